Source: an optimization exercise on an open RTL-to-GDS flow (aim: small area). Production flows keep margins and buffers that such runs may drop.
At most, simulation tests tie the RTL to the original design; equivalence was not proved.
The runs stand in the order in which they began. Some may have run side by side, so a run need not build on the results above it, and the first need not be the original design.
Some runs may be left out. An edit can pass the tests and still lose a function that they never use.
No functional check of the RTL was part of runs 2, 3, 11, 13, 14, 20 and 21.
Power figures rest on the tool's default switching activity, not on a simulated workload.

$ cat design.v
module ALU(
    input [31:0] A, B,
    input [2:0] ALUControl,
    output Carry, OverFlow, Zero, Negative,
    output [31:0] Result
);
    wire [31:0] B_inv;
    wire [32:0] Sum_result;
    wire is_sub;
    assign is_sub = (ALUControl == 3'b001);
    assign B_inv = is_sub ? ~B : B;
    assign Sum_result = A + B_inv + is_sub;
    reg [31:0] Result_reg;
    reg Cout_reg, OverFlow_reg;
    always @(*) begin
        Result_reg = 32'h0;
        Cout_reg = 1'b0;
        OverFlow_reg = 1'b0;
        case (ALUControl)
            3'b000: begin  
                Result_reg = Sum_result[31:0];
                Cout_reg = Sum_result[32];
                OverFlow_reg = (A[31] == B[31]) && (Result_reg[31] != A[31]);
            end
            3'b001: begin  
                Result_reg = Sum_result[31:0];
                Cout_reg = Sum_result[32];
                OverFlow_reg = (A[31] != B[31]) && (Result_reg[31] != A[31]);
            end
            3'b010: Result_reg = A & B;    
            3'b011: Result_reg = A | B;    
            3'b100: Result_reg = A ^ B;    
            3'b101: Result_reg = ($signed(A) < $signed(B)) ? 32'b1 : 32'b0;  
            3'b110: Result_reg = A << B[4:0];  
            3'b111: Result_reg = A >> B[4:0];  
            default: Result_reg = 32'h0;
        endcase
    end
    assign Result   = Result_reg;
    assign Zero     = (Result_reg == 32'b0);
    assign Negative = Result_reg[31];
    assign Carry    = Cout_reg;
    assign OverFlow = OverFlow_reg;
endmodule
`timescale 1ns / 1ps
module ALU_ft (
    input              clk,
    input              rst,
    input      [31:0]  A,
    input      [31:0]  B,
    input      [2:0]   ALUControl,
    output reg [31:0]  Result,
    output reg         Zero,
    output reg         Carry,
    output reg         OverFlow,
    output reg         Negative,
    output reg         fault_detected_out
);
    wire [31:0] alu_res;
    wire alu_z, alu_c, alu_v, alu_n;
    ALU u_alu (
        .A(A),
        .B(B),
        .ALUControl(ALUControl),
        .Result(alu_res),
        .Zero(alu_z),
        .Carry(alu_c),
        .OverFlow(alu_v),
        .Negative(alu_n)
    );
    reg [31:0] res_t1;
    reg [31:0] res_t2;
    localparam STAGE1 = 2'b00;
    localparam STAGE2 = 2'b01;
    localparam STAGE3 = 2'b10;
    reg [1:0] state;
    always @(posedge clk or negedge rst) begin
        if (!rst) begin
            state              <= STAGE1;
            fault_detected_out <= 1'b0;
            res_t1             <= 32'b0;
            res_t2             <= 32'b0;
            Result             <= 32'b0;
            Zero               <= 1'b0;
            Carry              <= 1'b0;
            OverFlow           <= 1'b0;
            Negative           <= 1'b0;
        end
        else begin
            case (state)
                STAGE1: begin
                    res_t1 <= alu_res;           
                    fault_detected_out <= 1'b0;
                    state <= STAGE2;
                end
                STAGE2: begin
                    res_t2 <= alu_res;           
                    if (res_t2 == res_t1) begin
                        Result   <= alu_res;
                        Zero     <= alu_z;
                        Carry    <= alu_c;
                        OverFlow <= alu_v;
                        Negative <= alu_n;
                        state    <= STAGE1;
                    end
                    else begin
                        fault_detected_out <= 1'b1;
                        state <= STAGE3;
                    end
                end
                STAGE3: begin
                    Result   <= alu_res;
                    Zero     <= alu_z;
                    Carry    <= alu_c;
                    OverFlow <= alu_v;
                    Negative <= alu_n;
                    state <= STAGE1;
                end
            endcase
        end
    end
endmodule
$ cat run.sh
#!/bin/bash
# synth_recipe.tcl (not shown) runs the flow's synth.tcl, then flattens the netlist and writes it again
# the make line also repeats each setting of config.mk as NAME=value (left out here)
make -C /OpenROAD-flow-scripts/flow DESIGN_CONFIG=/design/flow/config.mk WORK_HOME=/design/flow/orfs CLKGATE_MAP_FILE= SYNTH_SCRIPT=/design/flow/synth_recipe.tcl finish
$ cat config.mk
export PLATFORM = sky130hd
export DESIGN_NAME = ALU_ft
export DESIGN_NICKNAME = ALU_ft
export VERILOG_FILES = /design/flow/design.v
export SDC_FILE = /design/flow/constraint.sdc
export NUM_CORES = 4
export LEC_CHECK = 0
export CAP_MARGIN = 30
export CORE_MARGIN = 2
export CORE_UTILIZATION = 40
export SLEW_MARGIN = 30
$ cat constraint.sdc
create_clock -name core_clock -period 6.0 [get_ports {clk}]
set_input_delay 1.2000 -clock core_clock [delete_from_list [all_inputs] [get_ports {clk}]]
set_output_delay 1.2000 -clock core_clock [all_outputs]
set_load 0.01 [all_outputs]
==> qor.yml, run 1 <==
run_status:
  status: "complete, no violations"
logic_synthesis:
  synth_edf_count: 0
  syn_inst: 1547
  synth-async-reset-ratio_pct: 100
  synth.area.top_cells: "dfrtp_1 (20%), ha_1 (13%), mux4_2 (8.8%)"
  ys_seq_area_share_pct: 19.6
  yosysUniqueCellTypes: 86
  synth.avg_cell_area_um2: 8.43
  synth_compound_area_share_pct: 22.1
  syn-num-nets: 1748
  synthXorXnorAreaFrac_pct: 5.44
  synth-main-ff-cell: "dfrtp_1"
  synth_top_family_by_area: "compound AO/OA/AOI/OAI gates"
  synthMuxAreaShare_pct: 18.4
  synth_top_area_share_pct: 19.6
  synth-seq-cells: 102
  yosysTopAreaCell: "dfrtp_1"
  netlist_area_um2: 13000
  ys_warn_count: 2
  synth-simple-area-share_pct: 14.8
  synth_adder_area_share_pct: 12.7
routing:
  routedWlPerCell_um: 26.2
  num_vias: 13262
  drc: 0
  drt-total-wl_um: 55400
  drtPass1Iterations: 5
  viasPerCell: 6.28
  ant_nets: 0
  drt_iter0_markers: 1443
die:
  rows: 66
  die_area_um2: 34100
  die_x_um: 185
  start_util_pct: 40.4
  die_h_um: 185
  ios: 106
  coreArea_um2: 32300
clocking:
  clkTransAtPathRegs_ns: 0.07
  clk-insertion-delay-late_ns: 0.35
  clkSinkCount: 102
  post_cts_resized: 0
  cts.path.max_buffers: 2
  cts_root_buffer: "clkbuf_16"
  cts_made_buffers: 9
  htree_levels: 3
  cts_tree: "built"
  holdBufCountCts: 0
  postCtsSetupRepairBufs: 0
min_path:
  min_path_type: "register to register"
sta:
  worstMarginPinSlew_ns: 0.990
  slew_headroom_pct: 33.8
  fin_skew_ns: 0.0121
  rsz0062_at_grt: "false"
  setup_viol: 0
  fin_hold_ws_ns: 0.478
  finalMaxSlewViolations: 0
  report.final.hold_viol_count: 0
  period_share_pct: 95.3
  period_minus_slack_ns: 5.72
  max_freq_mhz: 175
worst_setup_path:
  critPathLaunchType: "input port"
  required_ns: 6.25
  crit_type: "input port to register"
  cp_max_fo: 7
  crit_arrival_ns: 5.97
  critPathCaptureType: "register"
grt:
  overflow: 0
  grt_pass1_vias: 13054
  grt_pass1_wl_um: 83800
  grt_max_degree: 79
  antenna_found_initial: 1
  grt_use_total_pct: 32.9
placed_design:
  place.gp.congestion: 1.03
  dp_hpwl_um: 44000
  dp_cells: 2097
  port_buffers: 105
final_layout:
  final_cells: 2113
  fillers: 3189
  num_antenna_cells: 0
  final_layout_size_suffix_gt1_share_pct: 16.2
  syn_to_final_growth_pct: 18.5
  nets: 1867
run:
  max-cap-violations: 0
power_and_ir_drop:
  vdd_drop_max_uv: 156
  powerDensity_nw_per_um2: 191
  p_leak_uw: 0.00671
## layer usage
layer	GRT usage, %	routed length [um]	vias up
li1	-	-	5934
met2	53.9	25600	642
met5	0	0	-
met1	43.3	22900	6530
met4	14.7	2890	0
met3	4.39	4030	156
## layout make-up
| class | instances | area, um2 | area share [%] |
|---|---|---|---|
| clock buffers | 10 | 229 | 1.48 |
| clock inverters | 6 | 100 | 0.648 |
| inverters | 96 | 360 | 2.33 |
| multi-input cells | 1228 | 9630 | 62.3 |
| flip-flops and latches | 102 | 2550 | 16.5 |
| well taps | 442 | 553 | 3.58 |
| repair buffers | 229 | 2030 | 13.1 |
## cell usage after synthesis, types with 6 or more instances
library cell,number
nor2_1,131
a22oi_1,33
nor2b_1,11
buf_1,19
a21o_1,9
mux4_2,51
mux2_2,49
o211ai_1,15
ha_1,131
o221ai_1,13
inv_1,92
nand4_1,18
a22o_1,6
a21oi_1,119
nand3_1,26
and2_1,6
buf_2,24
a32oi_1,6
a221oi_1,7
a31oi_1,15
mux2i_1,59
nand2_1,134
nor4_1,22
o31ai_1,7
dfrtp_1,102
or3_1,6
xor2_1,42
o21ai_0,81
nand2b_1,11
clkbuf_1,70
a211oi_1,24
xnor2_1,39
and3_1,8
o22ai_1,20
o21a_1,18
nor3_1,19
## cell families after synthesis
logic type | Yosys count
AND/OR/NAND/NOR | 415
buffers and inverters | 217
XOR/XNOR | 81
AO/OA/AOI/OAI | 436
adder cells (fa/ha/maj) | 132
flip-flops | 102
multiplexers | 164
## critical path: stages
cell             delay (ns)
clkdlybuf4s50_1        0.46
or2_2                  0.35
nor2_4                 0.28
xnor2_1                0.11
ha_1                   0.36
nand4_1                0.14
a211oi_1               0.33
nor2_1                 0.15
buf_4                  0.16
o21ba_2                0.21
xor2_1                 0.35
o2111a_1               0.34
nand3_1                0.13
or4b_1                 0.58
nor4_2                 0.34
nand4_1                0.16
o41ai_2                0.29
## where the power goes
part | switching [uW] | internal, uW | leakage, uW
clock network | 273 | 374 | 0.000161
logic | 836 | 610 | 0.00528
registers | 67.5 | 795 | 0.00126
total | 1180 | 1780 | 0.00671
## worst paths after layout
check	end	slack (ns)	startpoint	depth (start not counted)
min reg2reg	Result[23]	0.48	Result[23]	2
max	Zero	0.28	ALUControl[1]	17
max in group asynchronous	res_t1[18]	4.27	rst	2
min in group asynchronous	Zero	0.79	rst	1
min	Result[23]	0.48	Result[23]	2
max reg2reg	Zero	2.64	res_t1[22]	11
## metrics by stage
stage	power (uW)	instance area, um2	TNS [ns]	setup WS (ns)	utilization (%)
finish	2960	15500	0	0.281	47.9
global route	3110	15500	0	0.0497	47.9
CTS	2940	15400	0	0.176	47.8
detailed placement	2290	15100	-0.166	-0.166	46.8
global placement	2280	15100	-0.122	-0.122	46.8
floorplan	1680	13000	0	0.0497	-
## placed cells by master (no fill, tap or decap), drive strengths merged, types with 8 or more instances in the layout
cell | synthesis | layout
mux4 | 54 | 54
nand3 | 27 | 27
a21o | 9 | 9
o22ai | 20 | 20
a221oi | 8 | 8
inv | 93 | 96
ha | 131 | 131
o21ai | 84 | 84
buf | 51 | 129
dfrtp | 102 | 102
a21oi | 120 | 120
a211oi | 25 | 25
nor4 | 22 | 22
clkdlybuf4s50 | 0 | 100
mux2i | 59 | 59
nand2b | 11 | 11
o221ai | 13 | 13
xnor2 | 39 | 39
and3 | 8 | 8
nor2 | 132 | 132
a22oi | 33 | 33
o21a | 19 | 19
clkbuf | 70 | 10
o211ai | 15 | 15
mux2 | 51 | 51
nor3 | 19 | 19
nand4 | 18 | 18
nand2 | 134 | 134
a31oi | 15 | 15
xor2 | 42 | 42
nor2b | 11 | 11
==> run 2: changes to the inputs <==
==> design.v (replaced) <==
module ALU(
    input  [31:0] A, B,
    input  [2:0]  ALUControl,
    output        Carry, OverFlow, Zero, Negative,
    output [31:0] Result
);
    wire op_arith = (ALUControl[2:1] == 2'b00);
    wire is_sub   = (ALUControl == 3'b001) | (ALUControl == 3'b101);
    wire [31:0] bx = B ^ {32{is_sub}};
    wire [31:0] p  = A ^ bx;
    wire [31:0] g  = A & bx;
    wire [32:0] c;
    wire [7:0]  bg, bp;
    assign c[0] = is_sub;
    genvar i;
    generate
        for (i = 0; i < 8; i = i + 1) begin : blk
            assign bp[i] = &p[4*i+3:4*i];
            assign bg[i] = g[4*i+3] | (p[4*i+3] & g[4*i+2])
                         | (p[4*i+3] & p[4*i+2] & g[4*i+1])
                         | (p[4*i+3] & p[4*i+2] & p[4*i+1] & g[4*i]);
            assign c[4*i+1] = g[4*i]   | (p[4*i]   & c[4*i]);
            assign c[4*i+2] = g[4*i+1] | (p[4*i+1] & c[4*i+1]);
            assign c[4*i+3] = g[4*i+2] | (p[4*i+2] & c[4*i+2]);
            assign c[4*i+4] = bg[i]    | (bp[i]    & c[4*i]);
        end
    endgenerate
    wire [31:0] sum = p ^ c[31:0];
    wire slt = (A[31] ^ B[31]) ? A[31] : sum[31];
    wire [31:0] a_rev;
    generate
        for (i = 0; i < 32; i = i + 1) begin : rev_in
            assign a_rev[i] = A[31-i];
        end
    endgenerate
    wire [31:0] sh_in = ALUControl[0] ? A : a_rev;
    wire [31:0] sh = sh_in >> B[4:0];
    wire [31:0] sh_rev;
    generate
        for (i = 0; i < 32; i = i + 1) begin : rev_out
            assign sh_rev[i] = sh[31-i];
        end
    endgenerate
    reg [31:0] r;
    always @(*) begin
        case (ALUControl)
            3'b000, 3'b001: r = sum;
            3'b010: r = g;
            3'b011: r = p | g;
            3'b100: r = p;
            3'b101: r = {31'b0, slt};
            3'b110: r = sh_rev;
            default: r = sh;
        endcase
    end
    assign Result   = r;
    assign Zero     = (r == 32'b0);
    assign Negative = r[31];
    assign Carry    = op_arith & c[32];
    assign OverFlow = op_arith & (c[32] ^ c[31]);
endmodule
`timescale 1ns / 1ps
module ALU_ft (
    input              clk,
    input              rst,
    input      [31:0]  A,
    input      [31:0]  B,
    input      [2:0]   ALUControl,
    output reg [31:0]  Result,
    output reg         Zero,
    output reg         Carry,
    output reg         OverFlow,
    output             Negative,
    output reg         fault_detected_out
);
    wire [31:0] alu_res;
    wire alu_z, alu_c, alu_v, alu_n;
    ALU u_alu (
        .A(A),
        .B(B),
        .ALUControl(ALUControl),
        .Result(alu_res),
        .Zero(alu_z),
        .Carry(alu_c),
        .OverFlow(alu_v),
        .Negative(alu_n)
    );
    reg        q;
    reg        t2_valid;
    reg        mism;
    reg [31:0] t2;
    wire f    = fault_detected_out;
    wire s3   = q & f;
    wire load = q & (f | ~mism);
    always @(posedge clk or negedge rst) begin
        if (!rst) begin
            q                  <= 1'b0;
            fault_detected_out <= 1'b0;
            t2_valid           <= 1'b0;
            Result             <= 32'b0;
            Zero               <= 1'b0;
            Carry              <= 1'b0;
            OverFlow           <= 1'b0;
        end
        else begin
            q                  <= ~q | (~f & mism);
            fault_detected_out <= q & (f | mism);
            t2_valid           <= 1'b1;
            if (load) begin
                Result   <= alu_res;
                Zero     <= alu_z;
                Carry    <= alu_c;
                OverFlow <= alu_v;
            end
        end
    end
    always @(posedge clk) begin
        mism <= t2_valid ? (t2 != alu_res) : ~alu_z;
        if (!s3)
            t2 <= alu_res;
    end
    assign Negative = Result[31];
endmodule
--- a/config.mk
+++ b/config.mk
@@ -6,4 +6,5 @@
 export NUM_CORES = 4
 export LEC_CHECK = 0
+export ABC_AREA = 1
 export CAP_MARGIN = 30
 export CORE_MARGIN = 2
==> run 2 against run 1 <==
Net effect:
- area after synthesis decreased by 29%
- global-route usage decreased by 2.9 points
- register-to-register slack improved by 1.7 ns
- power increased by 2.7%
- still clean
==> qor.yml, run 2 <==
run_status:
  status: "complete, no violations"
placed_design:
  place.gp.congestion: 1.00  # -2.5%
  dp_hpwl_um: 28800  # -35%
  dp_cells: 1869  # -11%
  port_buffers: 105  # unchanged
  placed_cell_area_um2: 11200  # -26%
power_and_ir_drop:
  powerDensity_nw_per_um2: 261  # +36%
  vdd_drop_max_uv: 236  # +51%
  p_sw_uw: 1280  # +8.7%
  power.share.clock_pct: 17.1  # -4.8 points
  seqPwrFrac_pct: 29.0  # -0.2 points
  combinationalPowerShare_pct: 53.9  # +5.0 points
  switching_share_pct: 42.1  # +2.3 points
  p_int_uw: 1760  # -1.2%
  p_leak_uw: 0.00590  # -12%
logic_synthesis:
  synth_top_area_share_pct: 16.5  # -3.1 points
  synth.area.top_cells: "nand3_1 (16%), nand2_1 (16%), edfxtp_1 (10%)"
  synth_adder_area_share_pct: 13.7  # +0.97 points
  synth_edf_count: 32  # +32
  synthMuxAreaShare_pct: 0  # -18 points
  syn-num-nets: 1576  # -9.8%
  synth-seq-cells: 71  # -30%
  synth_compound_area_share_pct: 9.26  # -13 points
  synth_top_family_by_area: "simple AND/OR/NAND/NOR gates"
  syn_inst: 1420  # -8.2%
  synth_most_common_cell: "nand2_1"
  synthXorXnorAreaFrac_pct: 3.61  # -1.8 points
  synthTopCellsByCount: "nand2_1 (381), nand3_1 (303), inv_1 (174)"
  synth-main-ff-cell: "dfrtp_1"
  synth-simple-area-share_pct: 40.7  # +26 points
  netlist_area_um2: 9210  # -29%
  yosysUniqueCellTypes: 50  # -42%
  ys_warn_count: 2  # unchanged
  ys_seq_area_share_pct: 21.0  # +1.4 points
  yosysTopAreaCell: "nand3_1"
  synth-async-reset-ratio_pct: 53.5  # -46 points
  synth.avg_cell_area_um2: 6.49  # -23%
worst_setup_path:
  crit_arrival_ns: 5.84  # -0.13 ns
  crit_top_cell: "nand2_1"
  cpPeakStageDelay_ns: 0.55  # -0.03 ns
  crit_type: "input port to register"
  slowest_stage: "clkdlybuf4s50_1"
  critPathCaptureType: "register"
  critPathLaunchType: "input port"
  cp_num_buf_inv: 2  # unchanged
  required_ns: 6.24  # about the same
  crit_family: "simple AND/OR/NAND/NOR gates"
  r2r-start: "mism"
  rrSetupSlack_ns: 4.38  # +1.74 ns
  cp_max_fo: 4  # -3
  cp-startpoint: "A[7]"
sta:
  fin_setup_tns_ns: 0  # unchanged
  setup_viol: 0  # unchanged
  max_freq_mhz: 178  # +2.0%
  worstMarginPinSlew_ns: 0.733  # -0.257 ns
  period_minus_slack_ns: 5.60  # -0.114 ns
  slew_headroom_pct: 51.0  # +17 points
  period_share_pct: 93.4  # -1.9 points
  finalMaxSlewViolations: 0  # unchanged
  rsz0062_at_grt: "false"
  fin_skew_ns: 0.00852  # -0.00353 ns
  report.final.hold_viol_count: 0  # unchanged
grt:
  grtUsageMet2_pct: 45.4  # -8.4 points
  grt_use_total_pct: 30.0  # -2.9 points
  overflow: 0  # unchanged
  grt_max_degree: 69  # -13%
  busiest_layer: "met2"
  grt_pass1_wl_um: 55400  # -34%
  met3_usage_pct: 6.67  # +2.3 points
  grt_pass1_vias: 9727  # -25%
  antenna_found_initial: 0  # -1
  met1_usage_pct: 41.2  # -2.1 points
die:
  start_util_pct: 40.7  # +0.29 points
  die_area_um2: 24300  # -29%
  rows: 55  # -17%
  ios: 106  # unchanged
  die_x_um: 156  # -16%
  coreArea_um2: 22600  # -30%
  die_h_um: 156  # -16%
routing:
  drc: 0  # unchanged
  drt-total-wl_um: 36000  # -35%
  routedWlPerCell_um: 19.1  # -27%
  viasPerCell: 5.48  # -13%
  num_vias: 10332  # -22%
  drtPass1Iterations: 6  # +1
  ant_nets: 0  # unchanged
  drt_iter0_markers: 1059  # -27%
min_path:
  min_from: "Result[12]"
  min_path_type: "register to register"
final_layout:
  final_cells: 1887  # -11%
  mostFrequentLayoutCells: "nand2_1 (380), nand3_1 (303), inv_1 (171)"
  final_util_pct: 51.5  # +3.6 points
  nets: 1753  # -6.1%
  fillers: 2265  # -29%
  syn_to_final_growth_pct: 26.5
  final_layout_size_suffix_gt1_share_pct: 13.0  # -3.2 points
  final_common_cell: "nand2_1"
  top_regs: "Result x32, t2 x32"
  fin_area_um2: 11700  # -25%
  num_antenna_cells: 0  # unchanged
clocking:
  htree_levels: 3  # unchanged
  cts_tree: "built"
  clk-insertion-delay-late_ns: 0.34  # about the same
  clkSinkCount: 71  # -30%
  cts_root_buffer: "clkbuf_16"
  cts.path.max_buffers: 2  # unchanged
  cts_made_buffers: 9  # unchanged
  clkTransAtPathRegs_ns: 0.06  # about the same
run:
  max-cap-violations: 0  # unchanged
-- run 2: cell count changes in the layout (fill, tap and decap cells not counted), moves of 59 or more --
cell	delta
nand3_1	+277
mux2i_1	-59
nand2_1	+247
dfrtp_1	-64
inv_1	+79
ha_1	-65
a21oi_1	-106
-- run 2: cell families (layout without fill, tap and decap cells) --
kind of cell | Yosys count | count (layout)
simple gates | 830 | 831
xor+xnor | 38 | 38
compound gates | 137 | 137
fa+ha+maj | 87 | 87
buf+inv | 256 | 437
flops | 71 | 71
other cells | 1 | 1
-- run 2: routing by layer --
layer | up-vias | wire length [um] | part of all wire [%]
met3 | 71 | 3530 | 9.8
met1 | 4776 | 15600 | 43
met4 | 0 | 1600 | 4.4
met2 | 446 | 15300 | 43
met5 | - | 0 | 0
li1 | 5039 | - | -
-- run 2: path summary, 6_finish.rpt --
check,end,cells after the start
max in group asynchronous,Result[23],1
hold reg to reg,Result[12],2
setup / recovery,mism,32
setup reg to reg,Carry,5
hold / removal,Result[12],2
min in group asynchronous,Result[8],1
-- run 2: power groups by stage --
| stage | registers (uW) | clock network, uW | logic (uW) |
|---|---|---|---|
| final | 879 | 520 | 1640 |
| after global routing | 906 | 551 | 1820 |
| after CTS | 880 | 530 | 1630 |
| after detailed placement | 884 | 0 | 1620 |
| after global placement | 881 | 0 | 1600 |
| after floorplan | 906 | 0 | 851 |
-- run 2: layout make-up --
| class | instances | area [um2] | area share [%] |
|---|---|---|---|
| repair buffers | 238 | 2080 | 17.8 |
| multi-input cells | 1094 | 6300 | 54.1 |
| flip-flops and latches | 71 | 1930 | 16.6 |
| well taps | 285 | 357 | 3.06 |
| clock buffers | 10 | 239 | 2.05 |
| clock inverters | 6 | 52.6 | 0.451 |
| inverters | 183 | 691 | 5.93 |
-- run 2: tightest hold or removal path: cells and delay by family (launching register included) --
kind	cells	cell delay (ns)
AOI/OAI and AO/OA	1	0.06
DFF	1	0.34
and+or+nand+nor	1	0.05
-- run 2: stage by stage --
step                      hold WS [ns]  worst slack (ns)  power, uW
after global routing             0.507            0.0356       3280
final                            0.480             0.396       3040
after CTS                        0.486            0.0439       3040
after floorplan                  0.417            0.0840       1760
after detailed placement         0.472            -0.458       2500
after global placement           0.467            -0.245       2480
-- run 2: timing repair --
item	CTS	global route
setup endpoints to repair	2	7
buffers inserted	0	1
hold endpoints to repair	0	0
pin swaps	2	2
hold buffers	0	0
resized for setup	11	16
gates cloned	0	1
==> run 3: changes to the inputs <==
--- a/config.mk
+++ b/config.mk
@@ -10,3 +10,4 @@
 export CORE_MARGIN = 2
 export CORE_UTILIZATION = 40
+export GPL_TIMING_DRIVEN = 0
 export SLEW_MARGIN = 30
==> run 3 against run 2 <==
Net effect:
- global-route usage grew 3.5 points
- cell area is 1.8% lower
- critical path depth decreased by 4
- cell count down 2.4%
- wire length grew 12%
- die area did not move
- core utilization is 0.92 points lower
- sequential share of layout area rose by 0.30 points
- clock skew rose by 0.00098 ns
- setup slack worse by 0.24 ns
- largest cell class unchanged
- critical path type unchanged
==> qor.yml, run 3 <==
run_status:
  status: "complete, no violations"
placed_design:
  place.gp.congestion: 1.00  # +0.20%
  port_buffers: 100  # -4.8%
  dp_cells: 1808  # -3.3%
  placed_cell_area_um2: 10600  # -5.2%
  dp_hpwl_um: 32800  # +14%
clocking:
  cts_root_buffer: "clkbuf_16"
  clkTransAtPathRegs_ns: 0.06  # about the same
  cts.path.max_buffers: 2  # unchanged
  cts_tree: "built"
  clkSinkCount: 71  # unchanged
  clk-insertion-delay-late_ns: 0.34  # about the same
  holdBufCountCts: 0  # unchanged
  cts_made_buffers: 9  # unchanged
  htree_levels: 3  # unchanged
power_and_ir_drop:
  p_total_uw: 3080  # +1.3%
  p_leak_uw: 0.00567  # -3.8%
  vdd_drop_max_uv: 281  # +19%
  powerDensity_nw_per_um2: 269  # +3.1%
worst_setup_path:
  critPathLaunchType: "input port"
  slowest_stage: "a221oi_1"
  r2r-start: "fault_detected_out"
  cpPeakStageDelay_ns: 0.63  # +0.08 ns
  crit_type: "input port to register"
  crit_top_cell: "nand2_1"
  cp-startpoint: "ALUControl[1]"
  required_ns: 6.23  # about the same
  critPathCaptureType: "register"
  rrSetupSlack_ns: 4.32  # -0.06 ns
  crit_arrival_ns: 6.07  # +0.23 ns
  cp_max_fo: 6  # +2
routing:
  drt-total-wl_um: 40300  # +12%
  drtPass1Iterations: 8  # +2
  ant_nets: 0  # unchanged
  routedWlPerCell_um: 21.9  # +15%
  viasPerCell: 5.65  # +3.2%
  drc: 0  # unchanged
  drt_iter0_markers: 1086  # +2.5%
  num_vias: 10398  # +0.64%
logic_synthesis:
  synth.area.top_cells: "nand3_1 (16%), nand2_1 (16%), edfxtp_1 (10%)"
  synth_edf_count: 32  # unchanged
  synth-async-reset-ratio_pct: 53.5  # unchanged
  ys_warn_count: 2  # unchanged
  yosysUniqueCellTypes: 50  # unchanged
  synth_top_area_share_pct: 16.5  # unchanged
  syn-num-nets: 1576  # unchanged
  syn_inst: 1420  # unchanged
  ys_seq_area_share_pct: 21.0  # unchanged
  netlist_area_um2: 9210  # unchanged
  synth_most_common_cell: "nand2_1"
  synth-seq-cells: 71  # unchanged
  synth.avg_cell_area_um2: 6.49  # unchanged
  synth-main-ff-cell: "dfrtp_1"
  yosysTopAreaCell: "nand3_1"
  synthTopCellsByCount: "nand2_1 (381), nand3_1 (303), inv_1 (174)"
final_layout:
  top_regs: "Result x32, t2 x32"
  num_antenna_cells: 0  # unchanged
  final_util_pct: 50.5  # -0.92 points
  final_common_cell: "nand2_1"
  final_layout_size_suffix_gt1_share_pct: 11.1  # -1.9 points
  multi_input_area_um2: 6480  # +2.8%
  fin_area_um2: 11400  # -1.8%
  syn_to_final_growth_pct: 24.2
  regArea_um2: 1930  # unchanged
  final_cells: 1841  # -2.4%
  fillers: 2349  # +3.7%
  nets: 1707  # -2.6%
  mostFrequentLayoutCells: "nand2_1 (366), nand3_1 (302), inv_1 (172)"
die:
  die_x_um: 156  # unchanged
  die_h_um: 156  # unchanged
  die_area_um2: 24300  # unchanged
  ios: 106  # unchanged
  start_util_pct: 40.7  # unchanged
  coreArea_um2: 22600  # unchanged
  rows: 55  # unchanged
grt:
  antenna_found_initial: 0  # unchanged
  grt_use_total_pct: 33.5  # +3.5 points
  grt_pass1_vias: 9984  # +2.6%
  grt_max_degree: 27  # -61%
  grt_pass1_wl_um: 60200  # +8.6%
  overflow: 0  # unchanged
sta:
  period_minus_slack_ns: 5.84  # +0.238 ns
  fin_setup_tns_ns: 0  # unchanged
  finalMaxSlewViolations: 0  # unchanged
  slew_headroom_pct: 39.5  # -11 points
  report.final.hold_viol_count: 0  # unchanged
  setup_viol: 0  # unchanged
  max_freq_mhz: 171  # -4.1%
  rsz0062_at_grt: "true"
  worstMarginPinSlew_ns: 0.905  # +0.172 ns
  period_share_pct: 97.4  # +4.0 points
  fin_skew_ns: 0.00949  # +0.000976 ns
min_path:
  min_from: "mism"
  min_path_type: "register to register"
run:
  max-cap-violations: 0  # unchanged
run 3: cell types whose count changed in the layout (fill, tap and decap cells not counted), moves of 4 or more:
| cell | delta |
|---|---|
| buf_4 | -106 |
| ha_4 | +4 |
| a2111oi_0 | -5 |
| clkdlybuf4s50_1 | -7 |
| clkbuf_1 | +17 |
| buf_6 | +9 |
| nand2_1 | -14 |
| xor2_4 | +4 |
| ha_1 | -4 |
| buf_1 | +4 |
| buf_2 | +32 |
| nand2_2 | +11 |
run 3: path summary, 6_finish.rpt:
| check | cells past startpoint | to |
|---|---|---|
| worst max-delay path | 28 | mism |
| min in group asynchronous | 1 | Result[11] |
| max in group asynchronous | 2 | Result[24] |
| worst max register to register | 3 | Result[13] |
| worst min register to register | 2 | fault_detected_out |
| worst min-delay path | 2 | fault_detected_out |
run 3: metrics by stage:
stage | setup WS, ns | hold WS [ns]
6_report | 0.157 | 0.446
5_1_grt | -0.156 | 0.458
4_1_cts | 0.00553 | 0.454
3_5_place_dp | -2.01 | 0.444
3_3_place_gp | -2.09 | 0.436
2_1_floorplan | 0.0840 | 0.417
run 3: per-layer routing:
layer | GRT usage [%] | up-vias | part of all wire [%]
met4 | 10.7 | 0 | 3.5
met2 | 52.1 | 474 | 43
li1 | - | 4949 | -
met3 | 5.89 | 68 | 8.6
met1 | 47.2 | 4907 | 45
met5 | 0 | - | 0
run 3: report_power, final:
part           switching (uW)  internal (uW)
Clock                     225            325
Sequential                108            760
Combinational            1000            652
run 3: worst max-delay path, delay by kind of cell:
| kind | cells | cell delay, ns |
|---|---|---|
| AND/OR/NAND/NOR | 14 | 1.61 |
| adder cells (fa/ha/maj) | 4 | 1.52 |
| AO/OA/AOI/OAI | 3 | 0.85 |
| buffers and inverters | 6 | 0.64 |
| XOR/XNOR | 1 | 0.20 |
run 3: cell families (layout without fill, tap and decap cells):
| logic type | after synthesis | in the layout | share of synthesized area [%] |
|---|---|---|---|
| AND/OR/NAND/NOR | 830 | 830 | 40.7 |
| buffers and inverters | 256 | 392 | 11.7 |
| flip-flops | 71 | 71 | 21.0 |
| AO/OA/AOI/OAI | 137 | 137 | 9.26 |
| XOR/XNOR | 38 | 38 | 3.61 |
| adder cells (fa/ha/maj) | 87 | 87 | 13.7 |
| other | 1 | 1 | 0.0407 |
run 3: what timing repair did:
item,CTS,global route
gates resized for setup,42,57
endpoints found under the setup margin,43,4
pin swaps,12,27
setup buffers,9,11
run 3: layout make-up:
type	count	area share, %
multi-input cells	1093	56.6
clock buffers	10	2.00
well taps	285	3.12
clock inverters	6	0.601
repair buffers	123	10.9
inverters	183	6.13
plain buffers	70	3.70
flip-flops and latches	71	16.9
==> run 4: changes to the inputs <==
==> design.v (replaced) <==
module c_xor2(input a, input b, output y);
    assign y = a ^ b;
endmodule
module c_xnor2(input a, input b, output y);
    assign y = ~(a ^ b);
endmodule
module c_nand2(input a, input b, output y);
    assign y = ~(a & b);
endmodule
module c_nor2(input a, input b, output y);
    assign y = ~(a | b);
endmodule
module c_nand3(input a, input b, input c, output y);
    assign y = ~(a & b & c);
endmodule
module c_nand4(input a, input b, input c, input d, output y);
    assign y = ~(a & b & c & d);
endmodule
module c_and2(input a, input b, output y);
    assign y = a & b;
endmodule
module c_or4(input a, input b, input c, input d, output y);
    assign y = a | b | c | d;
endmodule
module c_inv(input a, output y);
    assign y = ~a;
endmodule
module c_a21o(input a1, input a2, input b1, output y);
    assign y = (a1 & a2) | b1;
endmodule
module c_o21ai(input a1, input a2, input b1, output y);
    assign y = ~((a1 | a2) & b1);
endmodule
module c_o22ai(input a1, input a2, input b1, input b2, output y);
    assign y = ~((a1 | a2) & (b1 | b2));
endmodule
module c_o22a(input a1, input a2, input b1, input b2, output y);
    assign y = (a1 | a2) & (b1 | b2);
endmodule
module c_a222oi(input a1, input a2, input b1, input b2, input c1, input c2, output y);
    assign y = ~((a1 & a2) | (b1 & b2) | (c1 & c2));
endmodule
module c_mux2i(input a0, input a1, input s, output y);
    assign y = ~(s ? a1 : a0);
endmodule
module c_ha(input a, input b, output s, output c);
    assign s = a ^ b;
    assign c = a & b;
endmodule
module ALU(
    input  [31:0] A, B,
    input  [2:0]  ALUControl,
    output [31:0] res,
    output        z, nz,
    output        cout, c31
);
    wire [2:0] op = ALUControl;
    wire sub  = op[0] & ~op[1];
    wire cen  = ~op[1] & ~(op[2] & ~op[0]);
    wire selx = (~op[2] & ~op[1]) | (~op[2] & op[1] & op[0]) | (op[2] & ~op[1] & ~op[0]);
    wire selg = ~op[2] & op[1];
    wire selr = op[2] & op[1] & op[0];
    wire sell = op[2] & op[1] & ~op[0];
    wire selt = op[2] & ~op[1] & op[0];
    wire dir  = op[0];
    wire dirn = ~op[0];
    wire [4:0] s  = B[4:0];
    wire [4:0] sn = ~B[4:0];
    wire [31:0] bx, p, g, xs, ncg;
    wire [32:0] c;
    c_xor2 u1 (.a(B[0]), .b(sub), .y(bx[0]));
    c_ha h0 (.a(A[0]), .b(bx[0]), .s(p[0]), .c(g[0]));
    c_xor2 u2 (.a(B[1]), .b(sub), .y(bx[1]));
    c_ha h1 (.a(A[1]), .b(bx[1]), .s(p[1]), .c(g[1]));
    c_xor2 u3 (.a(B[2]), .b(sub), .y(bx[2]));
    c_ha h2 (.a(A[2]), .b(bx[2]), .s(p[2]), .c(g[2]));
    c_xor2 u4 (.a(B[3]), .b(sub), .y(bx[3]));
    c_ha h3 (.a(A[3]), .b(bx[3]), .s(p[3]), .c(g[3]));
    c_xor2 u5 (.a(B[4]), .b(sub), .y(bx[4]));
    c_ha h4 (.a(A[4]), .b(bx[4]), .s(p[4]), .c(g[4]));
    c_xor2 u6 (.a(B[5]), .b(sub), .y(bx[5]));
    c_ha h5 (.a(A[5]), .b(bx[5]), .s(p[5]), .c(g[5]));
    c_xor2 u7 (.a(B[6]), .b(sub), .y(bx[6]));
    c_ha h6 (.a(A[6]), .b(bx[6]), .s(p[6]), .c(g[6]));
    c_xor2 u8 (.a(B[7]), .b(sub), .y(bx[7]));
    c_ha h7 (.a(A[7]), .b(bx[7]), .s(p[7]), .c(g[7]));
    c_xor2 u9 (.a(B[8]), .b(sub), .y(bx[8]));
    c_ha h8 (.a(A[8]), .b(bx[8]), .s(p[8]), .c(g[8]));
    c_xor2 u10 (.a(B[9]), .b(sub), .y(bx[9]));
    c_ha h9 (.a(A[9]), .b(bx[9]), .s(p[9]), .c(g[9]));
    c_xor2 u11 (.a(B[10]), .b(sub), .y(bx[10]));
    c_ha h10 (.a(A[10]), .b(bx[10]), .s(p[10]), .c(g[10]));
    c_xor2 u12 (.a(B[11]), .b(sub), .y(bx[11]));
    c_ha h11 (.a(A[11]), .b(bx[11]), .s(p[11]), .c(g[11]));
    c_xor2 u13 (.a(B[12]), .b(sub), .y(bx[12]));
    c_ha h12 (.a(A[12]), .b(bx[12]), .s(p[12]), .c(g[12]));
    c_xor2 u14 (.a(B[13]), .b(sub), .y(bx[13]));
    c_ha h13 (.a(A[13]), .b(bx[13]), .s(p[13]), .c(g[13]));
    c_xor2 u15 (.a(B[14]), .b(sub), .y(bx[14]));
    c_ha h14 (.a(A[14]), .b(bx[14]), .s(p[14]), .c(g[14]));
    c_xor2 u16 (.a(B[15]), .b(sub), .y(bx[15]));
    c_ha h15 (.a(A[15]), .b(bx[15]), .s(p[15]), .c(g[15]));
    c_xor2 u17 (.a(B[16]), .b(sub), .y(bx[16]));
    c_ha h16 (.a(A[16]), .b(bx[16]), .s(p[16]), .c(g[16]));
    c_xor2 u18 (.a(B[17]), .b(sub), .y(bx[17]));
    c_ha h17 (.a(A[17]), .b(bx[17]), .s(p[17]), .c(g[17]));
    c_xor2 u19 (.a(B[18]), .b(sub), .y(bx[18]));
    c_ha h18 (.a(A[18]), .b(bx[18]), .s(p[18]), .c(g[18]));
    c_xor2 u20 (.a(B[19]), .b(sub), .y(bx[19]));
    c_ha h19 (.a(A[19]), .b(bx[19]), .s(p[19]), .c(g[19]));
    c_xor2 u21 (.a(B[20]), .b(sub), .y(bx[20]));
    c_ha h20 (.a(A[20]), .b(bx[20]), .s(p[20]), .c(g[20]));
    c_xor2 u22 (.a(B[21]), .b(sub), .y(bx[21]));
    c_ha h21 (.a(A[21]), .b(bx[21]), .s(p[21]), .c(g[21]));
    c_xor2 u23 (.a(B[22]), .b(sub), .y(bx[22]));
    c_ha h22 (.a(A[22]), .b(bx[22]), .s(p[22]), .c(g[22]));
    c_xor2 u24 (.a(B[23]), .b(sub), .y(bx[23]));
    c_ha h23 (.a(A[23]), .b(bx[23]), .s(p[23]), .c(g[23]));
    c_xor2 u25 (.a(B[24]), .b(sub), .y(bx[24]));
    c_ha h24 (.a(A[24]), .b(bx[24]), .s(p[24]), .c(g[24]));
    c_xor2 u26 (.a(B[25]), .b(sub), .y(bx[25]));
    c_ha h25 (.a(A[25]), .b(bx[25]), .s(p[25]), .c(g[25]));
    c_xor2 u27 (.a(B[26]), .b(sub), .y(bx[26]));
    c_ha h26 (.a(A[26]), .b(bx[26]), .s(p[26]), .c(g[26]));
    c_xor2 u28 (.a(B[27]), .b(sub), .y(bx[27]));
    c_ha h27 (.a(A[27]), .b(bx[27]), .s(p[27]), .c(g[27]));
    c_xor2 u29 (.a(B[28]), .b(sub), .y(bx[28]));
    c_ha h28 (.a(A[28]), .b(bx[28]), .s(p[28]), .c(g[28]));
    c_xor2 u30 (.a(B[29]), .b(sub), .y(bx[29]));
    c_ha h29 (.a(A[29]), .b(bx[29]), .s(p[29]), .c(g[29]));
    c_xor2 u31 (.a(B[30]), .b(sub), .y(bx[30]));
    c_ha h30 (.a(A[30]), .b(bx[30]), .s(p[30]), .c(g[30]));
    c_xor2 u32 (.a(B[31]), .b(sub), .y(bx[31]));
    c_ha h31 (.a(A[31]), .b(bx[31]), .s(p[31]), .c(g[31]));
    assign c[0] = sub;
    wire g0c;
    c_a21o u33 (.a1(p[0]), .a2(sub), .b1(g[0]), .y(g0c));
    wire G1;
    c_a21o u34 (.a1(p[1]), .a2(g0c), .b1(g[1]), .y(G1));
    wire G2;
    c_a21o u35 (.a1(p[3]), .a2(g[2]), .b1(g[3]), .y(G2));
    wire P2;
    c_and2 u36 (.a(p[3]), .b(p[2]), .y(P2));
    wire G3;
    c_a21o u37 (.a1(p[5]), .a2(g[4]), .b1(g[5]), .y(G3));
    wire P3;
    c_and2 u38 (.a(p[5]), .b(p[4]), .y(P3));
    wire G4;
    c_a21o u39 (.a1(p[7]), .a2(g[6]), .b1(g[7]), .y(G4));
    wire P4;
    c_and2 u40 (.a(p[7]), .b(p[6]), .y(P4));
    wire G5;
    c_a21o u41 (.a1(p[9]), .a2(g[8]), .b1(g[9]), .y(G5));
    wire P5;
    c_and2 u42 (.a(p[9]), .b(p[8]), .y(P5));
    wire G6;
    c_a21o u43 (.a1(p[11]), .a2(g[10]), .b1(g[11]), .y(G6));
    wire P6;
    c_and2 u44 (.a(p[11]), .b(p[10]), .y(P6));
    wire G7;
    c_a21o u45 (.a1(p[13]), .a2(g[12]), .b1(g[13]), .y(G7));
    wire P7;
    c_and2 u46 (.a(p[13]), .b(p[12]), .y(P7));
    wire G8;
    c_a21o u47 (.a1(p[15]), .a2(g[14]), .b1(g[15]), .y(G8));
    wire P8;
    c_and2 u48 (.a(p[15]), .b(p[14]), .y(P8));
    wire G9;
    c_a21o u49 (.a1(p[17]), .a2(g[16]), .b1(g[17]), .y(G9));
    wire P9;
    c_and2 u50 (.a(p[17]), .b(p[16]), .y(P9));
    wire G10;
    c_a21o u51 (.a1(p[19]), .a2(g[18]), .b1(g[19]), .y(G10));
    wire P10;
    c_and2 u52 (.a(p[19]), .b(p[18]), .y(P10));
    wire G11;
    c_a21o u53 (.a1(p[21]), .a2(g[20]), .b1(g[21]), .y(G11));
    wire P11;
    c_and2 u54 (.a(p[21]), .b(p[20]), .y(P11));
    wire G12;
    c_a21o u55 (.a1(p[23]), .a2(g[22]), .b1(g[23]), .y(G12));
    wire P12;
    c_and2 u56 (.a(p[23]), .b(p[22]), .y(P12));
    wire G13;
    c_a21o u57 (.a1(p[25]), .a2(g[24]), .b1(g[25]), .y(G13));
    wire P13;
    c_and2 u58 (.a(p[25]), .b(p[24]), .y(P13));
    wire G14;
    c_a21o u59 (.a1(p[27]), .a2(g[26]), .b1(g[27]), .y(G14));
    wire P14;
    c_and2 u60 (.a(p[27]), .b(p[26]), .y(P14));
    wire G15;
    c_a21o u61 (.a1(p[29]), .a2(g[28]), .b1(g[29]), .y(G15));
    wire P15;
    c_and2 u62 (.a(p[29]), .b(p[28]), .y(P15));
    wire G16;
    c_a21o u63 (.a1(p[31]), .a2(g[30]), .b1(g[31]), .y(G16));
    wire P16;
    c_and2 u64 (.a(p[31]), .b(p[30]), .y(P16));
    wire G17;
    c_a21o u65 (.a1(P2), .a2(G1), .b1(G2), .y(G17));
    wire G18;
    c_a21o u66 (.a1(P4), .a2(G3), .b1(G4), .y(G18));
    wire P18;
    c_and2 u67 (.a(P4), .b(P3), .y(P18));
    wire G19;
    c_a21o u68 (.a1(P6), .a2(G5), .b1(G6), .y(G19));
    wire P19;
    c_and2 u69 (.a(P6), .b(P5), .y(P19));
    wire G20;
    c_a21o u70 (.a1(P8), .a2(G7), .b1(G8), .y(G20));
    wire P20;
    c_and2 u71 (.a(P8), .b(P7), .y(P20));
    wire G21;
    c_a21o u72 (.a1(P10), .a2(G9), .b1(G10), .y(G21));
    wire P21;
    c_and2 u73 (.a(P10), .b(P9), .y(P21));
    wire G22;
    c_a21o u74 (.a1(P12), .a2(G11), .b1(G12), .y(G22));
    wire P22;
    c_and2 u75 (.a(P12), .b(P11), .y(P22));
    wire G23;
    c_a21o u76 (.a1(P14), .a2(G13), .b1(G14), .y(G23));
    wire P23;
    c_and2 u77 (.a(P14), .b(P13), .y(P23));
    wire G24;
    c_a21o u78 (.a1(P16), .a2(G15), .b1(G16), .y(G24));
    wire P24;
    c_and2 u79 (.a(P16), .b(P15), .y(P24));
    wire G25;
    c_a21o u80 (.a1(P18), .a2(G17), .b1(G18), .y(G25));
    wire G26;
    c_a21o u81 (.a1(P20), .a2(G19), .b1(G20), .y(G26));
    wire P26;
    c_and2 u82 (.a(P20), .b(P19), .y(P26));
    wire G27;
    c_a21o u83 (.a1(P22), .a2(G21), .b1(G22), .y(G27));
    wire P27;
    c_and2 u84 (.a(P22), .b(P21), .y(P27));
    wire G28;
    c_a21o u85 (.a1(P24), .a2(G23), .b1(G24), .y(G28));
    wire P28;
    c_and2 u86 (.a(P24), .b(P23), .y(P28));
    wire G29;
    c_a21o u87 (.a1(P26), .a2(G25), .b1(G26), .y(G29));
    wire G30;
    c_a21o u88 (.a1(P28), .a2(G27), .b1(G28), .y(G30));
    wire P30;
    c_and2 u89 (.a(P28), .b(P27), .y(P30));
    wire G31;
    c_a21o u90 (.a1(P30), .a2(G29), .b1(G30), .y(G31));
    wire G32;
    c_a21o u91 (.a1(P27), .a2(G29), .b1(G27), .y(G32));
    wire G33;
    c_a21o u92 (.a1(P19), .a2(G25), .b1(G19), .y(G33));
    wire G34;
    c_a21o u93 (.a1(P21), .a2(G29), .b1(G21), .y(G34));
    wire G35;
    c_a21o u94 (.a1(P23), .a2(G32), .b1(G23), .y(G35));
    wire G36;
    c_a21o u95 (.a1(P3), .a2(G17), .b1(G3), .y(G36));
    wire G37;
    c_a21o u96 (.a1(P5), .a2(G25), .b1(G5), .y(G37));
    wire G38;
    c_a21o u97 (.a1(P7), .a2(G33), .b1(G7), .y(G38));
    wire G39;
    c_a21o u98 (.a1(P9), .a2(G29), .b1(G9), .y(G39));
    wire G40;
    c_a21o u99 (.a1(P11), .a2(G34), .b1(G11), .y(G40));
    wire G41;
    c_a21o u100 (.a1(P13), .a2(G32), .b1(G13), .y(G41));
    wire G42;
    c_a21o u101 (.a1(P15), .a2(G35), .b1(G15), .y(G42));
    wire G43;
    c_a21o u102 (.a1(p[2]), .a2(G1), .b1(g[2]), .y(G43));
    wire G44;
    c_a21o u103 (.a1(p[4]), .a2(G17), .b1(g[4]), .y(G44));
    wire G45;
    c_a21o u104 (.a1(p[6]), .a2(G36), .b1(g[6]), .y(G45));
    wire G46;
    c_a21o u105 (.a1(p[8]), .a2(G25), .b1(g[8]), .y(G46));
    wire G47;
    c_a21o u106 (.a1(p[10]), .a2(G37), .b1(g[10]), .y(G47));
    wire G48;
    c_a21o u107 (.a1(p[12]), .a2(G33), .b1(g[12]), .y(G48));
    wire G49;
    c_a21o u108 (.a1(p[14]), .a2(G38), .b1(g[14]), .y(G49));
    wire G50;
    c_a21o u109 (.a1(p[16]), .a2(G29), .b1(g[16]), .y(G50));
    wire G51;
    c_a21o u110 (.a1(p[18]), .a2(G39), .b1(g[18]), .y(G51));
    wire G52;
    c_a21o u111 (.a1(p[20]), .a2(G34), .b1(g[20]), .y(G52));
    wire G53;
    c_a21o u112 (.a1(p[22]), .a2(G40), .b1(g[22]), .y(G53));
    wire G54;
    c_a21o u113 (.a1(p[24]), .a2(G32), .b1(g[24]), .y(G54));
    wire G55;
    c_a21o u114 (.a1(p[26]), .a2(G41), .b1(g[26]), .y(G55));
    wire G56;
    c_a21o u115 (.a1(p[28]), .a2(G35), .b1(g[28]), .y(G56));
    wire G57;
    c_a21o u116 (.a1(p[30]), .a2(G42), .b1(g[30]), .y(G57));
    assign c[1] = g0c;
    assign c[2] = G1;
    assign c[3] = G43;
    assign c[4] = G17;
    assign c[5] = G44;
    assign c[6] = G36;
    assign c[7] = G45;
    assign c[8] = G25;
    assign c[9] = G46;
    assign c[10] = G37;
    assign c[11] = G47;
    assign c[12] = G33;
    assign c[13] = G48;
    assign c[14] = G38;
    assign c[15] = G49;
    assign c[16] = G29;
    assign c[17] = G50;
    assign c[18] = G39;
    assign c[19] = G51;
    assign c[20] = G34;
    assign c[21] = G52;
    assign c[22] = G40;
    assign c[23] = G53;
    assign c[24] = G32;
    assign c[25] = G54;
    assign c[26] = G41;
    assign c[27] = G55;
    assign c[28] = G35;
    assign c[29] = G56;
    assign c[30] = G42;
    assign c[31] = G57;
    assign c[32] = G31;
    assign cout = c[32];
    assign c31 = c[31];
    c_nand2 u117 (.a(c[0]), .b(cen), .y(ncg[0]));
    c_xnor2 u118 (.a(p[0]), .b(ncg[0]), .y(xs[0]));
    c_nand2 u119 (.a(c[1]), .b(cen), .y(ncg[1]));
    c_xnor2 u120 (.a(p[1]), .b(ncg[1]), .y(xs[1]));
    c_nand2 u121 (.a(c[2]), .b(cen), .y(ncg[2]));
    c_xnor2 u122 (.a(p[2]), .b(ncg[2]), .y(xs[2]));
    c_nand2 u123 (.a(c[3]), .b(cen), .y(ncg[3]));
    c_xnor2 u124 (.a(p[3]), .b(ncg[3]), .y(xs[3]));
    c_nand2 u125 (.a(c[4]), .b(cen), .y(ncg[4]));
    c_xnor2 u126 (.a(p[4]), .b(ncg[4]), .y(xs[4]));
    c_nand2 u127 (.a(c[5]), .b(cen), .y(ncg[5]));
    c_xnor2 u128 (.a(p[5]), .b(ncg[5]), .y(xs[5]));
    c_nand2 u129 (.a(c[6]), .b(cen), .y(ncg[6]));
    c_xnor2 u130 (.a(p[6]), .b(ncg[6]), .y(xs[6]));
    c_nand2 u131 (.a(c[7]), .b(cen), .y(ncg[7]));
    c_xnor2 u132 (.a(p[7]), .b(ncg[7]), .y(xs[7]));
    c_nand2 u133 (.a(c[8]), .b(cen), .y(ncg[8]));
    c_xnor2 u134 (.a(p[8]), .b(ncg[8]), .y(xs[8]));
    c_nand2 u135 (.a(c[9]), .b(cen), .y(ncg[9]));
    c_xnor2 u136 (.a(p[9]), .b(ncg[9]), .y(xs[9]));
    c_nand2 u137 (.a(c[10]), .b(cen), .y(ncg[10]));
    c_xnor2 u138 (.a(p[10]), .b(ncg[10]), .y(xs[10]));
    c_nand2 u139 (.a(c[11]), .b(cen), .y(ncg[11]));
    c_xnor2 u140 (.a(p[11]), .b(ncg[11]), .y(xs[11]));
    c_nand2 u141 (.a(c[12]), .b(cen), .y(ncg[12]));
    c_xnor2 u142 (.a(p[12]), .b(ncg[12]), .y(xs[12]));
    c_nand2 u143 (.a(c[13]), .b(cen), .y(ncg[13]));
    c_xnor2 u144 (.a(p[13]), .b(ncg[13]), .y(xs[13]));
    c_nand2 u145 (.a(c[14]), .b(cen), .y(ncg[14]));
    c_xnor2 u146 (.a(p[14]), .b(ncg[14]), .y(xs[14]));
    c_nand2 u147 (.a(c[15]), .b(cen), .y(ncg[15]));
    c_xnor2 u148 (.a(p[15]), .b(ncg[15]), .y(xs[15]));
    c_nand2 u149 (.a(c[16]), .b(cen), .y(ncg[16]));
    c_xnor2 u150 (.a(p[16]), .b(ncg[16]), .y(xs[16]));
    c_nand2 u151 (.a(c[17]), .b(cen), .y(ncg[17]));
    c_xnor2 u152 (.a(p[17]), .b(ncg[17]), .y(xs[17]));
    c_nand2 u153 (.a(c[18]), .b(cen), .y(ncg[18]));
    c_xnor2 u154 (.a(p[18]), .b(ncg[18]), .y(xs[18]));
    c_nand2 u155 (.a(c[19]), .b(cen), .y(ncg[19]));
    c_xnor2 u156 (.a(p[19]), .b(ncg[19]), .y(xs[19]));
    c_nand2 u157 (.a(c[20]), .b(cen), .y(ncg[20]));
    c_xnor2 u158 (.a(p[20]), .b(ncg[20]), .y(xs[20]));
    c_nand2 u159 (.a(c[21]), .b(cen), .y(ncg[21]));
    c_xnor2 u160 (.a(p[21]), .b(ncg[21]), .y(xs[21]));
    c_nand2 u161 (.a(c[22]), .b(cen), .y(ncg[22]));
    c_xnor2 u162 (.a(p[22]), .b(ncg[22]), .y(xs[22]));
    c_nand2 u163 (.a(c[23]), .b(cen), .y(ncg[23]));
    c_xnor2 u164 (.a(p[23]), .b(ncg[23]), .y(xs[23]));
    c_nand2 u165 (.a(c[24]), .b(cen), .y(ncg[24]));
    c_xnor2 u166 (.a(p[24]), .b(ncg[24]), .y(xs[24]));
    c_nand2 u167 (.a(c[25]), .b(cen), .y(ncg[25]));
    c_xnor2 u168 (.a(p[25]), .b(ncg[25]), .y(xs[25]));
    c_nand2 u169 (.a(c[26]), .b(cen), .y(ncg[26]));
    c_xnor2 u170 (.a(p[26]), .b(ncg[26]), .y(xs[26]));
    c_nand2 u171 (.a(c[27]), .b(cen), .y(ncg[27]));
    c_xnor2 u172 (.a(p[27]), .b(ncg[27]), .y(xs[27]));
    c_nand2 u173 (.a(c[28]), .b(cen), .y(ncg[28]));
    c_xnor2 u174 (.a(p[28]), .b(ncg[28]), .y(xs[28]));
    c_nand2 u175 (.a(c[29]), .b(cen), .y(ncg[29]));
    c_xnor2 u176 (.a(p[29]), .b(ncg[29]), .y(xs[29]));
    c_nand2 u177 (.a(c[30]), .b(cen), .y(ncg[30]));
    c_xnor2 u178 (.a(p[30]), .b(ncg[30]), .y(xs[30]));
    c_nand2 u179 (.a(c[31]), .b(cen), .y(ncg[31]));
    c_xnor2 u180 (.a(p[31]), .b(ncg[31]), .y(xs[31]));
    wire slt;
    assign slt = p[31] ? xs[31] : A[31];
    wire [31:0] l0;
    c_o22ai u181 (.a1(A[0]), .a2(dirn), .b1(A[31]), .b2(dir), .y(l0[0]));
    c_o22ai u182 (.a1(A[1]), .a2(dirn), .b1(A[30]), .b2(dir), .y(l0[1]));
    c_o22ai u183 (.a1(A[2]), .a2(dirn), .b1(A[29]), .b2(dir), .y(l0[2]));
    c_o22ai u184 (.a1(A[3]), .a2(dirn), .b1(A[28]), .b2(dir), .y(l0[3]));
    c_o22ai u185 (.a1(A[4]), .a2(dirn), .b1(A[27]), .b2(dir), .y(l0[4]));
    c_o22ai u186 (.a1(A[5]), .a2(dirn), .b1(A[26]), .b2(dir), .y(l0[5]));
    c_o22ai u187 (.a1(A[6]), .a2(dirn), .b1(A[25]), .b2(dir), .y(l0[6]));
    c_o22ai u188 (.a1(A[7]), .a2(dirn), .b1(A[24]), .b2(dir), .y(l0[7]));
    c_o22ai u189 (.a1(A[8]), .a2(dirn), .b1(A[23]), .b2(dir), .y(l0[8]));
    c_o22ai u190 (.a1(A[9]), .a2(dirn), .b1(A[22]), .b2(dir), .y(l0[9]));
    c_o22ai u191 (.a1(A[10]), .a2(dirn), .b1(A[21]), .b2(dir), .y(l0[10]));
    c_o22ai u192 (.a1(A[11]), .a2(dirn), .b1(A[20]), .b2(dir), .y(l0[11]));
    c_o22ai u193 (.a1(A[12]), .a2(dirn), .b1(A[19]), .b2(dir), .y(l0[12]));
    c_o22ai u194 (.a1(A[13]), .a2(dirn), .b1(A[18]), .b2(dir), .y(l0[13]));
    c_o22ai u195 (.a1(A[14]), .a2(dirn), .b1(A[17]), .b2(dir), .y(l0[14]));
    c_o22ai u196 (.a1(A[15]), .a2(dirn), .b1(A[16]), .b2(dir), .y(l0[15]));
    c_o22ai u197 (.a1(A[16]), .a2(dirn), .b1(A[15]), .b2(dir), .y(l0[16]));
    c_o22ai u198 (.a1(A[17]), .a2(dirn), .b1(A[14]), .b2(dir), .y(l0[17]));
    c_o22ai u199 (.a1(A[18]), .a2(dirn), .b1(A[13]), .b2(dir), .y(l0[18]));
    c_o22ai u200 (.a1(A[19]), .a2(dirn), .b1(A[12]), .b2(dir), .y(l0[19]));
    c_o22ai u201 (.a1(A[20]), .a2(dirn), .b1(A[11]), .b2(dir), .y(l0[20]));
    c_o22ai u202 (.a1(A[21]), .a2(dirn), .b1(A[10]), .b2(dir), .y(l0[21]));
    c_o22ai u203 (.a1(A[22]), .a2(dirn), .b1(A[9]), .b2(dir), .y(l0[22]));
    c_o22ai u204 (.a1(A[23]), .a2(dirn), .b1(A[8]), .b2(dir), .y(l0[23]));
    c_o22ai u205 (.a1(A[24]), .a2(dirn), .b1(A[7]), .b2(dir), .y(l0[24]));
    c_o22ai u206 (.a1(A[25]), .a2(dirn), .b1(A[6]), .b2(dir), .y(l0[25]));
    c_o22ai u207 (.a1(A[26]), .a2(dirn), .b1(A[5]), .b2(dir), .y(l0[26]));
    c_o22ai u208 (.a1(A[27]), .a2(dirn), .b1(A[4]), .b2(dir), .y(l0[27]));
    c_o22ai u209 (.a1(A[28]), .a2(dirn), .b1(A[3]), .b2(dir), .y(l0[28]));
    c_o22ai u210 (.a1(A[29]), .a2(dirn), .b1(A[2]), .b2(dir), .y(l0[29]));
    c_o22ai u211 (.a1(A[30]), .a2(dirn), .b1(A[1]), .b2(dir), .y(l0[30]));
    c_o22ai u212 (.a1(A[31]), .a2(dirn), .b1(A[0]), .b2(dir), .y(l0[31]));
    wire [31:0] l1;
    c_o22ai u213 (.a1(l0[1]), .a2(sn[0]), .b1(l0[0]), .b2(s[0]), .y(l1[0]));
    c_o22ai u214 (.a1(l0[2]), .a2(sn[0]), .b1(l0[1]), .b2(s[0]), .y(l1[1]));
    c_o22ai u215 (.a1(l0[3]), .a2(sn[0]), .b1(l0[2]), .b2(s[0]), .y(l1[2]));
    c_o22ai u216 (.a1(l0[4]), .a2(sn[0]), .b1(l0[3]), .b2(s[0]), .y(l1[3]));
    c_o22ai u217 (.a1(l0[5]), .a2(sn[0]), .b1(l0[4]), .b2(s[0]), .y(l1[4]));
    c_o22ai u218 (.a1(l0[6]), .a2(sn[0]), .b1(l0[5]), .b2(s[0]), .y(l1[5]));
    c_o22ai u219 (.a1(l0[7]), .a2(sn[0]), .b1(l0[6]), .b2(s[0]), .y(l1[6]));
    c_o22ai u220 (.a1(l0[8]), .a2(sn[0]), .b1(l0[7]), .b2(s[0]), .y(l1[7]));
    c_o22ai u221 (.a1(l0[9]), .a2(sn[0]), .b1(l0[8]), .b2(s[0]), .y(l1[8]));
    c_o22ai u222 (.a1(l0[10]), .a2(sn[0]), .b1(l0[9]), .b2(s[0]), .y(l1[9]));
    c_o22ai u223 (.a1(l0[11]), .a2(sn[0]), .b1(l0[10]), .b2(s[0]), .y(l1[10]));
    c_o22ai u224 (.a1(l0[12]), .a2(sn[0]), .b1(l0[11]), .b2(s[0]), .y(l1[11]));
    c_o22ai u225 (.a1(l0[13]), .a2(sn[0]), .b1(l0[12]), .b2(s[0]), .y(l1[12]));
    c_o22ai u226 (.a1(l0[14]), .a2(sn[0]), .b1(l0[13]), .b2(s[0]), .y(l1[13]));
    c_o22ai u227 (.a1(l0[15]), .a2(sn[0]), .b1(l0[14]), .b2(s[0]), .y(l1[14]));
    c_o22ai u228 (.a1(l0[16]), .a2(sn[0]), .b1(l0[15]), .b2(s[0]), .y(l1[15]));
    c_o22ai u229 (.a1(l0[17]), .a2(sn[0]), .b1(l0[16]), .b2(s[0]), .y(l1[16]));
    c_o22ai u230 (.a1(l0[18]), .a2(sn[0]), .b1(l0[17]), .b2(s[0]), .y(l1[17]));
    c_o22ai u231 (.a1(l0[19]), .a2(sn[0]), .b1(l0[18]), .b2(s[0]), .y(l1[18]));
    c_o22ai u232 (.a1(l0[20]), .a2(sn[0]), .b1(l0[19]), .b2(s[0]), .y(l1[19]));
    c_o22ai u233 (.a1(l0[21]), .a2(sn[0]), .b1(l0[20]), .b2(s[0]), .y(l1[20]));
    c_o22ai u234 (.a1(l0[22]), .a2(sn[0]), .b1(l0[21]), .b2(s[0]), .y(l1[21]));
    c_o22ai u235 (.a1(l0[23]), .a2(sn[0]), .b1(l0[22]), .b2(s[0]), .y(l1[22]));
    c_o22ai u236 (.a1(l0[24]), .a2(sn[0]), .b1(l0[23]), .b2(s[0]), .y(l1[23]));
    c_o22ai u237 (.a1(l0[25]), .a2(sn[0]), .b1(l0[24]), .b2(s[0]), .y(l1[24]));
    c_o22ai u238 (.a1(l0[26]), .a2(sn[0]), .b1(l0[25]), .b2(s[0]), .y(l1[25]));
    c_o22ai u239 (.a1(l0[27]), .a2(sn[0]), .b1(l0[26]), .b2(s[0]), .y(l1[26]));
    c_o22ai u240 (.a1(l0[28]), .a2(sn[0]), .b1(l0[27]), .b2(s[0]), .y(l1[27]));
    c_o22ai u241 (.a1(l0[29]), .a2(sn[0]), .b1(l0[28]), .b2(s[0]), .y(l1[28]));
    c_o22ai u242 (.a1(l0[30]), .a2(sn[0]), .b1(l0[29]), .b2(s[0]), .y(l1[29]));
    c_o22ai u243 (.a1(l0[31]), .a2(sn[0]), .b1(l0[30]), .b2(s[0]), .y(l1[30]));
    c_nor2 u244 (.a(s[0]), .b(l0[31]), .y(l1[31]));
    wire [31:0] l2;
    c_o22ai u245 (.a1(l1[2]), .a2(sn[1]), .b1(l1[0]), .b2(s[1]), .y(l2[0]));
    c_o22ai u246 (.a1(l1[3]), .a2(sn[1]), .b1(l1[1]), .b2(s[1]), .y(l2[1]));
    c_o22ai u247 (.a1(l1[4]), .a2(sn[1]), .b1(l1[2]), .b2(s[1]), .y(l2[2]));
    c_o22ai u248 (.a1(l1[5]), .a2(sn[1]), .b1(l1[3]), .b2(s[1]), .y(l2[3]));
    c_o22ai u249 (.a1(l1[6]), .a2(sn[1]), .b1(l1[4]), .b2(s[1]), .y(l2[4]));
    c_o22ai u250 (.a1(l1[7]), .a2(sn[1]), .b1(l1[5]), .b2(s[1]), .y(l2[5]));
    c_o22ai u251 (.a1(l1[8]), .a2(sn[1]), .b1(l1[6]), .b2(s[1]), .y(l2[6]));
    c_o22ai u252 (.a1(l1[9]), .a2(sn[1]), .b1(l1[7]), .b2(s[1]), .y(l2[7]));
    c_o22ai u253 (.a1(l1[10]), .a2(sn[1]), .b1(l1[8]), .b2(s[1]), .y(l2[8]));
    c_o22ai u254 (.a1(l1[11]), .a2(sn[1]), .b1(l1[9]), .b2(s[1]), .y(l2[9]));
    c_o22ai u255 (.a1(l1[12]), .a2(sn[1]), .b1(l1[10]), .b2(s[1]), .y(l2[10]));
    c_o22ai u256 (.a1(l1[13]), .a2(sn[1]), .b1(l1[11]), .b2(s[1]), .y(l2[11]));
    c_o22ai u257 (.a1(l1[14]), .a2(sn[1]), .b1(l1[12]), .b2(s[1]), .y(l2[12]));
    c_o22ai u258 (.a1(l1[15]), .a2(sn[1]), .b1(l1[13]), .b2(s[1]), .y(l2[13]));
    c_o22ai u259 (.a1(l1[16]), .a2(sn[1]), .b1(l1[14]), .b2(s[1]), .y(l2[14]));
    c_o22ai u260 (.a1(l1[17]), .a2(sn[1]), .b1(l1[15]), .b2(s[1]), .y(l2[15]));
    c_o22ai u261 (.a1(l1[18]), .a2(sn[1]), .b1(l1[16]), .b2(s[1]), .y(l2[16]));
    c_o22ai u262 (.a1(l1[19]), .a2(sn[1]), .b1(l1[17]), .b2(s[1]), .y(l2[17]));
    c_o22ai u263 (.a1(l1[20]), .a2(sn[1]), .b1(l1[18]), .b2(s[1]), .y(l2[18]));
    c_o22ai u264 (.a1(l1[21]), .a2(sn[1]), .b1(l1[19]), .b2(s[1]), .y(l2[19]));
    c_o22ai u265 (.a1(l1[22]), .a2(sn[1]), .b1(l1[20]), .b2(s[1]), .y(l2[20]));
    c_o22ai u266 (.a1(l1[23]), .a2(sn[1]), .b1(l1[21]), .b2(s[1]), .y(l2[21]));
    c_o22ai u267 (.a1(l1[24]), .a2(sn[1]), .b1(l1[22]), .b2(s[1]), .y(l2[22]));
    c_o22ai u268 (.a1(l1[25]), .a2(sn[1]), .b1(l1[23]), .b2(s[1]), .y(l2[23]));
    c_o22ai u269 (.a1(l1[26]), .a2(sn[1]), .b1(l1[24]), .b2(s[1]), .y(l2[24]));
    c_o22ai u270 (.a1(l1[27]), .a2(sn[1]), .b1(l1[25]), .b2(s[1]), .y(l2[25]));
    c_o22ai u271 (.a1(l1[28]), .a2(sn[1]), .b1(l1[26]), .b2(s[1]), .y(l2[26]));
    c_o22ai u272 (.a1(l1[29]), .a2(sn[1]), .b1(l1[27]), .b2(s[1]), .y(l2[27]));
    c_o22ai u273 (.a1(l1[30]), .a2(sn[1]), .b1(l1[28]), .b2(s[1]), .y(l2[28]));
    c_o22ai u274 (.a1(l1[31]), .a2(sn[1]), .b1(l1[29]), .b2(s[1]), .y(l2[29]));
    c_nand2 u275 (.a(sn[1]), .b(l1[30]), .y(l2[30]));
    c_nand2 u276 (.a(sn[1]), .b(l1[31]), .y(l2[31]));
    wire [31:0] l3;
    c_o22ai u277 (.a1(l2[4]), .a2(sn[2]), .b1(l2[0]), .b2(s[2]), .y(l3[0]));
    c_o22ai u278 (.a1(l2[5]), .a2(sn[2]), .b1(l2[1]), .b2(s[2]), .y(l3[1]));
    c_o22ai u279 (.a1(l2[6]), .a2(sn[2]), .b1(l2[2]), .b2(s[2]), .y(l3[2]));
    c_o22ai u280 (.a1(l2[7]), .a2(sn[2]), .b1(l2[3]), .b2(s[2]), .y(l3[3]));
    c_o22ai u281 (.a1(l2[8]), .a2(sn[2]), .b1(l2[4]), .b2(s[2]), .y(l3[4]));
    c_o22ai u282 (.a1(l2[9]), .a2(sn[2]), .b1(l2[5]), .b2(s[2]), .y(l3[5]));
    c_o22ai u283 (.a1(l2[10]), .a2(sn[2]), .b1(l2[6]), .b2(s[2]), .y(l3[6]));
    c_o22ai u284 (.a1(l2[11]), .a2(sn[2]), .b1(l2[7]), .b2(s[2]), .y(l3[7]));
    c_o22ai u285 (.a1(l2[12]), .a2(sn[2]), .b1(l2[8]), .b2(s[2]), .y(l3[8]));
    c_o22ai u286 (.a1(l2[13]), .a2(sn[2]), .b1(l2[9]), .b2(s[2]), .y(l3[9]));
    c_o22ai u287 (.a1(l2[14]), .a2(sn[2]), .b1(l2[10]), .b2(s[2]), .y(l3[10]));
    c_o22ai u288 (.a1(l2[15]), .a2(sn[2]), .b1(l2[11]), .b2(s[2]), .y(l3[11]));
    c_o22ai u289 (.a1(l2[16]), .a2(sn[2]), .b1(l2[12]), .b2(s[2]), .y(l3[12]));
    c_o22ai u290 (.a1(l2[17]), .a2(sn[2]), .b1(l2[13]), .b2(s[2]), .y(l3[13]));
    c_o22ai u291 (.a1(l2[18]), .a2(sn[2]), .b1(l2[14]), .b2(s[2]), .y(l3[14]));
    c_o22ai u292 (.a1(l2[19]), .a2(sn[2]), .b1(l2[15]), .b2(s[2]), .y(l3[15]));
    c_o22ai u293 (.a1(l2[20]), .a2(sn[2]), .b1(l2[16]), .b2(s[2]), .y(l3[16]));
    c_o22ai u294 (.a1(l2[21]), .a2(sn[2]), .b1(l2[17]), .b2(s[2]), .y(l3[17]));
    c_o22ai u295 (.a1(l2[22]), .a2(sn[2]), .b1(l2[18]), .b2(s[2]), .y(l3[18]));
    c_o22ai u296 (.a1(l2[23]), .a2(sn[2]), .b1(l2[19]), .b2(s[2]), .y(l3[19]));
    c_o22ai u297 (.a1(l2[24]), .a2(sn[2]), .b1(l2[20]), .b2(s[2]), .y(l3[20]));
    c_o22ai u298 (.a1(l2[25]), .a2(sn[2]), .b1(l2[21]), .b2(s[2]), .y(l3[21]));
    c_o22ai u299 (.a1(l2[26]), .a2(sn[2]), .b1(l2[22]), .b2(s[2]), .y(l3[22]));
    c_o22ai u300 (.a1(l2[27]), .a2(sn[2]), .b1(l2[23]), .b2(s[2]), .y(l3[23]));
    c_o22ai u301 (.a1(l2[28]), .a2(sn[2]), .b1(l2[24]), .b2(s[2]), .y(l3[24]));
    c_o22ai u302 (.a1(l2[29]), .a2(sn[2]), .b1(l2[25]), .b2(s[2]), .y(l3[25]));
    c_o22ai u303 (.a1(l2[30]), .a2(sn[2]), .b1(l2[26]), .b2(s[2]), .y(l3[26]));
    c_o22ai u304 (.a1(l2[31]), .a2(sn[2]), .b1(l2[27]), .b2(s[2]), .y(l3[27]));
    c_nor2 u305 (.a(s[2]), .b(l2[28]), .y(l3[28]));
    c_nor2 u306 (.a(s[2]), .b(l2[29]), .y(l3[29]));
    c_nor2 u307 (.a(s[2]), .b(l2[30]), .y(l3[30]));
    c_nor2 u308 (.a(s[2]), .b(l2[31]), .y(l3[31]));
    wire [31:0] l4;
    c_o22ai u309 (.a1(l3[8]), .a2(sn[3]), .b1(l3[0]), .b2(s[3]), .y(l4[0]));
    c_o22ai u310 (.a1(l3[9]), .a2(sn[3]), .b1(l3[1]), .b2(s[3]), .y(l4[1]));
    c_o22ai u311 (.a1(l3[10]), .a2(sn[3]), .b1(l3[2]), .b2(s[3]), .y(l4[2]));
    c_o22ai u312 (.a1(l3[11]), .a2(sn[3]), .b1(l3[3]), .b2(s[3]), .y(l4[3]));
    c_o22ai u313 (.a1(l3[12]), .a2(sn[3]), .b1(l3[4]), .b2(s[3]), .y(l4[4]));
    c_o22ai u314 (.a1(l3[13]), .a2(sn[3]), .b1(l3[5]), .b2(s[3]), .y(l4[5]));
    c_o22ai u315 (.a1(l3[14]), .a2(sn[3]), .b1(l3[6]), .b2(s[3]), .y(l4[6]));
    c_o22ai u316 (.a1(l3[15]), .a2(sn[3]), .b1(l3[7]), .b2(s[3]), .y(l4[7]));
    c_o22ai u317 (.a1(l3[16]), .a2(sn[3]), .b1(l3[8]), .b2(s[3]), .y(l4[8]));
    c_o22ai u318 (.a1(l3[17]), .a2(sn[3]), .b1(l3[9]), .b2(s[3]), .y(l4[9]));
    c_o22ai u319 (.a1(l3[18]), .a2(sn[3]), .b1(l3[10]), .b2(s[3]), .y(l4[10]));
    c_o22ai u320 (.a1(l3[19]), .a2(sn[3]), .b1(l3[11]), .b2(s[3]), .y(l4[11]));
    c_o22ai u321 (.a1(l3[20]), .a2(sn[3]), .b1(l3[12]), .b2(s[3]), .y(l4[12]));
    c_o22ai u322 (.a1(l3[21]), .a2(sn[3]), .b1(l3[13]), .b2(s[3]), .y(l4[13]));
    c_o22ai u323 (.a1(l3[22]), .a2(sn[3]), .b1(l3[14]), .b2(s[3]), .y(l4[14]));
    c_o22ai u324 (.a1(l3[23]), .a2(sn[3]), .b1(l3[15]), .b2(s[3]), .y(l4[15]));
    c_o22ai u325 (.a1(l3[24]), .a2(sn[3]), .b1(l3[16]), .b2(s[3]), .y(l4[16]));
    c_o22ai u326 (.a1(l3[25]), .a2(sn[3]), .b1(l3[17]), .b2(s[3]), .y(l4[17]));
    c_o22ai u327 (.a1(l3[26]), .a2(sn[3]), .b1(l3[18]), .b2(s[3]), .y(l4[18]));
    c_o22ai u328 (.a1(l3[27]), .a2(sn[3]), .b1(l3[19]), .b2(s[3]), .y(l4[19]));
    c_o22ai u329 (.a1(l3[28]), .a2(sn[3]), .b1(l3[20]), .b2(s[3]), .y(l4[20]));
    c_o22ai u330 (.a1(l3[29]), .a2(sn[3]), .b1(l3[21]), .b2(s[3]), .y(l4[21]));
    c_o22ai u331 (.a1(l3[30]), .a2(sn[3]), .b1(l3[22]), .b2(s[3]), .y(l4[22]));
    c_o22ai u332 (.a1(l3[31]), .a2(sn[3]), .b1(l3[23]), .b2(s[3]), .y(l4[23]));
    c_nand2 u333 (.a(sn[3]), .b(l3[24]), .y(l4[24]));
    c_nand2 u334 (.a(sn[3]), .b(l3[25]), .y(l4[25]));
    c_nand2 u335 (.a(sn[3]), .b(l3[26]), .y(l4[26]));
    c_nand2 u336 (.a(sn[3]), .b(l3[27]), .y(l4[27]));
    c_nand2 u337 (.a(sn[3]), .b(l3[28]), .y(l4[28]));
    c_nand2 u338 (.a(sn[3]), .b(l3[29]), .y(l4[29]));
    c_nand2 u339 (.a(sn[3]), .b(l3[30]), .y(l4[30]));
    c_nand2 u340 (.a(sn[3]), .b(l3[31]), .y(l4[31]));
    wire [31:0] l5;
    c_o22ai u341 (.a1(l4[16]), .a2(sn[4]), .b1(l4[0]), .b2(s[4]), .y(l5[0]));
    c_o22ai u342 (.a1(l4[17]), .a2(sn[4]), .b1(l4[1]), .b2(s[4]), .y(l5[1]));
    c_o22ai u343 (.a1(l4[18]), .a2(sn[4]), .b1(l4[2]), .b2(s[4]), .y(l5[2]));
    c_o22ai u344 (.a1(l4[19]), .a2(sn[4]), .b1(l4[3]), .b2(s[4]), .y(l5[3]));
    c_o22ai u345 (.a1(l4[20]), .a2(sn[4]), .b1(l4[4]), .b2(s[4]), .y(l5[4]));
    c_o22ai u346 (.a1(l4[21]), .a2(sn[4]), .b1(l4[5]), .b2(s[4]), .y(l5[5]));
    c_o22ai u347 (.a1(l4[22]), .a2(sn[4]), .b1(l4[6]), .b2(s[4]), .y(l5[6]));
    c_o22ai u348 (.a1(l4[23]), .a2(sn[4]), .b1(l4[7]), .b2(s[4]), .y(l5[7]));
    c_o22ai u349 (.a1(l4[24]), .a2(sn[4]), .b1(l4[8]), .b2(s[4]), .y(l5[8]));
    c_o22ai u350 (.a1(l4[25]), .a2(sn[4]), .b1(l4[9]), .b2(s[4]), .y(l5[9]));
    c_o22ai u351 (.a1(l4[26]), .a2(sn[4]), .b1(l4[10]), .b2(s[4]), .y(l5[10]));
    c_o22ai u352 (.a1(l4[27]), .a2(sn[4]), .b1(l4[11]), .b2(s[4]), .y(l5[11]));
    c_o22ai u353 (.a1(l4[28]), .a2(sn[4]), .b1(l4[12]), .b2(s[4]), .y(l5[12]));
    c_o22ai u354 (.a1(l4[29]), .a2(sn[4]), .b1(l4[13]), .b2(s[4]), .y(l5[13]));
    c_o22ai u355 (.a1(l4[30]), .a2(sn[4]), .b1(l4[14]), .b2(s[4]), .y(l5[14]));
    c_o22ai u356 (.a1(l4[31]), .a2(sn[4]), .b1(l4[15]), .b2(s[4]), .y(l5[15]));
    c_nor2 u357 (.a(s[4]), .b(l4[16]), .y(l5[16]));
    c_nor2 u358 (.a(s[4]), .b(l4[17]), .y(l5[17]));
    c_nor2 u359 (.a(s[4]), .b(l4[18]), .y(l5[18]));
    c_nor2 u360 (.a(s[4]), .b(l4[19]), .y(l5[19]));
    c_nor2 u361 (.a(s[4]), .b(l4[20]), .y(l5[20]));
    c_nor2 u362 (.a(s[4]), .b(l4[21]), .y(l5[21]));
    c_nor2 u363 (.a(s[4]), .b(l4[22]), .y(l5[22]));
    c_nor2 u364 (.a(s[4]), .b(l4[23]), .y(l5[23]));
    c_nor2 u365 (.a(s[4]), .b(l4[24]), .y(l5[24]));
    c_nor2 u366 (.a(s[4]), .b(l4[25]), .y(l5[25]));
    c_nor2 u367 (.a(s[4]), .b(l4[26]), .y(l5[26]));
    c_nor2 u368 (.a(s[4]), .b(l4[27]), .y(l5[27]));
    c_nor2 u369 (.a(s[4]), .b(l4[28]), .y(l5[28]));
    c_nor2 u370 (.a(s[4]), .b(l4[29]), .y(l5[29]));
    c_nor2 u371 (.a(s[4]), .b(l4[30]), .y(l5[30]));
    c_nor2 u372 (.a(s[4]), .b(l4[31]), .y(l5[31]));
    wire [31:0] sh = l5;
    wire [31:0] ra, rb;
    c_a222oi u373 (.a1(xs[0]), .a2(selx), .b1(g[0]), .b2(selg), .c1(sh[0]), .c2(selr), .y(ra[0]));
    c_nand2 u374 (.a(sh[31]), .b(sell), .y(rb[0]));
    wire rt;
    c_nand2 u375 (.a(slt), .b(selt), .y(rt));
    c_nand3 u376 (.a(ra[0]), .b(rb[0]), .c(rt), .y(res[0]));
    c_a222oi u377 (.a1(xs[1]), .a2(selx), .b1(g[1]), .b2(selg), .c1(sh[1]), .c2(selr), .y(ra[1]));
    c_nand2 u378 (.a(sh[30]), .b(sell), .y(rb[1]));
    c_nand2 u379 (.a(ra[1]), .b(rb[1]), .y(res[1]));
    c_a222oi u380 (.a1(xs[2]), .a2(selx), .b1(g[2]), .b2(selg), .c1(sh[2]), .c2(selr), .y(ra[2]));
    c_nand2 u381 (.a(sh[29]), .b(sell), .y(rb[2]));
    c_nand2 u382 (.a(ra[2]), .b(rb[2]), .y(res[2]));
    c_a222oi u383 (.a1(xs[3]), .a2(selx), .b1(g[3]), .b2(selg), .c1(sh[3]), .c2(selr), .y(ra[3]));
    c_nand2 u384 (.a(sh[28]), .b(sell), .y(rb[3]));
    c_nand2 u385 (.a(ra[3]), .b(rb[3]), .y(res[3]));
    c_a222oi u386 (.a1(xs[4]), .a2(selx), .b1(g[4]), .b2(selg), .c1(sh[4]), .c2(selr), .y(ra[4]));
    c_nand2 u387 (.a(sh[27]), .b(sell), .y(rb[4]));
    c_nand2 u388 (.a(ra[4]), .b(rb[4]), .y(res[4]));
    c_a222oi u389 (.a1(xs[5]), .a2(selx), .b1(g[5]), .b2(selg), .c1(sh[5]), .c2(selr), .y(ra[5]));
    c_nand2 u390 (.a(sh[26]), .b(sell), .y(rb[5]));
    c_nand2 u391 (.a(ra[5]), .b(rb[5]), .y(res[5]));
    c_a222oi u392 (.a1(xs[6]), .a2(selx), .b1(g[6]), .b2(selg), .c1(sh[6]), .c2(selr), .y(ra[6]));
    c_nand2 u393 (.a(sh[25]), .b(sell), .y(rb[6]));
    c_nand2 u394 (.a(ra[6]), .b(rb[6]), .y(res[6]));
    c_a222oi u395 (.a1(xs[7]), .a2(selx), .b1(g[7]), .b2(selg), .c1(sh[7]), .c2(selr), .y(ra[7]));
    c_nand2 u396 (.a(sh[24]), .b(sell), .y(rb[7]));
    c_nand2 u397 (.a(ra[7]), .b(rb[7]), .y(res[7]));
    c_a222oi u398 (.a1(xs[8]), .a2(selx), .b1(g[8]), .b2(selg), .c1(sh[8]), .c2(selr), .y(ra[8]));
    c_nand2 u399 (.a(sh[23]), .b(sell), .y(rb[8]));
    c_nand2 u400 (.a(ra[8]), .b(rb[8]), .y(res[8]));
    c_a222oi u401 (.a1(xs[9]), .a2(selx), .b1(g[9]), .b2(selg), .c1(sh[9]), .c2(selr), .y(ra[9]));
    c_nand2 u402 (.a(sh[22]), .b(sell), .y(rb[9]));
    c_nand2 u403 (.a(ra[9]), .b(rb[9]), .y(res[9]));
    c_a222oi u404 (.a1(xs[10]), .a2(selx), .b1(g[10]), .b2(selg), .c1(sh[10]), .c2(selr), .y(ra[10]));
    c_nand2 u405 (.a(sh[21]), .b(sell), .y(rb[10]));
    c_nand2 u406 (.a(ra[10]), .b(rb[10]), .y(res[10]));
    c_a222oi u407 (.a1(xs[11]), .a2(selx), .b1(g[11]), .b2(selg), .c1(sh[11]), .c2(selr), .y(ra[11]));
    c_nand2 u408 (.a(sh[20]), .b(sell), .y(rb[11]));
    c_nand2 u409 (.a(ra[11]), .b(rb[11]), .y(res[11]));
    c_a222oi u410 (.a1(xs[12]), .a2(selx), .b1(g[12]), .b2(selg), .c1(sh[12]), .c2(selr), .y(ra[12]));
    c_nand2 u411 (.a(sh[19]), .b(sell), .y(rb[12]));
    c_nand2 u412 (.a(ra[12]), .b(rb[12]), .y(res[12]));
    c_a222oi u413 (.a1(xs[13]), .a2(selx), .b1(g[13]), .b2(selg), .c1(sh[13]), .c2(selr), .y(ra[13]));
    c_nand2 u414 (.a(sh[18]), .b(sell), .y(rb[13]));
    c_nand2 u415 (.a(ra[13]), .b(rb[13]), .y(res[13]));
    c_a222oi u416 (.a1(xs[14]), .a2(selx), .b1(g[14]), .b2(selg), .c1(sh[14]), .c2(selr), .y(ra[14]));
    c_nand2 u417 (.a(sh[17]), .b(sell), .y(rb[14]));
    c_nand2 u418 (.a(ra[14]), .b(rb[14]), .y(res[14]));
    c_a222oi u419 (.a1(xs[15]), .a2(selx), .b1(g[15]), .b2(selg), .c1(sh[15]), .c2(selr), .y(ra[15]));
    c_nand2 u420 (.a(sh[16]), .b(sell), .y(rb[15]));
    c_nand2 u421 (.a(ra[15]), .b(rb[15]), .y(res[15]));
    c_a222oi u422 (.a1(xs[16]), .a2(selx), .b1(g[16]), .b2(selg), .c1(sh[16]), .c2(selr), .y(ra[16]));
    c_nand2 u423 (.a(sh[15]), .b(sell), .y(rb[16]));
    c_nand2 u424 (.a(ra[16]), .b(rb[16]), .y(res[16]));
    c_a222oi u425 (.a1(xs[17]), .a2(selx), .b1(g[17]), .b2(selg), .c1(sh[17]), .c2(selr), .y(ra[17]));
    c_nand2 u426 (.a(sh[14]), .b(sell), .y(rb[17]));
    c_nand2 u427 (.a(ra[17]), .b(rb[17]), .y(res[17]));
    c_a222oi u428 (.a1(xs[18]), .a2(selx), .b1(g[18]), .b2(selg), .c1(sh[18]), .c2(selr), .y(ra[18]));
    c_nand2 u429 (.a(sh[13]), .b(sell), .y(rb[18]));
    c_nand2 u430 (.a(ra[18]), .b(rb[18]), .y(res[18]));
    c_a222oi u431 (.a1(xs[19]), .a2(selx), .b1(g[19]), .b2(selg), .c1(sh[19]), .c2(selr), .y(ra[19]));
    c_nand2 u432 (.a(sh[12]), .b(sell), .y(rb[19]));
    c_nand2 u433 (.a(ra[19]), .b(rb[19]), .y(res[19]));
    c_a222oi u434 (.a1(xs[20]), .a2(selx), .b1(g[20]), .b2(selg), .c1(sh[20]), .c2(selr), .y(ra[20]));
    c_nand2 u435 (.a(sh[11]), .b(sell), .y(rb[20]));
    c_nand2 u436 (.a(ra[20]), .b(rb[20]), .y(res[20]));
    c_a222oi u437 (.a1(xs[21]), .a2(selx), .b1(g[21]), .b2(selg), .c1(sh[21]), .c2(selr), .y(ra[21]));
    c_nand2 u438 (.a(sh[10]), .b(sell), .y(rb[21]));
    c_nand2 u439 (.a(ra[21]), .b(rb[21]), .y(res[21]));
    c_a222oi u440 (.a1(xs[22]), .a2(selx), .b1(g[22]), .b2(selg), .c1(sh[22]), .c2(selr), .y(ra[22]));
    c_nand2 u441 (.a(sh[9]), .b(sell), .y(rb[22]));
    c_nand2 u442 (.a(ra[22]), .b(rb[22]), .y(res[22]));
    c_a222oi u443 (.a1(xs[23]), .a2(selx), .b1(g[23]), .b2(selg), .c1(sh[23]), .c2(selr), .y(ra[23]));
    c_nand2 u444 (.a(sh[8]), .b(sell), .y(rb[23]));
    c_nand2 u445 (.a(ra[23]), .b(rb[23]), .y(res[23]));
    c_a222oi u446 (.a1(xs[24]), .a2(selx), .b1(g[24]), .b2(selg), .c1(sh[24]), .c2(selr), .y(ra[24]));
    c_nand2 u447 (.a(sh[7]), .b(sell), .y(rb[24]));
    c_nand2 u448 (.a(ra[24]), .b(rb[24]), .y(res[24]));
    c_a222oi u449 (.a1(xs[25]), .a2(selx), .b1(g[25]), .b2(selg), .c1(sh[25]), .c2(selr), .y(ra[25]));
    c_nand2 u450 (.a(sh[6]), .b(sell), .y(rb[25]));
    c_nand2 u451 (.a(ra[25]), .b(rb[25]), .y(res[25]));
    c_a222oi u452 (.a1(xs[26]), .a2(selx), .b1(g[26]), .b2(selg), .c1(sh[26]), .c2(selr), .y(ra[26]));
    c_nand2 u453 (.a(sh[5]), .b(sell), .y(rb[26]));
    c_nand2 u454 (.a(ra[26]), .b(rb[26]), .y(res[26]));
    c_a222oi u455 (.a1(xs[27]), .a2(selx), .b1(g[27]), .b2(selg), .c1(sh[27]), .c2(selr), .y(ra[27]));
    c_nand2 u456 (.a(sh[4]), .b(sell), .y(rb[27]));
    c_nand2 u457 (.a(ra[27]), .b(rb[27]), .y(res[27]));
    c_a222oi u458 (.a1(xs[28]), .a2(selx), .b1(g[28]), .b2(selg), .c1(sh[28]), .c2(selr), .y(ra[28]));
    c_nand2 u459 (.a(sh[3]), .b(sell), .y(rb[28]));
    c_nand2 u460 (.a(ra[28]), .b(rb[28]), .y(res[28]));
    c_a222oi u461 (.a1(xs[29]), .a2(selx), .b1(g[29]), .b2(selg), .c1(sh[29]), .c2(selr), .y(ra[29]));
    c_nand2 u462 (.a(sh[2]), .b(sell), .y(rb[29]));
    c_nand2 u463 (.a(ra[29]), .b(rb[29]), .y(res[29]));
    c_a222oi u464 (.a1(xs[30]), .a2(selx), .b1(g[30]), .b2(selg), .c1(sh[30]), .c2(selr), .y(ra[30]));
    c_nand2 u465 (.a(sh[1]), .b(sell), .y(rb[30]));
    c_nand2 u466 (.a(ra[30]), .b(rb[30]), .y(res[30]));
    c_a222oi u467 (.a1(xs[31]), .a2(selx), .b1(g[31]), .b2(selg), .c1(sh[31]), .c2(selr), .y(ra[31]));
    c_nand2 u468 (.a(sh[0]), .b(sell), .y(rb[31]));
    c_nand2 u469 (.a(ra[31]), .b(rb[31]), .y(res[31]));
    wire [7:0] o4;
    wire [3:0] z8;
    wire [1:0] z16;
    c_or4 u470 (.a(res[0]), .b(res[1]), .c(res[2]), .d(res[3]), .y(o4[0]));
    c_or4 u471 (.a(res[4]), .b(res[5]), .c(res[6]), .d(res[7]), .y(o4[1]));
    c_or4 u472 (.a(res[8]), .b(res[9]), .c(res[10]), .d(res[11]), .y(o4[2]));
    c_or4 u473 (.a(res[12]), .b(res[13]), .c(res[14]), .d(res[15]), .y(o4[3]));
    c_or4 u474 (.a(res[16]), .b(res[17]), .c(res[18]), .d(res[19]), .y(o4[4]));
    c_or4 u475 (.a(res[20]), .b(res[21]), .c(res[22]), .d(res[23]), .y(o4[5]));
    c_or4 u476 (.a(res[24]), .b(res[25]), .c(res[26]), .d(res[27]), .y(o4[6]));
    c_or4 u477 (.a(res[28]), .b(res[29]), .c(res[30]), .d(res[31]), .y(o4[7]));
    c_nor2 u478 (.a(o4[0]), .b(o4[1]), .y(z8[0]));
    c_nor2 u479 (.a(o4[2]), .b(o4[3]), .y(z8[1]));
    c_nor2 u480 (.a(o4[4]), .b(o4[5]), .y(z8[2]));
    c_nor2 u481 (.a(o4[6]), .b(o4[7]), .y(z8[3]));
    wire n16a, n16b;
    c_nand2 u482 (.a(z8[0]), .b(z8[1]), .y(n16a));
    c_nand2 u483 (.a(z8[2]), .b(z8[3]), .y(n16b));
    c_nor2 u484 (.a(n16a), .b(n16b), .y(z));
    c_inv u485 (.a(z), .y(nz));
endmodule
`timescale 1ns / 1ps
module ALU_ft (
    input              clk,
    input              rst,
    input      [31:0]  A,
    input      [31:0]  B,
    input      [2:0]   ALUControl,
    output reg [31:0]  Result,
    output reg         Zero,
    output reg         Carry,
    output reg         OverFlow,
    output             Negative,
    output reg         fault_detected_out
);
    wire [31:0] res;
    wire z, nz, cout, c31;
    ALU u_alu (
        .A(A),
        .B(B),
        .ALUControl(ALUControl),
        .res(res),
        .z(z),
        .nz(nz),
        .cout(cout),
        .c31(c31)
    );
    reg        q;
    reg        t2_valid;
    reg        mism;
    reg [31:0] t2;
    wire f     = fault_detected_out;
    wire s3    = q & f;
    wire load  = q & (f | ~mism);
    wire nload = ~load;
    wire arith = ~ALUControl[2] & ~ALUControl[1];
    wire [31:0] r_d;
    genvar i;
    generate
        for (i = 0; i < 32; i = i + 1) begin : hold
            c_o22a u_h (.a1(res[i]), .a2(nload), .b1(Result[i]), .b2(load), .y(r_d[i]));
        end
    endgenerate
    wire [31:0] eq;
    wire [7:0]  e4n;
    wire [3:0]  e8;
    wire        ne;
    generate
        for (i = 0; i < 32; i = i + 1) begin : cmp
            c_xnor2 u_x (.a(res[i]), .b(t2[i]), .y(eq[i]));
        end
        for (i = 0; i < 8; i = i + 1) begin : cmp4
            c_nand4 u_n (.a(eq[4*i]), .b(eq[4*i+1]), .c(eq[4*i+2]), .d(eq[4*i+3]), .y(e4n[i]));
        end
        for (i = 0; i < 4; i = i + 1) begin : cmp8
            c_nor2 u_r (.a(e4n[2*i]), .b(e4n[2*i+1]), .y(e8[i]));
        end
    endgenerate
    c_nand4 u_ne (.a(e8[0]), .b(e8[1]), .c(e8[2]), .d(e8[3]), .y(ne));
    always @(posedge clk or negedge rst) begin
        if (!rst) begin
            q                  <= 1'b0;
            fault_detected_out <= 1'b0;
            t2_valid           <= 1'b0;
            Result             <= 32'b0;
            Zero               <= 1'b0;
            Carry              <= 1'b0;
            OverFlow           <= 1'b0;
        end
        else begin
            q                  <= ~q | (~f & mism);
            fault_detected_out <= q & (f | mism);
            t2_valid           <= 1'b1;
            Result             <= r_d;
            if (load) begin
                Zero     <= z;
                Carry    <= arith & cout;
                OverFlow <= arith & (cout ^ c31);
            end
        end
    end
    always @(posedge clk) begin
        mism <= t2_valid ? ne : nz;
        if (!s3)
            t2 <= res;
    end
    assign Negative = Result[31];
endmodule
--- a/config.mk
+++ b/config.mk
@@ -6,8 +6,7 @@
 export NUM_CORES = 4
 export LEC_CHECK = 0
-export ABC_AREA = 1
 export CAP_MARGIN = 30
 export CORE_MARGIN = 2
 export CORE_UTILIZATION = 40
-export GPL_TIMING_DRIVEN = 0
 export SLEW_MARGIN = 30
+export SYNTH_HIERARCHICAL = 1
==> run 4 against run 3 <==
Net effect:
- critical path depth is 4 lower
- hold slack better by 0.037 ns
- sequential power is 5.8% lower
- largest cell class unchanged
- highest routed layer unchanged
==> qor.yml, run 4 <==
min_path:
  min_path_type: "register to register"
clocking:
  cts_tree: "built"
  cts_made_buffers: 9  # unchanged
  clk-insertion-delay-late_ns: 0.32  # -0.02 ns
  postCtsSetupRepairBufs: 0  # -9
  clkSinkCount: 71  # unchanged
  htree_levels: 3  # unchanged
  cts_root_buffer: "clkbuf_16"
  clkTransAtPathRegs_ns: 0.06  # about the same
  cts.path.max_buffers: 2  # unchanged
final_layout:
  final_util_pct: 53.5  # +2.9 points
  regArea_um2: 1930  # unchanged
  final_layout_size_suffix_gt1_share_pct: 8.60  # -2.5 points
  final_common_cell: "o22ai_1"
  mostFrequentLayoutCells: "o22ai_1 (161), nand2_1 (110), clkdlybuf4s50_1 (104)"
  fillers: 1438  # -39%
  top_regs: "Result x32, t2 x32"
  nets: 956  # -44%
  syn_to_final_growth_pct: 30.8
  num_antenna_cells: 0  # unchanged
  multi_input_area_um2: 4260  # -34%
sta:
  worstMarginPinSlew_ns: 0.924  # +0.0195 ns
  fin_setup_tns_ns: 0  # unchanged
  finalMaxSlewViolations: 0  # unchanged
  fin_ws_ns: 0.317  # +0.160 ns
  max_freq_mhz: 176  # +2.8%
  slew_headroom_pct: 38.3  # -1.2 points
  period_minus_slack_ns: 5.68  # -0.160 ns
  fin_skew_ns: 0.00494  # -0.00455 ns
  fin_hold_ws_ns: 0.483  # +0.0368 ns
  setup_viol: 0  # unchanged
  period_share_pct: 94.7  # -2.7 points
  rsz0062_at_grt: "false"
  report.final.hold_viol_count: 0  # unchanged
grt:
  grt_max_degree: 39  # +44%
  grt_pass1_vias: 6557  # -34%
  grt_pass1_wl_um: 35400  # -41%
  antenna_found_initial: 0  # unchanged
  grt_use_total_pct: 27.5  # -5.9 points
  overflow: 0  # unchanged
logic_synthesis:
  syn_inst: 694  # -51%
  yosysUniqueCellTypes: 30  # -40%
  synth_edf_count: 32  # unchanged
  netlist_area_um2: 6210  # -33%
  synth.area.top_cells: "o22ai_1 (16%), edfxtp_1 (15%), dfrtp_1 (15%)"
  synth.avg_cell_area_um2: 8.95  # +38%
  synthTopCellsByCount: "o22ai_1 (161), nand2_1 (110), xnor2_1 (65)"
  synth-main-ff-cell: "dfrtp_1"
  synth_most_common_cell: "o22ai_1"
  synth_top_area_share_pct: 16.2  # -0.25 points
  syn-num-nets: 795  # -50%
  synth-async-reset-ratio_pct: 53.5  # unchanged
  synth-seq-cells: 71  # unchanged
  ys_warn_count: 7  # +5
  yosysTopAreaCell: "o22ai_1"
  ys_seq_area_share_pct: 31.1  # +10 points
routing:
  viasPerCell: 6.38  # +13%
  ant_nets: 0  # unchanged
  drtPass1Iterations: 9  # +1
  routedWlPerCell_um: 21.9  # about the same
  drt-total-wl_um: 22900  # -43%
  drt_iter0_markers: 885  # -19%
  num_vias: 6687  # -36%
  drc: 0  # unchanged
power_and_ir_drop:
  powerDensity_nw_per_um2: 318  # +18%
  vdd_drop_max_uv: 254  # -9.6%
  p_leak_uw: 0.00344  # -39%
worst_setup_path:
  crit_type: "input port to register"
  cp_max_fo: 15  # +9
  critPathLaunchType: "input port"
  required_ns: 6.22  # about the same
  crit_arrival_ns: 5.90  # -0.17 ns
  critPathCaptureType: "register"
run:
  max-cap-violations: 0  # unchanged
die:
  die_area_um2: 16500  # -32%
  rows: 45  # -18%
  coreArea_um2: 15200  # -33%
  die_x_um: 129  # -17%
  ios: 106  # unchanged
  start_util_pct: 40.9  # +0.18 points
  die_h_um: 129  # -17%
placed_design:
  port_buffers: 105  # +5.0%
  detailedPlace.worstSlack_ns: -0.0214  # +1.99 ns
  dp_hpwl_um: 17600  # -46%
  place.gp.congestion: 0.955  # -4.7%
run_status:
  status: "complete, no violations"
[run 4: cell types whose count changed in the layout (fill, tap and decap cells not counted), moves of 58 or more]
cell     change
xnor2_1     +61
o22ai_1    +151
nand2_1    -256
inv_1      -165
o21ai_0     -64
a21o_1      +58
nand3_1    -301
[run 4: what timing repair did]
action | in CTS | in global routing
resized for setup | 0 | 1
endpoints found under the setup margin | 0 | 1
hold buffers | 0 | 0
[run 4: worst max-delay path, stage by stage]
cell	delay, ns
clkdlybuf4s50_1	0.49
inv_2	0.07
nor2_4	0.14
buf_4	0.28
xor2_1	0.21
ha_1	0.30
and2_1	0.19
and2_1	0.16
a21o_1	0.20
a21o_1	0.18
a21o_1	0.20
a21o_1	0.18
a21o_1	0.17
a21o_1	0.17
nand2_1	0.08
xnor2_1	0.10
a222oi_1	0.37
nand2_1	0.11
or4_1	0.47
nor2_1	0.12
nand2_1	0.07
nor2_1	0.14
inv_1	0.05
mux2_2	0.25
[run 4: modules after synthesis, one instance, submodules excluded, a selection]
| module | cell area (um2) | flip-flops and latches | times used |
|---|---|---|---|
| ALU_ft | 2040 | 71 | 1 |
| c_and2 | 6.26 | 0 | 26 |
| c_xnor2 | 8.76 | 0 | 64 |
| c_inv | 3.75 | 0 | 1 |
| c_o22ai | 6.26 | 0 | 161 |
| ALU | 80.1 | 0 | 1 |
| c_nand4 | 6.26 | 0 | 9 |
| c_o22a | 8.76 | 0 | 32 |
| c_or4 | 7.51 | 0 | 8 |
| c_xor2 | 8.76 | 0 | 32 |
| c_ha | 12.5 | 0 | 32 |
| c_a21o | 7.51 | 0 | 58 |
| c_nor2 | 3.75 | 0 | 30 |
[run 4: final cells by class]
cell class | count | area share [%]
clock buffer | 12 | 2.91
clock inverter | 4 | 0.277
inverter | 9 | 0.416
multi-input combinational | 613 | 52.4
sequential | 71 | 23.8
tap | 188 | 2.89
timing repair buffer | 151 | 17.3
[run 4: power breakdown]
group	switching [uW]	internal [uW]	leakage (uW)	total, uW
combinational	629	677	0.00248	1310
clock	186	277	0.000126	464
sequential	98.9	719	0.000829	818
[run 4: kinds of logic (layout without fill, tap and decap cells)]
group	Yosys count	in the layout	synth area share, %
buffers and inverters	10	176	0.664
multiplexers	5	5	0.966
flip-flops	71	71	31.1
XOR/XNOR	97	97	13.7
AO/OA/AOI/OAI	287	287	33.5
adder cells (fa/ha/maj)	32	32	6.44
AND/OR/NAND/NOR	191	191	13.7
other	1	1	0.0603
[run 4: final timing paths]
check / slack (ns) / depth (start not counted) / start / endpoint
setup / recovery: 0.32 / 24 / ALUControl[0] / mism
hold / removal: 0.48 / 1 / Result[29] / Result[29]
setup reg to reg: 4.20 / 3 / fault_detected_out / Result[6]
hold reg to reg: 0.48 / 1 / Result[29] / Result[29]
max in group asynchronous: 4.81 / 1 / rst / Result[7]
min in group asynchronous: 0.84 / 1 / rst / Result[26]
[run 4: routing by layer]
layer  GRT usage [%]  vias to the layer above  wire length (um)
met4            8.31                        0               631
met2            43.7                      341             10200
met3            3.70                       47              1850
li1                -                     3114                 -
met5               0                        -                 0
met1            39.2                     3185             10200
[run 4: per-stage QoR]
step / instance area [um2] / instances / total power [uW]
final: 8130 / 1048 / 2590
after detailed placement: 7850 / 1031 / 2120
after global routing: 8130 / 1048 / 2740
after floorplan: 6220 / 694 / 1540
after global placement: 7840 / 1031 / 2090
after CTS: 8110 / 1047 / 2590
==> run 5: changes to the inputs <==
==> flow/run.sh (new file) <==
#!/bin/bash
# Own flow: the standard layout (standard.sh, unchanged synthesis), with
# the port buffers that buffer_ports inserts made sky130_fd_sc_hd__buf_1
# instead of the default it picks. Every tool's full output stays in
# orfs/logs/ under this folder; make's output goes to layout.log here.
set -euo pipefail
export BUFFER_PORTS_ARGS="-buffer_cell sky130_fd_sc_hd__buf_1"
bash standard.sh finish > layout.log 2>&1
test -f out/final.def
==> standard.sh (new file) <==
#!/bin/bash
# synth_recipe.tcl (not shown) runs the flow's synth.tcl, then flattens the netlist and writes it again
# the make line also repeats each setting of config.mk as NAME=value (left out here)
make -C /OpenROAD-flow-scripts/flow DESIGN_CONFIG=/design/flow/config.mk WORK_HOME=/design/flow/orfs CLKGATE_MAP_FILE= SYNTH_SCRIPT=/design/flow/synth_recipe.tcl "${@:-finish}"
removed: run.sh
==> run 5 against run 4 <==
Net effect:
- largest power group unchanged
- setup slack better by 0.15 ns
- sequential power about the same
- hold slack about the same
- still clean
- first-iteration DRC count down 18%
- sequential share of layout area up 2.6 points
- critical endpoint unchanged
- core utilization down 5.2 points
- synthesized cell count unchanged
- critical path type unchanged
- count of clock-buffer cells in the layout down 3
- maximum frequency up 2.7%
==> qor.yml, run 5 <==
logic_synthesis:
  netlist_area_um2: 6210  # unchanged
  yosysUniqueCellTypes: 30  # unchanged
  synth_edf_count: 32  # unchanged
  syn_inst: 694  # unchanged
  synth_top_family_by_area: "compound AO/OA/AOI/OAI gates"
  synth.avg_cell_area_um2: 8.95  # unchanged
  synth_adder_area_share_pct: 6.44  # unchanged
  synthXorXnorAreaFrac_pct: 13.7  # unchanged
  yosysTopAreaCell: "o22ai_1"
  ys_seq_area_share_pct: 31.1  # unchanged
  synthTopCellsByCount: "o22ai_1 (161), nand2_1 (110), xnor2_1 (65)"
  syn-num-nets: 795  # unchanged
  ys_warn_count: 7  # unchanged
  synth-main-ff-cell: "dfrtp_1"
  synth_top_area_share_pct: 16.2  # unchanged
  synth-seq-cells: 71  # unchanged
  synth_compound_area_share_pct: 33.5  # unchanged
  synth-simple-area-share_pct: 13.7  # unchanged
  synth-async-reset-ratio_pct: 53.5  # unchanged
  synth.area.top_cells: "o22ai_1 (16%), edfxtp_1 (15%), dfrtp_1 (15%)"
  synthMuxAreaShare_pct: 0.966  # unchanged
  synth_most_common_cell: "o22ai_1"
final_layout:
  final_cells: 1019  # -2.8%
  fin_area_um2: 7340  # -9.7%
  num_antenna_cells: 0  # unchanged
  final_common_cell: "o22ai_1"
  syn_to_final_growth_pct: 18.0
  nets: 927  # -3.0%
  final_layout_size_suffix_gt1_share_pct: 5.78  # -2.8 points
  top_regs: "Result x32, t2 x32"
  mostFrequentLayoutCells: "o22ai_1 (161), nand2_1 (110), buf_1 (104)"
grt:
  antenna_found_initial: 0  # unchanged
  grt_pass1_wl_um: 33900  # -4.3%
  grt_pass1_vias: 6268  # -4.4%
  overflow: 0  # unchanged
  grt_use_total_pct: 26.1  # -1.4 points
  grt_max_degree: 39  # unchanged
clocking:
  cts.path.max_buffers: 2  # unchanged
  postCtsSetupRepairBufs: 0  # unchanged
  cts_made_buffers: 9  # unchanged
  clkSinkCount: 71  # unchanged
  cts_tree: "built"
  holdBufCountCts: 0  # unchanged
  clkTransAtPathRegs_ns: 0.06  # about the same
  cts_root_buffer: "clkbuf_16"
  htree_levels: 3  # unchanged
  post_cts_resized: 0  # unchanged
  clk-insertion-delay-late_ns: 0.32  # about the same
worst_setup_path:
  critPathLaunchType: "input port"
  critPathCaptureType: "register"
  crit_top_cell: "a21o_1"
  r2r-end: "Result[30]"
  slowest_stage: "or4_1"
  r2r-start: "fault_detected_out"
  worstRegToRegCells: 4  # +1
  rrSetupSlack_ns: 4.30  # +0.10 ns
  crit_type: "input port to register"
  cp-endpoint: "mism"
  cp_max_fo: 8  # -7
  cpPeakStageDelay_ns: 0.54  # +0.05 ns
  required_ns: 6.21  # about the same
  cp-startpoint: "ALUControl[0]"
  crit_arrival_ns: 5.74  # -0.16 ns
routing:
  routedWlPerCell_um: 21.6  # -1.2%
  num_vias: 6596  # -1.4%
  drtPass1Iterations: 8  # -1
  drt-total-wl_um: 22000  # -4.0%
  ant_nets: 0  # unchanged
  drt_iter0_markers: 722  # -18%
  viasPerCell: 6.47  # +1.4%
  drc: 0  # unchanged
die:
  rows: 45  # unchanged
  start_util_pct: 40.9  # unchanged
  die_h_um: 129  # unchanged
  coreArea_um2: 15200  # unchanged
  ios: 106  # unchanged
  die_area_um2: 16500  # unchanged
  die_x_um: 129  # unchanged
sta:
  setup_viol: 0  # unchanged
  finalMaxSlewViolations: 0  # unchanged
  max_freq_mhz: 181  # +2.7%
  worstMarginPinSlew_ns: 0.941  # +0.0165 ns
  fin_skew_ns: 0.00533  # +0.000388 ns
  fin_setup_tns_ns: 0  # unchanged
  rsz0062_at_grt: "false"
  period_minus_slack_ns: 5.53  # -0.150 ns
  period_share_pct: 92.2  # -2.5 points
  slew_headroom_pct: 37.2  # -1.1 points
  report.final.hold_viol_count: 0  # unchanged
min_path:
  min_from: "Result[25]"
  min_path_type: "register to register"
  hold_depth: 1  # unchanged
power_and_ir_drop:
  switching_share_pct: 37.1  # +1.8 points
  p_int_uw: 1550  # -7.4%
  powerDensity_nw_per_um2: 336  # +5.5%
  p_leak_uw: 0.00305  # -11%
  p_total_uw: 2470  # -4.7%
  seqPwrFrac_pct: 33.0  # +1.4 points
  power.share.clock_pct: 23.0  # +5.1 points
  vdd_drop_max_uv: 235  # -7.4%
  p_sw_uw: 915  # about the same
  combinationalPowerShare_pct: 44.0  # -6.5 points
run_status:
  status: "complete, no violations"
placed_design:
  port_buffers: 105  # unchanged
  dp_cells: 1002  # -2.8%
  dp_hpwl_um: 16700  # -5.1%
  place.gp.congestion: 0.935  # -2.2%
  placed_cell_area_um2: 6980  # -11%
run:
  max-cap-violations: 0  # unchanged
run 5: cell types whose count changed in the layout (fill, tap and decap cells not counted), moves of 2 or more:
cell	before	now
clkbuf_1	3	0
clkinv_2	3	1
clkinv_4	0	2
bufinv_16	0	2
buf_1	0	104
clkdlybuf4s50_1	104	0
buf_4	45	17
run 5: worst min-delay path by stage:
stage / end / slack (ns)
final: Result[25] / 0.48
after global routing: mism / 0.50
after CTS: Result[1] / 0.49
after detailed placement: Result[1] / 0.48
after global placement: Result[25] / 0.47
after floorplan: fault_detected_out / 0.45
run 5: layout make-up:
| cell class | instances | area, um2 |
|---|---|---|
| clock buffer | 9 | 225 |
| clock inverter | 7 | 97.6 |
| fill | 1550 | 7870 |
| inverter | 9 | 33.8 |
| multi-input combinational | 613 | 4270 |
| sequential | 71 | 1930 |
| tap | 188 | 235 |
| timing repair buffer | 122 | 546 |
run 5: routing by layer:
layer | wire [um] | part of all wire [%] | global-route usage, %
met4 | 455 | 2.1 | 6.07
met1 | 9910 | 45 | 36.9
met5 | 0 | 0 | 0
met3 | 1820 | 8.3 | 4.32
met2 | 9820 | 45 | 42.1
run 5: critical path: cells and delay by family:
kind	cells	cell delay, ns
xor+xnor	2	0.28
simple gates	8	1.32
mux	2	0.51
buf+inv	4	0.47
compound gates	8	1.67
fa+ha+maj	1	0.28
run 5: Yosys stat by module (local to each module, per instance), a selection:
| module | copies in the design | area [um2] |
|---|---|---|
| ALU_ft | 1 | 2040 |
| c_o22a | 32 | 8.76 |
| c_inv | 1 | 3.75 |
| c_xor2 | 32 | 8.76 |
| c_ha | 32 | 12.5 |
| c_or4 | 8 | 7.51 |
| c_a21o | 58 | 7.51 |
| c_nand3 | 1 | 5.00 |
| c_a222oi | 32 | 10.0 |
| c_nand4 | 9 | 6.26 |
run 5: kinds of logic (layout without fill, tap and decap cells):
family                   Yosys count  count (layout)
AO/OA/AOI/OAI                    287             287
AND/OR/NAND/NOR                  191             191
XOR/XNOR                          97              97
flip-flops                        71              71
adder cells (fa/ha/maj)           32              32
buffers and inverters             10             147
multiplexers                       5               5
other                              1               1
run 5: power by group through the flow:
stage                     sequential (uW)  combinational, uW  clock, uW
after CTS                             817               1070        572
after global routing                  834               1190        595
final                                 815               1080        566
after floorplan                       863                679          0
after global placement                816               1050          0
after detailed placement              825               1060          0
run 5: through the flow:
stage | setup slack [ns] | hold slack [ns] | utilization, %
2_1_floorplan | 0.0185 | 0.448 | -
3_3_place_gp | 0.374 | 0.468 | 45.9
3_5_place_dp | 0.260 | 0.475 | 45.9
4_1_cts | 0.559 | 0.488 | 48.1
5_1_grt | 0.204 | 0.501 | 48.3
6_report | 0.468 | 0.483 | 48.3
==> run 6: changes to the inputs <==
--- a/config.mk
+++ b/config.mk
@@ -9,4 +9,6 @@
 export CORE_MARGIN = 2
 export CORE_UTILIZATION = 40
+export CTS_BUF_LIST = sky130_fd_sc_hd__clkbuf_4 sky130_fd_sc_hd__clkbuf_8
+export GPL_TIMING_DRIVEN = 0
 export SLEW_MARGIN = 30
 export SYNTH_HIERARCHICAL = 1
==> run 6 against run 5 <==
Net effect:
- critical path depth unchanged
- sequential power hardly changed
- clock skew increased by 0.0010 ns
- core utilization increased by 0.32 points
- via count is 1.4% lower
- area after synthesis is the same
- sequential share of layout area decreased by 0.17 points
- cell count shrank 0.39%
- non-clock buffer count decreased by 5
- synthesized cell count unchanged
- count of clock-buffer cells in the layout up 2
- largest power group unchanged
- combinational power is essentially flat
==> qor.yml, run 6 <==
placed_design:
  place.gp.congestion: 0.873  # -6.6%
  port_buffers: 105  # unchanged
  dp_hpwl_um: 16400  # -1.8%
  detailedPlace.worstSlack_ns: -1.72  # -1.98 ns
  placed_cell_area_um2: 7000  # +0.29%
clocking:
  clk-insertion-delay-late_ns: 0.35  # +0.03 ns
  cts_made_buffers: 9  # unchanged
  cts_tree: "built"
  cts.path.max_buffers: 2  # unchanged
  clkSinkCount: 71  # unchanged
  clkTransAtPathRegs_ns: 0.07  # about the same
  holdBufCountCts: 0  # unchanged
  htree_levels: 3  # unchanged
  cts_root_buffer: "clkbuf_8"
logic_synthesis:
  synth-seq-cells: 71  # unchanged
  synth-main-ff-cell: "dfrtp_1"
  synth-async-reset-ratio_pct: 53.5  # unchanged
  yosysUniqueCellTypes: 30  # unchanged
  synth_edf_count: 32  # unchanged
  ys_warn_count: 7  # unchanged
  synth_most_common_cell: "o22ai_1"
  synth.avg_cell_area_um2: 8.95  # unchanged
  yosysTopAreaCell: "o22ai_1"
  synthTopCellsByCount: "o22ai_1 (161), nand2_1 (110), xnor2_1 (65)"
  synth.area.top_cells: "o22ai_1 (16%), edfxtp_1 (15%), dfrtp_1 (15%)"
  syn-num-nets: 795  # unchanged
  ys_seq_area_share_pct: 31.1  # unchanged
  netlist_area_um2: 6210  # unchanged
  syn_inst: 694  # unchanged
  synth_top_area_share_pct: 16.2  # unchanged
run_status:
  status: "complete, no violations"
final_layout:
  fillers: 1507  # -2.8%
  final_common_cell: "o22ai_1"
  mostFrequentLayoutCells: "o22ai_1 (161), nand2_1 (109), buf_1 (97)"
  num_antenna_cells: 0  # unchanged
  top_regs: "Result x32, t2 x32"
  syn_to_final_growth_pct: 18.8
  nets: 923  # -0.43%
  fin_area_um2: 7380  # +0.67%
  final_layout_size_suffix_gt1_share_pct: 6.77  # +1.0 points
grt:
  grt_pass1_wl_um: 33300  # -1.7%
  overflow: 0  # unchanged
  antenna_found_initial: 0  # unchanged
  grt_use_total_pct: 25.8  # -0.32 points
  grt_pass1_vias: 6221  # -0.75%
  grt_max_degree: 38  # -2.6%
die:
  die_area_um2: 16500  # unchanged
  start_util_pct: 40.9  # unchanged
  die_h_um: 129  # unchanged
  die_x_um: 129  # unchanged
  ios: 106  # unchanged
  coreArea_um2: 15200  # unchanged
  rows: 45  # unchanged
sta:
  report.final.hold_viol_count: 0  # unchanged
  period_minus_slack_ns: 5.85  # +0.314 ns
  period_share_pct: 97.4  # +5.2 points
  fin_skew_ns: 0.00635  # +0.00102 ns
  fin_ws_ns: 0.153  # -0.314 ns
  slew_headroom_pct: 36.6  # -0.61 points
  setup_viol: 0  # unchanged
  rsz0062_at_grt: "false"
  finalMaxSlewViolations: 0  # unchanged
  worstMarginPinSlew_ns: 0.950  # +0.00912 ns
  max_freq_mhz: 171  # -5.4%
worst_setup_path:
  critPathCaptureType: "register"
  crit_arrival_ns: 6.09  # +0.35 ns
  cp_max_fo: 18  # +10
  critPathLaunchType: "input port"
  required_ns: 6.24  # +0.03 ns
  crit_type: "input port to register"
routing:
  ant_nets: 0  # unchanged
  drt_iter0_markers: 701  # -2.9%
  top_layer: "met4"
  wl_met3_um: 1670  # -8.1%
  drt-total-wl_um: 21800  # -1.1%
  drc: 0  # unchanged
  drtPass1Iterations: 10  # +2
  routedWlPerCell_um: 21.4  # -0.74%
  wl_met2_um: 10100  # +2.7%
  num_vias: 6502  # -1.4%
  viasPerCell: 6.41  # -1.0%
  drt-met1-wl_um: 9420  # -4.9%
run:
  max-cap-violations: 0  # unchanged
min_path:
  min_path_type: "register to register"
power_and_ir_drop:
  powerDensity_nw_per_um2: 312  # -7.2%
  vdd_drop_max_uv: 228  # -2.8%
  p_total_uw: 2300  # -6.6%
  p_leak_uw: 0.00305  # +0.11%
-- run 6: worst max-delay path, stage by stage --
cell and delay [ns]:
buf_16 0.16, clkinv_16 0.10, nor2_4 0.14, buf_16 0.19
xor2_2 0.17, ha_1 0.28, a21o_1 0.20, a21o_1 0.19
a21o_1 0.22, a21o_4 0.25, a21o_4 0.25, a21o_4 0.24
a21o_1 0.19, a21o_1 0.18, a21o_1 0.19, nand2_1 0.08
xnor2_1 0.10, a222oi_1 0.39, nand2_1 0.16, or4_1 0.48
nor2_1 0.17, nand2_1 0.09, nor2_2 0.14, inv_1 0.05
mux2_2 0.25
-- run 6: final cells by class --
class	instances	area, um2	share of cell area [%]
multi-input cells	613	4320	58.5
clock buffers	11	151	2.05
repair buffers	116	609	8.25
clock inverters	5	56.3	0.762
repair inverters	1	11.3	0.152
flip-flops and latches	71	1930	26.2
inverters	9	60.1	0.813
plain buffers	1	7.51	0.102
well taps	188	235	3.19
-- run 6: cells by family (layout without fill, tap and decap cells) --
| kind of cell | Yosys count | after routing | synth area share, % |
|---|---|---|---|
| DFF | 71 | 71 | 31.1 |
| other | 1 | 1 | 0.0603 |
| and+or+nand+nor | 191 | 191 | 13.7 |
| xor gates and xnor gates | 97 | 97 | 13.7 |
| adders and majority gates | 32 | 32 | 6.44 |
| muxes | 5 | 5 | 0.966 |
| buffers and inverters | 10 | 143 | 0.664 |
| AOI/OAI and AO/OA | 287 | 287 | 33.5 |
-- run 6: per-module statistics from Yosys, one instance, submodules excluded, a selection --
| module | cell area, um2 | cells inside | flip-flops and latches | times used |
|---|---|---|---|---|
| c_nand3 | 5.00 | 1 | 0 | 1 |
| c_nand4 | 6.26 | 1 | 0 | 9 |
| c_nor2 | 3.75 | 1 | 0 | 30 |
| c_xor2 | 8.76 | 1 | 0 | 32 |
| c_o22ai | 6.26 | 1 | 0 | 161 |
| c_or4 | 7.51 | 1 | 0 | 8 |
| c_inv | 3.75 | 1 | 0 | 1 |
| ALU | 80.1 | 15 | 0 | 1 |
| c_nand2 | 3.75 | 1 | 0 | 108 |
| c_a222oi | 10.0 | 1 | 0 | 32 |
| c_o22a | 8.76 | 1 | 0 | 32 |
| c_xnor2 | 8.76 | 1 | 0 | 64 |
| c_and2 | 6.26 | 1 | 0 | 26 |
-- run 6: worst paths after layout --
path | from | to | slack [ns] | cells past startpoint
worst max-delay path | ALUControl[0] | mism | 0.15 | 25
max in group asynchronous | rst | Result[0] | 4.84 | 2
worst min-delay path | mism | fault_detected_out | 0.48 | 1
worst min register to register | mism | fault_detected_out | 0.48 | 1
worst max register to register | fault_detected_out | Result[0] | 4.04 | 5
min in group asynchronous | rst | Result[24] | 0.73 | 1
-- run 6: per-stage QoR --
stage               utilization, %  hold WS [ns]  std cells  setup TNS (ns)
global placement              45.1         0.461        987          -74.30
floorplan                        -         0.448        694               0
detailed placement            46.1         0.472        993          -13.12
finish                        48.6         0.484       1015               0
CTS                           47.7         0.489       1011               0
global route                  48.6         0.504       1015               0
-- run 6: power by group --
part | internal, uW | switching (uW)
registers | 718 | 93.9
clock network | 213 | 174
logic | 486 | 618
total | 1420 | 887
-- run 6: timing repair --
action                                 CTS  global route
setup endpoints to repair               13             2
gates resized for setup                  9            12
endpoints found under the hold margin    0             0
gates cloned                             0             2
setup buffers                            2             1
pin swaps                                2             2
-- run 6: routing by layer --
metal  vias to the layer above  GRT usage (%)
met3                        42           3.87
met5                         -              0
met4                         0           8.06
li1                       3040              -
met2                       315           42.5
met1                      3105           35.1
==> run 7: changes to the inputs <==
==> design.v (replaced) <==
module c_xor2(input a, input b, output y);
    assign y = a ^ b;
endmodule
module c_xnor2(input a, input b, output y);
    assign y = ~(a ^ b);
endmodule
module c_nand2(input a, input b, output y);
    assign y = ~(a & b);
endmodule
module c_nor2(input a, input b, output y);
    assign y = ~(a | b);
endmodule
module c_nand3(input a, input b, input c, output y);
    assign y = ~(a & b & c);
endmodule
module c_nand4(input a, input b, input c, input d, output y);
    assign y = ~(a & b & c & d);
endmodule
module c_and2(input a, input b, output y);
    assign y = a & b;
endmodule
module c_or4(input a, input b, input c, input d, output y);
    assign y = a | b | c | d;
endmodule
module c_inv(input a, output y);
    assign y = ~a;
endmodule
module c_a21o(input a1, input a2, input b1, output y);
    assign y = (a1 & a2) | b1;
endmodule
module c_a21oi(input a1, input a2, input b1, output y);
    assign y = ~((a1 & a2) | b1);
endmodule
module c_o21ai(input a1, input a2, input b1, output y);
    assign y = ~((a1 | a2) & b1);
endmodule
module c_o22ai(input a1, input a2, input b1, input b2, output y);
    assign y = ~((a1 | a2) & (b1 | b2));
endmodule
module c_o22a(input a1, input a2, input b1, input b2, output y);
    assign y = (a1 | a2) & (b1 | b2);
endmodule
module c_a222oi(input a1, input a2, input b1, input b2, input c1, input c2, output y);
    assign y = ~((a1 & a2) | (b1 & b2) | (c1 & c2));
endmodule
module c_mux2i(input a0, input a1, input s, output y);
    assign y = ~(s ? a1 : a0);
endmodule
module c_ha(input a, input b, output s, output c);
    assign s = a ^ b;
    assign c = a & b;
endmodule
module ALU(
    input  [31:0] A, B,
    input  [2:0]  ALUControl,
    output [31:0] res,
    output        z, nz,
    output        cout, c31
);
    wire [2:0] op = ALUControl;
    wire sub  = op[0] & ~op[1];
    wire cen  = ~op[1] & ~(op[2] & ~op[0]);
    wire selx = (~op[2] & ~op[1]) | (~op[2] & op[1] & op[0]) | (op[2] & ~op[1] & ~op[0]);
    wire selg = ~op[2] & op[1];
    wire selr = op[2] & op[1] & op[0];
    wire sell = op[2] & op[1] & ~op[0];
    wire selt = op[2] & ~op[1] & op[0];
    wire dir  = op[0];
    wire dirn = ~op[0];
    wire [4:0] s  = B[4:0];
    wire [4:0] sn = ~B[4:0];
    wire [31:0] bx, p, g, xs, ncg;
    c_xor2 u1 (.a(B[0]), .b(sub), .y(bx[0]));
    c_ha h0 (.a(A[0]), .b(bx[0]), .s(p[0]), .c(g[0]));
    c_xor2 u2 (.a(B[1]), .b(sub), .y(bx[1]));
    c_ha h1 (.a(A[1]), .b(bx[1]), .s(p[1]), .c(g[1]));
    c_xor2 u3 (.a(B[2]), .b(sub), .y(bx[2]));
    c_ha h2 (.a(A[2]), .b(bx[2]), .s(p[2]), .c(g[2]));
    c_xor2 u4 (.a(B[3]), .b(sub), .y(bx[3]));
    c_ha h3 (.a(A[3]), .b(bx[3]), .s(p[3]), .c(g[3]));
    c_xor2 u5 (.a(B[4]), .b(sub), .y(bx[4]));
    c_ha h4 (.a(A[4]), .b(bx[4]), .s(p[4]), .c(g[4]));
    c_xor2 u6 (.a(B[5]), .b(sub), .y(bx[5]));
    c_ha h5 (.a(A[5]), .b(bx[5]), .s(p[5]), .c(g[5]));
    c_xor2 u7 (.a(B[6]), .b(sub), .y(bx[6]));
    c_ha h6 (.a(A[6]), .b(bx[6]), .s(p[6]), .c(g[6]));
    c_xor2 u8 (.a(B[7]), .b(sub), .y(bx[7]));
    c_ha h7 (.a(A[7]), .b(bx[7]), .s(p[7]), .c(g[7]));
    c_xor2 u9 (.a(B[8]), .b(sub), .y(bx[8]));
    c_ha h8 (.a(A[8]), .b(bx[8]), .s(p[8]), .c(g[8]));
    c_xor2 u10 (.a(B[9]), .b(sub), .y(bx[9]));
    c_ha h9 (.a(A[9]), .b(bx[9]), .s(p[9]), .c(g[9]));
    c_xor2 u11 (.a(B[10]), .b(sub), .y(bx[10]));
    c_ha h10 (.a(A[10]), .b(bx[10]), .s(p[10]), .c(g[10]));
    c_xor2 u12 (.a(B[11]), .b(sub), .y(bx[11]));
    c_ha h11 (.a(A[11]), .b(bx[11]), .s(p[11]), .c(g[11]));
    c_xor2 u13 (.a(B[12]), .b(sub), .y(bx[12]));
    c_ha h12 (.a(A[12]), .b(bx[12]), .s(p[12]), .c(g[12]));
    c_xor2 u14 (.a(B[13]), .b(sub), .y(bx[13]));
    c_ha h13 (.a(A[13]), .b(bx[13]), .s(p[13]), .c(g[13]));
    c_xor2 u15 (.a(B[14]), .b(sub), .y(bx[14]));
    c_ha h14 (.a(A[14]), .b(bx[14]), .s(p[14]), .c(g[14]));
    c_xor2 u16 (.a(B[15]), .b(sub), .y(bx[15]));
    c_ha h15 (.a(A[15]), .b(bx[15]), .s(p[15]), .c(g[15]));
    c_xor2 u17 (.a(B[16]), .b(sub), .y(bx[16]));
    c_ha h16 (.a(A[16]), .b(bx[16]), .s(p[16]), .c(g[16]));
    c_xor2 u18 (.a(B[17]), .b(sub), .y(bx[17]));
    c_ha h17 (.a(A[17]), .b(bx[17]), .s(p[17]), .c(g[17]));
    c_xor2 u19 (.a(B[18]), .b(sub), .y(bx[18]));
    c_ha h18 (.a(A[18]), .b(bx[18]), .s(p[18]), .c(g[18]));
    c_xor2 u20 (.a(B[19]), .b(sub), .y(bx[19]));
    c_ha h19 (.a(A[19]), .b(bx[19]), .s(p[19]), .c(g[19]));
    c_xor2 u21 (.a(B[20]), .b(sub), .y(bx[20]));
    c_ha h20 (.a(A[20]), .b(bx[20]), .s(p[20]), .c(g[20]));
    c_xor2 u22 (.a(B[21]), .b(sub), .y(bx[21]));
    c_ha h21 (.a(A[21]), .b(bx[21]), .s(p[21]), .c(g[21]));
    c_xor2 u23 (.a(B[22]), .b(sub), .y(bx[22]));
    c_ha h22 (.a(A[22]), .b(bx[22]), .s(p[22]), .c(g[22]));
    c_xor2 u24 (.a(B[23]), .b(sub), .y(bx[23]));
    c_ha h23 (.a(A[23]), .b(bx[23]), .s(p[23]), .c(g[23]));
    c_xor2 u25 (.a(B[24]), .b(sub), .y(bx[24]));
    c_ha h24 (.a(A[24]), .b(bx[24]), .s(p[24]), .c(g[24]));
    c_xor2 u26 (.a(B[25]), .b(sub), .y(bx[25]));
    c_ha h25 (.a(A[25]), .b(bx[25]), .s(p[25]), .c(g[25]));
    c_xor2 u27 (.a(B[26]), .b(sub), .y(bx[26]));
    c_ha h26 (.a(A[26]), .b(bx[26]), .s(p[26]), .c(g[26]));
    c_xor2 u28 (.a(B[27]), .b(sub), .y(bx[27]));
    c_ha h27 (.a(A[27]), .b(bx[27]), .s(p[27]), .c(g[27]));
    c_xor2 u29 (.a(B[28]), .b(sub), .y(bx[28]));
    c_ha h28 (.a(A[28]), .b(bx[28]), .s(p[28]), .c(g[28]));
    c_xor2 u30 (.a(B[29]), .b(sub), .y(bx[29]));
    c_ha h29 (.a(A[29]), .b(bx[29]), .s(p[29]), .c(g[29]));
    c_xor2 u31 (.a(B[30]), .b(sub), .y(bx[30]));
    c_ha h30 (.a(A[30]), .b(bx[30]), .s(p[30]), .c(g[30]));
    c_xor2 u32 (.a(B[31]), .b(sub), .y(bx[31]));
    c_ha h31 (.a(A[31]), .b(bx[31]), .s(p[31]), .c(g[31]));
    wire n1;
    c_a21oi u33 (.a1(p[0]), .a2(sub), .b1(g[0]), .y(n1));
    wire n2;
    c_inv u34 (.a(n1), .y(n2));
    wire n3;
    c_a21oi u35 (.a1(p[1]), .a2(n2), .b1(g[1]), .y(n3));
    wire n4;
    c_a21oi u36 (.a1(p[3]), .a2(g[2]), .b1(g[3]), .y(n4));
    wire n5;
    c_nand2 u37 (.a(p[3]), .b(p[2]), .y(n5));
    wire n6;
    c_a21oi u38 (.a1(p[5]), .a2(g[4]), .b1(g[5]), .y(n6));
    wire n7;
    c_nand2 u39 (.a(p[5]), .b(p[4]), .y(n7));
    wire n8;
    c_a21oi u40 (.a1(p[7]), .a2(g[6]), .b1(g[7]), .y(n8));
    wire n9;
    c_nand2 u41 (.a(p[7]), .b(p[6]), .y(n9));
    wire n10;
    c_a21oi u42 (.a1(p[9]), .a2(g[8]), .b1(g[9]), .y(n10));
    wire n11;
    c_nand2 u43 (.a(p[9]), .b(p[8]), .y(n11));
    wire n12;
    c_a21oi u44 (.a1(p[11]), .a2(g[10]), .b1(g[11]), .y(n12));
    wire n13;
    c_nand2 u45 (.a(p[11]), .b(p[10]), .y(n13));
    wire n14;
    c_a21oi u46 (.a1(p[13]), .a2(g[12]), .b1(g[13]), .y(n14));
    wire n15;
    c_nand2 u47 (.a(p[13]), .b(p[12]), .y(n15));
    wire n16;
    c_a21oi u48 (.a1(p[15]), .a2(g[14]), .b1(g[15]), .y(n16));
    wire n17;
    c_nand2 u49 (.a(p[15]), .b(p[14]), .y(n17));
    wire n18;
    c_a21oi u50 (.a1(p[17]), .a2(g[16]), .b1(g[17]), .y(n18));
    wire n19;
    c_nand2 u51 (.a(p[17]), .b(p[16]), .y(n19));
    wire n20;
    c_a21oi u52 (.a1(p[19]), .a2(g[18]), .b1(g[19]), .y(n20));
    wire n21;
    c_nand2 u53 (.a(p[19]), .b(p[18]), .y(n21));
    wire n22;
    c_a21oi u54 (.a1(p[21]), .a2(g[20]), .b1(g[21]), .y(n22));
    wire n23;
    c_nand2 u55 (.a(p[21]), .b(p[20]), .y(n23));
    wire n24;
    c_a21oi u56 (.a1(p[23]), .a2(g[22]), .b1(g[23]), .y(n24));
    wire n25;
    c_nand2 u57 (.a(p[23]), .b(p[22]), .y(n25));
    wire n26;
    c_a21oi u58 (.a1(p[25]), .a2(g[24]), .b1(g[25]), .y(n26));
    wire n27;
    c_nand2 u59 (.a(p[25]), .b(p[24]), .y(n27));
    wire n28;
    c_a21oi u60 (.a1(p[27]), .a2(g[26]), .b1(g[27]), .y(n28));
    wire n29;
    c_nand2 u61 (.a(p[27]), .b(p[26]), .y(n29));
    wire n30;
    c_a21oi u62 (.a1(p[29]), .a2(g[28]), .b1(g[29]), .y(n30));
    wire n31;
    c_nand2 u63 (.a(p[29]), .b(p[28]), .y(n31));
    wire n32;
    c_a21oi u64 (.a1(p[31]), .a2(g[30]), .b1(g[31]), .y(n32));
    wire n33;
    c_nand2 u65 (.a(p[31]), .b(p[30]), .y(n33));
    wire n34;
    c_o21ai u66 (.a1(n5), .a2(n3), .b1(n4), .y(n34));
    wire n35;
    c_o21ai u67 (.a1(n9), .a2(n6), .b1(n8), .y(n35));
    wire n36;
    c_nor2 u68 (.a(n9), .b(n7), .y(n36));
    wire n37;
    c_o21ai u69 (.a1(n13), .a2(n10), .b1(n12), .y(n37));
    wire n38;
    c_nor2 u70 (.a(n13), .b(n11), .y(n38));
    wire n39;
    c_o21ai u71 (.a1(n17), .a2(n14), .b1(n16), .y(n39));
    wire n40;
    c_nor2 u72 (.a(n17), .b(n15), .y(n40));
    wire n41;
    c_o21ai u73 (.a1(n21), .a2(n18), .b1(n20), .y(n41));
    wire n42;
    c_nor2 u74 (.a(n21), .b(n19), .y(n42));
    wire n43;
    c_o21ai u75 (.a1(n25), .a2(n22), .b1(n24), .y(n43));
    wire n44;
    c_nor2 u76 (.a(n25), .b(n23), .y(n44));
    wire n45;
    c_o21ai u77 (.a1(n29), .a2(n26), .b1(n28), .y(n45));
    wire n46;
    c_nor2 u78 (.a(n29), .b(n27), .y(n46));
    wire n47;
    c_o21ai u79 (.a1(n33), .a2(n30), .b1(n32), .y(n47));
    wire n48;
    c_nor2 u80 (.a(n33), .b(n31), .y(n48));
    wire n49;
    c_a21oi u81 (.a1(n36), .a2(n34), .b1(n35), .y(n49));
    wire n50;
    c_a21oi u82 (.a1(n40), .a2(n37), .b1(n39), .y(n50));
    wire n51;
    c_nand2 u83 (.a(n40), .b(n38), .y(n51));
    wire n52;
    c_a21oi u84 (.a1(n44), .a2(n41), .b1(n43), .y(n52));
    wire n53;
    c_nand2 u85 (.a(n44), .b(n42), .y(n53));
    wire n54;
    c_a21oi u86 (.a1(n48), .a2(n45), .b1(n47), .y(n54));
    wire n55;
    c_nand2 u87 (.a(n48), .b(n46), .y(n55));
    wire n56;
    c_o21ai u88 (.a1(n51), .a2(n49), .b1(n50), .y(n56));
    wire n57;
    c_o21ai u89 (.a1(n55), .a2(n52), .b1(n54), .y(n57));
    wire n58;
    c_nor2 u90 (.a(n55), .b(n53), .y(n58));
    wire n59;
    c_a21oi u91 (.a1(n58), .a2(n56), .b1(n57), .y(n59));
    wire n60;
    c_inv u92 (.a(n56), .y(n60));
    wire n61;
    c_o21ai u93 (.a1(n53), .a2(n60), .b1(n52), .y(n61));
    wire n62;
    c_inv u94 (.a(n49), .y(n62));
    wire n63;
    c_a21oi u95 (.a1(n38), .a2(n62), .b1(n37), .y(n63));
    wire n64;
    c_a21oi u96 (.a1(n42), .a2(n56), .b1(n41), .y(n64));
    wire n65;
    c_a21oi u97 (.a1(n46), .a2(n61), .b1(n45), .y(n65));
    wire n66;
    c_inv u98 (.a(n34), .y(n66));
    wire n67;
    c_o21ai u99 (.a1(n7), .a2(n66), .b1(n6), .y(n67));
    wire n68;
    c_o21ai u100 (.a1(n11), .a2(n49), .b1(n10), .y(n68));
    wire n69;
    c_o21ai u101 (.a1(n15), .a2(n63), .b1(n14), .y(n69));
    wire n70;
    c_o21ai u102 (.a1(n19), .a2(n60), .b1(n18), .y(n70));
    wire n71;
    c_o21ai u103 (.a1(n23), .a2(n64), .b1(n22), .y(n71));
    wire n72;
    c_inv u104 (.a(n61), .y(n72));
    wire n73;
    c_o21ai u105 (.a1(n27), .a2(n72), .b1(n26), .y(n73));
    wire n74;
    c_o21ai u106 (.a1(n31), .a2(n65), .b1(n30), .y(n74));
    wire n75;
    c_inv u107 (.a(n3), .y(n75));
    wire n76;
    c_a21oi u108 (.a1(p[2]), .a2(n75), .b1(g[2]), .y(n76));
    wire n77;
    c_a21oi u109 (.a1(p[4]), .a2(n34), .b1(g[4]), .y(n77));
    wire n78;
    c_a21oi u110 (.a1(p[6]), .a2(n67), .b1(g[6]), .y(n78));
    wire n79;
    c_a21oi u111 (.a1(p[8]), .a2(n62), .b1(g[8]), .y(n79));
    wire n80;
    c_a21oi u112 (.a1(p[10]), .a2(n68), .b1(g[10]), .y(n80));
    wire n81;
    c_inv u113 (.a(n63), .y(n81));
    wire n82;
    c_a21oi u114 (.a1(p[12]), .a2(n81), .b1(g[12]), .y(n82));
    wire n83;
    c_a21oi u115 (.a1(p[14]), .a2(n69), .b1(g[14]), .y(n83));
    wire n84;
    c_a21oi u116 (.a1(p[16]), .a2(n56), .b1(g[16]), .y(n84));
    wire n85;
    c_a21oi u117 (.a1(p[18]), .a2(n70), .b1(g[18]), .y(n85));
    wire n86;
    c_inv u118 (.a(n64), .y(n86));
    wire n87;
    c_a21oi u119 (.a1(p[20]), .a2(n86), .b1(g[20]), .y(n87));
    wire n88;
    c_a21oi u120 (.a1(p[22]), .a2(n71), .b1(g[22]), .y(n88));
    wire n89;
    c_a21oi u121 (.a1(p[24]), .a2(n61), .b1(g[24]), .y(n89));
    wire n90;
    c_a21oi u122 (.a1(p[26]), .a2(n73), .b1(g[26]), .y(n90));
    wire n91;
    c_inv u123 (.a(n65), .y(n91));
    wire n92;
    c_a21oi u124 (.a1(p[28]), .a2(n91), .b1(g[28]), .y(n92));
    wire n93;
    c_a21oi u125 (.a1(p[30]), .a2(n74), .b1(g[30]), .y(n93));
    wire n94;
    c_inv u126 (.a(n59), .y(n94));
    assign cout = n94;
    wire n95;
    c_inv u127 (.a(n93), .y(n95));
    assign c31 = n95;
    wire ncen = ~cen;
    c_nand2 u128 (.a(sub), .b(cen), .y(ncg[0]));
    c_xnor2 u129 (.a(p[0]), .b(ncg[0]), .y(xs[0]));
    c_nor2 u130 (.a(n1), .b(ncen), .y(ncg[1]));
    c_xor2 u131 (.a(p[1]), .b(ncg[1]), .y(xs[1]));
    c_nor2 u132 (.a(n3), .b(ncen), .y(ncg[2]));
    c_xor2 u133 (.a(p[2]), .b(ncg[2]), .y(xs[2]));
    c_nor2 u134 (.a(n76), .b(ncen), .y(ncg[3]));
    c_xor2 u135 (.a(p[3]), .b(ncg[3]), .y(xs[3]));
    c_nand2 u136 (.a(n34), .b(cen), .y(ncg[4]));
    c_xnor2 u137 (.a(p[4]), .b(ncg[4]), .y(xs[4]));
    c_nor2 u138 (.a(n77), .b(ncen), .y(ncg[5]));
    c_xor2 u139 (.a(p[5]), .b(ncg[5]), .y(xs[5]));
    c_nand2 u140 (.a(n67), .b(cen), .y(ncg[6]));
    c_xnor2 u141 (.a(p[6]), .b(ncg[6]), .y(xs[6]));
    c_nor2 u142 (.a(n78), .b(ncen), .y(ncg[7]));
    c_xor2 u143 (.a(p[7]), .b(ncg[7]), .y(xs[7]));
    c_nor2 u144 (.a(n49), .b(ncen), .y(ncg[8]));
    c_xor2 u145 (.a(p[8]), .b(ncg[8]), .y(xs[8]));
    c_nor2 u146 (.a(n79), .b(ncen), .y(ncg[9]));
    c_xor2 u147 (.a(p[9]), .b(ncg[9]), .y(xs[9]));
    c_nand2 u148 (.a(n68), .b(cen), .y(ncg[10]));
    c_xnor2 u149 (.a(p[10]), .b(ncg[10]), .y(xs[10]));
    c_nor2 u150 (.a(n80), .b(ncen), .y(ncg[11]));
    c_xor2 u151 (.a(p[11]), .b(ncg[11]), .y(xs[11]));
    c_nor2 u152 (.a(n63), .b(ncen), .y(ncg[12]));
    c_xor2 u153 (.a(p[12]), .b(ncg[12]), .y(xs[12]));
    c_nor2 u154 (.a(n82), .b(ncen), .y(ncg[13]));
    c_xor2 u155 (.a(p[13]), .b(ncg[13]), .y(xs[13]));
    c_nand2 u156 (.a(n69), .b(cen), .y(ncg[14]));
    c_xnor2 u157 (.a(p[14]), .b(ncg[14]), .y(xs[14]));
    c_nor2 u158 (.a(n83), .b(ncen), .y(ncg[15]));
    c_xor2 u159 (.a(p[15]), .b(ncg[15]), .y(xs[15]));
    c_nand2 u160 (.a(n56), .b(cen), .y(ncg[16]));
    c_xnor2 u161 (.a(p[16]), .b(ncg[16]), .y(xs[16]));
    c_nor2 u162 (.a(n84), .b(ncen), .y(ncg[17]));
    c_xor2 u163 (.a(p[17]), .b(ncg[17]), .y(xs[17]));
    c_nand2 u164 (.a(n70), .b(cen), .y(ncg[18]));
    c_xnor2 u165 (.a(p[18]), .b(ncg[18]), .y(xs[18]));
    c_nor2 u166 (.a(n85), .b(ncen), .y(ncg[19]));
    c_xor2 u167 (.a(p[19]), .b(ncg[19]), .y(xs[19]));
    c_nor2 u168 (.a(n64), .b(ncen), .y(ncg[20]));
    c_xor2 u169 (.a(p[20]), .b(ncg[20]), .y(xs[20]));
    c_nor2 u170 (.a(n87), .b(ncen), .y(ncg[21]));
    c_xor2 u171 (.a(p[21]), .b(ncg[21]), .y(xs[21]));
    c_nand2 u172 (.a(n71), .b(cen), .y(ncg[22]));
    c_xnor2 u173 (.a(p[22]), .b(ncg[22]), .y(xs[22]));
    c_nor2 u174 (.a(n88), .b(ncen), .y(ncg[23]));
    c_xor2 u175 (.a(p[23]), .b(ncg[23]), .y(xs[23]));
    c_nand2 u176 (.a(n61), .b(cen), .y(ncg[24]));
    c_xnor2 u177 (.a(p[24]), .b(ncg[24]), .y(xs[24]));
    c_nor2 u178 (.a(n89), .b(ncen), .y(ncg[25]));
    c_xor2 u179 (.a(p[25]), .b(ncg[25]), .y(xs[25]));
    c_nand2 u180 (.a(n73), .b(cen), .y(ncg[26]));
    c_xnor2 u181 (.a(p[26]), .b(ncg[26]), .y(xs[26]));
    c_nor2 u182 (.a(n90), .b(ncen), .y(ncg[27]));
    c_xor2 u183 (.a(p[27]), .b(ncg[27]), .y(xs[27]));
    c_nor2 u184 (.a(n65), .b(ncen), .y(ncg[28]));
    c_xor2 u185 (.a(p[28]), .b(ncg[28]), .y(xs[28]));
    c_nor2 u186 (.a(n92), .b(ncen), .y(ncg[29]));
    c_xor2 u187 (.a(p[29]), .b(ncg[29]), .y(xs[29]));
    c_nand2 u188 (.a(n74), .b(cen), .y(ncg[30]));
    c_xnor2 u189 (.a(p[30]), .b(ncg[30]), .y(xs[30]));
    c_nor2 u190 (.a(n93), .b(ncen), .y(ncg[31]));
    c_xor2 u191 (.a(p[31]), .b(ncg[31]), .y(xs[31]));
    wire slt;
    assign slt = p[31] ? xs[31] : A[31];
    wire [31:0] l0;
    c_o22ai u192 (.a1(A[0]), .a2(dirn), .b1(A[31]), .b2(dir), .y(l0[0]));
    c_o22ai u193 (.a1(A[1]), .a2(dirn), .b1(A[30]), .b2(dir), .y(l0[1]));
    c_o22ai u194 (.a1(A[2]), .a2(dirn), .b1(A[29]), .b2(dir), .y(l0[2]));
    c_o22ai u195 (.a1(A[3]), .a2(dirn), .b1(A[28]), .b2(dir), .y(l0[3]));
    c_o22ai u196 (.a1(A[4]), .a2(dirn), .b1(A[27]), .b2(dir), .y(l0[4]));
    c_o22ai u197 (.a1(A[5]), .a2(dirn), .b1(A[26]), .b2(dir), .y(l0[5]));
    c_o22ai u198 (.a1(A[6]), .a2(dirn), .b1(A[25]), .b2(dir), .y(l0[6]));
    c_o22ai u199 (.a1(A[7]), .a2(dirn), .b1(A[24]), .b2(dir), .y(l0[7]));
    c_o22ai u200 (.a1(A[8]), .a2(dirn), .b1(A[23]), .b2(dir), .y(l0[8]));
    c_o22ai u201 (.a1(A[9]), .a2(dirn), .b1(A[22]), .b2(dir), .y(l0[9]));
    c_o22ai u202 (.a1(A[10]), .a2(dirn), .b1(A[21]), .b2(dir), .y(l0[10]));
    c_o22ai u203 (.a1(A[11]), .a2(dirn), .b1(A[20]), .b2(dir), .y(l0[11]));
    c_o22ai u204 (.a1(A[12]), .a2(dirn), .b1(A[19]), .b2(dir), .y(l0[12]));
    c_o22ai u205 (.a1(A[13]), .a2(dirn), .b1(A[18]), .b2(dir), .y(l0[13]));
    c_o22ai u206 (.a1(A[14]), .a2(dirn), .b1(A[17]), .b2(dir), .y(l0[14]));
    c_o22ai u207 (.a1(A[15]), .a2(dirn), .b1(A[16]), .b2(dir), .y(l0[15]));
    c_o22ai u208 (.a1(A[16]), .a2(dirn), .b1(A[15]), .b2(dir), .y(l0[16]));
    c_o22ai u209 (.a1(A[17]), .a2(dirn), .b1(A[14]), .b2(dir), .y(l0[17]));
    c_o22ai u210 (.a1(A[18]), .a2(dirn), .b1(A[13]), .b2(dir), .y(l0[18]));
    c_o22ai u211 (.a1(A[19]), .a2(dirn), .b1(A[12]), .b2(dir), .y(l0[19]));
    c_o22ai u212 (.a1(A[20]), .a2(dirn), .b1(A[11]), .b2(dir), .y(l0[20]));
    c_o22ai u213 (.a1(A[21]), .a2(dirn), .b1(A[10]), .b2(dir), .y(l0[21]));
    c_o22ai u214 (.a1(A[22]), .a2(dirn), .b1(A[9]), .b2(dir), .y(l0[22]));
    c_o22ai u215 (.a1(A[23]), .a2(dirn), .b1(A[8]), .b2(dir), .y(l0[23]));
    c_o22ai u216 (.a1(A[24]), .a2(dirn), .b1(A[7]), .b2(dir), .y(l0[24]));
    c_o22ai u217 (.a1(A[25]), .a2(dirn), .b1(A[6]), .b2(dir), .y(l0[25]));
    c_o22ai u218 (.a1(A[26]), .a2(dirn), .b1(A[5]), .b2(dir), .y(l0[26]));
    c_o22ai u219 (.a1(A[27]), .a2(dirn), .b1(A[4]), .b2(dir), .y(l0[27]));
    c_o22ai u220 (.a1(A[28]), .a2(dirn), .b1(A[3]), .b2(dir), .y(l0[28]));
    c_o22ai u221 (.a1(A[29]), .a2(dirn), .b1(A[2]), .b2(dir), .y(l0[29]));
    c_o22ai u222 (.a1(A[30]), .a2(dirn), .b1(A[1]), .b2(dir), .y(l0[30]));
    c_o22ai u223 (.a1(A[31]), .a2(dirn), .b1(A[0]), .b2(dir), .y(l0[31]));
    wire [31:0] l1;
    c_o22ai u224 (.a1(l0[1]), .a2(sn[0]), .b1(l0[0]), .b2(s[0]), .y(l1[0]));
    c_o22ai u225 (.a1(l0[2]), .a2(sn[0]), .b1(l0[1]), .b2(s[0]), .y(l1[1]));
    c_o22ai u226 (.a1(l0[3]), .a2(sn[0]), .b1(l0[2]), .b2(s[0]), .y(l1[2]));
    c_o22ai u227 (.a1(l0[4]), .a2(sn[0]), .b1(l0[3]), .b2(s[0]), .y(l1[3]));
    c_o22ai u228 (.a1(l0[5]), .a2(sn[0]), .b1(l0[4]), .b2(s[0]), .y(l1[4]));
    c_o22ai u229 (.a1(l0[6]), .a2(sn[0]), .b1(l0[5]), .b2(s[0]), .y(l1[5]));
    c_o22ai u230 (.a1(l0[7]), .a2(sn[0]), .b1(l0[6]), .b2(s[0]), .y(l1[6]));
    c_o22ai u231 (.a1(l0[8]), .a2(sn[0]), .b1(l0[7]), .b2(s[0]), .y(l1[7]));
    c_o22ai u232 (.a1(l0[9]), .a2(sn[0]), .b1(l0[8]), .b2(s[0]), .y(l1[8]));
    c_o22ai u233 (.a1(l0[10]), .a2(sn[0]), .b1(l0[9]), .b2(s[0]), .y(l1[9]));
    c_o22ai u234 (.a1(l0[11]), .a2(sn[0]), .b1(l0[10]), .b2(s[0]), .y(l1[10]));
    c_o22ai u235 (.a1(l0[12]), .a2(sn[0]), .b1(l0[11]), .b2(s[0]), .y(l1[11]));
    c_o22ai u236 (.a1(l0[13]), .a2(sn[0]), .b1(l0[12]), .b2(s[0]), .y(l1[12]));
    c_o22ai u237 (.a1(l0[14]), .a2(sn[0]), .b1(l0[13]), .b2(s[0]), .y(l1[13]));
    c_o22ai u238 (.a1(l0[15]), .a2(sn[0]), .b1(l0[14]), .b2(s[0]), .y(l1[14]));
    c_o22ai u239 (.a1(l0[16]), .a2(sn[0]), .b1(l0[15]), .b2(s[0]), .y(l1[15]));
    c_o22ai u240 (.a1(l0[17]), .a2(sn[0]), .b1(l0[16]), .b2(s[0]), .y(l1[16]));
    c_o22ai u241 (.a1(l0[18]), .a2(sn[0]), .b1(l0[17]), .b2(s[0]), .y(l1[17]));
    c_o22ai u242 (.a1(l0[19]), .a2(sn[0]), .b1(l0[18]), .b2(s[0]), .y(l1[18]));
    c_o22ai u243 (.a1(l0[20]), .a2(sn[0]), .b1(l0[19]), .b2(s[0]), .y(l1[19]));
    c_o22ai u244 (.a1(l0[21]), .a2(sn[0]), .b1(l0[20]), .b2(s[0]), .y(l1[20]));
    c_o22ai u245 (.a1(l0[22]), .a2(sn[0]), .b1(l0[21]), .b2(s[0]), .y(l1[21]));
    c_o22ai u246 (.a1(l0[23]), .a2(sn[0]), .b1(l0[22]), .b2(s[0]), .y(l1[22]));
    c_o22ai u247 (.a1(l0[24]), .a2(sn[0]), .b1(l0[23]), .b2(s[0]), .y(l1[23]));
    c_o22ai u248 (.a1(l0[25]), .a2(sn[0]), .b1(l0[24]), .b2(s[0]), .y(l1[24]));
    c_o22ai u249 (.a1(l0[26]), .a2(sn[0]), .b1(l0[25]), .b2(s[0]), .y(l1[25]));
    c_o22ai u250 (.a1(l0[27]), .a2(sn[0]), .b1(l0[26]), .b2(s[0]), .y(l1[26]));
    c_o22ai u251 (.a1(l0[28]), .a2(sn[0]), .b1(l0[27]), .b2(s[0]), .y(l1[27]));
    c_o22ai u252 (.a1(l0[29]), .a2(sn[0]), .b1(l0[28]), .b2(s[0]), .y(l1[28]));
    c_o22ai u253 (.a1(l0[30]), .a2(sn[0]), .b1(l0[29]), .b2(s[0]), .y(l1[29]));
    c_o22ai u254 (.a1(l0[31]), .a2(sn[0]), .b1(l0[30]), .b2(s[0]), .y(l1[30]));
    c_nor2 u255 (.a(s[0]), .b(l0[31]), .y(l1[31]));
    wire [31:0] l2;
    c_o22ai u256 (.a1(l1[2]), .a2(sn[1]), .b1(l1[0]), .b2(s[1]), .y(l2[0]));
    c_o22ai u257 (.a1(l1[3]), .a2(sn[1]), .b1(l1[1]), .b2(s[1]), .y(l2[1]));
    c_o22ai u258 (.a1(l1[4]), .a2(sn[1]), .b1(l1[2]), .b2(s[1]), .y(l2[2]));
    c_o22ai u259 (.a1(l1[5]), .a2(sn[1]), .b1(l1[3]), .b2(s[1]), .y(l2[3]));
    c_o22ai u260 (.a1(l1[6]), .a2(sn[1]), .b1(l1[4]), .b2(s[1]), .y(l2[4]));
    c_o22ai u261 (.a1(l1[7]), .a2(sn[1]), .b1(l1[5]), .b2(s[1]), .y(l2[5]));
    c_o22ai u262 (.a1(l1[8]), .a2(sn[1]), .b1(l1[6]), .b2(s[1]), .y(l2[6]));
    c_o22ai u263 (.a1(l1[9]), .a2(sn[1]), .b1(l1[7]), .b2(s[1]), .y(l2[7]));
    c_o22ai u264 (.a1(l1[10]), .a2(sn[1]), .b1(l1[8]), .b2(s[1]), .y(l2[8]));
    c_o22ai u265 (.a1(l1[11]), .a2(sn[1]), .b1(l1[9]), .b2(s[1]), .y(l2[9]));
    c_o22ai u266 (.a1(l1[12]), .a2(sn[1]), .b1(l1[10]), .b2(s[1]), .y(l2[10]));
    c_o22ai u267 (.a1(l1[13]), .a2(sn[1]), .b1(l1[11]), .b2(s[1]), .y(l2[11]));
    c_o22ai u268 (.a1(l1[14]), .a2(sn[1]), .b1(l1[12]), .b2(s[1]), .y(l2[12]));
    c_o22ai u269 (.a1(l1[15]), .a2(sn[1]), .b1(l1[13]), .b2(s[1]), .y(l2[13]));
    c_o22ai u270 (.a1(l1[16]), .a2(sn[1]), .b1(l1[14]), .b2(s[1]), .y(l2[14]));
    c_o22ai u271 (.a1(l1[17]), .a2(sn[1]), .b1(l1[15]), .b2(s[1]), .y(l2[15]));
    c_o22ai u272 (.a1(l1[18]), .a2(sn[1]), .b1(l1[16]), .b2(s[1]), .y(l2[16]));
    c_o22ai u273 (.a1(l1[19]), .a2(sn[1]), .b1(l1[17]), .b2(s[1]), .y(l2[17]));
    c_o22ai u274 (.a1(l1[20]), .a2(sn[1]), .b1(l1[18]), .b2(s[1]), .y(l2[18]));
    c_o22ai u275 (.a1(l1[21]), .a2(sn[1]), .b1(l1[19]), .b2(s[1]), .y(l2[19]));
    c_o22ai u276 (.a1(l1[22]), .a2(sn[1]), .b1(l1[20]), .b2(s[1]), .y(l2[20]));
    c_o22ai u277 (.a1(l1[23]), .a2(sn[1]), .b1(l1[21]), .b2(s[1]), .y(l2[21]));
    c_o22ai u278 (.a1(l1[24]), .a2(sn[1]), .b1(l1[22]), .b2(s[1]), .y(l2[22]));
    c_o22ai u279 (.a1(l1[25]), .a2(sn[1]), .b1(l1[23]), .b2(s[1]), .y(l2[23]));
    c_o22ai u280 (.a1(l1[26]), .a2(sn[1]), .b1(l1[24]), .b2(s[1]), .y(l2[24]));
    c_o22ai u281 (.a1(l1[27]), .a2(sn[1]), .b1(l1[25]), .b2(s[1]), .y(l2[25]));
    c_o22ai u282 (.a1(l1[28]), .a2(sn[1]), .b1(l1[26]), .b2(s[1]), .y(l2[26]));
    c_o22ai u283 (.a1(l1[29]), .a2(sn[1]), .b1(l1[27]), .b2(s[1]), .y(l2[27]));
    c_o22ai u284 (.a1(l1[30]), .a2(sn[1]), .b1(l1[28]), .b2(s[1]), .y(l2[28]));
    c_o22ai u285 (.a1(l1[31]), .a2(sn[1]), .b1(l1[29]), .b2(s[1]), .y(l2[29]));
    c_nand2 u286 (.a(sn[1]), .b(l1[30]), .y(l2[30]));
    c_nand2 u287 (.a(sn[1]), .b(l1[31]), .y(l2[31]));
    wire [31:0] l3;
    c_o22ai u288 (.a1(l2[4]), .a2(sn[2]), .b1(l2[0]), .b2(s[2]), .y(l3[0]));
    c_o22ai u289 (.a1(l2[5]), .a2(sn[2]), .b1(l2[1]), .b2(s[2]), .y(l3[1]));
    c_o22ai u290 (.a1(l2[6]), .a2(sn[2]), .b1(l2[2]), .b2(s[2]), .y(l3[2]));
    c_o22ai u291 (.a1(l2[7]), .a2(sn[2]), .b1(l2[3]), .b2(s[2]), .y(l3[3]));
    c_o22ai u292 (.a1(l2[8]), .a2(sn[2]), .b1(l2[4]), .b2(s[2]), .y(l3[4]));
    c_o22ai u293 (.a1(l2[9]), .a2(sn[2]), .b1(l2[5]), .b2(s[2]), .y(l3[5]));
    c_o22ai u294 (.a1(l2[10]), .a2(sn[2]), .b1(l2[6]), .b2(s[2]), .y(l3[6]));
    c_o22ai u295 (.a1(l2[11]), .a2(sn[2]), .b1(l2[7]), .b2(s[2]), .y(l3[7]));
    c_o22ai u296 (.a1(l2[12]), .a2(sn[2]), .b1(l2[8]), .b2(s[2]), .y(l3[8]));
    c_o22ai u297 (.a1(l2[13]), .a2(sn[2]), .b1(l2[9]), .b2(s[2]), .y(l3[9]));
    c_o22ai u298 (.a1(l2[14]), .a2(sn[2]), .b1(l2[10]), .b2(s[2]), .y(l3[10]));
    c_o22ai u299 (.a1(l2[15]), .a2(sn[2]), .b1(l2[11]), .b2(s[2]), .y(l3[11]));
    c_o22ai u300 (.a1(l2[16]), .a2(sn[2]), .b1(l2[12]), .b2(s[2]), .y(l3[12]));
    c_o22ai u301 (.a1(l2[17]), .a2(sn[2]), .b1(l2[13]), .b2(s[2]), .y(l3[13]));
    c_o22ai u302 (.a1(l2[18]), .a2(sn[2]), .b1(l2[14]), .b2(s[2]), .y(l3[14]));
    c_o22ai u303 (.a1(l2[19]), .a2(sn[2]), .b1(l2[15]), .b2(s[2]), .y(l3[15]));
    c_o22ai u304 (.a1(l2[20]), .a2(sn[2]), .b1(l2[16]), .b2(s[2]), .y(l3[16]));
    c_o22ai u305 (.a1(l2[21]), .a2(sn[2]), .b1(l2[17]), .b2(s[2]), .y(l3[17]));
    c_o22ai u306 (.a1(l2[22]), .a2(sn[2]), .b1(l2[18]), .b2(s[2]), .y(l3[18]));
    c_o22ai u307 (.a1(l2[23]), .a2(sn[2]), .b1(l2[19]), .b2(s[2]), .y(l3[19]));
    c_o22ai u308 (.a1(l2[24]), .a2(sn[2]), .b1(l2[20]), .b2(s[2]), .y(l3[20]));
    c_o22ai u309 (.a1(l2[25]), .a2(sn[2]), .b1(l2[21]), .b2(s[2]), .y(l3[21]));
    c_o22ai u310 (.a1(l2[26]), .a2(sn[2]), .b1(l2[22]), .b2(s[2]), .y(l3[22]));
    c_o22ai u311 (.a1(l2[27]), .a2(sn[2]), .b1(l2[23]), .b2(s[2]), .y(l3[23]));
    c_o22ai u312 (.a1(l2[28]), .a2(sn[2]), .b1(l2[24]), .b2(s[2]), .y(l3[24]));
    c_o22ai u313 (.a1(l2[29]), .a2(sn[2]), .b1(l2[25]), .b2(s[2]), .y(l3[25]));
    c_o22ai u314 (.a1(l2[30]), .a2(sn[2]), .b1(l2[26]), .b2(s[2]), .y(l3[26]));
    c_o22ai u315 (.a1(l2[31]), .a2(sn[2]), .b1(l2[27]), .b2(s[2]), .y(l3[27]));
    c_nor2 u316 (.a(s[2]), .b(l2[28]), .y(l3[28]));
    c_nor2 u317 (.a(s[2]), .b(l2[29]), .y(l3[29]));
    c_nor2 u318 (.a(s[2]), .b(l2[30]), .y(l3[30]));
    c_nor2 u319 (.a(s[2]), .b(l2[31]), .y(l3[31]));
    wire [31:0] l4;
    c_o22ai u320 (.a1(l3[8]), .a2(sn[3]), .b1(l3[0]), .b2(s[3]), .y(l4[0]));
    c_o22ai u321 (.a1(l3[9]), .a2(sn[3]), .b1(l3[1]), .b2(s[3]), .y(l4[1]));
    c_o22ai u322 (.a1(l3[10]), .a2(sn[3]), .b1(l3[2]), .b2(s[3]), .y(l4[2]));
    c_o22ai u323 (.a1(l3[11]), .a2(sn[3]), .b1(l3[3]), .b2(s[3]), .y(l4[3]));
    c_o22ai u324 (.a1(l3[12]), .a2(sn[3]), .b1(l3[4]), .b2(s[3]), .y(l4[4]));
    c_o22ai u325 (.a1(l3[13]), .a2(sn[3]), .b1(l3[5]), .b2(s[3]), .y(l4[5]));
    c_o22ai u326 (.a1(l3[14]), .a2(sn[3]), .b1(l3[6]), .b2(s[3]), .y(l4[6]));
    c_o22ai u327 (.a1(l3[15]), .a2(sn[3]), .b1(l3[7]), .b2(s[3]), .y(l4[7]));
    c_o22ai u328 (.a1(l3[16]), .a2(sn[3]), .b1(l3[8]), .b2(s[3]), .y(l4[8]));
    c_o22ai u329 (.a1(l3[17]), .a2(sn[3]), .b1(l3[9]), .b2(s[3]), .y(l4[9]));
    c_o22ai u330 (.a1(l3[18]), .a2(sn[3]), .b1(l3[10]), .b2(s[3]), .y(l4[10]));
    c_o22ai u331 (.a1(l3[19]), .a2(sn[3]), .b1(l3[11]), .b2(s[3]), .y(l4[11]));
    c_o22ai u332 (.a1(l3[20]), .a2(sn[3]), .b1(l3[12]), .b2(s[3]), .y(l4[12]));
    c_o22ai u333 (.a1(l3[21]), .a2(sn[3]), .b1(l3[13]), .b2(s[3]), .y(l4[13]));
    c_o22ai u334 (.a1(l3[22]), .a2(sn[3]), .b1(l3[14]), .b2(s[3]), .y(l4[14]));
    c_o22ai u335 (.a1(l3[23]), .a2(sn[3]), .b1(l3[15]), .b2(s[3]), .y(l4[15]));
    c_o22ai u336 (.a1(l3[24]), .a2(sn[3]), .b1(l3[16]), .b2(s[3]), .y(l4[16]));
    c_o22ai u337 (.a1(l3[25]), .a2(sn[3]), .b1(l3[17]), .b2(s[3]), .y(l4[17]));
    c_o22ai u338 (.a1(l3[26]), .a2(sn[3]), .b1(l3[18]), .b2(s[3]), .y(l4[18]));
    c_o22ai u339 (.a1(l3[27]), .a2(sn[3]), .b1(l3[19]), .b2(s[3]), .y(l4[19]));
    c_o22ai u340 (.a1(l3[28]), .a2(sn[3]), .b1(l3[20]), .b2(s[3]), .y(l4[20]));
    c_o22ai u341 (.a1(l3[29]), .a2(sn[3]), .b1(l3[21]), .b2(s[3]), .y(l4[21]));
    c_o22ai u342 (.a1(l3[30]), .a2(sn[3]), .b1(l3[22]), .b2(s[3]), .y(l4[22]));
    c_o22ai u343 (.a1(l3[31]), .a2(sn[3]), .b1(l3[23]), .b2(s[3]), .y(l4[23]));
    c_nand2 u344 (.a(sn[3]), .b(l3[24]), .y(l4[24]));
    c_nand2 u345 (.a(sn[3]), .b(l3[25]), .y(l4[25]));
    c_nand2 u346 (.a(sn[3]), .b(l3[26]), .y(l4[26]));
    c_nand2 u347 (.a(sn[3]), .b(l3[27]), .y(l4[27]));
    c_nand2 u348 (.a(sn[3]), .b(l3[28]), .y(l4[28]));
    c_nand2 u349 (.a(sn[3]), .b(l3[29]), .y(l4[29]));
    c_nand2 u350 (.a(sn[3]), .b(l3[30]), .y(l4[30]));
    c_nand2 u351 (.a(sn[3]), .b(l3[31]), .y(l4[31]));
    wire [31:0] l5;
    c_o22ai u352 (.a1(l4[16]), .a2(sn[4]), .b1(l4[0]), .b2(s[4]), .y(l5[0]));
    c_o22ai u353 (.a1(l4[17]), .a2(sn[4]), .b1(l4[1]), .b2(s[4]), .y(l5[1]));
    c_o22ai u354 (.a1(l4[18]), .a2(sn[4]), .b1(l4[2]), .b2(s[4]), .y(l5[2]));
    c_o22ai u355 (.a1(l4[19]), .a2(sn[4]), .b1(l4[3]), .b2(s[4]), .y(l5[3]));
    c_o22ai u356 (.a1(l4[20]), .a2(sn[4]), .b1(l4[4]), .b2(s[4]), .y(l5[4]));
    c_o22ai u357 (.a1(l4[21]), .a2(sn[4]), .b1(l4[5]), .b2(s[4]), .y(l5[5]));
    c_o22ai u358 (.a1(l4[22]), .a2(sn[4]), .b1(l4[6]), .b2(s[4]), .y(l5[6]));
    c_o22ai u359 (.a1(l4[23]), .a2(sn[4]), .b1(l4[7]), .b2(s[4]), .y(l5[7]));
    c_o22ai u360 (.a1(l4[24]), .a2(sn[4]), .b1(l4[8]), .b2(s[4]), .y(l5[8]));
    c_o22ai u361 (.a1(l4[25]), .a2(sn[4]), .b1(l4[9]), .b2(s[4]), .y(l5[9]));
    c_o22ai u362 (.a1(l4[26]), .a2(sn[4]), .b1(l4[10]), .b2(s[4]), .y(l5[10]));
    c_o22ai u363 (.a1(l4[27]), .a2(sn[4]), .b1(l4[11]), .b2(s[4]), .y(l5[11]));
    c_o22ai u364 (.a1(l4[28]), .a2(sn[4]), .b1(l4[12]), .b2(s[4]), .y(l5[12]));
    c_o22ai u365 (.a1(l4[29]), .a2(sn[4]), .b1(l4[13]), .b2(s[4]), .y(l5[13]));
    c_o22ai u366 (.a1(l4[30]), .a2(sn[4]), .b1(l4[14]), .b2(s[4]), .y(l5[14]));
    c_o22ai u367 (.a1(l4[31]), .a2(sn[4]), .b1(l4[15]), .b2(s[4]), .y(l5[15]));
    c_nor2 u368 (.a(s[4]), .b(l4[16]), .y(l5[16]));
    c_nor2 u369 (.a(s[4]), .b(l4[17]), .y(l5[17]));
    c_nor2 u370 (.a(s[4]), .b(l4[18]), .y(l5[18]));
    c_nor2 u371 (.a(s[4]), .b(l4[19]), .y(l5[19]));
    c_nor2 u372 (.a(s[4]), .b(l4[20]), .y(l5[20]));
    c_nor2 u373 (.a(s[4]), .b(l4[21]), .y(l5[21]));
    c_nor2 u374 (.a(s[4]), .b(l4[22]), .y(l5[22]));
    c_nor2 u375 (.a(s[4]), .b(l4[23]), .y(l5[23]));
    c_nor2 u376 (.a(s[4]), .b(l4[24]), .y(l5[24]));
    c_nor2 u377 (.a(s[4]), .b(l4[25]), .y(l5[25]));
    c_nor2 u378 (.a(s[4]), .b(l4[26]), .y(l5[26]));
    c_nor2 u379 (.a(s[4]), .b(l4[27]), .y(l5[27]));
    c_nor2 u380 (.a(s[4]), .b(l4[28]), .y(l5[28]));
    c_nor2 u381 (.a(s[4]), .b(l4[29]), .y(l5[29]));
    c_nor2 u382 (.a(s[4]), .b(l4[30]), .y(l5[30]));
    c_nor2 u383 (.a(s[4]), .b(l4[31]), .y(l5[31]));
    wire [31:0] sh = l5;
    wire [31:0] ra, rb;
    c_a222oi u384 (.a1(xs[0]), .a2(selx), .b1(g[0]), .b2(selg), .c1(sh[0]), .c2(selr), .y(ra[0]));
    c_nand2 u385 (.a(sh[31]), .b(sell), .y(rb[0]));
    wire rt;
    c_nand2 u386 (.a(slt), .b(selt), .y(rt));
    c_nand3 u387 (.a(ra[0]), .b(rb[0]), .c(rt), .y(res[0]));
    c_a222oi u388 (.a1(xs[1]), .a2(selx), .b1(g[1]), .b2(selg), .c1(sh[1]), .c2(selr), .y(ra[1]));
    c_nand2 u389 (.a(sh[30]), .b(sell), .y(rb[1]));
    c_nand2 u390 (.a(ra[1]), .b(rb[1]), .y(res[1]));
    c_a222oi u391 (.a1(xs[2]), .a2(selx), .b1(g[2]), .b2(selg), .c1(sh[2]), .c2(selr), .y(ra[2]));
    c_nand2 u392 (.a(sh[29]), .b(sell), .y(rb[2]));
    c_nand2 u393 (.a(ra[2]), .b(rb[2]), .y(res[2]));
    c_a222oi u394 (.a1(xs[3]), .a2(selx), .b1(g[3]), .b2(selg), .c1(sh[3]), .c2(selr), .y(ra[3]));
    c_nand2 u395 (.a(sh[28]), .b(sell), .y(rb[3]));
    c_nand2 u396 (.a(ra[3]), .b(rb[3]), .y(res[3]));
    c_a222oi u397 (.a1(xs[4]), .a2(selx), .b1(g[4]), .b2(selg), .c1(sh[4]), .c2(selr), .y(ra[4]));
    c_nand2 u398 (.a(sh[27]), .b(sell), .y(rb[4]));
    c_nand2 u399 (.a(ra[4]), .b(rb[4]), .y(res[4]));
    c_a222oi u400 (.a1(xs[5]), .a2(selx), .b1(g[5]), .b2(selg), .c1(sh[5]), .c2(selr), .y(ra[5]));
    c_nand2 u401 (.a(sh[26]), .b(sell), .y(rb[5]));
    c_nand2 u402 (.a(ra[5]), .b(rb[5]), .y(res[5]));
    c_a222oi u403 (.a1(xs[6]), .a2(selx), .b1(g[6]), .b2(selg), .c1(sh[6]), .c2(selr), .y(ra[6]));
    c_nand2 u404 (.a(sh[25]), .b(sell), .y(rb[6]));
    c_nand2 u405 (.a(ra[6]), .b(rb[6]), .y(res[6]));
    c_a222oi u406 (.a1(xs[7]), .a2(selx), .b1(g[7]), .b2(selg), .c1(sh[7]), .c2(selr), .y(ra[7]));
    c_nand2 u407 (.a(sh[24]), .b(sell), .y(rb[7]));
    c_nand2 u408 (.a(ra[7]), .b(rb[7]), .y(res[7]));
    c_a222oi u409 (.a1(xs[8]), .a2(selx), .b1(g[8]), .b2(selg), .c1(sh[8]), .c2(selr), .y(ra[8]));
    c_nand2 u410 (.a(sh[23]), .b(sell), .y(rb[8]));
    c_nand2 u411 (.a(ra[8]), .b(rb[8]), .y(res[8]));
    c_a222oi u412 (.a1(xs[9]), .a2(selx), .b1(g[9]), .b2(selg), .c1(sh[9]), .c2(selr), .y(ra[9]));
    c_nand2 u413 (.a(sh[22]), .b(sell), .y(rb[9]));
    c_nand2 u414 (.a(ra[9]), .b(rb[9]), .y(res[9]));
    c_a222oi u415 (.a1(xs[10]), .a2(selx), .b1(g[10]), .b2(selg), .c1(sh[10]), .c2(selr), .y(ra[10]));
    c_nand2 u416 (.a(sh[21]), .b(sell), .y(rb[10]));
    c_nand2 u417 (.a(ra[10]), .b(rb[10]), .y(res[10]));
    c_a222oi u418 (.a1(xs[11]), .a2(selx), .b1(g[11]), .b2(selg), .c1(sh[11]), .c2(selr), .y(ra[11]));
    c_nand2 u419 (.a(sh[20]), .b(sell), .y(rb[11]));
    c_nand2 u420 (.a(ra[11]), .b(rb[11]), .y(res[11]));
    c_a222oi u421 (.a1(xs[12]), .a2(selx), .b1(g[12]), .b2(selg), .c1(sh[12]), .c2(selr), .y(ra[12]));
    c_nand2 u422 (.a(sh[19]), .b(sell), .y(rb[12]));
    c_nand2 u423 (.a(ra[12]), .b(rb[12]), .y(res[12]));
    c_a222oi u424 (.a1(xs[13]), .a2(selx), .b1(g[13]), .b2(selg), .c1(sh[13]), .c2(selr), .y(ra[13]));
    c_nand2 u425 (.a(sh[18]), .b(sell), .y(rb[13]));
    c_nand2 u426 (.a(ra[13]), .b(rb[13]), .y(res[13]));
    c_a222oi u427 (.a1(xs[14]), .a2(selx), .b1(g[14]), .b2(selg), .c1(sh[14]), .c2(selr), .y(ra[14]));
    c_nand2 u428 (.a(sh[17]), .b(sell), .y(rb[14]));
    c_nand2 u429 (.a(ra[14]), .b(rb[14]), .y(res[14]));
    c_a222oi u430 (.a1(xs[15]), .a2(selx), .b1(g[15]), .b2(selg), .c1(sh[15]), .c2(selr), .y(ra[15]));
    c_nand2 u431 (.a(sh[16]), .b(sell), .y(rb[15]));
    c_nand2 u432 (.a(ra[15]), .b(rb[15]), .y(res[15]));
    c_a222oi u433 (.a1(xs[16]), .a2(selx), .b1(g[16]), .b2(selg), .c1(sh[16]), .c2(selr), .y(ra[16]));
    c_nand2 u434 (.a(sh[15]), .b(sell), .y(rb[16]));
    c_nand2 u435 (.a(ra[16]), .b(rb[16]), .y(res[16]));
    c_a222oi u436 (.a1(xs[17]), .a2(selx), .b1(g[17]), .b2(selg), .c1(sh[17]), .c2(selr), .y(ra[17]));
    c_nand2 u437 (.a(sh[14]), .b(sell), .y(rb[17]));
    c_nand2 u438 (.a(ra[17]), .b(rb[17]), .y(res[17]));
    c_a222oi u439 (.a1(xs[18]), .a2(selx), .b1(g[18]), .b2(selg), .c1(sh[18]), .c2(selr), .y(ra[18]));
    c_nand2 u440 (.a(sh[13]), .b(sell), .y(rb[18]));
    c_nand2 u441 (.a(ra[18]), .b(rb[18]), .y(res[18]));
    c_a222oi u442 (.a1(xs[19]), .a2(selx), .b1(g[19]), .b2(selg), .c1(sh[19]), .c2(selr), .y(ra[19]));
    c_nand2 u443 (.a(sh[12]), .b(sell), .y(rb[19]));
    c_nand2 u444 (.a(ra[19]), .b(rb[19]), .y(res[19]));
    c_a222oi u445 (.a1(xs[20]), .a2(selx), .b1(g[20]), .b2(selg), .c1(sh[20]), .c2(selr), .y(ra[20]));
    c_nand2 u446 (.a(sh[11]), .b(sell), .y(rb[20]));
    c_nand2 u447 (.a(ra[20]), .b(rb[20]), .y(res[20]));
    c_a222oi u448 (.a1(xs[21]), .a2(selx), .b1(g[21]), .b2(selg), .c1(sh[21]), .c2(selr), .y(ra[21]));
    c_nand2 u449 (.a(sh[10]), .b(sell), .y(rb[21]));
    c_nand2 u450 (.a(ra[21]), .b(rb[21]), .y(res[21]));
    c_a222oi u451 (.a1(xs[22]), .a2(selx), .b1(g[22]), .b2(selg), .c1(sh[22]), .c2(selr), .y(ra[22]));
    c_nand2 u452 (.a(sh[9]), .b(sell), .y(rb[22]));
    c_nand2 u453 (.a(ra[22]), .b(rb[22]), .y(res[22]));
    c_a222oi u454 (.a1(xs[23]), .a2(selx), .b1(g[23]), .b2(selg), .c1(sh[23]), .c2(selr), .y(ra[23]));
    c_nand2 u455 (.a(sh[8]), .b(sell), .y(rb[23]));
    c_nand2 u456 (.a(ra[23]), .b(rb[23]), .y(res[23]));
    c_a222oi u457 (.a1(xs[24]), .a2(selx), .b1(g[24]), .b2(selg), .c1(sh[24]), .c2(selr), .y(ra[24]));
    c_nand2 u458 (.a(sh[7]), .b(sell), .y(rb[24]));
    c_nand2 u459 (.a(ra[24]), .b(rb[24]), .y(res[24]));
    c_a222oi u460 (.a1(xs[25]), .a2(selx), .b1(g[25]), .b2(selg), .c1(sh[25]), .c2(selr), .y(ra[25]));
    c_nand2 u461 (.a(sh[6]), .b(sell), .y(rb[25]));
    c_nand2 u462 (.a(ra[25]), .b(rb[25]), .y(res[25]));
    c_a222oi u463 (.a1(xs[26]), .a2(selx), .b1(g[26]), .b2(selg), .c1(sh[26]), .c2(selr), .y(ra[26]));
    c_nand2 u464 (.a(sh[5]), .b(sell), .y(rb[26]));
    c_nand2 u465 (.a(ra[26]), .b(rb[26]), .y(res[26]));
    c_a222oi u466 (.a1(xs[27]), .a2(selx), .b1(g[27]), .b2(selg), .c1(sh[27]), .c2(selr), .y(ra[27]));
    c_nand2 u467 (.a(sh[4]), .b(sell), .y(rb[27]));
    c_nand2 u468 (.a(ra[27]), .b(rb[27]), .y(res[27]));
    c_a222oi u469 (.a1(xs[28]), .a2(selx), .b1(g[28]), .b2(selg), .c1(sh[28]), .c2(selr), .y(ra[28]));
    c_nand2 u470 (.a(sh[3]), .b(sell), .y(rb[28]));
    c_nand2 u471 (.a(ra[28]), .b(rb[28]), .y(res[28]));
    c_a222oi u472 (.a1(xs[29]), .a2(selx), .b1(g[29]), .b2(selg), .c1(sh[29]), .c2(selr), .y(ra[29]));
    c_nand2 u473 (.a(sh[2]), .b(sell), .y(rb[29]));
    c_nand2 u474 (.a(ra[29]), .b(rb[29]), .y(res[29]));
    c_a222oi u475 (.a1(xs[30]), .a2(selx), .b1(g[30]), .b2(selg), .c1(sh[30]), .c2(selr), .y(ra[30]));
    c_nand2 u476 (.a(sh[1]), .b(sell), .y(rb[30]));
    c_nand2 u477 (.a(ra[30]), .b(rb[30]), .y(res[30]));
    c_a222oi u478 (.a1(xs[31]), .a2(selx), .b1(g[31]), .b2(selg), .c1(sh[31]), .c2(selr), .y(ra[31]));
    c_nand2 u479 (.a(sh[0]), .b(sell), .y(rb[31]));
    c_nand2 u480 (.a(ra[31]), .b(rb[31]), .y(res[31]));
    wire [7:0] o4;
    wire [3:0] z8;
    wire [1:0] z16;
    c_or4 u481 (.a(res[0]), .b(res[1]), .c(res[2]), .d(res[3]), .y(o4[0]));
    c_or4 u482 (.a(res[4]), .b(res[5]), .c(res[6]), .d(res[7]), .y(o4[1]));
    c_or4 u483 (.a(res[8]), .b(res[9]), .c(res[10]), .d(res[11]), .y(o4[2]));
    c_or4 u484 (.a(res[12]), .b(res[13]), .c(res[14]), .d(res[15]), .y(o4[3]));
    c_or4 u485 (.a(res[16]), .b(res[17]), .c(res[18]), .d(res[19]), .y(o4[4]));
    c_or4 u486 (.a(res[20]), .b(res[21]), .c(res[22]), .d(res[23]), .y(o4[5]));
    c_or4 u487 (.a(res[24]), .b(res[25]), .c(res[26]), .d(res[27]), .y(o4[6]));
    c_or4 u488 (.a(res[28]), .b(res[29]), .c(res[30]), .d(res[31]), .y(o4[7]));
    c_nor2 u489 (.a(o4[0]), .b(o4[1]), .y(z8[0]));
    c_nor2 u490 (.a(o4[2]), .b(o4[3]), .y(z8[1]));
    c_nor2 u491 (.a(o4[4]), .b(o4[5]), .y(z8[2]));
    c_nor2 u492 (.a(o4[6]), .b(o4[7]), .y(z8[3]));
    wire n16a, n16b;
    c_nand2 u493 (.a(z8[0]), .b(z8[1]), .y(n16a));
    c_nand2 u494 (.a(z8[2]), .b(z8[3]), .y(n16b));
    c_nor2 u495 (.a(n16a), .b(n16b), .y(z));
    c_inv u496 (.a(z), .y(nz));
endmodule
`timescale 1ns / 1ps
module ALU_ft (
    input              clk,
    input              rst,
    input      [31:0]  A,
    input      [31:0]  B,
    input      [2:0]   ALUControl,
    output reg [31:0]  Result,
    output reg         Zero,
    output reg         Carry,
    output reg         OverFlow,
    output             Negative,
    output reg         fault_detected_out
);
    wire [31:0] res;
    wire z, nz, cout, c31;
    ALU u_alu (
        .A(A),
        .B(B),
        .ALUControl(ALUControl),
        .res(res),
        .z(z),
        .nz(nz),
        .cout(cout),
        .c31(c31)
    );
    reg        q;
    reg        t2_valid;
    reg        mism;
    reg [31:0] t2;
    wire f     = fault_detected_out;
    wire s3    = q & f;
    wire load  = q & (f | ~mism);
    wire nload = ~load;
    wire arith = ~ALUControl[2] & ~ALUControl[1];
    wire [31:0] r_d;
    genvar i;
    generate
        for (i = 0; i < 32; i = i + 1) begin : hold
            c_o22a u_h (.a1(res[i]), .a2(nload), .b1(Result[i]), .b2(load), .y(r_d[i]));
        end
    endgenerate
    wire [31:0] t2_d;
    wire ns3 = ~s3;
    generate
        for (i = 0; i < 32; i = i + 1) begin : t2hold
            c_o22a u_t (.a1(res[i]), .a2(s3), .b1(t2[i]), .b2(ns3), .y(t2_d[i]));
        end
    endgenerate
    wire zero_d, carry_d, ovf_d, mism_d;
    wire nt2v = ~t2_valid;
    c_o22a u_zd (.a1(z), .a2(nload), .b1(Zero), .b2(load), .y(zero_d));
    c_o22a u_cd (.a1(arith & cout), .a2(nload), .b1(Carry), .b2(load), .y(carry_d));
    c_o22a u_vd (.a1(arith & (cout ^ c31)), .a2(nload), .b1(OverFlow), .b2(load), .y(ovf_d));
    c_o22a u_md (.a1(ne), .a2(nt2v), .b1(nz), .b2(t2_valid), .y(mism_d));
    wire [31:0] eq;
    wire [7:0]  e4n;
    wire [3:0]  e8;
    wire        ne;
    generate
        for (i = 0; i < 32; i = i + 1) begin : cmp
            c_xnor2 u_x (.a(res[i]), .b(t2[i]), .y(eq[i]));
        end
        for (i = 0; i < 8; i = i + 1) begin : cmp4
            c_nand4 u_n (.a(eq[4*i]), .b(eq[4*i+1]), .c(eq[4*i+2]), .d(eq[4*i+3]), .y(e4n[i]));
        end
        for (i = 0; i < 4; i = i + 1) begin : cmp8
            c_nor2 u_r (.a(e4n[2*i]), .b(e4n[2*i+1]), .y(e8[i]));
        end
    endgenerate
    c_nand4 u_ne (.a(e8[0]), .b(e8[1]), .c(e8[2]), .d(e8[3]), .y(ne));
    always @(posedge clk or negedge rst) begin
        if (!rst) begin
            q                  <= 1'b0;
            fault_detected_out <= 1'b0;
            t2_valid           <= 1'b0;
            Result             <= 32'b0;
            Zero               <= 1'b0;
            Carry              <= 1'b0;
            OverFlow           <= 1'b0;
        end
        else begin
            q                  <= ~q | (~f & mism);
            fault_detected_out <= q & (f | mism);
            t2_valid           <= 1'b1;
            Result             <= r_d;
            Zero               <= zero_d;
            Carry              <= carry_d;
            OverFlow           <= ovf_d;
        end
    end
    always @(posedge clk) begin
        mism <= mism_d;
        t2   <= t2_d;
    end
    assign Negative = Result[31];
endmodule
--- a/config.mk
+++ b/config.mk
@@ -10,5 +10,4 @@
 export CORE_UTILIZATION = 40
 export CTS_BUF_LIST = sky130_fd_sc_hd__clkbuf_4 sky130_fd_sc_hd__clkbuf_8
-export GPL_TIMING_DRIVEN = 0
 export SLEW_MARGIN = 30
 export SYNTH_HIERARCHICAL = 1
==> run 7 against run 6 <==
Net effect:
- count of clock-buffer cells in the layout increased by 1
- global-route usage down 0.14 points
- area after synthesis decreased by 0.91%
- register-to-register slack improved by 0.49 ns
- first-iteration DRC count up 0.57%
- wire length fell by 1.7%
- core utilization shrank 0.82 points
- critical path depth increased by 1
- non-clock buffer count rose by 14
- sequential cell count unchanged
- cell area fell by 2.1%
- critical endpoint unchanged
- largest cell class unchanged
- highest routed layer unchanged
==> qor.yml, run 7 <==
clocking:
  htree_levels: 3  # unchanged
  cts_tree: "built"
  postCtsSetupRepairBufs: 0  # -2
  clk-insertion-delay-late_ns: 0.35  # about the same
  holdBufCountCts: 0  # unchanged
  post_cts_resized: 0  # -9
  cts_root_buffer: "clkbuf_8"
  cts.path.max_buffers: 2  # unchanged
  clkSinkCount: 71  # unchanged
  clkTransAtPathRegs_ns: 0.07  # about the same
  cts_made_buffers: 9  # unchanged
power_and_ir_drop:
  p_leak_uw: 0.00277  # -9.1%
  vdd_drop_max_uv: 265  # +16%
  powerDensity_nw_per_um2: 346  # +11%
die:
  start_util_pct: 40.7  # -0.22 points
  die_h_um: 128  # -0.44%
  die_area_um2: 16400  # -0.88%
  ios: 106  # unchanged
  rows: 45  # unchanged
  coreArea_um2: 15100  # -0.37%
  die_x_um: 128  # -0.44%
logic_synthesis:
  synth-async-reset-ratio_pct: 53.5  # unchanged
  synth.area.top_cells: "o22ai_1 (16%), dfrtp_1 (15%), dfxtp_1 (11%)"
  synthTopCellsByCount: "o22ai_1 (161), nand2_1 (106), o22a_1 (68)"
  synth_top_area_share_pct: 16.4  # +0.15 points
  synth_most_common_cell: "o22ai_1"
  syn_inst: 740  # +6.6%
  ys_warn_count: 7  # unchanged
  yosysUniqueCellTypes: 30  # unchanged
  yosysTopAreaCell: "o22ai_1"
  synth.avg_cell_area_um2: 8.32  # -7.1%
  synth-seq-cells: 71  # unchanged
  ys_seq_area_share_pct: 26.2  # -4.9 points
  synth_edf_count: 0  # -100%
  synth-main-ff-cell: "dfrtp_1"
  netlist_area_um2: 6160  # -0.91%
  syn-num-nets: 841  # +5.8%
final_layout:
  final_layout_size_suffix_gt1_share_pct: 10.4  # +3.6 points
  final_util_pct: 47.8  # -0.82 points
  top_regs: "Result x32, t2 x32"
  final_common_cell: "o22ai_1"
  syn_to_final_growth_pct: 17.5
  mostFrequentLayoutCells: "o22ai_1 (161), nand2_1 (106), buf_1 (104)"
  nets: 982  # +6.4%
  num_antenna_cells: 0  # unchanged
routing:
  ant_nets: 0  # unchanged
  viasPerCell: 6.36  # -0.77%
  routedWlPerCell_um: 19.9  # -7.1%
  drt-total-wl_um: 21400  # -1.7%
  num_vias: 6827  # +5.0%
  drt_iter0_markers: 705  # +0.57%
  drtPass1Iterations: 8  # -2
  drc: 0  # unchanged
worst_setup_path:
  required_ns: 6.24  # about the same
  crit_type: "input port to register"
  cp_max_fo: 16  # -2
  crit_family: "simple AND/OR/NAND/NOR gates"
  cpPeakStageDelay_ns: 0.55  # +0.07 ns
  cp_num_buf_inv: 5  # +1
  critPathLaunchType: "input port"
  slowest_stage: "or4_1"
  critPathCaptureType: "register"
  crit_arrival_ns: 5.60  # -0.49 ns
min_path:
  min_path_type: "register to register"
sta:
  worstMarginPinSlew_ns: 0.906  # -0.0436 ns
  report.final.hold_viol_count: 0  # unchanged
  rsz0062_at_grt: "false"
  period_share_pct: 89.4  # -8.1 points
  slew_headroom_pct: 39.3  # +2.7 points
  period_minus_slack_ns: 5.36  # -0.484 ns
  fin_setup_tns_ns: 0  # unchanged
  fin_skew_ns: 0.00862  # +0.00227 ns
  setup_viol: 0  # unchanged
  finalMaxSlewViolations: 0  # unchanged
  max_freq_mhz: 186  # +9.0%
grt:
  grt_max_degree: 37  # -2.6%
  grt_use_total_pct: 25.7  # -0.14 points
  grt_pass1_wl_um: 33600  # +0.75%
  grt_pass1_vias: 6183  # -0.61%
  overflow: 0  # unchanged
  antenna_found_initial: 0  # unchanged
run:
  max-cap-violations: 0  # unchanged
placed_design:
  place.gp.congestion: 0.911  # +4.4%
  dp_hpwl_um: 16600  # +0.97%
  port_buffers: 105  # unchanged
run_status:
  status: "complete, no violations"
## run 7: cell count changes in the layout (fill, tap and decap cells not counted), moves of 12 or more
cell / previous run / this run
a21o_1: 55 / 0
a21oi_2: 0 / 40
o22a_1: 32 / 68
dfxtp_1: 1 / 33
edfxtp_1: 32 / 0
nor2_1: 30 / 60
and2_1: 26 / 1
xor2_1: 31 / 53
xnor2_1: 65 / 44
buf_4: 4 / 22
o21ai_1: 0 / 18
inv_1: 8 / 20
## run 7: worst register-to-register path: cells and delay by family, from the launching register on
| family | cells | cell delay, ns |
|---|---|---|
| AO/OA/AOI/OAI | 1 | 0.16 |
| AND/OR/NAND/NOR | 1 | 0.19 |
| flip-flops | 1 | 0.43 |
| buffers and inverters | 2 | 0.64 |
## run 7: Yosys stat by module (local to each module, per instance), excerpt
| module | copies in the design | flip-flops and latches | area, um2 |
|---|---|---|---|
| ALU | 1 | 0 | 85.1 |
| c_a222oi | 32 | 0 | 10.0 |
| c_ha | 32 | 0 | 12.5 |
| c_inv | 12 | 0 | 3.75 |
| c_nand2 | 105 | 0 | 3.75 |
| c_nand3 | 1 | 0 | 5.00 |
| c_nand4 | 9 | 0 | 6.26 |
| c_nor2 | 59 | 0 | 3.75 |
| c_or4 | 8 | 0 | 7.51 |
| c_xnor2 | 43 | 0 | 8.76 |
| c_xor2 | 53 | 0 | 8.76 |
## run 7: cells by family after synthesis
family / count (synthesis) / synth area share (%)
buffers and inverters: 22 / 1.40
adder cells (fa/ha/maj): 32 / 6.50
AO/OA/AOI/OAI: 325 / 39.0
XOR/XNOR: 97 / 13.8
AND/OR/NAND/NOR: 191 / 12.8
multiplexers: 1 / 0.183
other: 1 / 0.0609
flip-flops: 71 / 26.2
## run 7: power breakdown
part           switching (uW)  internal (uW)
clock network             169            168
registers                 139            710
logic                     721            598
## run 7: cell type report
cell class | instances | area, um2
Multi-Input combinational cell | 647 | 4490
Timing Repair Buffer | 131 | 646
Inverter | 21 | 78.8
Sequential cell | 71 | 1610
Tap cell | 188 | 235
Clock inverter | 4 | 22.5
Fill cell | 1549 | 7910
Clock buffer | 12 | 153
## run 7: worst paths after layout
check,from,endpoint,slack [ns],depth (start not counted)
worst max-delay path,ALUControl[0],mism,0.64,26
worst min-delay path,t2[11],t2[11],0.48,1
worst max register to register,q,t2[27],4.53,4
worst min register to register,t2[11],t2[11],0.48,1
max in group asynchronous,rst,fault_detected_out,4.74,3
min in group asynchronous,rst,Result[9],0.73,1
## run 7: layer usage
metal	vias up	wire (um)	track usage [%]
met5	-	0	0
met4	0	620	8.86
met3	48	1490	2.80
met2	323	9250	38.8
met1	3214	10000	38.0
li1	3242	-	-
## run 7: per-stage QoR
stage / hold WS [ns] / worst slack [ns] / area, um2 / instances / power [uW]
floorplan: 0.448 / 0.00567 / 6170 / 740 / 1770
global placement: 0.466 / 0.399 / 6970 / 1054 / 2140
detailed placement: 0.472 / 0.306 / 7040 / 1057 / 2160
CTS: 0.488 / 0.648 / 7220 / 1073 / 2510
global route: 0.497 / 0.260 / 7230 / 1074 / 2690
finish: 0.485 / 0.637 / 7230 / 1074 / 2510
==> run 8: changes to the inputs <==
==> config.mk (replaced) <==
export PLATFORM = sky130hd
export DESIGN_NAME = ALU_ft
export DESIGN_NICKNAME = ALU_ft
export VERILOG_FILES = /design/flow/design.v
export SDC_FILE = /design/flow/constraint.sdc
export NUM_CORES = 4
export LEC_CHECK = 0
export CAP_MARGIN = 10
export CORE_MARGIN = 2
export CORE_UTILIZATION = 40
export CTS_BUF_LIST = sky130_fd_sc_hd__clkbuf_4
export CTS_CLUSTER_SIZE = 30
export SLEW_MARGIN = 10
export SYNTH_HIERARCHICAL = 1
==> run 8 against run 7 <==
Net effect:
- synthesized cell count stayed put
- die area is the same
- clock skew increased by 0.0023 ns
- highest routed layer unchanged
- critical path depth decreased by 1
- first-iteration DRC count fell by 7.4%
- wire length is 0.19% lower
- largest cell class unchanged
- setup slack better by 0.067 ns
- register-to-register slack got worse by 0.22 ns
- non-clock buffer count shrank 4
- sequential share of layout area rose by 0.42 points
- count of clock-buffer cells in the layout decreased by 2
==> qor.yml, run 8 <==
sta:
  finalMaxSlewViolations: 0  # unchanged
  fin_skew_ns: 0.0109  # +0.00233 ns
  report.final.hold_viol_count: 0  # unchanged
  setup_viol: 0  # unchanged
  rsz0062_at_grt: "false"
  slew_headroom_pct: 23.9  # -15 points
  worstMarginPinSlew_ns: 1.14  # +0.235 ns
  period_minus_slack_ns: 5.30  # -0.0671 ns
  max_freq_mhz: 189  # +1.3%
  period_share_pct: 88.3  # -1.1 points
  fin_setup_tns_ns: 0  # unchanged
grt:
  antenna_found_initial: 1  # +1
  overflow: 0  # unchanged
  grt_pass1_wl_um: 33300  # -1.0%
  grt_pass1_vias: 6169  # -0.23%
  grt_use_total_pct: 25.5  # -0.15 points
  grt_max_degree: 39  # +5.4%
power_and_ir_drop:
  combinationalPowerShare_pct: 53.4  # +0.8 points
  switching_share_pct: 41.7  # +0.64 points
  power.share.clock_pct: 11.7  # -1.8 points
  seqPwrFrac_pct: 34.9  # +1.0 points
  vdd_drop_max_uv: 260  # -1.8%
  p_sw_uw: 1010  # -1.4%
  p_int_uw: 1420  # -4.0%
  p_leak_uw: 0.00271  # -2.2%
  powerDensity_nw_per_um2: 343  # -1.1%
final_layout:
  fillers: 1590  # +2.6%
  multi_input_area_um2: 4490  # about the same
  final_layout_size_suffix_gt1_share_pct: 9.52  # -0.86 points
  nets: 978  # -0.41%
  top_regs: "Result x32, t2 x32"
  mostFrequentLayoutCells: "o22ai_1 (161), nand2_1 (106), buf_1 (104)"
  regArea_um2: 1610  # unchanged
  syn_to_final_growth_pct: 15.3
  final_common_cell: "o22ai_1"
  final_cells: 1071  # -0.28%
  final_util_pct: 46.9  # -0.88 points
placed_design:
  place.gp.congestion: 0.911  # unchanged
  dp_hpwl_um: 16400  # -1.2%
  port_buffers: 105  # unchanged
  dp_cells: 1054  # -0.28%
worst_setup_path:
  slowest_stage: "or4_1"
  worstRegToRegCells: 3  # -1
  critPathCaptureType: "register"
  cpPeakStageDelay_ns: 0.55  # about the same
  cp_max_fo: 16  # unchanged
  required_ns: 6.30  # +0.06 ns
  critPathLaunchType: "input port"
  crit_type: "input port to register"
  crit_arrival_ns: 5.60  # about the same
clocking:
  holdBufCountCts: 0  # unchanged
  clk-insertion-delay-late_ns: 0.40  # +0.05 ns
  clkSinkCount: 71  # unchanged
  cts_tree: "built"
  cts.path.max_buffers: 2  # unchanged
  clkTransAtPathRegs_ns: 0.10  # +0.03 ns
  post_cts_resized: 0  # unchanged
  htree_levels: 3  # unchanged
  postCtsSetupRepairBufs: 0  # unchanged
  cts_root_buffer: "clkbuf_4"
  cts_made_buffers: 9  # unchanged
logic_synthesis:
  synth-main-ff-cell: "dfrtp_1"
  synthTopCellsByCount: "o22ai_1 (161), nand2_1 (106), o22a_1 (68)"
  netlist_area_um2: 6160  # unchanged
  synth_most_common_cell: "o22ai_1"
  yosysTopAreaCell: "o22ai_1"
  synth.avg_cell_area_um2: 8.32  # unchanged
  ys_warn_count: 7  # unchanged
  synth-async-reset-ratio_pct: 53.5  # unchanged
  synth_edf_count: 0  # unchanged
  ys_seq_area_share_pct: 26.2  # unchanged
  yosysUniqueCellTypes: 30  # unchanged
  synth-seq-cells: 71  # unchanged
  syn-num-nets: 841  # unchanged
  syn_inst: 740  # unchanged
  synth.area.top_cells: "o22ai_1 (16%), dfrtp_1 (15%), dfxtp_1 (11%)"
  synth_top_area_share_pct: 16.4  # unchanged
die:
  rows: 45  # unchanged
  die_area_um2: 16400  # unchanged
  die_x_um: 128  # unchanged
  start_util_pct: 40.7  # unchanged
  ios: 106  # unchanged
  coreArea_um2: 15100  # unchanged
  die_h_um: 128  # unchanged
routing:
  ant_nets: 0  # unchanged
  drt-total-wl_um: 21300  # -0.19%
  viasPerCell: 6.30  # -0.85%
  drtPass1Iterations: 9  # +1
  drt_iter0_markers: 653  # -7.4%
  routedWlPerCell_um: 19.9  # about the same
  drc: 0  # unchanged
  num_vias: 6750  # -1.1%
min_path:
  min_path_type: "register to register"
  hold_depth: 1  # unchanged
run:
  max-cap-violations: 0  # unchanged
run_status:
  status: "complete, no violations"
==> run 8: cell counts after synthesis <==
Identical to the previous run, type by type.
==> run 8: final timing paths <==
check	endpoint	start	slack, ns
max	mism	ALUControl[1]	0.70
min	t2[21]	t2[21]	0.49
max reg2reg	t2[19]	q	4.31
min reg2reg	t2[21]	t2[21]	0.49
max in group asynchronous	Result[27]	rst	4.47
min in group asynchronous	Result[22]	rst	0.92
==> run 8: final cells by class <==
cell class | count | share of cell area (%)
sequential | 71 | 22.7
inverter | 21 | 1.11
clock buffer | 10 | 1.06
tap | 188 | 3.31
timing repair buffer | 127 | 7.89
antenna | 1 | 0.0352
multi-input combinational | 647 | 63.2
clock inverter | 6 | 0.722
==> run 8: layer usage <==
| metal | global-route usage [%] | wire (um) |
|---|---|---|
| met2 | 39.1 | 9350 |
| met3 | 3.09 | 1600 |
| met5 | 0 | 0 |
| met1 | 36.9 | 9850 |
| met4 | 9.24 | 547 |
==> run 8: modules after synthesis, one instance, submodules excluded <==
module / flip-flops and latches / cells inside / cell area [um2] / copies in the design
ALU: 0 / 16 / 85.1 / 1
ALU_ft: 71 / 83 / 1690 / 1
c_a21oi: 0 / 1 / 8.76 / 40
c_a222oi: 0 / 1 / 10.0 / 32
c_ha: 0 / 1 / 12.5 / 32
c_inv: 0 / 1 / 3.75 / 12
c_nand2: 0 / 1 / 3.75 / 105
c_nand3: 0 / 1 / 5.00 / 1
c_nand4: 0 / 1 / 6.26 / 9
c_nor2: 0 / 1 / 3.75 / 59
c_o21ai: 0 / 1 / 5.00 / 18
c_o22a: 0 / 1 / 8.76 / 68
c_o22ai: 0 / 1 / 6.26 / 161
c_or4: 0 / 1 / 7.51 / 8
c_xnor2: 0 / 1 / 8.76 / 43
c_xor2: 0 / 1 / 8.76 / 53
==> run 8: per-stage QoR <==
step | hold slack, ns | area (um2) | total power, uW | setup WS [ns]
after detailed placement | 0.472 | 6970 | 2150 | 0.305
after global placement | 0.466 | 6970 | 2140 | 0.399
after CTS | 0.496 | 7100 | 2440 | 0.741
final | 0.493 | 7100 | 2430 | 0.704
after floorplan | 0.448 | 6170 | 1770 | 0.00567
after global routing | 0.507 | 7100 | 2620 | 0.300
==> run 8: cell families after synthesis <==
kind of cell	share of synthesized area [%]
adders and majority gates	6.50
other	0.0609
muxes	0.183
DFF	26.2
xor gates and xnor gates	13.8
AOI/OAI and AO/OA	39.0
buffers and inverters	1.40
and+or+nand+nor	12.8
==> run 8: power by group through the flow <==
stage               clock (uW)  sequential [uW]  combinational, uW
CTS                        294              849               1300
floorplan                    0              893                873
global route               313              878               1430
detailed placement           0              860               1290
global placement             0              855               1290
finish                     285              848               1300
==> run 8: worst max-delay path: cells and delay by family <==
family	cells	cell delay, ns
compound gates	6	1.16
simple gates	11	1.80
xor+xnor	2	0.21
mux	1	0.27
buf+inv	4	0.58
fa+ha+maj	1	0.35
==> run 9: changes to the inputs <==
==> flow/run.sh (replaced) <==
#!/bin/bash
# Own flow: the standard layout (standard.sh, unchanged synthesis) with
#  - port buffers made sky130_fd_sc_hd__buf_1 (BUFFER_PORTS_ARGS);
#  - clock tree synthesis without dummy loads, with clkbuf_4 buffers
#    (CTS_ARGS; the rest as cts.tcl sets them).
# Every tool's full output stays in orfs/logs/ under this folder; make's
# output goes to layout.log here.
set -euo pipefail
export BUFFER_PORTS_ARGS="-buffer_cell sky130_fd_sc_hd__buf_1"
export CTS_ARGS="-sink_clustering_enable -repair_clock_nets -buf_list sky130_fd_sc_hd__clkbuf_4 -sink_clustering_size 30 -dont_use_dummy_load"
bash standard.sh finish > layout.log 2>&1
test -f out/final.def
--- a/config.mk
+++ b/config.mk
@@ -9,6 +9,4 @@
 export CORE_MARGIN = 2
 export CORE_UTILIZATION = 40
-export CTS_BUF_LIST = sky130_fd_sc_hd__clkbuf_4
-export CTS_CLUSTER_SIZE = 30
 export SLEW_MARGIN = 10
 export SYNTH_HIERARCHICAL = 1
==> run 9 against run 8 <==
Net effect:
- count of clock-buffer cells in the layout shrank 1
- critical endpoint unchanged
- die area unchanged
- register-to-register slack improved by 0.02 ns
- hold slack worse by 0.0053 ns
- global-route usage hardly changed
- largest power group unchanged
- setup slack lost 0.028 ns
- still clean on timing, DRC and antenna
- core utilization shrank 0.39 points
- power down 3.1%
- maximum frequency down 0.52%
- via count is essentially flat
==> qor.yml, run 9 <==
sta:
  period_share_pct: 88.7  # +0.46 points
  worstMarginPinSlew_ns: 1.14  # -0.000113 ns
  fin_setup_tns_ns: 0  # unchanged
  fin_hold_ws_ns: 0.488  # -0.00527 ns
  max_freq_mhz: 188  # -0.52%
  fin_skew_ns: 0.0238  # +0.0128 ns
  report.final.hold_viol_count: 0  # unchanged
  rsz0062_at_grt: "false"
  fin_ws_ns: 0.677  # -0.0276 ns
  setup_viol: 0  # unchanged
  period_minus_slack_ns: 5.32  # +0.0276 ns
  finalMaxSlewViolations: 0  # unchanged
  slew_headroom_pct: 23.9  # about the same
die:
  die_x_um: 128  # unchanged
  start_util_pct: 40.7  # unchanged
  coreArea_um2: 15100  # unchanged
  ios: 106  # unchanged
  die_h_um: 128  # unchanged
  rows: 45  # unchanged
  die_area_um2: 16400  # unchanged
logic_synthesis:
  synth-simple-area-share_pct: 12.8  # unchanged
  syn_inst: 740  # unchanged
  synth_compound_area_share_pct: 39.0  # unchanged
  synth-async-reset-ratio_pct: 53.5  # unchanged
  synth_adder_area_share_pct: 6.50  # unchanged
  synth_edf_count: 0  # unchanged
  ys_warn_count: 7  # unchanged
  ys_seq_area_share_pct: 26.2  # unchanged
  synth_top_area_share_pct: 16.4  # unchanged
  synth_most_common_cell: "o22ai_1"
  synth_top_family_by_area: "compound AO/OA/AOI/OAI gates"
  netlist_area_um2: 6160  # unchanged
  synth-main-ff-cell: "dfrtp_1"
  synthTopCellsByCount: "o22ai_1 (161), nand2_1 (106), o22a_1 (68)"
  synthXorXnorAreaFrac_pct: 13.8  # unchanged
  synth.avg_cell_area_um2: 8.32  # unchanged
  syn-num-nets: 841  # unchanged
  yosysUniqueCellTypes: 30  # unchanged
  synth.area.top_cells: "o22ai_1 (16%), dfrtp_1 (15%), dfxtp_1 (11%)"
  synth-seq-cells: 71  # unchanged
  synthMuxAreaShare_pct: 0.183  # unchanged
  yosysTopAreaCell: "o22ai_1"
clocking:
  htree_levels: 3  # unchanged
  postCtsSetupRepairBufs: 0  # unchanged
  clkTransAtPathRegs_ns: 0.09  # about the same
  post_cts_resized: 0  # unchanged
  holdBufCountCts: 0  # unchanged
  clk-insertion-delay-late_ns: 0.40  # about the same
  cts_made_buffers: 9  # unchanged
  cts_tree: "built"
  clkSinkCount: 71  # unchanged
  cts_root_buffer: "clkbuf_4"
  cts.path.max_buffers: 2  # unchanged
final_layout:
  final_common_cell: "o22ai_1"
  syn_to_final_growth_pct: 14.3
  mostFrequentLayoutCells: "o22ai_1 (161), nand2_1 (106), buf_1 (104)"
  fillers: 1599  # +0.57%
  regArea_um2: 1610  # unchanged
  nets: 978  # unchanged
  top_regs: "Result x32, t2 x32"
  final_layout_size_suffix_gt1_share_pct: 9.14  # -0.38 points
  multi_input_area_um2: 4490  # unchanged
routing:
  drc: 0  # unchanged
  ant_nets: 0  # unchanged
  routedWlPerCell_um: 19.9  # about the same
  drt_iter0_markers: 638  # -2.3%
  num_vias: 6745  # -0.074%
  drtPass1Iterations: 7  # -2
  viasPerCell: 6.34  # +0.58%
  drt-total-wl_um: 21200  # -0.59%
min_path:
  min_path_type: "register to register"
run_status:
  status: "complete, no violations"
placed_design:
  dp_hpwl_um: 16400  # unchanged
  port_buffers: 105  # unchanged
  place.gp.congestion: 0.911  # unchanged
  detailedPlace.worstSlack_ns: 0.305  # unchanged
worst_setup_path:
  cp_max_fo: 16  # unchanged
  critPathCaptureType: "register"
  cp_num_buf_inv: 4  # unchanged
  crit_arrival_ns: 5.61  # about the same
  critPathLaunchType: "input port"
  required_ns: 6.29  # about the same
  slowest_stage: "or4_1"
  crit_family: "simple AND/OR/NAND/NOR gates"
  crit_type: "input port to register"
  cpPeakStageDelay_ns: 0.55  # about the same
grt:
  grt_max_degree: 39  # unchanged
  grtUsageMet2_pct: 39.1  # about the same
  grt_pass1_wl_um: 33200  # -0.19%
  grt_pass1_vias: 6156  # -0.21%
  antenna_found_initial: 1  # unchanged
  met3_usage_pct: 3.09  # unchanged
  busiest_layer: "met2"
  overflow: 0  # unchanged
  grt_use_total_pct: 25.5  # -0.035 points
  met1_usage_pct: 36.8  # -0.078 points
run:
  max-cap-violations: 0  # unchanged
power_and_ir_drop:
  vdd_drop_max_uv: 253  # -2.9%
  p_leak_uw: 0.00268  # -1.2%
  powerDensity_nw_per_um2: 335  # -2.3%
-- run 9: cell types whose count changed in the layout (fill, tap and decap cells not counted) --
cell,delta
clkinv_1,-3
clkinv_2,-2
bufinv_16,-1
clkbuf_4,-1
-- run 9: cell type report --
| type | count | share of cell area [%] |
|---|---|---|
| diodes | 1 | 0.0355 |
| repair buffers | 127 | 7.96 |
| inverters | 21 | 1.12 |
| well taps | 188 | 3.34 |
| clock buffers | 9 | 0.959 |
| flip-flops and latches | 71 | 22.9 |
| multi-input cells | 647 | 63.7 |
-- run 9: stage by stage --
step                      cells  total power, uW  area, um2  util, %
after global placement     1054             2140       6970     46.0
after CTS                  1063             2370       7040     46.5
after global routing       1064             2540       7040     46.5
after detailed placement   1054             2150       6970     46.0
after floorplan             740             1770       6170        -
final                      1064             2360       7040     46.5
-- run 9: final timing paths --
check                      slack (ns)          start  cells after the start         end
setup / recovery                 0.68  ALUControl[1]                     25        mism
hold / removal                   0.49          t2[2]                      1       t2[2]
setup reg to reg                 4.33              q                      3      t2[19]
hold reg to reg                  0.49          t2[2]                      1       t2[2]
max in group asynchronous        4.44            rst                      1  Result[25]
min in group asynchronous        0.93            rst                      1  Result[22]
-- run 9: per-module statistics from Yosys (local to each module, per instance), a selection --
module    flops+latches  cells  cell area, um2  copies in the design
c_or4                 0      1            7.51                     8
ALU_ft               71     83            1690                     1
ALU                   0     16            85.1                     1
c_nand4               0      1            6.26                     9
c_a21oi               0      1            8.76                    40
c_nor2                0      1            3.75                    59
c_ha                  0      1            12.5                    32
c_xor2                0      1            8.76                    53
c_a222oi              0      1            10.0                    32
c_inv                 0      1            3.75                    12
c_o22ai               0      1            6.26                   161
c_xnor2               0      1            8.76                    43
c_nand3               0      1            5.00                     1
c_o22a                0      1            8.76                    68
c_o21ai               0      1            5.00                    18
-- run 9: where the power goes --
part / internal (uW) / total (uW) / switching [uW]
combinational: 583 / 1300 / 715
sequential: 708 / 849 / 140
clock: 69.8 / 211 / 141
total: 1360 / 2360 / 996
-- run 9: routing by layer --
metal	routed length, um	share of wire (%)
met3	1570	7.4
met4	578	2.7
met1	9890	47
met2	9180	43
met5	0	0
-- run 9: logic make-up (layout without fill, tap and decap cells) --
group | count (synthesis) | in the layout
mux | 1 | 1
simple gates | 191 | 191
fa+ha+maj | 32 | 32
xor+xnor | 97 | 97
flops | 71 | 71
buf+inv | 22 | 157
other cells | 1 | 2
compound gates | 325 | 325
-- run 9: worst register-to-register path, cell delays in order, from the launching register on --
cell     delay, ns
dfrtp_1       0.44
and2_1        0.19
inv_1         0.71
o22a_1        0.28
==> run 10: changes to the inputs <==
==> flow/run.sh (replaced) <==
#!/bin/bash
# Own flow: the standard layout (standard.sh, unchanged synthesis) with
#  - the synthesized netlist's combinational cells set to drive strength 1
#    (flow/downsize.py) before floorplanning; the flow's repair steps size
#    them up again where needed;
#  - port buffers made sky130_fd_sc_hd__buf_1 (BUFFER_PORTS_ARGS);
#  - clock tree synthesis without dummy loads, with clkbuf_4 buffers
#    (CTS_ARGS; the rest as cts.tcl sets them).
# Every tool's full output stays in orfs/logs/ under this folder; make's
# output goes to synth.log and layout.log here, downsize.py's to downsize.log.
set -euo pipefail
export BUFFER_PORTS_ARGS="-buffer_cell sky130_fd_sc_hd__buf_1"
export CTS_ARGS="-sink_clustering_enable -repair_clock_nets -buf_list sky130_fd_sc_hd__clkbuf_4 -sink_clustering_size 30 -dont_use_dummy_load"
res=orfs/results/$FLOW_PLATFORM/ALU_ft/base
bash standard.sh synth > synth.log 2>&1
python3 flow/downsize.py $res/1_2_yosys.v $FLOW_HOME/platforms/$FLOW_PLATFORM/lib/sky130_fd_sc_hd__tt_025C_1v80.lib > downsize.log 2>&1
touch $res/1_2_yosys.v $res/1_2_yosys.sdc
rm -f $res/1_synth.odb $res/1_synth.sdc
bash standard.sh finish > layout.log 2>&1
test -f out/final.def
==> flow/downsize.py (new file) <==
#!/usr/bin/env python3
"""Sets every combinational cell of a synthesized netlist to its drive
strength 1 variant (same function and pins), when the platform has one.
Flip-flops, latches, tie cells and other special cells are left alone.
The layout flow's repair steps upsize cells again where timing, slew or
capacitance need it.  Usage: downsize.py NETLIST LIBERTY"""
import re, sys

net, lib = sys.argv[1], sys.argv[2]
cells = set(re.findall(r'^\s*cell\s*\(\s*"?(sky130_fd_sc_hd__\w+?)"?\s*\)', open(lib).read(), re.M))
skip = re.compile(r'sky130_fd_sc_hd__(df|edf|sdf|sedf|dl|conb|tap|fill|decap|diode|probe|lpflow|clk)')
pat = re.compile(r'^(\s*)(sky130_fd_sc_hd__[a-z0-9]+?)_(\d+)(\s)', re.M)
count = {}
def repl(m):
    base, size = m.group(2), m.group(3)
    if skip.match(base + '_') or size == '1' or base + '_1' not in cells:
        return m.group(0)
    key = f'{base}_{size}'
    count[key] = count.get(key, 0) + 1
    return f'{m.group(1)}{base}_1{m.group(4)}'
text = pat.sub(repl, open(net).read())
open(net, 'w').write(text)
for k, v in sorted(count.items()):
    print(f'downsized {v} x {k}')
==> run 10 against run 9 <==
Net effect:
- critical path type unchanged
- sequential share of layout area rose by 0.54 points
- core utilization rose by 0.67 points
- critical path depth did not move
- clock power fell by 2%
- hold slack improved by 0.0012 ns
- cell area fell by 2.3%
- setup slack got worse by 0.027 ns
- largest power group unchanged
- sequential power barely moved
- first-iteration DRC count rose by 14%
- synthesized cell count did not move
- highest routed layer unchanged
- clock skew fell by 0.0091 ns
==> qor.yml, run 10 <==
grt:
  grt_max_degree: 39  # unchanged
  busiest_layer: "met2"
  overflow: 0  # unchanged
  grtUsageMet2_pct: 43.3  # +4.2 points
  antenna_found_initial: 0  # -1
  met1_usage_pct: 36.6  # -0.26 points
  met3_usage_pct: 3.37  # +0.29 points
  grt_pass1_wl_um: 34500  # +3.9%
  grt_pass1_vias: 6463  # +5.0%
  grt_use_total_pct: 26.8  # +1.3 points
worst_setup_path:
  rrSetupSlack_ns: 4.10  # -0.23 ns
  cp-startpoint: "ALUControl[1]"
  r2r-end: "t2[29]"
  r2r-start: "q"
  critPathLaunchType: "input port"
  cp_max_fo: 10  # -6
  worstRegToRegCells: 4  # +1
  crit_arrival_ns: 5.65  # +0.04 ns
  critPathCaptureType: "register"
  cp-endpoint: "mism"
  crit_type: "input port to register"
  required_ns: 6.29  # about the same
power_and_ir_drop:
  p_leak_uw: 0.00265  # -1.4%
  seqPwrFrac_pct: 36.3  # +0.3 points
  switching_share_pct: 42.2  # about the same
  p_sw_uw: 985  # -1.1%
  p_int_uw: 1350  # -1.0%
  combinationalPowerShare_pct: 54.9  # -0.2 points
  powerDensity_nw_per_um2: 339  # +1.3%
  power.share.clock_pct: 8.9  # about the same
  vdd_drop_max_uv: 293  # +16%
sta:
  rsz0062_at_grt: "false"
  worstMarginPinSlew_ns: 1.24  # +0.0968 ns
  period_minus_slack_ns: 5.35  # +0.0268 ns
  max_freq_mhz: 187  # -0.50%
  fin_skew_ns: 0.0147  # -0.00911 ns
  finalMaxSlewViolations: 0  # unchanged
  fin_setup_tns_ns: 0  # unchanged
  fin_hold_ws_ns: 0.489  # +0.00125 ns
  period_share_pct: 89.2  # +0.45 points
  slew_headroom_pct: 17.5  # -6.5 points
  report.final.hold_viol_count: 0  # unchanged
  setup_viol: 0  # unchanged
clocking:
  cts_tree: "built"
  clk-insertion-delay-late_ns: 0.41  # about the same
  htree_levels: 3  # unchanged
  cts_made_buffers: 9  # unchanged
  clkSinkCount: 71  # unchanged
  post_cts_resized: 0  # unchanged
  postCtsSetupRepairBufs: 0  # unchanged
  cts.path.max_buffers: 2  # unchanged
  cts_root_buffer: "clkbuf_4"
  clkTransAtPathRegs_ns: 0.09  # about the same
  holdBufCountCts: 0  # unchanged
routing:
  num_vias: 6887  # +2.1%
  viasPerCell: 6.53  # +3.1%
  ant_nets: 0  # unchanged
  drtPass1Iterations: 9  # +2
  routedWlPerCell_um: 21.3  # +6.7%
  drt-total-wl_um: 22400  # +5.7%
  drc: 0  # unchanged
  drt_iter0_markers: 730  # +14%
logic_synthesis:
  synth.avg_cell_area_um2: 8.11  # -2.6%
  ys_warn_count: 7  # unchanged
  syn-num-nets: 841  # unchanged
  netlist_area_um2: 6000  # -2.6%
  syn_inst: 740  # unchanged
placed_design:
  dp_hpwl_um: 17300  # +5.5%
  place.gp.congestion: 0.932  # +2.3%
  port_buffers: 105  # unchanged
final_layout:
  mostFrequentLayoutCells: "o22ai_1 (161), nand2_1 (106), buf_1 (104)"
  final_common_cell: "o22ai_1"
  syn_to_final_growth_pct: 14.7
  final_layout_size_suffix_gt1_share_pct: 4.60  # -4.5 points
  nets: 973  # -0.51%
  num_antenna_cells: 0  # -1
  top_regs: "Result x32, t2 x32"
min_path:
  min_path_type: "register to register"
run:
  max-cap-violations: 0  # unchanged
die:
  die_area_um2: 16000  # -2.5%
  rows: 44  # -2.2%
  coreArea_um2: 14600  # -3.7%
  die_x_um: 126  # -1.3%
  die_h_um: 126  # -1.3%
  start_util_pct: 41.1  # +0.45 points
  ios: 106  # unchanged
run_status:
  status: "complete, no violations"
-- run 10: power groups by stage --
stage / clock [uW] / combinational [uW] / sequential, uW
2_1_floorplan: 0 / 844 / 893
3_3_place_gp: 0 / 1250 / 847
3_5_place_dp: 0 / 1260 / 858
4_1_cts: 218 / 1270 / 847
5_1_grt: 234 / 1400 / 877
6_report: 206 / 1280 / 846
-- run 10: routing by layer --
layer	vias to the layer above	part of all wire [%]	wire [um]
li1	3212	-	-
met1	3305	45	10100
met2	330	45	10200
met3	40	6.5	1470
met4	0	2.9	660
met5	-	0	0
-- run 10: cell type report --
| type | instances | area, um2 |
|---|---|---|
| tap | 184 | 230 |
| clock buffer | 9 | 67.6 |
| inverter | 21 | 82.6 |
| fill | 1494 | 7710 |
| sequential | 71 | 1610 |
| timing repair buffer | 122 | 536 |
| multi-input combinational | 647 | 4350 |
-- run 10: worst max-delay path, stage by stage --
cell      delay [ns]
buf_1           0.36
nor2_4          0.10
xor2_1          0.16
ha_1            0.34
a21oi_2         0.15
inv_1           0.07
a21oi_2         0.21
o21ai_2         0.12
a21oi_2         0.28
o21ai_2         0.14
inv_1           0.11
o21ai_2         0.11
a21oi_2         0.20
o21ai_1         0.10
a21oi_1         0.20
nor2_1          0.07
xor2_1          0.19
a222oi_1        0.34
nand2_1         0.17
or4_1           0.52
nor2_1          0.12
nand2_1         0.05
nor2_1          0.14
inv_1           0.05
o22a_1          0.14
-- run 10: worst min path at each step --
stage,cells after the start,slack [ns],to,from
after global placement,1,0.47,t2[31],t2[31]
after global routing,1,0.51,t2[16],t2[16]
after detailed placement,1,0.47,t2[22],t2[22]
after CTS,1,0.49,t2[31],t2[31]
final,1,0.49,t2[20],t2[20]
after floorplan,1,0.45,fault_detected_out,mism
-- run 10: per-stage QoR --
step	total power [uW]	setup slack (ns)	area, um2	std cells	util, %
6_report	2330	0.650	6880	1054	47.2
5_1_grt	2510	0.306	6880	1054	47.2
4_1_cts	2340	0.702	6880	1054	47.2
3_5_place_dp	2120	0.275	6810	1045	46.7
3_3_place_gp	2100	0.393	6810	1045	46.7
2_1_floorplan	1740	0.0418	6040	740	-
==> run 11: changes to the inputs <==
--- a/design.v
+++ b/design.v
@@ -23,4 +23,7 @@
     assign y = a | b | c | d;
 endmodule
+module c_nor4(input a, input b, input c, input d, output y);
+    assign y = ~(a | b | c | d);
+endmodule
 module c_inv(input a, output y);
     assign y = ~a;
@@ -692,24 +695,18 @@
     c_nand2 u479 (.a(sh[0]), .b(sell), .y(rb[31]));
     c_nand2 u480 (.a(ra[31]), .b(rb[31]), .y(res[31]));
-    wire [7:0] o4;
-    wire [3:0] z8;
-    wire [1:0] z16;
-    c_or4 u481 (.a(res[0]), .b(res[1]), .c(res[2]), .d(res[3]), .y(o4[0]));
-    c_or4 u482 (.a(res[4]), .b(res[5]), .c(res[6]), .d(res[7]), .y(o4[1]));
-    c_or4 u483 (.a(res[8]), .b(res[9]), .c(res[10]), .d(res[11]), .y(o4[2]));
-    c_or4 u484 (.a(res[12]), .b(res[13]), .c(res[14]), .d(res[15]), .y(o4[3]));
-    c_or4 u485 (.a(res[16]), .b(res[17]), .c(res[18]), .d(res[19]), .y(o4[4]));
-    c_or4 u486 (.a(res[20]), .b(res[21]), .c(res[22]), .d(res[23]), .y(o4[5]));
-    c_or4 u487 (.a(res[24]), .b(res[25]), .c(res[26]), .d(res[27]), .y(o4[6]));
-    c_or4 u488 (.a(res[28]), .b(res[29]), .c(res[30]), .d(res[31]), .y(o4[7]));
-    c_nor2 u489 (.a(o4[0]), .b(o4[1]), .y(z8[0]));
-    c_nor2 u490 (.a(o4[2]), .b(o4[3]), .y(z8[1]));
-    c_nor2 u491 (.a(o4[4]), .b(o4[5]), .y(z8[2]));
-    c_nor2 u492 (.a(o4[6]), .b(o4[7]), .y(z8[3]));
-    wire n16a, n16b;
-    c_nand2 u493 (.a(z8[0]), .b(z8[1]), .y(n16a));
-    c_nand2 u494 (.a(z8[2]), .b(z8[3]), .y(n16b));
-    c_nor2 u495 (.a(n16a), .b(n16b), .y(z));
-    c_inv u496 (.a(z), .y(nz));
+    wire [7:0] z4;
+    wire [1:0] zn16;
+    c_nor4 u481 (.a(res[0]), .b(res[1]), .c(res[2]), .d(res[3]), .y(z4[0]));
+    c_nor4 u482 (.a(res[4]), .b(res[5]), .c(res[6]), .d(res[7]), .y(z4[1]));
+    c_nor4 u483 (.a(res[8]), .b(res[9]), .c(res[10]), .d(res[11]), .y(z4[2]));
+    c_nor4 u484 (.a(res[12]), .b(res[13]), .c(res[14]), .d(res[15]), .y(z4[3]));
+    c_nor4 u485 (.a(res[16]), .b(res[17]), .c(res[18]), .d(res[19]), .y(z4[4]));
+    c_nor4 u486 (.a(res[20]), .b(res[21]), .c(res[22]), .d(res[23]), .y(z4[5]));
+    c_nor4 u487 (.a(res[24]), .b(res[25]), .c(res[26]), .d(res[27]), .y(z4[6]));
+    c_nor4 u488 (.a(res[28]), .b(res[29]), .c(res[30]), .d(res[31]), .y(z4[7]));
+    c_nand4 u489 (.a(z4[0]), .b(z4[1]), .c(z4[2]), .d(z4[3]), .y(zn16[0]));
+    c_nand4 u490 (.a(z4[4]), .b(z4[5]), .c(z4[6]), .d(z4[7]), .y(zn16[1]));
+    c_nor2 u491 (.a(zn16[0]), .b(zn16[1]), .y(z));
+    c_inv u492 (.a(z), .y(nz));
 endmodule
 `timescale 1ns / 1ps
==> flow/downsize.py (replaced) <==
#!/usr/bin/env python3
"""Sets every combinational cell of a synthesized netlist to its smallest
drive strength variant (same function and pins).
Flip-flops, latches, tie cells and other special cells are left alone.
The layout flow's repair steps upsize cells again where timing, slew or
capacitance need it.  Usage: downsize.py NETLIST LIBERTY"""
import re, sys

net, lib = sys.argv[1], sys.argv[2]
area = {}
text = open(lib).read()
heads = [(m.start(), m.group(1)) for m in re.finditer(r'^\s*cell\s*\(\s*"?(sky130_fd_sc_hd__\w+?)"?\s*\)', text, re.M)]
for k, (pos, name) in enumerate(heads):
    end = heads[k + 1][0] if k + 1 < len(heads) else len(text)
    m = re.search(r'\barea\s*:\s*([0-9.]+)', text[pos:end])
    if m:
        area[name] = float(m.group(1))
variants = {}
for name in area:
    m = re.match(r'(sky130_fd_sc_hd__[a-z0-9]+?)_(\d+)$', name)
    if m:
        variants.setdefault(m.group(1), []).append(m.group(2))
skip = re.compile(r'sky130_fd_sc_hd__(df|edf|sdf|sedf|dl|conb|tap|fill|decap|diode|probe|lpflow|clk)')
pat = re.compile(r'^(\s*)(sky130_fd_sc_hd__[a-z0-9]+?)_(\d+)(\s)', re.M)
count = {}
def repl(m):
    base, size = m.group(2), m.group(3)
    cur = f'{base}_{size}'
    if skip.match(base + '_') or cur not in area:
        return m.group(0)
    # smallest variant; on a tie keep the current one, else prefer _1
    best = min(variants[base], key=lambda v: (area[f'{base}_{v}'], v != size, v != '1'))
    if best == size:
        return m.group(0)
    count[cur] = count.get(cur, 0) + 1
    return f'{m.group(1)}{base}_{best}{m.group(4)}'
text = pat.sub(repl, open(net).read())
open(net, 'w').write(text)
for k, v in sorted(count.items()):
    print(f'downsized {v} x {k}')
==> run 11 against run 10 <==
Net effect:
- still clean
- cell area fell by 0.24%
- count of clock-buffer cells in the layout did not move
- non-clock buffer count is 5 higher
- sequential share of layout area is 0.056 points higher
- die area fell by 0.32%
- power grew 0.55%
- sequential cell count did not move
- via count grew 0.51%
- first-iteration DRC count increased by 13%
- critical path depth is the same
- critical endpoint unchanged
- largest cell class unchanged
- highest routed layer unchanged
==> qor.yml, run 11 <==
clocking:
  cts_tree: "built"
  cts_root_buffer: "clkbuf_4"
  htree_levels: 3  # unchanged
  cts_made_buffers: 9  # unchanged
  clkTransAtPathRegs_ns: 0.08  # about the same
  post_cts_resized: 0  # unchanged
  holdBufCountCts: 0  # unchanged
  clk-insertion-delay-late_ns: 0.42  # about the same
  clkSinkCount: 71  # unchanged
  cts.path.max_buffers: 2  # unchanged
  postCtsSetupRepairBufs: 0  # unchanged
worst_setup_path:
  cp-endpoint: "mism"
  crit_family: "compound AO/OA/AOI/OAI gates"
  r2r-end: "t2[1]"
  critPathCaptureType: "register"
  crit_top_cell: "a21oi_1"
  r2r-start: "fault_detected_out"
  crit_type: "input port to register"
  slowest_stage: "nor4_1"
  rrSetupSlack_ns: 3.30  # -0.80 ns
  required_ns: 6.29  # about the same
  path_depth: 25  # unchanged
  cp-startpoint: "ALUControl[0]"
  critPathLaunchType: "input port"
  cp_num_buf_inv: 5  # +1
  worstRegToRegCells: 3  # -1
  cpPeakStageDelay_ns: 0.36  # -0.16 ns
  crit_arrival_ns: 5.70  # +0.05 ns
  cp_max_fo: 5  # -5
placed_design:
  dp_hpwl_um: 17600  # +2.0%
  place.gp.congestion: 0.985  # +5.7%
  port_buffers: 105  # unchanged
die:
  die_h_um: 126  # -0.16%
  die_x_um: 126  # -0.16%
  ios: 106  # unchanged
  coreArea_um2: 14600  # unchanged
  rows: 44  # unchanged
  die_area_um2: 15900  # -0.32%
  start_util_pct: 41.0  # -0.14 points
power_and_ir_drop:
  vdd_drop_max_uv: 341  # +16%
  switching_share_pct: 42.5  # +0.30 points
  p_int_uw: 1350  # about the same
  p_sw_uw: 998  # +1.3%
  powerDensity_nw_per_um2: 342  # +0.79%
  combinationalPowerShare_pct: 54.9  # about the same
  power.share.clock_pct: 8.7  # -0.2 points
  seqPwrFrac_pct: 36.3  # about the same
  p_leak_uw: 0.00266  # +0.38%
logic_synthesis:
  synth.avg_cell_area_um2: 8.12  # +0.21%
  syn_inst: 736  # -0.54%
  ys_warn_count: 7  # unchanged
  syn-num-nets: 837  # -0.48%
  netlist_area_um2: 5980  # -0.33%
sta:
  fin_hold_ws_ns: 0.487  # -0.00279 ns
  slew_headroom_pct: 21.2  # +3.7 points
  finalMaxSlewViolations: 0  # unchanged
  fin_skew_ns: 0.0297  # +0.0150 ns
  setup_viol: 0  # unchanged
  period_minus_slack_ns: 5.41  # +0.0633 ns
  period_share_pct: 90.2  # +1.1 points
  rsz0062_at_grt: "false"
  worstMarginPinSlew_ns: 1.18  # -0.0556 ns
  max_freq_mhz: 185  # -1.2%
  fin_setup_tns_ns: 0  # unchanged
  report.final.hold_viol_count: 0  # unchanged
grt:
  grtUsageMet2_pct: 43.5  # +0.17 points
  grt_pass1_wl_um: 35400  # +2.8%
  overflow: 0  # unchanged
  grt_max_degree: 39  # unchanged
  busiest_layer: "met2"
  antenna_found_initial: 0  # unchanged
  met3_usage_pct: 2.63  # -0.74 points
  grt_pass1_vias: 6491  # +0.43%
  met1_usage_pct: 40.3  # +3.7 points
  grt_use_total_pct: 27.7  # +0.96 points
routing:
  routedWlPerCell_um: 21.6  # +1.7%
  drc: 0  # unchanged
  num_vias: 6922  # +0.51%
  drt-total-wl_um: 22800  # +1.8%
  drtPass1Iterations: 9  # unchanged
  viasPerCell: 6.56  # +0.41%
  drt_iter0_markers: 826  # +13%
  ant_nets: 0  # unchanged
run:
  max-cap-violations: 0  # unchanged
final_layout:
  nets: 974  # +0.10%
  num_antenna_cells: 0  # unchanged
  top_regs: "Result x32, t2 x32"
  mostFrequentLayoutCells: "o22ai_1 (161), nand2_1 (104), buf_1 (104)"
  syn_to_final_growth_pct: 14.8  # about the same
  final_layout_size_suffix_gt1_share_pct: 4.48  # -0.12 points
  final_common_cell: "o22ai_1"
min_path:
  min_path_type: "register to register"
run_status:
  status: "complete, no violations"
[run 11: worst min-delay path by stage]
stage,from,end,cells past startpoint
global route,t2[6],t2[6],1
CTS,t2[2],t2[2],1
detailed placement,t2[2],t2[2],1
finish,t2[2],t2[2],1
global placement,t2[18],t2[18],1
floorplan,mism,fault_detected_out,1
[run 11: layer usage]
metal	part of all wire (%)	wire length [um]	up-vias
met5	0	0	-
met4	2.6	599	0
met3	7.4	1690	45
met2	45	10300	378
met1	45	10200	3286
li1	-	-	3213
[run 11: cell type report]
class / instances / area (um2)
fill: 1461 / 7720
multi-input combinational: 643 / 4300
sequential: 71 / 1610
timing repair buffer: 127 / 573
tap: 184 / 230
inverter: 21 / 78.8
clock buffer: 9 / 67.6
[run 11: power groups by stage]
stage / registers, uW / logic [uW] / clock network, uW
2_1_floorplan: 893 / 840 / 0
3_3_place_gp: 849 / 1270 / 0
3_5_place_dp: 864 / 1280 / 0
4_1_cts: 854 / 1280 / 217
5_1_grt: 882 / 1410 / 231
6_report: 852 / 1290 / 205
[run 11: metrics by stage]
step           power (uW)  instances  instance area, um2  util (%)  setup WS (ns)
5_1_grt              2520       1055                6860      47.0          0.188
6_report             2350       1055                6860      47.0          0.587
4_1_cts              2350       1055                6860      47.0          0.695
3_5_place_dp         2140       1046                6800      46.6          0.267
2_1_floorplan        1730        736                5990         -          0.313
3_3_place_gp         2120       1046                6800      46.6          0.404
==> run 12: changes to the inputs <==
--- a/design.v
+++ b/design.v
@@ -23,7 +23,4 @@
     assign y = a | b | c | d;
 endmodule
-module c_nor4(input a, input b, input c, input d, output y);
-    assign y = ~(a | b | c | d);
-endmodule
 module c_inv(input a, output y);
     assign y = ~a;
@@ -695,18 +692,24 @@
     c_nand2 u479 (.a(sh[0]), .b(sell), .y(rb[31]));
     c_nand2 u480 (.a(ra[31]), .b(rb[31]), .y(res[31]));
-    wire [7:0] z4;
-    wire [1:0] zn16;
-    c_nor4 u481 (.a(res[0]), .b(res[1]), .c(res[2]), .d(res[3]), .y(z4[0]));
-    c_nor4 u482 (.a(res[4]), .b(res[5]), .c(res[6]), .d(res[7]), .y(z4[1]));
-    c_nor4 u483 (.a(res[8]), .b(res[9]), .c(res[10]), .d(res[11]), .y(z4[2]));
-    c_nor4 u484 (.a(res[12]), .b(res[13]), .c(res[14]), .d(res[15]), .y(z4[3]));
-    c_nor4 u485 (.a(res[16]), .b(res[17]), .c(res[18]), .d(res[19]), .y(z4[4]));
-    c_nor4 u486 (.a(res[20]), .b(res[21]), .c(res[22]), .d(res[23]), .y(z4[5]));
-    c_nor4 u487 (.a(res[24]), .b(res[25]), .c(res[26]), .d(res[27]), .y(z4[6]));
-    c_nor4 u488 (.a(res[28]), .b(res[29]), .c(res[30]), .d(res[31]), .y(z4[7]));
-    c_nand4 u489 (.a(z4[0]), .b(z4[1]), .c(z4[2]), .d(z4[3]), .y(zn16[0]));
-    c_nand4 u490 (.a(z4[4]), .b(z4[5]), .c(z4[6]), .d(z4[7]), .y(zn16[1]));
-    c_nor2 u491 (.a(zn16[0]), .b(zn16[1]), .y(z));
-    c_inv u492 (.a(z), .y(nz));
+    wire [7:0] o4;
+    wire [3:0] z8;
+    wire [1:0] z16;
+    c_or4 u481 (.a(res[0]), .b(res[1]), .c(res[2]), .d(res[3]), .y(o4[0]));
+    c_or4 u482 (.a(res[4]), .b(res[5]), .c(res[6]), .d(res[7]), .y(o4[1]));
+    c_or4 u483 (.a(res[8]), .b(res[9]), .c(res[10]), .d(res[11]), .y(o4[2]));
+    c_or4 u484 (.a(res[12]), .b(res[13]), .c(res[14]), .d(res[15]), .y(o4[3]));
+    c_or4 u485 (.a(res[16]), .b(res[17]), .c(res[18]), .d(res[19]), .y(o4[4]));
+    c_or4 u486 (.a(res[20]), .b(res[21]), .c(res[22]), .d(res[23]), .y(o4[5]));
+    c_or4 u487 (.a(res[24]), .b(res[25]), .c(res[26]), .d(res[27]), .y(o4[6]));
+    c_or4 u488 (.a(res[28]), .b(res[29]), .c(res[30]), .d(res[31]), .y(o4[7]));
+    c_nor2 u489 (.a(o4[0]), .b(o4[1]), .y(z8[0]));
+    c_nor2 u490 (.a(o4[2]), .b(o4[3]), .y(z8[1]));
+    c_nor2 u491 (.a(o4[4]), .b(o4[5]), .y(z8[2]));
+    c_nor2 u492 (.a(o4[6]), .b(o4[7]), .y(z8[3]));
+    wire n16a, n16b;
+    c_nand2 u493 (.a(z8[0]), .b(z8[1]), .y(n16a));
+    c_nand2 u494 (.a(z8[2]), .b(z8[3]), .y(n16b));
+    c_nor2 u495 (.a(n16a), .b(n16b), .y(z));
+    c_inv u496 (.a(z), .y(nz));
 endmodule
 `timescale 1ns / 1ps
==> run 12 against run 11 <==
Net effect:
- maximum frequency fell by 2.7%
- global-route usage fell by 0.36 points
- synthesized cell count rose by 0.54%
- via count fell by 0.56%
- critical endpoint unchanged
- largest cell class unchanged
==> qor.yml, run 12 <==
worst_setup_path:
  critPathLaunchType: "input port"
  cp_max_fo: 6  # +1
  crit_type: "input port to register"
  crit_arrival_ns: 5.85  # +0.15 ns
  worstRegToRegCells: 4  # +1
  cp-startpoint: "ALUControl[0]"
  critPathCaptureType: "register"
  cp-endpoint: "mism"
  required_ns: 6.29  # about the same
  r2r-end: "t2[1]"
  rrSetupSlack_ns: 4.03  # +0.73 ns
  r2r-start: "q"
die:
  die_x_um: 126  # +0.16%
  die_h_um: 126  # +0.16%
  ios: 106  # unchanged
  coreArea_um2: 14600  # unchanged
  rows: 44  # unchanged
  die_area_um2: 16000  # +0.32%
  start_util_pct: 41.1  # +0.14 points
sta:
  fin_skew_ns: 0.0288  # -0.000861 ns
  slew_headroom_pct: 20.0  # -1.2 points
  rsz0062_at_grt: "false"
  finalMaxSlewViolations: 0  # unchanged
  report.final.hold_viol_count: 0  # unchanged
  period_minus_slack_ns: 5.56  # +0.151 ns
  max_freq_mhz: 180  # -2.7%
  fin_setup_tns_ns: 0  # unchanged
  setup_viol: 0  # unchanged
  worstMarginPinSlew_ns: 1.20  # +0.0177 ns
  period_share_pct: 92.7  # +2.5 points
final_layout:
  num_antenna_cells: 0  # unchanged
  fillers: 1466  # +0.34%
  top_regs: "Result x32, t2 x32"
  syn_to_final_growth_pct: 14.4
  final_common_cell: "o22ai_1"
  nets: 977  # +0.31%
  final_layout_size_suffix_gt1_share_pct: 4.35  # -0.13 points
  mostFrequentLayoutCells: "o22ai_1 (161), nand2_1 (106), buf_1 (104)"
min_path:
  min_path_type: "register to register"
clocking:
  post_cts_resized: 0  # unchanged
  cts_root_buffer: "clkbuf_4"
  cts_made_buffers: 9  # unchanged
  cts_tree: "built"
  htree_levels: 3  # unchanged
  clkSinkCount: 71  # unchanged
  clk-insertion-delay-late_ns: 0.42  # about the same
  cts.path.max_buffers: 2  # unchanged
  holdBufCountCts: 0  # unchanged
  clkTransAtPathRegs_ns: 0.10  # +0.02 ns
  postCtsSetupRepairBufs: 0  # unchanged
routing:
  routedWlPerCell_um: 21.3  # -1.3%
  drtPass1Iterations: 12  # +3
  viasPerCell: 6.51  # -0.85%
  drc: 0  # unchanged
  num_vias: 6883  # -0.56%
  drt_iter0_markers: 873  # +5.7%
  ant_nets: 0  # unchanged
  drt-total-wl_um: 22600  # -1.0%
logic_synthesis:
  syn_inst: 740  # +0.54%
  ys_warn_count: 7  # unchanged
  syn-num-nets: 841  # +0.48%
  synth.avg_cell_area_um2: 8.11  # -0.21%
  netlist_area_um2: 6000  # +0.33%
grt:
  overflow: 0  # unchanged
  grt_pass1_wl_um: 35300  # -0.37%
  antenna_found_initial: 0  # unchanged
  grt_max_degree: 39  # unchanged
  grt_pass1_vias: 6460  # -0.48%
  grt_use_total_pct: 27.4  # -0.36 points
run_status:
  status: "complete, no violations"
power_and_ir_drop:
  vdd_drop_max_uv: 299  # -12%
  powerDensity_nw_per_um2: 341  # about the same
  p_total_uw: 2340  # about the same
  p_leak_uw: 0.00266  # about the same
placed_design:
  place.gp.congestion: 0.971  # -1.4%
  port_buffers: 105  # unchanged
  dp_hpwl_um: 17200  # -2.4%
run:
  max-cap-violations: 0  # unchanged
## run 12: cell types whose count changed in the layout (fill, tap and decap cells not counted)
cell / delta
or4_1: +8
nor4_1: -8
nand4_1: -2
buf_12: -1
nand2_1: +2
nor2_1: +4
## run 12: layout make-up
cell class	count	area, um2	share of cell area, %
inverter	21	78.8	1.15
sequential	71	1610	23.5
tap	184	230	3.35
timing repair buffer	126	553	8.06
clock buffer	9	67.6	0.984
multi-input combinational	647	4320	63.0
## run 12: where the power goes
part | total (uW) | switching, uW | leakage [uW] | internal (uW)
Sequential | 848 | 139 | 0.000742 | 709
Clock | 206 | 137 | 0.0000414 | 69.6
Combinational | 1290 | 716 | 0.00187 | 573
Total | 2340 | 992 | 0.00266 | 1350
## run 12: worst max-delay path: stages
cell and delay [ns]:
buf_1 0.11, inv_2 0.07, nor2_4 0.20, xor2_1 0.19, ha_1 0.28, a21oi_1 0.19
inv_1 0.06, a21oi_1 0.23, o21ai_1 0.20, a21oi_1 0.30, o21ai_1 0.20, inv_1 0.12
o21ai_1 0.13, a21oi_1 0.24, o21ai_1 0.13, a21oi_1 0.18, nor2_1 0.07, xor2_1 0.21
a222oi_1 0.33, nand2_1 0.13, or4_1 0.51, nor2_1 0.13, nand2_1 0.06, nor2_1 0.16
inv_1 0.06, o22a_1 0.15
## run 12: metal layers
layer | GRT usage [%] | wire, um | up-vias | part of all wire [%]
met2 | 44.6 | 10300 | 353 | 46
met1 | 38.5 | 9990 | 3261 | 44
met5 | 0 | 0 | - | 0
li1 | - | - | 3231 | -
met3 | 3.42 | 1770 | 38 | 7.8
met4 | 7.18 | 479 | 0 | 2.1
## run 12: worst min-delay path by stage
stage / end / cells after the start / start
2_1_floorplan: fault_detected_out / 1 / mism
3_3_place_gp: t2[23] / 1 / t2[23]
3_5_place_dp: fault_detected_out / 1 / mism
4_1_cts: fault_detected_out / 1 / mism
5_1_grt: t2[26] / 1 / t2[26]
6_report: fault_detected_out / 1 / mism
## run 12: metrics by stage
step           instance area [um2]  setup slack, ns  utilization, %  hold slack, ns  cells
2_1_floorplan                 6010           0.0605               -           0.448    740
3_3_place_gp                  6800            0.241            46.6           0.464   1049
3_5_place_dp                  6800            0.120            46.6           0.461   1049
4_1_cts                       6860            0.530            47.0           0.476   1058
5_1_grt                       6860           0.0573            47.0           0.504   1058
6_report                      6860            0.435            47.0           0.482   1058
==> run 13: changes to the inputs <==
--- a/design.v
+++ b/design.v
@@ -23,4 +23,7 @@
     assign y = a | b | c | d;
 endmodule
+module c_nor4(input a, input b, input c, input d, output y);
+    assign y = ~(a | b | c | d);
+endmodule
 module c_inv(input a, output y);
     assign y = ~a;
@@ -692,24 +695,18 @@
     c_nand2 u479 (.a(sh[0]), .b(sell), .y(rb[31]));
     c_nand2 u480 (.a(ra[31]), .b(rb[31]), .y(res[31]));
-    wire [7:0] o4;
-    wire [3:0] z8;
-    wire [1:0] z16;
-    c_or4 u481 (.a(res[0]), .b(res[1]), .c(res[2]), .d(res[3]), .y(o4[0]));
-    c_or4 u482 (.a(res[4]), .b(res[5]), .c(res[6]), .d(res[7]), .y(o4[1]));
-    c_or4 u483 (.a(res[8]), .b(res[9]), .c(res[10]), .d(res[11]), .y(o4[2]));
-    c_or4 u484 (.a(res[12]), .b(res[13]), .c(res[14]), .d(res[15]), .y(o4[3]));
-    c_or4 u485 (.a(res[16]), .b(res[17]), .c(res[18]), .d(res[19]), .y(o4[4]));
-    c_or4 u486 (.a(res[20]), .b(res[21]), .c(res[22]), .d(res[23]), .y(o4[5]));
-    c_or4 u487 (.a(res[24]), .b(res[25]), .c(res[26]), .d(res[27]), .y(o4[6]));
-    c_or4 u488 (.a(res[28]), .b(res[29]), .c(res[30]), .d(res[31]), .y(o4[7]));
-    c_nor2 u489 (.a(o4[0]), .b(o4[1]), .y(z8[0]));
-    c_nor2 u490 (.a(o4[2]), .b(o4[3]), .y(z8[1]));
-    c_nor2 u491 (.a(o4[4]), .b(o4[5]), .y(z8[2]));
-    c_nor2 u492 (.a(o4[6]), .b(o4[7]), .y(z8[3]));
-    wire n16a, n16b;
-    c_nand2 u493 (.a(z8[0]), .b(z8[1]), .y(n16a));
-    c_nand2 u494 (.a(z8[2]), .b(z8[3]), .y(n16b));
-    c_nor2 u495 (.a(n16a), .b(n16b), .y(z));
-    c_inv u496 (.a(z), .y(nz));
+    wire [7:0] z4;
+    wire [1:0] zn16;
+    c_nor4 u481 (.a(res[0]), .b(res[1]), .c(res[2]), .d(res[3]), .y(z4[0]));
+    c_nor4 u482 (.a(res[4]), .b(res[5]), .c(res[6]), .d(res[7]), .y(z4[1]));
+    c_nor4 u483 (.a(res[8]), .b(res[9]), .c(res[10]), .d(res[11]), .y(z4[2]));
+    c_nor4 u484 (.a(res[12]), .b(res[13]), .c(res[14]), .d(res[15]), .y(z4[3]));
+    c_nor4 u485 (.a(res[16]), .b(res[17]), .c(res[18]), .d(res[19]), .y(z4[4]));
+    c_nor4 u486 (.a(res[20]), .b(res[21]), .c(res[22]), .d(res[23]), .y(z4[5]));
+    c_nor4 u487 (.a(res[24]), .b(res[25]), .c(res[26]), .d(res[27]), .y(z4[6]));
+    c_nor4 u488 (.a(res[28]), .b(res[29]), .c(res[30]), .d(res[31]), .y(z4[7]));
+    c_nand4 u489 (.a(z4[0]), .b(z4[1]), .c(z4[2]), .d(z4[3]), .y(zn16[0]));
+    c_nand4 u490 (.a(z4[4]), .b(z4[5]), .c(z4[6]), .d(z4[7]), .y(zn16[1]));
+    c_nor2 u491 (.a(zn16[0]), .b(zn16[1]), .y(z));
+    c_inv u492 (.a(z), .y(nz));
 endmodule
 `timescale 1ns / 1ps
--- a/config.mk
+++ b/config.mk
@@ -9,4 +9,5 @@
 export CORE_MARGIN = 2
 export CORE_UTILIZATION = 40
+export GPL_TIMING_DRIVEN = 0
 export SLEW_MARGIN = 10
 export SYNTH_HIERARCHICAL = 1
==> run 13 against run 12 <==
Net effect:
- largest power group unchanged
- critical path type unchanged
- highest routed layer unchanged
- largest cell class unchanged
- power fell by 0.43%
- still clean
- cell area is 0.33% lower
- area after synthesis shrank 0.33%
- count of clock-buffer cells in the layout unchanged
- register-to-register slack got worse by 0.72 ns
==> qor.yml, run 13 <==
power_and_ir_drop:
  p_sw_uw: 990  # -0.22%
  combinationalPowerShare_pct: 54.7  # -0.3 points
  vdd_drop_max_uv: 256  # -14%
  p_int_uw: 1340  # -0.58%
  p_total_uw: 2330  # -0.43%
  p_leak_uw: 0.00262  # -1.4%
  power.share.clock_pct: 8.8  # about the same
  seqPwrFrac_pct: 36.5  # +0.3 points
  powerDensity_nw_per_um2: 341  # about the same
  switching_share_pct: 42.4  # +0.089 points
final_layout:
  syn_to_final_growth_pct: 14.4  # about the same
  nets: 959  # -1.8%
  multi_input_area_um2: 4370  # +1.1%
  num_antenna_cells: 0  # unchanged
  mostFrequentLayoutCells: "o22ai_1 (161), nand2_1 (103), buf_1 (98)"
  final_common_cell: "o22ai_1"
  fin_area_um2: 6840  # -0.33%
  top_regs: "Result x32, t2 x32"
  regArea_um2: 1610  # unchanged
  final_util_pct: 46.9  # -0.15 points
  fillers: 1479  # +0.89%
  final_layout_size_suffix_gt1_share_pct: 4.32  # -0.025 points
clocking:
  cts_root_buffer: "clkbuf_4"
  cts_tree: "built"
  cts.path.max_buffers: 2  # unchanged
  cts_made_buffers: 9  # unchanged
  holdBufCountCts: 0  # unchanged
  clkTransAtPathRegs_ns: 0.09  # about the same
  clk-insertion-delay-late_ns: 0.41  # about the same
  htree_levels: 3  # unchanged
  clkSinkCount: 71  # unchanged
grt:
  grt_pass1_wl_um: 33400  # -5.4%
  antenna_found_initial: 0  # unchanged
  grt_pass1_vias: 6312  # -2.3%
  grt_max_degree: 39  # unchanged
  grt_use_total_pct: 26.0  # -1.3 points
  overflow: 0  # unchanged
die:
  ios: 106  # unchanged
  start_util_pct: 41.0  # -0.14 points
  die_area_um2: 15900  # -0.32%
  coreArea_um2: 14600  # unchanged
  die_x_um: 126  # -0.16%
  die_h_um: 126  # -0.16%
  rows: 44  # unchanged
worst_setup_path:
  crit_family: "compound AO/OA/AOI/OAI gates"
  crit_top_cell: "o21ai_1"
  cp_max_fo: 38  # +32
  r2r-end: "t2[20]"
  critPathCaptureType: "register"
  required_ns: 6.29  # about the same
  rrSetupSlack_ns: 3.31  # -0.72 ns
  crit_type: "input port to register"
  crit_arrival_ns: 5.97  # +0.12 ns
  slowest_stage: "o21ai_1"
  path_cells: "buf_8, inv_12, nor2_4, buf_4, xor2_1, ha_1, a21oi_1, o21ai_1, a21oi_2, o21ai_2, inv_1, o21ai_1, a21oi_2, o21ai_1, a21oi_1, nor2_1, xor2_1, a222oi_1, nand2_2, nor4_2, nand4_1, nor2_1, inv_1, o22a_1"
  cpPeakStageDelay_ns: 0.41  # -0.10 ns
  cp-startpoint: "ALUControl[0]"
  r2r-start: "fault_detected_out"
  worstRegToRegCells: 3  # -1
  cp_num_buf_inv: 5  # unchanged
  critPathLaunchType: "input port"
sta:
  report.final.hold_viol_count: 0  # unchanged
  fin_skew_ns: 0.0319  # +0.00309 ns
  rsz0062_at_grt: "false"
  period_minus_slack_ns: 5.68  # +0.112 ns
  finalMaxSlewViolations: 0  # unchanged
  setup_viol: 0  # unchanged
  max_freq_mhz: 176  # -2.0%
  worstMarginPinSlew_ns: 1.31  # +0.106 ns
  period_share_pct: 94.6  # +1.9 points
  fin_setup_tns_ns: 0  # unchanged
  slew_headroom_pct: 12.9  # -7.1 points
min_path:
  min_to: "t2[23]"
  min_path_type: "register to register"
  min_from: "t2[23]"
  hold_depth: 1  # unchanged
run:
  max-cap-violations: 0  # unchanged
routing:
  drc: 0  # unchanged
  routedWlPerCell_um: 21.0  # -1.9%
  ant_nets: 0  # unchanged
  drt-total-wl_um: 21800  # -3.5%
  drtPass1Iterations: 7  # -5
  drt_iter0_markers: 852  # -2.4%
  viasPerCell: 6.59  # +1.2%
  num_vias: 6849  # -0.49%
logic_synthesis:
  syn_inst: 736  # -0.54%
  netlist_area_um2: 5980  # -0.33%
  syn-num-nets: 837  # -0.48%
  synth.avg_cell_area_um2: 8.12  # +0.21%
  ys_warn_count: 7  # unchanged
placed_design:
  placed_cell_area_um2: 6660  # -2.1%
  place.gp.congestion: 0.943  # -2.9%
  dp_hpwl_um: 16300  # -5.4%
  port_buffers: 105  # unchanged
run_status:
  status: "complete, no violations"
## run 13: cell type report
class	count	share of cell area, %
well taps	184	3.37
clock buffers	9	0.988
flip-flops and latches	71	23.6
repair buffers	110	6.84
inverters	21	1.34
plain buffers	1	0.0549
multi-input cells	644	63.9
## run 13: what timing repair did
| action | 4_1_cts | 5_1_grt |
|---|---|---|
| setup endpoints to repair | 43 | 2 |
| pin swaps | 1 | 1 |
| gates resized for setup | 11 | 16 |
| gates cloned | 1 | 0 |
| buffers inserted | 3 | 1 |
## run 13: worst reg2reg max path, stage by stage, from the launching register on
cell,delay (ns)
dfrtp_1,0.46
and2_1,0.95
inv_1,0.80
o22a_1,0.37
## run 13: power groups by stage
stage | Combinational (uW) | Sequential [uW] | Clock (uW)
floorplan | 840 | 893 | 0
global placement | 1220 | 843 | 0
detailed placement | 1250 | 864 | 0
CTS | 1260 | 854 | 217
global route | 1400 | 881 | 233
finish | 1280 | 852 | 204
## run 13: layer usage
metal	global-route usage (%)	vias to the layer above	wire, um
li1	-	3188	-
met1	36.6	3281	9600
met2	40.8	338	9930
met3	3.19	42	1660
met4	10.1	0	593
met5	0	-	0
## run 13: worst max path at each step
| stage | endpoint | cells after the start |
|---|---|---|
| 2_1_floorplan | mism | 25 |
| 3_3_place_gp | mism | 26 |
| 3_5_place_dp | mism | 26 |
| 4_1_cts | mism | 27 |
| 5_1_grt | mism | 26 |
| 6_report | mism | 24 |
## run 13: through the flow
stage,hold slack [ns],setup WS (ns),std cells
2_1_floorplan,0.448,0.313,736
3_3_place_gp,0.463,-2.80,1025
3_5_place_dp,0.464,-2.08,1026
4_1_cts,0.492,0.0568,1039
5_1_grt,0.512,0.00505,1040
6_report,0.491,0.323,1040
==> run 14: changes to the inputs <==
--- a/flow/run.sh
+++ b/flow/run.sh
@@ -11,5 +11,5 @@
 set -euo pipefail
 export BUFFER_PORTS_ARGS="-buffer_cell sky130_fd_sc_hd__buf_1"
-export CTS_ARGS="-sink_clustering_enable -repair_clock_nets -buf_list sky130_fd_sc_hd__clkbuf_4 -sink_clustering_size 30 -dont_use_dummy_load"
+export CTS_ARGS="-sink_clustering_enable -repair_clock_nets -buf_list sky130_fd_sc_hd__clkbuf_4 -sink_clustering_size 20 -sink_clustering_max_diameter 60 -dont_use_dummy_load"
 res=orfs/results/$FLOW_PLATFORM/ALU_ft/base
 bash standard.sh synth > synth.log 2>&1
--- a/config.mk
+++ b/config.mk
@@ -9,5 +9,4 @@
 export CORE_MARGIN = 2
 export CORE_UTILIZATION = 40
-export GPL_TIMING_DRIVEN = 0
 export SLEW_MARGIN = 10
 export SYNTH_HIERARCHICAL = 1
==> run 14 against run 13 <==
Net effect:
- global-route usage rose by 1.7 points
- still clean
- largest power group unchanged
- sequential share of layout area fell by 0.077 points
- setup slack improved by 0.26 ns
- cell count rose by 1.4%
- combinational power barely moved
- hold slack got worse by 0.0040 ns
- synthesized cell count did not move
- die area did not move
- critical path type unchanged
- cell area rose by 0.33%
==> qor.yml, run 14 <==
clocking:
  post_cts_resized: 0  # -11
  cts_tree: "built"
  holdBufCountCts: 0  # unchanged
  cts_made_buffers: 9  # unchanged
  clk-insertion-delay-late_ns: 0.42  # about the same
  cts.path.max_buffers: 2  # unchanged
  htree_levels: 3  # unchanged
  clkTransAtPathRegs_ns: 0.08  # about the same
  clkSinkCount: 71  # unchanged
  cts_root_buffer: "clkbuf_4"
  postCtsSetupRepairBufs: 0  # -3
power_and_ir_drop:
  seqPwrFrac_pct: 36.3  # -0.2 points
  combinationalPowerShare_pct: 54.9  # +0.2 points
  vdd_drop_max_uv: 341  # +33%
  p_leak_uw: 0.00266  # +1.3%
  power.share.clock_pct: 8.7  # about the same
  switching_share_pct: 42.5  # +0.11 points
  p_total_uw: 2350  # +0.49%
  p_int_uw: 1350  # +0.31%
  powerDensity_nw_per_um2: 342  # +0.16%
  p_sw_uw: 998  # +0.75%
placed_design:
  place.gp.congestion: 0.985  # +4.4%
  dp_hpwl_um: 17600  # +8.3%
  port_buffers: 105  # unchanged
  detailedPlace.worstSlack_ns: 0.267  # +2.35 ns
  dp_cells: 1046  # +1.9%
logic_synthesis:
  syn-num-nets: 837  # unchanged
  ys_warn_count: 7  # unchanged
  netlist_area_um2: 5980  # unchanged
  syn_inst: 736  # unchanged
  synth.avg_cell_area_um2: 8.12  # unchanged
sta:
  setup_viol: 0  # unchanged
  fin_ws_ns: 0.587  # +0.264 ns
  max_freq_mhz: 185  # +4.9%
  period_minus_slack_ns: 5.41  # -0.264 ns
  fin_hold_ws_ns: 0.487  # -0.00402 ns
  fin_skew_ns: 0.0297  # -0.00223 ns
  period_share_pct: 90.2  # -4.4 points
  worstMarginPinSlew_ns: 1.18  # -0.124 ns
  slew_headroom_pct: 21.2  # +8.2 points
  finalMaxSlewViolations: 0  # unchanged
  rsz0062_at_grt: "false"
  fin_setup_tns_ns: 0  # unchanged
  report.final.hold_viol_count: 0  # unchanged
run_status:
  status: "complete, no violations"
die:
  coreArea_um2: 14600  # unchanged
  die_h_um: 126  # unchanged
  die_area_um2: 15900  # unchanged
  ios: 106  # unchanged
  rows: 44  # unchanged
  die_x_um: 126  # unchanged
  start_util_pct: 41.0  # unchanged
min_path:
  min_path_type: "register to register"
grt:
  antenna_found_initial: 0  # unchanged
  overflow: 0  # unchanged
  grt_max_degree: 39  # unchanged
  grt_pass1_vias: 6491  # +2.8%
  grt_pass1_wl_um: 35400  # +6.1%
  grt_use_total_pct: 27.7  # +1.7 points
final_layout:
  final_cells: 1055  # +1.4%
  num_antenna_cells: 0  # unchanged
  syn_to_final_growth_pct: 14.8
  top_regs: "Result x32, t2 x32"
  fillers: 1461  # -1.2%
  mostFrequentLayoutCells: "o22ai_1 (161), nand2_1 (104), buf_1 (104)"
  final_layout_size_suffix_gt1_share_pct: 4.48  # +0.16 points
  final_common_cell: "o22ai_1"
  nets: 974  # +1.6%
routing:
  drt_iter0_markers: 826  # -3.1%
  routedWlPerCell_um: 21.6  # +3.3%
  drt-total-wl_um: 22800  # +4.8%
  viasPerCell: 6.56  # -0.37%
  ant_nets: 0  # unchanged
  drtPass1Iterations: 9  # +2
  drc: 0  # unchanged
  num_vias: 6922  # +1.1%
worst_setup_path:
  critPathLaunchType: "input port"
  crit_arrival_ns: 5.70  # -0.27 ns
  required_ns: 6.29  # about the same
  rrSetupSlack_ns: 3.30  # about the same
  crit_type: "input port to register"
  critPathCaptureType: "register"
  cp_max_fo: 5  # -87%
run:
  max-cap-violations: 0  # unchanged
==> run 14: path summary, 6_finish.rpt <==
kind / depth (start not counted) / endpoint / start
max in group asynchronous: 1 / Result[28] / rst
worst min-delay path: 1 / t2[2] / t2[2]
worst min register to register: 1 / t2[2] / t2[2]
worst max register to register: 3 / t2[1] / fault_detected_out
min in group asynchronous: 1 / Result[13] / rst
worst max-delay path: 25 / mism / ALUControl[0]
==> run 14: final cells by class <==
type                    count  area [um2]  area share, %
multi-input cells         643        4300           62.7
inverters                  21        78.8           1.15
clock buffers               9        67.6          0.984
flip-flops and latches     71        1610           23.5
well taps                 184         230           3.35
repair buffers            127         573           8.35
==> run 14: layer usage <==
layer | share of wire, % | track usage (%) | up-vias
li1 | - | - | 3213
met1 | 45 | 40.3 | 3286
met2 | 45 | 43.5 | 378
met3 | 7.4 | 2.63 | 45
met4 | 2.6 | 8.92 | 0
met5 | 0 | 0 | -
==> run 14: critical path, cell delays in order <==
cell      delay (ns)
buf_1           0.11
inv_2           0.06
nor2_4          0.16
xor2_1          0.19
ha_1            0.28
a21oi_1         0.20
inv_1           0.06
a21oi_1         0.22
o21ai_1         0.15
a21oi_1         0.32
o21ai_1         0.22
inv_1           0.13
o21ai_1         0.16
a21oi_1         0.29
o21ai_1         0.14
a21oi_1         0.17
nor2_1          0.07
xor2_1          0.17
a222oi_1        0.33
nand2_1         0.19
nor4_1          0.36
nand4_1         0.14
nor2_1          0.17
inv_1           0.05
o22a_1          0.15
==> run 14: power groups by stage <==
stage	registers, uW	logic, uW	clock network (uW)
2_1_floorplan	893	840	0
3_3_place_gp	849	1270	0
3_5_place_dp	864	1280	0
4_1_cts	854	1280	217
5_1_grt	882	1410	231
6_report	852	1290	205
==> run 14: metrics by stage <==
step | instance area [um2] | utilization, %
finish | 6860 | 47.0
global route | 6860 | 47.0
CTS | 6860 | 47.0
detailed placement | 6800 | 46.6
global placement | 6800 | 46.6
floorplan | 5990 | -
==> run 15: changes to the inputs <==
--- a/design.v
+++ b/design.v
@@ -737,5 +737,4 @@
     );
     reg        q;
-    reg        t2_valid;
     reg        mism;
     reg [31:0] t2;
@@ -759,10 +758,11 @@
         end
     endgenerate
-    wire zero_d, carry_d, ovf_d, mism_d;
-    wire nt2v = ~t2_valid;
+    wire zero_d, carry_d, ovf_d, mism_d, cmp_r;
+    wire nmism = ~mism;
     c_o22a u_zd (.a1(z), .a2(nload), .b1(Zero), .b2(load), .y(zero_d));
     c_o22a u_cd (.a1(arith & cout), .a2(nload), .b1(Carry), .b2(load), .y(carry_d));
     c_o22a u_vd (.a1(arith & (cout ^ c31)), .a2(nload), .b1(OverFlow), .b2(load), .y(ovf_d));
-    c_o22a u_md (.a1(ne), .a2(nt2v), .b1(nz), .b2(t2_valid), .y(mism_d));
+    c_o22a u_mc (.a1(ne), .a2(mism), .b1(nz), .b2(nmism), .y(cmp_r));
+    assign mism_d = ~q & cmp_r;
     wire [31:0] eq;
     wire [7:0]  e4n;
@@ -785,5 +785,4 @@
             q                  <= 1'b0;
             fault_detected_out <= 1'b0;
-            t2_valid           <= 1'b0;
             Result             <= 32'b0;
             Zero               <= 1'b0;
@@ -794,5 +793,4 @@
             q                  <= ~q | (~f & mism);
             fault_detected_out <= q & (f | mism);
-            t2_valid           <= 1'b1;
             Result             <= r_d;
             Zero               <= zero_d;
@@ -801,7 +799,12 @@
         end
     end
+    always @(posedge clk or negedge rst) begin
+        if (!rst)
+            mism <= 1'b1;
+        else
+            mism <= mism_d;
+    end
     always @(posedge clk) begin
-        mism <= mism_d;
-        t2   <= t2_d;
+        t2 <= t2_d;
     end
     assign Negative = Result[31];
--- a/flow/run.sh
+++ b/flow/run.sh
@@ -11,5 +11,5 @@
 set -euo pipefail
 export BUFFER_PORTS_ARGS="-buffer_cell sky130_fd_sc_hd__buf_1"
-export CTS_ARGS="-sink_clustering_enable -repair_clock_nets -buf_list sky130_fd_sc_hd__clkbuf_4 -sink_clustering_size 20 -sink_clustering_max_diameter 60 -dont_use_dummy_load"
+export CTS_ARGS="-sink_clustering_enable -repair_clock_nets -buf_list sky130_fd_sc_hd__clkbuf_4 -sink_clustering_size 30 -dont_use_dummy_load"
 res=orfs/results/$FLOW_PLATFORM/ALU_ft/base
 bash standard.sh synth > synth.log 2>&1
--- a/config.mk
+++ b/config.mk
@@ -9,4 +9,5 @@
 export CORE_MARGIN = 2
 export CORE_UTILIZATION = 40
+export GPL_TIMING_DRIVEN = 0
 export SLEW_MARGIN = 10
 export SYNTH_HIERARCHICAL = 1
==> run 15 against run 14 <==
Net effect:
- still clean
- area after synthesis shrank 0.31%
- die area shrank 0.30%
- cell count shrank 1.2%
- register-to-register slack lost 0.10 ns
- clock power is essentially flat
- cell area is essentially flat
- wire length shrank 2.1%
- critical endpoint is now mism
- largest power group unchanged
==> qor.yml, run 15 <==
run_status:
  status: "complete, no violations"
worst_setup_path:
  worstRegToRegCells: 3  # unchanged
  critPathLaunchType: "input port"
  rrSetupSlack_ns: 3.20  # -0.10 ns
  cp_num_buf_inv: 3  # -2
  slowest_stage: "nor2_4"
  crit_family: "compound AO/OA/AOI/OAI gates"
  crit_top_cell: "a21oi_1"
  critPathCaptureType: "register"
  path_cells: "buf_8, inv_8, nor2_4, xor2_1, ha_1, a21oi_1, o21ai_1, a21oi_1, o21ai_4, a21oi_4, o21ai_1, a21oi_1, nor2_1, xor2_1, a222oi_1, nand2_1, buf_4, xnor2_1, nand4_1, nor2_1, nand4_1, o22a_1, and2b_1"
  path_depth: 23  # -8.0%
  cpPeakStageDelay_ns: 0.59  # +0.23 ns
  cp_max_fo: 38  # +33
  crit_arrival_ns: 5.95  # +0.25 ns
  required_ns: 6.34  # +0.05 ns
  crit_type: "input port to register"
logic_synthesis:
  ys_warn_count: 7  # unchanged
  syn_inst: 734  # -0.27%
  synth.avg_cell_area_um2: 8.12  # about the same
  netlist_area_um2: 5960  # -0.31%
  syn-num-nets: 835  # -0.24%
clocking:
  cts_root_buffer: "clkbuf_4"
  htree_levels: 3  # unchanged
  holdBufCountCts: 0  # unchanged
  clk-insertion-delay-late_ns: 0.40  # -0.02 ns
  clkTransAtPathRegs_ns: 0.10  # +0.02 ns
  clkSinkCount: 70  # -1.4%
  cts.path.max_buffers: 2  # unchanged
  cts_tree: "built"
  cts_made_buffers: 9  # unchanged
final_layout:
  syn_to_final_growth_pct: 15.3
  final_cells: 1042  # -1.2%
  regArea_um2: 1590  # -1.2%
  top_regs: "Result x32, t2 x32"
  final_util_pct: 47.3  # +0.22 points
  final_common_cell: "o22ai_1"
  fillers: 1537  # +5.2%
  nets: 960  # -1.4%
  multi_input_area_um2: 4400  # +2.3%
  final_layout_size_suffix_gt1_share_pct: 4.90  # +0.42 points
  mostFrequentLayoutCells: "o22ai_1 (161), nand2_1 (104), buf_1 (99)"
die:
  start_util_pct: 41.0  # about the same
  die_h_um: 126  # -0.15%
  coreArea_um2: 14500  # -0.38%
  rows: 44  # unchanged
  die_x_um: 126  # -0.15%
  ios: 106  # unchanged
  die_area_um2: 15900  # -0.30%
grt:
  grt_max_degree: 39  # unchanged
  overflow: 0  # unchanged
  grt_use_total_pct: 26.8  # -0.97 points
  antenna_found_initial: 1  # +1
  grt_pass1_vias: 6379  # -1.7%
  grt_pass1_wl_um: 34400  # -2.9%
min_path:
  min_path_type: "register to register"
  hold_depth: 1  # unchanged
sta:
  slew_headroom_pct: 14.2  # -7.0 points
  setup_viol: 0  # unchanged
  rsz0062_at_grt: "false"
  report.final.hold_viol_count: 0  # unchanged
  fin_ws_ns: 0.393  # -0.194 ns
  period_share_pct: 93.5  # +3.2 points
  max_freq_mhz: 178  # -3.5%
  period_minus_slack_ns: 5.61  # +0.194 ns
  fin_skew_ns: 0.0176  # -0.0121 ns
  worstMarginPinSlew_ns: 1.29  # +0.106 ns
  finalMaxSlewViolations: 0  # unchanged
placed_design:
  port_buffers: 105  # unchanged
  dp_hpwl_um: 16700  # -5.1%
  detailedPlace.worstSlack_ns: -2.26  # -2.52 ns
  place.gp.congestion: 0.940  # -4.6%
  dp_cells: 1025  # -2.0%
run:
  max-cap-violations: 0  # unchanged
power_and_ir_drop:
  vdd_drop_max_uv: 211  # -38%
  p_leak_uw: 0.00262  # -1.3%
  p_total_uw: 2050  # -12%
  powerDensity_nw_per_um2: 299  # -12%
routing:
  drtPass1Iterations: 11  # +2
  num_vias: 6808  # -1.6%
  routedWlPerCell_um: 21.4  # -0.86%
  drt_iter0_markers: 912  # +10%
  ant_nets: 0  # unchanged
  drc: 0  # unchanged
  viasPerCell: 6.53  # -0.42%
  drt-total-wl_um: 22300  # -2.1%
## run 15: per-layer routing
layer / up-vias / global-route usage [%] / wire length [um]
met1: 3210 / 37.4 / 9850
li1: 3184 / - / -
met4: 0 / 10.5 / 677
met5: - / 0 / 0
met2: 365 / 42.2 / 10100
met3: 49 / 3.44 / 1680
## run 15: cell type report
type / instances / area share, %
multi-input combinational: 644 / 64.1
sequential: 70 / 23.2
timing repair buffer: 113 / 7.14
tap: 184 / 3.35
inverter: 20 / 1.20
clock buffer: 9 / 0.983
buffer: 1 / 0.0546
antenna: 1 / 0.0364
## run 15: power breakdown
| part | internal (uW) | switching, uW | leakage (uW) | total (uW) |
|---|---|---|---|---|
| Clock | 69.7 | 136 | 0.0000414 | 205 |
| Sequential | 638 | 100 | 0.000736 | 738 |
| Combinational | 476 | 636 | 0.00185 | 1110 |
## run 15: worst reg2reg max path, cell delays in order (launching register included)
cell and delay [ns]:
dfrtp_1 0.47, and2_1 0.97, inv_1 0.83, o22a_1 0.41
## run 15: what timing repair did
| item | CTS | global route |
|---|---|---|
| setup buffers | 3 | 3 |
| setup endpoints to repair | 43 | 2 |
| hold endpoints to repair | 0 | 0 |
| cloned | 1 | 0 |
| pin swaps | 2 | 1 |
| resized for setup | 15 | 13 |
## run 15: path summary, 6_finish.rpt
path,from,end
setup / recovery,ALUControl[0],mism
hold / removal,t2[0],t2[0]
setup reg to reg,fault_detected_out,t2[8]
hold reg to reg,t2[0],t2[0]
max in group asynchronous,rst,Result[2]
min in group asynchronous,rst,Result[9]
## run 15: through the flow
step	hold slack (ns)	setup TNS [ns]	instance area [um2]
global route	0.506	0	6870
detailed placement	0.472	-43.42	6650
global placement	0.465	-91.16	6590
floorplan	0.458	0	5970
CTS	0.491	0	6800
finish	0.486	0	6870
==> run 16: changes to the inputs <==
--- a/config.mk
+++ b/config.mk
@@ -10,4 +10,5 @@
 export CORE_UTILIZATION = 40
 export GPL_TIMING_DRIVEN = 0
+export PLACE_DENSITY = 0.75
 export SLEW_MARGIN = 10
 export SYNTH_HIERARCHICAL = 1
==> run 16 against run 15 <==
Net effect:
- count of clock-buffer cells in the layout did not move
- critical path depth up 3
- non-clock buffer count shrank 1
- critical endpoint unchanged
==> qor.yml, run 16 <==
grt:
  grt_pass1_wl_um: 31000  # -9.8%
  overflow: 0  # unchanged
  grt_max_degree: 39  # unchanged
  grt_use_total_pct: 24.1  # -2.6 points
  grt_pass1_vias: 5815  # -8.8%
  antenna_found_initial: 0  # -1
sta:
  max_freq_mhz: 176  # -1.5%
  fin_ws_ns: 0.310  # -0.0830 ns
  report.final.hold_viol_count: 0  # unchanged
  period_minus_slack_ns: 5.69  # +0.0830 ns
  fin_skew_ns: 0.0207  # +0.00307 ns
  rsz0062_at_grt: "false"
  slew_headroom_pct: 15.8  # +1.6 points
  finalMaxSlewViolations: 0  # unchanged
  fin_hold_ws_ns: 0.491  # +0.00484 ns
  period_share_pct: 94.8  # +1.4 points
  setup_viol: 0  # unchanged
  worstMarginPinSlew_ns: 1.26  # -0.0242 ns
routing:
  wl_met2_um: 8840  # -13%
  ant_nets: 0  # unchanged
  viasPerCell: 6.42  # -1.8%
  num_vias: 6672  # -2.0%
  drt-total-wl_um: 19900  # -11%
  drt-met1-wl_um: 9010  # -8.5%
  drtPass1Iterations: 7  # -4
  drc: 0  # unchanged
  wl_met3_um: 1590  # -5.4%
  top_layer: "met4"
  drt_iter0_markers: 1004  # +10%
  routedWlPerCell_um: 19.2  # -11%
die:
  coreArea_um2: 14500  # unchanged
  die_h_um: 126  # unchanged
  start_util_pct: 41.0  # unchanged
  die_area_um2: 15900  # unchanged
  ios: 106  # unchanged
  rows: 44  # unchanged
  die_x_um: 126  # unchanged
clocking:
  cts_made_buffers: 9  # unchanged
  clkSinkCount: 70  # unchanged
  cts_tree: "built"
  htree_levels: 3  # unchanged
  holdBufCountCts: 0  # unchanged
  cts_root_buffer: "clkbuf_4"
  cts.path.max_buffers: 2  # unchanged
  clkTransAtPathRegs_ns: 0.09  # about the same
  clk-insertion-delay-late_ns: 0.40  # about the same
power_and_ir_drop:
  seqPwrFrac_pct: 36.3  # +0.4 points
  p_sw_uw: 853  # -2.0%
  p_int_uw: 1180  # about the same
  p_leak_uw: 0.00262  # about the same
  combinationalPowerShare_pct: 53.6  # -0.5 points
  power.share.clock_pct: 10.1  # about the same
  switching_share_pct: 41.9  # -0.52 points
  vdd_drop_max_uv: 262  # +24%
  powerDensity_nw_per_um2: 297  # -0.69%
worst_setup_path:
  cp_max_fo: 38  # unchanged
  required_ns: 6.34  # about the same
  crit_arrival_ns: 6.03  # +0.08 ns
  worstRegToRegCells: 3  # unchanged
  critPathCaptureType: "register"
  crit_type: "input port to register"
  critPathLaunchType: "input port"
run:
  max-cap-violations: 0  # unchanged
final_layout:
  mostFrequentLayoutCells: "o22ai_1 (161), nand2_1 (103), buf_1 (98)"
  nets: 959  # -0.10%
  fin_area_um2: 6860  # -0.13%
  num_antenna_cells: 0  # -1
  syn_to_final_growth_pct: 15.1
  fillers: 1530  # -0.46%
  final_common_cell: "o22ai_1"
  final_util_pct: 47.2  # -0.060 points
  final_layout_size_suffix_gt1_share_pct: 4.91  # +0.0057 points
  top_regs: "Result x32, t2 x32"
placed_design:
  dp_hpwl_um: 15000  # -10%
  placed_cell_area_um2: 6680  # +0.47%
  place.gp.congestion: 0.955  # +1.7%
  port_buffers: 105  # unchanged
  detailedPlace.worstSlack_ns: -1.98  # +0.279 ns
logic_synthesis:
  synth.avg_cell_area_um2: 8.12  # unchanged
  syn-num-nets: 835  # unchanged
  syn_inst: 734  # unchanged
  ys_warn_count: 7  # unchanged
  netlist_area_um2: 5960  # unchanged
min_path:
  hold_depth: 1  # unchanged
  min_path_type: "register to register"
run_status:
  status: "complete, no violations"
## run 16: worst max-delay path, cell delays in order
cell	delay, ns
buf_8	0.16
inv_6	0.26
nor2_4	0.06
buf_4	0.18
buf_4	0.20
xor2_1	0.18
ha_1	0.38
nand2_1	0.09
o21ai_1	0.15
a21oi_2	0.08
o21ai_2	0.30
inv_1	0.11
o21ai_1	0.33
a21oi_2	0.13
o21ai_1	0.21
a21oi_1	0.11
nor2_1	0.12
xor2_1	0.11
a222oi_1	0.41
nand2_2	0.18
nor4_2	0.33
nand4_1	0.15
nor2_2	0.19
inv_1	0.06
o22a_1	0.15
and2b_1	0.15
## run 16: metrics by stage
step           std cells  power [uW]  setup TNS (ns)
2_1_floorplan        734        1480               0
3_5_place_dp        1027        1810          -31.14
6_report            1040        2040               0
3_3_place_gp        1023        1770          -76.48
4_1_cts             1039        2030               0
5_1_grt             1040        2190               0
## run 16: layout make-up
| type | instances | area, um2 | area share (%) |
|---|---|---|---|
| clock buffers | 9 | 67.6 | 0.985 |
| well taps | 184 | 230 | 3.36 |
| inverters | 20 | 80.1 | 1.17 |
| flip-flops and latches | 70 | 1590 | 23.2 |
| plain buffers | 1 | 3.75 | 0.0547 |
| multi-input cells | 644 | 4370 | 63.7 |
| repair buffers | 112 | 515 | 7.51 |
## run 16: power by group through the flow
stage / Sequential [uW] / Clock [uW] / Combinational [uW]
finish: 740 / 205 / 1090
global route: 760 / 233 / 1200
CTS: 740 / 214 / 1070
detailed placement: 749 / 0 / 1060
global placement: 740 / 0 / 1030
floorplan: 779 / 0 / 704
## run 16: metal layers
metal	global-route usage, %	up-vias
met1	35.1	3087
met2	37.0	361
li1	-	3192
met3	2.76	32
met4	8.60	0
met5	0	-
## run 16: timing repair
item | CTS | global route
gates cloned | 1 | 0
gates resized for setup | 12 | 15
pin swaps | 1 | 1
setup endpoints to repair | 37 | 2
buffers inserted | 2 | 1
## run 16: path summary, 6_finish.rpt
path | startpoint | end | slack (ns)
min | t2[8] | t2[8] | 0.49
min in group asynchronous | rst | Result[20] | 0.63
min reg2reg | t2[8] | t2[8] | 0.49
max | ALUControl[0] | mism | 0.31
max reg2reg | fault_detected_out | t2[29] | 3.26
max in group asynchronous | rst | mism | 4.88
==> run 17: changes to the inputs <==
--- a/config.mk
+++ b/config.mk
@@ -9,6 +9,4 @@
 export CORE_MARGIN = 2
 export CORE_UTILIZATION = 40
-export GPL_TIMING_DRIVEN = 0
-export PLACE_DENSITY = 0.75
 export SLEW_MARGIN = 10
 export SYNTH_HIERARCHICAL = 1
==> run 17 against run 16 <==
Net effect:
- synthesized cell count unchanged
- count of clock-buffer cells in the layout unchanged
- global-route usage increased by 4.0 points
- die area unchanged
- via count increased by 4.7%
- cell area decreased by 0.20%
- core utilization decreased by 0.095 points
- sequential share of layout area about the same
==> qor.yml, run 17 <==
run_status:
  status: "complete, no violations"
clocking:
  cts.path.max_buffers: 2  # unchanged
  htree_levels: 3  # unchanged
  clkSinkCount: 70  # unchanged
  holdBufCountCts: 0  # unchanged
  postCtsSetupRepairBufs: 0  # -2
  clkTransAtPathRegs_ns: 0.09  # about the same
  cts_tree: "built"
  cts_made_buffers: 9  # unchanged
  post_cts_resized: 0  # -12
  clk-insertion-delay-late_ns: 0.41  # about the same
  cts_root_buffer: "clkbuf_4"
routing:
  ant_nets: 0  # unchanged
  viasPerCell: 6.62  # +3.2%
  drtPass1Iterations: 7  # unchanged
  drc: 0  # unchanged
  num_vias: 6986  # +4.7%
  drt_iter0_markers: 915  # -8.9%
  drt-total-wl_um: 23300  # +17%
  routedWlPerCell_um: 22.1  # +15%
sta:
  report.final.hold_viol_count: 0  # unchanged
  finalMaxSlewViolations: 0  # unchanged
  fin_skew_ns: 0.0270  # +0.00631 ns
  fin_setup_tns_ns: 0  # unchanged
  slew_headroom_pct: 19.1  # +3.4 points
  period_minus_slack_ns: 5.61  # -0.0813 ns
  fin_ws_ns: 0.391  # +0.0813 ns
  max_freq_mhz: 178  # +1.4%
  period_share_pct: 93.5  # -1.4 points
  worstMarginPinSlew_ns: 1.21  # -0.0558 ns
  setup_viol: 0  # unchanged
  rsz0062_at_grt: "false"
power_and_ir_drop:
  p_total_uw: 2050  # +0.75%
  p_int_uw: 1180  # -0.36%
  p_sw_uw: 873  # +2.3%
  powerDensity_nw_per_um2: 300  # +0.95%
  vdd_drop_max_uv: 221  # -16%
  switching_share_pct: 42.5  # +0.64 points
  combinationalPowerShare_pct: 54.0  # +0.4 points
  power.share.clock_pct: 10.0  # about the same
  seqPwrFrac_pct: 36.0  # -0.3 points
  p_leak_uw: 0.00265  # +1.1%
logic_synthesis:
  synth.avg_cell_area_um2: 8.12  # unchanged
  syn_inst: 734  # unchanged
  syn-num-nets: 835  # unchanged
  netlist_area_um2: 5960  # unchanged
  ys_warn_count: 7  # unchanged
final_layout:
  regArea_um2: 1590  # unchanged
  num_antenna_cells: 0  # unchanged
  mostFrequentLayoutCells: "o22ai_1 (161), nand2_1 (104), buf_1 (104)"
  fillers: 1536  # +0.39%
  syn_to_final_growth_pct: 14.9
  final_common_cell: "o22ai_1"
  multi_input_area_um2: 4310  # -1.5%
  final_layout_size_suffix_gt1_share_pct: 4.82  # -0.084 points
  nets: 974  # +1.6%
  final_util_pct: 47.1  # -0.095 points
  top_regs: "Result x32, t2 x32"
worst_setup_path:
  crit_type: "input port to register"
  critPathLaunchType: "input port"
  critPathCaptureType: "register"
  required_ns: 6.34  # about the same
  cp_max_fo: 4  # -89%
  crit_arrival_ns: 5.95  # -0.08 ns
placed_design:
  detailedPlace.worstSlack_ns: 0.0335  # +2.01 ns
  port_buffers: 105  # unchanged
  place.gp.congestion: 0.968  # +1.4%
  dp_hpwl_um: 18000  # +20%
die:
  die_h_um: 126  # unchanged
  coreArea_um2: 14500  # unchanged
  rows: 44  # unchanged
  start_util_pct: 41.0  # unchanged
  die_area_um2: 15900  # unchanged
  die_x_um: 126  # unchanged
  ios: 106  # unchanged
grt:
  antenna_found_initial: 0  # unchanged
  grt_pass1_vias: 6493  # +12%
  overflow: 0  # unchanged
  grt_pass1_wl_um: 35600  # +15%
  grt_max_degree: 39  # unchanged
  grt_use_total_pct: 28.1  # +4.0 points
run:
  max-cap-violations: 0  # unchanged
min_path:
  min_path_type: "register to register"
[run 17: area by class of cell]
class	count	share of cell area, %
clock buffer	9	0.987
inverter	20	1.10
multi-input combinational	643	62.9
sequential	70	23.3
tap	184	3.36
timing repair buffer	129	8.40
[run 17: final timing paths]
kind | slack, ns | from | to | depth (start not counted)
setup / recovery | 0.39 | ALUControl[0] | mism | 26
min in group asynchronous | 0.93 | rst | Result[16] | 1
hold / removal | 0.49 | t2[3] | t2[3] | 1
hold reg to reg | 0.49 | t2[3] | t2[3] | 1
setup reg to reg | 3.31 | fault_detected_out | t2[1] | 3
max in group asynchronous | 4.44 | rst | Result[1] | 1
[run 17: power groups by stage]
stage               logic, uW  clock network, uW  registers [uW]
detailed placement       1090                  0             749
floorplan                 704                  0             779
global placement         1070                  0             739
global route             1200                234             761
CTS                      1100                218             739
finish                   1110                205             739
[run 17: critical path: stages]
cell      delay (ns)
buf_1           0.11
inv_2           0.07
nor2_4          0.12
xor2_1          0.17
ha_1            0.27
a21oi_1         0.23
inv_1           0.08
a21oi_1         0.23
o21ai_1         0.21
a21oi_1         0.29
buf_4           0.18
inv_1           0.04
a21oi_1         0.28
o21ai_1         0.15
a21oi_1         0.17
nor2_1          0.07
xor2_1          0.19
a222oi_1        0.35
nand2_1         0.22
nor4_1          0.49
buf_4           0.19
nand4_1         0.09
nor2_1          0.16
inv_1           0.06
o22a_1          0.15
and2b_1         0.15
[run 17: metal layers]
metal	part of all wire, %	GRT usage, %	wire length [um]	vias up
met1	44	39.3	10200	3328
met2	45	44.4	10600	376
met3	7.6	3.53	1760	55
met5	0	0	0	-
li1	-	-	-	3227
met4	3.1	10.7	728	0
[run 17: metrics by stage]
stage	instance area [um2]	hold slack, ns	std cells
4_1_cts	6850	0.492	1055
5_1_grt	6850	0.515	1055
2_1_floorplan	5970	0.458	734
6_report	6850	0.489	1055
3_5_place_dp	6780	0.472	1046
3_3_place_gp	6780	0.464	1046
==> run 18: changes to the inputs <==
--- a/flow/run.sh
+++ b/flow/run.sh
@@ -11,5 +11,5 @@
 set -euo pipefail
 export BUFFER_PORTS_ARGS="-buffer_cell sky130_fd_sc_hd__buf_1"
-export CTS_ARGS="-sink_clustering_enable -repair_clock_nets -buf_list sky130_fd_sc_hd__clkbuf_4 -sink_clustering_size 30 -dont_use_dummy_load"
+export CTS_ARGS="-sink_clustering_enable -repair_clock_nets -buf_list sky130_fd_sc_hd__clkbuf_8 -sink_clustering_size 40 -sink_clustering_max_diameter 200 -dont_use_dummy_load"
 res=orfs/results/$FLOW_PLATFORM/ALU_ft/base
 bash standard.sh synth > synth.log 2>&1
==> run 18 against run 17 <==
Net effect:
- hold slack got worse by 0.0057 ns
- register-to-register slack got worse by 0.05 ns
- power rose by 3.4%
- clock skew fell by 0.0097 ns
- cell area rose by 0.82%
- die area did not move
- wire length fell by 0.70%
- maximum frequency fell by 1.3%
- largest power group unchanged
- still clean
- via count fell by 0.72%
- clock power rose by 36%
==> qor.yml, run 18 <==
worst_setup_path:
  critPathCaptureType: "register"
  required_ns: 6.27  # -0.07 ns
  cp_max_fo: 4  # unchanged
  rrSetupSlack_ns: 3.26  # -0.05 ns
  crit_type: "input port to register"
  r2r-end: "t2[20]"
  cp-endpoint: "mism"
  r2r-start: "fault_detected_out"
  cp-startpoint: "ALUControl[0]"
  critPathLaunchType: "input port"
  crit_arrival_ns: 5.96  # about the same
  worstRegToRegCells: 3  # unchanged
routing:
  ant_nets: 0  # unchanged
  drt_iter0_markers: 843  # -7.9%
  drt-total-wl_um: 23100  # -0.70%
  drc: 0  # unchanged
  num_vias: 6936  # -0.72%
  viasPerCell: 6.57  # -0.72%
  drtPass1Iterations: 10  # +3
  routedWlPerCell_um: 21.9  # -0.70%
clocking:
  clkSinkCount: 70  # unchanged
  post_cts_resized: 0  # unchanged
  postCtsSetupRepairBufs: 0  # unchanged
  holdBufCountCts: 0  # unchanged
  cts_made_buffers: 9  # unchanged
  htree_levels: 3  # unchanged
  clk-insertion-delay-late_ns: 0.34  # -0.07 ns
  cts_root_buffer: "clkbuf_8"
  cts.path.max_buffers: 2  # unchanged
  cts_tree: "built"
  clkTransAtPathRegs_ns: 0.06  # -0.03 ns
placed_design:
  placed_cell_area_um2: 6780  # unchanged
  port_buffers: 105  # unchanged
  dp_cells: 1046  # unchanged
  place.gp.congestion: 0.968  # unchanged
  detailedPlace.worstSlack_ns: 0.0335  # unchanged
  dp_hpwl_um: 18000  # unchanged
die:
  ios: 106  # unchanged
  die_x_um: 126  # unchanged
  coreArea_um2: 14500  # unchanged
  die_h_um: 126  # unchanged
  die_area_um2: 15900  # unchanged
  rows: 44  # unchanged
  start_util_pct: 41.0  # unchanged
sta:
  max_freq_mhz: 176  # -1.3%
  worstMarginPinSlew_ns: 1.24  # +0.0311 ns
  period_share_pct: 94.7  # +1.3 points
  fin_setup_tns_ns: 0  # unchanged
  rsz0062_at_grt: "false"
  fin_ws_ns: 0.315  # -0.0758 ns
  report.final.hold_viol_count: 0  # unchanged
  finalMaxSlewViolations: 0  # unchanged
  setup_viol: 0  # unchanged
  period_minus_slack_ns: 5.68  # +0.0758 ns
  fin_hold_ws_ns: 0.484  # -0.00567 ns
  slew_headroom_pct: 17.4  # -1.7 points
  fin_skew_ns: 0.0173  # -0.00966 ns
grt:
  grtUsageMet2_pct: 44.5  # about the same
  met3_usage_pct: 3.23  # -0.30 points
  overflow: 0  # unchanged
  met1_usage_pct: 39.3  # +0.090 points
  busiest_layer: "met2"
  grt_pass1_wl_um: 35600  # unchanged
  grt_max_degree: 39  # unchanged
  grt_pass1_vias: 6482  # -0.17%
  antenna_found_initial: 0  # unchanged
  grt_use_total_pct: 28.0  # -0.078 points
final_layout:
  fillers: 1528  # -0.52%
  fin_area_um2: 6900  # +0.82%
  num_antenna_cells: 0  # unchanged
  final_common_cell: "o22ai_1"
  nets: 974  # unchanged
  final_cells: 1055  # unchanged
  final_layout_size_suffix_gt1_share_pct: 4.82  # unchanged
  mostFrequentLayoutCells: "o22ai_1 (161), nand2_1 (104), buf_1 (104)"
  top_regs: "Result x32, t2 x32"
  syn_to_final_growth_pct: 15.9
logic_synthesis:
  netlist_area_um2: 5960  # unchanged
  ys_warn_count: 7  # unchanged
  syn-num-nets: 835  # unchanged
  synth.avg_cell_area_um2: 8.12  # unchanged
  syn_inst: 734  # unchanged
run_status:
  status: "complete, no violations"
min_path:
  min_path_type: "register to register"
run:
  max-cap-violations: 0  # unchanged
power_and_ir_drop:
  powerDensity_nw_per_um2: 308  # +2.6%
  p_leak_uw: 0.00267  # +0.88%
  vdd_drop_max_uv: 230  # +4.0%
-- run 18: through the flow --
step	util (%)	power (uW)
2_1_floorplan	-	1480
3_3_place_gp	46.6	1810
3_5_place_dp	46.6	1840
4_1_cts	47.5	2130
5_1_grt	47.5	2270
6_report	47.5	2120
-- run 18: report_power, final --
part           switching (uW)  internal [uW]
sequential                100            639
combinational             634            472
clock                     144            133
-- run 18: routing by layer --
layer / wire length [um] / up-vias
met1: 10100 / 3296
li1: - / 3227
met3: 1770 / 55
met4: 759 / 0
met2: 10500 / 358
met5: 0 / -
-- run 18: worst min path at each step --
stage | slack [ns] | cells after the start | startpoint | to
after floorplan | 0.46 | 1 | t2[0] | t2[0]
after detailed placement | 0.47 | 1 | t2[7] | t2[7]
after global placement | 0.46 | 1 | t2[20] | t2[20]
after global routing | 0.51 | 1 | Result[4] | Result[4]
after CTS | 0.49 | 1 | t2[17] | t2[17]
final | 0.48 | 1 | t2[19] | t2[19]
-- run 18: worst max-delay path, cell delays in order --
cell	delay, ns
buf_1	0.11
inv_2	0.07
nor2_4	0.12
xor2_1	0.16
ha_1	0.27
a21oi_1	0.22
inv_1	0.08
a21oi_1	0.22
o21ai_1	0.20
a21oi_1	0.30
buf_4	0.18
inv_1	0.04
a21oi_1	0.29
o21ai_1	0.16
a21oi_1	0.16
nor2_1	0.06
xor2_1	0.19
a222oi_1	0.35
nand2_1	0.23
nor4_1	0.51
buf_4	0.20
nand4_1	0.09
nor2_1	0.16
inv_1	0.06
o22a_1	0.15
and2b_1	0.16
-- run 18: final cells by class --
| class | count | area [um2] | area share, % |
|---|---|---|---|
| Multi-Input combinational cell | 643 | 4310 | 62.4 |
| Sequential cell | 70 | 1590 | 23.1 |
| Timing Repair Buffer | 129 | 576 | 8.34 |
| Clock buffer | 9 | 124 | 1.79 |
| Inverter | 20 | 75.1 | 1.09 |
| Tap cell | 184 | 230 | 3.33 |
==> run 19: changes to the inputs <==
--- a/flow/run.sh
+++ b/flow/run.sh
@@ -11,5 +11,5 @@
 set -euo pipefail
 export BUFFER_PORTS_ARGS="-buffer_cell sky130_fd_sc_hd__buf_1"
-export CTS_ARGS="-sink_clustering_enable -repair_clock_nets -buf_list sky130_fd_sc_hd__clkbuf_8 -sink_clustering_size 40 -sink_clustering_max_diameter 200 -dont_use_dummy_load"
+export CTS_ARGS="-repair_clock_nets -buf_list sky130_fd_sc_hd__clkbuf_16 -dont_use_dummy_load"
 res=orfs/results/$FLOW_PLATFORM/ALU_ft/base
 bash standard.sh synth > synth.log 2>&1
==> run 19 against run 18 <==
Net effect:
- clock power grew 53%
- area after synthesis is the same
- cell count is the same
- synthesized cell count is the same
- critical path depth is the same
- combinational power is essentially flat
- die area is the same
- clock skew shrank 0.0070 ns
- setup slack gained 0.10 ns
- critical endpoint unchanged
- largest cell class unchanged
- largest power group unchanged
==> qor.yml, run 19 <==
sta:
  period_minus_slack_ns: 5.58  # -0.103 ns
  setup_viol: 0  # unchanged
  fin_setup_tns_ns: 0  # unchanged
  report.final.hold_viol_count: 0  # unchanged
  slew_headroom_pct: 17.3  # -0.13 points
  period_share_pct: 93.0  # -1.7 points
  worstMarginPinSlew_ns: 1.24  # +0.00196 ns
  max_freq_mhz: 179  # +1.8%
  fin_hold_ws_ns: 0.481  # -0.00221 ns
  fin_skew_ns: 0.0103  # -0.00704 ns
  rsz0062_at_grt: "false"
  finalMaxSlewViolations: 0  # unchanged
clocking:
  cts_tree: "built"
  cts_root_buffer: "clkbuf_16"
  postCtsSetupRepairBufs: 0  # unchanged
  htree_levels: 3  # unchanged
  cts.path.max_buffers: 2  # unchanged
  holdBufCountCts: 0  # unchanged
  clkTransAtPathRegs_ns: 0.05  # about the same
  clk-insertion-delay-late_ns: 0.33  # about the same
  clkSinkCount: 70  # unchanged
  post_cts_resized: 0  # unchanged
  cts_made_buffers: 9  # unchanged
worst_setup_path:
  cp-startpoint: "ALUControl[0]"
  critPathLaunchType: "input port"
  r2r-start: "fault_detected_out"
  r2r-end: "t2[24]"
  crit_top_cell: "a21oi_1"
  rrSetupSlack_ns: 3.23  # -0.03 ns
  worstRegToRegCells: 3  # unchanged
  slowest_stage: "nor4_2"
  critPathCaptureType: "register"
  crit_type: "input port to register"
  cp_max_fo: 4  # unchanged
  path_depth: 26  # unchanged
  crit_arrival_ns: 5.84  # -0.12 ns
  cpPeakStageDelay_ns: 0.38  # -0.13 ns
  required_ns: 6.25  # -0.02 ns
  cp_num_buf_inv: 7  # unchanged
  crit_family: "compound AO/OA/AOI/OAI gates"
  cp-endpoint: "mism"
final_layout:
  top_regs: "Result x32, t2 x32"
  nets: 974  # unchanged
  regArea_um2: 1590  # unchanged
  final_layout_size_suffix_gt1_share_pct: 4.94  # +0.11 points
  final_cells: 1055  # unchanged
  final_common_cell: "o22ai_1"
  syn_to_final_growth_pct: 17.7
  multi_input_area_um2: 4310  # +0.15%
  num_antenna_cells: 0  # unchanged
  mostFrequentLayoutCells: "o22ai_1 (161), nand2_1 (104), buf_1 (104)"
  fillers: 1515  # -0.85%
die:
  start_util_pct: 41.0  # unchanged
  coreArea_um2: 14500  # unchanged
  die_area_um2: 15900  # unchanged
  rows: 44  # unchanged
  ios: 106  # unchanged
  die_h_um: 126  # unchanged
  die_x_um: 126  # unchanged
routing:
  drtPass1Iterations: 9  # -1
  ant_nets: 0  # unchanged
  viasPerCell: 6.57  # -0.13%
  num_vias: 6927  # -0.13%
  drt-total-wl_um: 23400  # +1.4%
  routedWlPerCell_um: 22.2  # +1.4%
  drt_iter0_markers: 816  # -3.2%
  drc: 0  # unchanged
power_and_ir_drop:
  p_sw_uw: 903  # +2.8%
  vdd_drop_max_uv: 251  # +9.5%
  seqPwrFrac_pct: 32.6  # -2.2 points
  switching_share_pct: 39.6  # -1.7 points
  power.share.clock_pct: 18.6  # +5.5 points
  p_leak_uw: 0.00272  # +1.8%
  combinationalPowerShare_pct: 48.8  # -3.3 points
  powerDensity_nw_per_um2: 325  # +5.6%
  p_int_uw: 1380  # +10%
placed_design:
  place.gp.congestion: 0.968  # unchanged
  port_buffers: 105  # unchanged
  dp_cells: 1046  # unchanged
  dp_hpwl_um: 18000  # unchanged
logic_synthesis:
  syn-num-nets: 835  # unchanged
  ys_warn_count: 7  # unchanged
  netlist_area_um2: 5960  # unchanged
  syn_inst: 734  # unchanged
  synth.avg_cell_area_um2: 8.12  # unchanged
grt:
  grt_max_degree: 39  # unchanged
  grt_use_total_pct: 28.2  # +0.16 points
  grt_pass1_vias: 6517  # +0.54%
  overflow: 0  # unchanged
  grt_pass1_wl_um: 35800  # +0.39%
  antenna_found_initial: 0  # unchanged
run_status:
  status: "complete, no violations"
run:
  max-cap-violations: 0  # unchanged
min_path:
  min_path_type: "register to register"
[run 19: worst reg2reg max path, delay by kind of cell (launching register included)]
kind                   cells  cell delay, ns
AND/OR/NAND/NOR            1            0.98
buffers and inverters      1            0.87
flip-flops                 1            0.40
AO/OA/AOI/OAI              1            0.39
[run 19: power groups by stage]
stage / Sequential (uW) / Clock, uW / Combinational, uW
2_1_floorplan: 779 / 0 / 704
3_3_place_gp: 739 / 0 / 1070
3_5_place_dp: 749 / 0 / 1090
4_1_cts: 742 / 434 / 1100
5_1_grt: 764 / 450 / 1210
6_report: 742 / 425 / 1110
[run 19: per-stage QoR]
step,util (%),setup slack [ns],power [uW],cell area [um2]
finish,48.2,0.418,2280,7010
global route,48.2,0.0551,2420,7010
CTS,48.2,0.349,2280,7000
detailed placement,46.6,0.0335,1840,6780
global placement,46.6,0.214,1810,6780
floorplan,-,0.212,1480,5970
[run 19: metal layers]
metal	part of all wire, %	GRT usage, %
met3	7.9	2.89
met1	43	39.3
met2	45	44.8
met4	3.2	11.5
met5	0	0
[run 19: worst min path at each step]
stage | slack, ns | depth (start not counted) | endpoint | start
detailed placement | 0.47 | 1 | t2[7] | t2[7]
finish | 0.48 | 1 | t2[19] | t2[19]
global route | 0.50 | 1 | Result[4] | Result[4]
floorplan | 0.46 | 1 | t2[0] | t2[0]
global placement | 0.46 | 1 | t2[20] | t2[20]
CTS | 0.48 | 1 | t2[17] | t2[17]
[run 19: layout make-up]
class | instances | share of cell area, %
inverters | 20 | 1.07
repair buffers | 129 | 8.21
flip-flops and latches | 70 | 22.7
clock buffers | 9 | 3.21
multi-input cells | 643 | 61.5
well taps | 184 | 3.28
==> run 20: changes to the inputs <==
--- a/design.v
+++ b/design.v
@@ -767,5 +767,5 @@
     wire [31:0] eq;
     wire [7:0]  e4n;
-    wire [3:0]  e8;
+    wire [1:0]  e16;
     wire        ne;
     generate
@@ -776,9 +776,9 @@
             c_nand4 u_n (.a(eq[4*i]), .b(eq[4*i+1]), .c(eq[4*i+2]), .d(eq[4*i+3]), .y(e4n[i]));
         end
-        for (i = 0; i < 4; i = i + 1) begin : cmp8
-            c_nor2 u_r (.a(e4n[2*i]), .b(e4n[2*i+1]), .y(e8[i]));
+        for (i = 0; i < 2; i = i + 1) begin : cmp16
+            c_nor4 u_r (.a(e4n[4*i]), .b(e4n[4*i+1]), .c(e4n[4*i+2]), .d(e4n[4*i+3]), .y(e16[i]));
         end
     endgenerate
-    c_nand4 u_ne (.a(e8[0]), .b(e8[1]), .c(e8[2]), .d(e8[3]), .y(ne));
+    c_nand2 u_ne (.a(e16[0]), .b(e16[1]), .y(ne));
     always @(posedge clk or negedge rst) begin
         if (!rst) begin
--- a/flow/run.sh
+++ b/flow/run.sh
@@ -11,5 +11,5 @@
 set -euo pipefail
 export BUFFER_PORTS_ARGS="-buffer_cell sky130_fd_sc_hd__buf_1"
-export CTS_ARGS="-repair_clock_nets -buf_list sky130_fd_sc_hd__clkbuf_16 -dont_use_dummy_load"
+export CTS_ARGS="-sink_clustering_enable -repair_clock_nets -buf_list sky130_fd_sc_hd__clkbuf_4 -sink_clustering_size 30 -dont_use_dummy_load"
 res=orfs/results/$FLOW_PLATFORM/ALU_ft/base
 bash standard.sh synth > synth.log 2>&1
==> run 20 against run 19 <==
Net effect:
- non-clock buffer count increased by 1
- count of clock-buffer cells in the layout unchanged
- via count decreased by 1.5%
- power decreased by 10%
- critical path depth unchanged
- sequential cell count unchanged
- hold slack improved by 0.0042 ns
- core utilization decreased by 1.1 points
- register-to-register slack improved by 1.1 ns
- sequential power about the same
- largest power group unchanged
==> qor.yml, run 20 <==
power_and_ir_drop:
  switching_share_pct: 42.4  # +2.7 points
  p_sw_uw: 869  # -3.8%
  seqPwrFrac_pct: 36.1  # +3.5 points
  vdd_drop_max_uv: 233  # -7.5%
  p_leak_uw: 0.00265  # -2.5%
  combinationalPowerShare_pct: 53.9  # +5.1 points
  p_int_uw: 1180  # -14%
  powerDensity_nw_per_um2: 299  # -7.9%
  power.share.clock_pct: 10.0  # -8.6 points
clocking:
  clkSinkCount: 70  # unchanged
  cts.path.max_buffers: 2  # unchanged
  post_cts_resized: 0  # unchanged
  holdBufCountCts: 0  # unchanged
  cts_made_buffers: 9  # unchanged
  postCtsSetupRepairBufs: 0  # unchanged
  htree_levels: 3  # unchanged
  clkTransAtPathRegs_ns: 0.07  # +0.02 ns
  cts_tree: "built"
  clk-insertion-delay-late_ns: 0.40  # +0.07 ns
  cts_root_buffer: "clkbuf_4"
logic_synthesis:
  syn-num-nets: 833  # -0.24%
  synth.avg_cell_area_um2: 8.13  # +0.19%
  syn_inst: 732  # -0.27%
  ys_warn_count: 7  # unchanged
  netlist_area_um2: 5950  # about the same
routing:
  num_vias: 6822  # -1.5%
  ant_nets: 0  # unchanged
  drtPass1Iterations: 7  # -2
  drt-total-wl_um: 22500  # -4.1%
  routedWlPerCell_um: 21.3  # -4.1%
  drt_iter0_markers: 760  # -6.9%
  drc: 0  # unchanged
  viasPerCell: 6.47  # -1.5%
worst_setup_path:
  critPathLaunchType: "input port"
  r2r-end: "t2[1]"
  critPathCaptureType: "register"
  slowest_stage: "ha_1"
  cp_max_fo: 19  # +15
  crit_top_cell: "o21ai_1"
  worstRegToRegCells: 3  # unchanged
  crit_type: "input port to register"
  rrSetupSlack_ns: 4.29  # +1.06 ns
  r2r-start: "q"
  required_ns: 6.32  # +0.07 ns
  cpPeakStageDelay_ns: 0.36  # -0.02 ns
  crit_arrival_ns: 5.80  # -0.04 ns
grt:
  grt_pass1_wl_um: 34500  # -3.5%
  grt_use_total_pct: 27.3  # -0.94 points
  grt_max_degree: 39  # unchanged
  grt_pass1_vias: 6405  # -1.7%
  antenna_found_initial: 1  # +1
  overflow: 0  # unchanged
sta:
  finalMaxSlewViolations: 0  # unchanged
  period_minus_slack_ns: 5.48  # -0.0979 ns
  report.final.hold_viol_count: 0  # unchanged
  slew_headroom_pct: 17.1  # -0.21 points
  fin_setup_tns_ns: 0  # unchanged
  fin_skew_ns: 0.0252  # +0.0149 ns
  setup_viol: 0  # unchanged
  rsz0062_at_grt: "false"
  period_share_pct: 91.4  # -1.6 points
  max_freq_mhz: 182  # +1.8%
  worstMarginPinSlew_ns: 1.24  # +0.00318 ns
placed_design:
  dp_hpwl_um: 17700  # -1.8%
  port_buffers: 105  # unchanged
  place.gp.congestion: 0.950  # -1.9%
final_layout:
  syn_to_final_growth_pct: 15.1
  nets: 973  # -0.10%
  final_common_cell: "o22ai_1"
  mostFrequentLayoutCells: "o22ai_1 (161), nand2_1 (105), buf_1 (104)"
  final_util_pct: 47.2  # -1.1 points
  top_regs: "Result x32, t2 x32"
  final_layout_size_suffix_gt1_share_pct: 4.94  # +0.0057 points
  fillers: 1482  # -2.2%
die:
  coreArea_um2: 14500  # unchanged
  die_x_um: 126  # about the same
  ios: 106  # unchanged
  start_util_pct: 41.0  # about the same
  die_h_um: 126  # about the same
  rows: 44  # unchanged
  die_area_um2: 15900  # about the same
min_path:
  hold_depth: 1  # unchanged
  min_to: "t2[2]"
  min_from: "t2[2]"
  min_path_type: "register to register"
run:
  max-cap-violations: 0  # unchanged
run_status:
  status: "complete, no violations"
## run 20: final cells by class
class	instances	area, um2	share of cell area, %
multi-input cells	641	4300	62.8
inverters	20	75.1	1.10
clock buffers	9	67.6	0.986
well taps	184	230	3.36
flip-flops and latches	70	1590	23.2
diodes	1	2.50	0.0365
repair buffers	130	583	8.51
## run 20: power groups by stage
stage / Clock, uW / Sequential, uW / Combinational [uW]
2_1_floorplan: 0 / 779 / 704
3_3_place_gp: 0 / 739 / 1080
3_5_place_dp: 0 / 749 / 1090
4_1_cts: 216 / 739 / 1100
5_1_grt: 231 / 761 / 1200
6_report: 205 / 740 / 1100
## run 20: per-stage QoR
stage / cells / total power [uW] / worst slack [ns] / hold WS (ns) / instance area [um2]
global placement: 1045 / 1820 / 0.273 / 0.464 / 6780
detailed placement: 1045 / 1840 / 0.161 / 0.473 / 6780
floorplan: 732 / 1480 / 0.145 / 0.458 / 5960
CTS: 1054 / 2050 / 0.573 / 0.492 / 6850
finish: 1055 / 2050 / 0.516 / 0.486 / 6850
global route: 1055 / 2190 / 0.137 / 0.512 / 6850
## run 20: how the worst max path moves through the flow
stage	end	depth (start not counted)	from
CTS	mism	26	ALUControl[0]
global placement	mism	26	ALUControl[0]
detailed placement	mism	26	ALUControl[0]
finish	mism	26	ALUControl[0]
floorplan	mism	26	ALUControl[0]
global route	mism	26	ALUControl[0]
## run 20: metal layers
| metal | wire length (um) | up-vias | track usage (%) |
|---|---|---|---|
| met1 | 10200 | 3236 | 38.6 |
| met2 | 9960 | 328 | 42.5 |
| li1 | - | 3217 | - |
| met4 | 670 | 0 | 10.3 |
| met5 | 0 | - | 0 |
| met3 | 1630 | 41 | 3.53 |
## run 20: worst max-delay path: cells and delay by family
family | cells | cell delay (ns)
AOI/OAI and AO/OA | 9 | 1.74
and+or+nand+nor | 8 | 1.42
buffers and inverters | 6 | 0.85
adders and majority gates | 1 | 0.36
xor gates and xnor gates | 2 | 0.22
==> run 21: changes to the inputs <==
==> design.v (replaced) <==
module c_xor2(input a, input b, output y);
    assign y = a ^ b;
endmodule
module c_xnor2(input a, input b, output y);
    assign y = ~(a ^ b);
endmodule
module c_nand2(input a, input b, output y);
    assign y = ~(a & b);
endmodule
module c_nor2(input a, input b, output y);
    assign y = ~(a | b);
endmodule
module c_nand3(input a, input b, input c, output y);
    assign y = ~(a & b & c);
endmodule
module c_nand4(input a, input b, input c, input d, output y);
    assign y = ~(a & b & c & d);
endmodule
module c_and2(input a, input b, output y);
    assign y = a & b;
endmodule
module c_or4(input a, input b, input c, input d, output y);
    assign y = a | b | c | d;
endmodule
module c_nor4(input a, input b, input c, input d, output y);
    assign y = ~(a | b | c | d);
endmodule
module c_inv(input a, output y);
    assign y = ~a;
endmodule
module c_a21o(input a1, input a2, input b1, output y);
    assign y = (a1 & a2) | b1;
endmodule
module c_a21oi(input a1, input a2, input b1, output y);
    assign y = ~((a1 & a2) | b1);
endmodule
module c_o21ai(input a1, input a2, input b1, output y);
    assign y = ~((a1 | a2) & b1);
endmodule
module c_o22ai(input a1, input a2, input b1, input b2, output y);
    assign y = ~((a1 | a2) & (b1 | b2));
endmodule
module c_o22a(input a1, input a2, input b1, input b2, output y);
    assign y = (a1 | a2) & (b1 | b2);
endmodule
module c_a222oi(input a1, input a2, input b1, input b2, input c1, input c2, output y);
    assign y = ~((a1 & a2) | (b1 & b2) | (c1 & c2));
endmodule
module c_mux2i(input a0, input a1, input s, output y);
    assign y = ~(s ? a1 : a0);
endmodule
module c_ha(input a, input b, output s, output c);
    assign s = a ^ b;
    assign c = a & b;
endmodule
module ALU(
    input  [31:0] A, B,
    input  [2:0]  ALUControl,
    output [31:0] res,
    output        z, nz,
    output        cflag, vflag
);
    wire [2:0] op = ALUControl;
    wire sub  = op[0] & ~op[1];
    wire cen  = ~op[1] & ~(op[2] & ~op[0]);
    wire selx = (~op[2] & ~op[1]) | (~op[2] & op[1] & op[0]) | (op[2] & ~op[1] & ~op[0]);
    wire selg = ~op[2] & op[1];
    wire selr = op[2] & op[1] & op[0];
    wire sell = op[2] & op[1] & ~op[0];
    wire selt = op[2] & ~op[1] & op[0];
    wire dir  = op[0];
    wire dirn = ~op[0];
    wire [4:0] s  = B[4:0];
    wire [4:0] sn = ~B[4:0];
    wire [31:0] bx, p, g, xs, ncg;
    c_xor2 u1 (.a(B[0]), .b(sub), .y(bx[0]));
    c_ha h0 (.a(A[0]), .b(bx[0]), .s(p[0]), .c(g[0]));
    c_xor2 u2 (.a(B[1]), .b(sub), .y(bx[1]));
    c_ha h1 (.a(A[1]), .b(bx[1]), .s(p[1]), .c(g[1]));
    c_xor2 u3 (.a(B[2]), .b(sub), .y(bx[2]));
    c_ha h2 (.a(A[2]), .b(bx[2]), .s(p[2]), .c(g[2]));
    c_xor2 u4 (.a(B[3]), .b(sub), .y(bx[3]));
    c_ha h3 (.a(A[3]), .b(bx[3]), .s(p[3]), .c(g[3]));
    c_xor2 u5 (.a(B[4]), .b(sub), .y(bx[4]));
    c_ha h4 (.a(A[4]), .b(bx[4]), .s(p[4]), .c(g[4]));
    c_xor2 u6 (.a(B[5]), .b(sub), .y(bx[5]));
    c_ha h5 (.a(A[5]), .b(bx[5]), .s(p[5]), .c(g[5]));
    c_xor2 u7 (.a(B[6]), .b(sub), .y(bx[6]));
    c_ha h6 (.a(A[6]), .b(bx[6]), .s(p[6]), .c(g[6]));
    c_xor2 u8 (.a(B[7]), .b(sub), .y(bx[7]));
    c_ha h7 (.a(A[7]), .b(bx[7]), .s(p[7]), .c(g[7]));
    c_xor2 u9 (.a(B[8]), .b(sub), .y(bx[8]));
    c_ha h8 (.a(A[8]), .b(bx[8]), .s(p[8]), .c(g[8]));
    c_xor2 u10 (.a(B[9]), .b(sub), .y(bx[9]));
    c_ha h9 (.a(A[9]), .b(bx[9]), .s(p[9]), .c(g[9]));
    c_xor2 u11 (.a(B[10]), .b(sub), .y(bx[10]));
    c_ha h10 (.a(A[10]), .b(bx[10]), .s(p[10]), .c(g[10]));
    c_xor2 u12 (.a(B[11]), .b(sub), .y(bx[11]));
    c_ha h11 (.a(A[11]), .b(bx[11]), .s(p[11]), .c(g[11]));
    c_xor2 u13 (.a(B[12]), .b(sub), .y(bx[12]));
    c_ha h12 (.a(A[12]), .b(bx[12]), .s(p[12]), .c(g[12]));
    c_xor2 u14 (.a(B[13]), .b(sub), .y(bx[13]));
    c_ha h13 (.a(A[13]), .b(bx[13]), .s(p[13]), .c(g[13]));
    c_xor2 u15 (.a(B[14]), .b(sub), .y(bx[14]));
    c_ha h14 (.a(A[14]), .b(bx[14]), .s(p[14]), .c(g[14]));
    c_xor2 u16 (.a(B[15]), .b(sub), .y(bx[15]));
    c_ha h15 (.a(A[15]), .b(bx[15]), .s(p[15]), .c(g[15]));
    c_xor2 u17 (.a(B[16]), .b(sub), .y(bx[16]));
    c_ha h16 (.a(A[16]), .b(bx[16]), .s(p[16]), .c(g[16]));
    c_xor2 u18 (.a(B[17]), .b(sub), .y(bx[17]));
    c_ha h17 (.a(A[17]), .b(bx[17]), .s(p[17]), .c(g[17]));
    c_xor2 u19 (.a(B[18]), .b(sub), .y(bx[18]));
    c_ha h18 (.a(A[18]), .b(bx[18]), .s(p[18]), .c(g[18]));
    c_xor2 u20 (.a(B[19]), .b(sub), .y(bx[19]));
    c_ha h19 (.a(A[19]), .b(bx[19]), .s(p[19]), .c(g[19]));
    c_xor2 u21 (.a(B[20]), .b(sub), .y(bx[20]));
    c_ha h20 (.a(A[20]), .b(bx[20]), .s(p[20]), .c(g[20]));
    c_xor2 u22 (.a(B[21]), .b(sub), .y(bx[21]));
    c_ha h21 (.a(A[21]), .b(bx[21]), .s(p[21]), .c(g[21]));
    c_xor2 u23 (.a(B[22]), .b(sub), .y(bx[22]));
    c_ha h22 (.a(A[22]), .b(bx[22]), .s(p[22]), .c(g[22]));
    c_xor2 u24 (.a(B[23]), .b(sub), .y(bx[23]));
    c_ha h23 (.a(A[23]), .b(bx[23]), .s(p[23]), .c(g[23]));
    c_xor2 u25 (.a(B[24]), .b(sub), .y(bx[24]));
    c_ha h24 (.a(A[24]), .b(bx[24]), .s(p[24]), .c(g[24]));
    c_xor2 u26 (.a(B[25]), .b(sub), .y(bx[25]));
    c_ha h25 (.a(A[25]), .b(bx[25]), .s(p[25]), .c(g[25]));
    c_xor2 u27 (.a(B[26]), .b(sub), .y(bx[26]));
    c_ha h26 (.a(A[26]), .b(bx[26]), .s(p[26]), .c(g[26]));
    c_xor2 u28 (.a(B[27]), .b(sub), .y(bx[27]));
    c_ha h27 (.a(A[27]), .b(bx[27]), .s(p[27]), .c(g[27]));
    c_xor2 u29 (.a(B[28]), .b(sub), .y(bx[28]));
    c_ha h28 (.a(A[28]), .b(bx[28]), .s(p[28]), .c(g[28]));
    c_xor2 u30 (.a(B[29]), .b(sub), .y(bx[29]));
    c_ha h29 (.a(A[29]), .b(bx[29]), .s(p[29]), .c(g[29]));
    c_xor2 u31 (.a(B[30]), .b(sub), .y(bx[30]));
    c_ha h30 (.a(A[30]), .b(bx[30]), .s(p[30]), .c(g[30]));
    c_xor2 u32 (.a(B[31]), .b(sub), .y(bx[31]));
    c_ha h31 (.a(A[31]), .b(bx[31]), .s(p[31]), .c(g[31]));
    wire n1;
    c_a21oi u33 (.a1(p[0]), .a2(sub), .b1(g[0]), .y(n1));
    wire n2;
    c_inv u34 (.a(n1), .y(n2));
    wire n3;
    c_a21oi u35 (.a1(p[1]), .a2(n2), .b1(g[1]), .y(n3));
    wire n4;
    c_a21oi u36 (.a1(p[3]), .a2(g[2]), .b1(g[3]), .y(n4));
    wire n5;
    c_nand2 u37 (.a(p[3]), .b(p[2]), .y(n5));
    wire n6;
    c_a21oi u38 (.a1(p[5]), .a2(g[4]), .b1(g[5]), .y(n6));
    wire n7;
    c_nand2 u39 (.a(p[5]), .b(p[4]), .y(n7));
    wire n8;
    c_a21oi u40 (.a1(p[7]), .a2(g[6]), .b1(g[7]), .y(n8));
    wire n9;
    c_nand2 u41 (.a(p[7]), .b(p[6]), .y(n9));
    wire n10;
    c_a21oi u42 (.a1(p[9]), .a2(g[8]), .b1(g[9]), .y(n10));
    wire n11;
    c_nand2 u43 (.a(p[9]), .b(p[8]), .y(n11));
    wire n12;
    c_a21oi u44 (.a1(p[11]), .a2(g[10]), .b1(g[11]), .y(n12));
    wire n13;
    c_nand2 u45 (.a(p[11]), .b(p[10]), .y(n13));
    wire n14;
    c_a21oi u46 (.a1(p[13]), .a2(g[12]), .b1(g[13]), .y(n14));
    wire n15;
    c_nand2 u47 (.a(p[13]), .b(p[12]), .y(n15));
    wire n16;
    c_a21oi u48 (.a1(p[15]), .a2(g[14]), .b1(g[15]), .y(n16));
    wire n17;
    c_nand2 u49 (.a(p[15]), .b(p[14]), .y(n17));
    wire n18;
    c_a21oi u50 (.a1(p[17]), .a2(g[16]), .b1(g[17]), .y(n18));
    wire n19;
    c_nand2 u51 (.a(p[17]), .b(p[16]), .y(n19));
    wire n20;
    c_a21oi u52 (.a1(p[19]), .a2(g[18]), .b1(g[19]), .y(n20));
    wire n21;
    c_nand2 u53 (.a(p[19]), .b(p[18]), .y(n21));
    wire n22;
    c_a21oi u54 (.a1(p[21]), .a2(g[20]), .b1(g[21]), .y(n22));
    wire n23;
    c_nand2 u55 (.a(p[21]), .b(p[20]), .y(n23));
    wire n24;
    c_a21oi u56 (.a1(p[23]), .a2(g[22]), .b1(g[23]), .y(n24));
    wire n25;
    c_nand2 u57 (.a(p[23]), .b(p[22]), .y(n25));
    wire n26;
    c_a21oi u58 (.a1(p[25]), .a2(g[24]), .b1(g[25]), .y(n26));
    wire n27;
    c_nand2 u59 (.a(p[25]), .b(p[24]), .y(n27));
    wire n28;
    c_a21oi u60 (.a1(p[27]), .a2(g[26]), .b1(g[27]), .y(n28));
    wire n29;
    c_nand2 u61 (.a(p[27]), .b(p[26]), .y(n29));
    wire n30;
    c_a21oi u62 (.a1(p[29]), .a2(g[28]), .b1(g[29]), .y(n30));
    wire n31;
    c_nand2 u63 (.a(p[29]), .b(p[28]), .y(n31));
    wire n32;
    c_a21oi u64 (.a1(p[31]), .a2(g[30]), .b1(g[31]), .y(n32));
    wire n33;
    c_nand2 u65 (.a(p[31]), .b(p[30]), .y(n33));
    wire n34;
    c_o21ai u66 (.a1(n5), .a2(n3), .b1(n4), .y(n34));
    wire n35;
    c_o21ai u67 (.a1(n9), .a2(n6), .b1(n8), .y(n35));
    wire n36;
    c_nor2 u68 (.a(n9), .b(n7), .y(n36));
    wire n37;
    c_o21ai u69 (.a1(n13), .a2(n10), .b1(n12), .y(n37));
    wire n38;
    c_nor2 u70 (.a(n13), .b(n11), .y(n38));
    wire n39;
    c_o21ai u71 (.a1(n17), .a2(n14), .b1(n16), .y(n39));
    wire n40;
    c_nor2 u72 (.a(n17), .b(n15), .y(n40));
    wire n41;
    c_o21ai u73 (.a1(n21), .a2(n18), .b1(n20), .y(n41));
    wire n42;
    c_nor2 u74 (.a(n21), .b(n19), .y(n42));
    wire n43;
    c_o21ai u75 (.a1(n25), .a2(n22), .b1(n24), .y(n43));
    wire n44;
    c_nor2 u76 (.a(n25), .b(n23), .y(n44));
    wire n45;
    c_o21ai u77 (.a1(n29), .a2(n26), .b1(n28), .y(n45));
    wire n46;
    c_nor2 u78 (.a(n29), .b(n27), .y(n46));
    wire n47;
    c_o21ai u79 (.a1(n33), .a2(n30), .b1(n32), .y(n47));
    wire n48;
    c_nor2 u80 (.a(n33), .b(n31), .y(n48));
    wire n49;
    c_a21oi u81 (.a1(n36), .a2(n34), .b1(n35), .y(n49));
    wire n50;
    c_a21oi u82 (.a1(n40), .a2(n37), .b1(n39), .y(n50));
    wire n51;
    c_nand2 u83 (.a(n40), .b(n38), .y(n51));
    wire n52;
    c_a21oi u84 (.a1(n44), .a2(n41), .b1(n43), .y(n52));
    wire n53;
    c_nand2 u85 (.a(n44), .b(n42), .y(n53));
    wire n54;
    c_a21oi u86 (.a1(n48), .a2(n45), .b1(n47), .y(n54));
    wire n55;
    c_nand2 u87 (.a(n48), .b(n46), .y(n55));
    wire n56;
    c_o21ai u88 (.a1(n51), .a2(n49), .b1(n50), .y(n56));
    wire n57;
    c_o21ai u89 (.a1(n55), .a2(n52), .b1(n54), .y(n57));
    wire n58;
    c_nor2 u90 (.a(n55), .b(n53), .y(n58));
    wire n59;
    c_a21oi u91 (.a1(n58), .a2(n56), .b1(n57), .y(n59));
    wire n60;
    c_inv u92 (.a(n56), .y(n60));
    wire n61;
    c_o21ai u93 (.a1(n53), .a2(n60), .b1(n52), .y(n61));
    wire n62;
    c_inv u94 (.a(n49), .y(n62));
    wire n63;
    c_a21oi u95 (.a1(n38), .a2(n62), .b1(n37), .y(n63));
    wire n64;
    c_a21oi u96 (.a1(n42), .a2(n56), .b1(n41), .y(n64));
    wire n65;
    c_a21oi u97 (.a1(n46), .a2(n61), .b1(n45), .y(n65));
    wire n66;
    c_inv u98 (.a(n34), .y(n66));
    wire n67;
    c_o21ai u99 (.a1(n7), .a2(n66), .b1(n6), .y(n67));
    wire n68;
    c_o21ai u100 (.a1(n11), .a2(n49), .b1(n10), .y(n68));
    wire n69;
    c_o21ai u101 (.a1(n15), .a2(n63), .b1(n14), .y(n69));
    wire n70;
    c_o21ai u102 (.a1(n19), .a2(n60), .b1(n18), .y(n70));
    wire n71;
    c_o21ai u103 (.a1(n23), .a2(n64), .b1(n22), .y(n71));
    wire n72;
    c_inv u104 (.a(n61), .y(n72));
    wire n73;
    c_o21ai u105 (.a1(n27), .a2(n72), .b1(n26), .y(n73));
    wire n74;
    c_o21ai u106 (.a1(n31), .a2(n65), .b1(n30), .y(n74));
    wire n75;
    c_inv u107 (.a(n3), .y(n75));
    wire n76;
    c_a21oi u108 (.a1(p[2]), .a2(n75), .b1(g[2]), .y(n76));
    wire n77;
    c_a21oi u109 (.a1(p[4]), .a2(n34), .b1(g[4]), .y(n77));
    wire n78;
    c_a21oi u110 (.a1(p[6]), .a2(n67), .b1(g[6]), .y(n78));
    wire n79;
    c_a21oi u111 (.a1(p[8]), .a2(n62), .b1(g[8]), .y(n79));
    wire n80;
    c_a21oi u112 (.a1(p[10]), .a2(n68), .b1(g[10]), .y(n80));
    wire n81;
    c_inv u113 (.a(n63), .y(n81));
    wire n82;
    c_a21oi u114 (.a1(p[12]), .a2(n81), .b1(g[12]), .y(n82));
    wire n83;
    c_a21oi u115 (.a1(p[14]), .a2(n69), .b1(g[14]), .y(n83));
    wire n84;
    c_a21oi u116 (.a1(p[16]), .a2(n56), .b1(g[16]), .y(n84));
    wire n85;
    c_a21oi u117 (.a1(p[18]), .a2(n70), .b1(g[18]), .y(n85));
    wire n86;
    c_inv u118 (.a(n64), .y(n86));
    wire n87;
    c_a21oi u119 (.a1(p[20]), .a2(n86), .b1(g[20]), .y(n87));
    wire n88;
    c_a21oi u120 (.a1(p[22]), .a2(n71), .b1(g[22]), .y(n88));
    wire n89;
    c_a21oi u121 (.a1(p[24]), .a2(n61), .b1(g[24]), .y(n89));
    wire n90;
    c_a21oi u122 (.a1(p[26]), .a2(n73), .b1(g[26]), .y(n90));
    wire n91;
    c_inv u123 (.a(n65), .y(n91));
    wire n92;
    c_a21oi u124 (.a1(p[28]), .a2(n91), .b1(g[28]), .y(n92));
    wire n93;
    c_a21oi u125 (.a1(p[30]), .a2(n74), .b1(g[30]), .y(n93));
    wire arith = ~op[2] & ~op[1];
    assign cflag = arith & ~n59;
    assign vflag = arith & (n59 ^ n93);
    wire ncen = ~cen;
    c_xor2 u126 (.a(p[0]), .b(sub), .y(xs[0]));
    c_nor2 u127 (.a(n1), .b(ncen), .y(ncg[1]));
    c_xor2 u128 (.a(p[1]), .b(ncg[1]), .y(xs[1]));
    c_nor2 u129 (.a(n3), .b(ncen), .y(ncg[2]));
    c_xor2 u130 (.a(p[2]), .b(ncg[2]), .y(xs[2]));
    c_nor2 u131 (.a(n76), .b(ncen), .y(ncg[3]));
    c_xor2 u132 (.a(p[3]), .b(ncg[3]), .y(xs[3]));
    c_nand2 u133 (.a(n34), .b(cen), .y(ncg[4]));
    c_xnor2 u134 (.a(p[4]), .b(ncg[4]), .y(xs[4]));
    c_nor2 u135 (.a(n77), .b(ncen), .y(ncg[5]));
    c_xor2 u136 (.a(p[5]), .b(ncg[5]), .y(xs[5]));
    c_nand2 u137 (.a(n67), .b(cen), .y(ncg[6]));
    c_xnor2 u138 (.a(p[6]), .b(ncg[6]), .y(xs[6]));
    c_nor2 u139 (.a(n78), .b(ncen), .y(ncg[7]));
    c_xor2 u140 (.a(p[7]), .b(ncg[7]), .y(xs[7]));
    c_nor2 u141 (.a(n49), .b(ncen), .y(ncg[8]));
    c_xor2 u142 (.a(p[8]), .b(ncg[8]), .y(xs[8]));
    c_nor2 u143 (.a(n79), .b(ncen), .y(ncg[9]));
    c_xor2 u144 (.a(p[9]), .b(ncg[9]), .y(xs[9]));
    c_nand2 u145 (.a(n68), .b(cen), .y(ncg[10]));
    c_xnor2 u146 (.a(p[10]), .b(ncg[10]), .y(xs[10]));
    c_nor2 u147 (.a(n80), .b(ncen), .y(ncg[11]));
    c_xor2 u148 (.a(p[11]), .b(ncg[11]), .y(xs[11]));
    c_nor2 u149 (.a(n63), .b(ncen), .y(ncg[12]));
    c_xor2 u150 (.a(p[12]), .b(ncg[12]), .y(xs[12]));
    c_nor2 u151 (.a(n82), .b(ncen), .y(ncg[13]));
    c_xor2 u152 (.a(p[13]), .b(ncg[13]), .y(xs[13]));
    c_nand2 u153 (.a(n69), .b(cen), .y(ncg[14]));
    c_xnor2 u154 (.a(p[14]), .b(ncg[14]), .y(xs[14]));
    c_nor2 u155 (.a(n83), .b(ncen), .y(ncg[15]));
    c_xor2 u156 (.a(p[15]), .b(ncg[15]), .y(xs[15]));
    c_nand2 u157 (.a(n56), .b(cen), .y(ncg[16]));
    c_xnor2 u158 (.a(p[16]), .b(ncg[16]), .y(xs[16]));
    c_nor2 u159 (.a(n84), .b(ncen), .y(ncg[17]));
    c_xor2 u160 (.a(p[17]), .b(ncg[17]), .y(xs[17]));
    c_nand2 u161 (.a(n70), .b(cen), .y(ncg[18]));
    c_xnor2 u162 (.a(p[18]), .b(ncg[18]), .y(xs[18]));
    c_nor2 u163 (.a(n85), .b(ncen), .y(ncg[19]));
    c_xor2 u164 (.a(p[19]), .b(ncg[19]), .y(xs[19]));
    c_nor2 u165 (.a(n64), .b(ncen), .y(ncg[20]));
    c_xor2 u166 (.a(p[20]), .b(ncg[20]), .y(xs[20]));
    c_nor2 u167 (.a(n87), .b(ncen), .y(ncg[21]));
    c_xor2 u168 (.a(p[21]), .b(ncg[21]), .y(xs[21]));
    c_nand2 u169 (.a(n71), .b(cen), .y(ncg[22]));
    c_xnor2 u170 (.a(p[22]), .b(ncg[22]), .y(xs[22]));
    c_nor2 u171 (.a(n88), .b(ncen), .y(ncg[23]));
    c_xor2 u172 (.a(p[23]), .b(ncg[23]), .y(xs[23]));
    c_nand2 u173 (.a(n61), .b(cen), .y(ncg[24]));
    c_xnor2 u174 (.a(p[24]), .b(ncg[24]), .y(xs[24]));
    c_nor2 u175 (.a(n89), .b(ncen), .y(ncg[25]));
    c_xor2 u176 (.a(p[25]), .b(ncg[25]), .y(xs[25]));
    c_nand2 u177 (.a(n73), .b(cen), .y(ncg[26]));
    c_xnor2 u178 (.a(p[26]), .b(ncg[26]), .y(xs[26]));
    c_nor2 u179 (.a(n90), .b(ncen), .y(ncg[27]));
    c_xor2 u180 (.a(p[27]), .b(ncg[27]), .y(xs[27]));
    c_nor2 u181 (.a(n65), .b(ncen), .y(ncg[28]));
    c_xor2 u182 (.a(p[28]), .b(ncg[28]), .y(xs[28]));
    c_nor2 u183 (.a(n92), .b(ncen), .y(ncg[29]));
    c_xor2 u184 (.a(p[29]), .b(ncg[29]), .y(xs[29]));
    c_nand2 u185 (.a(n74), .b(cen), .y(ncg[30]));
    c_xnor2 u186 (.a(p[30]), .b(ncg[30]), .y(xs[30]));
    c_nor2 u187 (.a(n93), .b(ncen), .y(ncg[31]));
    c_xor2 u188 (.a(p[31]), .b(ncg[31]), .y(xs[31]));
    wire slt;
    assign slt = p[31] ? xs[31] : A[31];
    wire [31:0] l0;
    c_o22ai u189 (.a1(A[0]), .a2(dirn), .b1(A[31]), .b2(dir), .y(l0[0]));
    c_o22ai u190 (.a1(A[1]), .a2(dirn), .b1(A[30]), .b2(dir), .y(l0[1]));
    c_o22ai u191 (.a1(A[2]), .a2(dirn), .b1(A[29]), .b2(dir), .y(l0[2]));
    c_o22ai u192 (.a1(A[3]), .a2(dirn), .b1(A[28]), .b2(dir), .y(l0[3]));
    c_o22ai u193 (.a1(A[4]), .a2(dirn), .b1(A[27]), .b2(dir), .y(l0[4]));
    c_o22ai u194 (.a1(A[5]), .a2(dirn), .b1(A[26]), .b2(dir), .y(l0[5]));
    c_o22ai u195 (.a1(A[6]), .a2(dirn), .b1(A[25]), .b2(dir), .y(l0[6]));
    c_o22ai u196 (.a1(A[7]), .a2(dirn), .b1(A[24]), .b2(dir), .y(l0[7]));
    c_o22ai u197 (.a1(A[8]), .a2(dirn), .b1(A[23]), .b2(dir), .y(l0[8]));
    c_o22ai u198 (.a1(A[9]), .a2(dirn), .b1(A[22]), .b2(dir), .y(l0[9]));
    c_o22ai u199 (.a1(A[10]), .a2(dirn), .b1(A[21]), .b2(dir), .y(l0[10]));
    c_o22ai u200 (.a1(A[11]), .a2(dirn), .b1(A[20]), .b2(dir), .y(l0[11]));
    c_o22ai u201 (.a1(A[12]), .a2(dirn), .b1(A[19]), .b2(dir), .y(l0[12]));
    c_o22ai u202 (.a1(A[13]), .a2(dirn), .b1(A[18]), .b2(dir), .y(l0[13]));
    c_o22ai u203 (.a1(A[14]), .a2(dirn), .b1(A[17]), .b2(dir), .y(l0[14]));
    c_o22ai u204 (.a1(A[15]), .a2(dirn), .b1(A[16]), .b2(dir), .y(l0[15]));
    c_o22ai u205 (.a1(A[16]), .a2(dirn), .b1(A[15]), .b2(dir), .y(l0[16]));
    c_o22ai u206 (.a1(A[17]), .a2(dirn), .b1(A[14]), .b2(dir), .y(l0[17]));
    c_o22ai u207 (.a1(A[18]), .a2(dirn), .b1(A[13]), .b2(dir), .y(l0[18]));
    c_o22ai u208 (.a1(A[19]), .a2(dirn), .b1(A[12]), .b2(dir), .y(l0[19]));
    c_o22ai u209 (.a1(A[20]), .a2(dirn), .b1(A[11]), .b2(dir), .y(l0[20]));
    c_o22ai u210 (.a1(A[21]), .a2(dirn), .b1(A[10]), .b2(dir), .y(l0[21]));
    c_o22ai u211 (.a1(A[22]), .a2(dirn), .b1(A[9]), .b2(dir), .y(l0[22]));
    c_o22ai u212 (.a1(A[23]), .a2(dirn), .b1(A[8]), .b2(dir), .y(l0[23]));
    c_o22ai u213 (.a1(A[24]), .a2(dirn), .b1(A[7]), .b2(dir), .y(l0[24]));
    c_o22ai u214 (.a1(A[25]), .a2(dirn), .b1(A[6]), .b2(dir), .y(l0[25]));
    c_o22ai u215 (.a1(A[26]), .a2(dirn), .b1(A[5]), .b2(dir), .y(l0[26]));
    c_o22ai u216 (.a1(A[27]), .a2(dirn), .b1(A[4]), .b2(dir), .y(l0[27]));
    c_o22ai u217 (.a1(A[28]), .a2(dirn), .b1(A[3]), .b2(dir), .y(l0[28]));
    c_o22ai u218 (.a1(A[29]), .a2(dirn), .b1(A[2]), .b2(dir), .y(l0[29]));
    c_o22ai u219 (.a1(A[30]), .a2(dirn), .b1(A[1]), .b2(dir), .y(l0[30]));
    c_o22ai u220 (.a1(A[31]), .a2(dirn), .b1(A[0]), .b2(dir), .y(l0[31]));
    wire [31:0] l1;
    c_o22ai u221 (.a1(l0[1]), .a2(sn[0]), .b1(l0[0]), .b2(s[0]), .y(l1[0]));
    c_o22ai u222 (.a1(l0[2]), .a2(sn[0]), .b1(l0[1]), .b2(s[0]), .y(l1[1]));
    c_o22ai u223 (.a1(l0[3]), .a2(sn[0]), .b1(l0[2]), .b2(s[0]), .y(l1[2]));
    c_o22ai u224 (.a1(l0[4]), .a2(sn[0]), .b1(l0[3]), .b2(s[0]), .y(l1[3]));
    c_o22ai u225 (.a1(l0[5]), .a2(sn[0]), .b1(l0[4]), .b2(s[0]), .y(l1[4]));
    c_o22ai u226 (.a1(l0[6]), .a2(sn[0]), .b1(l0[5]), .b2(s[0]), .y(l1[5]));
    c_o22ai u227 (.a1(l0[7]), .a2(sn[0]), .b1(l0[6]), .b2(s[0]), .y(l1[6]));
    c_o22ai u228 (.a1(l0[8]), .a2(sn[0]), .b1(l0[7]), .b2(s[0]), .y(l1[7]));
    c_o22ai u229 (.a1(l0[9]), .a2(sn[0]), .b1(l0[8]), .b2(s[0]), .y(l1[8]));
    c_o22ai u230 (.a1(l0[10]), .a2(sn[0]), .b1(l0[9]), .b2(s[0]), .y(l1[9]));
    c_o22ai u231 (.a1(l0[11]), .a2(sn[0]), .b1(l0[10]), .b2(s[0]), .y(l1[10]));
    c_o22ai u232 (.a1(l0[12]), .a2(sn[0]), .b1(l0[11]), .b2(s[0]), .y(l1[11]));
    c_o22ai u233 (.a1(l0[13]), .a2(sn[0]), .b1(l0[12]), .b2(s[0]), .y(l1[12]));
    c_o22ai u234 (.a1(l0[14]), .a2(sn[0]), .b1(l0[13]), .b2(s[0]), .y(l1[13]));
    c_o22ai u235 (.a1(l0[15]), .a2(sn[0]), .b1(l0[14]), .b2(s[0]), .y(l1[14]));
    c_o22ai u236 (.a1(l0[16]), .a2(sn[0]), .b1(l0[15]), .b2(s[0]), .y(l1[15]));
    c_o22ai u237 (.a1(l0[17]), .a2(sn[0]), .b1(l0[16]), .b2(s[0]), .y(l1[16]));
    c_o22ai u238 (.a1(l0[18]), .a2(sn[0]), .b1(l0[17]), .b2(s[0]), .y(l1[17]));
    c_o22ai u239 (.a1(l0[19]), .a2(sn[0]), .b1(l0[18]), .b2(s[0]), .y(l1[18]));
    c_o22ai u240 (.a1(l0[20]), .a2(sn[0]), .b1(l0[19]), .b2(s[0]), .y(l1[19]));
    c_o22ai u241 (.a1(l0[21]), .a2(sn[0]), .b1(l0[20]), .b2(s[0]), .y(l1[20]));
    c_o22ai u242 (.a1(l0[22]), .a2(sn[0]), .b1(l0[21]), .b2(s[0]), .y(l1[21]));
    c_o22ai u243 (.a1(l0[23]), .a2(sn[0]), .b1(l0[22]), .b2(s[0]), .y(l1[22]));
    c_o22ai u244 (.a1(l0[24]), .a2(sn[0]), .b1(l0[23]), .b2(s[0]), .y(l1[23]));
    c_o22ai u245 (.a1(l0[25]), .a2(sn[0]), .b1(l0[24]), .b2(s[0]), .y(l1[24]));
    c_o22ai u246 (.a1(l0[26]), .a2(sn[0]), .b1(l0[25]), .b2(s[0]), .y(l1[25]));
    c_o22ai u247 (.a1(l0[27]), .a2(sn[0]), .b1(l0[26]), .b2(s[0]), .y(l1[26]));
    c_o22ai u248 (.a1(l0[28]), .a2(sn[0]), .b1(l0[27]), .b2(s[0]), .y(l1[27]));
    c_o22ai u249 (.a1(l0[29]), .a2(sn[0]), .b1(l0[28]), .b2(s[0]), .y(l1[28]));
    c_o22ai u250 (.a1(l0[30]), .a2(sn[0]), .b1(l0[29]), .b2(s[0]), .y(l1[29]));
    c_o22ai u251 (.a1(l0[31]), .a2(sn[0]), .b1(l0[30]), .b2(s[0]), .y(l1[30]));
    c_nor2 u252 (.a(s[0]), .b(l0[31]), .y(l1[31]));
    wire [31:0] l2;
    c_o22ai u253 (.a1(l1[2]), .a2(sn[1]), .b1(l1[0]), .b2(s[1]), .y(l2[0]));
    c_o22ai u254 (.a1(l1[3]), .a2(sn[1]), .b1(l1[1]), .b2(s[1]), .y(l2[1]));
    c_o22ai u255 (.a1(l1[4]), .a2(sn[1]), .b1(l1[2]), .b2(s[1]), .y(l2[2]));
    c_o22ai u256 (.a1(l1[5]), .a2(sn[1]), .b1(l1[3]), .b2(s[1]), .y(l2[3]));
    c_o22ai u257 (.a1(l1[6]), .a2(sn[1]), .b1(l1[4]), .b2(s[1]), .y(l2[4]));
    c_o22ai u258 (.a1(l1[7]), .a2(sn[1]), .b1(l1[5]), .b2(s[1]), .y(l2[5]));
    c_o22ai u259 (.a1(l1[8]), .a2(sn[1]), .b1(l1[6]), .b2(s[1]), .y(l2[6]));
    c_o22ai u260 (.a1(l1[9]), .a2(sn[1]), .b1(l1[7]), .b2(s[1]), .y(l2[7]));
    c_o22ai u261 (.a1(l1[10]), .a2(sn[1]), .b1(l1[8]), .b2(s[1]), .y(l2[8]));
    c_o22ai u262 (.a1(l1[11]), .a2(sn[1]), .b1(l1[9]), .b2(s[1]), .y(l2[9]));
    c_o22ai u263 (.a1(l1[12]), .a2(sn[1]), .b1(l1[10]), .b2(s[1]), .y(l2[10]));
    c_o22ai u264 (.a1(l1[13]), .a2(sn[1]), .b1(l1[11]), .b2(s[1]), .y(l2[11]));
    c_o22ai u265 (.a1(l1[14]), .a2(sn[1]), .b1(l1[12]), .b2(s[1]), .y(l2[12]));
    c_o22ai u266 (.a1(l1[15]), .a2(sn[1]), .b1(l1[13]), .b2(s[1]), .y(l2[13]));
    c_o22ai u267 (.a1(l1[16]), .a2(sn[1]), .b1(l1[14]), .b2(s[1]), .y(l2[14]));
    c_o22ai u268 (.a1(l1[17]), .a2(sn[1]), .b1(l1[15]), .b2(s[1]), .y(l2[15]));
    c_o22ai u269 (.a1(l1[18]), .a2(sn[1]), .b1(l1[16]), .b2(s[1]), .y(l2[16]));
    c_o22ai u270 (.a1(l1[19]), .a2(sn[1]), .b1(l1[17]), .b2(s[1]), .y(l2[17]));
    c_o22ai u271 (.a1(l1[20]), .a2(sn[1]), .b1(l1[18]), .b2(s[1]), .y(l2[18]));
    c_o22ai u272 (.a1(l1[21]), .a2(sn[1]), .b1(l1[19]), .b2(s[1]), .y(l2[19]));
    c_o22ai u273 (.a1(l1[22]), .a2(sn[1]), .b1(l1[20]), .b2(s[1]), .y(l2[20]));
    c_o22ai u274 (.a1(l1[23]), .a2(sn[1]), .b1(l1[21]), .b2(s[1]), .y(l2[21]));
    c_o22ai u275 (.a1(l1[24]), .a2(sn[1]), .b1(l1[22]), .b2(s[1]), .y(l2[22]));
    c_o22ai u276 (.a1(l1[25]), .a2(sn[1]), .b1(l1[23]), .b2(s[1]), .y(l2[23]));
    c_o22ai u277 (.a1(l1[26]), .a2(sn[1]), .b1(l1[24]), .b2(s[1]), .y(l2[24]));
    c_o22ai u278 (.a1(l1[27]), .a2(sn[1]), .b1(l1[25]), .b2(s[1]), .y(l2[25]));
    c_o22ai u279 (.a1(l1[28]), .a2(sn[1]), .b1(l1[26]), .b2(s[1]), .y(l2[26]));
    c_o22ai u280 (.a1(l1[29]), .a2(sn[1]), .b1(l1[27]), .b2(s[1]), .y(l2[27]));
    c_o22ai u281 (.a1(l1[30]), .a2(sn[1]), .b1(l1[28]), .b2(s[1]), .y(l2[28]));
    c_o22ai u282 (.a1(l1[31]), .a2(sn[1]), .b1(l1[29]), .b2(s[1]), .y(l2[29]));
    c_nand2 u283 (.a(sn[1]), .b(l1[30]), .y(l2[30]));
    c_nand2 u284 (.a(sn[1]), .b(l1[31]), .y(l2[31]));
    wire [31:0] l3;
    c_o22ai u285 (.a1(l2[4]), .a2(sn[2]), .b1(l2[0]), .b2(s[2]), .y(l3[0]));
    c_o22ai u286 (.a1(l2[5]), .a2(sn[2]), .b1(l2[1]), .b2(s[2]), .y(l3[1]));
    c_o22ai u287 (.a1(l2[6]), .a2(sn[2]), .b1(l2[2]), .b2(s[2]), .y(l3[2]));
    c_o22ai u288 (.a1(l2[7]), .a2(sn[2]), .b1(l2[3]), .b2(s[2]), .y(l3[3]));
    c_o22ai u289 (.a1(l2[8]), .a2(sn[2]), .b1(l2[4]), .b2(s[2]), .y(l3[4]));
    c_o22ai u290 (.a1(l2[9]), .a2(sn[2]), .b1(l2[5]), .b2(s[2]), .y(l3[5]));
    c_o22ai u291 (.a1(l2[10]), .a2(sn[2]), .b1(l2[6]), .b2(s[2]), .y(l3[6]));
    c_o22ai u292 (.a1(l2[11]), .a2(sn[2]), .b1(l2[7]), .b2(s[2]), .y(l3[7]));
    c_o22ai u293 (.a1(l2[12]), .a2(sn[2]), .b1(l2[8]), .b2(s[2]), .y(l3[8]));
    c_o22ai u294 (.a1(l2[13]), .a2(sn[2]), .b1(l2[9]), .b2(s[2]), .y(l3[9]));
    c_o22ai u295 (.a1(l2[14]), .a2(sn[2]), .b1(l2[10]), .b2(s[2]), .y(l3[10]));
    c_o22ai u296 (.a1(l2[15]), .a2(sn[2]), .b1(l2[11]), .b2(s[2]), .y(l3[11]));
    c_o22ai u297 (.a1(l2[16]), .a2(sn[2]), .b1(l2[12]), .b2(s[2]), .y(l3[12]));
    c_o22ai u298 (.a1(l2[17]), .a2(sn[2]), .b1(l2[13]), .b2(s[2]), .y(l3[13]));
    c_o22ai u299 (.a1(l2[18]), .a2(sn[2]), .b1(l2[14]), .b2(s[2]), .y(l3[14]));
    c_o22ai u300 (.a1(l2[19]), .a2(sn[2]), .b1(l2[15]), .b2(s[2]), .y(l3[15]));
    c_o22ai u301 (.a1(l2[20]), .a2(sn[2]), .b1(l2[16]), .b2(s[2]), .y(l3[16]));
    c_o22ai u302 (.a1(l2[21]), .a2(sn[2]), .b1(l2[17]), .b2(s[2]), .y(l3[17]));
    c_o22ai u303 (.a1(l2[22]), .a2(sn[2]), .b1(l2[18]), .b2(s[2]), .y(l3[18]));
    c_o22ai u304 (.a1(l2[23]), .a2(sn[2]), .b1(l2[19]), .b2(s[2]), .y(l3[19]));
    c_o22ai u305 (.a1(l2[24]), .a2(sn[2]), .b1(l2[20]), .b2(s[2]), .y(l3[20]));
    c_o22ai u306 (.a1(l2[25]), .a2(sn[2]), .b1(l2[21]), .b2(s[2]), .y(l3[21]));
    c_o22ai u307 (.a1(l2[26]), .a2(sn[2]), .b1(l2[22]), .b2(s[2]), .y(l3[22]));
    c_o22ai u308 (.a1(l2[27]), .a2(sn[2]), .b1(l2[23]), .b2(s[2]), .y(l3[23]));
    c_o22ai u309 (.a1(l2[28]), .a2(sn[2]), .b1(l2[24]), .b2(s[2]), .y(l3[24]));
    c_o22ai u310 (.a1(l2[29]), .a2(sn[2]), .b1(l2[25]), .b2(s[2]), .y(l3[25]));
    c_o22ai u311 (.a1(l2[30]), .a2(sn[2]), .b1(l2[26]), .b2(s[2]), .y(l3[26]));
    c_o22ai u312 (.a1(l2[31]), .a2(sn[2]), .b1(l2[27]), .b2(s[2]), .y(l3[27]));
    c_nor2 u313 (.a(s[2]), .b(l2[28]), .y(l3[28]));
    c_nor2 u314 (.a(s[2]), .b(l2[29]), .y(l3[29]));
    c_nor2 u315 (.a(s[2]), .b(l2[30]), .y(l3[30]));
    c_nor2 u316 (.a(s[2]), .b(l2[31]), .y(l3[31]));
    wire [31:0] l4;
    c_o22ai u317 (.a1(l3[8]), .a2(sn[3]), .b1(l3[0]), .b2(s[3]), .y(l4[0]));
    c_o22ai u318 (.a1(l3[9]), .a2(sn[3]), .b1(l3[1]), .b2(s[3]), .y(l4[1]));
    c_o22ai u319 (.a1(l3[10]), .a2(sn[3]), .b1(l3[2]), .b2(s[3]), .y(l4[2]));
    c_o22ai u320 (.a1(l3[11]), .a2(sn[3]), .b1(l3[3]), .b2(s[3]), .y(l4[3]));
    c_o22ai u321 (.a1(l3[12]), .a2(sn[3]), .b1(l3[4]), .b2(s[3]), .y(l4[4]));
    c_o22ai u322 (.a1(l3[13]), .a2(sn[3]), .b1(l3[5]), .b2(s[3]), .y(l4[5]));
    c_o22ai u323 (.a1(l3[14]), .a2(sn[3]), .b1(l3[6]), .b2(s[3]), .y(l4[6]));
    c_o22ai u324 (.a1(l3[15]), .a2(sn[3]), .b1(l3[7]), .b2(s[3]), .y(l4[7]));
    c_o22ai u325 (.a1(l3[16]), .a2(sn[3]), .b1(l3[8]), .b2(s[3]), .y(l4[8]));
    c_o22ai u326 (.a1(l3[17]), .a2(sn[3]), .b1(l3[9]), .b2(s[3]), .y(l4[9]));
    c_o22ai u327 (.a1(l3[18]), .a2(sn[3]), .b1(l3[10]), .b2(s[3]), .y(l4[10]));
    c_o22ai u328 (.a1(l3[19]), .a2(sn[3]), .b1(l3[11]), .b2(s[3]), .y(l4[11]));
    c_o22ai u329 (.a1(l3[20]), .a2(sn[3]), .b1(l3[12]), .b2(s[3]), .y(l4[12]));
    c_o22ai u330 (.a1(l3[21]), .a2(sn[3]), .b1(l3[13]), .b2(s[3]), .y(l4[13]));
    c_o22ai u331 (.a1(l3[22]), .a2(sn[3]), .b1(l3[14]), .b2(s[3]), .y(l4[14]));
    c_o22ai u332 (.a1(l3[23]), .a2(sn[3]), .b1(l3[15]), .b2(s[3]), .y(l4[15]));
    c_o22ai u333 (.a1(l3[24]), .a2(sn[3]), .b1(l3[16]), .b2(s[3]), .y(l4[16]));
    c_o22ai u334 (.a1(l3[25]), .a2(sn[3]), .b1(l3[17]), .b2(s[3]), .y(l4[17]));
    c_o22ai u335 (.a1(l3[26]), .a2(sn[3]), .b1(l3[18]), .b2(s[3]), .y(l4[18]));
    c_o22ai u336 (.a1(l3[27]), .a2(sn[3]), .b1(l3[19]), .b2(s[3]), .y(l4[19]));
    c_o22ai u337 (.a1(l3[28]), .a2(sn[3]), .b1(l3[20]), .b2(s[3]), .y(l4[20]));
    c_o22ai u338 (.a1(l3[29]), .a2(sn[3]), .b1(l3[21]), .b2(s[3]), .y(l4[21]));
    c_o22ai u339 (.a1(l3[30]), .a2(sn[3]), .b1(l3[22]), .b2(s[3]), .y(l4[22]));
    c_o22ai u340 (.a1(l3[31]), .a2(sn[3]), .b1(l3[23]), .b2(s[3]), .y(l4[23]));
    c_nand2 u341 (.a(sn[3]), .b(l3[24]), .y(l4[24]));
    c_nand2 u342 (.a(sn[3]), .b(l3[25]), .y(l4[25]));
    c_nand2 u343 (.a(sn[3]), .b(l3[26]), .y(l4[26]));
    c_nand2 u344 (.a(sn[3]), .b(l3[27]), .y(l4[27]));
    c_nand2 u345 (.a(sn[3]), .b(l3[28]), .y(l4[28]));
    c_nand2 u346 (.a(sn[3]), .b(l3[29]), .y(l4[29]));
    c_nand2 u347 (.a(sn[3]), .b(l3[30]), .y(l4[30]));
    c_nand2 u348 (.a(sn[3]), .b(l3[31]), .y(l4[31]));
    wire [31:0] l5;
    c_o22ai u349 (.a1(l4[16]), .a2(sn[4]), .b1(l4[0]), .b2(s[4]), .y(l5[0]));
    c_o22ai u350 (.a1(l4[17]), .a2(sn[4]), .b1(l4[1]), .b2(s[4]), .y(l5[1]));
    c_o22ai u351 (.a1(l4[18]), .a2(sn[4]), .b1(l4[2]), .b2(s[4]), .y(l5[2]));
    c_o22ai u352 (.a1(l4[19]), .a2(sn[4]), .b1(l4[3]), .b2(s[4]), .y(l5[3]));
    c_o22ai u353 (.a1(l4[20]), .a2(sn[4]), .b1(l4[4]), .b2(s[4]), .y(l5[4]));
    c_o22ai u354 (.a1(l4[21]), .a2(sn[4]), .b1(l4[5]), .b2(s[4]), .y(l5[5]));
    c_o22ai u355 (.a1(l4[22]), .a2(sn[4]), .b1(l4[6]), .b2(s[4]), .y(l5[6]));
    c_o22ai u356 (.a1(l4[23]), .a2(sn[4]), .b1(l4[7]), .b2(s[4]), .y(l5[7]));
    c_o22ai u357 (.a1(l4[24]), .a2(sn[4]), .b1(l4[8]), .b2(s[4]), .y(l5[8]));
    c_o22ai u358 (.a1(l4[25]), .a2(sn[4]), .b1(l4[9]), .b2(s[4]), .y(l5[9]));
    c_o22ai u359 (.a1(l4[26]), .a2(sn[4]), .b1(l4[10]), .b2(s[4]), .y(l5[10]));
    c_o22ai u360 (.a1(l4[27]), .a2(sn[4]), .b1(l4[11]), .b2(s[4]), .y(l5[11]));
    c_o22ai u361 (.a1(l4[28]), .a2(sn[4]), .b1(l4[12]), .b2(s[4]), .y(l5[12]));
    c_o22ai u362 (.a1(l4[29]), .a2(sn[4]), .b1(l4[13]), .b2(s[4]), .y(l5[13]));
    c_o22ai u363 (.a1(l4[30]), .a2(sn[4]), .b1(l4[14]), .b2(s[4]), .y(l5[14]));
    c_o22ai u364 (.a1(l4[31]), .a2(sn[4]), .b1(l4[15]), .b2(s[4]), .y(l5[15]));
    c_nor2 u365 (.a(s[4]), .b(l4[16]), .y(l5[16]));
    c_nor2 u366 (.a(s[4]), .b(l4[17]), .y(l5[17]));
    c_nor2 u367 (.a(s[4]), .b(l4[18]), .y(l5[18]));
    c_nor2 u368 (.a(s[4]), .b(l4[19]), .y(l5[19]));
    c_nor2 u369 (.a(s[4]), .b(l4[20]), .y(l5[20]));
    c_nor2 u370 (.a(s[4]), .b(l4[21]), .y(l5[21]));
    c_nor2 u371 (.a(s[4]), .b(l4[22]), .y(l5[22]));
    c_nor2 u372 (.a(s[4]), .b(l4[23]), .y(l5[23]));
    c_nor2 u373 (.a(s[4]), .b(l4[24]), .y(l5[24]));
    c_nor2 u374 (.a(s[4]), .b(l4[25]), .y(l5[25]));
    c_nor2 u375 (.a(s[4]), .b(l4[26]), .y(l5[26]));
    c_nor2 u376 (.a(s[4]), .b(l4[27]), .y(l5[27]));
    c_nor2 u377 (.a(s[4]), .b(l4[28]), .y(l5[28]));
    c_nor2 u378 (.a(s[4]), .b(l4[29]), .y(l5[29]));
    c_nor2 u379 (.a(s[4]), .b(l4[30]), .y(l5[30]));
    c_nor2 u380 (.a(s[4]), .b(l4[31]), .y(l5[31]));
    wire [31:0] sh = l5;
    wire [31:0] ra, rb;
    c_a222oi u381 (.a1(xs[0]), .a2(selx), .b1(g[0]), .b2(selg), .c1(sh[0]), .c2(selr), .y(ra[0]));
    c_nand2 u382 (.a(sh[31]), .b(sell), .y(rb[0]));
    wire rt;
    c_nand2 u383 (.a(slt), .b(selt), .y(rt));
    c_nand3 u384 (.a(ra[0]), .b(rb[0]), .c(rt), .y(res[0]));
    c_a222oi u385 (.a1(xs[1]), .a2(selx), .b1(g[1]), .b2(selg), .c1(sh[1]), .c2(selr), .y(ra[1]));
    c_nand2 u386 (.a(sh[30]), .b(sell), .y(rb[1]));
    c_nand2 u387 (.a(ra[1]), .b(rb[1]), .y(res[1]));
    c_a222oi u388 (.a1(xs[2]), .a2(selx), .b1(g[2]), .b2(selg), .c1(sh[2]), .c2(selr), .y(ra[2]));
    c_nand2 u389 (.a(sh[29]), .b(sell), .y(rb[2]));
    c_nand2 u390 (.a(ra[2]), .b(rb[2]), .y(res[2]));
    c_a222oi u391 (.a1(xs[3]), .a2(selx), .b1(g[3]), .b2(selg), .c1(sh[3]), .c2(selr), .y(ra[3]));
    c_nand2 u392 (.a(sh[28]), .b(sell), .y(rb[3]));
    c_nand2 u393 (.a(ra[3]), .b(rb[3]), .y(res[3]));
    c_a222oi u394 (.a1(xs[4]), .a2(selx), .b1(g[4]), .b2(selg), .c1(sh[4]), .c2(selr), .y(ra[4]));
    c_nand2 u395 (.a(sh[27]), .b(sell), .y(rb[4]));
    c_nand2 u396 (.a(ra[4]), .b(rb[4]), .y(res[4]));
    c_a222oi u397 (.a1(xs[5]), .a2(selx), .b1(g[5]), .b2(selg), .c1(sh[5]), .c2(selr), .y(ra[5]));
    c_nand2 u398 (.a(sh[26]), .b(sell), .y(rb[5]));
    c_nand2 u399 (.a(ra[5]), .b(rb[5]), .y(res[5]));
    c_a222oi u400 (.a1(xs[6]), .a2(selx), .b1(g[6]), .b2(selg), .c1(sh[6]), .c2(selr), .y(ra[6]));
    c_nand2 u401 (.a(sh[25]), .b(sell), .y(rb[6]));
    c_nand2 u402 (.a(ra[6]), .b(rb[6]), .y(res[6]));
    c_a222oi u403 (.a1(xs[7]), .a2(selx), .b1(g[7]), .b2(selg), .c1(sh[7]), .c2(selr), .y(ra[7]));
    c_nand2 u404 (.a(sh[24]), .b(sell), .y(rb[7]));
    c_nand2 u405 (.a(ra[7]), .b(rb[7]), .y(res[7]));
    c_a222oi u406 (.a1(xs[8]), .a2(selx), .b1(g[8]), .b2(selg), .c1(sh[8]), .c2(selr), .y(ra[8]));
    c_nand2 u407 (.a(sh[23]), .b(sell), .y(rb[8]));
    c_nand2 u408 (.a(ra[8]), .b(rb[8]), .y(res[8]));
    c_a222oi u409 (.a1(xs[9]), .a2(selx), .b1(g[9]), .b2(selg), .c1(sh[9]), .c2(selr), .y(ra[9]));
    c_nand2 u410 (.a(sh[22]), .b(sell), .y(rb[9]));
    c_nand2 u411 (.a(ra[9]), .b(rb[9]), .y(res[9]));
    c_a222oi u412 (.a1(xs[10]), .a2(selx), .b1(g[10]), .b2(selg), .c1(sh[10]), .c2(selr), .y(ra[10]));
    c_nand2 u413 (.a(sh[21]), .b(sell), .y(rb[10]));
    c_nand2 u414 (.a(ra[10]), .b(rb[10]), .y(res[10]));
    c_a222oi u415 (.a1(xs[11]), .a2(selx), .b1(g[11]), .b2(selg), .c1(sh[11]), .c2(selr), .y(ra[11]));
    c_nand2 u416 (.a(sh[20]), .b(sell), .y(rb[11]));
    c_nand2 u417 (.a(ra[11]), .b(rb[11]), .y(res[11]));
    c_a222oi u418 (.a1(xs[12]), .a2(selx), .b1(g[12]), .b2(selg), .c1(sh[12]), .c2(selr), .y(ra[12]));
    c_nand2 u419 (.a(sh[19]), .b(sell), .y(rb[12]));
    c_nand2 u420 (.a(ra[12]), .b(rb[12]), .y(res[12]));
    c_a222oi u421 (.a1(xs[13]), .a2(selx), .b1(g[13]), .b2(selg), .c1(sh[13]), .c2(selr), .y(ra[13]));
    c_nand2 u422 (.a(sh[18]), .b(sell), .y(rb[13]));
    c_nand2 u423 (.a(ra[13]), .b(rb[13]), .y(res[13]));
    c_a222oi u424 (.a1(xs[14]), .a2(selx), .b1(g[14]), .b2(selg), .c1(sh[14]), .c2(selr), .y(ra[14]));
    c_nand2 u425 (.a(sh[17]), .b(sell), .y(rb[14]));
    c_nand2 u426 (.a(ra[14]), .b(rb[14]), .y(res[14]));
    c_a222oi u427 (.a1(xs[15]), .a2(selx), .b1(g[15]), .b2(selg), .c1(sh[15]), .c2(selr), .y(ra[15]));
    c_nand2 u428 (.a(sh[16]), .b(sell), .y(rb[15]));
    c_nand2 u429 (.a(ra[15]), .b(rb[15]), .y(res[15]));
    c_a222oi u430 (.a1(xs[16]), .a2(selx), .b1(g[16]), .b2(selg), .c1(sh[16]), .c2(selr), .y(ra[16]));
    c_nand2 u431 (.a(sh[15]), .b(sell), .y(rb[16]));
    c_nand2 u432 (.a(ra[16]), .b(rb[16]), .y(res[16]));
    c_a222oi u433 (.a1(xs[17]), .a2(selx), .b1(g[17]), .b2(selg), .c1(sh[17]), .c2(selr), .y(ra[17]));
    c_nand2 u434 (.a(sh[14]), .b(sell), .y(rb[17]));
    c_nand2 u435 (.a(ra[17]), .b(rb[17]), .y(res[17]));
    c_a222oi u436 (.a1(xs[18]), .a2(selx), .b1(g[18]), .b2(selg), .c1(sh[18]), .c2(selr), .y(ra[18]));
    c_nand2 u437 (.a(sh[13]), .b(sell), .y(rb[18]));
    c_nand2 u438 (.a(ra[18]), .b(rb[18]), .y(res[18]));
    c_a222oi u439 (.a1(xs[19]), .a2(selx), .b1(g[19]), .b2(selg), .c1(sh[19]), .c2(selr), .y(ra[19]));
    c_nand2 u440 (.a(sh[12]), .b(sell), .y(rb[19]));
    c_nand2 u441 (.a(ra[19]), .b(rb[19]), .y(res[19]));
    c_a222oi u442 (.a1(xs[20]), .a2(selx), .b1(g[20]), .b2(selg), .c1(sh[20]), .c2(selr), .y(ra[20]));
    c_nand2 u443 (.a(sh[11]), .b(sell), .y(rb[20]));
    c_nand2 u444 (.a(ra[20]), .b(rb[20]), .y(res[20]));
    c_a222oi u445 (.a1(xs[21]), .a2(selx), .b1(g[21]), .b2(selg), .c1(sh[21]), .c2(selr), .y(ra[21]));
    c_nand2 u446 (.a(sh[10]), .b(sell), .y(rb[21]));
    c_nand2 u447 (.a(ra[21]), .b(rb[21]), .y(res[21]));
    c_a222oi u448 (.a1(xs[22]), .a2(selx), .b1(g[22]), .b2(selg), .c1(sh[22]), .c2(selr), .y(ra[22]));
    c_nand2 u449 (.a(sh[9]), .b(sell), .y(rb[22]));
    c_nand2 u450 (.a(ra[22]), .b(rb[22]), .y(res[22]));
    c_a222oi u451 (.a1(xs[23]), .a2(selx), .b1(g[23]), .b2(selg), .c1(sh[23]), .c2(selr), .y(ra[23]));
    c_nand2 u452 (.a(sh[8]), .b(sell), .y(rb[23]));
    c_nand2 u453 (.a(ra[23]), .b(rb[23]), .y(res[23]));
    c_a222oi u454 (.a1(xs[24]), .a2(selx), .b1(g[24]), .b2(selg), .c1(sh[24]), .c2(selr), .y(ra[24]));
    c_nand2 u455 (.a(sh[7]), .b(sell), .y(rb[24]));
    c_nand2 u456 (.a(ra[24]), .b(rb[24]), .y(res[24]));
    c_a222oi u457 (.a1(xs[25]), .a2(selx), .b1(g[25]), .b2(selg), .c1(sh[25]), .c2(selr), .y(ra[25]));
    c_nand2 u458 (.a(sh[6]), .b(sell), .y(rb[25]));
    c_nand2 u459 (.a(ra[25]), .b(rb[25]), .y(res[25]));
    c_a222oi u460 (.a1(xs[26]), .a2(selx), .b1(g[26]), .b2(selg), .c1(sh[26]), .c2(selr), .y(ra[26]));
    c_nand2 u461 (.a(sh[5]), .b(sell), .y(rb[26]));
    c_nand2 u462 (.a(ra[26]), .b(rb[26]), .y(res[26]));
    c_a222oi u463 (.a1(xs[27]), .a2(selx), .b1(g[27]), .b2(selg), .c1(sh[27]), .c2(selr), .y(ra[27]));
    c_nand2 u464 (.a(sh[4]), .b(sell), .y(rb[27]));
    c_nand2 u465 (.a(ra[27]), .b(rb[27]), .y(res[27]));
    c_a222oi u466 (.a1(xs[28]), .a2(selx), .b1(g[28]), .b2(selg), .c1(sh[28]), .c2(selr), .y(ra[28]));
    c_nand2 u467 (.a(sh[3]), .b(sell), .y(rb[28]));
    c_nand2 u468 (.a(ra[28]), .b(rb[28]), .y(res[28]));
    c_a222oi u469 (.a1(xs[29]), .a2(selx), .b1(g[29]), .b2(selg), .c1(sh[29]), .c2(selr), .y(ra[29]));
    c_nand2 u470 (.a(sh[2]), .b(sell), .y(rb[29]));
    c_nand2 u471 (.a(ra[29]), .b(rb[29]), .y(res[29]));
    c_a222oi u472 (.a1(xs[30]), .a2(selx), .b1(g[30]), .b2(selg), .c1(sh[30]), .c2(selr), .y(ra[30]));
    c_nand2 u473 (.a(sh[1]), .b(sell), .y(rb[30]));
    c_nand2 u474 (.a(ra[30]), .b(rb[30]), .y(res[30]));
    c_a222oi u475 (.a1(xs[31]), .a2(selx), .b1(g[31]), .b2(selg), .c1(sh[31]), .c2(selr), .y(ra[31]));
    c_nand2 u476 (.a(sh[0]), .b(sell), .y(rb[31]));
    c_nand2 u477 (.a(ra[31]), .b(rb[31]), .y(res[31]));
    wire [7:0] z4;
    wire [1:0] zn16;
    c_nor4 u478 (.a(res[0]), .b(res[1]), .c(res[2]), .d(res[3]), .y(z4[0]));
    c_nor4 u479 (.a(res[4]), .b(res[5]), .c(res[6]), .d(res[7]), .y(z4[1]));
    c_nor4 u480 (.a(res[8]), .b(res[9]), .c(res[10]), .d(res[11]), .y(z4[2]));
    c_nor4 u481 (.a(res[12]), .b(res[13]), .c(res[14]), .d(res[15]), .y(z4[3]));
    c_nor4 u482 (.a(res[16]), .b(res[17]), .c(res[18]), .d(res[19]), .y(z4[4]));
    c_nor4 u483 (.a(res[20]), .b(res[21]), .c(res[22]), .d(res[23]), .y(z4[5]));
    c_nor4 u484 (.a(res[24]), .b(res[25]), .c(res[26]), .d(res[27]), .y(z4[6]));
    c_nor4 u485 (.a(res[28]), .b(res[29]), .c(res[30]), .d(res[31]), .y(z4[7]));
    c_nand4 u486 (.a(z4[0]), .b(z4[1]), .c(z4[2]), .d(z4[3]), .y(zn16[0]));
    c_nand4 u487 (.a(z4[4]), .b(z4[5]), .c(z4[6]), .d(z4[7]), .y(zn16[1]));
    c_nor2 u488 (.a(zn16[0]), .b(zn16[1]), .y(z));
    c_inv u489 (.a(z), .y(nz));
endmodule
`timescale 1ns / 1ps
module ALU_ft (
    input              clk,
    input              rst,
    input      [31:0]  A,
    input      [31:0]  B,
    input      [2:0]   ALUControl,
    output reg [31:0]  Result,
    output reg         Zero,
    output reg         Carry,
    output reg         OverFlow,
    output             Negative,
    output reg         fault_detected_out
);
    wire [31:0] res;
    wire z, nz, cflag, vflag;
    ALU u_alu (
        .A(A),
        .B(B),
        .ALUControl(ALUControl),
        .res(res),
        .z(z),
        .nz(nz),
        .cflag(cflag),
        .vflag(vflag)
    );
    reg        q;
    reg        mism;
    reg [31:0] t2;
    wire f     = fault_detected_out;
    wire s3    = q & f;
    wire load  = q & (f | ~mism);
    wire nload = ~load;
    wire [31:0] r_d;
    genvar i;
    generate
        for (i = 0; i < 32; i = i + 1) begin : hold
            c_o22a u_h (.a1(res[i]), .a2(nload), .b1(Result[i]), .b2(load), .y(r_d[i]));
        end
    endgenerate
    wire [31:0] t2_d;
    wire ns3 = ~s3;
    generate
        for (i = 0; i < 32; i = i + 1) begin : t2hold
            c_o22a u_t (.a1(res[i]), .a2(s3), .b1(t2[i]), .b2(ns3), .y(t2_d[i]));
        end
    endgenerate
    wire zero_d, carry_d, ovf_d, mism_d, cmp_r;
    wire nmism = ~mism;
    c_o22a u_zd (.a1(z), .a2(nload), .b1(Zero), .b2(load), .y(zero_d));
    c_o22a u_cd (.a1(cflag), .a2(nload), .b1(Carry), .b2(load), .y(carry_d));
    c_o22a u_vd (.a1(vflag), .a2(nload), .b1(OverFlow), .b2(load), .y(ovf_d));
    c_o22a u_mc (.a1(ne), .a2(mism), .b1(nz), .b2(nmism), .y(cmp_r));
    assign mism_d = ~q & cmp_r;
    wire [31:0] eq;
    wire [7:0]  e4n;
    wire [1:0]  e16;
    wire        ne;
    generate
        for (i = 0; i < 32; i = i + 1) begin : cmp
            c_xnor2 u_x (.a(res[i]), .b(t2[i]), .y(eq[i]));
        end
        for (i = 0; i < 8; i = i + 1) begin : cmp4
            c_nand4 u_n (.a(eq[4*i]), .b(eq[4*i+1]), .c(eq[4*i+2]), .d(eq[4*i+3]), .y(e4n[i]));
        end
        for (i = 0; i < 2; i = i + 1) begin : cmp16
            c_nor4 u_r (.a(e4n[4*i]), .b(e4n[4*i+1]), .c(e4n[4*i+2]), .d(e4n[4*i+3]), .y(e16[i]));
        end
    endgenerate
    c_nand2 u_ne (.a(e16[0]), .b(e16[1]), .y(ne));
    always @(posedge clk or negedge rst) begin
        if (!rst) begin
            q                  <= 1'b0;
            fault_detected_out <= 1'b0;
            Result             <= 32'b0;
            Zero               <= 1'b0;
            Carry              <= 1'b0;
            OverFlow           <= 1'b0;
        end
        else begin
            q                  <= ~q | (~f & mism);
            fault_detected_out <= q & (f | mism);
            Result             <= r_d;
            Zero               <= zero_d;
            Carry              <= carry_d;
            OverFlow           <= ovf_d;
        end
    end
    always @(posedge clk or negedge rst) begin
        if (!rst)
            mism <= 1'b1;
        else
            mism <= mism_d;
    end
    always @(posedge clk) begin
        t2 <= t2_d;
    end
    assign Negative = Result[31];
endmodule
==> run 21 against run 20 <==
Net effect:
- non-clock buffer count up 1
- critical endpoint unchanged
- register-to-register slack gained 0.26 ns
- critical path depth unchanged
- maximum frequency is essentially flat
- sequential power about the same
- still clean on timing, DRC and antenna
==> qor.yml, run 21 <==
worst_setup_path:
  critPathCaptureType: "register"
  rrSetupSlack_ns: 4.55  # +0.26 ns
  r2r-start: "t2[18]"
  crit_arrival_ns: 5.79  # about the same
  r2r-end: "mism"
  worstRegToRegCells: 6  # +3
  crit_type: "input port to register"
  critPathLaunchType: "input port"
  required_ns: 6.31  # about the same
  cp_max_fo: 4  # -15
logic_synthesis:
  netlist_area_um2: 5940  # -0.17%
  syn-num-nets: 831  # -0.24%
  syn_inst: 730  # -0.27%
  synth.avg_cell_area_um2: 8.14  # +0.11%
  ys_warn_count: 7  # unchanged
run_status:
  status: "complete, no violations"
clocking:
  post_cts_resized: 0  # unchanged
  holdBufCountCts: 0  # unchanged
  cts.path.max_buffers: 2  # unchanged
  cts_root_buffer: "clkbuf_4"
  htree_levels: 3  # unchanged
  clk-insertion-delay-late_ns: 0.41  # about the same
  postCtsSetupRepairBufs: 0  # unchanged
  clkSinkCount: 70  # unchanged
  cts_tree: "built"
  clkTransAtPathRegs_ns: 0.07  # about the same
  cts_made_buffers: 9  # unchanged
routing:
  drtPass1Iterations: 9  # +2
  routedWlPerCell_um: 22.0  # +3.4%
  drt-total-wl_um: 23200  # +3.1%
  drt_iter0_markers: 916  # +21%
  ant_nets: 0  # unchanged
  num_vias: 6909  # +1.3%
  viasPerCell: 6.57  # +1.6%
  drc: 0  # unchanged
grt:
  grt_pass1_vias: 6459  # +0.84%
  grt_use_total_pct: 28.2  # +0.91 points
  grt_max_degree: 39  # unchanged
  grt_pass1_wl_um: 35600  # +3.2%
  overflow: 0  # unchanged
  antenna_found_initial: 0  # -1
min_path:
  min_to: "t2[16]"
  hold_depth: 1  # unchanged
  min_from: "t2[16]"
  min_path_type: "register to register"
run:
  max-cap-violations: 0  # unchanged
die:
  ios: 106  # unchanged
  die_area_um2: 15900  # -0.17%
  start_util_pct: 40.9  # -0.069 points
  coreArea_um2: 14500  # unchanged
  rows: 44  # unchanged
  die_x_um: 126  # about the same
  die_h_um: 126  # about the same
final_layout:
  num_antenna_cells: 0  # -1
  syn_to_final_growth_pct: 15.6
  top_regs: "Result x32, t2 x32"
  final_common_cell: "o22ai_1"
  mostFrequentLayoutCells: "o22ai_1 (161), nand2_1 (104), buf_1 (104)"
  final_cells: 1052  # -0.28%
  fin_area_um2: 6870  # +0.29%
  nets: 971  # -0.21%
  final_layout_size_suffix_gt1_share_pct: 5.65  # +0.70 points
power_and_ir_drop:
  powerDensity_nw_per_um2: 300  # +0.21%
  p_total_uw: 2060  # +0.50%
  p_leak_uw: 0.00265  # -0.29%
  vdd_drop_max_uv: 240  # +3.2%
placed_design:
  port_buffers: 105  # unchanged
  placed_cell_area_um2: 6800  # +0.33%
  dp_hpwl_um: 18200  # +2.9%
  dp_cells: 1043  # -0.19%
  place.gp.congestion: 1.00  # +5.6%
sta:
  max_freq_mhz: 182  # about the same
  period_share_pct: 91.3  # about the same
  fin_setup_tns_ns: 0  # unchanged
  slew_headroom_pct: 19.2  # +2.1 points
  setup_viol: 0  # unchanged
  fin_skew_ns: 0.0255  # +0.000345 ns
  report.final.hold_viol_count: 0  # unchanged
  period_minus_slack_ns: 5.48  # -0.00360 ns
  worstMarginPinSlew_ns: 1.21  # -0.0314 ns
  rsz0062_at_grt: "false"
  finalMaxSlewViolations: 0  # unchanged
## run 21: critical path: stages
cell and delay, ns:
buf_1 0.15, clkinvlp_4 0.14, nor2_4 0.16, xor2_1 0.18, ha_1 0.28, a21oi_1 0.20, inv_1 0.06, a21oi_1 0.22
o21ai_1 0.21, a21oi_2 0.23, o21ai_2 0.09, inv_1 0.09, o21ai_1 0.13, a21oi_2 0.21, o21ai_1 0.14, a21oi_2 0.18
nor2_1 0.07, xor2_1 0.20, a222oi_1 0.35, nand2_1 0.18, nor4_1 0.45, nand4_1 0.15, nor2_1 0.17, inv_1 0.06
o22a_1 0.14, nor2b_1 0.13
## run 21: cell type report
class	count	area, um2
Clock buffer	9	67.6
Fill cell	1547	7660
Inverter	18	71.3
Multi-Input combinational cell	640	4310
Sequential cell	70	1590
Tap cell	184	230
Timing Repair Buffer	131	603
## run 21: how the worst max path moves through the flow
stage | startpoint | end | slack [ns]
2_1_floorplan | ALUControl[0] | mism | 0.01
6_report | ALUControl[0] | mism | 0.52
4_1_cts | ALUControl[0] | mism | 0.60
3_3_place_gp | ALUControl[0] | mism | 0.31
5_1_grt | ALUControl[0] | mism | 0.27
3_5_place_dp | ALUControl[0] | mism | 0.22
## run 21: routing by layer
metal,vias up,wire (um),share of wire [%],GRT usage [%]
met5,-,0,0,0
met4,0,716,3.1,10.4
met3,47,1920,8.3,5.44
met2,395,10600,46,44.2
met1,3255,9940,43,38.6
li1,3212,-,-,-
## run 21: where the power goes
part	internal, uW	switching [uW]
sequential	638	100
clock	69.7	135
combinational	476	641
total	1180	876
## run 21: per-stage QoR
stage               hold slack, ns  utilization, %  worst slack [ns]
finish                       0.491            47.3             0.519
global route                 0.508            47.3             0.271
CTS                          0.492            47.3             0.605
detailed placement           0.467            46.8             0.220
global placement             0.461            46.8             0.307
floorplan                    0.421               -            0.0109
==> run 22: changes to the inputs <==
==> design.v: back to that of run 15 <==
==> run.sh (new file) <==
#!/bin/bash
# synth_recipe.tcl (not shown) runs the flow's synth.tcl, then flattens the netlist and writes it again
# the make line also repeats each setting of config.mk as NAME=value (left out here)
make -C /OpenROAD-flow-scripts/flow DESIGN_CONFIG=/design/flow/config.mk WORK_HOME=/design/flow/orfs CLKGATE_MAP_FILE= SYNTH_SCRIPT=/design/flow/synth_recipe.tcl finish
--- a/config.mk
+++ b/config.mk
@@ -9,4 +9,6 @@
 export CORE_MARGIN = 2
 export CORE_UTILIZATION = 40
+export CTS_BUF_LIST = sky130_fd_sc_hd__clkbuf_4
+export CTS_CLUSTER_SIZE = 30
 export SLEW_MARGIN = 10
 export SYNTH_HIERARCHICAL = 1
removed: flow/run.sh
removed: flow/downsize.py
removed: standard.sh
==> run 22 against run 21 <==
Net effect:
- critical path depth increased by 1
- cell area is 14% higher
- sequential share of layout area down 2.8 points
- first-iteration DRC count is 21% lower
- critical path type unchanged
- sequential cell count did not move
- setup slack got worse by 0.0022 ns
==> qor.yml, run 22 <==
routing:
  drtPass1Iterations: 9  # unchanged
  drt-total-wl_um: 23700  # +2.4%
  drt-met1-wl_um: 10600  # +6.2%
  wl_met2_um: 10600  # +0.58%
  ant_nets: 0  # unchanged
  num_vias: 6978  # +1.0%
  viasPerCell: 6.53  # -0.61%
  drt_iter0_markers: 726  # -21%
  top_layer: "met4"
  drc: 0  # unchanged
  wl_met3_um: 1840  # -4.6%
  routedWlPerCell_um: 22.2  # +0.75%
worst_setup_path:
  slowest_stage: "clkdlybuf4s50_1"
  required_ns: 6.35  # +0.04 ns
  cp_max_fo: 32  # +28
  rrSetupSlack_ns: 3.79  # -0.76 ns
  cpPeakStageDelay_ns: 0.50  # +0.05 ns
  critPathLaunchType: "input port"
  crit_top_cell: "a21oi_2"
  crit_arrival_ns: 5.84  # +0.05 ns
  crit_type: "input port to register"
  critPathCaptureType: "register"
placed_design:
  detailedPlace.worstSlack_ns: 0.141  # -0.0783 ns
  place.gp.congestion: 0.967  # -3.6%
  placed_cell_area_um2: 7670  # +13%
  port_buffers: 105  # unchanged
  dp_hpwl_um: 18300  # +0.63%
min_path:
  min_path_type: "register to register"
final_layout:
  fin_area_um2: 7810  # +14%
  mostFrequentLayoutCells: "o22ai_1 (161), nand2_1 (104), clkdlybuf4s50_1 (104)"
  nets: 977  # +0.62%
  final_layout_size_suffix_gt1_share_pct: 11.4  # +5.7 points
  final_common_cell: "o22ai_1"
  syn_to_final_growth_pct: 26.6
  num_antenna_cells: 0  # unchanged
  top_regs: "Result x32, t2 x32"
clocking:
  clkSinkCount: 70  # unchanged
  cts.path.max_buffers: 2  # unchanged
  cts_tree: "built"
  clk-insertion-delay-late_ns: 0.41  # about the same
  htree_levels: 3  # unchanged
  holdBufCountCts: 0  # unchanged
  postCtsSetupRepairBufs: 0  # unchanged
  post_cts_resized: 0  # unchanged
  cts_root_buffer: "clkbuf_4"
  cts_made_buffers: 9  # unchanged
  clkTransAtPathRegs_ns: 0.10  # +0.03 ns
sta:
  report.final.hold_viol_count: 0  # unchanged
  period_minus_slack_ns: 5.48  # +0.00222 ns
  rsz0062_at_grt: "false"
  setup_viol: 0  # unchanged
  fin_ws_ns: 0.517  # -0.00222 ns
  fin_hold_ws_ns: 0.491  # +0.000172 ns
  fin_skew_ns: 0.00930  # -0.0162 ns
  fin_setup_tns_ns: 0  # unchanged
  max_freq_mhz: 182  # about the same
  worstMarginPinSlew_ns: 1.02  # -0.191 ns
  period_share_pct: 91.4  # about the same
  finalMaxSlewViolations: 0  # unchanged
  slew_headroom_pct: 31.8  # +13 points
logic_synthesis:
  synthTopCellsByCount: "o22ai_1 (161), nand2_1 (104), o22a_1 (68)"
  synth-async-reset-ratio_pct: 54.3
  ys_seq_area_share_pct: 25.8
  synth_most_common_cell: "o22ai_1"
  yosysTopAreaCell: "o22ai_1"
  syn_inst: 734  # +0.55%
  synth.area.top_cells: "o22ai_1 (16%), dfrtp_1 (15%), dfxtp_1 (10%)"
  synth-main-ff-cell: "dfrtp_1"
  yosysUniqueCellTypes: 31
  synth_top_area_share_pct: 16.3
  synth-seq-cells: 70
  syn-num-nets: 835  # +0.48%
  ys_warn_count: 7  # unchanged
  synth.avg_cell_area_um2: 8.41  # +3.2%
  synth_edf_count: 0
  netlist_area_um2: 6170  # +3.8%
grt:
  grt_pass1_vias: 6568  # +1.7%
  antenna_found_initial: 0  # unchanged
  grt_max_degree: 39  # unchanged
  grt_pass1_wl_um: 36200  # +1.6%
  grt_use_total_pct: 28.2  # about the same
  overflow: 0  # unchanged
die:
  start_util_pct: 40.7  # -0.16 points
  coreArea_um2: 15100  # +4.2%
  die_x_um: 128  # +1.8%
  rows: 45  # +2.3%
  ios: 106  # unchanged
  die_area_um2: 16400  # +3.7%
  die_h_um: 128  # +1.8%
power_and_ir_drop:
  vdd_drop_max_uv: 280  # +17%
  powerDensity_nw_per_um2: 299  # -0.11%
  p_leak_uw: 0.00301  # +14%
run:
  max-cap-violations: 0  # unchanged
run_status:
  status: "complete, no violations"
-- run 22: cell count changes in the layout (fill, tap and decap cells not counted), moves of 3 or more --
cell / change
a21oi_1: -37
a21oi_2: +37
buf_1: -104
clkdlybuf4s50_1: +104
clkinv_2: +3
inv_1: +4
nor2_1: +4
nor4_1: -10
nor4_2: +8
-- run 22: cell type report --
type                    instances  area [um2]
multi-input cells             643        4510
flip-flops and latches         70        1590
well taps                     188         235
inverters                      20        75.1
repair buffers                132        1270
fillers                      1459        7330
clock inverters                 6        52.6
clock buffers                  10        75.1
-- run 22: per-stage QoR --
stage | instances | total power (uW) | utilization, %
global route | 1069 | 2490 | 51.6
finish | 1069 | 2340 | 51.6
global placement | 1052 | 2020 | 50.6
CTS | 1068 | 2340 | 51.5
detailed placement | 1052 | 2050 | 50.6
floorplan | 734 | 1530 | -
-- run 22: cells by family after synthesis --
group | after synthesis | synth area share [%]
buffers and inverters | 21 | 1.34
AND/OR/NAND/NOR | 188 | 13.4
AO/OA/AOI/OAI | 325 | 39.0
XOR/XNOR | 97 | 13.8
flip-flops | 70 | 25.8
multiplexers | 1 | 0.182
adder cells (fa/ha/maj) | 32 | 6.49
-- run 22: worst max-delay path, delay by kind of cell --
family                     cells  cell delay [ns]
AOI/OAI and AO/OA              9             1.48
xor gates and xnor gates       3             0.55
adders and majority gates      1             0.29
buffers and inverters          7             1.35
and+or+nand+nor                7             0.95
-- run 22: metal layers --
metal	up-vias	GRT usage [%]
li1	3229	-
met3	54	3.88
met5	-	0
met2	366	44.5
met1	3329	39.7
met4	0	9.18
-- run 22: Yosys stat by module, one instance, submodules excluded, excerpt --
module   copies in the design  cells inside  cell area (um2)
c_xnor2                    43             1             8.76
ALU                         1            16             85.1
c_nor2                     55             1             3.75
c_nor4                      8             1             12.5
c_a21oi                    40             1             8.76
c_ha                       32             1             12.5
c_nand2                   103             1             3.75
c_o21ai                    18             1             5.00
c_nand4                    11             1             6.26
c_o22ai                   161             1             6.26
-- run 22: power by group --
part / internal (uW) / switching [uW] / leakage (uW)
Combinational: 649 / 669 / 0.00219
Sequential: 638 / 103 / 0.000736
Clock: 127 / 154 / 0.0000750
Total: 1410 / 925 / 0.00301
-- run 22: worst paths after layout --
kind / start / end / depth (start not counted)
worst max-delay path: ALUControl[0] / mism / 27
worst min-delay path: t2[2] / t2[2] / 1
worst max register to register: fault_detected_out / t2[29] / 3
worst min register to register: t2[2] / t2[2] / 1
max in group asynchronous: rst / Result[29] / 1
min in group asynchronous: rst / Result[23] / 1
==> run 23: changes to the inputs <==
==> flow/run.sh (new file) <==
#!/bin/bash
# Own flow: the standard layout (standard.sh, unchanged synthesis) with
#  - the synthesized netlist's combinational cells set to drive strength 1
#    (flow/downsize.py) before floorplanning; the flow's repair steps size
#    them up again where needed;
#  - port buffers made sky130_fd_sc_hd__buf_1 (BUFFER_PORTS_ARGS);
#  - clock tree synthesis without dummy loads, with clkbuf_4 buffers
#    (CTS_ARGS; the rest as cts.tcl sets them);
#  - after global routing, repair_timing -recover_power 100 sizes cells on
#    paths with positive slack back down (RECOVER_POWER).
# Every tool's full output stays in orfs/logs/ under this folder; make's
# output goes to synth.log and layout.log here, downsize.py's to downsize.log.
set -euo pipefail
export BUFFER_PORTS_ARGS="-buffer_cell sky130_fd_sc_hd__buf_1"
export CTS_ARGS="-sink_clustering_enable -repair_clock_nets -buf_list sky130_fd_sc_hd__clkbuf_4 -sink_clustering_size 30 -dont_use_dummy_load"
export RECOVER_POWER=100
res=orfs/results/$FLOW_PLATFORM/ALU_ft/base
bash standard.sh synth > synth.log 2>&1
python3 flow/downsize.py $res/1_2_yosys.v $FLOW_HOME/platforms/$FLOW_PLATFORM/lib/sky130_fd_sc_hd__tt_025C_1v80.lib > downsize.log 2>&1
touch $res/1_2_yosys.v $res/1_2_yosys.sdc
rm -f $res/1_synth.odb $res/1_synth.sdc
bash standard.sh finish > layout.log 2>&1
test -f out/final.def
==> flow/downsize.py (new file) <==
#!/usr/bin/env python3
"""Sets every combinational cell of a synthesized netlist to its smallest
drive strength variant (same function and pins).
Flip-flops, latches, tie cells and other special cells are left alone.
The layout flow's repair steps upsize cells again where timing, slew or
capacitance need it.  Usage: downsize.py NETLIST LIBERTY"""
import re, sys

net, lib = sys.argv[1], sys.argv[2]
area = {}
text = open(lib).read()
heads = [(m.start(), m.group(1)) for m in re.finditer(r'^\s*cell\s*\(\s*"?(sky130_fd_sc_hd__\w+?)"?\s*\)', text, re.M)]
for k, (pos, name) in enumerate(heads):
    end = heads[k + 1][0] if k + 1 < len(heads) else len(text)
    m = re.search(r'\barea\s*:\s*([0-9.]+)', text[pos:end])
    if m:
        area[name] = float(m.group(1))
variants = {}
for name in area:
    m = re.match(r'(sky130_fd_sc_hd__[a-z0-9]+?)_(\d+)$', name)
    if m:
        variants.setdefault(m.group(1), []).append(m.group(2))
skip = re.compile(r'sky130_fd_sc_hd__(df|edf|sdf|sedf|dl|conb|tap|fill|decap|diode|probe|lpflow|clk)')
pat = re.compile(r'^(\s*)(sky130_fd_sc_hd__[a-z0-9]+?)_(\d+)(\s)', re.M)
count = {}
def repl(m):
    base, size = m.group(2), m.group(3)
    cur = f'{base}_{size}'
    if skip.match(base + '_') or cur not in area:
        return m.group(0)
    # smallest variant; on a tie keep the current one, else prefer _1
    best = min(variants[base], key=lambda v: (area[f'{base}_{v}'], v != size, v != '1'))
    if best == size:
        return m.group(0)
    count[cur] = count.get(cur, 0) + 1
    return f'{m.group(1)}{base}_{best}{m.group(4)}'
text = pat.sub(repl, open(net).read())
open(net, 'w').write(text)
for k, v in sorted(count.items()):
    print(f'downsized {v} x {k}')
==> standard.sh (new file) <==
#!/bin/bash
# synth_recipe.tcl (not shown) runs the flow's synth.tcl, then flattens the netlist and writes it again
# the make line also repeats each setting of config.mk as NAME=value (left out here)
make -C /OpenROAD-flow-scripts/flow DESIGN_CONFIG=/design/flow/config.mk WORK_HOME=/design/flow/orfs CLKGATE_MAP_FILE= SYNTH_SCRIPT=/design/flow/synth_recipe.tcl "${@:-finish}"
--- a/config.mk
+++ b/config.mk
@@ -9,6 +9,4 @@
 export CORE_MARGIN = 2
 export CORE_UTILIZATION = 40
-export CTS_BUF_LIST = sky130_fd_sc_hd__clkbuf_4
-export CTS_CLUSTER_SIZE = 30
 export SLEW_MARGIN = 10
 export SYNTH_HIERARCHICAL = 1
removed: run.sh
==> run 23 against run 22 <==
Net effect:
- the layout now fails its checks (capacitance limit, slew limit)
- critical path type unchanged
- clock power shrank 27%
- sequential power is essentially flat
- core utilization shrank 4.6 points
- critical path depth shrank 1
- largest cell class unchanged
- synthesized cell count is the same
- via count is essentially flat
- register-to-register slack lost 0.50 ns
- wire length shrank 2.0%
==> qor.yml, run 23 <==
logic_synthesis:
  syn-num-nets: 835  # unchanged
  synth.avg_cell_area_um2: 8.12  # -3.4%
  ys_warn_count: 7  # unchanged
  netlist_area_um2: 5960  # -3.4%
  syn_inst: 734  # unchanged
die:
  rows: 44  # -2.2%
  die_area_um2: 15900  # -3.3%
  die_h_um: 126  # -1.7%
  ios: 106  # unchanged
  coreArea_um2: 14500  # -4.0%
  die_x_um: 126  # -1.7%
  start_util_pct: 41.0  # +0.26 points
clocking:
  htree_levels: 3  # unchanged
  cts_made_buffers: 9  # unchanged
  postCtsSetupRepairBufs: 0  # unchanged
  holdBufCountCts: 0  # unchanged
  cts_tree: "built"
  cts.path.max_buffers: 2  # unchanged
  clk-insertion-delay-late_ns: 0.41  # about the same
  cts_root_buffer: "clkbuf_4"
  clkTransAtPathRegs_ns: 0.09  # about the same
  post_cts_resized: 0  # unchanged
  clkSinkCount: 70  # unchanged
sta:
  max_freq_mhz: 175  # -3.9%
  slew_headroom_pct: -39.2  # -71 points
  worstMarginPinSlew_ns: 2.09  # +1.07 ns
  fin_skew_ns: 0.0274  # +0.0181 ns
  rsz0062_at_grt: "false"
  period_minus_slack_ns: 5.71  # +0.225 ns
  report.final.hold_viol_count: 0  # unchanged
  period_share_pct: 95.1  # +3.7 points
  setup_viol: 0  # unchanged
  finalMaxSlewViolations: 75  # +75
  fin_setup_tns_ns: 0  # unchanged
  fin_ws_ns: 0.292  # -0.225 ns
final_layout:
  mostFrequentLayoutCells: "o22ai_1 (161), nand2_1 (104), buf_1 (104)"
  final_layout_size_suffix_gt1_share_pct: 4.13  # -7.2 points
  top_regs: "Result x32, t2 x32"
  nets: 974  # -0.31%
  syn_to_final_growth_pct: 14.7
  fin_area_um2: 6840  # -13%
  final_cells: 1055  # -1.3%
  num_antenna_cells: 0  # unchanged
  final_common_cell: "o22ai_1"
worst_setup_path:
  critPathCaptureType: "register"
  critPathLaunchType: "input port"
  slowest_stage: "nor4_1"
  required_ns: 6.34  # about the same
  cp_max_fo: 4  # -88%
  crit_top_cell: "a21oi_1"
  cpPeakStageDelay_ns: 0.50  # about the same
  crit_type: "input port to register"
  crit_arrival_ns: 6.05  # +0.21 ns
placed_design:
  dp_cells: 1046  # -0.57%
  dp_hpwl_um: 18000  # -1.7%
  detailedPlace.worstSlack_ns: 0.0335  # -0.108 ns
  port_buffers: 105  # unchanged
  place.gp.congestion: 0.968  # +0.14%
  placed_cell_area_um2: 6780  # -12%
routing:
  num_vias: 6983  # +0.072%
  viasPerCell: 6.62  # +1.4%
  drt-total-wl_um: 23200  # -2.0%
  drc: 0  # unchanged
  routedWlPerCell_um: 22.0  # -0.70%
  drtPass1Iterations: 10  # +1
  ant_nets: 0  # unchanged
  drt_iter0_markers: 962  # +33%
grt:
  grt_max_degree: 39  # unchanged
  grt_pass1_vias: 6493  # -1.1%
  grt_pass1_wl_um: 35600  # -1.5%
  antenna_found_initial: 0  # unchanged
  grt_use_total_pct: 28.1  # -0.076 points
  overflow: 0  # unchanged
power_and_ir_drop:
  switching_share_pct: 42.6  # +3.0 points
  power.share.clock_pct: 10.0  # -2.0 points
  p_int_uw: 1180  # -17%
  seqPwrFrac_pct: 36.1  # +4.5 points
  p_leak_uw: 0.00264  # -12%
  p_total_uw: 2050  # -12%
  powerDensity_nw_per_um2: 300  # about the same
  p_sw_uw: 872  # -5.7%
  combinationalPowerShare_pct: 53.9  # -2.5 points
  vdd_drop_max_uv: 221  # -21%
run_status:
  failed_checks: "capacitance limit, slew limit"
  status: "finished with violations"
run:
  max-cap-violations: 2  # +2
min_path:
  min_path_type: "register to register"
## run 23: power by group through the flow
stage          logic [uW]  registers, uW  clock network [uW]
6_report             1100            739                 205
5_1_grt              1200            761                 234
4_1_cts              1100            739                 218
3_5_place_dp         1090            749                   0
3_3_place_gp         1070            739                   0
2_1_floorplan         704            779                   0
## run 23: layer usage
metal	part of all wire (%)	wire length [um]	global-route usage, %
met4	3.2	733	10.7
met1	43	10100	39.3
met2	45	10600	44.4
met5	0	0	0
met3	8.0	1870	3.53
## run 23: worst paths after layout
path	start	endpoint	slack, ns	depth (start not counted)
min	t2[3]	t2[3]	0.49	1
min in group asynchronous	rst	Result[16]	1.38	1
max in group asynchronous	rst	Result[1]	3.39	1
max	ALUControl[0]	mism	0.29	26
min reg2reg	t2[3]	t2[3]	0.49	1
max reg2reg	fault_detected_out	t2[1]	3.29	3
## run 23: through the flow
stage          hold slack (ns)  util, %
6_report                 0.490     47.0
3_5_place_dp             0.472     46.6
4_1_cts                  0.492     47.1
2_1_floorplan            0.458        -
5_1_grt                  0.515     47.0
3_3_place_gp             0.464     46.6
## run 23: critical path: cells and delay by family
family	cells	cell delay, ns
AOI/OAI and AO/OA	9	2.11
xor gates and xnor gates	2	0.36
adders and majority gates	1	0.27
buffers and inverters	7	0.75
and+or+nand+nor	7	1.34
## run 23: final cells by class
type | count | area, um2
inverters | 20 | 75.1
flip-flops and latches | 70 | 1590
clock buffers | 9 | 67.6
fillers | 1536 | 7700
multi-input cells | 643 | 4310
repair buffers | 129 | 563
well taps | 184 | 230

==> what the ideal ports hide <==
In the flow no input, the clock included, has a driving cell. The finished layouts below were timed again as built, in two steps. Step 1 assumes that a clkbuf_16 drives the clock port and a buf_2 every other input. Step 2, shift: input delay + t, output delay - t, t = (earliest + latest rising clock arrival at the registers) / 2. This alone moves slack from input paths to output paths. Slacks: ideal ports / drivers / drivers and shift; pairs: ideal ports / drivers.
| run | shift t [ns] | slack for setup (ns) | worst hold slack (ns) | worst data-port slew with drivers (ns) | pins driven straight from the clock port |
|---|---|---|---|---|---|
| run 1 | 0.383 | 0.281 / 0.297 / -0.086 | 0.478 / 0.478 / 0.478 | 0.04 | 1 |
| run 2 | 0.377 | 0.396 / 0.411 / 0.034 | 0.480 / 0.480 / 0.480 | 0.04 | 1 |
| run 3 | 0.374 | 0.157 / 0.135 / -0.239 | 0.446 / 0.446 / 0.446 | 0.06 | 1 |
| run 4 | 0.357 | 0.317 / 0.327 / -0.030 | 0.483 / 0.483 / 0.483 | 0.05 | 1 |
| run 5 | 0.353 | 0.468 / 0.476 / 0.123 | 0.483 / 0.483 / 0.483 | 0.05 | 1 |
| run 6 | 0.375 | 0.153 / 0.010 / -0.365 | 0.484 / 0.484 / 0.484 | 0.18 | 1 |
| run 7 | 0.364 | 0.637 / 0.635 / 0.271 | 0.485 / 0.485 / 0.485 | 0.04 | 1 |
| run 8 | 0.425 | 0.704 / 0.711 / 0.285 | 0.493 / 0.493 / 0.493 | 0.03 | 1 |
| run 9 | 0.416 | 0.677 / 0.680 / 0.264 | 0.488 / 0.488 / 0.488 | 0.04 | 1 |
| run 10 | 0.426 | 0.650 / 0.653 / 0.227 | 0.489 / 0.489 / 0.489 | 0.04 | 1 |
| run 11 | 0.426 | 0.587 / 0.589 / 0.162 | 0.487 / 0.487 / 0.487 | 0.04 | 1 |
| run 12 | 0.425 | 0.435 / 0.433 / 0.008 | 0.482 / 0.482 / 0.482 | 0.04 | 1 |
| run 13 | 0.421 | 0.323 / 0.300 / -0.122 | 0.491 / 0.491 / 0.491 | 0.06 | 1 |
| run 14 | 0.426 | 0.587 / 0.589 / 0.162 | 0.487 / 0.487 / 0.487 | 0.04 | 1 |
| run 15 | 0.422 | 0.393 / 0.368 / -0.054 | 0.486 / 0.486 / 0.486 | 0.05 | 1 |
| run 16 | 0.415 | 0.310 / 0.289 / -0.126 | 0.491 / 0.491 / 0.491 | 0.05 | 1 |
| run 17 | 0.422 | 0.391 / 0.397 / -0.025 | 0.489 / 0.489 / 0.489 | 0.04 | 1 |
| run 18 | 0.365 | 0.315 / 0.324 / -0.041 | 0.484 / 0.484 / 0.484 | 0.04 | 1 |
| run 19 | 0.356 | 0.418 / 0.431 / 0.075 | 0.481 / 0.481 / 0.481 | 0.04 | 1 |
| run 20 | 0.417 | 0.516 / 0.513 / 0.096 | 0.486 / 0.486 / 0.486 | 0.04 | 1 |
| run 21 | 0.416 | 0.519 / 0.520 / 0.103 | 0.491 / 0.491 / 0.491 | 0.04 | 1 |
| run 22 | 0.434 | 0.517 / 0.515 / 0.081 | 0.491 / 0.491 / 0.491 | 0.04 | 1 |
| run 23 | 0.423 | 0.292 / 0.298 / -0.125 | 0.490 / 0.490 / 0.490 | 0.04 | 1 |
For run 6, which loses most, drivers alone change the setup slack by -0.143 ns; drivers and shift together by -0.518 ns.
